What follows belongs to an exercise in optimizing a design on an open flow for small area; a production flow would make more cautious choices.
At most, simulation tests tie the RTL to the original design; equivalence was not proved.
The runs stand in the order in which they began. Some may have run side by side, so a run need not build on the results above it, and the first need not be the original design.
The series may have gaps, and a smaller design here may also do less where the tests do not look.
The RTL of runs 2, 3, 5, 10 to 12, 19, 23 and 24 was laid out without a check of its function.
Power and IR drop assume default switching activity.

==> flow/design.v <==
 `timescale 1ns / 1ps
module calc_logic(
   input clk,
   input rst,
   input [4:0] keycode,
   input newkey,
   output [15:0] Xdisplay,
   output LED_NEG_digit,
   output LED_OVW
   );
   localparam[4:0] KEY_CE = 5'b01100,
                   KEY_CA = 5'b00100,
                   KEY_MULTI = 5'b01001,
                   KEY_SUB = 5'b01010,
                   KEY_ADD = 5'b01011,
                   KEY_SQR = 5'b00001,
                   KEY_CH_SIGN = 5'b00010,
                   KEY_EQUALS = 5'b00011;
   reg signed [17:0] X, nextX, Y, nextY, ANS;
   reg [1:0] OP, nextOP;
   wire ADD = (OP == KEY_ADD [1:0]);
   wire SUB = (OP == KEY_SUB [1:0]);
   wire MULTI = (OP == KEY_MULTI [1:0]);        
   wire OP_T2 = (newkey && (keycode[4:2] == 3'b010) );
   wire CA = (newkey && (keycode == KEY_CA) );             
   wire CE = (newkey && (keycode == KEY_CE) );
   wire digit = (newkey && (keycode[4] == 1'b1) );
   wire EQUALS = (newkey && (keycode == KEY_EQUALS) );
   wire SQR = (newkey && (keycode == KEY_SQR) );
   wire CH_SIGN = (newkey && (keycode == KEY_CH_SIGN) );
   wire [6:0] CONTROL = {CE, CA, OP_T2, digit, EQUALS, SQR, CH_SIGN};  
   wire signed [17:0] ANS_ADD, ANS_MULTI, ANS_SUB, ANS_SQR, ANS_CH_SIGN;
   assign ANS_ADD = X+Y;
   assign ANS_SUB = Y-X;
   assign ANS_MULTI = X*Y;
   assign ANS_SQR = X*X;
   assign ANS_CH_SIGN = X*-1;  
   assign LED_OVW = X[16]; 
   assign Xdisplay = X[15:0];
   assign LED_NEG_digit = X[17];  
   always @ (ADD, MULTI, SUB, ANS_ADD, ANS_MULTI, ANS_SUB, X)
       case({ADD, SUB, MULTI})
           3'b100: ANS = ANS_ADD;
           3'b010: ANS = ANS_SUB;
           3'b001: ANS = ANS_MULTI;
           default: ANS = X;
       endcase   
   always @ (CONTROL, X, keycode, ANS, ANS_SQR, ANS_CH_SIGN)
       casez(CONTROL)
           7'b1000000: nextX = 18'b0;
           7'b?1?????: nextX = 18'b0;
           7'b0010000: nextX = 18'b0;
           7'b0001000: nextX = {X[12:0], keycode[3:0]};  
           7'b0000100: nextX = ANS;
           7'b0000010: nextX = ANS_SQR;
           7'b0000001: nextX = ANS_CH_SIGN;
           default: nextX = X;
       endcase
   always @ (posedge clk or posedge rst)
   begin
       if(rst) X <= 18'b0;
       else X <= nextX;
   end
   always @ (OP_T2, CA, Y, X)
       case({OP_T2, CA})
           2'b00: nextY = Y;
           2'b10: nextY = X;
           default: nextY = 18'b0;
       endcase
   always @ (posedge clk or posedge rst)
     begin
         if(rst) Y <= 18'b0;
         else Y <= nextY;
     end
   always @ (OP_T2, CA, keycode, OP)
       case({OP_T2, CA})
           2'b00: nextOP = OP;
           2'b10: nextOP = keycode[1:0];
           default: nextOP = 2'b0;
       endcase
   always @ (posedge clk or posedge rst)
     begin
         if(rst) OP <= 2'b0;
         else OP <= nextOP;
     end
   endmodule
==> flow/run.sh <==
#!/bin/bash
# synth_recipe.tcl (not shown) runs the flow's synth.tcl, then flattens the netlist and writes it again
# the make line also repeats each setting of config.mk as NAME=value (left out here)
make -C /OpenROAD-flow-scripts/flow DESIGN_CONFIG=/design/flow/config.mk WORK_HOME=/design/flow/orfs CLKGATE_MAP_FILE= SYNTH_SCRIPT=/design/flow/synth_recipe.tcl finish
==> flow/config.mk <==
export PLATFORM = sky130hd
export DESIGN_NAME = calc_logic
export DESIGN_NICKNAME = calc_logic
export VERILOG_FILES = /design/flow/design.v
export SDC_FILE = /design/flow/constraint.sdc
export NUM_CORES = 4
export LEC_CHECK = 0
export CAP_MARGIN = 20
export CORE_MARGIN = 2
export CORE_UTILIZATION = 40
export SLEW_MARGIN = 20
==> flow/constraint.sdc <==
create_clock -name core_clock -period 8.0 [get_ports {clk}]
set_input_delay 1.6000 -clock core_clock [delete_from_list [all_inputs] [get_ports {clk}]]
set_output_delay 1.6000 -clock core_clock [all_outputs]
set_load 0.01 [all_outputs]
==> flow_metrics.env, run 1 <==
export IMPL_timing_final_setup_violations=0
export IMPL_synthToLayoutAreaGrowth_pct=6.63
export IMPL_worst_slack_ps=1490
export IMPL_first_global_vias=10600
export IMPL_grt_max_degree=39
export IMPL_wl_per_cell_um=18.8
export IMPL_vias_per_cell=5.28
export IMPL_cts_resized=0
export IMPL_crit_path_start_kind="flop"
export IMPL_worstRegToRegCells=20
export IMPL_setup_worst_path_end="X[17]"
export IMPL_postRouteAntennaNets=0
export IMPL_numClockSinks=38
export IMPL_via_count=9777
export IMPL_routed_wirelength_um=34800
export IMPL_design_portCount=26
export IMPL_seq_area_frac_synth_pct=7.47
export IMPL_syn_area_per_cell_um2=8.68
export IMPL_detailedRoute_firstPassIterationCount=5
export IMPL_number_of_non_filler_instances_in_the_completed_layout=1852
export IMPL_synth_warning_count=1
export IMPL_maxSlewViolCount=0
export IMPL_die_x_um=182
export IMPL_total_power_mw=1.28
export IMPL_finClkSkew_ps=9.29
export IMPL_max_freq_mhz=154
export IMPL_die_height_um=182
export IMPL_routed_wl_met3_um=1990
export IMPL_placed_cells=1844
export IMPL_min_period_over_period_pct=81.3
export IMPL_cts_hold_buffers_added=0
export IMPL_final_min_period_ps=6510
export IMPL_highest_signal_layer="met4"
export IMPL_whs_ps=588
export IMPL_max_vdd_ir_drop_v=0.0000821
export IMPL_root_buffer="sky130_fd_sc_hd__clkbuf_16"
export IMPL_critical_path_most_common_cell="sky130_fd_sc_hd__fa_1"
export IMPL_worstReg2RegEnd="X[17]"
export IMPL_post_route_setup_tns_ps=0
export IMPL_placementRows=65
export IMPL_wire_length_of_the_first_global_routing_pass_um=58000
export IMPL_h_tree_depth=2
export IMPL_clkLatencyLatePin_ps=300
export IMPL_critical_path_required_ps=8180
export IMPL_timing_critical_path_depth=20
export IMPL_count_of_nets_after_finishing=1815
export IMPL_worstMarginPinSlew_ps=1060
export IMPL_setup_repair_after_global_routing_missed_its_margin="no"
export IMPL_buffer_ports_inserted=25
export IMPL_postSynthRegisterBits=38
export IMPL_clock_tree_buffer_depth=2
export IMPL_postCtsSetupRepairBufs=0
export IMPL_post_dp_hpwl_um=26500
export IMPL_cts_tree="built"
export IMPL_critPathBufInv=4
export IMPL_drt_initial_drc_count=744
export IMPL_slowest_stage_delay_on_critical_path_ps=1040
export IMPL_clkTransAtPathRegs_ps=70
export IMPL_synth_area_um2=12700
export IMPL_die_area_um2=33300
export IMPL_drc=0
export IMPL_async_reset_ff_share_pct=100
export IMPL_worst_endpoint_arrival_ps=6690
export IMPL_global_route_usage_total_pct=22.3
export IMPL_dpl_worst_slack_ps=1560
export IMPL_status="no timing/DRC/antenna violations"
export IMPL_timing_critical_path_to_type="flop"
export IMPL_floorplan_initialDensity_pct=40.4
export IMPL_critical_path_reg2reg_startpoint="X[9]"
export IMPL_total_length_of_routed_met2_wires_um=16900
export IMPL_max_slew_margin_rel_pct=29.6
export IMPL_timing_critical_path_max_delay_family="adder cells"
export IMPL_syn_inst=1466
export IMPL_num_antenna_cells=0
export IMPL_synth_lib_cells_used_distinct=63
export IMPL_max_cap_violations=0
export IMPL_slowest_stage_cell_crit_path="sky130_fd_sc_hd__dfrtp_1"
export IMPL_cellLeakagePower_nw=7.18
export IMPL_cts_bufs_inserted=5
export IMPL_detail_route_wirelength_met1_um=14900
export IMPL_gr_total_overflow=0
export IMPL_post_synth_edffs=0
export IMPL_ws_path_type="reg -> reg"
export IMPL_r2r_slack_ps=1490
export IMPL_power_density_nw_per_um2=93.9
export IMPL_drive_gt1_share_pct=3.03
export IMPL_min_delay_path_class="reg -> reg"
export IMPL_antenna_found_initial=0
export IMPL_timing_critical_path_fanout_max=25
export IMPL_startpoint="X[9]"
export IMPL_gpl_final_weighted_congestion=0.896
export IMPL_core_area_um2=31500
export IMPL_synth_ff_type="sky130_fd_sc_hd__dfrtp_1"
export IMPL_crit_chain="and2_1 -> fa_1 -> fa_1 -> ha_1 -> inv_1 -> fa_1 -> inv_1 -> fa_1 -> inv_1 -> fa_1 -> inv_1 -> ha_1 -> or3_1 -> o21bai_1 -> a311o_1 -> a21o_1 -> a21oi_1 -> xnor2_1 -> o22ai_1 -> a221o_1"
export IMPL_final_hold_viol_count=0
## area by class of cell
class,instances,area [um2]
Fill cell,3094,17900
Inverter,294,1100
Clock buffer,5,125
Timing Repair Buffer,48,423
Tap cell,402,503
Sequential cell,38,951
Clock inverter,3,68.8
Multi-Input combinational cell,1062,10400
## power by group
| group | total, mW | internal [mW] | leakage (nW) | switching (mW) |
|---|---|---|---|---|
| clock | 0.273 | 0.180 | 0.0940 | 0.0938 |
| sequential | 0.283 | 0.209 | 0.519 | 0.0743 |
| combinational | 0.719 | 0.299 | 6.56 | 0.420 |
## cells in the mapped netlist (9+ instances only)
library cell,count,area [um2]
sky130_fd_sc_hd__o21a_1,15,113
sky130_fd_sc_hd__ha_1,158,1980
sky130_fd_sc_hd__and2_1,142,888
sky130_fd_sc_hd__inv_1,294,1100
sky130_fd_sc_hd__a21oi_1,31,155
sky130_fd_sc_hd__nor2_1,62,233
sky130_fd_sc_hd__fa_1,200,4000
sky130_fd_sc_hd__nor2b_1,9,56.3
sky130_fd_sc_hd__clkbuf_1,64,240
sky130_fd_sc_hd__nand2_1,130,488
sky130_fd_sc_hd__xor2_1,26,228
sky130_fd_sc_hd__a211oi_1,13,97.6
sky130_fd_sc_hd__nor3_1,20,100
sky130_fd_sc_hd__a22o_1,25,219
sky130_fd_sc_hd__o21ai_0,31,155
sky130_fd_sc_hd__a21o_1,11,82.6
sky130_fd_sc_hd__dfrtp_1,38,951
sky130_fd_sc_hd__xnor2_1,79,692
## how the worst min path moves through the flow
stage                from    end  slack (ps)  cells after the start
CTS                 Y[17]  Y[17]         590                      1
global placement    Y[17]  Y[17]         570                      1
global route        Y[16]  Y[16]         610                      1
detailed placement  Y[17]  Y[17]         570                      1
floorplan           Y[16]  Y[16]         510                      1
finish              Y[17]  Y[17]         590                      1
## per-stage QoR
step	area, um2	util, %
final	13600	43.1
after CTS	13600	43.1
after global placement	13400	42.5
after global routing	13600	43.1
after detailed placement	13400	42.5
after floorplan	12700	-
## layer usage
layer / global-route usage (%) / vias to the layer above
met2: 38.5 / 327
met1: 29.6 / 4836
met4: 6.48 / 0
met3: 2.16 / 62
met5: 0 / -
li1: - / 4552
## placed cells by master (no fill, tap or decap), types with 5 or more instances in the layout
master / count
sky130_fd_sc_hd__inv_1: 294
sky130_fd_sc_hd__fa_1: 200
sky130_fd_sc_hd__ha_1: 158
sky130_fd_sc_hd__and2_1: 142
sky130_fd_sc_hd__nand2_1: 130
sky130_fd_sc_hd__xnor2_1: 79
sky130_fd_sc_hd__nor2_1: 62
sky130_fd_sc_hd__dfrtp_1: 38
sky130_fd_sc_hd__a21oi_1: 31
sky130_fd_sc_hd__o21ai_0: 30
sky130_fd_sc_hd__xor2_1: 26
sky130_fd_sc_hd__a22o_1: 25
sky130_fd_sc_hd__clkdlybuf4s50_1: 25
sky130_fd_sc_hd__buf_4: 23
sky130_fd_sc_hd__nor3_1: 20
sky130_fd_sc_hd__o21a_1: 15
sky130_fd_sc_hd__a211oi_1: 13
sky130_fd_sc_hd__a21o_1: 11
sky130_fd_sc_hd__nor2b_1: 9
sky130_fd_sc_hd__or3_1: 8
sky130_fd_sc_hd__a222oi_1: 8
sky130_fd_sc_hd__nand3_1: 7
sky130_fd_sc_hd__mux2i_1: 6
sky130_fd_sc_hd__nand2b_1: 5
sky130_fd_sc_hd__o21bai_1: 5
sky130_fd_sc_hd__o22ai_1: 5
sky130_fd_sc_hd__clkbuf_16: 5
## flip-flops by register name, summed over array words and instances (netlist names)
name and cells:
Y 18, X 18, OP 2
## kinds of logic (layout without fill, tap and decap cells)
| logic type | Yosys count | after routing | synth area share [%] |
|---|---|---|---|
| simple gates | 407 | 407 | 16.4 |
| mux | 6 | 6 | 0.472 |
| fa+ha+maj | 358 | 358 | 47.0 |
| compound gates | 184 | 184 | 10.2 |
| xor+xnor | 107 | 107 | 7.58 |
| flops | 38 | 38 | 7.47 |
| buf+inv | 366 | 350 | 10.9 |
==> run 2, diff against run 1 <==
==> flow/design.v (replaced) <==
module calc_logic(
   input clk,
   input rst,
   input [4:0] keycode,
   input newkey,
   output [15:0] Xdisplay,
   output LED_NEG_digit,
   output LED_OVW
   );
   reg [17:0] X, Y;
   reg [1:0] OP;
   assign Xdisplay = X[15:0];
   assign LED_OVW = X[16];
   assign LED_NEG_digit = X[17];
   wire digit  = newkey & keycode[4];
   wire optr   = newkey & (keycode[4:2] == 3'b010);
   wire clra   = newkey & (keycode == 5'b00100);
   wire clre   = newkey & (keycode == 5'b01100);
   wire equals = newkey & (keycode == 5'b00011);
   wire sqr    = newkey & (keycode == 5'b00001);
   wire chs    = newkey & (keycode == 5'b00010);
   wire eq_add = equals & (OP == 2'b11);
   wire eq_sub = equals & (OP == 2'b10);
   wire eq_mul = equals & (OP == 2'b01);
   wire zero   = optr | clra | clre;
   wire b_all  = eq_sub | chs;
   wire b_one  = ~(zero | digit | sqr | eq_mul);
   wire c_y    = eq_add | eq_sub;
   wire [17:0] B, C;
   genvar gi;
   generate for (gi = 0; gi < 18; gi = gi + 1) begin : g_bc
      if (gi == 0)
         assign B[gi] = b_one | (sqr & X[gi]) | (eq_mul & Y[gi]);
      else if (gi == 4)
         assign B[gi] = b_all | digit | (sqr & X[gi]) | (eq_mul & Y[gi]);
      else
         assign B[gi] = b_all | (sqr & X[gi]) | (eq_mul & Y[gi]);
      if (gi < 4)
         assign C[gi] = (c_y & Y[gi]) | (digit & keycode[gi]);
      else
         assign C[gi] = c_y & Y[gi];
   end endgenerate
   wire p1, p2, p3, p4, p5, p6, p7, p8, p9, p10, p11, p12, p13, p14, p15, p16, p17, p18, p19, p20, p21, p22, p23, p24, p25, p26, p27, p28, p29, p30, p31, p32, p33, p34, p35, p36, p37, p38, p39, p40, p41, p42, p43, p44, p45, p46, p47, p48, p49, p50, p51, p52, p53, p54, p55, p56, p57, p58, p59, p60, p61, p62, p63, p64, p65, p66, p67, p68, p69, p70, p71, p72, p73, p74, p75, p76, p77, p78, p79, p80, p81, p82, p83, p84, p85, p86, p87, p88, p89, p90, s91, c92, s93, c94, s95, c96, s97, c98, s99, s100, s101, c102, s103, c104, s105, c106, s107, c108, s109, c110, s111, c112, s113, c114, s115, c116, s117, c118, s119, c120, s121, c122, s123, c124, s125, c126, s127, c128, s129, c130, s131, c132, s133, c134, s135, c136, s137, c138, s139, c140, s141, c142, s143, s144, s145, s146, c147, s148, c149, s150, c151, s152, c153, s154, c155, s156, c157, s158, c159, s160, c161, s162, c163, s164, c165, s166, c167, s168, c169, s170, c171, s172, c173, s174, c175, s176, c177, s178, c179, s180, c181, s182, c183, s184, c185, s186, c187, s188, c189, s190, c191, s192, c193, s194, s195, s196, c197, s198, c199, s200, c201, s202, c203, s204, c205, s206, c207, s208, c209, s210, c211, s212, c213, s214, c215, s216, c217, s218, c219, s220, c221, s222, c223, s224, c225, s226, s227, c228, s229, c230, s231, c232, s233, c234, s235, c236, s237, c238, s239, c240, s241, c242, s243, c244, s245, c246, s247, c248, s249, c250, s251, c252, s253, c254, s255, c256, s257, c258, s259, c260, s261, s262, c263, s264, c265, s266, c267, s268, c269, s270, c271, s272, c273, s274, c275, s276, c277, s278, c279, s280, c281, s282, c283, s284, c285, s286, c287, s288, c289, s290, c291, s292, c293, s294, c295, s296;
   wire one0 = B[0] ^ 1'b0;
   wire two0 = (B[1] & ~B[0] & ~1'b0) | (~B[1] & B[0] & 1'b0);
   wire neg0 = B[1];
   assign p1 = ((one0 & X[0]) | (two0 & 1'b0)) ^ neg0;
   assign p2 = ((one0 & X[1]) | (two0 & X[0])) ^ neg0;
   assign p3 = ((one0 & X[2]) | (two0 & X[1])) ^ neg0;
   assign p4 = ((one0 & X[3]) | (two0 & X[2])) ^ neg0;
   assign p5 = ((one0 & X[4]) | (two0 & X[3])) ^ neg0;
   assign p6 = ((one0 & X[5]) | (two0 & X[4])) ^ neg0;
   assign p7 = ((one0 & X[6]) | (two0 & X[5])) ^ neg0;
   assign p8 = ((one0 & X[7]) | (two0 & X[6])) ^ neg0;
   assign p9 = ((one0 & X[8]) | (two0 & X[7])) ^ neg0;
   assign p10 = ((one0 & X[9]) | (two0 & X[8])) ^ neg0;
   assign p11 = ((one0 & X[10]) | (two0 & X[9])) ^ neg0;
   assign p12 = ((one0 & X[11]) | (two0 & X[10])) ^ neg0;
   assign p13 = ((one0 & X[12]) | (two0 & X[11])) ^ neg0;
   assign p14 = ((one0 & X[13]) | (two0 & X[12])) ^ neg0;
   assign p15 = ((one0 & X[14]) | (two0 & X[13])) ^ neg0;
   assign p16 = ((one0 & X[15]) | (two0 & X[14])) ^ neg0;
   assign p17 = ((one0 & X[16]) | (two0 & X[15])) ^ neg0;
   assign p18 = ((one0 & X[17]) | (two0 & X[16])) ^ neg0;
   wire one1 = B[2] ^ B[1];
   wire two1 = (B[3] & ~B[2] & ~B[1]) | (~B[3] & B[2] & B[1]);
   wire neg1 = B[3];
   assign p19 = ((one1 & X[0]) | (two1 & 1'b0)) ^ neg1;
   assign p20 = ((one1 & X[1]) | (two1 & X[0])) ^ neg1;
   assign p21 = ((one1 & X[2]) | (two1 & X[1])) ^ neg1;
   assign p22 = ((one1 & X[3]) | (two1 & X[2])) ^ neg1;
   assign p23 = ((one1 & X[4]) | (two1 & X[3])) ^ neg1;
   assign p24 = ((one1 & X[5]) | (two1 & X[4])) ^ neg1;
   assign p25 = ((one1 & X[6]) | (two1 & X[5])) ^ neg1;
   assign p26 = ((one1 & X[7]) | (two1 & X[6])) ^ neg1;
   assign p27 = ((one1 & X[8]) | (two1 & X[7])) ^ neg1;
   assign p28 = ((one1 & X[9]) | (two1 & X[8])) ^ neg1;
   assign p29 = ((one1 & X[10]) | (two1 & X[9])) ^ neg1;
   assign p30 = ((one1 & X[11]) | (two1 & X[10])) ^ neg1;
   assign p31 = ((one1 & X[12]) | (two1 & X[11])) ^ neg1;
   assign p32 = ((one1 & X[13]) | (two1 & X[12])) ^ neg1;
   assign p33 = ((one1 & X[14]) | (two1 & X[13])) ^ neg1;
   assign p34 = ((one1 & X[15]) | (two1 & X[14])) ^ neg1;
   wire one2 = B[4] ^ B[3];
   wire two2 = (B[5] & ~B[4] & ~B[3]) | (~B[5] & B[4] & B[3]);
   wire neg2 = B[5];
   assign p35 = ((one2 & X[0]) | (two2 & 1'b0)) ^ neg2;
   assign p36 = ((one2 & X[1]) | (two2 & X[0])) ^ neg2;
   assign p37 = ((one2 & X[2]) | (two2 & X[1])) ^ neg2;
   assign p38 = ((one2 & X[3]) | (two2 & X[2])) ^ neg2;
   assign p39 = ((one2 & X[4]) | (two2 & X[3])) ^ neg2;
   assign p40 = ((one2 & X[5]) | (two2 & X[4])) ^ neg2;
   assign p41 = ((one2 & X[6]) | (two2 & X[5])) ^ neg2;
   assign p42 = ((one2 & X[7]) | (two2 & X[6])) ^ neg2;
   assign p43 = ((one2 & X[8]) | (two2 & X[7])) ^ neg2;
   assign p44 = ((one2 & X[9]) | (two2 & X[8])) ^ neg2;
   assign p45 = ((one2 & X[10]) | (two2 & X[9])) ^ neg2;
   assign p46 = ((one2 & X[11]) | (two2 & X[10])) ^ neg2;
   assign p47 = ((one2 & X[12]) | (two2 & X[11])) ^ neg2;
   assign p48 = ((one2 & X[13]) | (two2 & X[12])) ^ neg2;
   wire one3 = B[6] ^ B[5];
   wire two3 = (B[7] & ~B[6] & ~B[5]) | (~B[7] & B[6] & B[5]);
   wire neg3 = B[7];
   assign p49 = ((one3 & X[0]) | (two3 & 1'b0)) ^ neg3;
   assign p50 = ((one3 & X[1]) | (two3 & X[0])) ^ neg3;
   assign p51 = ((one3 & X[2]) | (two3 & X[1])) ^ neg3;
   assign p52 = ((one3 & X[3]) | (two3 & X[2])) ^ neg3;
   assign p53 = ((one3 & X[4]) | (two3 & X[3])) ^ neg3;
   assign p54 = ((one3 & X[5]) | (two3 & X[4])) ^ neg3;
   assign p55 = ((one3 & X[6]) | (two3 & X[5])) ^ neg3;
   assign p56 = ((one3 & X[7]) | (two3 & X[6])) ^ neg3;
   assign p57 = ((one3 & X[8]) | (two3 & X[7])) ^ neg3;
   assign p58 = ((one3 & X[9]) | (two3 & X[8])) ^ neg3;
   assign p59 = ((one3 & X[10]) | (two3 & X[9])) ^ neg3;
   assign p60 = ((one3 & X[11]) | (two3 & X[10])) ^ neg3;
   wire one4 = B[8] ^ B[7];
   wire two4 = (B[9] & ~B[8] & ~B[7]) | (~B[9] & B[8] & B[7]);
   wire neg4 = B[9];
   assign p61 = ((one4 & X[0]) | (two4 & 1'b0)) ^ neg4;
   assign p62 = ((one4 & X[1]) | (two4 & X[0])) ^ neg4;
   assign p63 = ((one4 & X[2]) | (two4 & X[1])) ^ neg4;
   assign p64 = ((one4 & X[3]) | (two4 & X[2])) ^ neg4;
   assign p65 = ((one4 & X[4]) | (two4 & X[3])) ^ neg4;
   assign p66 = ((one4 & X[5]) | (two4 & X[4])) ^ neg4;
   assign p67 = ((one4 & X[6]) | (two4 & X[5])) ^ neg4;
   assign p68 = ((one4 & X[7]) | (two4 & X[6])) ^ neg4;
   assign p69 = ((one4 & X[8]) | (two4 & X[7])) ^ neg4;
   assign p70 = ((one4 & X[9]) | (two4 & X[8])) ^ neg4;
   wire one5 = B[10] ^ B[9];
   wire two5 = (B[11] & ~B[10] & ~B[9]) | (~B[11] & B[10] & B[9]);
   wire neg5 = B[11];
   assign p71 = ((one5 & X[0]) | (two5 & 1'b0)) ^ neg5;
   assign p72 = ((one5 & X[1]) | (two5 & X[0])) ^ neg5;
   assign p73 = ((one5 & X[2]) | (two5 & X[1])) ^ neg5;
   assign p74 = ((one5 & X[3]) | (two5 & X[2])) ^ neg5;
   assign p75 = ((one5 & X[4]) | (two5 & X[3])) ^ neg5;
   assign p76 = ((one5 & X[5]) | (two5 & X[4])) ^ neg5;
   assign p77 = ((one5 & X[6]) | (two5 & X[5])) ^ neg5;
   assign p78 = ((one5 & X[7]) | (two5 & X[6])) ^ neg5;
   wire one6 = B[12] ^ B[11];
   wire two6 = (B[13] & ~B[12] & ~B[11]) | (~B[13] & B[12] & B[11]);
   wire neg6 = B[13];
   assign p79 = ((one6 & X[0]) | (two6 & 1'b0)) ^ neg6;
   assign p80 = ((one6 & X[1]) | (two6 & X[0])) ^ neg6;
   assign p81 = ((one6 & X[2]) | (two6 & X[1])) ^ neg6;
   assign p82 = ((one6 & X[3]) | (two6 & X[2])) ^ neg6;
   assign p83 = ((one6 & X[4]) | (two6 & X[3])) ^ neg6;
   assign p84 = ((one6 & X[5]) | (two6 & X[4])) ^ neg6;
   wire one7 = B[14] ^ B[13];
   wire two7 = (B[15] & ~B[14] & ~B[13]) | (~B[15] & B[14] & B[13]);
   wire neg7 = B[15];
   assign p85 = ((one7 & X[0]) | (two7 & 1'b0)) ^ neg7;
   assign p86 = ((one7 & X[1]) | (two7 & X[0])) ^ neg7;
   assign p87 = ((one7 & X[2]) | (two7 & X[1])) ^ neg7;
   assign p88 = ((one7 & X[3]) | (two7 & X[2])) ^ neg7;
   wire one8 = B[16] ^ B[15];
   wire two8 = (B[17] & ~B[16] & ~B[15]) | (~B[17] & B[16] & B[15]);
   wire neg8 = B[17];
   assign p89 = ((one8 & X[0]) | (two8 & 1'b0)) ^ neg8;
   assign p90 = ((one8 & X[1]) | (two8 & X[0])) ^ neg8;
   assign s91 = p15 ^ p31;
   assign c92 = p15 & p31;
   assign s93 = p16 ^ p32;
   assign c94 = p16 & p32;
   assign s95 = p17 ^ p33 ^ p47;
   assign c96 = (p17 & p33) | (p17 & p47) | (p33 & p47);
   assign s97 = p59 ^ p69;
   assign c98 = p59 & p69;
   assign s99 = p18 ^ p34 ^ p48;
   assign s100 = p60 ^ p70;
   assign s101 = p9 ^ p25;
   assign c102 = p9 & p25;
   assign s103 = p10 ^ p26;
   assign c104 = p10 & p26;
   assign s105 = p11 ^ p27 ^ p41;
   assign c106 = (p11 & p27) | (p11 & p41) | (p27 & p41);
   assign s107 = p53 ^ p63;
   assign c108 = p53 & p63;
   assign s109 = p12 ^ p28 ^ p42;
   assign c110 = (p12 & p28) | (p12 & p42) | (p28 & p42);
   assign s111 = p54 ^ p64;
   assign c112 = p54 & p64;
   assign s113 = p13 ^ p29 ^ p43;
   assign c114 = (p13 & p29) | (p13 & p43) | (p29 & p43);
   assign s115 = p55 ^ p65 ^ p73;
   assign c116 = (p55 & p65) | (p55 & p73) | (p65 & p73);
   assign s117 = p79 ^ neg6;
   assign c118 = p79 & neg6;
   assign s119 = p14 ^ p30 ^ p44;
   assign c120 = (p14 & p30) | (p14 & p44) | (p30 & p44);
   assign s121 = p56 ^ p66 ^ p74;
   assign c122 = (p56 & p66) | (p56 & p74) | (p66 & p74);
   assign s123 = p80 ^ C[13];
   assign c124 = p80 & C[13];
   assign s125 = p45 ^ p57 ^ p67;
   assign c126 = (p45 & p57) | (p45 & p67) | (p57 & p67);
   assign s127 = p75 ^ p81 ^ p85;
   assign c128 = (p75 & p81) | (p75 & p85) | (p81 & p85);
   assign s129 = neg7 ^ C[14] ^ s91;
   assign c130 = (neg7 & C[14]) | (neg7 & s91) | (C[14] & s91);
   assign s131 = p46 ^ p58 ^ p68;
   assign c132 = (p46 & p58) | (p46 & p68) | (p58 & p68);
   assign s133 = p76 ^ p82 ^ p86;
   assign c134 = (p76 & p82) | (p76 & p86) | (p82 & p86);
   assign s135 = C[15] ^ s93 ^ c92;
   assign c136 = (C[15] & s93) | (C[15] & c92) | (s93 & c92);
   assign s137 = p77 ^ p83 ^ p87;
   assign c138 = (p77 & p83) | (p77 & p87) | (p83 & p87);
   assign s139 = p89 ^ neg8 ^ C[16];
   assign c140 = (p89 & neg8) | (p89 & C[16]) | (neg8 & C[16]);
   assign s141 = s95 ^ s97 ^ c94;
   assign c142 = (s95 & s97) | (s95 & c94) | (s97 & c94);
   assign s143 = p78 ^ p84 ^ p88;
   assign s144 = p90 ^ C[17] ^ s99;
   assign s145 = s100 ^ c96 ^ c98;
   assign s146 = p5 ^ p21;
   assign c147 = p5 & p21;
   assign s148 = p6 ^ p22;
   assign c149 = p6 & p22;
   assign s150 = p7 ^ p23 ^ p37;
   assign c151 = (p7 & p23) | (p7 & p37) | (p23 & p37);
   assign s152 = p49 ^ neg3;
   assign c153 = p49 & neg3;
   assign s154 = p8 ^ p24 ^ p38;
   assign c155 = (p8 & p24) | (p8 & p38) | (p24 & p38);
   assign s156 = p50 ^ C[7];
   assign c157 = p50 & C[7];
   assign s158 = p39 ^ p51 ^ p61;
   assign c159 = (p39 & p51) | (p39 & p61) | (p51 & p61);
   assign s160 = neg4 ^ C[8] ^ s101;
   assign c161 = (neg4 & C[8]) | (neg4 & s101) | (C[8] & s101);
   assign s162 = p40 ^ p52 ^ p62;
   assign c163 = (p40 & p52) | (p40 & p62) | (p52 & p62);
   assign s164 = C[9] ^ s103 ^ c102;
   assign c165 = (C[9] & s103) | (C[9] & c102) | (s103 & c102);
   assign s166 = p71 ^ neg5 ^ C[10];
   assign c167 = (p71 & neg5) | (p71 & C[10]) | (neg5 & C[10]);
   assign s168 = s105 ^ s107 ^ c104;
   assign c169 = (s105 & s107) | (s105 & c104) | (s107 & c104);
   assign s170 = p72 ^ C[11] ^ s109;
   assign c171 = (p72 & C[11]) | (p72 & s109) | (C[11] & s109);
   assign s172 = s111 ^ c106 ^ c108;
   assign c173 = (s111 & c106) | (s111 & c108) | (c106 & c108);
   assign s174 = C[12] ^ s113 ^ s115;
   assign c175 = (C[12] & s113) | (C[12] & s115) | (s113 & s115);
   assign s176 = s117 ^ c110 ^ c112;
   assign c177 = (s117 & c110) | (s117 & c112) | (c110 & c112);
   assign s178 = s119 ^ s121 ^ s123;
   assign c179 = (s119 & s121) | (s119 & s123) | (s121 & s123);
   assign s180 = c114 ^ c116 ^ c118;
   assign c181 = (c114 & c116) | (c114 & c118) | (c116 & c118);
   assign s182 = s125 ^ s127 ^ s129;
   assign c183 = (s125 & s127) | (s125 & s129) | (s127 & s129);
   assign s184 = c120 ^ c122 ^ c124;
   assign c185 = (c120 & c122) | (c120 & c124) | (c122 & c124);
   assign s186 = s131 ^ s133 ^ s135;
   assign c187 = (s131 & s133) | (s131 & s135) | (s133 & s135);
   assign s188 = c126 ^ c128 ^ c130;
   assign c189 = (c126 & c128) | (c126 & c130) | (c128 & c130);
   assign s190 = s137 ^ s139 ^ s141;
   assign c191 = (s137 & s139) | (s137 & s141) | (s139 & s141);
   assign s192 = c132 ^ c134 ^ c136;
   assign c193 = (c132 & c134) | (c132 & c136) | (c134 & c136);
   assign s194 = s143 ^ s144 ^ s145;
   assign s195 = c138 ^ c140 ^ c142;
   assign s196 = p3 ^ p19;
   assign c197 = p3 & p19;
   assign s198 = p4 ^ p20;
   assign c199 = p4 & p20;
   assign s200 = p35 ^ neg2 ^ C[4];
   assign c201 = (p35 & neg2) | (p35 & C[4]) | (neg2 & C[4]);
   assign s202 = p36 ^ C[5] ^ s148;
   assign c203 = (p36 & C[5]) | (p36 & s148) | (C[5] & s148);
   assign s204 = C[6] ^ s150 ^ s152;
   assign c205 = (C[6] & s150) | (C[6] & s152) | (s150 & s152);
   assign s206 = s154 ^ s156 ^ c151;
   assign c207 = (s154 & s156) | (s154 & c151) | (s156 & c151);
   assign s208 = s158 ^ s160 ^ c155;
   assign c209 = (s158 & s160) | (s158 & c155) | (s160 & c155);
   assign s210 = s162 ^ s164 ^ c159;
   assign c211 = (s162 & s164) | (s162 & c159) | (s164 & c159);
   assign s212 = s166 ^ s168 ^ c163;
   assign c213 = (s166 & s168) | (s166 & c163) | (s168 & c163);
   assign s214 = s170 ^ s172 ^ c167;
   assign c215 = (s170 & s172) | (s170 & c167) | (s172 & c167);
   assign s216 = s174 ^ s176 ^ c171;
   assign c217 = (s174 & s176) | (s174 & c171) | (s176 & c171);
   assign s218 = s178 ^ s180 ^ c175;
   assign c219 = (s178 & s180) | (s178 & c175) | (s180 & c175);
   assign s220 = s182 ^ s184 ^ c179;
   assign c221 = (s182 & s184) | (s182 & c179) | (s184 & c179);
   assign s222 = s186 ^ s188 ^ c183;
   assign c223 = (s186 & s188) | (s186 & c183) | (s188 & c183);
   assign s224 = s190 ^ s192 ^ c187;
   assign c225 = (s190 & s192) | (s190 & c187) | (s192 & c187);
   assign s226 = s194 ^ s195 ^ c191;
   assign s227 = p1 ^ neg0;
   assign c228 = p1 & neg0;
   assign s229 = p2 ^ C[1];
   assign c230 = p2 & C[1];
   assign s231 = neg1 ^ C[2] ^ s196;
   assign c232 = (neg1 & C[2]) | (neg1 & s196) | (C[2] & s196);
   assign s233 = C[3] ^ s198 ^ c197;
   assign c234 = (C[3] & s198) | (C[3] & c197) | (s198 & c197);
   assign s235 = s146 ^ s200 ^ c199;
   assign c236 = (s146 & s200) | (s146 & c199) | (s200 & c199);
   assign s237 = c147 ^ s202 ^ c201;
   assign c238 = (c147 & s202) | (c147 & c201) | (s202 & c201);
   assign s239 = c149 ^ s204 ^ c203;
   assign c240 = (c149 & s204) | (c149 & c203) | (s204 & c203);
   assign s241 = c153 ^ s206 ^ c205;
   assign c242 = (c153 & s206) | (c153 & c205) | (s206 & c205);
   assign s243 = c157 ^ s208 ^ c207;
   assign c244 = (c157 & s208) | (c157 & c207) | (s208 & c207);
   assign s245 = c161 ^ s210 ^ c209;
   assign c246 = (c161 & s210) | (c161 & c209) | (s210 & c209);
   assign s247 = c165 ^ s212 ^ c211;
   assign c248 = (c165 & s212) | (c165 & c211) | (s212 & c211);
   assign s249 = c169 ^ s214 ^ c213;
   assign c250 = (c169 & s214) | (c169 & c213) | (s214 & c213);
   assign s251 = c173 ^ s216 ^ c215;
   assign c252 = (c173 & s216) | (c173 & c215) | (s216 & c215);
   assign s253 = c177 ^ s218 ^ c217;
   assign c254 = (c177 & s218) | (c177 & c217) | (s218 & c217);
   assign s255 = c181 ^ s220 ^ c219;
   assign c256 = (c181 & s220) | (c181 & c219) | (s220 & c219);
   assign s257 = c185 ^ s222 ^ c221;
   assign c258 = (c185 & s222) | (c185 & c221) | (s222 & c221);
   assign s259 = c189 ^ s224 ^ c223;
   assign c260 = (c189 & s224) | (c189 & c223) | (s224 & c223);
   assign s261 = c193 ^ s226 ^ c225;
   assign s262 = C[0] ^ s227;
   assign c263 = C[0] & s227;
   assign s264 = s229 ^ c228 ^ c263;
   assign c265 = (s229 & c228) | (s229 & c263) | (c228 & c263);
   assign s266 = s231 ^ c230 ^ c265;
   assign c267 = (s231 & c230) | (s231 & c265) | (c230 & c265);
   assign s268 = s233 ^ c232 ^ c267;
   assign c269 = (s233 & c232) | (s233 & c267) | (c232 & c267);
   assign s270 = s235 ^ c234 ^ c269;
   assign c271 = (s235 & c234) | (s235 & c269) | (c234 & c269);
   assign s272 = s237 ^ c236 ^ c271;
   assign c273 = (s237 & c236) | (s237 & c271) | (c236 & c271);
   assign s274 = s239 ^ c238 ^ c273;
   assign c275 = (s239 & c238) | (s239 & c273) | (c238 & c273);
   assign s276 = s241 ^ c240 ^ c275;
   assign c277 = (s241 & c240) | (s241 & c275) | (c240 & c275);
   assign s278 = s243 ^ c242 ^ c277;
   assign c279 = (s243 & c242) | (s243 & c277) | (c242 & c277);
   assign s280 = s245 ^ c244 ^ c279;
   assign c281 = (s245 & c244) | (s245 & c279) | (c244 & c279);
   assign s282 = s247 ^ c246 ^ c281;
   assign c283 = (s247 & c246) | (s247 & c281) | (c246 & c281);
   assign s284 = s249 ^ c248 ^ c283;
   assign c285 = (s249 & c248) | (s249 & c283) | (c248 & c283);
   assign s286 = s251 ^ c250 ^ c285;
   assign c287 = (s251 & c250) | (s251 & c285) | (c250 & c285);
   assign s288 = s253 ^ c252 ^ c287;
   assign c289 = (s253 & c252) | (s253 & c287) | (c252 & c287);
   assign s290 = s255 ^ c254 ^ c289;
   assign c291 = (s255 & c254) | (s255 & c289) | (c254 & c289);
   assign s292 = s257 ^ c256 ^ c291;
   assign c293 = (s257 & c256) | (s257 & c291) | (c256 & c291);
   assign s294 = s259 ^ c258 ^ c293;
   assign c295 = (s259 & c258) | (s259 & c293) | (c258 & c293);
   assign s296 = s261 ^ c260 ^ c295;
   wire [17:0] R = {s296, s294, s292, s290, s288, s286, s284, s282, s280, s278, s276, s274, s272, s270, s268, s266, s264, s262};
   wire [17:0] nextX = {R[17] & ~digit, R[16:0]};
   always @(posedge clk or posedge rst)
      if (rst) begin
         X <= 18'b0;
         OP <= 2'b0;
      end else begin
         X <= nextX;
         if (optr | clra) OP <= clra ? 2'b00 : keycode[1:0];
      end
   always @(posedge clk)
      if (optr) Y <= X;
endmodule
==> run 2 against run 1 <==
Now fails the layout checks on setup timing. Clock power down 21%. Synthesized cell count down 55%. Register-to-register slack worse by 2500 ps. Sequential power up 22%. Critical path depth up 17. Worst hold slack better by 33 ps. Worst setup slack worse by 3600 ps.
==> flow_metrics.env, run 2 <==
export IMPL_synthTopCellsByCount="sky130_fd_sc_hd__fa_1 (77), sky130_fd_sc_hd__inv_1 (72), sky130_fd_sc_hd__a22oi_1 (52), sky130_fd_sc_hd__nand2_1 (49), sky130_fd_sc_hd__a21oi_1 (45)"
export IMPL_synth_warning_count=1
export IMPL_netSwitchingFraction_pct=47.9
export IMPL_numClockSinks=38
export IMPL_r2r_slack_ps=-1050
export IMPL_critical_path_most_common_cell="sky130_fd_sc_hd__fa_2"
export IMPL_slowest_stage_cell_crit_path="sky130_fd_sc_hd__or4b_4"
export IMPL_wl_per_cell_um=21.1
export IMPL_min_period_over_period_pct=126
export IMPL_final_fill_count=1416
export IMPL_design_portCount=26
export IMPL_finClkSkew_ps=6.97
export IMPL_seq_area_frac_synth_pct=16.7
export IMPL_floorplan_initialDensity_pct=41.0
export IMPL_count_of_nets_after_finishing=856
export IMPL_pwr_share_seq_pct=19.9
export IMPL_postRouteAntennaNets=0
export IMPL_critical_path_required_ps=8230
export IMPL_final_hold_viol_count=0
export IMPL_share_clk_of_total_power_pct=12.6
export IMPL_placementRows=45
export IMPL_routed_wirelength_um=19800
export IMPL_worst_slack_ps=-2120
export IMPL_min_delay_path_class="reg -> reg"
export IMPL_synth_lib_cells_used_distinct=61
export IMPL_die_height_um=129
export IMPL_gpl_final_weighted_congestion=0.890
export IMPL_power_density_nw_per_um2=225
export IMPL_antenna_found_initial=0
export IMPL_max_cap_violations=0
export IMPL_net_switching_power_uw=826
export IMPL_grt_max_degree=25
export IMPL_synth_ff_type="sky130_fd_sc_hd__dfrtp_1"
export IMPL_post_synth_edffs=18
export IMPL_timing_critical_path_fanout_max=15
export IMPL_final_min_period_ps=10120
export IMPL_layout_top_registers="X x18, Y x18, OP x2"
export IMPL_max_slew_margin_rel_pct=65.9
export IMPL_h_tree_depth=2
export IMPL_max_freq_mhz=98.8
export IMPL_syn_area_per_cell_um2=9.40
export IMPL_layout_cells_most_common="sky130_fd_sc_hd__buf_4"
export IMPL_mostFrequentLayoutCells="sky130_fd_sc_hd__buf_4 (109), sky130_fd_sc_hd__inv_1 (66), sky130_fd_sc_hd__fa_1 (63)"
export IMPL_critPathBufInv=7
export IMPL_ys_top_cells_by_area="sky130_fd_sc_hd__fa_1 (25%), sky130_fd_sc_hd__edfxtp_1 (8.7%), sky130_fd_sc_hd__dfrtp_1 (8.0%)"
export IMPL_synth_area_um2=6240
export IMPL_clkTransAtPathRegs_ps=60
export IMPL_area_of_the_multi_input_gates_um2=4820
export IMPL_whs_ps=622
export IMPL_cellInternalPower_uw=899
export IMPL_crit_path_start_kind="input pin"
export IMPL_register_area_um2=1040
export IMPL_first_global_vias=5766
export IMPL_worst_endpoint_arrival_ps=10340
export IMPL_total_power_mw=1.73
export IMPL_post_dp_hpwl_um=15100
export IMPL_detailedRoute_firstPassIterationCount=6
export IMPL_die_area_um2=16600
export IMPL_core_area_um2=15200
export IMPL_post_route_setup_tns_ps=-3770
export IMPL_root_buffer="sky130_fd_sc_hd__clkbuf_16"
export IMPL_clkLatencyLatePin_ps=300
export IMPL_wire_length_of_the_first_global_routing_pass_um=31700
export IMPL_maxSlewViolCount=0
export IMPL_async_reset_ff_share_pct=52.6
export IMPL_cts_tree="built"
export IMPL_max_vdd_ir_drop_v=0.0000977
export IMPL_slowest_stage_delay_on_critical_path_ps=560
export IMPL_drt_initial_drc_count=537
export IMPL_ws_path_type="in -> reg"
export IMPL_comb_power_share_pct=67.4
export IMPL_die_x_um=129
export IMPL_synthDominantAreaCellType="sky130_fd_sc_hd__fa_1"
export IMPL_timing_critical_path_to_type="flop"
export IMPL_synthToLayoutAreaGrowth_pct=22.7
export IMPL_status="finished with violations"
export IMPL_cts_bufs_inserted=5
export IMPL_drive_gt1_share_pct=23.6
export IMPL_postSynthRegisterBits=38
export IMPL_via_count=5469
export IMPL_worstMarginPinSlew_ps=498
export IMPL_so_faults="setup timing"
export IMPL_cellLeakagePower_nw=3.18
export IMPL_num_antenna_cells=0
export IMPL_buffer_ports_inserted=25
export IMPL_gr_total_overflow=0
export IMPL_global_route_usage_total_pct=25.1
export IMPL_timing_critical_path_max_delay_family="adder cells"
export IMPL_setup_repair_after_global_routing_missed_its_margin="yes"
export IMPL_timing_final_setup_violations=4
export IMPL_drc=0
export IMPL_vias_per_cell=5.81
export IMPL_post_synth_top_count_cell="sky130_fd_sc_hd__fa_1"
export IMPL_syn_inst=664
export IMPL_netlist_area_leader_share_pct=24.7
export IMPL_clock_tree_buffer_depth=2
[run 2: worst paths after layout]
path	from	cells after the start	endpoint
max in group asynchronous	rst	3	X[17]
worst min-delay path	X[17]	0	Y[17]
worst max register to register	OP[1]	38	X[17]
worst max-delay path	keycode[3]	37	X[17]
min in group asynchronous	rst	2	X[8]
worst min register to register	X[17]	0	Y[17]
[run 2: repair_timing]
action	4_1_cts	5_1_grt
buffers inserted	9	0
pin swaps	34	0
gates resized for setup	37	2
hold buffers	0	0
endpoints found under the setup margin	6	5
[run 2: stage by stage]
step / setup slack (ps) / utilization, % / cells / instance area [um2]
3_3_place_gp: -2850 / 48.6 / 925 / 7390
2_1_floorplan: -2350 / - / 664 / 6370
4_1_cts: -2170 / 50.3 / 941 / 7640
6_report: -2120 / 50.4 / 942 / 7650
3_5_place_dp: -2950 / 48.6 / 925 / 7390
5_1_grt: -2460 / 50.4 / 942 / 7650
[run 2: power by group through the flow]
stage	registers, mW	logic, mW	clock network (mW)
after global routing	0.351	1.29	0.229
after detailed placement	0.347	1.15	0
final	0.344	1.16	0.217
after floorplan	0.344	0.725	0
after CTS	0.343	1.16	0.222
after global placement	0.345	1.13	0
[run 2: cell type report]
cell class | instances | share of cell area (%)
clock buffers | 6 | 1.81
clock inverters | 2 | 0.163
inverters | 72 | 3.53
multi-input cells | 495 | 62.9
flip-flops and latches | 38 | 13.6
well taps | 188 | 3.07
repair buffers | 141 | 14.9
[run 2: logic make-up (layout without fill, tap and decap cells)]
family	count (synthesis)	count (layout)	synth area share, %
AO/OA/AOI/OAI	170	170	20.5
AND/OR/NAND/NOR	132	132	11.1
buffers and inverters	131	221	8.20
adder cells (fa/ha/maj)	95	95	28.3
XOR/XNOR	69	69	10.4
flip-flops	38	38	16.7
multiplexers	29	29	4.85
[run 2: worst register-to-register path: cells and delay by family, from the launching register on]
kind                       cells  cell delay [ps]
and+or+nand+nor                4              600
muxes                          1              130
AOI/OAI and AO/OA              2              470
adders and majority gates     16             5220
DFF                            1              440
buffers and inverters          7              630
xor gates and xnor gates       8             1460
[run 2: per-layer routing]
layer	up-vias	wire length [um]	global-route usage, %
met3	42	1370	4.37
met4	0	619	9.59
met5	-	0	0
li1	2483	-	-
met2	218	9560	41.3
met1	2726	8290	33.3
==> run 3, diff against run 2 <==
==> flow/design.v (replaced) <==
module calc_logic(
   input clk,
   input rst,
   input [4:0] keycode,
   input newkey,
   output [15:0] Xdisplay,
   output LED_NEG_digit,
   output LED_OVW
   );
   reg [17:0] X, Y;
   reg [1:0] OP;
   assign Xdisplay = X[15:0];
   assign LED_OVW = X[16];
   assign LED_NEG_digit = X[17];
   wire digit  = newkey & keycode[4];
   wire optr   = newkey & (keycode[4:2] == 3'b010);
   wire clra   = newkey & (keycode == 5'b00100);
   wire equals = newkey & (keycode == 5'b00011);
   wire sqr    = newkey & (keycode == 5'b00001);
   wire chs    = newkey & (keycode == 5'b00010);
   wire eq_add = equals & (OP == 2'b11);
   wire eq_sub = equals & (OP == 2'b10);
   wire eq_mul = equals & (OP == 2'b01);
   wire hold   = ~newkey | (keycode == 5'b00000) | (keycode == 5'b00101) |
                 (keycode == 5'b00110) | (keycode == 5'b00111) |
                 (keycode == 5'b01101) | (keycode == 5'b01110) |
                 (keycode == 5'b01111) | (equals & (OP == 2'b00));
   wire ysel   = eq_add | eq_sub;
   wire c_one  = hold | eq_add | eq_sub | chs;    
   wire c_neg  = eq_sub | chs;                    
   wire [8:0] one, two, neg;
   wire one2_top;
   wire [3:0] C = ({4{ysel}} & Y[3:0]) | ({4{digit}} & keycode[3:0]);
   wire [17:0] B = ({18{sqr}} & X) | ({18{eq_mul}} & Y);
   wire [8:0] e_one, e_two, e_neg;
   calc_benc u_enc (.b(B), .one(e_one), .two(e_two), .neg(e_neg));
   assign one = e_one | {6'b0, digit, 1'b0, c_one};
   assign two = e_two;
   assign neg = e_neg | {8'b0, c_neg};
   assign one2_top = e_one[2];
   wire p1, pn2, p3, pn4, p5, pn6, p7, pn8, p9, pn10, p11, pn12, p13, pn14, p15, pn16, p17, pn18, p19, pn20, p21, pn22, p23, pn24, p25, pn26, p27, pn28, p29, pn30, p31, pn32, p33, pn34, p35, pn36, p37, pn38, p39, pn40, p41, p42, p43, p44, p45, p46, p47, p48, p49, p50, p51, p52, p53, p54, p55, pn56, p57, pn58, p59, pn60, p61, pn62, p63, pn64, p65, pn66, p67, pn68, p69, pn70, p71, pn72, p73, pn74, p75, pn76, p77, pn78, p79, pn80, p81, pn82, p83, pn84, p85, pn86, p87, pn88, p89, pn90, p91, pn92, p93, pn94, p95, pn96, p97, pn98, p99, pn100, p101, pn102, p103, pn104, p105, pn106, p107, pn108, p109, pn110, p111, pn112, p113, pn114, p115, pn116, p117, pn118, p119, pn120, p121, pn122, p123, pn124, p125, pn126, p127, pn128, p129, pn130, p131, pn132, p133, pn134, p135, pn136, p137, pn138, p139, pn140, p141, pn142, p143, pn144, p145, pn146, p147, pn148, p149, pn150, p151, pn152, p153, pn154, p155, pn156, p157, pn158, p159, pn160, p161, pn162, p163, pn164, p165, pn166, s167, c168, x169, s170, c171, s172, c173, s174, c175, s176, c177, s178, c179, s180, c181, s182, c183, s184, c185, s186, c187, s188, c189, s190, c191, s192, c193, s194, c195, s196, c197, s198, c199, x200, x201, x202, s203, c204, s205, c206, s207, c208, s209, c210, s211, c212, s213, c214, s215, c216, s217, c218, s219, c220, s221, c222, s223, c224, s225, c226, s227, c228, s229, c230, s231, c232, s233, c234, s235, c236, s237, c238, s239, c240, s241, c242, x243, x244, s245, c246, s247, c248, s249, c250, s251, c252, s253, c254, s255, c256, s257, c258, s259, c260, s261, c262, s263, c264, s265, c266, s267, c268, s269, c270, s271, c272, s273, c274, x275, s276, c277, s278, c279, s280, c281, s282, c283, s284, c285, s286, c287, s288, c289, s290, c291, s292, c293, s294, c295, s296, c297, s298, c299, s300, c301, s302, c303, s304, c305, s306, c307, s308, c309, x310, s311, c312, s313, c314, s315, c316, s317, c318, s319, c320, s321, c322, s323, c324, s325, c326, s327, c328, s329, c330, s331, c332, s333, c334, s335, c336, s337, c338, s339, c340, s341, c342, s343, c344, x345, g346, g347, q348, g349, q350, g351, q352, g353, q354, g355, q356, g357, q358, g359, q360, g361, q362, g363, g364, g365, q366, g367, q368, g369, q370, g371, q372, g373, q374, g375, q376, g377, g378, g379, g380, g381, q382, g383, q384, g385, q386, g387, q388, g389, g390, g391, g392, g393, g394, g395, g396, g397, g398, x399, x400, x401, x402, x403, x404, x405, x406, x407, x408, x409, x410, x411, x412, x413, x414, x415;
   calc_ao22n u_bs0_0 (.a1(one[0]), .b1(X[0]), .a2(two[0]), .b2(1'b0), .y(pn2));
   assign p1 = ~(pn2 ^ neg[0]);
   calc_ao22n u_bs1_0 (.a1(one[0]), .b1(X[1]), .a2(two[0]), .b2(X[0]), .y(pn4));
   assign p3 = ~(pn4 ^ neg[0]);
   calc_ao22n u_bs2_0 (.a1(one[0]), .b1(X[2]), .a2(two[0]), .b2(X[1]), .y(pn6));
   assign p5 = ~(pn6 ^ neg[0]);
   calc_ao22n u_bs3_0 (.a1(one[0]), .b1(X[3]), .a2(two[0]), .b2(X[2]), .y(pn8));
   assign p7 = ~(pn8 ^ neg[0]);
   calc_ao22n u_bs4_0 (.a1(one[0]), .b1(X[4]), .a2(two[0]), .b2(X[3]), .y(pn10));
   assign p9 = ~(pn10 ^ neg[0]);
   calc_ao22n u_bs5_0 (.a1(one[0]), .b1(X[5]), .a2(two[0]), .b2(X[4]), .y(pn12));
   assign p11 = ~(pn12 ^ neg[0]);
   calc_ao22n u_bs6_0 (.a1(one[0]), .b1(X[6]), .a2(two[0]), .b2(X[5]), .y(pn14));
   assign p13 = ~(pn14 ^ neg[0]);
   calc_ao22n u_bs7_0 (.a1(one[0]), .b1(X[7]), .a2(two[0]), .b2(X[6]), .y(pn16));
   assign p15 = ~(pn16 ^ neg[0]);
   calc_ao22n u_bs8_0 (.a1(one[0]), .b1(X[8]), .a2(two[0]), .b2(X[7]), .y(pn18));
   assign p17 = ~(pn18 ^ neg[0]);
   calc_ao22n u_bs9_0 (.a1(one[0]), .b1(X[9]), .a2(two[0]), .b2(X[8]), .y(pn20));
   assign p19 = ~(pn20 ^ neg[0]);
   calc_ao22n u_bs10_0 (.a1(one[0]), .b1(X[10]), .a2(two[0]), .b2(X[9]), .y(pn22));
   assign p21 = ~(pn22 ^ neg[0]);
   calc_ao22n u_bs11_0 (.a1(one[0]), .b1(X[11]), .a2(two[0]), .b2(X[10]), .y(pn24));
   assign p23 = ~(pn24 ^ neg[0]);
   calc_ao22n u_bs12_0 (.a1(one[0]), .b1(X[12]), .a2(two[0]), .b2(X[11]), .y(pn26));
   assign p25 = ~(pn26 ^ neg[0]);
   calc_ao22n u_bs13_0 (.a1(one[0]), .b1(X[13]), .a2(two[0]), .b2(X[12]), .y(pn28));
   assign p27 = ~(pn28 ^ neg[0]);
   calc_ao22n u_bs14_0 (.a1(one[0]), .b1(X[14]), .a2(two[0]), .b2(X[13]), .y(pn30));
   assign p29 = ~(pn30 ^ neg[0]);
   calc_ao22n u_bs15_0 (.a1(one[0]), .b1(X[15]), .a2(two[0]), .b2(X[14]), .y(pn32));
   assign p31 = ~(pn32 ^ neg[0]);
   calc_ao22n u_bs16_0 (.a1(one[0]), .b1(X[16]), .a2(two[0]), .b2(X[15]), .y(pn34));
   assign p33 = ~(pn34 ^ neg[0]);
   calc_ao22n u_bs17_0 (.a1(one[0]), .b1(X[17]), .a2(two[0]), .b2(X[16]), .y(pn36));
   assign p35 = ~(pn36 ^ neg[0]);
   calc_ao22n u_bs2_1 (.a1(one[1]), .b1(X[0]), .a2(two[1]), .b2(1'b0), .y(pn38));
   assign p37 = ~(pn38 ^ neg[1]);
   calc_ao22n u_bs3_1 (.a1(one[1]), .b1(X[1]), .a2(two[1]), .b2(X[0]), .y(pn40));
   assign p39 = ~(pn40 ^ neg[1]);
   calc_bsel3 u_bs4_1 (.one(one[1]), .two(two[1]), .neg(neg[1]), .ys(ysel), .x1(X[2]), .x2(X[1]), .y(Y[4]), .p(p41));
   calc_bsel3 u_bs5_1 (.one(one[1]), .two(two[1]), .neg(neg[1]), .ys(ysel), .x1(X[3]), .x2(X[2]), .y(Y[5]), .p(p42));
   calc_bsel3 u_bs6_1 (.one(one[1]), .two(two[1]), .neg(neg[1]), .ys(ysel), .x1(X[4]), .x2(X[3]), .y(Y[6]), .p(p43));
   calc_bsel3 u_bs7_1 (.one(one[1]), .two(two[1]), .neg(neg[1]), .ys(ysel), .x1(X[5]), .x2(X[4]), .y(Y[7]), .p(p44));
   calc_bsel3 u_bs8_1 (.one(one[1]), .two(two[1]), .neg(neg[1]), .ys(ysel), .x1(X[6]), .x2(X[5]), .y(Y[8]), .p(p45));
   calc_bsel3 u_bs9_1 (.one(one[1]), .two(two[1]), .neg(neg[1]), .ys(ysel), .x1(X[7]), .x2(X[6]), .y(Y[9]), .p(p46));
   calc_bsel3 u_bs10_1 (.one(one[1]), .two(two[1]), .neg(neg[1]), .ys(ysel), .x1(X[8]), .x2(X[7]), .y(Y[10]), .p(p47));
   calc_bsel3 u_bs11_1 (.one(one[1]), .two(two[1]), .neg(neg[1]), .ys(ysel), .x1(X[9]), .x2(X[8]), .y(Y[11]), .p(p48));
   calc_bsel3 u_bs12_1 (.one(one[1]), .two(two[1]), .neg(neg[1]), .ys(ysel), .x1(X[10]), .x2(X[9]), .y(Y[12]), .p(p49));
   calc_bsel3 u_bs13_1 (.one(one[1]), .two(two[1]), .neg(neg[1]), .ys(ysel), .x1(X[11]), .x2(X[10]), .y(Y[13]), .p(p50));
   calc_bsel3 u_bs14_1 (.one(one[1]), .two(two[1]), .neg(neg[1]), .ys(ysel), .x1(X[12]), .x2(X[11]), .y(Y[14]), .p(p51));
   calc_bsel3 u_bs15_1 (.one(one[1]), .two(two[1]), .neg(neg[1]), .ys(ysel), .x1(X[13]), .x2(X[12]), .y(Y[15]), .p(p52));
   calc_bsel3 u_bs16_1 (.one(one[1]), .two(two[1]), .neg(neg[1]), .ys(ysel), .x1(X[14]), .x2(X[13]), .y(Y[16]), .p(p53));
   calc_bsel3 u_bs17_1 (.one(one[1]), .two(two[1]), .neg(neg[1]), .ys(ysel), .x1(X[15]), .x2(X[14]), .y(Y[17]), .p(p54));
   calc_ao22n u_bs4_2 (.a1(one[2]), .b1(X[0]), .a2(two[2]), .b2(1'b0), .y(pn56));
   assign p55 = ~(pn56 ^ neg[2]);
   calc_ao22n u_bs5_2 (.a1(one[2]), .b1(X[1]), .a2(two[2]), .b2(X[0]), .y(pn58));
   assign p57 = ~(pn58 ^ neg[2]);
   calc_ao22n u_bs6_2 (.a1(one[2]), .b1(X[2]), .a2(two[2]), .b2(X[1]), .y(pn60));
   assign p59 = ~(pn60 ^ neg[2]);
   calc_ao22n u_bs7_2 (.a1(one[2]), .b1(X[3]), .a2(two[2]), .b2(X[2]), .y(pn62));
   assign p61 = ~(pn62 ^ neg[2]);
   calc_ao22n u_bs8_2 (.a1(one[2]), .b1(X[4]), .a2(two[2]), .b2(X[3]), .y(pn64));
   assign p63 = ~(pn64 ^ neg[2]);
   calc_ao22n u_bs9_2 (.a1(one[2]), .b1(X[5]), .a2(two[2]), .b2(X[4]), .y(pn66));
   assign p65 = ~(pn66 ^ neg[2]);
   calc_ao22n u_bs10_2 (.a1(one[2]), .b1(X[6]), .a2(two[2]), .b2(X[5]), .y(pn68));
   assign p67 = ~(pn68 ^ neg[2]);
   calc_ao22n u_bs11_2 (.a1(one[2]), .b1(X[7]), .a2(two[2]), .b2(X[6]), .y(pn70));
   assign p69 = ~(pn70 ^ neg[2]);
   calc_ao22n u_bs12_2 (.a1(one[2]), .b1(X[8]), .a2(two[2]), .b2(X[7]), .y(pn72));
   assign p71 = ~(pn72 ^ neg[2]);
   calc_ao22n u_bs13_2 (.a1(one[2]), .b1(X[9]), .a2(two[2]), .b2(X[8]), .y(pn74));
   assign p73 = ~(pn74 ^ neg[2]);
   calc_ao22n u_bs14_2 (.a1(one[2]), .b1(X[10]), .a2(two[2]), .b2(X[9]), .y(pn76));
   assign p75 = ~(pn76 ^ neg[2]);
   calc_ao22n u_bs15_2 (.a1(one[2]), .b1(X[11]), .a2(two[2]), .b2(X[10]), .y(pn78));
   assign p77 = ~(pn78 ^ neg[2]);
   calc_ao22n u_bs16_2 (.a1(one[2]), .b1(X[12]), .a2(two[2]), .b2(X[11]), .y(pn80));
   assign p79 = ~(pn80 ^ neg[2]);
   calc_ao22n u_bs17_2 (.a1(one2_top), .b1(X[13]), .a2(two[2]), .b2(X[12]), .y(pn82));
   assign p81 = ~(pn82 ^ neg[2]);
   calc_ao22n u_bs6_3 (.a1(one[3]), .b1(X[0]), .a2(two[3]), .b2(1'b0), .y(pn84));
   assign p83 = ~(pn84 ^ neg[3]);
   calc_ao22n u_bs7_3 (.a1(one[3]), .b1(X[1]), .a2(two[3]), .b2(X[0]), .y(pn86));
   assign p85 = ~(pn86 ^ neg[3]);
   calc_ao22n u_bs8_3 (.a1(one[3]), .b1(X[2]), .a2(two[3]), .b2(X[1]), .y(pn88));
   assign p87 = ~(pn88 ^ neg[3]);
   calc_ao22n u_bs9_3 (.a1(one[3]), .b1(X[3]), .a2(two[3]), .b2(X[2]), .y(pn90));
   assign p89 = ~(pn90 ^ neg[3]);
   calc_ao22n u_bs10_3 (.a1(one[3]), .b1(X[4]), .a2(two[3]), .b2(X[3]), .y(pn92));
   assign p91 = ~(pn92 ^ neg[3]);
   calc_ao22n u_bs11_3 (.a1(one[3]), .b1(X[5]), .a2(two[3]), .b2(X[4]), .y(pn94));
   assign p93 = ~(pn94 ^ neg[3]);
   calc_ao22n u_bs12_3 (.a1(one[3]), .b1(X[6]), .a2(two[3]), .b2(X[5]), .y(pn96));
   assign p95 = ~(pn96 ^ neg[3]);
   calc_ao22n u_bs13_3 (.a1(one[3]), .b1(X[7]), .a2(two[3]), .b2(X[6]), .y(pn98));
   assign p97 = ~(pn98 ^ neg[3]);
   calc_ao22n u_bs14_3 (.a1(one[3]), .b1(X[8]), .a2(two[3]), .b2(X[7]), .y(pn100));
   assign p99 = ~(pn100 ^ neg[3]);
   calc_ao22n u_bs15_3 (.a1(one[3]), .b1(X[9]), .a2(two[3]), .b2(X[8]), .y(pn102));
   assign p101 = ~(pn102 ^ neg[3]);
   calc_ao22n u_bs16_3 (.a1(one[3]), .b1(X[10]), .a2(two[3]), .b2(X[9]), .y(pn104));
   assign p103 = ~(pn104 ^ neg[3]);
   calc_ao22n u_bs17_3 (.a1(one[3]), .b1(X[11]), .a2(two[3]), .b2(X[10]), .y(pn106));
   assign p105 = ~(pn106 ^ neg[3]);
   calc_ao22n u_bs8_4 (.a1(one[4]), .b1(X[0]), .a2(two[4]), .b2(1'b0), .y(pn108));
   assign p107 = ~(pn108 ^ neg[4]);
   calc_ao22n u_bs9_4 (.a1(one[4]), .b1(X[1]), .a2(two[4]), .b2(X[0]), .y(pn110));
   assign p109 = ~(pn110 ^ neg[4]);
   calc_ao22n u_bs10_4 (.a1(one[4]), .b1(X[2]), .a2(two[4]), .b2(X[1]), .y(pn112));
   assign p111 = ~(pn112 ^ neg[4]);
   calc_ao22n u_bs11_4 (.a1(one[4]), .b1(X[3]), .a2(two[4]), .b2(X[2]), .y(pn114));
   assign p113 = ~(pn114 ^ neg[4]);
   calc_ao22n u_bs12_4 (.a1(one[4]), .b1(X[4]), .a2(two[4]), .b2(X[3]), .y(pn116));
   assign p115 = ~(pn116 ^ neg[4]);
   calc_ao22n u_bs13_4 (.a1(one[4]), .b1(X[5]), .a2(two[4]), .b2(X[4]), .y(pn118));
   assign p117 = ~(pn118 ^ neg[4]);
   calc_ao22n u_bs14_4 (.a1(one[4]), .b1(X[6]), .a2(two[4]), .b2(X[5]), .y(pn120));
   assign p119 = ~(pn120 ^ neg[4]);
   calc_ao22n u_bs15_4 (.a1(one[4]), .b1(X[7]), .a2(two[4]), .b2(X[6]), .y(pn122));
   assign p121 = ~(pn122 ^ neg[4]);
   calc_ao22n u_bs16_4 (.a1(one[4]), .b1(X[8]), .a2(two[4]), .b2(X[7]), .y(pn124));
   assign p123 = ~(pn124 ^ neg[4]);
   calc_ao22n u_bs17_4 (.a1(one[4]), .b1(X[9]), .a2(two[4]), .b2(X[8]), .y(pn126));
   assign p125 = ~(pn126 ^ neg[4]);
   calc_ao22n u_bs10_5 (.a1(one[5]), .b1(X[0]), .a2(two[5]), .b2(1'b0), .y(pn128));
   assign p127 = ~(pn128 ^ neg[5]);
   calc_ao22n u_bs11_5 (.a1(one[5]), .b1(X[1]), .a2(two[5]), .b2(X[0]), .y(pn130));
   assign p129 = ~(pn130 ^ neg[5]);
   calc_ao22n u_bs12_5 (.a1(one[5]), .b1(X[2]), .a2(two[5]), .b2(X[1]), .y(pn132));
   assign p131 = ~(pn132 ^ neg[5]);
   calc_ao22n u_bs13_5 (.a1(one[5]), .b1(X[3]), .a2(two[5]), .b2(X[2]), .y(pn134));
   assign p133 = ~(pn134 ^ neg[5]);
   calc_ao22n u_bs14_5 (.a1(one[5]), .b1(X[4]), .a2(two[5]), .b2(X[3]), .y(pn136));
   assign p135 = ~(pn136 ^ neg[5]);
   calc_ao22n u_bs15_5 (.a1(one[5]), .b1(X[5]), .a2(two[5]), .b2(X[4]), .y(pn138));
   assign p137 = ~(pn138 ^ neg[5]);
   calc_ao22n u_bs16_5 (.a1(one[5]), .b1(X[6]), .a2(two[5]), .b2(X[5]), .y(pn140));
   assign p139 = ~(pn140 ^ neg[5]);
   calc_ao22n u_bs17_5 (.a1(one[5]), .b1(X[7]), .a2(two[5]), .b2(X[6]), .y(pn142));
   assign p141 = ~(pn142 ^ neg[5]);
   calc_ao22n u_bs12_6 (.a1(one[6]), .b1(X[0]), .a2(two[6]), .b2(1'b0), .y(pn144));
   assign p143 = ~(pn144 ^ neg[6]);
   calc_ao22n u_bs13_6 (.a1(one[6]), .b1(X[1]), .a2(two[6]), .b2(X[0]), .y(pn146));
   assign p145 = ~(pn146 ^ neg[6]);
   calc_ao22n u_bs14_6 (.a1(one[6]), .b1(X[2]), .a2(two[6]), .b2(X[1]), .y(pn148));
   assign p147 = ~(pn148 ^ neg[6]);
   calc_ao22n u_bs15_6 (.a1(one[6]), .b1(X[3]), .a2(two[6]), .b2(X[2]), .y(pn150));
   assign p149 = ~(pn150 ^ neg[6]);
   calc_ao22n u_bs16_6 (.a1(one[6]), .b1(X[4]), .a2(two[6]), .b2(X[3]), .y(pn152));
   assign p151 = ~(pn152 ^ neg[6]);
   calc_ao22n u_bs17_6 (.a1(one[6]), .b1(X[5]), .a2(two[6]), .b2(X[4]), .y(pn154));
   assign p153 = ~(pn154 ^ neg[6]);
   calc_ao22n u_bs14_7 (.a1(one[7]), .b1(X[0]), .a2(two[7]), .b2(1'b0), .y(pn156));
   assign p155 = ~(pn156 ^ neg[7]);
   calc_ao22n u_bs15_7 (.a1(one[7]), .b1(X[1]), .a2(two[7]), .b2(X[0]), .y(pn158));
   assign p157 = ~(pn158 ^ neg[7]);
   calc_ao22n u_bs16_7 (.a1(one[7]), .b1(X[2]), .a2(two[7]), .b2(X[1]), .y(pn160));
   assign p159 = ~(pn160 ^ neg[7]);
   calc_ao22n u_bs17_7 (.a1(one[7]), .b1(X[3]), .a2(two[7]), .b2(X[2]), .y(pn162));
   assign p161 = ~(pn162 ^ neg[7]);
   calc_ao22n u_bs16_8 (.a1(one[8]), .b1(X[0]), .a2(two[8]), .b2(1'b0), .y(pn164));
   assign p163 = ~(pn164 ^ neg[8]);
   calc_ao22n u_bs17_8 (.a1(one[8]), .b1(X[1]), .a2(two[8]), .b2(X[0]), .y(pn166));
   assign p165 = ~(pn166 ^ neg[8]);
   calc_ha u_ha1 (.a(neg[8]), .b(p33), .s(s167), .co(c168));
   assign x169 = p35 ^ p54;
   calc_ha u_ha2 (.a(neg[5]), .b(p21), .s(s170), .co(c171));
   calc_ha u_ha3 (.a(p23), .b(p48), .s(s172), .co(c173));
   calc_fa u_fa4 (.a(neg[6]), .b(p25), .c(p49), .s(s174), .co(c175));
   calc_ha u_ha5 (.a(p71), .b(p95), .s(s176), .co(c177));
   calc_fa u_fa6 (.a(p27), .b(p50), .c(p73), .s(s178), .co(c179));
   calc_ha u_ha7 (.a(p97), .b(p117), .s(s180), .co(c181));
   calc_fa u_fa8 (.a(neg[7]), .b(p29), .c(p51), .s(s182), .co(c183));
   calc_fa u_fa9 (.a(p75), .b(p99), .c(p119), .s(s184), .co(c185));
   calc_ha u_ha10 (.a(p135), .b(p147), .s(s186), .co(c187));
   calc_fa u_fa11 (.a(p31), .b(p52), .c(p77), .s(s188), .co(c189));
   calc_fa u_fa12 (.a(p101), .b(p121), .c(p137), .s(s190), .co(c191));
   calc_ha u_ha13 (.a(p149), .b(p157), .s(s192), .co(c193));
   calc_fa u_fa14 (.a(p53), .b(p79), .c(p103), .s(s194), .co(c195));
   calc_fa u_fa15 (.a(p123), .b(p139), .c(p151), .s(s196), .co(c197));
   calc_fa u_fa16 (.a(p159), .b(p163), .c(s167), .s(s198), .co(c199));
   assign x200 = p81 ^ p105 ^ p125;
   assign x201 = p141 ^ p153 ^ p161;
   assign x202 = p165 ^ c168 ^ x169;
   calc_ha u_ha17 (.a(neg[3]), .b(p13), .s(s203), .co(c204));
   calc_ha u_ha18 (.a(p15), .b(p44), .s(s205), .co(c206));
   calc_fa u_fa19 (.a(neg[4]), .b(p17), .c(p45), .s(s207), .co(c208));
   calc_ha u_ha20 (.a(p63), .b(p87), .s(s209), .co(c210));
   calc_fa u_fa21 (.a(p19), .b(p46), .c(p65), .s(s211), .co(c212));
   calc_ha u_ha22 (.a(p89), .b(p109), .s(s213), .co(c214));
   calc_fa u_fa23 (.a(p47), .b(p67), .c(p91), .s(s215), .co(c216));
   calc_fa u_fa24 (.a(p111), .b(p127), .c(s170), .s(s217), .co(c218));
   calc_fa u_fa25 (.a(p69), .b(p93), .c(p113), .s(s219), .co(c220));
   calc_fa u_fa26 (.a(p129), .b(c171), .c(s172), .s(s221), .co(c222));
   calc_fa u_fa27 (.a(p115), .b(p131), .c(p143), .s(s223), .co(c224));
   calc_fa u_fa28 (.a(c173), .b(s176), .c(s174), .s(s225), .co(c226));
   calc_fa u_fa29 (.a(p133), .b(p145), .c(c177), .s(s227), .co(c228));
   calc_fa u_fa30 (.a(s180), .b(c175), .c(s178), .s(s229), .co(c230));
   calc_fa u_fa31 (.a(p155), .b(c181), .c(s186), .s(s231), .co(c232));
   calc_fa u_fa32 (.a(c179), .b(s182), .c(s184), .s(s233), .co(c234));
   calc_fa u_fa33 (.a(c187), .b(s192), .c(c183), .s(s235), .co(c236));
   calc_fa u_fa34 (.a(c185), .b(s188), .c(s190), .s(s237), .co(c238));
   calc_fa u_fa35 (.a(c193), .b(c189), .c(c191), .s(s239), .co(c240));
   calc_fa u_fa36 (.a(s194), .b(s196), .c(s198), .s(s241), .co(c242));
   assign x243 = c195 ^ c197 ^ x200;
   assign x244 = x201 ^ c199 ^ x202;
   calc_ha u_ha37 (.a(C[2]), .b(neg[1]), .s(s245), .co(c246));
   calc_ha u_ha38 (.a(C[3]), .b(p7), .s(s247), .co(c248));
   calc_fa u_fa39 (.a(neg[2]), .b(p9), .c(p41), .s(s249), .co(c250));
   calc_ha u_ha40 (.a(p11), .b(p42), .s(s251), .co(c252));
   calc_fa u_fa41 (.a(p43), .b(p59), .c(p83), .s(s253), .co(c254));
   calc_fa u_fa42 (.a(p61), .b(p85), .c(c204), .s(s255), .co(c256));
   calc_fa u_fa43 (.a(p107), .b(c206), .c(s209), .s(s257), .co(c258));
   calc_fa u_fa44 (.a(c210), .b(s213), .c(c208), .s(s259), .co(c260));
   calc_fa u_fa45 (.a(c214), .b(c212), .c(s215), .s(s261), .co(c262));
   calc_fa u_fa46 (.a(c216), .b(s219), .c(c218), .s(s263), .co(c264));
   calc_fa u_fa47 (.a(c220), .b(s223), .c(c222), .s(s265), .co(c266));
   calc_fa u_fa48 (.a(c224), .b(s227), .c(c226), .s(s267), .co(c268));
   calc_fa u_fa49 (.a(c228), .b(s231), .c(c230), .s(s269), .co(c270));
   calc_fa u_fa50 (.a(c232), .b(s235), .c(c234), .s(s271), .co(c272));
   calc_fa u_fa51 (.a(c236), .b(s239), .c(c238), .s(s273), .co(c274));
   assign x275 = c240 ^ x243 ^ c242;
   calc_ha u_ha52 (.a(C[0]), .b(neg[0]), .s(s276), .co(c277));
   calc_ha u_ha53 (.a(C[1]), .b(p3), .s(s278), .co(c279));
   calc_fa u_fa54 (.a(p5), .b(p37), .c(s245), .s(s280), .co(c281));
   calc_fa u_fa55 (.a(c246), .b(p39), .c(s247), .s(s282), .co(c283));
   calc_fa u_fa56 (.a(p55), .b(c248), .c(s249), .s(s284), .co(c285));
   calc_fa u_fa57 (.a(p57), .b(s251), .c(c250), .s(s286), .co(c287));
   calc_fa u_fa58 (.a(c252), .b(s203), .c(s253), .s(s288), .co(c289));
   calc_fa u_fa59 (.a(s205), .b(c254), .c(s255), .s(s290), .co(c291));
   calc_fa u_fa60 (.a(s207), .b(c256), .c(s257), .s(s292), .co(c293));
   calc_fa u_fa61 (.a(s211), .b(c258), .c(s259), .s(s294), .co(c295));
   calc_fa u_fa62 (.a(s217), .b(c260), .c(s261), .s(s296), .co(c297));
   calc_fa u_fa63 (.a(s221), .b(c262), .c(s263), .s(s298), .co(c299));
   calc_fa u_fa64 (.a(s225), .b(c264), .c(s265), .s(s300), .co(c301));
   calc_fa u_fa65 (.a(s229), .b(c266), .c(s267), .s(s302), .co(c303));
   calc_fa u_fa66 (.a(s233), .b(c268), .c(s269), .s(s304), .co(c305));
   calc_fa u_fa67 (.a(s237), .b(c270), .c(s271), .s(s306), .co(c307));
   calc_fa u_fa68 (.a(s241), .b(c272), .c(s273), .s(s308), .co(c309));
   assign x310 = x244 ^ c274 ^ x275;
   calc_ha u_ha69 (.a(p1), .b(s276), .s(s311), .co(c312));
   calc_ha u_ha70 (.a(c277), .b(s278), .s(s313), .co(c314));
   calc_ha u_ha71 (.a(c279), .b(s280), .s(s315), .co(c316));
   calc_ha u_ha72 (.a(c281), .b(s282), .s(s317), .co(c318));
   calc_ha u_ha73 (.a(c283), .b(s284), .s(s319), .co(c320));
   calc_ha u_ha74 (.a(s286), .b(c285), .s(s321), .co(c322));
   calc_ha u_ha75 (.a(c287), .b(s288), .s(s323), .co(c324));
   calc_ha u_ha76 (.a(c289), .b(s290), .s(s325), .co(c326));
   calc_ha u_ha77 (.a(c291), .b(s292), .s(s327), .co(c328));
   calc_ha u_ha78 (.a(c293), .b(s294), .s(s329), .co(c330));
   calc_ha u_ha79 (.a(c295), .b(s296), .s(s331), .co(c332));
   calc_ha u_ha80 (.a(c297), .b(s298), .s(s333), .co(c334));
   calc_ha u_ha81 (.a(c299), .b(s300), .s(s335), .co(c336));
   calc_ha u_ha82 (.a(c301), .b(s302), .s(s337), .co(c338));
   calc_ha u_ha83 (.a(c303), .b(s304), .s(s339), .co(c340));
   calc_ha u_ha84 (.a(c305), .b(s306), .s(s341), .co(c342));
   calc_ha u_ha85 (.a(c307), .b(s308), .s(s343), .co(c344));
   assign x345 = c309 ^ x310;
   assign g346 = c312 | (s311 & 1'b0);
   assign g347 = c316 | (s315 & c314);
   assign q348 = s315 & s313;
   assign g349 = c320 | (s319 & c318);
   assign q350 = s319 & s317;
   assign g351 = c324 | (s323 & c322);
   assign q352 = s323 & s321;
   assign g353 = c328 | (s327 & c326);
   assign q354 = s327 & s325;
   assign g355 = c332 | (s331 & c330);
   assign q356 = s331 & s329;
   assign g357 = c336 | (s335 & c334);
   assign q358 = s335 & s333;
   assign g359 = c340 | (s339 & c338);
   assign q360 = s339 & s337;
   assign g361 = c344 | (s343 & c342);
   assign q362 = s343 & s341;
   assign g363 = c314 | (s313 & g346);
   assign g364 = g347 | (q348 & g346);
   assign g365 = c322 | (s321 & g349);
   assign q366 = s321 & q350;
   assign g367 = g351 | (q352 & g349);
   assign q368 = q352 & q350;
   assign g369 = c330 | (s329 & g353);
   assign q370 = s329 & q354;
   assign g371 = g355 | (q356 & g353);
   assign q372 = q356 & q354;
   assign g373 = c338 | (s337 & g357);
   assign q374 = s337 & q358;
   assign g375 = g359 | (q360 & g357);
   assign q376 = q360 & q358;
   assign g377 = c318 | (s317 & g364);
   assign g378 = g349 | (q350 & g364);
   assign g379 = g365 | (q366 & g364);
   assign g380 = g367 | (q368 & g364);
   assign g381 = c334 | (s333 & g371);
   assign q382 = s333 & q372;
   assign g383 = g357 | (q358 & g371);
   assign q384 = q358 & q372;
   assign g385 = g373 | (q374 & g371);
   assign q386 = q374 & q372;
   assign g387 = g375 | (q376 & g371);
   assign q388 = q376 & q372;
   assign g389 = c326 | (s325 & g380);
   assign g390 = g353 | (q354 & g380);
   assign g391 = g369 | (q370 & g380);
   assign g392 = g371 | (q372 & g380);
   assign g393 = g381 | (q382 & g380);
   assign g394 = g383 | (q384 & g380);
   assign g395 = g385 | (q386 & g380);
   assign g396 = g387 | (q388 & g380);
   assign g397 = c342 | (s341 & g396);
   assign g398 = g361 | (q362 & g396);
   assign x399 = s313 ^ g346;
   assign x400 = s315 ^ g363;
   assign x401 = s317 ^ g364;
   assign x402 = s319 ^ g377;
   assign x403 = s321 ^ g378;
   assign x404 = s323 ^ g379;
   assign x405 = s325 ^ g380;
   assign x406 = s327 ^ g389;
   assign x407 = s329 ^ g390;
   assign x408 = s331 ^ g391;
   assign x409 = s333 ^ g392;
   assign x410 = s335 ^ g393;
   assign x411 = s337 ^ g394;
   assign x412 = s339 ^ g395;
   assign x413 = s341 ^ g396;
   assign x414 = s343 ^ g397;
   assign x415 = x345 ^ g398;
   wire [17:0] nextX = {x415, x414, x413, x412, x411, x410, x409, x408, x407, x406, x405, x404, x403, x402, x401, x400, x399, s311};
   always @(posedge clk or posedge rst)
      if (rst) begin
         X <= 18'b0;
         OP <= 2'b0;
      end else begin
         X <= nextX;
         if (optr | clra) OP <= clra ? 2'b00 : keycode[1:0];
      end
   always @(posedge clk)
      if (optr) Y <= X;
endmodule
module calc_benc(input [17:0] b, output [8:0] one, output [8:0] two, output [8:0] neg);
   wire [18:0] bb = {b, 1'b0};
   genvar j;
   generate for (j = 0; j < 9; j = j + 1) begin : g_enc
      assign one[j] = bb[2*j+1] ^ bb[2*j];
      assign two[j] = (bb[2*j+2] & ~bb[2*j+1] & ~bb[2*j]) | (~bb[2*j+2] & bb[2*j+1] & bb[2*j]);
      assign neg[j] = bb[2*j+2];
   end endgenerate
endmodule
module calc_fa(input a, input b, input c, output s, output co);
   assign s = a ^ b ^ c;
   assign co = (a & b) | (a & c) | (b & c);
endmodule
module calc_ha(input a, input b, output s, output co);
   assign s = a ^ b;
   assign co = a & b;
endmodule
module calc_bsel(input one, input two, input neg, input x1, input x2, output p);
   assign p = ((one & x1) | (two & x2)) ^ neg;
endmodule
module calc_ao22n(input a1, input b1, input a2, input b2, output y);
   assign y = ~((a1 & b1) | (a2 & b2));
endmodule
module calc_bsel3(input one, input two, input neg, input ys, input x1, input x2, input y, output p);
   assign p = ((one & x1) | (two & x2) | (ys & y)) ^ neg;
endmodule
--- a/flow/config.mk
+++ b/flow/config.mk
@@ -10,2 +10,4 @@
 export CORE_UTILIZATION = 40
 export SLEW_MARGIN = 20
+export SYNTH_HIERARCHICAL = 1
+export SYNTH_MINIMUM_KEEP_SIZE = 0
==> run 3 against run 2 <==
Wire length decreased by 22%. Largest cell class unchanged. Non-clock buffer count is 61 lower. Now clean on timing, DRC and antenna. Fmax increased by 36%. Count of clock-buffer cells in the layout is 1 lower.
==> flow_metrics.env, run 3 <==
export IMPL_routed_wirelength_um=15500
export IMPL_synth_warning_count=7
export IMPL_via_count=4294
export IMPL_seq_area_frac_synth_pct=18.4
export IMPL_worst_slack_ps=548
export IMPL_worstMarginPinSlew_ps=885
export IMPL_status="no timing/DRC/antenna violations"
export IMPL_syn_area_per_cell_um2=11.6
export IMPL_timing_critical_path_to_type="flop"
export IMPL_final_min_period_ps=7450
export IMPL_drt_initial_drc_count=277
export IMPL_die_x_um=123
export IMPL_postCtsSetupRepairBufs=0
export IMPL_numClockSinks=38
export IMPL_vias_per_cell=5.79
export IMPL_timing_critical_path_fanout_max=11
export IMPL_setup_repair_after_global_routing_missed_its_margin="no"
export IMPL_critical_path_required_ps=8210
export IMPL_clkTransAtPathRegs_ps=60
export IMPL_synth_ff_type="sky130_fd_sc_hd__dfrtp_1"
export IMPL_clkLatencyLatePin_ps=290
export IMPL_placed_cells=733
export IMPL_cts_tree="built"
export IMPL_postSynthRegisterBits=38
export IMPL_drc=0
export IMPL_wl_per_cell_um=20.9
export IMPL_r2r_slack_ps=2430
export IMPL_detailedRoute_firstPassIterationCount=5
export IMPL_synthTopCellsByCount="sky130_fd_sc_hd__xnor2_1 (95), sky130_fd_sc_hd__a22oi_2 (76), sky130_fd_sc_hd__fa_1 (52), sky130_fd_sc_hd__ha_1 (37), sky130_fd_sc_hd__xor2_1 (29)"
export IMPL_count_of_nets_after_finishing=657
export IMPL_cts_bufs_inserted=5
export IMPL_max_freq_mhz=134
export IMPL_cellLeakagePower_nw=2.65
export IMPL_max_cap_violations=0
export IMPL_post_dp_hpwl_um=11900
export IMPL_net_switching_power_uw=592
export IMPL_first_global_vias=4621
export IMPL_number_of_non_filler_instances_in_the_completed_layout=741
export IMPL_min_period_over_period_pct=93.1
export IMPL_finClkSkew_ps=4.37
export IMPL_max_vdd_ir_drop_v=0.000151
export IMPL_root_buffer="sky130_fd_sc_hd__clkbuf_16"
export IMPL_critical_path_reg2reg_startpoint="OP[1]"
export IMPL_floorplan_initialDensity_pct=40.8
export IMPL_dpl_worst_slack_ps=337
export IMPL_share_clk_of_total_power_pct=18.0
export IMPL_netlist_area_leader_share_pct=18.4
export IMPL_post_synth_edffs=18
export IMPL_wire_length_of_the_first_global_routing_pass_um=25600
export IMPL_power_density_nw_per_um2=196
export IMPL_synthDominantAreaCellType="sky130_fd_sc_hd__fa_1"
export IMPL_clock_tree_buffer_depth=2
export IMPL_synth_lib_cells_used_distinct=50
export IMPL_postRouteAntennaNets=0
export IMPL_final_core_utilization_pct=47.9
export IMPL_max_slew_margin_rel_pct=41.0
export IMPL_async_reset_ff_share_pct=52.6
export IMPL_startpoint="keycode[4]"
export IMPL_global_route_usage_total_pct=22.3
export IMPL_gpl_final_weighted_congestion=0.911
export IMPL_gr_total_overflow=0
export IMPL_hold_path_startpoint="OP[1]"
export IMPL_comb_power_share_pct=52.9
export IMPL_crit_path_start_kind="input pin"
export IMPL_ws_path_type="in -> reg"
export IMPL_ys_top_cells_by_area="sky130_fd_sc_hd__fa_1 (18%), sky130_fd_sc_hd__a22oi_2 (17%), sky130_fd_sc_hd__xnor2_1 (15%)"
export IMPL_final_fill_count=1264
export IMPL_num_antenna_cells=0
export IMPL_netSwitchingFraction_pct=45.3
export IMPL_design_portCount=26
export IMPL_die_area_um2=15100
export IMPL_maxSlewViolCount=0
export IMPL_core_area_um2=13900
export IMPL_synth_area_um2=5670
export IMPL_mostFrequentLayoutCells="sky130_fd_sc_hd__xnor2_1 (95), sky130_fd_sc_hd__a22oi_2 (76), sky130_fd_sc_hd__buf_4 (55)"
export IMPL_pwr_share_seq_pct=29.1
export IMPL_buffer_ports_inserted=25
export IMPL_final_hold_viol_count=0
export IMPL_post_synth_top_count_cell="sky130_fd_sc_hd__xnor2_1"
export IMPL_cellInternalPower_uw=713
export IMPL_placementRows=43
export IMPL_cts_hold_buffers_added=0
export IMPL_min_delay_path_class="reg -> reg"
export IMPL_post_route_setup_tns_ps=0
export IMPL_cts_resized=0
export IMPL_worst_endpoint_arrival_ps=7660
export IMPL_layout_top_registers="X x18, Y x18, OP x2"
export IMPL_layout_cells_most_common="sky130_fd_sc_hd__xnor2_1"
export IMPL_die_height_um=123
export IMPL_drive_gt1_share_pct=26.6
export IMPL_grt_max_degree=22
export IMPL_antenna_found_initial=0
export IMPL_syn_inst=488
export IMPL_timing_final_setup_violations=0
export IMPL_total_power_mw=1.30
export IMPL_synthToLayoutAreaGrowth_pct=17.4
export IMPL_h_tree_depth=2
-- run 3: cell count changes after synthesis, sizes merged, moves of 10 or more --
cell,delta
clkbuf,-38
nand4b,-10
a221oi,-11
ha,+19
a21oi,-39
inv,-66
mux2i,-21
a22oi,+24
a222oi,+14
fa,-25
xnor2,+56
and2,-14
nand2,-42
-- run 3: area by class of cell --
cell class	instances	area [um2]	area share [%]
multi-input cells	429	4530	68.2
flip-flops and latches	38	1040	15.7
repair buffers	80	663	9.97
well taps	180	225	3.39
clock buffers	5	125	1.88
clock inverters	3	40.0	0.602
inverters	6	22.5	0.339
-- run 3: power by group through the flow --
stage	clock (mW)	combinational, mW	sequential (mW)
final	0.235	0.690	0.379
after global routing	0.248	0.747	0.388
after floorplan	0	0.357	0.416
after global placement	0	0.670	0.380
after CTS	0.241	0.688	0.376
after detailed placement	0	0.678	0.380
-- run 3: cell families after synthesis --
kind of cell               share of synthesized area (%)
AOI/OAI and AO/OA                                   27.8
xor gates and xnor gates                            19.2
adders and majority gates                           26.5
and+or+nand+nor                                     5.15
DFF                                                 18.4
buffers and inverters                               2.69
other                                             0.0662
muxes                                              0.177
-- run 3: through the flow --
stage / hold slack, ps / cell area, um2
floorplan: 466 / 5700
CTS: 535 / 6650
global route: 548 / 6650
finish: 527 / 6650
global placement: 494 / 6480
detailed placement: 517 / 6480
-- run 3: per-module statistics from Yosys (local to each module, per instance) --
module	cells	cell area, um2
calc_fa	1	20.0
calc_ha	1	12.5
calc_benc	43	299
calc_logic	256	2700
calc_ao22n	1	12.5
calc_bsel3	2	18.8
-- run 3: final timing paths --
path / cells after the start / end
max: 22 / X[16]
min: 1 / OP[1]
max reg2reg: 21 / X[16]
min reg2reg: 1 / OP[1]
max in group asynchronous: 2 / OP[1]
min in group asynchronous: 2 / X[8]
-- run 3: critical path, cell delays in order --
cell	delay, ps
sky130_fd_sc_hd__clkdlybuf4s50_1	420
sky130_fd_sc_hd__nand2b_1	200
sky130_fd_sc_hd__nor4b_1	370
sky130_fd_sc_hd__nand2_1	150
sky130_fd_sc_hd__nor2_2	210
sky130_fd_sc_hd__buf_4	210
sky130_fd_sc_hd__a22o_1	210
sky130_fd_sc_hd__xor2_1	340
sky130_fd_sc_hd__a222oi_1	190
sky130_fd_sc_hd__xnor2_1	250
sky130_fd_sc_hd__fa_1	490
sky130_fd_sc_hd__fa_1	400
sky130_fd_sc_hd__fa_1	510
sky130_fd_sc_hd__fa_1	430
sky130_fd_sc_hd__ha_1	340
sky130_fd_sc_hd__a21oi_1	140
sky130_fd_sc_hd__o21ai_0	110
sky130_fd_sc_hd__or4_1	420
sky130_fd_sc_hd__o22a_2	230
sky130_fd_sc_hd__ha_1	170
sky130_fd_sc_hd__nor2_1	130
sky130_fd_sc_hd__xnor2_1	140
-- run 3: routing by layer --
| metal | GRT usage [%] | routed length [um] | vias up |
|---|---|---|---|
| met4 | 3.98 | 140 | 0 |
| met5 | 0 | 0 | - |
| li1 | - | - | 1973 |
| met1 | 32.2 | 7410 | 2200 |
| met3 | 3.14 | 807 | 12 |
| met2 | 36.0 | 7120 | 109 |
==> run 4, diff against run 3 <==
==> flow/design.v (replaced) <==
module calc_logic(
   input clk,
   input rst,
   input [4:0] keycode,
   input newkey,
   output [15:0] Xdisplay,
   output LED_NEG_digit,
   output LED_OVW
   );
   reg [17:0] X, Y;
   reg [1:0] OP;
   assign Xdisplay = X[15:0];
   assign LED_OVW = X[16];
   assign LED_NEG_digit = X[17];
   wire digit  = newkey & keycode[4];
   wire optr   = newkey & (keycode[4:2] == 3'b010);
   wire clra   = newkey & (keycode == 5'b00100);
   wire equals = newkey & (keycode == 5'b00011);
   wire sqr    = newkey & (keycode == 5'b00001);
   wire chs    = newkey & (keycode == 5'b00010);
   wire eq_add = equals & (OP == 2'b11);
   wire eq_sub = equals & (OP == 2'b10);
   wire eq_mul = equals & (OP == 2'b01);
   wire hold   = ~newkey | (keycode == 5'b00000) | (keycode == 5'b00101) |
                 (keycode == 5'b00110) | (keycode == 5'b00111) |
                 (keycode == 5'b01101) | (keycode == 5'b01110) |
                 (keycode == 5'b01111) | (equals & (OP == 2'b00));
   wire ysel   = eq_add | eq_sub;
   wire c_one  = hold | eq_add | eq_sub | chs;    
   wire c_neg  = eq_sub | chs;                    
   wire [8:0] one, two, neg;
   wire one2_top;
   wire [3:0] C = ({4{ysel}} & Y[3:0]) | ({4{digit}} & keycode[3:0]);
   wire [17:0] B = ({18{sqr}} & X) | ({18{eq_mul}} & Y);
   wire [8:0] e_one, e_two, e_neg;
   calc_benc u_enc (.b(B), .one(e_one), .two(e_two), .neg(e_neg));
   assign one = e_one | {6'b0, digit, 1'b0, c_one};
   assign two = e_two;
   assign neg = e_neg | {8'b0, c_neg};
   assign one2_top = e_one[2];
   wire p1, p2, p3, p4, p5, p6, p7, p8, p9, p10, p11, p12, p13, p14, p15, p16, p17, p18, p19, p20, p21, p22, p23, p24, p25, p26, p27, p28, p29, p30, p31, p32, p33, p34, p35, p36, p37, p38, p39, p40, p41, p42, p43, p44, p45, p46, p47, p48, p49, p50, p51, p52, p53, p54, p55, p56, p57, p58, p59, p60, p61, p62, p63, p64, p65, p66, p67, p68, p69, p70, p71, p72, p73, p74, p75, p76, p77, p78, p79, p80, p81, p82, p83, p84, p85, p86, p87, p88, p89, p90, s91, c92, x93, s94, c95, s96, c97, s98, c99, s100, c101, s102, c103, s104, c105, s106, c107, s108, c109, s110, c111, s112, c113, s114, c115, s116, c117, s118, c119, s120, c121, s122, c123, x124, x125, x126, s127, c128, s129, c130, s131, c132, s133, c134, s135, c136, s137, c138, s139, c140, s141, c142, s143, c144, s145, c146, s147, c148, s149, c150, s151, c152, s153, c154, s155, c156, s157, c158, s159, c160, s161, c162, s163, c164, s165, c166, x167, x168, s169, c170, s171, c172, s173, c174, s175, c176, s177, c178, s179, c180, s181, c182, s183, c184, s185, c186, s187, c188, s189, c190, s191, c192, s193, c194, s195, c196, s197, c198, x199, s200, c201, s202, c203, s204, c205, s206, c207, s208, c209, s210, c211, s212, c213, s214, c215, s216, c217, s218, c219, s220, c221, s222, c223, s224, c225, s226, c227, s228, c229, s230, c231, s232, c233, x234, s235, c236, s237, c238, s239, c240, s241, c242, s243, c244, s245, c246, s247, c248, s249, c250, s251, c252, s253, c254, s255, c256, s257, c258, s259, c260, s261, c262, s263, c264, s265, c266, s267, c268, x269, g270, g271, q272, g273, q274, g275, q276, g277, q278, g279, q280, g281, q282, g283, q284, g285, q286, g287, g288, q289, g290, q291, g292, q293, g294, g295, q296, g297, g298, g299, g300, g301, g302, g303, g304, g305, g306, g307, g308, g309, g310, x311, x312, x313, x314, x315, x316, x317, x318, x319, x320, x321, x322, x323, x324, x325, x326, x327;
   calc_bsel u_bs0_0 (.one(one[0]), .two(two[0]), .neg(neg[0]), .x1(X[0]), .x2(1'b0), .p(p1));
   calc_bsel u_bs1_0 (.one(one[0]), .two(two[0]), .neg(neg[0]), .x1(X[1]), .x2(X[0]), .p(p2));
   calc_bsel u_bs2_0 (.one(one[0]), .two(two[0]), .neg(neg[0]), .x1(X[2]), .x2(X[1]), .p(p3));
   calc_bsel u_bs3_0 (.one(one[0]), .two(two[0]), .neg(neg[0]), .x1(X[3]), .x2(X[2]), .p(p4));
   calc_bsel u_bs4_0 (.one(one[0]), .two(two[0]), .neg(neg[0]), .x1(X[4]), .x2(X[3]), .p(p5));
   calc_bsel u_bs5_0 (.one(one[0]), .two(two[0]), .neg(neg[0]), .x1(X[5]), .x2(X[4]), .p(p6));
   calc_bsel u_bs6_0 (.one(one[0]), .two(two[0]), .neg(neg[0]), .x1(X[6]), .x2(X[5]), .p(p7));
   calc_bsel u_bs7_0 (.one(one[0]), .two(two[0]), .neg(neg[0]), .x1(X[7]), .x2(X[6]), .p(p8));
   calc_bsel u_bs8_0 (.one(one[0]), .two(two[0]), .neg(neg[0]), .x1(X[8]), .x2(X[7]), .p(p9));
   calc_bsel u_bs9_0 (.one(one[0]), .two(two[0]), .neg(neg[0]), .x1(X[9]), .x2(X[8]), .p(p10));
   calc_bsel u_bs10_0 (.one(one[0]), .two(two[0]), .neg(neg[0]), .x1(X[10]), .x2(X[9]), .p(p11));
   calc_bsel u_bs11_0 (.one(one[0]), .two(two[0]), .neg(neg[0]), .x1(X[11]), .x2(X[10]), .p(p12));
   calc_bsel u_bs12_0 (.one(one[0]), .two(two[0]), .neg(neg[0]), .x1(X[12]), .x2(X[11]), .p(p13));
   calc_bsel u_bs13_0 (.one(one[0]), .two(two[0]), .neg(neg[0]), .x1(X[13]), .x2(X[12]), .p(p14));
   calc_bsel u_bs14_0 (.one(one[0]), .two(two[0]), .neg(neg[0]), .x1(X[14]), .x2(X[13]), .p(p15));
   calc_bsel u_bs15_0 (.one(one[0]), .two(two[0]), .neg(neg[0]), .x1(X[15]), .x2(X[14]), .p(p16));
   calc_bsel u_bs16_0 (.one(one[0]), .two(two[0]), .neg(neg[0]), .x1(X[16]), .x2(X[15]), .p(p17));
   calc_bsel u_bs17_0 (.one(one[0]), .two(two[0]), .neg(neg[0]), .x1(X[17]), .x2(X[16]), .p(p18));
   calc_bsel u_bs2_1 (.one(one[1]), .two(two[1]), .neg(neg[1]), .x1(X[0]), .x2(1'b0), .p(p19));
   calc_bsel u_bs3_1 (.one(one[1]), .two(two[1]), .neg(neg[1]), .x1(X[1]), .x2(X[0]), .p(p20));
   calc_bsel3 u_bs4_1 (.one(one[1]), .two(two[1]), .neg(neg[1]), .ys(ysel), .x1(X[2]), .x2(X[1]), .y(Y[4]), .p(p21));
   calc_bsel3 u_bs5_1 (.one(one[1]), .two(two[1]), .neg(neg[1]), .ys(ysel), .x1(X[3]), .x2(X[2]), .y(Y[5]), .p(p22));
   calc_bsel3 u_bs6_1 (.one(one[1]), .two(two[1]), .neg(neg[1]), .ys(ysel), .x1(X[4]), .x2(X[3]), .y(Y[6]), .p(p23));
   calc_bsel3 u_bs7_1 (.one(one[1]), .two(two[1]), .neg(neg[1]), .ys(ysel), .x1(X[5]), .x2(X[4]), .y(Y[7]), .p(p24));
   calc_bsel3 u_bs8_1 (.one(one[1]), .two(two[1]), .neg(neg[1]), .ys(ysel), .x1(X[6]), .x2(X[5]), .y(Y[8]), .p(p25));
   calc_bsel3 u_bs9_1 (.one(one[1]), .two(two[1]), .neg(neg[1]), .ys(ysel), .x1(X[7]), .x2(X[6]), .y(Y[9]), .p(p26));
   calc_bsel3 u_bs10_1 (.one(one[1]), .two(two[1]), .neg(neg[1]), .ys(ysel), .x1(X[8]), .x2(X[7]), .y(Y[10]), .p(p27));
   calc_bsel3 u_bs11_1 (.one(one[1]), .two(two[1]), .neg(neg[1]), .ys(ysel), .x1(X[9]), .x2(X[8]), .y(Y[11]), .p(p28));
   calc_bsel3 u_bs12_1 (.one(one[1]), .two(two[1]), .neg(neg[1]), .ys(ysel), .x1(X[10]), .x2(X[9]), .y(Y[12]), .p(p29));
   calc_bsel3 u_bs13_1 (.one(one[1]), .two(two[1]), .neg(neg[1]), .ys(ysel), .x1(X[11]), .x2(X[10]), .y(Y[13]), .p(p30));
   calc_bsel3 u_bs14_1 (.one(one[1]), .two(two[1]), .neg(neg[1]), .ys(ysel), .x1(X[12]), .x2(X[11]), .y(Y[14]), .p(p31));
   calc_bsel3 u_bs15_1 (.one(one[1]), .two(two[1]), .neg(neg[1]), .ys(ysel), .x1(X[13]), .x2(X[12]), .y(Y[15]), .p(p32));
   calc_bsel3 u_bs16_1 (.one(one[1]), .two(two[1]), .neg(neg[1]), .ys(ysel), .x1(X[14]), .x2(X[13]), .y(Y[16]), .p(p33));
   calc_bsel3 u_bs17_1 (.one(one[1]), .two(two[1]), .neg(neg[1]), .ys(ysel), .x1(X[15]), .x2(X[14]), .y(Y[17]), .p(p34));
   calc_bsel u_bs4_2 (.one(one[2]), .two(two[2]), .neg(neg[2]), .x1(X[0]), .x2(1'b0), .p(p35));
   calc_bsel u_bs5_2 (.one(one[2]), .two(two[2]), .neg(neg[2]), .x1(X[1]), .x2(X[0]), .p(p36));
   calc_bsel u_bs6_2 (.one(one[2]), .two(two[2]), .neg(neg[2]), .x1(X[2]), .x2(X[1]), .p(p37));
   calc_bsel u_bs7_2 (.one(one[2]), .two(two[2]), .neg(neg[2]), .x1(X[3]), .x2(X[2]), .p(p38));
   calc_bsel u_bs8_2 (.one(one[2]), .two(two[2]), .neg(neg[2]), .x1(X[4]), .x2(X[3]), .p(p39));
   calc_bsel u_bs9_2 (.one(one[2]), .two(two[2]), .neg(neg[2]), .x1(X[5]), .x2(X[4]), .p(p40));
   calc_bsel u_bs10_2 (.one(one[2]), .two(two[2]), .neg(neg[2]), .x1(X[6]), .x2(X[5]), .p(p41));
   calc_bsel u_bs11_2 (.one(one[2]), .two(two[2]), .neg(neg[2]), .x1(X[7]), .x2(X[6]), .p(p42));
   calc_bsel u_bs12_2 (.one(one[2]), .two(two[2]), .neg(neg[2]), .x1(X[8]), .x2(X[7]), .p(p43));
   calc_bsel u_bs13_2 (.one(one[2]), .two(two[2]), .neg(neg[2]), .x1(X[9]), .x2(X[8]), .p(p44));
   calc_bsel u_bs14_2 (.one(one[2]), .two(two[2]), .neg(neg[2]), .x1(X[10]), .x2(X[9]), .p(p45));
   calc_bsel u_bs15_2 (.one(one[2]), .two(two[2]), .neg(neg[2]), .x1(X[11]), .x2(X[10]), .p(p46));
   calc_bsel u_bs16_2 (.one(one[2]), .two(two[2]), .neg(neg[2]), .x1(X[12]), .x2(X[11]), .p(p47));
   calc_bsel u_bs17_2 (.one(one2_top), .two(two[2]), .neg(neg[2]), .x1(X[13]), .x2(X[12]), .p(p48));
   calc_bsel u_bs6_3 (.one(one[3]), .two(two[3]), .neg(neg[3]), .x1(X[0]), .x2(1'b0), .p(p49));
   calc_bsel u_bs7_3 (.one(one[3]), .two(two[3]), .neg(neg[3]), .x1(X[1]), .x2(X[0]), .p(p50));
   calc_bsel u_bs8_3 (.one(one[3]), .two(two[3]), .neg(neg[3]), .x1(X[2]), .x2(X[1]), .p(p51));
   calc_bsel u_bs9_3 (.one(one[3]), .two(two[3]), .neg(neg[3]), .x1(X[3]), .x2(X[2]), .p(p52));
   calc_bsel u_bs10_3 (.one(one[3]), .two(two[3]), .neg(neg[3]), .x1(X[4]), .x2(X[3]), .p(p53));
   calc_bsel u_bs11_3 (.one(one[3]), .two(two[3]), .neg(neg[3]), .x1(X[5]), .x2(X[4]), .p(p54));
   calc_bsel u_bs12_3 (.one(one[3]), .two(two[3]), .neg(neg[3]), .x1(X[6]), .x2(X[5]), .p(p55));
   calc_bsel u_bs13_3 (.one(one[3]), .two(two[3]), .neg(neg[3]), .x1(X[7]), .x2(X[6]), .p(p56));
   calc_bsel u_bs14_3 (.one(one[3]), .two(two[3]), .neg(neg[3]), .x1(X[8]), .x2(X[7]), .p(p57));
   calc_bsel u_bs15_3 (.one(one[3]), .two(two[3]), .neg(neg[3]), .x1(X[9]), .x2(X[8]), .p(p58));
   calc_bsel u_bs16_3 (.one(one[3]), .two(two[3]), .neg(neg[3]), .x1(X[10]), .x2(X[9]), .p(p59));
   calc_bsel u_bs17_3 (.one(one[3]), .two(two[3]), .neg(neg[3]), .x1(X[11]), .x2(X[10]), .p(p60));
   calc_bsel u_bs8_4 (.one(one[4]), .two(two[4]), .neg(neg[4]), .x1(X[0]), .x2(1'b0), .p(p61));
   calc_bsel u_bs9_4 (.one(one[4]), .two(two[4]), .neg(neg[4]), .x1(X[1]), .x2(X[0]), .p(p62));
   calc_bsel u_bs10_4 (.one(one[4]), .two(two[4]), .neg(neg[4]), .x1(X[2]), .x2(X[1]), .p(p63));
   calc_bsel u_bs11_4 (.one(one[4]), .two(two[4]), .neg(neg[4]), .x1(X[3]), .x2(X[2]), .p(p64));
   calc_bsel u_bs12_4 (.one(one[4]), .two(two[4]), .neg(neg[4]), .x1(X[4]), .x2(X[3]), .p(p65));
   calc_bsel u_bs13_4 (.one(one[4]), .two(two[4]), .neg(neg[4]), .x1(X[5]), .x2(X[4]), .p(p66));
   calc_bsel u_bs14_4 (.one(one[4]), .two(two[4]), .neg(neg[4]), .x1(X[6]), .x2(X[5]), .p(p67));
   calc_bsel u_bs15_4 (.one(one[4]), .two(two[4]), .neg(neg[4]), .x1(X[7]), .x2(X[6]), .p(p68));
   calc_bsel u_bs16_4 (.one(one[4]), .two(two[4]), .neg(neg[4]), .x1(X[8]), .x2(X[7]), .p(p69));
   calc_bsel u_bs17_4 (.one(one[4]), .two(two[4]), .neg(neg[4]), .x1(X[9]), .x2(X[8]), .p(p70));
   calc_bsel u_bs10_5 (.one(one[5]), .two(two[5]), .neg(neg[5]), .x1(X[0]), .x2(1'b0), .p(p71));
   calc_bsel u_bs11_5 (.one(one[5]), .two(two[5]), .neg(neg[5]), .x1(X[1]), .x2(X[0]), .p(p72));
   calc_bsel u_bs12_5 (.one(one[5]), .two(two[5]), .neg(neg[5]), .x1(X[2]), .x2(X[1]), .p(p73));
   calc_bsel u_bs13_5 (.one(one[5]), .two(two[5]), .neg(neg[5]), .x1(X[3]), .x2(X[2]), .p(p74));
   calc_bsel u_bs14_5 (.one(one[5]), .two(two[5]), .neg(neg[5]), .x1(X[4]), .x2(X[3]), .p(p75));
   calc_bsel u_bs15_5 (.one(one[5]), .two(two[5]), .neg(neg[5]), .x1(X[5]), .x2(X[4]), .p(p76));
   calc_bsel u_bs16_5 (.one(one[5]), .two(two[5]), .neg(neg[5]), .x1(X[6]), .x2(X[5]), .p(p77));
   calc_bsel u_bs17_5 (.one(one[5]), .two(two[5]), .neg(neg[5]), .x1(X[7]), .x2(X[6]), .p(p78));
   calc_bsel u_bs12_6 (.one(one[6]), .two(two[6]), .neg(neg[6]), .x1(X[0]), .x2(1'b0), .p(p79));
   calc_bsel u_bs13_6 (.one(one[6]), .two(two[6]), .neg(neg[6]), .x1(X[1]), .x2(X[0]), .p(p80));
   calc_bsel u_bs14_6 (.one(one[6]), .two(two[6]), .neg(neg[6]), .x1(X[2]), .x2(X[1]), .p(p81));
   calc_bsel u_bs15_6 (.one(one[6]), .two(two[6]), .neg(neg[6]), .x1(X[3]), .x2(X[2]), .p(p82));
   calc_bsel u_bs16_6 (.one(one[6]), .two(two[6]), .neg(neg[6]), .x1(X[4]), .x2(X[3]), .p(p83));
   calc_bsel u_bs17_6 (.one(one[6]), .two(two[6]), .neg(neg[6]), .x1(X[5]), .x2(X[4]), .p(p84));
   calc_bsel u_bs14_7 (.one(one[7]), .two(two[7]), .neg(neg[7]), .x1(X[0]), .x2(1'b0), .p(p85));
   calc_bsel u_bs15_7 (.one(one[7]), .two(two[7]), .neg(neg[7]), .x1(X[1]), .x2(X[0]), .p(p86));
   calc_bsel u_bs16_7 (.one(one[7]), .two(two[7]), .neg(neg[7]), .x1(X[2]), .x2(X[1]), .p(p87));
   calc_bsel u_bs17_7 (.one(one[7]), .two(two[7]), .neg(neg[7]), .x1(X[3]), .x2(X[2]), .p(p88));
   calc_bsel u_bs16_8 (.one(one[8]), .two(two[8]), .neg(neg[8]), .x1(X[0]), .x2(1'b0), .p(p89));
   calc_bsel u_bs17_8 (.one(one[8]), .two(two[8]), .neg(neg[8]), .x1(X[1]), .x2(X[0]), .p(p90));
   calc_ha u_ha1 (.a(neg[8]), .b(p17), .s(s91), .co(c92));
   assign x93 = p18 ^ p34;
   calc_ha u_ha2 (.a(neg[5]), .b(p11), .s(s94), .co(c95));
   calc_ha u_ha3 (.a(p12), .b(p28), .s(s96), .co(c97));
   calc_fa u_fa4 (.a(neg[6]), .b(p13), .c(p29), .s(s98), .co(c99));
   calc_ha u_ha5 (.a(p43), .b(p55), .s(s100), .co(c101));
   calc_fa u_fa6 (.a(p14), .b(p30), .c(p44), .s(s102), .co(c103));
   calc_ha u_ha7 (.a(p56), .b(p66), .s(s104), .co(c105));
   calc_fa u_fa8 (.a(neg[7]), .b(p15), .c(p31), .s(s106), .co(c107));
   calc_fa u_fa9 (.a(p45), .b(p57), .c(p67), .s(s108), .co(c109));
   calc_ha u_ha10 (.a(p75), .b(p81), .s(s110), .co(c111));
   calc_fa u_fa11 (.a(p16), .b(p32), .c(p46), .s(s112), .co(c113));
   calc_fa u_fa12 (.a(p58), .b(p68), .c(p76), .s(s114), .co(c115));
   calc_ha u_ha13 (.a(p82), .b(p86), .s(s116), .co(c117));
   calc_fa u_fa14 (.a(p33), .b(p47), .c(p59), .s(s118), .co(c119));
   calc_fa u_fa15 (.a(p69), .b(p77), .c(p83), .s(s120), .co(c121));
   calc_fa u_fa16 (.a(p87), .b(p89), .c(s91), .s(s122), .co(c123));
   assign x124 = p48 ^ p60 ^ p70;
   assign x125 = p78 ^ p84 ^ p88;
   assign x126 = p90 ^ c92 ^ x93;
   calc_ha u_ha17 (.a(neg[3]), .b(p7), .s(s127), .co(c128));
   calc_ha u_ha18 (.a(p8), .b(p24), .s(s129), .co(c130));
   calc_fa u_fa19 (.a(neg[4]), .b(p9), .c(p25), .s(s131), .co(c132));
   calc_ha u_ha20 (.a(p39), .b(p51), .s(s133), .co(c134));
   calc_fa u_fa21 (.a(p10), .b(p26), .c(p40), .s(s135), .co(c136));
   calc_ha u_ha22 (.a(p52), .b(p62), .s(s137), .co(c138));
   calc_fa u_fa23 (.a(p27), .b(p41), .c(p53), .s(s139), .co(c140));
   calc_fa u_fa24 (.a(p63), .b(p71), .c(s94), .s(s141), .co(c142));
   calc_fa u_fa25 (.a(p42), .b(p54), .c(p64), .s(s143), .co(c144));
   calc_fa u_fa26 (.a(p72), .b(c95), .c(s96), .s(s145), .co(c146));
   calc_fa u_fa27 (.a(p65), .b(p73), .c(p79), .s(s147), .co(c148));
   calc_fa u_fa28 (.a(c97), .b(s100), .c(s98), .s(s149), .co(c150));
   calc_fa u_fa29 (.a(p74), .b(p80), .c(c101), .s(s151), .co(c152));
   calc_fa u_fa30 (.a(s104), .b(c99), .c(s102), .s(s153), .co(c154));
   calc_fa u_fa31 (.a(p85), .b(c105), .c(s110), .s(s155), .co(c156));
   calc_fa u_fa32 (.a(c103), .b(s106), .c(s108), .s(s157), .co(c158));
   calc_fa u_fa33 (.a(c111), .b(s116), .c(c107), .s(s159), .co(c160));
   calc_fa u_fa34 (.a(c109), .b(s112), .c(s114), .s(s161), .co(c162));
   calc_fa u_fa35 (.a(c117), .b(c113), .c(c115), .s(s163), .co(c164));
   calc_fa u_fa36 (.a(s118), .b(s120), .c(s122), .s(s165), .co(c166));
   assign x167 = c119 ^ c121 ^ x124;
   assign x168 = x125 ^ c123 ^ x126;
   calc_ha u_ha37 (.a(C[2]), .b(neg[1]), .s(s169), .co(c170));
   calc_ha u_ha38 (.a(C[3]), .b(p4), .s(s171), .co(c172));
   calc_fa u_fa39 (.a(neg[2]), .b(p5), .c(p21), .s(s173), .co(c174));
   calc_ha u_ha40 (.a(p6), .b(p22), .s(s175), .co(c176));
   calc_fa u_fa41 (.a(p23), .b(p37), .c(p49), .s(s177), .co(c178));
   calc_fa u_fa42 (.a(p38), .b(p50), .c(c128), .s(s179), .co(c180));
   calc_fa u_fa43 (.a(p61), .b(c130), .c(s133), .s(s181), .co(c182));
   calc_fa u_fa44 (.a(c134), .b(s137), .c(c132), .s(s183), .co(c184));
   calc_fa u_fa45 (.a(c138), .b(c136), .c(s139), .s(s185), .co(c186));
   calc_fa u_fa46 (.a(c140), .b(s143), .c(c142), .s(s187), .co(c188));
   calc_fa u_fa47 (.a(c144), .b(s147), .c(c146), .s(s189), .co(c190));
   calc_fa u_fa48 (.a(c148), .b(s151), .c(c150), .s(s191), .co(c192));
   calc_fa u_fa49 (.a(c152), .b(s155), .c(c154), .s(s193), .co(c194));
   calc_fa u_fa50 (.a(c156), .b(s159), .c(c158), .s(s195), .co(c196));
   calc_fa u_fa51 (.a(c160), .b(s163), .c(c162), .s(s197), .co(c198));
   assign x199 = c164 ^ x167 ^ c166;
   calc_ha u_ha52 (.a(C[0]), .b(neg[0]), .s(s200), .co(c201));
   calc_ha u_ha53 (.a(C[1]), .b(p2), .s(s202), .co(c203));
   calc_fa u_fa54 (.a(p3), .b(p19), .c(s169), .s(s204), .co(c205));
   calc_fa u_fa55 (.a(c170), .b(p20), .c(s171), .s(s206), .co(c207));
   calc_fa u_fa56 (.a(p35), .b(c172), .c(s173), .s(s208), .co(c209));
   calc_fa u_fa57 (.a(p36), .b(s175), .c(c174), .s(s210), .co(c211));
   calc_fa u_fa58 (.a(c176), .b(s127), .c(s177), .s(s212), .co(c213));
   calc_fa u_fa59 (.a(s129), .b(c178), .c(s179), .s(s214), .co(c215));
   calc_fa u_fa60 (.a(s131), .b(c180), .c(s181), .s(s216), .co(c217));
   calc_fa u_fa61 (.a(s135), .b(c182), .c(s183), .s(s218), .co(c219));
   calc_fa u_fa62 (.a(s141), .b(c184), .c(s185), .s(s220), .co(c221));
   calc_fa u_fa63 (.a(s145), .b(c186), .c(s187), .s(s222), .co(c223));
   calc_fa u_fa64 (.a(s149), .b(c188), .c(s189), .s(s224), .co(c225));
   calc_fa u_fa65 (.a(s153), .b(c190), .c(s191), .s(s226), .co(c227));
   calc_fa u_fa66 (.a(s157), .b(c192), .c(s193), .s(s228), .co(c229));
   calc_fa u_fa67 (.a(s161), .b(c194), .c(s195), .s(s230), .co(c231));
   calc_fa u_fa68 (.a(s165), .b(c196), .c(s197), .s(s232), .co(c233));
   assign x234 = x168 ^ c198 ^ x199;
   calc_ha u_ha69 (.a(p1), .b(s200), .s(s235), .co(c236));
   calc_ha u_ha70 (.a(c201), .b(s202), .s(s237), .co(c238));
   calc_ha u_ha71 (.a(c203), .b(s204), .s(s239), .co(c240));
   calc_ha u_ha72 (.a(c205), .b(s206), .s(s241), .co(c242));
   calc_ha u_ha73 (.a(c207), .b(s208), .s(s243), .co(c244));
   calc_ha u_ha74 (.a(s210), .b(c209), .s(s245), .co(c246));
   calc_ha u_ha75 (.a(c211), .b(s212), .s(s247), .co(c248));
   calc_ha u_ha76 (.a(c213), .b(s214), .s(s249), .co(c250));
   calc_ha u_ha77 (.a(c215), .b(s216), .s(s251), .co(c252));
   calc_ha u_ha78 (.a(c217), .b(s218), .s(s253), .co(c254));
   calc_ha u_ha79 (.a(c219), .b(s220), .s(s255), .co(c256));
   calc_ha u_ha80 (.a(c221), .b(s222), .s(s257), .co(c258));
   calc_ha u_ha81 (.a(c223), .b(s224), .s(s259), .co(c260));
   calc_ha u_ha82 (.a(c225), .b(s226), .s(s261), .co(c262));
   calc_ha u_ha83 (.a(c227), .b(s228), .s(s263), .co(c264));
   calc_ha u_ha84 (.a(c229), .b(s230), .s(s265), .co(c266));
   calc_ha u_ha85 (.a(c231), .b(s232), .s(s267), .co(c268));
   assign x269 = c233 ^ x234;
   assign g270 = c236 | (s235 & 1'b0);
   assign g271 = c240 | (s239 & c238);
   assign q272 = s239 & s237;
   assign g273 = c244 | (s243 & c242);
   assign q274 = s243 & s241;
   assign g275 = c248 | (s247 & c246);
   assign q276 = s247 & s245;
   assign g277 = c252 | (s251 & c250);
   assign q278 = s251 & s249;
   assign g279 = c256 | (s255 & c254);
   assign q280 = s255 & s253;
   assign g281 = c260 | (s259 & c258);
   assign q282 = s259 & s257;
   assign g283 = c264 | (s263 & c262);
   assign q284 = s263 & s261;
   assign g285 = c268 | (s267 & c266);
   assign q286 = s267 & s265;
   assign g287 = g271 | (q272 & g270);
   assign g288 = g275 | (q276 & g273);
   assign q289 = q276 & q274;
   assign g290 = g279 | (q280 & g277);
   assign q291 = q280 & q278;
   assign g292 = g283 | (q284 & g281);
   assign q293 = q284 & q282;
   assign g294 = g288 | (q289 & g287);
   assign g295 = g292 | (q293 & g290);
   assign q296 = q293 & q291;
   assign g297 = g295 | (q296 & g294);
   assign g298 = g290 | (q291 & g294);
   assign g299 = g273 | (q274 & g287);
   assign g300 = g277 | (q278 & g294);
   assign g301 = g281 | (q282 & g298);
   assign g302 = g285 | (q286 & g297);
   assign g303 = c238 | (s237 & g270);
   assign g304 = c242 | (s241 & g287);
   assign g305 = c246 | (s245 & g299);
   assign g306 = c250 | (s249 & g294);
   assign g307 = c254 | (s253 & g300);
   assign g308 = c258 | (s257 & g298);
   assign g309 = c262 | (s261 & g301);
   assign g310 = c266 | (s265 & g297);
   assign x311 = s237 ^ g270;
   assign x312 = s239 ^ g303;
   assign x313 = s241 ^ g287;
   assign x314 = s243 ^ g304;
   assign x315 = s245 ^ g299;
   assign x316 = s247 ^ g305;
   assign x317 = s249 ^ g294;
   assign x318 = s251 ^ g306;
   assign x319 = s253 ^ g300;
   assign x320 = s255 ^ g307;
   assign x321 = s257 ^ g298;
   assign x322 = s259 ^ g308;
   assign x323 = s261 ^ g301;
   assign x324 = s263 ^ g309;
   assign x325 = s265 ^ g297;
   assign x326 = s267 ^ g310;
   assign x327 = x269 ^ g302;
   wire [17:0] nextX = {x327, x326, x325, x324, x323, x322, x321, x320, x319, x318, x317, x316, x315, x314, x313, x312, x311, s235};
   always @(posedge clk or posedge rst)
      if (rst) begin
         X <= 18'b0;
         OP <= 2'b0;
      end else begin
         X <= nextX;
         if (optr | clra) OP <= clra ? 2'b00 : keycode[1:0];
      end
   always @(posedge clk)
      if (optr) Y <= X;
endmodule
module calc_benc(input [17:0] b, output [8:0] one, output [8:0] two, output [8:0] neg);
   wire [18:0] bb = {b, 1'b0};
   genvar j;
   generate for (j = 0; j < 9; j = j + 1) begin : g_enc
      assign one[j] = bb[2*j+1] ^ bb[2*j];
      assign two[j] = (bb[2*j+2] & ~bb[2*j+1] & ~bb[2*j]) | (~bb[2*j+2] & bb[2*j+1] & bb[2*j]);
      assign neg[j] = bb[2*j+2];
   end endgenerate
endmodule
module calc_fa(input a, input b, input c, output s, output co);
   assign s = a ^ b ^ c;
   assign co = (a & b) | (a & c) | (b & c);
endmodule
module calc_ha(input a, input b, output s, output co);
   assign s = a ^ b;
   assign co = a & b;
endmodule
module calc_bsel(input one, input two, input neg, input x1, input x2, output p);
   assign p = ((one & x1) | (two & x2)) ^ neg;
endmodule
module calc_bsel3(input one, input two, input neg, input ys, input x1, input x2, input y, output p);
   assign p = ((one & x1) | (two & x2) | (ys & y)) ^ neg;
endmodule
==> run 4 against run 3 <==
Wire length shrank 0.72%. Count of clock-buffer cells in the layout grew 1. First-iteration DRC count grew 38%. Highest routed layer unchanged. Still clean. Fmax shrank 0.57%. Worst setup slack lost 43 ps. Critical path depth grew 2. Via count shrank 1.4%.
==> flow_metrics.env, run 4 <==
export IMPL_status="no timing/DRC/antenna violations"
export IMPL_drive_gt1_share_pct=23.6
export IMPL_synth_lib_cells_used_distinct=42
export IMPL_max_vdd_ir_drop_v=0.000137
export IMPL_min_period_over_period_pct=93.7
export IMPL_postSynthRegisterBits=38
export IMPL_comb_power_share_pct=49.6
export IMPL_critical_path_required_ps=8210
export IMPL_post_route_setup_tns_ps=0
export IMPL_worst_endpoint_arrival_ps=7710
export IMPL_postCtsSetupRepairBufs=0
export IMPL_setup_repair_after_global_routing_missed_its_margin="no"
export IMPL_mostFrequentLayoutCells="sky130_fd_sc_hd__xnor2_1 (113), sky130_fd_sc_hd__a22oi_2 (76), sky130_fd_sc_hd__fa_1 (52)"
export IMPL_syn_inst=481
export IMPL_post_dp_hpwl_um=11500
export IMPL_detailedRoute_firstPassIterationCount=6
export IMPL_clock_tree_buffer_depth=2
export IMPL_final_min_period_ps=7490
export IMPL_cellLeakagePower_nw=2.61
export IMPL_postRouteAntennaNets=0
export IMPL_cts_resized=0
export IMPL_async_reset_ff_share_pct=52.6
export IMPL_h_tree_depth=2
export IMPL_global_route_usage_met2_pct=35.5
export IMPL_grt_busiest_layer="met2"
export IMPL_wire_length_of_the_first_global_routing_pass_um=25500
export IMPL_max_freq_mhz=133
export IMPL_root_buffer="sky130_fd_sc_hd__clkbuf_16"
export IMPL_core_area_um2=13900
export IMPL_die_x_um=123
export IMPL_synthToLayoutAreaGrowth_pct=14.8
export IMPL_design_portCount=26
export IMPL_timing_final_setup_violations=0
export IMPL_synth_area_um2=5670
export IMPL_global_route_usage_total_pct=22.0
export IMPL_worstMarginPinSlew_ps=965
export IMPL_placementRows=43
export IMPL_clkTransAtPathRegs_ps=60
export IMPL_synthDominantAreaCellType="sky130_fd_sc_hd__fa_1"
export IMPL_cellInternalPower_uw=645
export IMPL_pwr_share_seq_pct=33.4
export IMPL_vias_per_cell=5.83
export IMPL_first_global_vias=4601
export IMPL_min_delay_path_class="reg -> reg"
export IMPL_grt_met3_usage_pct=3.51
export IMPL_floorplan_initialDensity_pct=40.9
export IMPL_die_area_um2=15100
export IMPL_finClkSkew_ps=3.12
export IMPL_drt_initial_drc_count=382
export IMPL_clkLatencyLatePin_ps=290
export IMPL_gpl_final_weighted_congestion=0.866
export IMPL_routed_wirelength_um=15400
export IMPL_netlist_area_leader_share_pct=18.4
export IMPL_final_hold_viol_count=0
export IMPL_cts_tree="built"
export IMPL_final_fill_count=1302
export IMPL_numClockSinks=38
export IMPL_antenna_found_initial=0
export IMPL_count_of_nets_after_finishing=647
export IMPL_crit_path_start_kind="input pin"
export IMPL_buffer_ports_inserted=25
export IMPL_maxSlewViolCount=0
export IMPL_cts_bufs_inserted=5
export IMPL_cts_hold_buffers_added=0
export IMPL_seq_area_frac_synth_pct=18.4
export IMPL_net_switching_power_uw=543
export IMPL_ys_top_cells_by_area="sky130_fd_sc_hd__fa_1 (18%), sky130_fd_sc_hd__xnor2_1 (17%), sky130_fd_sc_hd__a22oi_2 (17%)"
export IMPL_power_density_nw_per_um2=182
export IMPL_timing_critical_path_fanout_max=21
export IMPL_synth_ff_type="sky130_fd_sc_hd__dfrtp_1"
export IMPL_max_cap_violations=0
export IMPL_share_clk_of_total_power_pct=16.9
export IMPL_gr_total_overflow=0
export IMPL_num_antenna_cells=0
export IMPL_layout_top_registers="X x18, Y x18, OP x2"
export IMPL_wl_per_cell_um=21.1
export IMPL_synth_warning_count=7
export IMPL_timing_critical_path_to_type="flop"
export IMPL_netSwitchingFraction_pct=45.7
export IMPL_drc=0
export IMPL_number_of_non_filler_instances_in_the_completed_layout=727
export IMPL_placed_cells=719
export IMPL_max_slew_margin_rel_pct=35.7
export IMPL_globalRouteMet1Util_pct=31.9
export IMPL_die_height_um=123
export IMPL_post_synth_edffs=18
export IMPL_syn_area_per_cell_um2=11.8
export IMPL_via_count=4235
export IMPL_ws_path_type="in -> reg"
export IMPL_layout_cells_most_common="sky130_fd_sc_hd__xnor2_1"
export IMPL_post_synth_top_count_cell="sky130_fd_sc_hd__xnor2_1"
export IMPL_grt_max_degree=22
export IMPL_synthTopCellsByCount="sky130_fd_sc_hd__xnor2_1 (113), sky130_fd_sc_hd__a22oi_2 (76), sky130_fd_sc_hd__fa_1 (52), sky130_fd_sc_hd__ha_1 (41), sky130_fd_sc_hd__dfrtp_1 (20)"
## run 4: cell types whose count changed in the layout (fill, tap and decap cells not counted), sizes merged, moves of 4 or more
cell	before	now
xor2	29	10
xnor2	95	113
buf	55	39
nand2	7	12
ha	37	41
## run 4: path summary, 6_finish.rpt
check	from	end	slack [ps]	depth (start not counted)
worst max-delay path	keycode[4]	X[16]	510	24
worst min-delay path	OP[1]	OP[1]	540	2
worst max register to register	OP[1]	X[16]	2430	22
worst min register to register	OP[1]	OP[1]	540	2
max in group asynchronous	rst	X[17]	5610	2
min in group asynchronous	rst	X[5]	1820	2
## run 4: power groups by stage
stage               Combinational, mW  Clock [mW]  Sequential (mW)
finish                          0.590       0.201            0.397
global route                    0.652       0.212            0.404
CTS                             0.597       0.205            0.394
detailed placement              0.588           0            0.398
global placement                0.580           0            0.398
floorplan                       0.316           0            0.409
## run 4: per-module statistics from Yosys (local to each module, per instance)
module      cells inside  times used
calc_benc             43           1
calc_bsel              2          76
calc_bsel3             2          14
calc_ha                1          33
calc_logic           173           1
calc_fa                1          52
## run 4: routing by layer
layer,up-vias,share of wire (%)
met2,132,46
met5,-,0
met4,0,1.2
li1,1936,-
met1,2147,47
met3,20,6.2
## run 4: logic make-up (layout without fill, tap and decap cells)
group | count (synthesis) | in the layout | share of synthesized area, %
AO/OA/AOI/OAI | 149 | 149 | 26.7
XOR/XNOR | 123 | 123 | 19.0
adder cells (fa/ha/maj) | 93 | 93 | 27.4
buffers and inverters | 20 | 78 | 2.18
flip-flops | 38 | 38 | 18.4
other | 1 | 9 | 0.0661
AND/OR/NAND/NOR | 57 | 57 | 6.27
## run 4: per-stage QoR
step	power [mW]	area, um2	setup slack (ps)	utilization (%)	hold WS, ps
global route	1.27	6510	148	46.9	572
CTS	1.20	6510	581	46.9	545
detailed placement	0.986	6370	309	45.9	538
finish	1.19	6510	506	46.9	540
global placement	0.978	6370	468	45.9	522
floorplan	0.725	5700	686	-	514
## run 4: critical path, stage by stage
cell and delay (ps):
sky130_fd_sc_hd__clkdlybuf4s50_1 570, sky130_fd_sc_hd__nand2b_4 250, sky130_fd_sc_hd__nor4b_4 280, sky130_fd_sc_hd__nand2_2 150
sky130_fd_sc_hd__nor2_8 300, sky130_fd_sc_hd__a22o_1 240, sky130_fd_sc_hd__buf_4 320, sky130_fd_sc_hd__nand2b_1 90
sky130_fd_sc_hd__o22ai_1 130, sky130_fd_sc_hd__buf_4 240, sky130_fd_sc_hd__a222oi_1 110, sky130_fd_sc_hd__xnor2_1 330
sky130_fd_sc_hd__fa_1 480, sky130_fd_sc_hd__fa_1 540, sky130_fd_sc_hd__fa_1 430, sky130_fd_sc_hd__ha_1 340
sky130_fd_sc_hd__nand4_1 130, sky130_fd_sc_hd__nor2_1 60, sky130_fd_sc_hd__a211o_1 280, sky130_fd_sc_hd__o21ai_0 290
sky130_fd_sc_hd__nand2_1 110, sky130_fd_sc_hd__ha_1 190, sky130_fd_sc_hd__nor2_1 130, sky130_fd_sc_hd__xnor2_1 130
## run 4: final cells by class
type                            count  area (um2)  share of cell area [%]
Clock inverter                      2        8.76                   0.135
Multi-Input combinational cell    431        4540                    69.8
Sequential cell                    38        1040                    16.0
Tap cell                          180         225                    3.46
Timing Repair Buffer               64         543                    8.34
Clock buffer                        6         129                    1.98
Inverter                            6        22.5                   0.346
==> run 5, diff against run 4 <==
==> flow/design.v (replaced) <==
module calc_logic(
   input clk,
   input rst,
   input [4:0] keycode,
   input newkey,
   output [15:0] Xdisplay,
   output LED_NEG_digit,
   output LED_OVW
   );
   reg [17:0] X, Y;
   reg [1:0] OP;
   assign Xdisplay = X[15:0];
   assign LED_OVW = X[16];
   assign LED_NEG_digit = X[17];
   wire digit  = newkey & keycode[4];
   wire optr   = newkey & (keycode[4:2] == 3'b010);
   wire clra   = newkey & (keycode == 5'b00100);
   wire equals = newkey & (keycode == 5'b00011);
   wire sqr    = newkey & (keycode == 5'b00001);
   wire chs    = newkey & (keycode == 5'b00010);
   wire eq_add = equals & (OP == 2'b11);
   wire eq_sub = equals & (OP == 2'b10);
   wire eq_mul = equals & (OP == 2'b01);
   wire hold   = ~newkey | (keycode == 5'b00000) | (keycode == 5'b00101) |
                 (keycode == 5'b00110) | (keycode == 5'b00111) |
                 (keycode == 5'b01101) | (keycode == 5'b01110) |
                 (keycode == 5'b01111) | (equals & (OP == 2'b00));
   wire ysel   = eq_add | eq_sub;
   wire c_one  = hold | eq_add | eq_sub | chs;    
   wire c_neg  = eq_sub | chs;                    
   wire [8:0] one, two, neg;
   wire one2_top;
   wire [3:0] C = ({4{ysel}} & Y[3:0]) | ({4{digit}} & keycode[3:0]);
   wire [17:0] B = ({18{sqr}} & X) | ({18{eq_mul}} & Y);
   wire [8:0] e_one, e_two, e_neg;
   calc_benc u_enc (.b(B), .one(e_one), .two(e_two), .neg(e_neg));
   assign one = e_one | {6'b0, digit, 1'b0, c_one};
   assign two = e_two;
   assign neg = e_neg | {8'b0, c_neg};
   assign one2_top = e_one[2];
   wire [17:0] nX = ~X;
   wire [8:0] onen = ~one, twon = ~two;
   wire one2_topn = ~one2_top;
   wire p1, sl2, p3, sl4, p5, sl6, p7, sl8, p9, sl10, p11, sl12, p13, sl14, p15, sl16, p17, sl18, p19, sl20, p21, sl22, p23, sl24, p25, sl26, p27, sl28, p29, sl30, p31, sl32, p33, sl34, p35, sl36, p37, sl38, p39, sl40, p41, p42, p43, p44, p45, p46, p47, p48, p49, p50, p51, p52, p53, p54, p55, sl56, p57, sl58, p59, sl60, p61, sl62, p63, sl64, p65, sl66, p67, sl68, p69, sl70, p71, sl72, p73, sl74, p75, sl76, p77, sl78, p79, sl80, p81, sl82, p83, sl84, p85, sl86, p87, sl88, p89, sl90, p91, sl92, p93, sl94, p95, sl96, p97, sl98, p99, sl100, p101, sl102, p103, sl104, p105, sl106, p107, sl108, p109, sl110, p111, sl112, p113, sl114, p115, sl116, p117, sl118, p119, sl120, p121, sl122, p123, sl124, p125, sl126, p127, sl128, p129, sl130, p131, sl132, p133, sl134, p135, sl136, p137, sl138, p139, sl140, p141, sl142, p143, sl144, p145, sl146, p147, sl148, p149, sl150, p151, sl152, p153, sl154, p155, sl156, p157, sl158, p159, sl160, p161, sl162, p163, sl164, p165, sl166, s167, c168, x169, s170, c171, s172, c173, s174, c175, s176, c177, s178, c179, s180, c181, s182, c183, s184, c185, s186, c187, s188, c189, s190, c191, s192, c193, s194, c195, s196, c197, s198, c199, x200, x201, x202, s203, c204, s205, c206, s207, c208, s209, c210, s211, c212, s213, c214, s215, c216, s217, c218, s219, c220, s221, c222, s223, c224, s225, c226, s227, c228, s229, c230, s231, c232, s233, c234, s235, c236, s237, c238, s239, c240, s241, c242, x243, x244, s245, c246, s247, c248, s249, c250, s251, c252, s253, c254, s255, c256, s257, c258, s259, c260, s261, c262, s263, c264, s265, c266, s267, c268, s269, c270, s271, c272, s273, c274, x275, s276, c277, s278, c279, s280, c281, s282, c283, s284, c285, s286, c287, s288, c289, s290, c291, s292, c293, s294, c295, s296, c297, s298, c299, s300, c301, s302, c303, s304, c305, s306, c307, s308, c309, x310, s311, c312, s313, c314, s315, c316, s317, c318, s319, c320, s321, c322, s323, c324, s325, c326, s327, c328, s329, c330, s331, c332, s333, c334, s335, c336, s337, c338, s339, c340, s341, c342, s343, c344, x345, g346, g347, q348, g349, q350, g351, q352, g353, q354, g355, q356, g357, q358, g359, q360, g361, q362, g363, g364, q365, g366, q367, g368, q369, g370, g371, q372, g373, g374, g375, g376, g377, g378, g379, g380, g381, g382, g383, g384, g385, g386, x387, x388, x389, x390, x391, x392, x393, x394, x395, x396, x397, x398, x399, x400, x401, x402, x403;
   calc_o22ai u_bs0_0 (.a1(onen[0]), .a2(nX[0]), .b1(twon[0]), .b2(1'b1), .y(sl2));
   assign p1 = sl2 ^ neg[0];
   calc_o22ai u_bs1_0 (.a1(onen[0]), .a2(nX[1]), .b1(twon[0]), .b2(nX[0]), .y(sl4));
   assign p3 = sl4 ^ neg[0];
   calc_o22ai u_bs2_0 (.a1(onen[0]), .a2(nX[2]), .b1(twon[0]), .b2(nX[1]), .y(sl6));
   assign p5 = sl6 ^ neg[0];
   calc_o22ai u_bs3_0 (.a1(onen[0]), .a2(nX[3]), .b1(twon[0]), .b2(nX[2]), .y(sl8));
   assign p7 = sl8 ^ neg[0];
   calc_o22ai u_bs4_0 (.a1(onen[0]), .a2(nX[4]), .b1(twon[0]), .b2(nX[3]), .y(sl10));
   assign p9 = sl10 ^ neg[0];
   calc_o22ai u_bs5_0 (.a1(onen[0]), .a2(nX[5]), .b1(twon[0]), .b2(nX[4]), .y(sl12));
   assign p11 = sl12 ^ neg[0];
   calc_o22ai u_bs6_0 (.a1(onen[0]), .a2(nX[6]), .b1(twon[0]), .b2(nX[5]), .y(sl14));
   assign p13 = sl14 ^ neg[0];
   calc_o22ai u_bs7_0 (.a1(onen[0]), .a2(nX[7]), .b1(twon[0]), .b2(nX[6]), .y(sl16));
   assign p15 = sl16 ^ neg[0];
   calc_o22ai u_bs8_0 (.a1(onen[0]), .a2(nX[8]), .b1(twon[0]), .b2(nX[7]), .y(sl18));
   assign p17 = sl18 ^ neg[0];
   calc_o22ai u_bs9_0 (.a1(onen[0]), .a2(nX[9]), .b1(twon[0]), .b2(nX[8]), .y(sl20));
   assign p19 = sl20 ^ neg[0];
   calc_o22ai u_bs10_0 (.a1(onen[0]), .a2(nX[10]), .b1(twon[0]), .b2(nX[9]), .y(sl22));
   assign p21 = sl22 ^ neg[0];
   calc_o22ai u_bs11_0 (.a1(onen[0]), .a2(nX[11]), .b1(twon[0]), .b2(nX[10]), .y(sl24));
   assign p23 = sl24 ^ neg[0];
   calc_o22ai u_bs12_0 (.a1(onen[0]), .a2(nX[12]), .b1(twon[0]), .b2(nX[11]), .y(sl26));
   assign p25 = sl26 ^ neg[0];
   calc_o22ai u_bs13_0 (.a1(onen[0]), .a2(nX[13]), .b1(twon[0]), .b2(nX[12]), .y(sl28));
   assign p27 = sl28 ^ neg[0];
   calc_o22ai u_bs14_0 (.a1(onen[0]), .a2(nX[14]), .b1(twon[0]), .b2(nX[13]), .y(sl30));
   assign p29 = sl30 ^ neg[0];
   calc_o22ai u_bs15_0 (.a1(onen[0]), .a2(nX[15]), .b1(twon[0]), .b2(nX[14]), .y(sl32));
   assign p31 = sl32 ^ neg[0];
   calc_o22ai u_bs16_0 (.a1(onen[0]), .a2(nX[16]), .b1(twon[0]), .b2(nX[15]), .y(sl34));
   assign p33 = sl34 ^ neg[0];
   calc_o22ai u_bs17_0 (.a1(onen[0]), .a2(nX[17]), .b1(twon[0]), .b2(nX[16]), .y(sl36));
   assign p35 = sl36 ^ neg[0];
   calc_o22ai u_bs2_1 (.a1(onen[1]), .a2(nX[0]), .b1(twon[1]), .b2(1'b1), .y(sl38));
   assign p37 = sl38 ^ neg[1];
   calc_o22ai u_bs3_1 (.a1(onen[1]), .a2(nX[1]), .b1(twon[1]), .b2(nX[0]), .y(sl40));
   assign p39 = sl40 ^ neg[1];
   calc_bsel3 u_bs4_1 (.one(one[1]), .two(two[1]), .neg(neg[1]), .ys(ysel), .x1(X[2]), .x2(X[1]), .y(Y[4]), .p(p41));
   calc_bsel3 u_bs5_1 (.one(one[1]), .two(two[1]), .neg(neg[1]), .ys(ysel), .x1(X[3]), .x2(X[2]), .y(Y[5]), .p(p42));
   calc_bsel3 u_bs6_1 (.one(one[1]), .two(two[1]), .neg(neg[1]), .ys(ysel), .x1(X[4]), .x2(X[3]), .y(Y[6]), .p(p43));
   calc_bsel3 u_bs7_1 (.one(one[1]), .two(two[1]), .neg(neg[1]), .ys(ysel), .x1(X[5]), .x2(X[4]), .y(Y[7]), .p(p44));
   calc_bsel3 u_bs8_1 (.one(one[1]), .two(two[1]), .neg(neg[1]), .ys(ysel), .x1(X[6]), .x2(X[5]), .y(Y[8]), .p(p45));
   calc_bsel3 u_bs9_1 (.one(one[1]), .two(two[1]), .neg(neg[1]), .ys(ysel), .x1(X[7]), .x2(X[6]), .y(Y[9]), .p(p46));
   calc_bsel3 u_bs10_1 (.one(one[1]), .two(two[1]), .neg(neg[1]), .ys(ysel), .x1(X[8]), .x2(X[7]), .y(Y[10]), .p(p47));
   calc_bsel3 u_bs11_1 (.one(one[1]), .two(two[1]), .neg(neg[1]), .ys(ysel), .x1(X[9]), .x2(X[8]), .y(Y[11]), .p(p48));
   calc_bsel3 u_bs12_1 (.one(one[1]), .two(two[1]), .neg(neg[1]), .ys(ysel), .x1(X[10]), .x2(X[9]), .y(Y[12]), .p(p49));
   calc_bsel3 u_bs13_1 (.one(one[1]), .two(two[1]), .neg(neg[1]), .ys(ysel), .x1(X[11]), .x2(X[10]), .y(Y[13]), .p(p50));
   calc_bsel3 u_bs14_1 (.one(one[1]), .two(two[1]), .neg(neg[1]), .ys(ysel), .x1(X[12]), .x2(X[11]), .y(Y[14]), .p(p51));
   calc_bsel3 u_bs15_1 (.one(one[1]), .two(two[1]), .neg(neg[1]), .ys(ysel), .x1(X[13]), .x2(X[12]), .y(Y[15]), .p(p52));
   calc_bsel3 u_bs16_1 (.one(one[1]), .two(two[1]), .neg(neg[1]), .ys(ysel), .x1(X[14]), .x2(X[13]), .y(Y[16]), .p(p53));
   calc_bsel3 u_bs17_1 (.one(one[1]), .two(two[1]), .neg(neg[1]), .ys(ysel), .x1(X[15]), .x2(X[14]), .y(Y[17]), .p(p54));
   calc_o22ai u_bs4_2 (.a1(onen[2]), .a2(nX[0]), .b1(twon[2]), .b2(1'b1), .y(sl56));
   assign p55 = sl56 ^ neg[2];
   calc_o22ai u_bs5_2 (.a1(onen[2]), .a2(nX[1]), .b1(twon[2]), .b2(nX[0]), .y(sl58));
   assign p57 = sl58 ^ neg[2];
   calc_o22ai u_bs6_2 (.a1(onen[2]), .a2(nX[2]), .b1(twon[2]), .b2(nX[1]), .y(sl60));
   assign p59 = sl60 ^ neg[2];
   calc_o22ai u_bs7_2 (.a1(onen[2]), .a2(nX[3]), .b1(twon[2]), .b2(nX[2]), .y(sl62));
   assign p61 = sl62 ^ neg[2];
   calc_o22ai u_bs8_2 (.a1(onen[2]), .a2(nX[4]), .b1(twon[2]), .b2(nX[3]), .y(sl64));
   assign p63 = sl64 ^ neg[2];
   calc_o22ai u_bs9_2 (.a1(onen[2]), .a2(nX[5]), .b1(twon[2]), .b2(nX[4]), .y(sl66));
   assign p65 = sl66 ^ neg[2];
   calc_o22ai u_bs10_2 (.a1(onen[2]), .a2(nX[6]), .b1(twon[2]), .b2(nX[5]), .y(sl68));
   assign p67 = sl68 ^ neg[2];
   calc_o22ai u_bs11_2 (.a1(onen[2]), .a2(nX[7]), .b1(twon[2]), .b2(nX[6]), .y(sl70));
   assign p69 = sl70 ^ neg[2];
   calc_o22ai u_bs12_2 (.a1(onen[2]), .a2(nX[8]), .b1(twon[2]), .b2(nX[7]), .y(sl72));
   assign p71 = sl72 ^ neg[2];
   calc_o22ai u_bs13_2 (.a1(onen[2]), .a2(nX[9]), .b1(twon[2]), .b2(nX[8]), .y(sl74));
   assign p73 = sl74 ^ neg[2];
   calc_o22ai u_bs14_2 (.a1(onen[2]), .a2(nX[10]), .b1(twon[2]), .b2(nX[9]), .y(sl76));
   assign p75 = sl76 ^ neg[2];
   calc_o22ai u_bs15_2 (.a1(onen[2]), .a2(nX[11]), .b1(twon[2]), .b2(nX[10]), .y(sl78));
   assign p77 = sl78 ^ neg[2];
   calc_o22ai u_bs16_2 (.a1(onen[2]), .a2(nX[12]), .b1(twon[2]), .b2(nX[11]), .y(sl80));
   assign p79 = sl80 ^ neg[2];
   calc_o22ai u_bs17_2 (.a1(one2_topn), .a2(nX[13]), .b1(twon[2]), .b2(nX[12]), .y(sl82));
   assign p81 = sl82 ^ neg[2];
   calc_o22ai u_bs6_3 (.a1(onen[3]), .a2(nX[0]), .b1(twon[3]), .b2(1'b1), .y(sl84));
   assign p83 = sl84 ^ neg[3];
   calc_o22ai u_bs7_3 (.a1(onen[3]), .a2(nX[1]), .b1(twon[3]), .b2(nX[0]), .y(sl86));
   assign p85 = sl86 ^ neg[3];
   calc_o22ai u_bs8_3 (.a1(onen[3]), .a2(nX[2]), .b1(twon[3]), .b2(nX[1]), .y(sl88));
   assign p87 = sl88 ^ neg[3];
   calc_o22ai u_bs9_3 (.a1(onen[3]), .a2(nX[3]), .b1(twon[3]), .b2(nX[2]), .y(sl90));
   assign p89 = sl90 ^ neg[3];
   calc_o22ai u_bs10_3 (.a1(onen[3]), .a2(nX[4]), .b1(twon[3]), .b2(nX[3]), .y(sl92));
   assign p91 = sl92 ^ neg[3];
   calc_o22ai u_bs11_3 (.a1(onen[3]), .a2(nX[5]), .b1(twon[3]), .b2(nX[4]), .y(sl94));
   assign p93 = sl94 ^ neg[3];
   calc_o22ai u_bs12_3 (.a1(onen[3]), .a2(nX[6]), .b1(twon[3]), .b2(nX[5]), .y(sl96));
   assign p95 = sl96 ^ neg[3];
   calc_o22ai u_bs13_3 (.a1(onen[3]), .a2(nX[7]), .b1(twon[3]), .b2(nX[6]), .y(sl98));
   assign p97 = sl98 ^ neg[3];
   calc_o22ai u_bs14_3 (.a1(onen[3]), .a2(nX[8]), .b1(twon[3]), .b2(nX[7]), .y(sl100));
   assign p99 = sl100 ^ neg[3];
   calc_o22ai u_bs15_3 (.a1(onen[3]), .a2(nX[9]), .b1(twon[3]), .b2(nX[8]), .y(sl102));
   assign p101 = sl102 ^ neg[3];
   calc_o22ai u_bs16_3 (.a1(onen[3]), .a2(nX[10]), .b1(twon[3]), .b2(nX[9]), .y(sl104));
   assign p103 = sl104 ^ neg[3];
   calc_o22ai u_bs17_3 (.a1(onen[3]), .a2(nX[11]), .b1(twon[3]), .b2(nX[10]), .y(sl106));
   assign p105 = sl106 ^ neg[3];
   calc_o22ai u_bs8_4 (.a1(onen[4]), .a2(nX[0]), .b1(twon[4]), .b2(1'b1), .y(sl108));
   assign p107 = sl108 ^ neg[4];
   calc_o22ai u_bs9_4 (.a1(onen[4]), .a2(nX[1]), .b1(twon[4]), .b2(nX[0]), .y(sl110));
   assign p109 = sl110 ^ neg[4];
   calc_o22ai u_bs10_4 (.a1(onen[4]), .a2(nX[2]), .b1(twon[4]), .b2(nX[1]), .y(sl112));
   assign p111 = sl112 ^ neg[4];
   calc_o22ai u_bs11_4 (.a1(onen[4]), .a2(nX[3]), .b1(twon[4]), .b2(nX[2]), .y(sl114));
   assign p113 = sl114 ^ neg[4];
   calc_o22ai u_bs12_4 (.a1(onen[4]), .a2(nX[4]), .b1(twon[4]), .b2(nX[3]), .y(sl116));
   assign p115 = sl116 ^ neg[4];
   calc_o22ai u_bs13_4 (.a1(onen[4]), .a2(nX[5]), .b1(twon[4]), .b2(nX[4]), .y(sl118));
   assign p117 = sl118 ^ neg[4];
   calc_o22ai u_bs14_4 (.a1(onen[4]), .a2(nX[6]), .b1(twon[4]), .b2(nX[5]), .y(sl120));
   assign p119 = sl120 ^ neg[4];
   calc_o22ai u_bs15_4 (.a1(onen[4]), .a2(nX[7]), .b1(twon[4]), .b2(nX[6]), .y(sl122));
   assign p121 = sl122 ^ neg[4];
   calc_o22ai u_bs16_4 (.a1(onen[4]), .a2(nX[8]), .b1(twon[4]), .b2(nX[7]), .y(sl124));
   assign p123 = sl124 ^ neg[4];
   calc_o22ai u_bs17_4 (.a1(onen[4]), .a2(nX[9]), .b1(twon[4]), .b2(nX[8]), .y(sl126));
   assign p125 = sl126 ^ neg[4];
   calc_o22ai u_bs10_5 (.a1(onen[5]), .a2(nX[0]), .b1(twon[5]), .b2(1'b1), .y(sl128));
   assign p127 = sl128 ^ neg[5];
   calc_o22ai u_bs11_5 (.a1(onen[5]), .a2(nX[1]), .b1(twon[5]), .b2(nX[0]), .y(sl130));
   assign p129 = sl130 ^ neg[5];
   calc_o22ai u_bs12_5 (.a1(onen[5]), .a2(nX[2]), .b1(twon[5]), .b2(nX[1]), .y(sl132));
   assign p131 = sl132 ^ neg[5];
   calc_o22ai u_bs13_5 (.a1(onen[5]), .a2(nX[3]), .b1(twon[5]), .b2(nX[2]), .y(sl134));
   assign p133 = sl134 ^ neg[5];
   calc_o22ai u_bs14_5 (.a1(onen[5]), .a2(nX[4]), .b1(twon[5]), .b2(nX[3]), .y(sl136));
   assign p135 = sl136 ^ neg[5];
   calc_o22ai u_bs15_5 (.a1(onen[5]), .a2(nX[5]), .b1(twon[5]), .b2(nX[4]), .y(sl138));
   assign p137 = sl138 ^ neg[5];
   calc_o22ai u_bs16_5 (.a1(onen[5]), .a2(nX[6]), .b1(twon[5]), .b2(nX[5]), .y(sl140));
   assign p139 = sl140 ^ neg[5];
   calc_o22ai u_bs17_5 (.a1(onen[5]), .a2(nX[7]), .b1(twon[5]), .b2(nX[6]), .y(sl142));
   assign p141 = sl142 ^ neg[5];
   calc_o22ai u_bs12_6 (.a1(onen[6]), .a2(nX[0]), .b1(twon[6]), .b2(1'b1), .y(sl144));
   assign p143 = sl144 ^ neg[6];
   calc_o22ai u_bs13_6 (.a1(onen[6]), .a2(nX[1]), .b1(twon[6]), .b2(nX[0]), .y(sl146));
   assign p145 = sl146 ^ neg[6];
   calc_o22ai u_bs14_6 (.a1(onen[6]), .a2(nX[2]), .b1(twon[6]), .b2(nX[1]), .y(sl148));
   assign p147 = sl148 ^ neg[6];
   calc_o22ai u_bs15_6 (.a1(onen[6]), .a2(nX[3]), .b1(twon[6]), .b2(nX[2]), .y(sl150));
   assign p149 = sl150 ^ neg[6];
   calc_o22ai u_bs16_6 (.a1(onen[6]), .a2(nX[4]), .b1(twon[6]), .b2(nX[3]), .y(sl152));
   assign p151 = sl152 ^ neg[6];
   calc_o22ai u_bs17_6 (.a1(onen[6]), .a2(nX[5]), .b1(twon[6]), .b2(nX[4]), .y(sl154));
   assign p153 = sl154 ^ neg[6];
   calc_o22ai u_bs14_7 (.a1(onen[7]), .a2(nX[0]), .b1(twon[7]), .b2(1'b1), .y(sl156));
   assign p155 = sl156 ^ neg[7];
   calc_o22ai u_bs15_7 (.a1(onen[7]), .a2(nX[1]), .b1(twon[7]), .b2(nX[0]), .y(sl158));
   assign p157 = sl158 ^ neg[7];
   calc_o22ai u_bs16_7 (.a1(onen[7]), .a2(nX[2]), .b1(twon[7]), .b2(nX[1]), .y(sl160));
   assign p159 = sl160 ^ neg[7];
   calc_o22ai u_bs17_7 (.a1(onen[7]), .a2(nX[3]), .b1(twon[7]), .b2(nX[2]), .y(sl162));
   assign p161 = sl162 ^ neg[7];
   calc_o22ai u_bs16_8 (.a1(onen[8]), .a2(nX[0]), .b1(twon[8]), .b2(1'b1), .y(sl164));
   assign p163 = sl164 ^ neg[8];
   calc_o22ai u_bs17_8 (.a1(onen[8]), .a2(nX[1]), .b1(twon[8]), .b2(nX[0]), .y(sl166));
   assign p165 = sl166 ^ neg[8];
   calc_ha u_ha1 (.a(neg[8]), .b(p33), .s(s167), .co(c168));
   assign x169 = p35 ^ p54;
   calc_ha u_ha2 (.a(neg[5]), .b(p21), .s(s170), .co(c171));
   calc_ha u_ha3 (.a(p23), .b(p48), .s(s172), .co(c173));
   calc_fa u_fa4 (.a(neg[6]), .b(p25), .c(p49), .s(s174), .co(c175));
   calc_ha u_ha5 (.a(p71), .b(p95), .s(s176), .co(c177));
   calc_fa u_fa6 (.a(p27), .b(p50), .c(p73), .s(s178), .co(c179));
   calc_ha u_ha7 (.a(p97), .b(p117), .s(s180), .co(c181));
   calc_fa u_fa8 (.a(neg[7]), .b(p29), .c(p51), .s(s182), .co(c183));
   calc_fa u_fa9 (.a(p75), .b(p99), .c(p119), .s(s184), .co(c185));
   calc_ha u_ha10 (.a(p135), .b(p147), .s(s186), .co(c187));
   calc_fa u_fa11 (.a(p31), .b(p52), .c(p77), .s(s188), .co(c189));
   calc_fa u_fa12 (.a(p101), .b(p121), .c(p137), .s(s190), .co(c191));
   calc_ha u_ha13 (.a(p149), .b(p157), .s(s192), .co(c193));
   calc_fa u_fa14 (.a(p53), .b(p79), .c(p103), .s(s194), .co(c195));
   calc_fa u_fa15 (.a(p123), .b(p139), .c(p151), .s(s196), .co(c197));
   calc_fa u_fa16 (.a(p159), .b(p163), .c(s167), .s(s198), .co(c199));
   assign x200 = p81 ^ p105 ^ p125;
   assign x201 = p141 ^ p153 ^ p161;
   assign x202 = p165 ^ c168 ^ x169;
   calc_ha u_ha17 (.a(neg[3]), .b(p13), .s(s203), .co(c204));
   calc_ha u_ha18 (.a(p15), .b(p44), .s(s205), .co(c206));
   calc_fa u_fa19 (.a(neg[4]), .b(p17), .c(p45), .s(s207), .co(c208));
   calc_ha u_ha20 (.a(p63), .b(p87), .s(s209), .co(c210));
   calc_fa u_fa21 (.a(p19), .b(p46), .c(p65), .s(s211), .co(c212));
   calc_ha u_ha22 (.a(p89), .b(p109), .s(s213), .co(c214));
   calc_fa u_fa23 (.a(p47), .b(p67), .c(p91), .s(s215), .co(c216));
   calc_fa u_fa24 (.a(p111), .b(p127), .c(s170), .s(s217), .co(c218));
   calc_fa u_fa25 (.a(p69), .b(p93), .c(p113), .s(s219), .co(c220));
   calc_fa u_fa26 (.a(p129), .b(c171), .c(s172), .s(s221), .co(c222));
   calc_fa u_fa27 (.a(p115), .b(p131), .c(p143), .s(s223), .co(c224));
   calc_fa u_fa28 (.a(c173), .b(s176), .c(s174), .s(s225), .co(c226));
   calc_fa u_fa29 (.a(p133), .b(p145), .c(c177), .s(s227), .co(c228));
   calc_fa u_fa30 (.a(s180), .b(c175), .c(s178), .s(s229), .co(c230));
   calc_fa u_fa31 (.a(p155), .b(c181), .c(s186), .s(s231), .co(c232));
   calc_fa u_fa32 (.a(c179), .b(s182), .c(s184), .s(s233), .co(c234));
   calc_fa u_fa33 (.a(c187), .b(s192), .c(c183), .s(s235), .co(c236));
   calc_fa u_fa34 (.a(c185), .b(s188), .c(s190), .s(s237), .co(c238));
   calc_fa u_fa35 (.a(c193), .b(c189), .c(c191), .s(s239), .co(c240));
   calc_fa u_fa36 (.a(s194), .b(s196), .c(s198), .s(s241), .co(c242));
   assign x243 = c195 ^ c197 ^ x200;
   assign x244 = x201 ^ c199 ^ x202;
   calc_ha u_ha37 (.a(C[2]), .b(neg[1]), .s(s245), .co(c246));
   calc_ha u_ha38 (.a(C[3]), .b(p7), .s(s247), .co(c248));
   calc_fa u_fa39 (.a(neg[2]), .b(p9), .c(p41), .s(s249), .co(c250));
   calc_ha u_ha40 (.a(p11), .b(p42), .s(s251), .co(c252));
   calc_fa u_fa41 (.a(p43), .b(p59), .c(p83), .s(s253), .co(c254));
   calc_fa u_fa42 (.a(p61), .b(p85), .c(c204), .s(s255), .co(c256));
   calc_fa u_fa43 (.a(p107), .b(c206), .c(s209), .s(s257), .co(c258));
   calc_fa u_fa44 (.a(c210), .b(s213), .c(c208), .s(s259), .co(c260));
   calc_fa u_fa45 (.a(c214), .b(c212), .c(s215), .s(s261), .co(c262));
   calc_fa u_fa46 (.a(c216), .b(s219), .c(c218), .s(s263), .co(c264));
   calc_fa u_fa47 (.a(c220), .b(s223), .c(c222), .s(s265), .co(c266));
   calc_fa u_fa48 (.a(c224), .b(s227), .c(c226), .s(s267), .co(c268));
   calc_fa u_fa49 (.a(c228), .b(s231), .c(c230), .s(s269), .co(c270));
   calc_fa u_fa50 (.a(c232), .b(s235), .c(c234), .s(s271), .co(c272));
   calc_fa u_fa51 (.a(c236), .b(s239), .c(c238), .s(s273), .co(c274));
   assign x275 = c240 ^ x243 ^ c242;
   calc_ha u_ha52 (.a(C[0]), .b(neg[0]), .s(s276), .co(c277));
   calc_ha u_ha53 (.a(C[1]), .b(p3), .s(s278), .co(c279));
   calc_fa u_fa54 (.a(p5), .b(p37), .c(s245), .s(s280), .co(c281));
   calc_fa u_fa55 (.a(c246), .b(p39), .c(s247), .s(s282), .co(c283));
   calc_fa u_fa56 (.a(p55), .b(c248), .c(s249), .s(s284), .co(c285));
   calc_fa u_fa57 (.a(p57), .b(s251), .c(c250), .s(s286), .co(c287));
   calc_fa u_fa58 (.a(c252), .b(s203), .c(s253), .s(s288), .co(c289));
   calc_fa u_fa59 (.a(s205), .b(c254), .c(s255), .s(s290), .co(c291));
   calc_fa u_fa60 (.a(s207), .b(c256), .c(s257), .s(s292), .co(c293));
   calc_fa u_fa61 (.a(s211), .b(c258), .c(s259), .s(s294), .co(c295));
   calc_fa u_fa62 (.a(s217), .b(c260), .c(s261), .s(s296), .co(c297));
   calc_fa u_fa63 (.a(s221), .b(c262), .c(s263), .s(s298), .co(c299));
   calc_fa u_fa64 (.a(s225), .b(c264), .c(s265), .s(s300), .co(c301));
   calc_fa u_fa65 (.a(s229), .b(c266), .c(s267), .s(s302), .co(c303));
   calc_fa u_fa66 (.a(s233), .b(c268), .c(s269), .s(s304), .co(c305));
   calc_fa u_fa67 (.a(s237), .b(c270), .c(s271), .s(s306), .co(c307));
   calc_fa u_fa68 (.a(s241), .b(c272), .c(s273), .s(s308), .co(c309));
   assign x310 = x244 ^ c274 ^ x275;
   calc_ha u_ha69 (.a(p1), .b(s276), .s(s311), .co(c312));
   calc_ha u_ha70 (.a(c277), .b(s278), .s(s313), .co(c314));
   calc_ha u_ha71 (.a(c279), .b(s280), .s(s315), .co(c316));
   calc_ha u_ha72 (.a(c281), .b(s282), .s(s317), .co(c318));
   calc_ha u_ha73 (.a(c283), .b(s284), .s(s319), .co(c320));
   calc_ha u_ha74 (.a(s286), .b(c285), .s(s321), .co(c322));
   calc_ha u_ha75 (.a(c287), .b(s288), .s(s323), .co(c324));
   calc_ha u_ha76 (.a(c289), .b(s290), .s(s325), .co(c326));
   calc_ha u_ha77 (.a(c291), .b(s292), .s(s327), .co(c328));
   calc_ha u_ha78 (.a(c293), .b(s294), .s(s329), .co(c330));
   calc_ha u_ha79 (.a(c295), .b(s296), .s(s331), .co(c332));
   calc_ha u_ha80 (.a(c297), .b(s298), .s(s333), .co(c334));
   calc_ha u_ha81 (.a(c299), .b(s300), .s(s335), .co(c336));
   calc_ha u_ha82 (.a(c301), .b(s302), .s(s337), .co(c338));
   calc_ha u_ha83 (.a(c303), .b(s304), .s(s339), .co(c340));
   calc_ha u_ha84 (.a(c305), .b(s306), .s(s341), .co(c342));
   calc_ha u_ha85 (.a(c307), .b(s308), .s(s343), .co(c344));
   assign x345 = c309 ^ x310;
   assign g346 = c312 | (s311 & 1'b0);
   assign g347 = c316 | (s315 & c314);
   assign q348 = s315 & s313;
   assign g349 = c320 | (s319 & c318);
   assign q350 = s319 & s317;
   assign g351 = c324 | (s323 & c322);
   assign q352 = s323 & s321;
   assign g353 = c328 | (s327 & c326);
   assign q354 = s327 & s325;
   assign g355 = c332 | (s331 & c330);
   assign q356 = s331 & s329;
   assign g357 = c336 | (s335 & c334);
   assign q358 = s335 & s333;
   assign g359 = c340 | (s339 & c338);
   assign q360 = s339 & s337;
   assign g361 = c344 | (s343 & c342);
   assign q362 = s343 & s341;
   assign g363 = g347 | (q348 & g346);
   assign g364 = g351 | (q352 & g349);
   assign q365 = q352 & q350;
   assign g366 = g355 | (q356 & g353);
   assign q367 = q356 & q354;
   assign g368 = g359 | (q360 & g357);
   assign q369 = q360 & q358;
   assign g370 = g364 | (q365 & g363);
   assign g371 = g368 | (q369 & g366);
   assign q372 = q369 & q367;
   assign g373 = g371 | (q372 & g370);
   assign g374 = g366 | (q367 & g370);
   assign g375 = g349 | (q350 & g363);
   assign g376 = g353 | (q354 & g370);
   assign g377 = g357 | (q358 & g374);
   assign g378 = g361 | (q362 & g373);
   assign g379 = c314 | (s313 & g346);
   assign g380 = c318 | (s317 & g363);
   assign g381 = c322 | (s321 & g375);
   assign g382 = c326 | (s325 & g370);
   assign g383 = c330 | (s329 & g376);
   assign g384 = c334 | (s333 & g374);
   assign g385 = c338 | (s337 & g377);
   assign g386 = c342 | (s341 & g373);
   assign x387 = s313 ^ g346;
   assign x388 = s315 ^ g379;
   assign x389 = s317 ^ g363;
   assign x390 = s319 ^ g380;
   assign x391 = s321 ^ g375;
   assign x392 = s323 ^ g381;
   assign x393 = s325 ^ g370;
   assign x394 = s327 ^ g382;
   assign x395 = s329 ^ g376;
   assign x396 = s331 ^ g383;
   assign x397 = s333 ^ g374;
   assign x398 = s335 ^ g384;
   assign x399 = s337 ^ g377;
   assign x400 = s339 ^ g385;
   assign x401 = s341 ^ g373;
   assign x402 = s343 ^ g386;
   assign x403 = x345 ^ g378;
   wire [17:0] nextX = {x403, x402, x401, x400, x399, x398, x397, x396, x395, x394, x393, x392, x391, x390, x389, x388, x387, s311};
   always @(posedge clk or posedge rst)
      if (rst) begin
         X <= 18'b0;
         OP <= 2'b0;
      end else begin
         X <= nextX;
         if (optr | clra) OP <= clra ? 2'b00 : keycode[1:0];
      end
   always @(posedge clk)
      if (optr) Y <= X;
endmodule
module calc_benc(input [17:0] b, output [8:0] one, output [8:0] two, output [8:0] neg);
   wire [18:0] bb = {b, 1'b0};
   genvar j;
   generate for (j = 0; j < 9; j = j + 1) begin : g_enc
      assign one[j] = bb[2*j+1] ^ bb[2*j];
      assign two[j] = (bb[2*j+2] & ~bb[2*j+1] & ~bb[2*j]) | (~bb[2*j+2] & bb[2*j+1] & bb[2*j]);
      assign neg[j] = bb[2*j+2];
   end endgenerate
endmodule
module calc_fa(input a, input b, input c, output s, output co);
   assign s = a ^ b ^ c;
   assign co = (a & b) | (a & c) | (b & c);
endmodule
module calc_ha(input a, input b, output s, output co);
   assign s = a ^ b;
   assign co = a & b;
endmodule
module calc_bsel(input one, input two, input neg, input x1, input x2, output p);
   assign p = ((one & x1) | (two & x2)) ^ neg;
endmodule
module calc_o22ai(input a1, input a2, input b1, input b2, output y);
   assign y = ~((a1 | a2) & (b1 | b2));
endmodule
module calc_ao22n(input a1, input b1, input a2, input b2, output y);
   assign y = ~((a1 & b1) | (a2 & b2));
endmodule
module calc_bsel3(input one, input two, input neg, input ys, input x1, input x2, input y, output p);
   assign p = ((one & x1) | (two & x2) | (ys & y)) ^ neg;
endmodule
==> run 5 against run 4 <==
Wire length decreased by 2.6%. Clock power is 15% higher. Via count grew 2.7%. Die area is 4.9% lower. Non-clock buffer count shrank 12. Count of clock-buffer cells in the layout is 1 lower. Worst setup slack got worse by 76 ps. First-iteration DRC count is 19% higher. Power down 2.3%. Fmax shrank 1.0%. Critical path depth down 2. Core utilization decreased by 0.48 points. Critical endpoint is now X[14]. Largest cell class unchanged. Highest routed layer unchanged.
==> flow_metrics.env, run 5 <==
export IMPL_status="no timing/DRC/antenna violations"
export IMPL_detailedRoute_firstPassIterationCount=5
export IMPL_r2r_slack_ps=2290
export IMPL_netSwitchingFraction_pct=42.9
export IMPL_root_buffer="sky130_fd_sc_hd__clkbuf_16"
export IMPL_wl_per_cell_um=20.1
export IMPL_drive_gt1_share_pct=7.94
export IMPL_slowest_stage_cell_crit_path="sky130_fd_sc_hd__clkdlybuf4s50_1"
export IMPL_dpl_worst_slack_ps=273
export IMPL_antenna_found_initial=0
export IMPL_postCtsSetupRepairBufs=0
export IMPL_layout_cells_most_common="sky130_fd_sc_hd__o22ai_1"
export IMPL_min_delay_path_class="reg -> reg"
export IMPL_critical_path_most_common_cell="sky130_fd_sc_hd__fa_1"
export IMPL_post_synth_edffs=18
export IMPL_floorplan_initialDensity_pct=40.8
export IMPL_via_count=4350
export IMPL_max_freq_mhz=132
export IMPL_final_min_period_ps=7570
export IMPL_crit_chain="clkdlybuf4s50_1 -> nor4b_4 -> nand2_1 -> nor2_2 -> a22o_1 -> buf_4 -> o22ai_1 -> buf_4 -> a222oi_1 -> xnor2_1 -> fa_1 -> fa_1 -> fa_1 -> ha_1 -> and4_1 -> a221o_1 -> or2_1 -> a21o_1 -> a21o_1 -> ha_1 -> nor2_1 -> xnor2_1"
export IMPL_register_area_um2=1040
export IMPL_max_cap_violations=0
export IMPL_design_area_um2=6120
export IMPL_clock_tree_buffer_depth=2
export IMPL_setup_repair_after_global_routing_missed_its_margin="no"
export IMPL_vias_per_cell=5.85
export IMPL_die_x_um=120
export IMPL_synthTopCellsByCount="sky130_fd_sc_hd__o22ai_1 (77), sky130_fd_sc_hd__xnor2_1 (61), sky130_fd_sc_hd__xor2_1 (61), sky130_fd_sc_hd__fa_1 (52), sky130_fd_sc_hd__ha_1 (41)"
export IMPL_finClkSkew_ps=6.05
export IMPL_seq_area_frac_synth_pct=19.3
export IMPL_grt_max_degree=22
export IMPL_synthDominantAreaCellType="sky130_fd_sc_hd__fa_1"
export IMPL_worstMarginPinSlew_ps=861
export IMPL_worst_endpoint_arrival_ps=7760
export IMPL_critical_path_required_ps=8190
export IMPL_design_portCount=26
export IMPL_timing_critical_path_fanout_max=21
export IMPL_post_synth_top_count_cell="sky130_fd_sc_hd__o22ai_1"
export IMPL_whs_ps=518
export IMPL_post_route_setup_tns_ps=0
export IMPL_h_tree_depth=2
export IMPL_die_area_um2=14400
export IMPL_numClockSinks=38
export IMPL_cts_hold_buffers_added=0
export IMPL_synth_lib_cells_used_distinct=48
export IMPL_final_core_utilization_pct=46.4
export IMPL_global_route_usage_total_pct=21.8
export IMPL_syn_area_per_cell_um2=10.3
export IMPL_wire_length_of_the_first_global_routing_pass_um=24300
export IMPL_net_switching_power_uw=498
export IMPL_crit_path_start_kind="input pin"
export IMPL_final_hold_viol_count=0
export IMPL_post_dp_hpwl_um=11300
export IMPL_drc=0
export IMPL_cts_resized=0
export IMPL_timing_final_setup_violations=0
export IMPL_ys_top_cells_by_area="sky130_fd_sc_hd__fa_1 (19%), sky130_fd_sc_hd__edfxtp_1 (10%), sky130_fd_sc_hd__xnor2_1 (9.9%)"
export IMPL_postSynthRegisterBits=38
export IMPL_ws_path_type="in -> reg"
export IMPL_drt_initial_drc_count=454
export IMPL_layout_top_registers="X x18, Y x18, OP x2"
export IMPL_timing_critical_path_max_delay_family="adder cells"
export IMPL_share_clk_of_total_power_pct=20.0
export IMPL_area_of_the_multi_input_gates_um2=4090
export IMPL_netlist_area_leader_share_pct=19.3
export IMPL_mostFrequentLayoutCells="sky130_fd_sc_hd__o22ai_1 (77), sky130_fd_sc_hd__xor2_1 (61), sky130_fd_sc_hd__xnor2_1 (61)"
export IMPL_maxSlewViolCount=0
export IMPL_postRouteAntennaNets=0
export IMPL_syn_inst=522
export IMPL_cts_tree="built"
export IMPL_gpl_final_weighted_congestion=0.899
export IMPL_core_area_um2=13200
export IMPL_clkLatencyLatePin_ps=290
export IMPL_slowest_stage_delay_on_critical_path_ps=610
export IMPL_final_fill_count=1241
export IMPL_critPathBufInv=3
export IMPL_count_of_nets_after_finishing=667
export IMPL_min_period_over_period_pct=94.6
export IMPL_buffer_ports_inserted=25
export IMPL_synth_warning_count=7
export IMPL_die_height_um=120
export IMPL_gr_total_overflow=0
export IMPL_clkTransAtPathRegs_ps=60
export IMPL_comb_power_share_pct=50.7
export IMPL_cellLeakagePower_nw=2.98
export IMPL_cellInternalPower_uw=663
export IMPL_worst_slack_ps=429
export IMPL_cts_bufs_inserted=5
export IMPL_routed_wirelength_um=15000
export IMPL_first_global_vias=4396
export IMPL_max_vdd_ir_drop_v=0.000144
export IMPL_placementRows=42
export IMPL_synth_area_um2=5380
export IMPL_num_antenna_cells=0
export IMPL_max_slew_margin_rel_pct=42.5
export IMPL_postPlaceCellArea_um2=5950
export IMPL_synth_ff_type="sky130_fd_sc_hd__dfrtp_1"
export IMPL_power_density_nw_per_um2=190
export IMPL_async_reset_ff_share_pct=52.6
export IMPL_pwr_share_seq_pct=29.3
export IMPL_timing_critical_path_to_type="flop"
export IMPL_synthToLayoutAreaGrowth_pct=13.8
==> run 5: through the flow <==
step / cells / power [mW]
floorplan: 530 / 0.686
global placement: 735 / 0.919
detailed placement: 735 / 0.923
CTS: 743 / 1.16
global route: 743 / 1.24
finish: 743 / 1.16
==> run 5: kinds of logic after synthesis <==
group | share of synthesized area, %
compound gates | 19.9
xor+xnor | 20.2
fa+ha+maj | 28.9
buf+inv | 5.46
flops | 19.3
other cells | 0.0697
simple gates | 6.25
==> run 5: layout make-up <==
class                   count  share of cell area [%]
inverters                  39                    2.39
flip-flops and latches     38                    17.0
clock inverters             3                   0.736
clock buffers               5                    2.04
repair buffers             52                    7.40
well taps                 176                    3.60
multi-input cells         430                    66.8
==> run 5: power groups by stage <==
| stage | sequential, mW | combinational, mW | clock [mW] |
|---|---|---|---|
| 6_report | 0.340 | 0.589 | 0.232 |
| 5_1_grt | 0.347 | 0.648 | 0.244 |
| 4_1_cts | 0.338 | 0.589 | 0.236 |
| 3_5_place_dp | 0.342 | 0.581 | 0 |
| 3_3_place_gp | 0.341 | 0.577 | 0 |
| 2_1_floorplan | 0.324 | 0.363 | 0 |
==> run 5: Yosys stat by module (local to each module, per instance) <==
| module | area [um2] | flops+latches |
|---|---|---|
| calc_benc | 299 | 0 |
| calc_ha | 12.5 | 0 |
| calc_o22ai | 6.26 | 0 |
| calc_fa | 20.0 | 0 |
| calc_bsel3 | 18.8 | 0 |
| calc_logic | 2890 | 38 |
==> run 5: worst paths after layout <==
kind | startpoint | cells past startpoint | to
max in group asynchronous | rst | 2 | X[15]
max | keycode[1] | 22 | X[14]
min | X[16] | 0 | Y[16]
min in group asynchronous | rst | 2 | X[6]
min reg2reg | X[16] | 0 | Y[16]
max reg2reg | OP[1] | 21 | X[14]
==> run 5: per-layer routing <==
layer,routed length (um),vias up,share of wire (%),track usage (%)
li1,-,1986,-,-
met1,7010,2186,47,31.7
met2,6810,160,46,33.9
met3,979,18,6.5,4.13
met4,153,0,1.0,4.19
met5,0,-,0,0
==> run 6, diff against run 5 <==
--- a/flow/design.v
+++ b/flow/design.v
@@ -42,6 +42,6 @@
    wire [8:0] onen = ~one, twon = ~two;
    wire one2_topn = ~one2_top;
-   wire p1, sl2, p3, sl4, p5, sl6, p7, sl8, p9, sl10, p11, sl12, p13, sl14, p15, sl16, p17, sl18, p19, sl20, p21, sl22, p23, sl24, p25, sl26, p27, sl28, p29, sl30, p31, sl32, p33, sl34, p35, sl36, p37, sl38, p39, sl40, p41, p42, p43, p44, p45, p46, p47, p48, p49, p50, p51, p52, p53, p54, p55, sl56, p57, sl58, p59, sl60, p61, sl62, p63, sl64, p65, sl66, p67, sl68, p69, sl70, p71, sl72, p73, sl74, p75, sl76, p77, sl78, p79, sl80, p81, sl82, p83, sl84, p85, sl86, p87, sl88, p89, sl90, p91, sl92, p93, sl94, p95, sl96, p97, sl98, p99, sl100, p101, sl102, p103, sl104, p105, sl106, p107, sl108, p109, sl110, p111, sl112, p113, sl114, p115, sl116, p117, sl118, p119, sl120, p121, sl122, p123, sl124, p125, sl126, p127, sl128, p129, sl130, p131, sl132, p133, sl134, p135, sl136, p137, sl138, p139, sl140, p141, sl142, p143, sl144, p145, sl146, p147, sl148, p149, sl150, p151, sl152, p153, sl154, p155, sl156, p157, sl158, p159, sl160, p161, sl162, p163, sl164, p165, sl166, s167, c168, x169, s170, c171, s172, c173, s174, c175, s176, c177, s178, c179, s180, c181, s182, c183, s184, c185, s186, c187, s188, c189, s190, c191, s192, c193, s194, c195, s196, c197, s198, c199, x200, x201, x202, s203, c204, s205, c206, s207, c208, s209, c210, s211, c212, s213, c214, s215, c216, s217, c218, s219, c220, s221, c222, s223, c224, s225, c226, s227, c228, s229, c230, s231, c232, s233, c234, s235, c236, s237, c238, s239, c240, s241, c242, x243, x244, s245, c246, s247, c248, s249, c250, s251, c252, s253, c254, s255, c256, s257, c258, s259, c260, s261, c262, s263, c264, s265, c266, s267, c268, s269, c270, s271, c272, s273, c274, x275, s276, c277, s278, c279, s280, c281, s282, c283, s284, c285, s286, c287, s288, c289, s290, c291, s292, c293, s294, c295, s296, c297, s298, c299, s300, c301, s302, c303, s304, c305, s306, c307, s308, c309, x310, s311, c312, s313, c314, s315, c316, s317, c318, s319, c320, s321, c322, s323, c324, s325, c326, s327, c328, s329, c330, s331, c332, s333, c334, s335, c336, s337, c338, s339, c340, s341, c342, s343, c344, x345, g346, g347, q348, g349, q350, g351, q352, g353, q354, g355, q356, g357, q358, g359, q360, g361, q362, g363, g364, q365, g366, q367, g368, q369, g370, g371, q372, g373, g374, g375, g376, g377, g378, g379, g380, g381, g382, g383, g384, g385, g386, x387, x388, x389, x390, x391, x392, x393, x394, x395, x396, x397, x398, x399, x400, x401, x402, x403;
-   calc_o22ai u_bs0_0 (.a1(onen[0]), .a2(nX[0]), .b1(twon[0]), .b2(1'b1), .y(sl2));
+   wire p1, sl2, p3, sl4, p5, sl6, p7, sl8, p9, sl10, p11, sl12, p13, sl14, p15, sl16, p17, sl18, p19, sl20, p21, sl22, p23, sl24, p25, sl26, p27, sl28, p29, sl30, p31, sl32, p33, sl34, p35, sl36, p37, sl38, p39, sl40, p41, p42, p43, p44, p45, p46, p47, p48, p49, p50, p51, p52, p53, p54, p55, sl56, p57, sl58, p59, sl60, p61, sl62, p63, sl64, p65, sl66, p67, sl68, p69, sl70, p71, sl72, p73, sl74, p75, sl76, p77, sl78, p79, sl80, p81, sl82, p83, sl84, p85, sl86, p87, sl88, p89, sl90, p91, sl92, p93, sl94, p95, sl96, p97, sl98, p99, sl100, p101, sl102, p103, sl104, p105, sl106, p107, sl108, p109, sl110, p111, sl112, p113, sl114, p115, sl116, p117, sl118, p119, sl120, p121, sl122, p123, sl124, p125, sl126, p127, sl128, p129, sl130, p131, sl132, p133, sl134, p135, sl136, p137, sl138, p139, sl140, p141, sl142, p143, sl144, p145, sl146, p147, sl148, p149, sl150, p151, sl152, p153, sl154, p155, sl156, p157, sl158, p159, sl160, p161, sl162, p163, sl164, p165, sl166, s167, c168, x169, s170, c171, s172, c173, s174, c175, s176, c177, s178, c179, s180, c181, s182, c183, s184, c185, s186, c187, s188, c189, s190, c191, s192, c193, s194, c195, s196, c197, s198, c199, x200, x201, x202, s203, c204, s205, c206, s207, c208, s209, c210, s211, c212, s213, c214, s215, c216, s217, c218, s219, c220, s221, c222, s223, c224, s225, c226, s227, c228, s229, c230, s231, c232, s233, c234, s235, c236, s237, c238, s239, c240, s241, c242, x243, x244, s245, c246, s247, c248, s249, c250, s251, c252, s253, c254, s255, c256, s257, c258, s259, c260, s261, c262, s263, c264, s265, c266, s267, c268, s269, c270, s271, c272, s273, c274, x275, s276, c277, s278, c279, s280, c281, s282, c283, s284, c285, s286, c287, s288, c289, s290, c291, s292, c293, s294, c295, s296, c297, s298, c299, s300, c301, s302, c303, s304, c305, s306, c307, s308, c309, x310, s311, c312, s313, c314, s315, c316, s317, c318, s319, c320, s321, c322, s323, c324, s325, c326, s327, c328, s329, c330, s331, c332, s333, c334, s335, c336, s337, c338, s339, c340, s341, c342, s343, c344, x345, g346, g347, q348, g349, q350, g351, q352, g353, q354, g355, q356, g357, g358, q359, g360, q361, g362, g363, g364, g365, g366, g367, g368, g369, g370, x371, x372, x373, x374, x375, x376, x377, x378, x379, x380, x381, x382;
+   calc_nor2 u_bs0_0 (.a(onen[0]), .b(nX[0]), .y(sl2));
    assign p1 = sl2 ^ neg[0];
    calc_o22ai u_bs1_0 (.a1(onen[0]), .a2(nX[1]), .b1(twon[0]), .b2(nX[0]), .y(sl4));
@@ -79,5 +79,5 @@
    calc_o22ai u_bs17_0 (.a1(onen[0]), .a2(nX[17]), .b1(twon[0]), .b2(nX[16]), .y(sl36));
    assign p35 = sl36 ^ neg[0];
-   calc_o22ai u_bs2_1 (.a1(onen[1]), .a2(nX[0]), .b1(twon[1]), .b2(1'b1), .y(sl38));
+   calc_nor2 u_bs2_1 (.a(onen[1]), .b(nX[0]), .y(sl38));
    assign p37 = sl38 ^ neg[1];
    calc_o22ai u_bs3_1 (.a1(onen[1]), .a2(nX[1]), .b1(twon[1]), .b2(nX[0]), .y(sl40));
@@ -97,5 +97,5 @@
    calc_bsel3 u_bs16_1 (.one(one[1]), .two(two[1]), .neg(neg[1]), .ys(ysel), .x1(X[14]), .x2(X[13]), .y(Y[16]), .p(p53));
    calc_bsel3 u_bs17_1 (.one(one[1]), .two(two[1]), .neg(neg[1]), .ys(ysel), .x1(X[15]), .x2(X[14]), .y(Y[17]), .p(p54));
-   calc_o22ai u_bs4_2 (.a1(onen[2]), .a2(nX[0]), .b1(twon[2]), .b2(1'b1), .y(sl56));
+   calc_nor2 u_bs4_2 (.a(onen[2]), .b(nX[0]), .y(sl56));
    assign p55 = sl56 ^ neg[2];
    calc_o22ai u_bs5_2 (.a1(onen[2]), .a2(nX[1]), .b1(twon[2]), .b2(nX[0]), .y(sl58));
@@ -125,5 +125,5 @@
    calc_o22ai u_bs17_2 (.a1(one2_topn), .a2(nX[13]), .b1(twon[2]), .b2(nX[12]), .y(sl82));
    assign p81 = sl82 ^ neg[2];
-   calc_o22ai u_bs6_3 (.a1(onen[3]), .a2(nX[0]), .b1(twon[3]), .b2(1'b1), .y(sl84));
+   calc_nor2 u_bs6_3 (.a(onen[3]), .b(nX[0]), .y(sl84));
    assign p83 = sl84 ^ neg[3];
    calc_o22ai u_bs7_3 (.a1(onen[3]), .a2(nX[1]), .b1(twon[3]), .b2(nX[0]), .y(sl86));
@@ -149,5 +149,5 @@
    calc_o22ai u_bs17_3 (.a1(onen[3]), .a2(nX[11]), .b1(twon[3]), .b2(nX[10]), .y(sl106));
    assign p105 = sl106 ^ neg[3];
-   calc_o22ai u_bs8_4 (.a1(onen[4]), .a2(nX[0]), .b1(twon[4]), .b2(1'b1), .y(sl108));
+   calc_nor2 u_bs8_4 (.a(onen[4]), .b(nX[0]), .y(sl108));
    assign p107 = sl108 ^ neg[4];
    calc_o22ai u_bs9_4 (.a1(onen[4]), .a2(nX[1]), .b1(twon[4]), .b2(nX[0]), .y(sl110));
@@ -169,5 +169,5 @@
    calc_o22ai u_bs17_4 (.a1(onen[4]), .a2(nX[9]), .b1(twon[4]), .b2(nX[8]), .y(sl126));
    assign p125 = sl126 ^ neg[4];
-   calc_o22ai u_bs10_5 (.a1(onen[5]), .a2(nX[0]), .b1(twon[5]), .b2(1'b1), .y(sl128));
+   calc_nor2 u_bs10_5 (.a(onen[5]), .b(nX[0]), .y(sl128));
    assign p127 = sl128 ^ neg[5];
    calc_o22ai u_bs11_5 (.a1(onen[5]), .a2(nX[1]), .b1(twon[5]), .b2(nX[0]), .y(sl130));
@@ -185,5 +185,5 @@
    calc_o22ai u_bs17_5 (.a1(onen[5]), .a2(nX[7]), .b1(twon[5]), .b2(nX[6]), .y(sl142));
    assign p141 = sl142 ^ neg[5];
-   calc_o22ai u_bs12_6 (.a1(onen[6]), .a2(nX[0]), .b1(twon[6]), .b2(1'b1), .y(sl144));
+   calc_nor2 u_bs12_6 (.a(onen[6]), .b(nX[0]), .y(sl144));
    assign p143 = sl144 ^ neg[6];
    calc_o22ai u_bs13_6 (.a1(onen[6]), .a2(nX[1]), .b1(twon[6]), .b2(nX[0]), .y(sl146));
@@ -197,5 +197,5 @@
    calc_o22ai u_bs17_6 (.a1(onen[6]), .a2(nX[5]), .b1(twon[6]), .b2(nX[4]), .y(sl154));
    assign p153 = sl154 ^ neg[6];
-   calc_o22ai u_bs14_7 (.a1(onen[7]), .a2(nX[0]), .b1(twon[7]), .b2(1'b1), .y(sl156));
+   calc_nor2 u_bs14_7 (.a(onen[7]), .b(nX[0]), .y(sl156));
    assign p155 = sl156 ^ neg[7];
    calc_o22ai u_bs15_7 (.a1(onen[7]), .a2(nX[1]), .b1(twon[7]), .b2(nX[0]), .y(sl158));
@@ -205,5 +205,5 @@
    calc_o22ai u_bs17_7 (.a1(onen[7]), .a2(nX[3]), .b1(twon[7]), .b2(nX[2]), .y(sl162));
    assign p161 = sl162 ^ neg[7];
-   calc_o22ai u_bs16_8 (.a1(onen[8]), .a2(nX[0]), .b1(twon[8]), .b2(1'b1), .y(sl164));
+   calc_nor2 u_bs16_8 (.a(onen[8]), .b(nX[0]), .y(sl164));
    assign p163 = sl164 ^ neg[8];
    calc_o22ai u_bs17_8 (.a1(onen[8]), .a2(nX[1]), .b1(twon[8]), .b2(nX[0]), .y(sl166));
@@ -286,9 +286,9 @@
    assign x310 = x244 ^ c274 ^ x275;
    calc_ha u_ha69 (.a(p1), .b(s276), .s(s311), .co(c312));
-   calc_ha u_ha70 (.a(c277), .b(s278), .s(s313), .co(c314));
-   calc_ha u_ha71 (.a(c279), .b(s280), .s(s315), .co(c316));
-   calc_ha u_ha72 (.a(c281), .b(s282), .s(s317), .co(c318));
-   calc_ha u_ha73 (.a(c283), .b(s284), .s(s319), .co(c320));
-   calc_ha u_ha74 (.a(s286), .b(c285), .s(s321), .co(c322));
+   calc_fa u_fa70 (.a(c277), .b(s278), .c(c312), .s(s313), .co(c314));
+   calc_fa u_fa71 (.a(c279), .b(s280), .c(c314), .s(s315), .co(c316));
+   calc_fa u_fa72 (.a(c281), .b(s282), .c(c316), .s(s317), .co(c318));
+   calc_fa u_fa73 (.a(c283), .b(s284), .c(c318), .s(s319), .co(c320));
+   calc_fa u_fa74 (.a(s286), .b(c285), .c(c320), .s(s321), .co(c322));
    calc_ha u_ha75 (.a(c287), .b(s288), .s(s323), .co(c324));
    calc_ha u_ha76 (.a(c289), .b(s290), .s(s325), .co(c326));
@@ -303,63 +303,42 @@
    calc_ha u_ha85 (.a(c307), .b(s308), .s(s343), .co(c344));
    assign x345 = c309 ^ x310;
-   assign g346 = c312 | (s311 & 1'b0);
-   assign g347 = c316 | (s315 & c314);
-   assign q348 = s315 & s313;
-   assign g349 = c320 | (s319 & c318);
-   assign q350 = s319 & s317;
-   assign g351 = c324 | (s323 & c322);
-   assign q352 = s323 & s321;
-   assign g353 = c328 | (s327 & c326);
-   assign q354 = s327 & s325;
-   assign g355 = c332 | (s331 & c330);
-   assign q356 = s331 & s329;
-   assign g357 = c336 | (s335 & c334);
-   assign q358 = s335 & s333;
-   assign g359 = c340 | (s339 & c338);
-   assign q360 = s339 & s337;
-   assign g361 = c344 | (s343 & c342);
-   assign q362 = s343 & s341;
-   assign g363 = g347 | (q348 & g346);
-   assign g364 = g351 | (q352 & g349);
-   assign q365 = q352 & q350;
-   assign g366 = g355 | (q356 & g353);
-   assign q367 = q356 & q354;
-   assign g368 = g359 | (q360 & g357);
-   assign q369 = q360 & q358;
-   assign g370 = g364 | (q365 & g363);
-   assign g371 = g368 | (q369 & g366);
-   assign q372 = q369 & q367;
-   assign g373 = g371 | (q372 & g370);
-   assign g374 = g366 | (q367 & g370);
-   assign g375 = g349 | (q350 & g363);
-   assign g376 = g353 | (q354 & g370);
-   assign g377 = g357 | (q358 & g374);
-   assign g378 = g361 | (q362 & g373);
-   assign g379 = c314 | (s313 & g346);
-   assign g380 = c318 | (s317 & g363);
-   assign g381 = c322 | (s321 & g375);
-   assign g382 = c326 | (s325 & g370);
-   assign g383 = c330 | (s329 & g376);
-   assign g384 = c334 | (s333 & g374);
-   assign g385 = c338 | (s337 & g377);
-   assign g386 = c342 | (s341 & g373);
-   assign x387 = s313 ^ g346;
-   assign x388 = s315 ^ g379;
-   assign x389 = s317 ^ g363;
-   assign x390 = s319 ^ g380;
-   assign x391 = s321 ^ g375;
-   assign x392 = s323 ^ g381;
-   assign x393 = s325 ^ g370;
-   assign x394 = s327 ^ g382;
-   assign x395 = s329 ^ g376;
-   assign x396 = s331 ^ g383;
-   assign x397 = s333 ^ g374;
-   assign x398 = s335 ^ g384;
-   assign x399 = s337 ^ g377;
-   assign x400 = s339 ^ g385;
-   assign x401 = s341 ^ g373;
-   assign x402 = s343 ^ g386;
-   assign x403 = x345 ^ g378;
-   wire [17:0] nextX = {x403, x402, x401, x400, x399, x398, x397, x396, x395, x394, x393, x392, x391, x390, x389, x388, x387, s311};
+   assign g346 = c324 | (s323 & c322);
+   assign g347 = c328 | (s327 & c326);
+   assign q348 = s327 & s325;
+   assign g349 = c332 | (s331 & c330);
+   assign q350 = s331 & s329;
+   assign g351 = c336 | (s335 & c334);
+   assign q352 = s335 & s333;
+   assign g353 = c340 | (s339 & c338);
+   assign q354 = s339 & s337;
+   assign g355 = c344 | (s343 & c342);
+   assign q356 = s343 & s341;
+   assign g357 = g347 | (q348 & g346);
+   assign g358 = g351 | (q352 & g349);
+   assign q359 = q352 & q350;
+   assign g360 = g355 | (q356 & g353);
+   assign q361 = q356 & q354;
+   assign g362 = g358 | (q359 & g357);
+   assign g363 = g360 | (q361 & g362);
+   assign g364 = g349 | (q350 & g357);
+   assign g365 = g353 | (q354 & g362);
+   assign g366 = c326 | (s325 & g346);
+   assign g367 = c330 | (s329 & g357);
+   assign g368 = c334 | (s333 & g364);
+   assign g369 = c338 | (s337 & g362);
+   assign g370 = c342 | (s341 & g365);
+   assign x371 = s323 ^ c322;
+   assign x372 = s325 ^ g346;
+   assign x373 = s327 ^ g366;
+   assign x374 = s329 ^ g357;
+   assign x375 = s331 ^ g367;
+   assign x376 = s333 ^ g364;
+   assign x377 = s335 ^ g368;
+   assign x378 = s337 ^ g362;
+   assign x379 = s339 ^ g369;
+   assign x380 = s341 ^ g365;
+   assign x381 = s343 ^ g370;
+   assign x382 = x345 ^ g363;
+   wire [17:0] nextX = {x382, x381, x380, x379, x378, x377, x376, x375, x374, x373, x372, x371, s321, s319, s317, s315, s313, s311};
    always @(posedge clk or posedge rst)
       if (rst) begin
@@ -393,4 +372,7 @@
    assign p = ((one & x1) | (two & x2)) ^ neg;
 endmodule
+module calc_nor2(input a, input b, output y);
+   assign y = ~(a | b);
+endmodule
 module calc_o22ai(input a1, input a2, input b1, input b2, output y);
    assign y = ~((a1 | a2) & (b1 | b2));
--- a/flow/config.mk
+++ b/flow/config.mk
@@ -9,4 +9,5 @@
 export CORE_MARGIN = 2
 export CORE_UTILIZATION = 40
+export CTS_BUF_LIST = sky130_fd_sc_hd__clkbuf_4
 export SLEW_MARGIN = 20
 export SYNTH_HIERARCHICAL = 1
==> run 6 against run 5 <==
Count of clock-buffer cells in the layout is 2 higher. Power is 7.8% lower. Combinational power is 0.7% lower. Worst setup slack better by 180 ps. First-iteration DRC count is 2.4% lower. Critical endpoint is now X[16]. Non-clock buffer count is 2 lower. Via count is 7.0% lower.
==> flow_metrics.env, run 6 <==
export IMPL_syn_inst=496
export IMPL_synth_area_um2=5240
export IMPL_drive_gt1_share_pct=8.29
export IMPL_synthToLayoutAreaGrowth_pct=11.4
export IMPL_layout_cells_most_common="sky130_fd_sc_hd__o22ai_1"
export IMPL_max_vdd_ir_drop_v=0.000108
export IMPL_final_min_period_ps=7400
export IMPL_slowest_stage_cell_crit_path="sky130_fd_sc_hd__clkdlybuf4s50_1"
export IMPL_critical_path_required_ps=8290
export IMPL_mostFrequentLayoutCells="sky130_fd_sc_hd__o22ai_1 (68), sky130_fd_sc_hd__xor2_1 (60), sky130_fd_sc_hd__xnor2_1 (59)"
export IMPL_drt_initial_drc_count=443
export IMPL_gr_total_overflow=0
export IMPL_clkLatencyLatePin_ps=370
export IMPL_netlist_area_leader_share_pct=21.8
export IMPL_ys_top_cells_by_area="sky130_fd_sc_hd__fa_1 (22%), sky130_fd_sc_hd__edfxtp_1 (10%), sky130_fd_sc_hd__xor2_1 (10%)"
export IMPL_worst_slack_ps=605
export IMPL_min_period_over_period_pct=92.4
export IMPL_cts_bufs_inserted=5
export IMPL_vias_per_cell=5.71
export IMPL_antenna_found_initial=1
export IMPL_die_area_um2=14000
export IMPL_placementRows=41
export IMPL_synth_warning_count=7
export IMPL_maxSlewViolCount=0
export IMPL_slowest_stage_delay_on_critical_path_ps=540
export IMPL_max_cap_violations=0
export IMPL_min_delay_path_class="reg -> reg"
export IMPL_post_route_setup_tns_ps=0
export IMPL_design_portCount=26
export IMPL_max_slew_margin_rel_pct=33.8
export IMPL_synth_lib_cells_used_distinct=43
export IMPL_post_synth_edffs=18
export IMPL_synthTopCellsByCount="sky130_fd_sc_hd__o22ai_1 (68), sky130_fd_sc_hd__xor2_1 (60), sky130_fd_sc_hd__xnor2_1 (59), sky130_fd_sc_hd__fa_1 (57), sky130_fd_sc_hd__inv_1 (40)"
export IMPL_ws_path_type="in -> reg"
export IMPL_clock_tree_buffer_depth=2
export IMPL_finClkSkew_ps=8.97
export IMPL_setup_repair_after_global_routing_missed_its_margin="no"
export IMPL_critical_path_most_common_cell="sky130_fd_sc_hd__fa_1"
export IMPL_floorplan_initialDensity_pct=41.2
export IMPL_final_core_utilization_pct=45.9
export IMPL_timing_critical_path_fanout_max=8
export IMPL_wl_per_cell_um=19.5
export IMPL_core_area_um2=12700
export IMPL_critPathBufInv=3
export IMPL_seq_area_frac_synth_pct=19.9
export IMPL_die_height_um=118
export IMPL_async_reset_ff_share_pct=52.6
export IMPL_synth_ff_type="sky130_fd_sc_hd__dfrtp_1"
export IMPL_global_route_usage_total_pct=20.4
export IMPL_syn_area_per_cell_um2=10.6
export IMPL_drc=0
export IMPL_count_of_nets_after_finishing=629
export IMPL_routed_wirelength_um=13800
export IMPL_postRouteAntennaNets=0
export IMPL_root_buffer="sky130_fd_sc_hd__clkbuf_4"
export IMPL_cts_resized=0
export IMPL_crit_path_start_kind="input pin"
export IMPL_h_tree_depth=2
export IMPL_gpl_final_weighted_congestion=0.911
export IMPL_area_of_the_multi_input_gates_um2=3900
export IMPL_cellLeakagePower_nw=2.80
export IMPL_timing_final_setup_violations=0
export IMPL_die_x_um=118
export IMPL_post_synth_top_count_cell="sky130_fd_sc_hd__o22ai_1"
export IMPL_final_fill_count=1275
export IMPL_final_hold_viol_count=0
export IMPL_timing_critical_path_max_delay_family="adder cells"
export IMPL_postSynthRegisterBits=38
export IMPL_power_density_nw_per_um2=183
export IMPL_cts_hold_buffers_added=0
export IMPL_placed_cells=695
export IMPL_status="no timing/DRC/antenna violations"
export IMPL_register_area_um2=1040
export IMPL_synthDominantAreaCellType="sky130_fd_sc_hd__fa_1"
export IMPL_layout_top_registers="X x18, Y x18, OP x2"
export IMPL_timing_critical_path_to_type="flop"
export IMPL_dpl_worst_slack_ps=82.7
export IMPL_grt_max_degree=21
export IMPL_numClockSinks=38
export IMPL_first_global_vias=4206
export IMPL_worstMarginPinSlew_ps=993
export IMPL_postCtsSetupRepairBufs=0
export IMPL_number_of_non_filler_instances_in_the_completed_layout=708
export IMPL_clkTransAtPathRegs_ps=130
export IMPL_buffer_ports_inserted=25
export IMPL_cts_tree="built"
export IMPL_via_count=4046
export IMPL_max_freq_mhz=135
export IMPL_post_dp_hpwl_um=10700
export IMPL_wire_length_of_the_first_global_routing_pass_um=22700
export IMPL_worst_endpoint_arrival_ps=7690
export IMPL_detailedRoute_firstPassIterationCount=5
[run 6: final timing paths]
path,from,to,slack [ps],depth (start not counted)
worst min-delay path,OP[1],OP[1],540,1
worst max-delay path,keycode[3],X[16],600,26
min in group asynchronous,rst,OP[1],1720,2
worst max register to register,OP[1],X[16],2270,24
worst min register to register,OP[1],OP[1],540,1
max in group asynchronous,rst,X[7],5720,2
[run 6: cell type report]
type	instances	share of cell area, %
multi-input combinational	395	66.8
sequential	38	17.8
timing repair buffer	50	7.50
tap	172	3.69
inverter	40	2.57
clock buffer	7	0.900
clock inverter	1	0.514
antenna	5	0.214
[run 6: worst register-to-register path: cells and delay by family (launching register included)]
kind / cells / cell delay [ps]
adders and majority gates: 7 / 2410
and+or+nand+nor: 6 / 1030
buffers and inverters: 2 / 320
DFF: 1 / 400
xor gates and xnor gates: 2 / 430
AOI/OAI and AO/OA: 7 / 1060
[run 6: per-module statistics from Yosys (local to each module, per instance)]
module      cell area [um2]  flops+latches  cells  copies in the design
calc_logic             2730             38    264                     1
calc_benc               299              0     43                     1
calc_fa                20.0              0      1                    57
calc_bsel3             18.8              0      2                    14
calc_ha                12.5              0      1                    28
calc_o22ai             6.26              0      1                    67
calc_nor2              3.75              0      1                     9
[run 6: cells by family after synthesis]
| family | Yosys count | synth area share, % |
|---|---|---|
| AO/OA/AOI/OAI | 130 | 17.8 |
| XOR/XNOR | 120 | 20.2 |
| adder cells (fa/ha/maj) | 91 | 29.9 |
| buffers and inverters | 63 | 5.92 |
| AND/OR/NAND/NOR | 52 | 5.90 |
| flip-flops | 38 | 19.9 |
| multiplexers | 2 | 0.430 |
[run 6: power breakdown]
part | internal, mW | switching (mW)
Combinational | 0.255 | 0.330
Sequential | 0.261 | 0.0809
Clock | 0.0731 | 0.0699
[run 6: layer usage]
| layer | GRT usage, % | routed length, um | up-vias |
|---|---|---|---|
| li1 | - | - | 1857 |
| met4 | 5.13 | 273 | 0 |
| met5 | 0 | 0 | - |
| met2 | 31.6 | 6170 | 151 |
| met3 | 2.75 | 831 | 20 |
| met1 | 30.2 | 6560 | 2018 |
[run 6: metrics by stage]
| stage | total power [mW] | cell area, um2 | hold slack [ps] |
|---|---|---|---|
| after floorplan | 0.687 | 5250 | 479 |
| after global placement | 0.921 | 5740 | 497 |
| after detailed placement | 0.922 | 5740 | 502 |
| after CTS | 1.07 | 5820 | 542 |
| after global routing | 1.15 | 5840 | 559 |
| final | 1.07 | 5840 | 539 |
==> run 7, diff against run 6 <==
--- a/flow/config.mk
+++ b/flow/config.mk
@@ -10,4 +10,5 @@
 export CORE_UTILIZATION = 40
 export CTS_BUF_LIST = sky130_fd_sc_hd__clkbuf_4
+export CTS_CLUSTER_SIZE = 8
 export SLEW_MARGIN = 20
 export SYNTH_HIERARCHICAL = 1
==> run 7 against run 6 <==
Via count unchanged. Sequential power about the same. Die area unchanged. Synthesized area unchanged. Sequential share of layout area unchanged. First-iteration DRC count unchanged. Clock power about the same. Critical path type unchanged. Largest cell class unchanged.
==> flow_metrics.env, run 7 <==
export IMPL_cts_tree="built"
export IMPL_mostFrequentLayoutCells="sky130_fd_sc_hd__o22ai_1 (68), sky130_fd_sc_hd__xor2_1 (60), sky130_fd_sc_hd__xnor2_1 (59)"
export IMPL_gr_total_overflow=0
export IMPL_netlist_area_leader_share_pct=21.8
export IMPL_worstMarginPinSlew_ps=993
export IMPL_synth_area_um2=5240
export IMPL_max_slew_margin_rel_pct=33.8
export IMPL_floorplan_initialDensity_pct=41.2
export IMPL_detailedRoute_firstPassIterationCount=5
export IMPL_final_core_utilization_pct=45.9
export IMPL_timing_critical_path_max_delay_family="adder cells"
export IMPL_post_dp_hpwl_um=10700
export IMPL_cts_hold_buffers_added=0
export IMPL_comb_power_share_pct=54.7
export IMPL_critPathBufInv=3
export IMPL_first_global_vias=4206
export IMPL_buffer_ports_inserted=25
export IMPL_drc=0
export IMPL_slowest_stage_delay_on_critical_path_ps=540
export IMPL_min_period_over_period_pct=92.4
export IMPL_ys_top_cells_by_area="sky130_fd_sc_hd__fa_1 (22%), sky130_fd_sc_hd__edfxtp_1 (10%), sky130_fd_sc_hd__xor2_1 (10%)"
export IMPL_numClockSinks=38
export IMPL_netSwitchingFraction_pct=44.9
export IMPL_synth_ff_type="sky130_fd_sc_hd__dfrtp_1"
export IMPL_critical_path_most_common_cell="sky130_fd_sc_hd__fa_1"
export IMPL_post_route_setup_tns_ps=0
export IMPL_final_min_period_ps=7400
export IMPL_die_height_um=118
export IMPL_die_area_um2=14000
export IMPL_global_route_usage_total_pct=20.4
export IMPL_finClkSkew_ps=8.97
export IMPL_count_of_nets_after_finishing=629
export IMPL_final_hold_viol_count=0
export IMPL_clock_tree_buffer_depth=2
export IMPL_gpl_final_weighted_congestion=0.911
export IMPL_ws_path_type="in -> reg"
export IMPL_cts_bufs_inserted=5
export IMPL_timing_critical_path_to_type="flop"
export IMPL_async_reset_ff_share_pct=52.6
export IMPL_total_power_mw=1.07
export IMPL_via_count=4046
export IMPL_slowest_stage_cell_crit_path="sky130_fd_sc_hd__clkdlybuf4s50_1"
export IMPL_postCtsSetupRepairBufs=0
export IMPL_r2r_slack_ps=2270
export IMPL_cts_resized=0
export IMPL_routed_wirelength_um=13800
export IMPL_layout_top_registers="X x18, Y x18, OP x2"
export IMPL_layout_cells_most_common="sky130_fd_sc_hd__o22ai_1"
export IMPL_min_delay_path_class="reg -> reg"
export IMPL_antenna_found_initial=1
export IMPL_synth_warning_count=7
export IMPL_final_fill_count=1275
export IMPL_vias_per_cell=5.71
export IMPL_syn_area_per_cell_um2=10.6
export IMPL_die_x_um=118
export IMPL_timing_final_setup_violations=0
export IMPL_status="no timing/DRC/antenna violations"
export IMPL_synthTopCellsByCount="sky130_fd_sc_hd__o22ai_1 (68), sky130_fd_sc_hd__xor2_1 (60), sky130_fd_sc_hd__xnor2_1 (59), sky130_fd_sc_hd__fa_1 (57), sky130_fd_sc_hd__inv_1 (40)"
export IMPL_maxSlewViolCount=0
export IMPL_clkTransAtPathRegs_ps=130
export IMPL_seq_area_frac_synth_pct=19.9
export IMPL_max_freq_mhz=135
export IMPL_root_buffer="sky130_fd_sc_hd__clkbuf_4"
export IMPL_crit_path_start_kind="input pin"
export IMPL_h_tree_depth=2
export IMPL_placementRows=41
export IMPL_synth_lib_cells_used_distinct=43
export IMPL_postRouteAntennaNets=0
export IMPL_post_synth_top_count_cell="sky130_fd_sc_hd__o22ai_1"
export IMPL_postSynthRegisterBits=38
export IMPL_synthDominantAreaCellType="sky130_fd_sc_hd__fa_1"
export IMPL_design_portCount=26
export IMPL_share_clk_of_total_power_pct=13.4
export IMPL_grt_max_degree=21
export IMPL_max_cap_violations=0
export IMPL_critical_path_required_ps=8290
export IMPL_pwr_share_seq_pct=32.0
export IMPL_drt_initial_drc_count=443
export IMPL_power_density_nw_per_um2=183
export IMPL_core_area_um2=12700
export IMPL_drive_gt1_share_pct=8.29
export IMPL_clkLatencyLatePin_ps=370
export IMPL_post_synth_edffs=18
export IMPL_timing_critical_path_fanout_max=8
export IMPL_worst_endpoint_arrival_ps=7690
export IMPL_wire_length_of_the_first_global_routing_pass_um=22700
export IMPL_net_switching_power_uw=481
export IMPL_syn_inst=496
export IMPL_cellInternalPower_uw=590
export IMPL_max_vdd_ir_drop_v=0.000108
export IMPL_wl_per_cell_um=19.5
export IMPL_cellLeakagePower_nw=2.80
export IMPL_synthToLayoutAreaGrowth_pct=11.4
export IMPL_setup_repair_after_global_routing_missed_its_margin="no"
## run 7: worst paths after layout
path / start / end / cells after the start
setup / recovery: keycode[3] / X[16] / 26
hold / removal: OP[1] / OP[1] / 1
setup reg to reg: OP[1] / X[16] / 24
hold reg to reg: OP[1] / OP[1] / 1
max in group asynchronous: rst / X[7] / 2
min in group asynchronous: rst / OP[1] / 2
## run 7: area by class of cell
type / instances / area [um2] / share of cell area, %
multi-input combinational: 395 / 3900 / 66.8
sequential: 38 / 1040 / 17.8
timing repair buffer: 50 / 438 / 7.50
tap: 172 / 215 / 3.69
inverter: 40 / 150 / 2.57
clock buffer: 7 / 52.6 / 0.900
clock inverter: 1 / 30.0 / 0.514
antenna: 5 / 12.5 / 0.214
## run 7: Yosys stat by module (local to each module, per instance)
module      copies in the design  flops+latches  cells inside  cell area (um2)
calc_bsel3                    14              0             2             18.8
calc_nor2                      9              0             1             3.75
calc_o22ai                    67              0             1             6.26
calc_fa                       57              0             1             20.0
calc_logic                     1             38           264             2730
calc_ha                       28              0             1             12.5
calc_benc                      1              0            43              299
## run 7: per-stage QoR
stage | hold WS [ps] | instances | setup slack, ps | cell area, um2
after floorplan | 479 | 496 | 537 | 5250
after global placement | 497 | 695 | 227 | 5740
after detailed placement | 502 | 695 | 82.7 | 5740
after CTS | 542 | 703 | 466 | 5820
after global routing | 559 | 708 | 130 | 5840
final | 539 | 708 | 605 | 5840
## run 7: worst register-to-register path: cells and delay by family, from the launching register on
kind                       cells  cell delay [ps]
AOI/OAI and AO/OA              7             1060
xor gates and xnor gates       2              430
adders and majority gates      7             2410
buffers and inverters          2              320
DFF                            1              400
and+or+nand+nor                6             1030
## run 7: logic make-up (layout without fill, tap and decap cells)
family / Yosys count / count (layout) / synth area share [%]
AOI/OAI and AO/OA: 130 / 130 / 17.8
xor gates and xnor gates: 120 / 120 / 20.2
adders and majority gates: 91 / 91 / 29.9
buffers and inverters: 63 / 98 / 5.92
and+or+nand+nor: 52 / 52 / 5.90
DFF: 38 / 38 / 19.9
muxes: 2 / 2 / 0.430
other: 0 / 5 / 0
## run 7: layer usage
metal / routed length [um] / up-vias / GRT usage (%)
met2: 6170 / 151 / 31.6
met4: 273 / 0 / 5.13
met1: 6560 / 2018 / 30.2
met5: 0 / - / 0
li1: - / 1857 / -
met3: 831 / 20 / 2.75
## run 7: power groups by stage
| stage | clock [mW] | combinational (mW) | sequential (mW) |
|---|---|---|---|
| global route | 0.155 | 0.645 | 0.349 |
| CTS | 0.147 | 0.586 | 0.342 |
| floorplan | 0 | 0.359 | 0.328 |
| detailed placement | 0 | 0.577 | 0.345 |
| finish | 0.143 | 0.585 | 0.342 |
| global placement | 0 | 0.575 | 0.347 |
==> run 8, diff against run 7 <==
--- a/flow/config.mk
+++ b/flow/config.mk
@@ -9,6 +9,5 @@
 export CORE_MARGIN = 2
 export CORE_UTILIZATION = 40
-export CTS_BUF_LIST = sky130_fd_sc_hd__clkbuf_4
-export CTS_CLUSTER_SIZE = 8
+export CTS_BUF_LIST = sky130_fd_sc_hd__clkbuf_8
 export SLEW_MARGIN = 20
 export SYNTH_HIERARCHICAL = 1
==> run 8 against run 7 <==
Sequential power is essentially flat. Critical path type unchanged. Register-to-register slack hardly changed. Still clean on timing, DRC and antenna. Core utilization grew 0.089 points. Global-route usage grew 0.16 points. Largest cell class unchanged. Final area rose by 0.19%. Non-clock buffer count unchanged. Highest routed layer unchanged. Power rose by 2.2%. Clock skew decreased by 1.4 ps.
==> flow_metrics.env, run 8 <==
export IMPL_status="no timing/DRC/antenna violations"
export IMPL_slowest_stage_delay_on_critical_path_ps=540
export IMPL_timing_final_setup_violations=0
export IMPL_critical_path_required_ps=8230
export IMPL_seq_area_frac_synth_pct=19.9
export IMPL_syn_area_per_cell_um2=10.6
export IMPL_post_dp_hpwl_um=10700
export IMPL_worst_endpoint_arrival_ps=7690
export IMPL_comb_power_share_pct=53.6
export IMPL_max_vdd_ir_drop_v=0.000109
export IMPL_antenna_found_initial=0
export IMPL_synth_warning_count=7
export IMPL_first_global_vias=4198
export IMPL_startpoint="keycode[3]"
export IMPL_crit_path_start_kind="input pin"
export IMPL_max_cap_violations=0
export IMPL_post_synth_top_count_cell="sky130_fd_sc_hd__o22ai_1"
export IMPL_cts_hold_buffers_added=0
export IMPL_clkLatencyLatePin_ps=310
export IMPL_syn_inst=496
export IMPL_synth_area_um2=5240
export IMPL_cellInternalPower_uw=609
export IMPL_gr_total_overflow=0
export IMPL_synth_ff_type="sky130_fd_sc_hd__dfrtp_1"
export IMPL_post_synth_edffs=18
export IMPL_buffer_ports_inserted=25
export IMPL_cts_bufs_inserted=5
export IMPL_critical_path_reg2reg_startpoint="OP[1]"
export IMPL_numClockSinks=38
export IMPL_finClkSkew_ps=7.54
export IMPL_setup_worst_path_end="X[16]"
export IMPL_net_switching_power_uw=485
export IMPL_synthTopCellsByCount="sky130_fd_sc_hd__o22ai_1 (68), sky130_fd_sc_hd__xor2_1 (60), sky130_fd_sc_hd__xnor2_1 (59), sky130_fd_sc_hd__fa_1 (57), sky130_fd_sc_hd__inv_1 (40)"
export IMPL_postRouteAntennaNets=0
export IMPL_max_slew_margin_rel_pct=37.4
export IMPL_design_area_um2=5850
export IMPL_die_area_um2=14000
export IMPL_routed_wirelength_um=13800
export IMPL_ys_top_cells_by_area="sky130_fd_sc_hd__fa_1 (22%), sky130_fd_sc_hd__edfxtp_1 (10%), sky130_fd_sc_hd__xor2_1 (10%)"
export IMPL_drive_gt1_share_pct=7.91
export IMPL_root_buffer="sky130_fd_sc_hd__clkbuf_8"
export IMPL_core_area_um2=12700
export IMPL_h_tree_depth=2
export IMPL_drt_initial_drc_count=393
export IMPL_min_delay_path_class="reg -> reg"
export IMPL_worstMarginPinSlew_ps=940
export IMPL_die_height_um=118
export IMPL_layout_top_registers="X x18, Y x18, OP x2"
export IMPL_min_period_over_period_pct=93.2
export IMPL_ws_path_type="in -> reg"
export IMPL_netSwitchingFraction_pct=44.4
export IMPL_global_route_usage_total_pct=20.6
export IMPL_final_min_period_ps=7450
export IMPL_postCtsSetupRepairBufs=0
export IMPL_slowest_stage_cell_crit_path="sky130_fd_sc_hd__clkdlybuf4s50_1"
export IMPL_design_portCount=26
export IMPL_wire_length_of_the_first_global_routing_pass_um=22700
export IMPL_mostFrequentLayoutCells="sky130_fd_sc_hd__o22ai_1 (68), sky130_fd_sc_hd__xor2_1 (60), sky130_fd_sc_hd__xnor2_1 (59)"
export IMPL_detailedRoute_firstPassIterationCount=7
export IMPL_power_density_nw_per_um2=187
export IMPL_cts_resized=0
export IMPL_cellLeakagePower_nw=2.81
export IMPL_synth_lib_cells_used_distinct=43
export IMPL_post_route_setup_tns_ps=0
export IMPL_synthToLayoutAreaGrowth_pct=11.6
export IMPL_worstReg2RegEnd="X[16]"
export IMPL_worstRegToRegCells=24
export IMPL_postSynthRegisterBits=38
export IMPL_die_x_um=118
export IMPL_async_reset_ff_share_pct=52.6
export IMPL_final_hold_viol_count=0
export IMPL_postPlaceCellArea_um2=5740
export IMPL_maxSlewViolCount=0
export IMPL_whs_ps=528
export IMPL_floorplan_initialDensity_pct=41.2
export IMPL_cts_tree="built"
export IMPL_share_clk_of_total_power_pct=15.1
export IMPL_via_count=4031
export IMPL_timing_critical_path_fanout_max=8
export IMPL_timing_critical_path_to_type="flop"
export IMPL_layout_cells_most_common="sky130_fd_sc_hd__o22ai_1"
export IMPL_gpl_final_weighted_congestion=0.911
export IMPL_drc=0
export IMPL_setup_repair_after_global_routing_missed_its_margin="no"
export IMPL_netlist_area_leader_share_pct=21.8
export IMPL_critical_path_most_common_cell="sky130_fd_sc_hd__fa_1"
export IMPL_r2r_slack_ps=2270
export IMPL_synthDominantAreaCellType="sky130_fd_sc_hd__fa_1"
export IMPL_clock_tree_buffer_depth=2
export IMPL_grt_max_degree=21
export IMPL_vias_per_cell=5.73
export IMPL_pwr_share_seq_pct=31.4
export IMPL_max_freq_mhz=134
export IMPL_clkTransAtPathRegs_ps=80
export IMPL_wl_per_cell_um=19.7
export IMPL_count_of_nets_after_finishing=629
export IMPL_num_antenna_cells=0
export IMPL_placementRows=41
## run 8: worst min-delay path by stage
| stage | start | endpoint | slack, ps | cells after the start |
|---|---|---|---|---|
| 2_1_floorplan | OP[1] | OP[1] | 480 | 1 |
| 3_3_place_gp | OP[1] | OP[1] | 500 | 1 |
| 3_5_place_dp | OP[1] | OP[1] | 500 | 1 |
| 4_1_cts | OP[1] | OP[1] | 530 | 1 |
| 5_1_grt | OP[1] | OP[1] | 550 | 1 |
| 6_report | OP[1] | OP[1] | 530 | 1 |
## run 8: metal layers
layer	vias to the layer above	global-route usage [%]	routed length, um
li1	1849	-	-
met2	147	32.1	6230
met4	0	5.43	272
met3	21	2.99	842
met1	2014	30.0	6480
met5	-	0	0
## run 8: logic make-up (layout without fill, tap and decap cells)
group	count (synthesis)	count (layout)	synth area share (%)
XOR/XNOR	120	120	20.2
adder cells (fa/ha/maj)	91	91	29.9
buffers and inverters	63	98	5.92
AO/OA/AOI/OAI	130	130	17.8
multiplexers	2	2	0.430
flip-flops	38	38	19.9
AND/OR/NAND/NOR	52	52	5.90
## run 8: area by class of cell
cell class              instances  area (um2)
clock buffers                   5        68.8
fillers                      1272        6870
repair buffers                 50         438
flip-flops and latches         38        1040
clock inverters                 3        37.5
well taps                     172         215
inverters                      40         150
multi-input cells             395        3900
## run 8: through the flow
step | std cells | util (%) | power (mW) | setup slack [ps]
2_1_floorplan | 496 | - | 0.687 | 537
3_3_place_gp | 695 | 45.1 | 0.921 | 227
3_5_place_dp | 695 | 45.1 | 0.922 | 82.7
4_1_cts | 703 | 45.9 | 1.10 | 400
5_1_grt | 703 | 46.0 | 1.17 | 64.3
6_report | 703 | 46.0 | 1.09 | 545
## run 8: per-module statistics from Yosys, one instance, submodules excluded
module      times used  flops+latches  cells inside  cell area (um2)
calc_bsel3          14              0             2             18.8
calc_ha             28              0             1             12.5
calc_logic           1             38           264             2730
calc_nor2            9              0             1             3.75
calc_fa             57              0             1             20.0
calc_o22ai          67              0             1             6.26
calc_benc            1              0            43              299
## run 8: critical path, delay by kind of cell
kind,cells,cell delay (ps)
compound gates,5,850
simple gates,8,1340
xor+xnor,3,620
fa+ha+maj,7,2410
buf+inv,3,830
## run 8: power groups by stage
stage / logic (mW) / clock network (mW) / registers (mW)
floorplan: 0.359 / 0 / 0.328
global placement: 0.575 / 0 / 0.347
detailed placement: 0.577 / 0 / 0.345
CTS: 0.587 / 0.169 / 0.342
global route: 0.646 / 0.178 / 0.349
finish: 0.586 / 0.165 / 0.343
==> run 9, diff against run 8 <==
==> flow/flow/run.sh (new file) <==
#!/bin/bash
# Standard ORFS layout (standard.sh, standard synthesis unchanged) with three
# layout-only tweaks: plain buf_1 port buffers, no CTS dummy loads, and a power/area
# recovery pass (downsizing of gates off the critical path) after global routing.
set -euo pipefail
bash standard.sh \
  "BUFFER_PORTS_ARGS=-buffer_cell sky130_fd_sc_hd__buf_1" \
  "CTS_ARGS=-sink_clustering_enable -repair_clock_nets -buf_list sky130_fd_sc_hd__clkbuf_8 -dont_use_dummy_load" \
  "RECOVER_POWER=100" \
  finish > flow_make.log 2>&1
==> flow/standard.sh (new file) <==
#!/bin/bash
# synth_recipe.tcl (not shown) runs the flow's synth.tcl, then flattens the netlist and writes it again
# the make line also repeats each setting of config.mk as NAME=value (left out here)
make -C /OpenROAD-flow-scripts/flow DESIGN_CONFIG=/design/flow/config.mk WORK_HOME=/design/flow/orfs CLKGATE_MAP_FILE= SYNTH_SCRIPT=/design/flow/synth_recipe.tcl "${@:-finish}"
removed: flow/run.sh
==> run 9 against run 8 <==
Still clean. First-iteration DRC count is 2.8% higher. Sequential power is 2% higher. Critical path depth is 4 lower. Die area stayed put. Synthesized cell count stayed put. Count of clock-buffer cells in the layout stayed put. Register-to-register slack better by 20 ps. Non-clock buffer count is 9 lower. Core utilization is 2.2 points lower. Critical endpoint is now X[17]. Highest routed layer unchanged.
==> flow_metrics.env, run 9 <==
export IMPL_status="no timing/DRC/antenna violations"
export IMPL_power_density_nw_per_um2=181
export IMPL_clkTransAtPathRegs_ps=70
export IMPL_critPathBufInv=3
export IMPL_post_synth_edffs=18
export IMPL_via_count=3983
export IMPL_detail_route_wirelength_met1_um=6260
export IMPL_slowest_stage_delay_on_critical_path_ps=650
export IMPL_cts_tree="built"
export IMPL_worst_endpoint_arrival_ps=7540
export IMPL_gpl_final_weighted_congestion=0.864
export IMPL_min_delay_path_class="reg -> reg"
export IMPL_drive_gt1_share_pct=5.39
export IMPL_critical_path_reg2reg_startpoint="OP[1]"
export IMPL_synth_lib_cells_used_distinct=43
export IMPL_design_portCount=26
export IMPL_critical_path_most_common_cell="sky130_fd_sc_hd__fa_1"
export IMPL_synthToLayoutAreaGrowth_pct=6.38
export IMPL_max_freq_mhz=136
export IMPL_count_of_nets_after_finishing=620
export IMPL_clkLatencyLatePin_ps=300
export IMPL_timing_critical_path_max_delay_family="adder cells"
export IMPL_seq_area_frac_synth_pct=19.9
export IMPL_h_tree_depth=2
export IMPL_post_route_setup_tns_ps=0
export IMPL_timing_critical_path_to_type="flop"
export IMPL_startpoint="keycode[4]"
export IMPL_max_vdd_ir_drop_v=0.0000823
export IMPL_clock_tree_buffer_depth=2
export IMPL_drt_initial_drc_count=404
export IMPL_setup_repair_after_global_routing_missed_its_margin="no"
export IMPL_layout_top_registers="X x18, Y x18, OP x2"
export IMPL_postCtsSetupRepairBufs=0
export IMPL_synthDominantAreaCellType="sky130_fd_sc_hd__fa_1"
export IMPL_ys_top_cells_by_area="sky130_fd_sc_hd__fa_1 (22%), sky130_fd_sc_hd__edfxtp_1 (10%), sky130_fd_sc_hd__xor2_1 (10%)"
export IMPL_die_height_um=118
export IMPL_post_dp_hpwl_um=10600
export IMPL_highest_signal_layer="met4"
export IMPL_grt_max_degree=21
export IMPL_async_reset_ff_share_pct=52.6
export IMPL_num_antenna_cells=0
export IMPL_drc=0
export IMPL_max_slew_margin_rel_pct=38.2
export IMPL_final_hold_viol_count=0
export IMPL_ws_path_type="in -> reg"
export IMPL_wire_length_of_the_first_global_routing_pass_um=22400
export IMPL_cellLeakagePower_nw=2.67
export IMPL_post_synth_top_count_cell="sky130_fd_sc_hd__o22ai_1"
export IMPL_cts_resized=0
export IMPL_buffer_ports_inserted=25
export IMPL_min_period_over_period_pct=92.1
export IMPL_root_buffer="sky130_fd_sc_hd__clkbuf_8"
export IMPL_area_of_the_multi_input_gates_um2=3880
export IMPL_floorplan_initialDensity_pct=41.2
export IMPL_syn_area_per_cell_um2=10.6
export IMPL_synth_ff_type="sky130_fd_sc_hd__dfrtp_1"
export IMPL_global_route_usage_total_pct=20.4
export IMPL_crit_path_start_kind="input pin"
export IMPL_synth_warning_count=7
export IMPL_synthTopCellsByCount="sky130_fd_sc_hd__o22ai_1 (68), sky130_fd_sc_hd__xor2_1 (60), sky130_fd_sc_hd__xnor2_1 (59), sky130_fd_sc_hd__fa_1 (57), sky130_fd_sc_hd__inv_1 (40)"
export IMPL_cts_hold_buffers_added=0
export IMPL_timing_critical_path_fanout_max=10
export IMPL_crit_chain="clkbuf_1 -> nor4b_4 -> and2_0 -> nand2_1 -> nor2_4 -> buf_4 -> a22o_1 -> xor2_1 -> a21oi_1 -> buf_4 -> o22ai_1 -> xor2_1 -> ha_1 -> fa_1 -> fa_1 -> fa_1 -> ha_1 -> a21oi_1 -> a21boi_0 -> o21a_1 -> o32ai_1 -> xnor2_1"
export IMPL_finClkSkew_ps=12.7
export IMPL_wl_per_cell_um=20.1
export IMPL_die_x_um=118
export IMPL_worstMarginPinSlew_ps=926
export IMPL_register_area_um2=1040
export IMPL_final_fill_count=1268
export IMPL_timing_final_setup_violations=0
export IMPL_slowest_stage_cell_crit_path="sky130_fd_sc_hd__a21oi_1"
export IMPL_final_min_period_ps=7370
export IMPL_total_length_of_routed_met2_wires_um=6450
export IMPL_cts_bufs_inserted=5
export IMPL_first_global_vias=4043
export IMPL_detailedRoute_firstPassIterationCount=6
export IMPL_core_area_um2=12700
export IMPL_maxSlewViolCount=0
export IMPL_gr_total_overflow=0
export IMPL_placementRows=41
export IMPL_hold_path_startpoint="OP[1]"
export IMPL_numClockSinks=38
export IMPL_postSynthRegisterBits=38
export IMPL_antenna_found_initial=0
export IMPL_routed_wirelength_um=13900
export IMPL_total_power_mw=1.01
export IMPL_synth_area_um2=5240
export IMPL_critical_path_required_ps=8170
export IMPL_max_cap_violations=0
export IMPL_syn_inst=496
export IMPL_layout_cells_most_common="sky130_fd_sc_hd__o22ai_1"
export IMPL_die_area_um2=14000
export IMPL_routed_wl_met3_um=896
export IMPL_netlist_area_leader_share_pct=21.8
export IMPL_vias_per_cell=5.76
export IMPL_postRouteAntennaNets=0
export IMPL_mostFrequentLayoutCells="sky130_fd_sc_hd__o22ai_1 (68), sky130_fd_sc_hd__xor2_1 (60), sky130_fd_sc_hd__xnor2_1 (59)"
[run 9: through the flow]
| step | instance area [um2] | hold WS (ps) | setup WS (ps) | std cells | util (%) |
|---|---|---|---|---|---|
| finish | 5570 | 542 | 632 | 691 | 43.8 |
| global route | 5570 | 568 | 160 | 691 | 43.8 |
| CTS | 5580 | 538 | 756 | 691 | 43.9 |
| detailed placement | 5510 | 512 | 432 | 686 | 43.3 |
| global placement | 5510 | 500 | 583 | 686 | 43.3 |
| floorplan | 5250 | 479 | 537 | 496 | - |
[run 9: final timing paths]
kind                            endpoint  slack [ps]  cells past startpoint
min in group asynchronous           X[1]        1470                      2
worst max register to register     X[17]        2290                     20
max in group asynchronous          OP[1]        5960                      2
worst max-delay path               X[17]         630                     22
worst min register to register     OP[1]         540                      1
worst min-delay path               OP[1]         540                      1
[run 9: layout make-up]
class                           count  area share [%]
Sequential cell                    38            18.7
Timing Repair Buffer               41            3.84
Tap cell                          172            3.86
Clock buffer                        5            1.23
Inverter                           40            2.69
Multi-Input combinational cell    395            69.7
[run 9: worst reg2reg max path: cells and delay by family, from the launching register on]
kind                       cells  cell delay (ps)
and+or+nand+nor                2              320
adders and majority gates      5             2050
AOI/OAI and AO/OA              7             1790
xor gates and xnor gates       3              440
DFF                            1              390
buffers and inverters          3              600
[run 9: cell families after synthesis]
| logic type | count (synthesis) | share of synthesized area, % |
|---|---|---|
| xor gates and xnor gates | 120 | 20.2 |
| DFF | 38 | 19.9 |
| AOI/OAI and AO/OA | 130 | 17.8 |
| buffers and inverters | 63 | 5.92 |
| muxes | 2 | 0.430 |
| and+or+nand+nor | 52 | 5.90 |
| adders and majority gates | 91 | 29.9 |
[run 9: Yosys stat by module (local to each module, per instance)]
module	cell area (um2)	flops+latches	copies in the design
calc_benc	299	0	1
calc_fa	20.0	0	57
calc_bsel3	18.8	0	14
calc_logic	2730	38	1
calc_nor2	3.75	0	9
calc_o22ai	6.26	0	67
calc_ha	12.5	0	28
[run 9: power breakdown]
part	switching (mW)	internal, mW	total (mW)
Combinational	0.330	0.206	0.536
Sequential	0.0875	0.262	0.349
Clock	0.0681	0.0563	0.124
[run 9: routing by layer]
| metal | vias up | track usage, % |
|---|---|---|
| li1 | 1823 | - |
| met1 | 1977 | 29.9 |
| met2 | 161 | 31.4 |
| met3 | 22 | 3.33 |
| met4 | 0 | 4.91 |
| met5 | - | 0 |
==> run 10, diff against run 9 <==
--- a/flow/design.v
+++ b/flow/design.v
@@ -42,5 +42,5 @@
    wire [8:0] onen = ~one, twon = ~two;
    wire one2_topn = ~one2_top;
-   wire p1, sl2, p3, sl4, p5, sl6, p7, sl8, p9, sl10, p11, sl12, p13, sl14, p15, sl16, p17, sl18, p19, sl20, p21, sl22, p23, sl24, p25, sl26, p27, sl28, p29, sl30, p31, sl32, p33, sl34, p35, sl36, p37, sl38, p39, sl40, p41, p42, p43, p44, p45, p46, p47, p48, p49, p50, p51, p52, p53, p54, p55, sl56, p57, sl58, p59, sl60, p61, sl62, p63, sl64, p65, sl66, p67, sl68, p69, sl70, p71, sl72, p73, sl74, p75, sl76, p77, sl78, p79, sl80, p81, sl82, p83, sl84, p85, sl86, p87, sl88, p89, sl90, p91, sl92, p93, sl94, p95, sl96, p97, sl98, p99, sl100, p101, sl102, p103, sl104, p105, sl106, p107, sl108, p109, sl110, p111, sl112, p113, sl114, p115, sl116, p117, sl118, p119, sl120, p121, sl122, p123, sl124, p125, sl126, p127, sl128, p129, sl130, p131, sl132, p133, sl134, p135, sl136, p137, sl138, p139, sl140, p141, sl142, p143, sl144, p145, sl146, p147, sl148, p149, sl150, p151, sl152, p153, sl154, p155, sl156, p157, sl158, p159, sl160, p161, sl162, p163, sl164, p165, sl166, s167, c168, x169, s170, c171, s172, c173, s174, c175, s176, c177, s178, c179, s180, c181, s182, c183, s184, c185, s186, c187, s188, c189, s190, c191, s192, c193, s194, c195, s196, c197, s198, c199, x200, x201, x202, s203, c204, s205, c206, s207, c208, s209, c210, s211, c212, s213, c214, s215, c216, s217, c218, s219, c220, s221, c222, s223, c224, s225, c226, s227, c228, s229, c230, s231, c232, s233, c234, s235, c236, s237, c238, s239, c240, s241, c242, x243, x244, s245, c246, s247, c248, s249, c250, s251, c252, s253, c254, s255, c256, s257, c258, s259, c260, s261, c262, s263, c264, s265, c266, s267, c268, s269, c270, s271, c272, s273, c274, x275, s276, c277, s278, c279, s280, c281, s282, c283, s284, c285, s286, c287, s288, c289, s290, c291, s292, c293, s294, c295, s296, c297, s298, c299, s300, c301, s302, c303, s304, c305, s306, c307, s308, c309, x310, s311, c312, s313, c314, s315, c316, s317, c318, s319, c320, s321, c322, s323, c324, s325, c326, s327, c328, s329, c330, s331, c332, s333, c334, s335, c336, s337, c338, s339, c340, s341, c342, s343, c344, x345, g346, g347, q348, g349, q350, g351, q352, g353, q354, g355, q356, g357, g358, q359, g360, q361, g362, g363, g364, g365, g366, g367, g368, g369, g370, x371, x372, x373, x374, x375, x376, x377, x378, x379, x380, x381, x382;
+   wire p1, sl2, p3, sl4, p5, sl6, p7, sl8, p9, sl10, p11, sl12, p13, sl14, p15, sl16, p17, sl18, p19, sl20, p21, sl22, p23, sl24, p25, sl26, p27, sl28, p29, sl30, p31, sl32, p33, sl34, p35, sl36, p37, sl38, p39, sl40, p41, p42, p43, p44, p45, p46, p47, p48, p49, p50, p51, p52, p53, p54, p55, sl56, p57, sl58, p59, sl60, p61, sl62, p63, sl64, p65, sl66, p67, sl68, p69, sl70, p71, sl72, p73, sl74, p75, sl76, p77, sl78, p79, sl80, p81, sl82, p83, sl84, p85, sl86, p87, sl88, p89, sl90, p91, sl92, p93, sl94, p95, sl96, p97, sl98, p99, sl100, p101, sl102, p103, sl104, p105, sl106, p107, sl108, p109, sl110, p111, sl112, p113, sl114, p115, sl116, p117, sl118, p119, sl120, p121, sl122, p123, sl124, p125, sl126, p127, sl128, p129, sl130, p131, sl132, p133, sl134, p135, sl136, p137, sl138, p139, sl140, p141, sl142, p143, sl144, p145, sl146, p147, sl148, p149, sl150, p151, sl152, p153, sl154, p155, sl156, p157, sl158, p159, sl160, p161, sl162, p163, sl164, p165, sl166, s167, c168, x169, s170, c171, s172, c173, s174, c175, s176, c177, s178, c179, s180, c181, s182, c183, s184, c185, s186, c187, s188, c189, s190, c191, s192, c193, s194, c195, s196, c197, s198, c199, x200, x201, x202, s203, c204, s205, c206, s207, c208, s209, c210, s211, c212, s213, c214, s215, c216, s217, c218, s219, c220, s221, c222, s223, c224, s225, c226, s227, c228, s229, c230, s231, c232, s233, c234, s235, c236, s237, c238, s239, c240, s241, c242, x243, x244, s245, c246, s247, c248, s249, c250, s251, c252, s253, c254, s255, c256, s257, c258, s259, c260, s261, c262, s263, c264, s265, c266, s267, c268, s269, c270, s271, c272, s273, c274, x275, s276, c277, s278, c279, s280, c281, s282, c283, s284, c285, s286, c287, s288, c289, s290, c291, s292, c293, s294, c295, s296, c297, s298, c299, s300, c301, s302, c303, s304, c305, s306, c307, s308, c309, x310, s311, c312, s313, c314, s315, c316, s317, c318, s319, c320, s321, c322, s323, c324, s325, c326, s327, c328, s329, c330, s331, c332, s333, c334, s335, c336, s337, c338, s339, c340, s341, c342, s343, c344, x345, g346, g347, q348, g349, q350, g351, q352, g353, q354, g355, g356, q357, g358, g359, g360, g361, g362, g363, g364, x365, x366, x367, x368, x369, x370, x371, x372, x373, x374;
    calc_nor2 u_bs0_0 (.a(onen[0]), .b(nX[0]), .y(sl2));
    assign p1 = sl2 ^ neg[0];
@@ -291,6 +291,6 @@
    calc_fa u_fa73 (.a(c283), .b(s284), .c(c318), .s(s319), .co(c320));
    calc_fa u_fa74 (.a(s286), .b(c285), .c(c320), .s(s321), .co(c322));
-   calc_ha u_ha75 (.a(c287), .b(s288), .s(s323), .co(c324));
-   calc_ha u_ha76 (.a(c289), .b(s290), .s(s325), .co(c326));
+   calc_fa u_fa75 (.a(c287), .b(s288), .c(c322), .s(s323), .co(c324));
+   calc_fa u_fa76 (.a(c289), .b(s290), .c(c324), .s(s325), .co(c326));
    calc_ha u_ha77 (.a(c291), .b(s292), .s(s327), .co(c328));
    calc_ha u_ha78 (.a(c293), .b(s294), .s(s329), .co(c330));
@@ -303,42 +303,34 @@
    calc_ha u_ha85 (.a(c307), .b(s308), .s(s343), .co(c344));
    assign x345 = c309 ^ x310;
-   assign g346 = c324 | (s323 & c322);
-   assign g347 = c328 | (s327 & c326);
-   assign q348 = s327 & s325;
-   assign g349 = c332 | (s331 & c330);
-   assign q350 = s331 & s329;
-   assign g351 = c336 | (s335 & c334);
-   assign q352 = s335 & s333;
-   assign g353 = c340 | (s339 & c338);
-   assign q354 = s339 & s337;
-   assign g355 = c344 | (s343 & c342);
-   assign q356 = s343 & s341;
-   assign g357 = g347 | (q348 & g346);
-   assign g358 = g351 | (q352 & g349);
-   assign q359 = q352 & q350;
-   assign g360 = g355 | (q356 & g353);
-   assign q361 = q356 & q354;
-   assign g362 = g358 | (q359 & g357);
-   assign g363 = g360 | (q361 & g362);
-   assign g364 = g349 | (q350 & g357);
-   assign g365 = g353 | (q354 & g362);
-   assign g366 = c326 | (s325 & g346);
-   assign g367 = c330 | (s329 & g357);
-   assign g368 = c334 | (s333 & g364);
-   assign g369 = c338 | (s337 & g362);
-   assign g370 = c342 | (s341 & g365);
-   assign x371 = s323 ^ c322;
-   assign x372 = s325 ^ g346;
-   assign x373 = s327 ^ g366;
-   assign x374 = s329 ^ g357;
-   assign x375 = s331 ^ g367;
-   assign x376 = s333 ^ g364;
-   assign x377 = s335 ^ g368;
-   assign x378 = s337 ^ g362;
-   assign x379 = s339 ^ g369;
-   assign x380 = s341 ^ g365;
-   assign x381 = s343 ^ g370;
-   assign x382 = x345 ^ g363;
-   wire [17:0] nextX = {x382, x381, x380, x379, x378, x377, x376, x375, x374, x373, x372, x371, s321, s319, s317, s315, s313, s311};
+   assign g346 = c328 | (s327 & c326);
+   assign g347 = c332 | (s331 & c330);
+   assign q348 = s331 & s329;
+   assign g349 = c336 | (s335 & c334);
+   assign q350 = s335 & s333;
+   assign g351 = c340 | (s339 & c338);
+   assign q352 = s339 & s337;
+   assign g353 = c344 | (s343 & c342);
+   assign q354 = s343 & s341;
+   assign g355 = g347 | (q348 & g346);
+   assign g356 = g351 | (q352 & g349);
+   assign q357 = q352 & q350;
+   assign g358 = g356 | (q357 & g355);
+   assign g359 = g349 | (q350 & g355);
+   assign g360 = g353 | (q354 & g358);
+   assign g361 = c330 | (s329 & g346);
+   assign g362 = c334 | (s333 & g355);
+   assign g363 = c338 | (s337 & g359);
+   assign g364 = c342 | (s341 & g358);
+   assign x365 = s327 ^ c326;
+   assign x366 = s329 ^ g346;
+   assign x367 = s331 ^ g361;
+   assign x368 = s333 ^ g355;
+   assign x369 = s335 ^ g362;
+   assign x370 = s337 ^ g359;
+   assign x371 = s339 ^ g363;
+   assign x372 = s341 ^ g358;
+   assign x373 = s343 ^ g364;
+   assign x374 = x345 ^ g360;
+   wire [17:0] nextX = {x374, x373, x372, x371, x370, x369, x368, x367, x366, x365, s325, s323, s321, s319, s317, s315, s313, s311};
    always @(posedge clk or posedge rst)
       if (rst) begin
==> flow/run.sh (new file) <==
#!/bin/bash
# synth_recipe.tcl (not shown) runs the flow's synth.tcl, then flattens the netlist and writes it again
# the make line also repeats each setting of config.mk as NAME=value (left out here)
make -C /OpenROAD-flow-scripts/flow DESIGN_CONFIG=/design/flow/config.mk WORK_HOME=/design/flow/orfs CLKGATE_MAP_FILE= SYNTH_SCRIPT=/design/flow/synth_recipe.tcl finish
--- a/flow/config.mk
+++ b/flow/config.mk
@@ -8,5 +8,5 @@
 export CAP_MARGIN = 20
 export CORE_MARGIN = 2
-export CORE_UTILIZATION = 40
+export CORE_UTILIZATION = 65
 export CTS_BUF_LIST = sky130_fd_sc_hd__clkbuf_8
 export SLEW_MARGIN = 20
removed: flow/flow/run.sh
removed: flow/standard.sh
==> run 10 against run 9 <==
Die area fell by 38%. Sequential share of layout area fell by 1.2 points. Via count is 8.5% higher. Final area up 6.8%. Critical path depth up 5. Largest cell class unchanged.
==> flow_metrics.env, run 10 <==
export IMPL_status="no timing/DRC/antenna violations"
export IMPL_netlist_area_leader_share_pct=22.7
export IMPL_drt_initial_drc_count=530
export IMPL_core_area_um2=7730
export IMPL_whs_ps=561
export IMPL_maxSlewViolCount=0
export IMPL_wire_length_of_the_first_global_routing_pass_um=23800
export IMPL_drive_gt1_share_pct=13.0
export IMPL_synth_lib_cells_used_distinct=42
export IMPL_detailedRoute_firstPassIterationCount=8
export IMPL_async_reset_ff_share_pct=52.6
export IMPL_gpl_final_weighted_congestion=0.922
export IMPL_cellLeakagePower_nw=2.87
export IMPL_placementRows=32
export IMPL_timing_critical_path_to_type="flop"
export IMPL_numClockSinks=38
export IMPL_post_synth_top_count_cell="sky130_fd_sc_hd__o22ai_1"
export IMPL_grt_max_degree=21
export IMPL_timing_final_setup_violations=0
export IMPL_first_global_vias=4378
export IMPL_dpl_worst_slack_ps=-158
export IMPL_design_portCount=26
export IMPL_die_x_um=93.5
export IMPL_max_slew_margin_rel_pct=52.7
export IMPL_number_of_non_filler_instances_in_the_completed_layout=647
export IMPL_cts_bufs_inserted=5
export IMPL_worst_endpoint_arrival_ps=7820
export IMPL_ws_path_type="in -> reg"
export IMPL_mostFrequentLayoutCells="sky130_fd_sc_hd__o22ai_1 (66), sky130_fd_sc_hd__xor2_1 (59), sky130_fd_sc_hd__xnor2_1 (58)"
export IMPL_h_tree_depth=2
export IMPL_routed_wirelength_um=14400
export IMPL_min_period_over_period_pct=94.9
export IMPL_cts_tree="built"
export IMPL_die_height_um=93.5
export IMPL_min_delay_path_class="reg -> reg"
export IMPL_synth_area_um2=5200
export IMPL_synth_warning_count=7
export IMPL_synthToLayoutAreaGrowth_pct=14.4
export IMPL_postSynthRegisterBits=38
export IMPL_startpoint="keycode[4]"
export IMPL_final_hold_viol_count=0
export IMPL_slowest_stage_delay_on_critical_path_ps=510
export IMPL_postRouteAntennaNets=0
export IMPL_total_power_mw=1.08
export IMPL_crit_path_start_kind="input pin"
export IMPL_synth_ff_type="sky130_fd_sc_hd__dfrtp_1"
export IMPL_critical_path_most_common_cell="sky130_fd_sc_hd__fa_1"
export IMPL_finClkSkew_ps=10.9
export IMPL_gr_total_overflow=0
export IMPL_syn_inst=492
export IMPL_worst_slack_ps=404
export IMPL_max_vdd_ir_drop_v=0.000155
export IMPL_layout_cells_most_common="sky130_fd_sc_hd__o22ai_1"
export IMPL_ys_top_cells_by_area="sky130_fd_sc_hd__fa_1 (23%), sky130_fd_sc_hd__edfxtp_1 (10%), sky130_fd_sc_hd__xor2_1 (10%)"
export IMPL_global_route_usage_total_pct=35.7
export IMPL_num_antenna_cells=0
export IMPL_slowest_stage_cell_crit_path="sky130_fd_sc_hd__fa_1"
export IMPL_vias_per_cell=6.68
export IMPL_max_freq_mhz=132
export IMPL_clock_tree_buffer_depth=2
export IMPL_synthDominantAreaCellType="sky130_fd_sc_hd__fa_1"
export IMPL_final_min_period_ps=7600
export IMPL_critical_path_reg2reg_startpoint="OP[1]"
export IMPL_hold_path_startpoint="X[0]"
export IMPL_post_dp_hpwl_um=11000
export IMPL_via_count=4322
export IMPL_max_cap_violations=0
export IMPL_critical_path_required_ps=8230
export IMPL_placed_cells=637
export IMPL_count_of_nets_after_finishing=642
export IMPL_floorplan_initialDensity_pct=67.3
export IMPL_seq_area_frac_synth_pct=20.0
export IMPL_worstMarginPinSlew_ps=709
export IMPL_wl_per_cell_um=22.2
export IMPL_synthTopCellsByCount="sky130_fd_sc_hd__o22ai_1 (69), sky130_fd_sc_hd__xor2_1 (60), sky130_fd_sc_hd__fa_1 (59), sky130_fd_sc_hd__xnor2_1 (58), sky130_fd_sc_hd__inv_1 (39)"
export IMPL_drc=0
export IMPL_root_buffer="sky130_fd_sc_hd__clkbuf_8"
export IMPL_clkLatencyLatePin_ps=300
export IMPL_timing_critical_path_fanout_max=14
export IMPL_layout_top_registers="X x18, Y x18, OP x2"
export IMPL_buffer_ports_inserted=25
export IMPL_power_density_nw_per_um2=181
export IMPL_antenna_found_initial=0
export IMPL_die_area_um2=8730
export IMPL_syn_area_per_cell_um2=10.6
export IMPL_clkTransAtPathRegs_ps=90
export IMPL_post_synth_edffs=18
run 10: cell families after synthesis:
kind of cell	share of synthesized area, %
compound gates	17.6
fa+ha+maj	30.2
simple gates	6.25
buf+inv	5.75
flops	20.0
xor+xnor	20.2
run 10: per-module statistics from Yosys, one instance, submodules excluded:
| module | cells inside | flip-flops and latches | area [um2] | copies in the design |
|---|---|---|---|---|
| calc_o22ai | 1 | 0 | 6.26 | 67 |
| calc_logic | 260 | 38 | 2680 | 1 |
| calc_benc | 43 | 0 | 299 | 1 |
| calc_nor2 | 1 | 0 | 3.75 | 9 |
| calc_ha | 1 | 0 | 12.5 | 26 |
| calc_fa | 1 | 0 | 20.0 | 59 |
| calc_bsel3 | 2 | 0 | 18.8 | 14 |
run 10: cell type report:
cell class	instances	area [um2]
Multi-Input combinational cell	392	3930
Clock inverter	2	12.5
Timing Repair Buffer	68	612
Fill cell	558	1780
Clock buffer	6	82.6
Tap cell	102	128
Inverter	39	146
Sequential cell	38	1040
run 10: where the power goes:
group	switching [mW]	internal, mW	total (mW)
Clock	0.0793	0.0695	0.149
Combinational	0.331	0.254	0.584
Sequential	0.0865	0.259	0.345
Total	0.497	0.582	1.08
run 10: metal layers:
layer / part of all wire (%) / vias to the layer above / GRT usage (%) / routed length, um
met1: 41 / 2133 / 52.7 / 5890
met2: 47 / 277 / 57.0 / 6710
met5: 0 / - / 0 / 0
li1: - / 1868 / - / -
met4: 2.2 / 0 / 6.86 / 317
met3: 10 / 44 / 4.92 / 1480
run 10: worst max-delay path: cells and delay by family:
family | cells | cell delay (ps)
AO/OA/AOI/OAI | 6 | 1190
XOR/XNOR | 3 | 380
adder cells (fa/ha/maj) | 8 | 2890
buffers and inverters | 3 | 740
AND/OR/NAND/NOR | 7 | 1020
run 10: per-stage QoR:
step	instance area [um2]	utilization (%)	setup TNS [ps]
3_5_place_dp	5770	74.7	-479
3_3_place_gp	5770	74.7	-12.6
5_1_grt	5950	77.0	-8.27
2_1_floorplan	5220	-	0
4_1_cts	5870	76.0	0
6_report	5950	77.0	0
run 10: path summary, 6_finish.rpt:
check | slack (ps) | to | cells past startpoint
min | 560 | Y[0] | 0
max | 400 | X[16] | 27
min reg2reg | 560 | Y[0] | 0
max in group asynchronous | 5940 | X[8] | 3
max reg2reg | 1850 | X[16] | 27
min in group asynchronous | 1600 | X[13] | 2
run 10: timing repair:
item	CTS	global route
gates resized for setup	0	13
endpoints found under the setup margin	0	5
hold buffers	0	0
setup buffers	0	1
==> run 11, diff against run 10 <==
==> flow/design.v (replaced) <==
module calc_logic(
   input clk,
   input rst,
   input [4:0] keycode,
   input newkey,
   output [15:0] Xdisplay,
   output LED_NEG_digit,
   output LED_OVW
   );
   reg [17:0] X, Y;
   reg [1:0] OP;
   assign Xdisplay = X[15:0];
   assign LED_OVW = X[16];
   assign LED_NEG_digit = X[17];
   wire digit  = newkey & keycode[4];
   wire optr   = newkey & (keycode[4:2] == 3'b010);
   wire clra   = newkey & (keycode == 5'b00100);
   wire equals = newkey & (keycode == 5'b00011);
   wire sqr    = newkey & (keycode == 5'b00001);
   wire chs    = newkey & (keycode == 5'b00010);
   wire eq_add = equals & (OP == 2'b11);
   wire eq_sub = equals & (OP == 2'b10);
   wire eq_mul = equals & (OP == 2'b01);
   wire hold   = ~newkey | (keycode == 5'b00000) | (keycode == 5'b00101) |
                 (keycode == 5'b00110) | (keycode == 5'b00111) |
                 (keycode == 5'b01101) | (keycode == 5'b01110) |
                 (keycode == 5'b01111) | (equals & (OP == 2'b00));
   wire ysel   = eq_add | eq_sub;
   wire c_one  = hold | eq_add | eq_sub | chs;    
   wire c_neg  = eq_sub | chs;                    
   wire [8:0] neg, onen, twon, e_onen, e_twon;
   wire one2_topn;
   wire [3:0] C = ({4{ysel}} & Y[3:0]) | ({4{digit}} & keycode[3:0]);
   wire [17:0] B = ({18{sqr}} & X) | ({18{eq_mul}} & Y);
   wire [18:0] Bx = {B, 1'b0};
   genvar gj;
   generate for (gj = 0; gj < 9; gj = gj + 1) begin : g_enc
      wire d21;
      calc_xnor2 u_one (.a(Bx[2*gj+1]), .b(Bx[2*gj]), .y(e_onen[gj]));
      calc_xor2  u_d21 (.a(Bx[2*gj+2]), .b(Bx[2*gj+1]), .y(d21));
      calc_nand2 u_two (.a(e_onen[gj]), .b(d21), .y(e_twon[gj]));
   end endgenerate
   assign onen = e_onen & ~{6'b0, digit, 1'b0, c_one};
   assign twon = e_twon;
   assign neg = {B[17], B[15], B[13], B[11], B[9], B[7], B[5], B[3], B[1]} | {8'b0, c_neg};
   assign one2_topn = e_onen[2];
   wire [17:0] nX = ~X;
   wire [8:0] one = ~onen, two = ~twon;
   wire p1, sl2, cn3, p4, sl5, p6, sl7, p8, sl9, p10, sl11, p12, sl13, p14, sl15, p16, sl17, p18, sl19, p20, sl21, p22, sl23, p24, sl25, p26, sl27, p28, sl29, p30, sl31, p32, sl33, p34, sl35, p36, sl37, p38, sl39, cn40, m41, m42, p43, sl44, p45, p46, p47, p48, p49, p50, p51, p52, p53, p54, p55, p56, p57, p58, p59, sl60, cn61, p62, sl63, p64, sl65, p66, sl67, p68, sl69, p70, sl71, p72, sl73, p74, sl75, p76, sl77, p78, sl79, p80, sl81, p82, sl83, p84, sl85, p86, sl87, p88, sl89, cn90, p91, sl92, p93, sl94, p95, sl96, p97, sl98, p99, sl100, p101, sl102, p103, sl104, p105, sl106, p107, sl108, p109, sl110, p111, sl112, p113, sl114, cn115, p116, sl117, p118, sl119, p120, sl121, p122, sl123, p124, sl125, p126, sl127, p128, sl129, p130, sl131, p132, sl133, p134, sl135, cn136, p137, sl138, p139, sl140, p141, sl142, p143, sl144, p145, sl146, p147, sl148, p149, sl150, p151, sl152, cn153, p154, sl155, p156, sl157, p158, sl159, p160, sl161, p162, sl163, p164, sl165, cn166, p167, sl168, p169, sl170, p171, sl172, p173, sl174, cn175, p176, sl177, x178, s179, c180, s181, c182, s183, c184, s185, c186, s187, c188, s189, c190, s191, c192, s193, c194, s195, c196, s197, c198, s199, c200, s201, c202, x203, x204, x205, s206, c207, s208, c209, s210, c211, s212, c213, s214, c215, s216, c217, s218, c219, s220, c221, s222, c223, s224, c225, s226, c227, s228, c229, s230, c231, s232, c233, s234, c235, s236, c237, s238, c239, s240, c241, x242, x243, s244, c245, s246, c247, s248, c249, s250, c251, s252, c253, s254, c255, s256, c257, s258, c259, s260, c261, s262, c263, s264, c265, s266, c267, x268, s269, c270, s271, c272, s273, c274, s275, c276, s277, c278, s279, c280, s281, c282, s283, c284, s285, c286, s287, c288, s289, c290, s291, c292, s293, c294, s295, c296, s297, c298, s299, c300, x301, s302, c303, s304, c305, s306, c307, s308, c309, s310, c311, s312, c313, s314, c315, s316, c317, s318, c319, s320, c321, s322, c323, s324, c325, s326, c327, s328, c329, s330, c331, s332, c333, s334, c335, x336, g337, g338, q339, g340, q341, g342, q343, g344, q345, g346, g347, q348, g349, g350, g351, g352, g353, g354, g355, x356, x357, x358, x359, x360, x361, x362, x363, x364, x365;
   calc_nor2 u_bs0_0 (.a(onen[0]), .b(nX[0]), .y(sl2));
   assign cn3 = neg[0] & ~sl2;
   calc_o22ai u_bs1_0 (.a1(onen[0]), .a2(nX[1]), .b1(twon[0]), .b2(nX[0]), .y(sl5));
   assign p4 = sl5 ^ neg[0];
   calc_o22ai u_bs2_0 (.a1(onen[0]), .a2(nX[2]), .b1(twon[0]), .b2(nX[1]), .y(sl7));
   assign p6 = sl7 ^ neg[0];
   calc_o22ai u_bs3_0 (.a1(onen[0]), .a2(nX[3]), .b1(twon[0]), .b2(nX[2]), .y(sl9));
   assign p8 = sl9 ^ neg[0];
   calc_o22ai u_bs4_0 (.a1(onen[0]), .a2(nX[4]), .b1(twon[0]), .b2(nX[3]), .y(sl11));
   assign p10 = sl11 ^ neg[0];
   calc_o22ai u_bs5_0 (.a1(onen[0]), .a2(nX[5]), .b1(twon[0]), .b2(nX[4]), .y(sl13));
   assign p12 = sl13 ^ neg[0];
   calc_o22ai u_bs6_0 (.a1(onen[0]), .a2(nX[6]), .b1(twon[0]), .b2(nX[5]), .y(sl15));
   assign p14 = sl15 ^ neg[0];
   calc_o22ai u_bs7_0 (.a1(onen[0]), .a2(nX[7]), .b1(twon[0]), .b2(nX[6]), .y(sl17));
   assign p16 = sl17 ^ neg[0];
   calc_o22ai u_bs8_0 (.a1(onen[0]), .a2(nX[8]), .b1(twon[0]), .b2(nX[7]), .y(sl19));
   assign p18 = sl19 ^ neg[0];
   calc_o22ai u_bs9_0 (.a1(onen[0]), .a2(nX[9]), .b1(twon[0]), .b2(nX[8]), .y(sl21));
   assign p20 = sl21 ^ neg[0];
   calc_o22ai u_bs10_0 (.a1(onen[0]), .a2(nX[10]), .b1(twon[0]), .b2(nX[9]), .y(sl23));
   assign p22 = sl23 ^ neg[0];
   calc_o22ai u_bs11_0 (.a1(onen[0]), .a2(nX[11]), .b1(twon[0]), .b2(nX[10]), .y(sl25));
   assign p24 = sl25 ^ neg[0];
   calc_o22ai u_bs12_0 (.a1(onen[0]), .a2(nX[12]), .b1(twon[0]), .b2(nX[11]), .y(sl27));
   assign p26 = sl27 ^ neg[0];
   calc_o22ai u_bs13_0 (.a1(onen[0]), .a2(nX[13]), .b1(twon[0]), .b2(nX[12]), .y(sl29));
   assign p28 = sl29 ^ neg[0];
   calc_o22ai u_bs14_0 (.a1(onen[0]), .a2(nX[14]), .b1(twon[0]), .b2(nX[13]), .y(sl31));
   assign p30 = sl31 ^ neg[0];
   calc_o22ai u_bs15_0 (.a1(onen[0]), .a2(nX[15]), .b1(twon[0]), .b2(nX[14]), .y(sl33));
   assign p32 = sl33 ^ neg[0];
   calc_o22ai u_bs16_0 (.a1(onen[0]), .a2(nX[16]), .b1(twon[0]), .b2(nX[15]), .y(sl35));
   assign p34 = sl35 ^ neg[0];
   calc_o22ai u_bs17_0 (.a1(onen[0]), .a2(nX[17]), .b1(twon[0]), .b2(nX[16]), .y(sl37));
   assign p36 = sl37 ^ neg[0];
   calc_nor2 u_bs2_1 (.a(onen[1]), .b(nX[0]), .y(sl39));
   assign cn40 = neg[1] & ~sl39;
   assign m41 = sl39 | C[2];
   assign m42 = cn40 | C[3];
   calc_o22ai u_bs3_1 (.a1(onen[1]), .a2(nX[1]), .b1(twon[1]), .b2(nX[0]), .y(sl44));
   assign p43 = sl44 ^ neg[1];
   calc_bsel3 u_bs4_1 (.one(one[1]), .two(two[1]), .neg(neg[1]), .ys(ysel), .x1(X[2]), .x2(X[1]), .y(Y[4]), .p(p45));
   calc_bsel3 u_bs5_1 (.one(one[1]), .two(two[1]), .neg(neg[1]), .ys(ysel), .x1(X[3]), .x2(X[2]), .y(Y[5]), .p(p46));
   calc_bsel3 u_bs6_1 (.one(one[1]), .two(two[1]), .neg(neg[1]), .ys(ysel), .x1(X[4]), .x2(X[3]), .y(Y[6]), .p(p47));
   calc_bsel3 u_bs7_1 (.one(one[1]), .two(two[1]), .neg(neg[1]), .ys(ysel), .x1(X[5]), .x2(X[4]), .y(Y[7]), .p(p48));
   calc_bsel3 u_bs8_1 (.one(one[1]), .two(two[1]), .neg(neg[1]), .ys(ysel), .x1(X[6]), .x2(X[5]), .y(Y[8]), .p(p49));
   calc_bsel3 u_bs9_1 (.one(one[1]), .two(two[1]), .neg(neg[1]), .ys(ysel), .x1(X[7]), .x2(X[6]), .y(Y[9]), .p(p50));
   calc_bsel3 u_bs10_1 (.one(one[1]), .two(two[1]), .neg(neg[1]), .ys(ysel), .x1(X[8]), .x2(X[7]), .y(Y[10]), .p(p51));
   calc_bsel3 u_bs11_1 (.one(one[1]), .two(two[1]), .neg(neg[1]), .ys(ysel), .x1(X[9]), .x2(X[8]), .y(Y[11]), .p(p52));
   calc_bsel3 u_bs12_1 (.one(one[1]), .two(two[1]), .neg(neg[1]), .ys(ysel), .x1(X[10]), .x2(X[9]), .y(Y[12]), .p(p53));
   calc_bsel3 u_bs13_1 (.one(one[1]), .two(two[1]), .neg(neg[1]), .ys(ysel), .x1(X[11]), .x2(X[10]), .y(Y[13]), .p(p54));
   calc_bsel3 u_bs14_1 (.one(one[1]), .two(two[1]), .neg(neg[1]), .ys(ysel), .x1(X[12]), .x2(X[11]), .y(Y[14]), .p(p55));
   calc_bsel3 u_bs15_1 (.one(one[1]), .two(two[1]), .neg(neg[1]), .ys(ysel), .x1(X[13]), .x2(X[12]), .y(Y[15]), .p(p56));
   calc_bsel3 u_bs16_1 (.one(one[1]), .two(two[1]), .neg(neg[1]), .ys(ysel), .x1(X[14]), .x2(X[13]), .y(Y[16]), .p(p57));
   calc_bsel3 u_bs17_1 (.one(one[1]), .two(two[1]), .neg(neg[1]), .ys(ysel), .x1(X[15]), .x2(X[14]), .y(Y[17]), .p(p58));
   calc_nor2 u_bs4_2 (.a(onen[2]), .b(nX[0]), .y(sl60));
   assign cn61 = neg[2] & ~sl60;
   calc_o22ai u_bs5_2 (.a1(onen[2]), .a2(nX[1]), .b1(twon[2]), .b2(nX[0]), .y(sl63));
   assign p62 = sl63 ^ neg[2];
   calc_o22ai u_bs6_2 (.a1(onen[2]), .a2(nX[2]), .b1(twon[2]), .b2(nX[1]), .y(sl65));
   assign p64 = sl65 ^ neg[2];
   calc_o22ai u_bs7_2 (.a1(onen[2]), .a2(nX[3]), .b1(twon[2]), .b2(nX[2]), .y(sl67));
   assign p66 = sl67 ^ neg[2];
   calc_o22ai u_bs8_2 (.a1(onen[2]), .a2(nX[4]), .b1(twon[2]), .b2(nX[3]), .y(sl69));
   assign p68 = sl69 ^ neg[2];
   calc_o22ai u_bs9_2 (.a1(onen[2]), .a2(nX[5]), .b1(twon[2]), .b2(nX[4]), .y(sl71));
   assign p70 = sl71 ^ neg[2];
   calc_o22ai u_bs10_2 (.a1(onen[2]), .a2(nX[6]), .b1(twon[2]), .b2(nX[5]), .y(sl73));
   assign p72 = sl73 ^ neg[2];
   calc_o22ai u_bs11_2 (.a1(onen[2]), .a2(nX[7]), .b1(twon[2]), .b2(nX[6]), .y(sl75));
   assign p74 = sl75 ^ neg[2];
   calc_o22ai u_bs12_2 (.a1(onen[2]), .a2(nX[8]), .b1(twon[2]), .b2(nX[7]), .y(sl77));
   assign p76 = sl77 ^ neg[2];
   calc_o22ai u_bs13_2 (.a1(onen[2]), .a2(nX[9]), .b1(twon[2]), .b2(nX[8]), .y(sl79));
   assign p78 = sl79 ^ neg[2];
   calc_o22ai u_bs14_2 (.a1(onen[2]), .a2(nX[10]), .b1(twon[2]), .b2(nX[9]), .y(sl81));
   assign p80 = sl81 ^ neg[2];
   calc_o22ai u_bs15_2 (.a1(onen[2]), .a2(nX[11]), .b1(twon[2]), .b2(nX[10]), .y(sl83));
   assign p82 = sl83 ^ neg[2];
   calc_o22ai u_bs16_2 (.a1(onen[2]), .a2(nX[12]), .b1(twon[2]), .b2(nX[11]), .y(sl85));
   assign p84 = sl85 ^ neg[2];
   calc_o22ai u_bs17_2 (.a1(one2_topn), .a2(nX[13]), .b1(twon[2]), .b2(nX[12]), .y(sl87));
   assign p86 = sl87 ^ neg[2];
   calc_nor2 u_bs6_3 (.a(onen[3]), .b(nX[0]), .y(sl89));
   assign cn90 = neg[3] & ~sl89;
   calc_o22ai u_bs7_3 (.a1(onen[3]), .a2(nX[1]), .b1(twon[3]), .b2(nX[0]), .y(sl92));
   assign p91 = sl92 ^ neg[3];
   calc_o22ai u_bs8_3 (.a1(onen[3]), .a2(nX[2]), .b1(twon[3]), .b2(nX[1]), .y(sl94));
   assign p93 = sl94 ^ neg[3];
   calc_o22ai u_bs9_3 (.a1(onen[3]), .a2(nX[3]), .b1(twon[3]), .b2(nX[2]), .y(sl96));
   assign p95 = sl96 ^ neg[3];
   calc_o22ai u_bs10_3 (.a1(onen[3]), .a2(nX[4]), .b1(twon[3]), .b2(nX[3]), .y(sl98));
   assign p97 = sl98 ^ neg[3];
   calc_o22ai u_bs11_3 (.a1(onen[3]), .a2(nX[5]), .b1(twon[3]), .b2(nX[4]), .y(sl100));
   assign p99 = sl100 ^ neg[3];
   calc_o22ai u_bs12_3 (.a1(onen[3]), .a2(nX[6]), .b1(twon[3]), .b2(nX[5]), .y(sl102));
   assign p101 = sl102 ^ neg[3];
   calc_o22ai u_bs13_3 (.a1(onen[3]), .a2(nX[7]), .b1(twon[3]), .b2(nX[6]), .y(sl104));
   assign p103 = sl104 ^ neg[3];
   calc_o22ai u_bs14_3 (.a1(onen[3]), .a2(nX[8]), .b1(twon[3]), .b2(nX[7]), .y(sl106));
   assign p105 = sl106 ^ neg[3];
   calc_o22ai u_bs15_3 (.a1(onen[3]), .a2(nX[9]), .b1(twon[3]), .b2(nX[8]), .y(sl108));
   assign p107 = sl108 ^ neg[3];
   calc_o22ai u_bs16_3 (.a1(onen[3]), .a2(nX[10]), .b1(twon[3]), .b2(nX[9]), .y(sl110));
   assign p109 = sl110 ^ neg[3];
   calc_o22ai u_bs17_3 (.a1(onen[3]), .a2(nX[11]), .b1(twon[3]), .b2(nX[10]), .y(sl112));
   assign p111 = sl112 ^ neg[3];
   calc_nor2 u_bs8_4 (.a(onen[4]), .b(nX[0]), .y(sl114));
   assign cn115 = neg[4] & ~sl114;
   calc_o22ai u_bs9_4 (.a1(onen[4]), .a2(nX[1]), .b1(twon[4]), .b2(nX[0]), .y(sl117));
   assign p116 = sl117 ^ neg[4];
   calc_o22ai u_bs10_4 (.a1(onen[4]), .a2(nX[2]), .b1(twon[4]), .b2(nX[1]), .y(sl119));
   assign p118 = sl119 ^ neg[4];
   calc_o22ai u_bs11_4 (.a1(onen[4]), .a2(nX[3]), .b1(twon[4]), .b2(nX[2]), .y(sl121));
   assign p120 = sl121 ^ neg[4];
   calc_o22ai u_bs12_4 (.a1(onen[4]), .a2(nX[4]), .b1(twon[4]), .b2(nX[3]), .y(sl123));
   assign p122 = sl123 ^ neg[4];
   calc_o22ai u_bs13_4 (.a1(onen[4]), .a2(nX[5]), .b1(twon[4]), .b2(nX[4]), .y(sl125));
   assign p124 = sl125 ^ neg[4];
   calc_o22ai u_bs14_4 (.a1(onen[4]), .a2(nX[6]), .b1(twon[4]), .b2(nX[5]), .y(sl127));
   assign p126 = sl127 ^ neg[4];
   calc_o22ai u_bs15_4 (.a1(onen[4]), .a2(nX[7]), .b1(twon[4]), .b2(nX[6]), .y(sl129));
   assign p128 = sl129 ^ neg[4];
   calc_o22ai u_bs16_4 (.a1(onen[4]), .a2(nX[8]), .b1(twon[4]), .b2(nX[7]), .y(sl131));
   assign p130 = sl131 ^ neg[4];
   calc_o22ai u_bs17_4 (.a1(onen[4]), .a2(nX[9]), .b1(twon[4]), .b2(nX[8]), .y(sl133));
   assign p132 = sl133 ^ neg[4];
   calc_nor2 u_bs10_5 (.a(onen[5]), .b(nX[0]), .y(sl135));
   assign cn136 = neg[5] & ~sl135;
   calc_o22ai u_bs11_5 (.a1(onen[5]), .a2(nX[1]), .b1(twon[5]), .b2(nX[0]), .y(sl138));
   assign p137 = sl138 ^ neg[5];
   calc_o22ai u_bs12_5 (.a1(onen[5]), .a2(nX[2]), .b1(twon[5]), .b2(nX[1]), .y(sl140));
   assign p139 = sl140 ^ neg[5];
   calc_o22ai u_bs13_5 (.a1(onen[5]), .a2(nX[3]), .b1(twon[5]), .b2(nX[2]), .y(sl142));
   assign p141 = sl142 ^ neg[5];
   calc_o22ai u_bs14_5 (.a1(onen[5]), .a2(nX[4]), .b1(twon[5]), .b2(nX[3]), .y(sl144));
   assign p143 = sl144 ^ neg[5];
   calc_o22ai u_bs15_5 (.a1(onen[5]), .a2(nX[5]), .b1(twon[5]), .b2(nX[4]), .y(sl146));
   assign p145 = sl146 ^ neg[5];
   calc_o22ai u_bs16_5 (.a1(onen[5]), .a2(nX[6]), .b1(twon[5]), .b2(nX[5]), .y(sl148));
   assign p147 = sl148 ^ neg[5];
   calc_o22ai u_bs17_5 (.a1(onen[5]), .a2(nX[7]), .b1(twon[5]), .b2(nX[6]), .y(sl150));
   assign p149 = sl150 ^ neg[5];
   calc_nor2 u_bs12_6 (.a(onen[6]), .b(nX[0]), .y(sl152));
   assign cn153 = neg[6] & ~sl152;
   calc_o22ai u_bs13_6 (.a1(onen[6]), .a2(nX[1]), .b1(twon[6]), .b2(nX[0]), .y(sl155));
   assign p154 = sl155 ^ neg[6];
   calc_o22ai u_bs14_6 (.a1(onen[6]), .a2(nX[2]), .b1(twon[6]), .b2(nX[1]), .y(sl157));
   assign p156 = sl157 ^ neg[6];
   calc_o22ai u_bs15_6 (.a1(onen[6]), .a2(nX[3]), .b1(twon[6]), .b2(nX[2]), .y(sl159));
   assign p158 = sl159 ^ neg[6];
   calc_o22ai u_bs16_6 (.a1(onen[6]), .a2(nX[4]), .b1(twon[6]), .b2(nX[3]), .y(sl161));
   assign p160 = sl161 ^ neg[6];
   calc_o22ai u_bs17_6 (.a1(onen[6]), .a2(nX[5]), .b1(twon[6]), .b2(nX[4]), .y(sl163));
   assign p162 = sl163 ^ neg[6];
   calc_nor2 u_bs14_7 (.a(onen[7]), .b(nX[0]), .y(sl165));
   assign cn166 = neg[7] & ~sl165;
   calc_o22ai u_bs15_7 (.a1(onen[7]), .a2(nX[1]), .b1(twon[7]), .b2(nX[0]), .y(sl168));
   assign p167 = sl168 ^ neg[7];
   calc_o22ai u_bs16_7 (.a1(onen[7]), .a2(nX[2]), .b1(twon[7]), .b2(nX[1]), .y(sl170));
   assign p169 = sl170 ^ neg[7];
   calc_o22ai u_bs17_7 (.a1(onen[7]), .a2(nX[3]), .b1(twon[7]), .b2(nX[2]), .y(sl172));
   assign p171 = sl172 ^ neg[7];
   calc_nor2 u_bs16_8 (.a(onen[8]), .b(nX[0]), .y(sl174));
   assign cn175 = neg[8] & ~sl174;
   calc_o22ai u_bs17_8 (.a1(onen[8]), .a2(nX[1]), .b1(twon[8]), .b2(nX[0]), .y(sl177));
   assign p176 = sl177 ^ neg[8];
   assign x178 = p36 ^ p58;
   calc_ha u_ha1 (.a(p24), .b(p52), .s(s179), .co(c180));
   calc_fa u_fa2 (.a(p26), .b(p53), .c(p76), .s(s181), .co(c182));
   calc_fa u_fa3 (.a(p28), .b(p54), .c(p78), .s(s183), .co(c184));
   calc_ha u_ha4 (.a(p103), .b(p124), .s(s185), .co(c186));
   calc_fa u_fa5 (.a(p30), .b(p55), .c(p80), .s(s187), .co(c188));
   calc_fa u_fa6 (.a(p105), .b(p126), .c(p143), .s(s189), .co(c190));
   calc_fa u_fa7 (.a(p32), .b(p56), .c(p82), .s(s191), .co(c192));
   calc_fa u_fa8 (.a(p107), .b(p128), .c(p145), .s(s193), .co(c194));
   calc_ha u_ha9 (.a(p158), .b(cn166), .s(s195), .co(c196));
   calc_fa u_fa10 (.a(p34), .b(p57), .c(p84), .s(s197), .co(c198));
   calc_fa u_fa11 (.a(p109), .b(p130), .c(p147), .s(s199), .co(c200));
   calc_fa u_fa12 (.a(p160), .b(p169), .c(sl174), .s(s201), .co(c202));
   assign x203 = p86 ^ p111 ^ p132;
   assign x204 = p149 ^ p162 ^ p171;
   assign x205 = cn175 ^ p176 ^ x178;
   calc_ha u_ha13 (.a(p16), .b(p48), .s(s206), .co(c207));
   calc_fa u_fa14 (.a(p18), .b(p49), .c(p68), .s(s208), .co(c209));
   calc_fa u_fa15 (.a(p20), .b(p50), .c(p70), .s(s210), .co(c211));
   calc_ha u_ha16 (.a(p95), .b(cn115), .s(s212), .co(c213));
   calc_fa u_fa17 (.a(p22), .b(p51), .c(p72), .s(s214), .co(c215));
   calc_fa u_fa18 (.a(p97), .b(p118), .c(sl135), .s(s216), .co(c217));
   calc_fa u_fa19 (.a(p74), .b(p99), .c(p120), .s(s218), .co(c219));
   calc_fa u_fa20 (.a(cn136), .b(p137), .c(s179), .s(s220), .co(c221));
   calc_fa u_fa21 (.a(p101), .b(p122), .c(p139), .s(s222), .co(c223));
   calc_fa u_fa22 (.a(sl152), .b(c180), .c(s181), .s(s224), .co(c225));
   calc_fa u_fa23 (.a(p141), .b(cn153), .c(p154), .s(s226), .co(c227));
   calc_fa u_fa24 (.a(s185), .b(c182), .c(s183), .s(s228), .co(c229));
   calc_fa u_fa25 (.a(p156), .b(sl165), .c(c186), .s(s230), .co(c231));
   calc_fa u_fa26 (.a(c184), .b(s187), .c(s189), .s(s232), .co(c233));
   calc_fa u_fa27 (.a(p167), .b(s195), .c(c188), .s(s234), .co(c235));
   calc_fa u_fa28 (.a(c190), .b(s191), .c(s193), .s(s236), .co(c237));
   calc_fa u_fa29 (.a(c196), .b(c192), .c(c194), .s(s238), .co(c239));
   calc_fa u_fa30 (.a(s197), .b(s199), .c(s201), .s(s240), .co(c241));
   assign x242 = c198 ^ c200 ^ c202;
   assign x243 = x203 ^ x204 ^ x205;
   calc_ha u_ha31 (.a(p12), .b(p46), .s(s244), .co(c245));
   calc_fa u_fa32 (.a(p14), .b(p47), .c(p64), .s(s246), .co(c247));
   calc_fa u_fa33 (.a(p66), .b(cn90), .c(p91), .s(s248), .co(c249));
   calc_fa u_fa34 (.a(p93), .b(sl114), .c(c207), .s(s250), .co(c251));
   calc_fa u_fa35 (.a(p116), .b(s212), .c(c209), .s(s252), .co(c253));
   calc_fa u_fa36 (.a(c213), .b(c211), .c(s214), .s(s254), .co(c255));
   calc_fa u_fa37 (.a(c215), .b(c217), .c(s218), .s(s256), .co(c257));
   calc_fa u_fa38 (.a(c219), .b(s222), .c(c221), .s(s258), .co(c259));
   calc_fa u_fa39 (.a(c223), .b(s226), .c(c225), .s(s260), .co(c261));
   calc_fa u_fa40 (.a(c227), .b(s230), .c(c229), .s(s262), .co(c263));
   calc_fa u_fa41 (.a(c231), .b(s234), .c(c233), .s(s264), .co(c265));
   calc_fa u_fa42 (.a(c235), .b(s238), .c(c237), .s(s266), .co(c267));
   assign x268 = c239 ^ x242 ^ c241;
   calc_ha u_ha43 (.a(C[1]), .b(cn3), .s(s269), .co(c270));
   calc_ha u_ha44 (.a(p6), .b(m41), .s(s271), .co(c272));
   calc_fa u_fa45 (.a(p8), .b(m42), .c(p43), .s(s273), .co(c274));
   calc_fa u_fa46 (.a(p10), .b(p45), .c(sl60), .s(s275), .co(c276));
   calc_fa u_fa47 (.a(cn61), .b(p62), .c(s244), .s(s277), .co(c278));
   calc_fa u_fa48 (.a(sl89), .b(c245), .c(s246), .s(s279), .co(c280));
   calc_fa u_fa49 (.a(s206), .b(c247), .c(s248), .s(s281), .co(c282));
   calc_fa u_fa50 (.a(c249), .b(s208), .c(s250), .s(s283), .co(c284));
   calc_fa u_fa51 (.a(s210), .b(c251), .c(s252), .s(s285), .co(c286));
   calc_fa u_fa52 (.a(s216), .b(c253), .c(s254), .s(s287), .co(c288));
   calc_fa u_fa53 (.a(s220), .b(c255), .c(s256), .s(s289), .co(c290));
   calc_fa u_fa54 (.a(c257), .b(s224), .c(s258), .s(s291), .co(c292));
   calc_fa u_fa55 (.a(s228), .b(c259), .c(s260), .s(s293), .co(c294));
   calc_fa u_fa56 (.a(s232), .b(c261), .c(s262), .s(s295), .co(c296));
   calc_fa u_fa57 (.a(s236), .b(c263), .c(s264), .s(s297), .co(c298));
   calc_fa u_fa58 (.a(s240), .b(c265), .c(s266), .s(s299), .co(c300));
   assign x301 = x243 ^ c267 ^ x268;
   calc_ha u_ha59 (.a(C[0]), .b(sl2), .s(s302), .co(c303));
   calc_fa u_fa60 (.a(p4), .b(s269), .c(c303), .s(s304), .co(c305));
   calc_fa u_fa61 (.a(c270), .b(s271), .c(c305), .s(s306), .co(c307));
   calc_fa u_fa62 (.a(c272), .b(s273), .c(c307), .s(s308), .co(c309));
   calc_fa u_fa63 (.a(c274), .b(s275), .c(c309), .s(s310), .co(c311));
   calc_fa u_fa64 (.a(c276), .b(s277), .c(c311), .s(s312), .co(c313));
   calc_fa u_fa65 (.a(c278), .b(s279), .c(c313), .s(s314), .co(c315));
   calc_fa u_fa66 (.a(c280), .b(s281), .c(c315), .s(s316), .co(c317));
   calc_ha u_ha67 (.a(c282), .b(s283), .s(s318), .co(c319));
   calc_ha u_ha68 (.a(c284), .b(s285), .s(s320), .co(c321));
   calc_ha u_ha69 (.a(c286), .b(s287), .s(s322), .co(c323));
   calc_ha u_ha70 (.a(c288), .b(s289), .s(s324), .co(c325));
   calc_ha u_ha71 (.a(c290), .b(s291), .s(s326), .co(c327));
   calc_ha u_ha72 (.a(c292), .b(s293), .s(s328), .co(c329));
   calc_ha u_ha73 (.a(c294), .b(s295), .s(s330), .co(c331));
   calc_ha u_ha74 (.a(c296), .b(s297), .s(s332), .co(c333));
   calc_ha u_ha75 (.a(c298), .b(s299), .s(s334), .co(c335));
   assign x336 = c300 ^ x301;
   assign g337 = c319 | (s318 & c317);
   assign g338 = c323 | (s322 & c321);
   assign q339 = s322 & s320;
   assign g340 = c327 | (s326 & c325);
   assign q341 = s326 & s324;
   assign g342 = c331 | (s330 & c329);
   assign q343 = s330 & s328;
   assign g344 = c335 | (s334 & c333);
   assign q345 = s334 & s332;
   assign g346 = g338 | (q339 & g337);
   assign g347 = g342 | (q343 & g340);
   assign q348 = q343 & q341;
   assign g349 = g347 | (q348 & g346);
   assign g350 = g340 | (q341 & g346);
   assign g351 = g344 | (q345 & g349);
   assign g352 = c321 | (s320 & g337);
   assign g353 = c325 | (s324 & g346);
   assign g354 = c329 | (s328 & g350);
   assign g355 = c333 | (s332 & g349);
   assign x356 = s318 ^ c317;
   assign x357 = s320 ^ g337;
   assign x358 = s322 ^ g352;
   assign x359 = s324 ^ g346;
   assign x360 = s326 ^ g353;
   assign x361 = s328 ^ g350;
   assign x362 = s330 ^ g354;
   assign x363 = s332 ^ g349;
   assign x364 = s334 ^ g355;
   assign x365 = x336 ^ g351;
   wire [17:0] nextX = {x365, x364, x363, x362, x361, x360, x359, x358, x357, x356, s316, s314, s312, s310, s308, s306, s304, s302};
   always @(posedge clk or posedge rst)
      if (rst) begin
         X <= 18'b0;
         OP <= 2'b0;
      end else begin
         X <= nextX;
         if (optr | clra) OP <= clra ? 2'b00 : keycode[1:0];
      end
   always @(posedge clk)
      if (optr) Y <= X;
endmodule
module calc_benc(input [17:0] b, output [8:0] one, output [8:0] two, output [8:0] neg);
   wire [18:0] bb = {b, 1'b0};
   genvar j;
   generate for (j = 0; j < 9; j = j + 1) begin : g_enc
      assign one[j] = bb[2*j+1] ^ bb[2*j];
      assign two[j] = (bb[2*j+2] & ~bb[2*j+1] & ~bb[2*j]) | (~bb[2*j+2] & bb[2*j+1] & bb[2*j]);
      assign neg[j] = bb[2*j+2];
   end endgenerate
endmodule
module calc_fa(input a, input b, input c, output s, output co);
   assign s = a ^ b ^ c;
   assign co = (a & b) | (a & c) | (b & c);
endmodule
module calc_ha(input a, input b, output s, output co);
   assign s = a ^ b;
   assign co = a & b;
endmodule
module calc_bsel(input one, input two, input neg, input x1, input x2, output p);
   assign p = ((one & x1) | (two & x2)) ^ neg;
endmodule
module calc_xnor2(input a, input b, output y);
   assign y = ~(a ^ b);
endmodule
module calc_xor2(input a, input b, output y);
   assign y = a ^ b;
endmodule
module calc_nand2(input a, input b, output y);
   assign y = ~(a & b);
endmodule
module calc_nor2(input a, input b, output y);
   assign y = ~(a | b);
endmodule
module calc_o22ai(input a1, input a2, input b1, input b2, output y);
   assign y = ~((a1 | a2) & (b1 | b2));
endmodule
module calc_ao22n(input a1, input b1, input a2, input b2, output y);
   assign y = ~((a1 & b1) | (a2 & b2));
endmodule
module calc_bsel3(input one, input two, input neg, input ys, input x1, input x2, input y, output p);
   assign p = ((one & x1) | (two & x2) | (ys & y)) ^ neg;
endmodule
==> flow/flow/run.sh (new file) <==
#!/bin/bash
# Standard ORFS layout (standard.sh, standard synthesis unchanged) with three
# layout-only tweaks: plain buf_1 port buffers, no CTS dummy loads, and a power/area
# recovery pass (downsizing of gates off the critical path) after global routing.
set -euo pipefail
bash standard.sh \
  "BUFFER_PORTS_ARGS=-buffer_cell sky130_fd_sc_hd__buf_1" \
  "CTS_ARGS=-sink_clustering_enable -repair_clock_nets -buf_list sky130_fd_sc_hd__clkbuf_8 -dont_use_dummy_load" \
  "RECOVER_POWER=100" \
  finish > flow_make.log 2>&1
==> flow/standard.sh (new file) <==
#!/bin/bash
# synth_recipe.tcl (not shown) runs the flow's synth.tcl, then flattens the netlist and writes it again
# the make line also repeats each setting of config.mk as NAME=value (left out here)
make -C /OpenROAD-flow-scripts/flow DESIGN_CONFIG=/design/flow/config.mk WORK_HOME=/design/flow/orfs CLKGATE_MAP_FILE= SYNTH_SCRIPT=/design/flow/synth_recipe.tcl "${@:-finish}"
--- a/flow/config.mk
+++ b/flow/config.mk
@@ -8,6 +8,5 @@
 export CAP_MARGIN = 20
 export CORE_MARGIN = 2
-export CORE_UTILIZATION = 65
-export CTS_BUF_LIST = sky130_fd_sc_hd__clkbuf_8
+export CORE_UTILIZATION = 40
 export SLEW_MARGIN = 20
 export SYNTH_HIERARCHICAL = 1
removed: flow/run.sh
==> run 11 against run 10 <==
The layout now fails its checks (capacitance limit, slew limit). Count of clock-buffer cells in the layout fell by 1. Sequential share of layout area rose by 1.5 points. Synthesized cell count fell by 1.4%. Sequential power rose by 9.3%. Via count fell by 6.2%. Critical path type unchanged. Final area fell by 7.9%. Combinational power rose by 48%. Largest cell class unchanged. Worst setup slack got worse by 36 ps. Power rose by 27%. Critical path depth rose by 1. Critical endpoint unchanged.
==> flow_metrics.env, run 11 <==
export IMPL_synthDominantAreaCellType="sky130_fd_sc_hd__fa_1"
export IMPL_timing_critical_path_fanout_max=12
export IMPL_layout_top_registers="X x18, Y x18, OP x2"
export IMPL_crit_path_start_kind="input pin"
export IMPL_setup_repair_after_global_routing_missed_its_margin="no"
export IMPL_seq_area_frac_synth_pct=20.9
export IMPL_netSwitchingFraction_pct=49.1
export IMPL_num_antenna_cells=0
export IMPL_power_density_nw_per_um2=249
export IMPL_postCtsSetupRepairBufs=0
export IMPL_gr_total_overflow=0
export IMPL_status="finished with violations"
export IMPL_routed_wirelength_um=14200
export IMPL_syn_area_per_cell_um2=10.3
export IMPL_synthToLayoutAreaGrowth_pct=9.83
export IMPL_worst_slack_ps=368
export IMPL_cts_hold_buffers_added=0
export IMPL_buffer_ports_inserted=25
export IMPL_synth_lib_cells_used_distinct=47
export IMPL_timing_critical_path_max_delay_family="adder cells"
export IMPL_drt_initial_drc_count=437
export IMPL_async_reset_ff_share_pct=52.6
export IMPL_gpl_final_weighted_congestion=0.945
export IMPL_clock_tree_buffer_depth=2
export IMPL_first_global_vias=4285
export IMPL_synth_ff_type="sky130_fd_sc_hd__dfrtp_1"
export IMPL_critical_path_required_ps=8210
export IMPL_slowest_stage_delay_on_critical_path_ps=410
export IMPL_comb_power_share_pct=63.4
export IMPL_post_synth_edffs=18
export IMPL_critPathBufInv=2
export IMPL_placementRows=40
export IMPL_max_cap_violations=1
export IMPL_post_dp_hpwl_um=10700
export IMPL_antenna_found_initial=0
export IMPL_die_x_um=116
export IMPL_max_slew_margin_rel_pct=-21.6
export IMPL_core_area_um2=12100
export IMPL_design_portCount=26
export IMPL_dpl_worst_slack_ps=88.7
export IMPL_ws_path_type="in -> reg"
export IMPL_worstMarginPinSlew_ps=1820
export IMPL_min_delay_path_class="reg -> reg"
export IMPL_max_vdd_ir_drop_v=0.000189
export IMPL_netlist_area_leader_share_pct=22.9
export IMPL_via_count=4052
export IMPL_min_period_over_period_pct=95.4
export IMPL_floorplan_initialDensity_pct=41.2
export IMPL_die_height_um=116
export IMPL_max_freq_mhz=131
export IMPL_clkTransAtPathRegs_ps=70
export IMPL_mostFrequentLayoutCells="sky130_fd_sc_hd__xnor2_1 (87), sky130_fd_sc_hd__o22ai_1 (68), sky130_fd_sc_hd__fa_1 (57)"
export IMPL_net_switching_power_uw=671
export IMPL_share_clk_of_total_power_pct=9.0
export IMPL_h_tree_depth=2
export IMPL_wl_per_cell_um=20.5
export IMPL_finClkSkew_ps=12.5
export IMPL_ys_top_cells_by_area="sky130_fd_sc_hd__fa_1 (23%), sky130_fd_sc_hd__xnor2_1 (15%), sky130_fd_sc_hd__edfxtp_1 (11%)"
export IMPL_slowest_stage_cell_crit_path="sky130_fd_sc_hd__fa_1"
export IMPL_cellLeakagePower_nw=2.43
export IMPL_cts_tree="built"
export IMPL_synthTopCellsByCount="sky130_fd_sc_hd__xnor2_1 (87), sky130_fd_sc_hd__o22ai_1 (68), sky130_fd_sc_hd__fa_1 (57), sky130_fd_sc_hd__nor2_1 (32), sky130_fd_sc_hd__inv_1 (30)"
export IMPL_post_route_setup_tns_ps=0
export IMPL_final_hold_viol_count=0
export IMPL_post_synth_top_count_cell="sky130_fd_sc_hd__xnor2_1"
export IMPL_cellInternalPower_uw=695
export IMPL_count_of_nets_after_finishing=615
export IMPL_vias_per_cell=5.85
export IMPL_die_area_um2=13400
export IMPL_root_buffer="sky130_fd_sc_hd__clkbuf_8"
export IMPL_final_min_period_ps=7630
export IMPL_critical_path_most_common_cell="sky130_fd_sc_hd__fa_1"
export IMPL_pwr_share_seq_pct=27.6
export IMPL_synth_area_um2=4990
export IMPL_postRouteAntennaNets=0
export IMPL_cts_bufs_inserted=5
export IMPL_synth_warning_count=7
export IMPL_postSynthRegisterBits=38
export IMPL_detailedRoute_firstPassIterationCount=8
export IMPL_layout_cells_most_common="sky130_fd_sc_hd__xnor2_1"
export IMPL_syn_inst=485
export IMPL_drive_gt1_share_pct=6.29
export IMPL_grt_max_degree=26
export IMPL_so_faults="capacitance limit, slew limit"
export IMPL_numClockSinks=38
export IMPL_maxSlewViolCount=21
export IMPL_worst_endpoint_arrival_ps=7840
export IMPL_drc=0
export IMPL_wire_length_of_the_first_global_routing_pass_um=23300
export IMPL_total_power_mw=1.37
export IMPL_global_route_usage_total_pct=22.8
export IMPL_timing_final_setup_violations=0
export IMPL_clkLatencyLatePin_ps=300
export IMPL_timing_critical_path_to_type="flop"
export IMPL_cts_resized=0
-- run 11: per-module statistics from Yosys (local to each module, per instance) --
module / copies in the design / flops+latches / cells inside / cell area [um2]
calc_xor2: 9 / 0 / 1 / 8.76
calc_o22ai: 67 / 0 / 1 / 6.26
calc_nand2: 9 / 0 / 1 / 3.75
calc_bsel3: 14 / 0 / 2 / 18.8
calc_nor2: 9 / 0 / 1 / 3.75
calc_xnor2: 9 / 0 / 1 / 8.76
calc_logic: 1 / 38 / 279 / 2710
calc_fa: 57 / 0 / 1 / 20.0
calc_ha: 18 / 0 / 1 / 12.5
-- run 11: path summary, 6_finish.rpt --
kind	endpoint	slack [ps]	from	depth (start not counted)
setup / recovery	X[16]	370	keycode[2]	28
hold / removal	Y[17]	520	X[17]	0
setup reg to reg	X[16]	1520	OP[0]	25
hold reg to reg	Y[17]	520	X[17]	0
max in group asynchronous	X[9]	6000	rst	2
min in group asynchronous	X[1]	1440	rst	2
-- run 11: routing by layer --
layer | part of all wire, % | GRT usage (%) | routed length, um | vias up
met5 | 0 | 0 | 0 | -
met2 | 47 | 37.2 | 6740 | 178
met4 | 1.1 | 4.76 | 157 | 0
met3 | 8.6 | 5.44 | 1220 | 16
li1 | - | - | - | 1825
met1 | 43 | 31.3 | 6090 | 2033
-- run 11: cell families after synthesis --
logic type | synth area share, %
xor+xnor | 21.1
buf+inv | 3.49
fa+ha+maj | 28.7
other cells | 0.0752
flops | 20.9
simple gates | 8.35
compound gates | 17.5
-- run 11: per-stage QoR --
step | area [um2] | hold WS (ps) | std cells | utilization [%]
2_1_floorplan | 5000 | 525 | 485 | -
3_3_place_gp | 5420 | 494 | 688 | 44.7
3_5_place_dp | 5420 | 506 | 688 | 44.7
4_1_cts | 5480 | 522 | 693 | 45.3
5_1_grt | 5480 | 536 | 693 | 45.2
6_report | 5480 | 523 | 693 | 45.2
-- run 11: power groups by stage --
stage	logic, mW	clock network (mW)	registers (mW)
after floorplan	0.607	0	0.355
after global placement	0.857	0	0.379
after detailed placement	0.856	0	0.378
after CTS	0.873	0.128	0.375
after global routing	0.971	0.134	0.386
final	0.865	0.123	0.377
-- run 11: final cells by class --
cell class	count	area, um2
Sequential cell	38	1040
Tap cell	168	210
Fill cell	1212	6630
Multi-Input combinational cell	405	3790
Timing Repair Buffer	47	255
Clock buffer	5	68.8
Inverter	30	113
==> run 12, diff against run 11 <==
==> flow/flow/run.sh (replaced) <==
#!/bin/bash
# Standard ORFS layout (standard.sh, standard synthesis unchanged) with two
# layout-only tweaks: plain buf_1 port buffers and no CTS dummy loads.
set -euo pipefail
bash standard.sh \
  "BUFFER_PORTS_ARGS=-buffer_cell sky130_fd_sc_hd__buf_1" \
  "CTS_ARGS=-sink_clustering_enable -repair_clock_nets -buf_list sky130_fd_sc_hd__clkbuf_8 -dont_use_dummy_load" \
  finish > flow_make.log 2>&1
==> run 12 against run 11 <==
Now clean on timing, DRC and antenna. Power about the same. First-iteration DRC count unchanged. Largest power group unchanged. Register-to-register slack better by 20 ps.
==> flow_metrics.env, run 12 <==
export IMPL_wl_per_cell_um=20.5
export IMPL_post_route_setup_tns_ps=0
export IMPL_async_reset_ff_share_pct=52.6
export IMPL_cts_bufs_inserted=5
export IMPL_cellInternalPower_uw=695
export IMPL_min_delay_path_depth=0
export IMPL_num_antenna_cells=0
export IMPL_synth_area_um2=4990
export IMPL_postSynthRegisterBits=38
export IMPL_die_height_um=116
export IMPL_max_slew_margin_rel_pct=42.0
export IMPL_post_synth_edffs=18
export IMPL_final_hold_viol_count=0
export IMPL_gr_total_overflow=0
export IMPL_setup_repair_after_global_routing_missed_its_margin="no"
export IMPL_first_global_vias=4285
export IMPL_max_cap_violations=0
export IMPL_r2r_slack_ps=1540
export IMPL_layout_cells_most_common="sky130_fd_sc_hd__xnor2_1"
export IMPL_status="no timing/DRC/antenna violations"
export IMPL_ws_path_type="in -> reg"
export IMPL_drc=0
export IMPL_design_portCount=26
export IMPL_cts_hold_buffers_added=0
export IMPL_floorplan_initialDensity_pct=41.2
export IMPL_cts_resized=0
export IMPL_layout_top_registers="X x18, Y x18, OP x2"
export IMPL_timing_critical_path_fanout_max=12
export IMPL_gpl_final_weighted_congestion=0.945
export IMPL_drt_initial_drc_count=437
export IMPL_ys_top_cells_by_area="sky130_fd_sc_hd__fa_1 (23%), sky130_fd_sc_hd__xnor2_1 (15%), sky130_fd_sc_hd__edfxtp_1 (11%)"
export IMPL_synthTopCellsByCount="sky130_fd_sc_hd__xnor2_1 (87), sky130_fd_sc_hd__o22ai_1 (68), sky130_fd_sc_hd__fa_1 (57), sky130_fd_sc_hd__nor2_1 (32), sky130_fd_sc_hd__inv_1 (30)"
export IMPL_timing_final_setup_violations=0
export IMPL_syn_area_per_cell_um2=10.3
export IMPL_worst_slack_ps=367
export IMPL_min_delay_path_class="reg -> reg"
export IMPL_syn_inst=485
export IMPL_dpl_worst_slack_ps=88.7
export IMPL_global_route_usage_total_pct=22.8
export IMPL_core_area_um2=12100
export IMPL_synth_warning_count=7
export IMPL_postCtsSetupRepairBufs=0
export IMPL_worstRegToRegCells=25
export IMPL_critical_path_reg2reg_startpoint="OP[0]"
export IMPL_post_dp_hpwl_um=10700
export IMPL_synth_ff_type="sky130_fd_sc_hd__dfrtp_1"
export IMPL_die_x_um=116
export IMPL_die_area_um2=13400
export IMPL_root_buffer="sky130_fd_sc_hd__clkbuf_8"
export IMPL_drive_gt1_share_pct=6.67
export IMPL_wire_length_of_the_first_global_routing_pass_um=23300
export IMPL_max_freq_mhz=131
export IMPL_post_synth_top_count_cell="sky130_fd_sc_hd__xnor2_1"
export IMPL_finClkSkew_ps=11.7
export IMPL_power_density_nw_per_um2=249
export IMPL_synth_lib_cells_used_distinct=47
export IMPL_synthDominantAreaCellType="sky130_fd_sc_hd__fa_1"
export IMPL_numClockSinks=38
export IMPL_share_clk_of_total_power_pct=9.0
export IMPL_mostFrequentLayoutCells="sky130_fd_sc_hd__xnor2_1 (87), sky130_fd_sc_hd__o22ai_1 (68), sky130_fd_sc_hd__fa_1 (57)"
export IMPL_detailedRoute_firstPassIterationCount=7
export IMPL_net_switching_power_uw=671
export IMPL_routed_wirelength_um=14200
export IMPL_clock_tree_buffer_depth=2
export IMPL_netSwitchingFraction_pct=49.1
export IMPL_cellLeakagePower_nw=2.43
export IMPL_clkLatencyLatePin_ps=300
export IMPL_comb_power_share_pct=63.3
export IMPL_hold_path_end="Y[17]"
export IMPL_worstMarginPinSlew_ps=869
export IMPL_timing_critical_path_to_type="flop"
export IMPL_postRouteAntennaNets=0
export IMPL_cts_tree="built"
export IMPL_h_tree_depth=2
export IMPL_max_vdd_ir_drop_v=0.000191
export IMPL_vias_per_cell=5.87
export IMPL_crit_path_start_kind="input pin"
export IMPL_count_of_nets_after_finishing=615
export IMPL_clkTransAtPathRegs_ps=70
export IMPL_hold_path_startpoint="X[17]"
export IMPL_synthToLayoutAreaGrowth_pct=10.1
export IMPL_grt_max_degree=26
export IMPL_seq_area_frac_synth_pct=20.9
export IMPL_critical_path_required_ps=8210
export IMPL_pwr_share_seq_pct=27.7
export IMPL_final_min_period_ps=7630
export IMPL_placementRows=40
export IMPL_worstReg2RegEnd="X[16]"
export IMPL_buffer_ports_inserted=25
export IMPL_worst_endpoint_arrival_ps=7840
export IMPL_maxSlewViolCount=0
export IMPL_min_period_over_period_pct=95.4
export IMPL_antenna_found_initial=0
export IMPL_via_count=4069
export IMPL_netlist_area_leader_share_pct=22.9
-- run 12: cell counts after synthesis --
No cell type changed its count.
-- run 12: worst max path at each step --
stage	start	cells past startpoint	endpoint
after floorplan	keycode[1]	27	X[14]
after global placement	keycode[2]	28	X[16]
after detailed placement	keycode[2]	28	X[16]
after CTS	keycode[2]	28	X[16]
after global routing	keycode[2]	28	X[16]
final	keycode[2]	28	X[16]
-- run 12: modules after synthesis (local to each module, per instance) --
module      cells  times used
calc_logic    279           1
calc_xnor2      1           9
calc_fa         1          57
calc_o22ai      1          67
calc_nand2      1           9
calc_ha         1          18
calc_xor2       1           9
calc_bsel3      2          14
calc_nor2       1           9
-- run 12: logic make-up (layout without fill, tap and decap cells) --
group | after synthesis | after routing | share of synthesized area (%)
buffers and inverters | 42 | 82 | 3.49
flip-flops | 38 | 38 | 20.9
AO/OA/AOI/OAI | 125 | 125 | 17.5
adder cells (fa/ha/maj) | 80 | 80 | 28.7
other | 1 | 1 | 0.0752
AND/OR/NAND/NOR | 82 | 82 | 8.35
XOR/XNOR | 117 | 117 | 21.1
-- run 12: cell type report --
| cell class | count | area (um2) |
|---|---|---|
| Timing Repair Buffer | 47 | 259 |
| Clock buffer | 5 | 68.8 |
| Fill cell | 1212 | 6620 |
| Inverter | 30 | 113 |
| Tap cell | 168 | 210 |
| Multi-Input combinational cell | 405 | 3800 |
| Sequential cell | 38 | 1040 |
-- run 12: through the flow --
step	power [mW]	utilization [%]	instances	hold slack (ps)	cell area [um2]
after floorplan	0.963	-	485	525	5000
after global placement	1.24	44.7	688	494	5420
after detailed placement	1.23	44.7	688	506	5420
after CTS	1.38	45.3	693	522	5480
after global routing	1.49	45.3	693	536	5490
final	1.37	45.3	693	521	5490
-- run 12: worst max-delay path, stage by stage --
cell and delay (ps):
sky130_fd_sc_hd__buf_1 280, sky130_fd_sc_hd__nor4b_4 100, sky130_fd_sc_hd__nand2_2 170, sky130_fd_sc_hd__nor2_1 90, sky130_fd_sc_hd__a22o_1 270, sky130_fd_sc_hd__xnor2_1 190
sky130_fd_sc_hd__nand2_1 110, sky130_fd_sc_hd__a221oi_4 260, sky130_fd_sc_hd__buf_4 260, sky130_fd_sc_hd__o22ai_1 130, sky130_fd_sc_hd__xor2_1 230, sky130_fd_sc_hd__ha_1 330
sky130_fd_sc_hd__fa_1 410, sky130_fd_sc_hd__fa_1 380, sky130_fd_sc_hd__fa_1 390, sky130_fd_sc_hd__fa_1 400, sky130_fd_sc_hd__fa_1 390, sky130_fd_sc_hd__fa_1 380
sky130_fd_sc_hd__ha_1 200, sky130_fd_sc_hd__or2_2 300, sky130_fd_sc_hd__nand3_1 80, sky130_fd_sc_hd__nand2_1 90, sky130_fd_sc_hd__nand4_1 130, sky130_fd_sc_hd__nand2_1 60
sky130_fd_sc_hd__a21o_1 180, sky130_fd_sc_hd__ha_1 170, sky130_fd_sc_hd__nor2_1 120, sky130_fd_sc_hd__xnor2_1 140
-- run 12: per-layer routing --
layer / share of wire [%] / wire length [um] / vias up / GRT usage, %
li1: - / - / 1823 / -
met1: 43 / 6090 / 2049 / 31.3
met2: 48 / 6770 / 182 / 37.2
met3: 8.4 / 1200 / 15 / 5.44
met4: 1.1 / 156 / 0 / 4.76
met5: 0 / 0 / - / 0
-- run 12: power groups by stage --
| stage | Clock [mW] | Sequential (mW) | Combinational, mW |
|---|---|---|---|
| after global routing | 0.134 | 0.386 | 0.971 |
| after global placement | 0 | 0.379 | 0.857 |
| after detailed placement | 0 | 0.378 | 0.856 |
| after CTS | 0.128 | 0.375 | 0.873 |
| after floorplan | 0 | 0.355 | 0.607 |
| final | 0.123 | 0.378 | 0.865 |
==> run 13, diff against run 12 <==
--- a/flow/design.v
+++ b/flow/design.v
@@ -29,22 +29,17 @@
    wire c_one  = hold | eq_add | eq_sub | chs;    
    wire c_neg  = eq_sub | chs;                    
-   wire [8:0] neg, onen, twon, e_onen, e_twon;
-   wire one2_topn;
+   wire [8:0] one, two, neg;
+   wire one2_top;
    wire [3:0] C = ({4{ysel}} & Y[3:0]) | ({4{digit}} & keycode[3:0]);
    wire [17:0] B = ({18{sqr}} & X) | ({18{eq_mul}} & Y);
-   wire [18:0] Bx = {B, 1'b0};
-   genvar gj;
-   generate for (gj = 0; gj < 9; gj = gj + 1) begin : g_enc
-      wire d21;
-      calc_xnor2 u_one (.a(Bx[2*gj+1]), .b(Bx[2*gj]), .y(e_onen[gj]));
-      calc_xor2  u_d21 (.a(Bx[2*gj+2]), .b(Bx[2*gj+1]), .y(d21));
-      calc_nand2 u_two (.a(e_onen[gj]), .b(d21), .y(e_twon[gj]));
-   end endgenerate
-   assign onen = e_onen & ~{6'b0, digit, 1'b0, c_one};
-   assign twon = e_twon;
-   assign neg = {B[17], B[15], B[13], B[11], B[9], B[7], B[5], B[3], B[1]} | {8'b0, c_neg};
-   assign one2_topn = e_onen[2];
+   wire [8:0] e_one, e_two, e_neg;
+   calc_benc u_enc (.b(B), .one(e_one), .two(e_two), .neg(e_neg));
+   assign one = e_one | {6'b0, digit, 1'b0, c_one};
+   assign two = e_two;
+   assign neg = e_neg | {8'b0, c_neg};
+   assign one2_top = e_one[2];
    wire [17:0] nX = ~X;
-   wire [8:0] one = ~onen, two = ~twon;
+   wire [8:0] onen = ~one, twon = ~two;
+   wire one2_topn = ~one2_top;
    wire p1, sl2, cn3, p4, sl5, p6, sl7, p8, sl9, p10, sl11, p12, sl13, p14, sl15, p16, sl17, p18, sl19, p20, sl21, p22, sl23, p24, sl25, p26, sl27, p28, sl29, p30, sl31, p32, sl33, p34, sl35, p36, sl37, p38, sl39, cn40, m41, m42, p43, sl44, p45, p46, p47, p48, p49, p50, p51, p52, p53, p54, p55, p56, p57, p58, p59, sl60, cn61, p62, sl63, p64, sl65, p66, sl67, p68, sl69, p70, sl71, p72, sl73, p74, sl75, p76, sl77, p78, sl79, p80, sl81, p82, sl83, p84, sl85, p86, sl87, p88, sl89, cn90, p91, sl92, p93, sl94, p95, sl96, p97, sl98, p99, sl100, p101, sl102, p103, sl104, p105, sl106, p107, sl108, p109, sl110, p111, sl112, p113, sl114, cn115, p116, sl117, p118, sl119, p120, sl121, p122, sl123, p124, sl125, p126, sl127, p128, sl129, p130, sl131, p132, sl133, p134, sl135, cn136, p137, sl138, p139, sl140, p141, sl142, p143, sl144, p145, sl146, p147, sl148, p149, sl150, p151, sl152, cn153, p154, sl155, p156, sl157, p158, sl159, p160, sl161, p162, sl163, p164, sl165, cn166, p167, sl168, p169, sl170, p171, sl172, p173, sl174, cn175, p176, sl177, x178, s179, c180, s181, c182, s183, c184, s185, c186, s187, c188, s189, c190, s191, c192, s193, c194, s195, c196, s197, c198, s199, c200, s201, c202, x203, x204, x205, s206, c207, s208, c209, s210, c211, s212, c213, s214, c215, s216, c217, s218, c219, s220, c221, s222, c223, s224, c225, s226, c227, s228, c229, s230, c231, s232, c233, s234, c235, s236, c237, s238, c239, s240, c241, x242, x243, s244, c245, s246, c247, s248, c249, s250, c251, s252, c253, s254, c255, s256, c257, s258, c259, s260, c261, s262, c263, s264, c265, s266, c267, x268, s269, c270, s271, c272, s273, c274, s275, c276, s277, c278, s279, c280, s281, c282, s283, c284, s285, c286, s287, c288, s289, c290, s291, c292, s293, c294, s295, c296, s297, c298, s299, c300, x301, s302, c303, s304, c305, s306, c307, s308, c309, s310, c311, s312, c313, s314, c315, s316, c317, s318, c319, s320, c321, s322, c323, s324, c325, s326, c327, s328, c329, s330, c331, s332, c333, s334, c335, x336, g337, g338, q339, g340, q341, g342, q343, g344, q345, g346, g347, q348, g349, g350, g351, g352, g353, g354, g355, x356, x357, x358, x359, x360, x361, x362, x363, x364, x365;
    calc_nor2 u_bs0_0 (.a(onen[0]), .b(nX[0]), .y(sl2));
@@ -361,13 +356,4 @@
    assign p = ((one & x1) | (two & x2)) ^ neg;
 endmodule
-module calc_xnor2(input a, input b, output y);
-   assign y = ~(a ^ b);
-endmodule
-module calc_xor2(input a, input b, output y);
-   assign y = a ^ b;
-endmodule
-module calc_nand2(input a, input b, output y);
-   assign y = ~(a & b);
-endmodule
 module calc_nor2(input a, input b, output y);
    assign y = ~(a | b);
==> flow/flow/run.sh (replaced) <==
#!/bin/bash
# Standard ORFS layout (standard.sh, standard synthesis unchanged) with two
# layout-only tweaks: plain buf_1 port buffers and no CTS dummy loads.
set -euo pipefail
bash standard.sh \
  "BUFFER_PORTS_ARGS=-buffer_cell sky130_fd_sc_hd__buf_1" \
  "CTS_ARGS=-sink_clustering_enable -repair_clock_nets -buf_list sky130_fd_sc_hd__clkbuf_8 -dont_use_dummy_load -sink_clustering_size 20 -sink_clustering_max_diameter 300" \
  finish > flow_make.log 2>&1
==> run 13 against run 12 <==
Final cell count decreased by 2.9%. Largest power group unchanged. Still clean on timing, DRC and antenna. Combinational power is 39% lower. Sequential power decreased by 6.9%.
==> flow_metrics.env, run 13 <==
export IMPL_async_reset_ff_share_pct=52.6
export IMPL_buffer_ports_inserted=25
export IMPL_root_buffer="sky130_fd_sc_hd__clkbuf_8"
export IMPL_crit_path_start_kind="input pin"
export IMPL_h_tree_depth=2
export IMPL_timing_final_setup_violations=0
export IMPL_final_core_utilization_pct=44.5
export IMPL_ys_top_cells_by_area="sky130_fd_sc_hd__fa_1 (23%), sky130_fd_sc_hd__edfxtp_1 (11%), sky130_fd_sc_hd__dfrtp_1 (10%)"
export IMPL_syn_inst=480
export IMPL_count_of_nets_after_finishing=595
export IMPL_critical_path_required_ps=8210
export IMPL_final_hold_viol_count=0
export IMPL_postRouteAntennaNets=0
export IMPL_die_area_um2=13400
export IMPL_max_slew_margin_rel_pct=38.5
export IMPL_max_cap_violations=0
export IMPL_floorplan_initialDensity_pct=41.3
export IMPL_grt_busiest_layer="met2"
export IMPL_design_portCount=26
export IMPL_synthTopCellsByCount="sky130_fd_sc_hd__o22ai_1 (69), sky130_fd_sc_hd__fa_1 (57), sky130_fd_sc_hd__xnor2_1 (54), sky130_fd_sc_hd__xor2_1 (53), sky130_fd_sc_hd__inv_1 (38)"
export IMPL_gr_total_overflow=0
export IMPL_max_freq_mhz=132
export IMPL_grt_max_degree=21
export IMPL_antenna_found_initial=0
export IMPL_dpl_worst_slack_ps=103
export IMPL_post_route_setup_tns_ps=0
export IMPL_timing_critical_path_fanout_max=10
export IMPL_placementRows=40
export IMPL_worstMarginPinSlew_ps=920
export IMPL_synth_lib_cells_used_distinct=40
export IMPL_cellLeakagePower_nw=2.51
export IMPL_cts_hold_buffers_added=0
export IMPL_first_global_vias=4034
export IMPL_total_power_mw=1.00
export IMPL_ws_path_type="in -> reg"
export IMPL_routed_wirelength_um=14000
export IMPL_global_route_usage_met2_pct=34.6
export IMPL_final_fill_count=1181
export IMPL_seq_area_frac_synth_pct=20.8
export IMPL_worst_slack_ps=407
export IMPL_die_x_um=116
export IMPL_timing_critical_path_to_type="flop"
export IMPL_synthDominantAreaCellType="sky130_fd_sc_hd__fa_1"
export IMPL_synthToLayoutAreaGrowth_pct=7.52
export IMPL_max_vdd_ir_drop_v=0.000101
export IMPL_postSynthRegisterBits=38
export IMPL_min_period_over_period_pct=94.9
export IMPL_mostFrequentLayoutCells="sky130_fd_sc_hd__o22ai_1 (69), sky130_fd_sc_hd__fa_1 (57), sky130_fd_sc_hd__xnor2_1 (54)"
export IMPL_finClkSkew_ps=9.60
export IMPL_detailedRoute_firstPassIterationCount=6
export IMPL_synth_warning_count=7
export IMPL_final_min_period_ps=7590
export IMPL_layout_top_registers="X x18, Y x18, OP x2"
export IMPL_clkTransAtPathRegs_ps=80
export IMPL_num_antenna_cells=0
export IMPL_gpl_final_weighted_congestion=0.877
export IMPL_clkLatencyLatePin_ps=290
export IMPL_drive_gt1_share_pct=6.14
export IMPL_min_delay_path_class="reg -> reg"
export IMPL_post_synth_edffs=18
export IMPL_synth_ff_type="sky130_fd_sc_hd__dfrtp_1"
export IMPL_syn_area_per_cell_um2=10.4
export IMPL_worst_endpoint_arrival_ps=7800
export IMPL_globalRouteMet1Util_pct=31.4
export IMPL_post_synth_top_count_cell="sky130_fd_sc_hd__o22ai_1"
export IMPL_netlist_area_leader_share_pct=22.8
export IMPL_global_route_usage_total_pct=22.2
export IMPL_drt_initial_drc_count=415
export IMPL_status="no timing/DRC/antenna violations"
export IMPL_clock_tree_buffer_depth=2
export IMPL_cts_bufs_inserted=5
export IMPL_power_density_nw_per_um2=186
export IMPL_synth_area_um2=5010
export IMPL_core_area_um2=12100
export IMPL_cts_resized=0
export IMPL_die_height_um=116
export IMPL_numClockSinks=38
export IMPL_wire_length_of_the_first_global_routing_pass_um=22600
export IMPL_via_count=3954
export IMPL_vias_per_cell=5.88
export IMPL_grt_met3_usage_pct=5.13
export IMPL_cts_tree="built"
export IMPL_post_dp_hpwl_um=10400
export IMPL_wl_per_cell_um=20.8
export IMPL_layout_cells_most_common="sky130_fd_sc_hd__o22ai_1"
export IMPL_drc=0
export IMPL_maxSlewViolCount=0
export IMPL_postCtsSetupRepairBufs=0
-- run 13: cell count changes in the layout (fill, tap and decap cells not counted), moves of 7 or more --
| cell | previous run | this run |
|---|---|---|
| sky130_fd_sc_hd__xnor2_1 | 87 | 54 |
| sky130_fd_sc_hd__xor2_1 | 28 | 53 |
| sky130_fd_sc_hd__nand2_1 | 21 | 4 |
| sky130_fd_sc_hd__a22o_1 | 9 | 20 |
| sky130_fd_sc_hd__inv_1 | 30 | 38 |
| sky130_fd_sc_hd__nor2_1 | 31 | 24 |
-- run 13: per-module statistics from Yosys, one instance, submodules excluded --
| module | copies in the design | area (um2) |
|---|---|---|
| calc_benc | 1 | 299 |
| calc_bsel3 | 14 | 18.8 |
| calc_fa | 57 | 20.0 |
| calc_ha | 18 | 12.5 |
| calc_logic | 1 | 2630 |
| calc_nor2 | 9 | 3.75 |
| calc_o22ai | 67 | 6.26 |
-- run 13: layout make-up --
cell class / count / area, um2 / share of cell area [%]
inverter: 38 / 143 / 2.65
multi-input combinational: 382 / 3680 / 68.3
sequential: 38 / 1040 / 19.3
clock buffer: 5 / 68.8 / 1.28
tap: 168 / 210 / 3.90
timing repair buffer: 42 / 241 / 4.49
-- run 13: worst paths after layout --
path                            depth (start not counted)  slack (ps)  endpoint        from
worst min register to register                          0         520      Y[0]        X[0]
worst max register to register                         26        1700     X[16]       OP[1]
max in group asynchronous                               3        6300      X[5]         rst
worst max-delay path                                   26         410     X[16]  keycode[1]
min in group asynchronous                               2        1280     X[13]         rst
worst min-delay path                                    0         520      Y[0]        X[0]
-- run 13: stage by stage --
step	area (um2)	hold WS [ps]	cells
after detailed placement	5280	511	666
after global placement	5280	517	666
after CTS	5350	533	671
final	5380	525	673
after floorplan	5010	495	480
after global routing	5380	538	673
-- run 13: power breakdown --
group / switching, mW / leakage [nW] / internal, mW / total (mW)
logic: 0.319 / 2.06 / 0.205 / 0.524
registers: 0.0918 / 0.418 / 0.261 / 0.352
clock network: 0.0705 / 0.0359 / 0.0564 / 0.127
-- run 13: per-layer routing --
metal  vias to the layer above  part of all wire (%)  wire length, um
li1                       1767                     -                -
met2                       193                    46             6420
met1                      1968                    43             6020
met3                        26                   9.0             1260
met4                         0                   2.1              293
met5                         -                     0                0
-- run 13: worst max-delay path: stages --
cell                       delay, ps
sky130_fd_sc_hd__buf_1           240
sky130_fd_sc_hd__nor4b_4         290
sky130_fd_sc_hd__nand2_1         120
sky130_fd_sc_hd__nor2_2          210
sky130_fd_sc_hd__a22o_1          300
sky130_fd_sc_hd__nor2b_1         160
sky130_fd_sc_hd__inv_1           160
sky130_fd_sc_hd__o22ai_1         180
sky130_fd_sc_hd__xnor2_1         140
sky130_fd_sc_hd__fa_1            450
sky130_fd_sc_hd__fa_1            390
sky130_fd_sc_hd__fa_1            380
sky130_fd_sc_hd__fa_1            400
sky130_fd_sc_hd__fa_1            400
sky130_fd_sc_hd__fa_1            390
sky130_fd_sc_hd__fa_1            390
sky130_fd_sc_hd__ha_1            220
sky130_fd_sc_hd__o21a_1          180
sky130_fd_sc_hd__o21ai_0         130
sky130_fd_sc_hd__nand2b_1        120
sky130_fd_sc_hd__a31o_2          290
sky130_fd_sc_hd__nor2_1           80
sky130_fd_sc_hd__o21ai_0          90
sky130_fd_sc_hd__ha_1            200
sky130_fd_sc_hd__nor2_1          140
sky130_fd_sc_hd__xnor2_1         130
-- run 13: cell families (layout without fill, tap and decap cells) --
| group | Yosys count | after routing | share of synthesized area (%) |
|---|---|---|---|
| fa+ha+maj | 80 | 80 | 28.5 |
| buf+inv | 60 | 85 | 5.92 |
| simple gates | 64 | 64 | 7.32 |
| flops | 38 | 38 | 20.8 |
| xor+xnor | 109 | 109 | 19.4 |
| compound gates | 129 | 129 | 18.1 |
==> run 14, diff against run 13 <==
==> flow/flow/run.sh (replaced) <==
#!/bin/bash
# Standard ORFS layout (standard.sh, standard synthesis unchanged) with three
# layout-only tweaks: plain buf_1 port buffers, no CTS dummy loads, and a power/area
# recovery pass (downsizing of gates off the critical path) after global routing.
set -euo pipefail
bash standard.sh \
  "BUFFER_PORTS_ARGS=-buffer_cell sky130_fd_sc_hd__buf_1" \
  "CTS_ARGS=-sink_clustering_enable -repair_clock_nets -buf_list sky130_fd_sc_hd__clkbuf_8 -dont_use_dummy_load" \
  "RECOVER_POWER=100" \
  finish > flow_make.log 2>&1
==> run 14 against run 13 <==
Still clean on timing, DRC and antenna. Core utilization down 0.23 points. Final cell count unchanged. Global-route usage unchanged. Sequential power about the same. Wire length up 0.12%. Sequential share of layout area up 0.099 points. Synthesized area unchanged. Clock power about the same. Non-clock buffer count unchanged. Flip-flop and latch count unchanged. First-iteration DRC count up 6.7%.
==> flow_metrics.env, run 14 <==
export IMPL_cts_resized=0
export IMPL_drive_gt1_share_pct=5.74
export IMPL_via_count=3943
export IMPL_gpl_final_weighted_congestion=0.877
export IMPL_synthToLayoutAreaGrowth_pct=6.97
export IMPL_design_portCount=26
export IMPL_total_power_mw=1.00
export IMPL_worst_endpoint_arrival_ps=7780
export IMPL_drt_initial_drc_count=443
export IMPL_netlist_area_leader_share_pct=22.8
export IMPL_power_density_nw_per_um2=188
export IMPL_mostFrequentLayoutCells="sky130_fd_sc_hd__o22ai_1 (69), sky130_fd_sc_hd__fa_1 (57), sky130_fd_sc_hd__xnor2_1 (54)"
export IMPL_buffer_ports_inserted=25
export IMPL_clock_tree_buffer_depth=2
export IMPL_max_cap_violations=0
export IMPL_synthTopCellsByCount="sky130_fd_sc_hd__o22ai_1 (69), sky130_fd_sc_hd__fa_1 (57), sky130_fd_sc_hd__xnor2_1 (54), sky130_fd_sc_hd__xor2_1 (53), sky130_fd_sc_hd__inv_1 (38)"
export IMPL_max_vdd_ir_drop_v=0.000103
export IMPL_cts_bufs_inserted=5
export IMPL_clkLatencyLatePin_ps=290
export IMPL_grt_max_degree=21
export IMPL_antenna_found_initial=0
export IMPL_syn_area_per_cell_um2=10.4
export IMPL_clkTransAtPathRegs_ps=80
export IMPL_layout_top_registers="X x18, Y x18, OP x2"
export IMPL_postPlaceCellArea_um2=5280
export IMPL_wl_per_cell_um=20.8
export IMPL_post_route_setup_tns_ps=0
export IMPL_gr_total_overflow=0
export IMPL_layout_cells_most_common="sky130_fd_sc_hd__o22ai_1"
export IMPL_num_antenna_cells=0
export IMPL_numClockSinks=38
export IMPL_finClkSkew_ps=7.62
export IMPL_ws_path_type="in -> reg"
export IMPL_critical_path_required_ps=8210
export IMPL_synth_lib_cells_used_distinct=40
export IMPL_drc=0
export IMPL_synth_ff_type="sky130_fd_sc_hd__dfrtp_1"
export IMPL_slowest_stage_delay_on_critical_path_ps=450
export IMPL_synth_warning_count=7
export IMPL_wire_length_of_the_first_global_routing_pass_um=22600
export IMPL_synthDominantAreaCellType="sky130_fd_sc_hd__fa_1"
export IMPL_postRouteAntennaNets=0
export IMPL_min_delay_path_class="reg -> reg"
export IMPL_cellLeakagePower_nw=2.50
export IMPL_status="no timing/DRC/antenna violations"
export IMPL_min_period_over_period_pct=94.5
export IMPL_post_dp_hpwl_um=10400
export IMPL_timing_critical_path_to_type="flop"
export IMPL_worstMarginPinSlew_ps=940
export IMPL_detailedRoute_firstPassIterationCount=5
export IMPL_seq_area_frac_synth_pct=20.8
export IMPL_async_reset_ff_share_pct=52.6
export IMPL_cts_tree="built"
export IMPL_worst_slack_ps=436
export IMPL_floorplan_initialDensity_pct=41.3
export IMPL_vias_per_cell=5.86
export IMPL_count_of_nets_after_finishing=595
export IMPL_h_tree_depth=2
export IMPL_dpl_worst_slack_ps=103
export IMPL_final_min_period_ps=7560
export IMPL_slowest_stage_cell_crit_path="sky130_fd_sc_hd__fa_1"
export IMPL_placementRows=40
export IMPL_maxSlewViolCount=0
export IMPL_timing_final_setup_violations=0
export IMPL_die_area_um2=13400
export IMPL_post_synth_edffs=18
export IMPL_max_slew_margin_rel_pct=37.3
export IMPL_timing_critical_path_fanout_max=10
export IMPL_core_area_um2=12100
export IMPL_die_height_um=116
export IMPL_design_area_um2=5360
export IMPL_first_global_vias=4034
export IMPL_final_hold_viol_count=0
export IMPL_max_freq_mhz=132
export IMPL_routed_wirelength_um=14000
export IMPL_post_synth_top_count_cell="sky130_fd_sc_hd__o22ai_1"
export IMPL_ys_top_cells_by_area="sky130_fd_sc_hd__fa_1 (23%), sky130_fd_sc_hd__edfxtp_1 (11%), sky130_fd_sc_hd__dfrtp_1 (10%)"
export IMPL_crit_path_start_kind="input pin"
export IMPL_synth_area_um2=5010
export IMPL_whs_ps=524
export IMPL_postSynthRegisterBits=38
export IMPL_syn_inst=480
export IMPL_critical_path_most_common_cell="sky130_fd_sc_hd__fa_1"
export IMPL_root_buffer="sky130_fd_sc_hd__clkbuf_8"
export IMPL_global_route_usage_total_pct=22.2
export IMPL_die_x_um=116
export IMPL_cts_hold_buffers_added=0
-- run 14: changes by cell type in the layout (fill, tap and decap cells not counted), sizes merged --
cell,change
buf,-5
clkbuf,+5
-- run 14: path summary, 6_finish.rpt --
| check | startpoint | to | slack, ps | depth (start not counted) |
|---|---|---|---|---|
| setup / recovery | keycode[1] | X[16] | 440 | 26 |
| hold / removal | X[0] | Y[0] | 520 | 0 |
| setup reg to reg | OP[1] | X[16] | 1720 | 26 |
| hold reg to reg | X[0] | Y[0] | 520 | 0 |
| max in group asynchronous | rst | X[5] | 5610 | 3 |
| min in group asynchronous | rst | X[13] | 1240 | 2 |
-- run 14: power breakdown --
part	total, mW	internal [mW]	switching (mW)
sequential	0.353	0.261	0.0919
clock	0.129	0.0565	0.0721
combinational	0.523	0.204	0.319
-- run 14: per-stage QoR --
stage	utilization [%]	cells
after CTS	44.2	671
after floorplan	-	480
after global placement	43.6	666
final	44.2	673
after global routing	44.2	673
after detailed placement	43.6	666
-- run 14: what timing repair did --
action                     4_1_cts  5_1_grt
buffers inserted                 0        1
setup endpoints to repair        0        1
hold endpoints to repair         0        0
-- run 14: worst max-delay path, delay by kind of cell --
kind / cells / cell delay [ps]
AOI/OAI and AO/OA: 6 / 1180
xor gates and xnor gates: 2 / 270
buffers and inverters: 2 / 390
adders and majority gates: 9 / 3210
and+or+nand+nor: 7 / 1120
-- run 14: cell families (layout without fill, tap and decap cells) --
group,count (synthesis),count (layout),synth area share (%)
DFF,38,38,20.8
AOI/OAI and AO/OA,129,129,18.1
xor gates and xnor gates,109,109,19.4
adders and majority gates,80,80,28.5
buffers and inverters,60,85,5.92
and+or+nand+nor,64,64,7.32
-- run 14: area by class of cell --
| class | instances | area [um2] |
|---|---|---|
| inverter | 38 | 143 |
| clock buffer | 5 | 68.8 |
| timing repair buffer | 42 | 214 |
| sequential | 38 | 1040 |
| fill | 1184 | 6760 |
| tap | 168 | 210 |
| multi-input combinational | 382 | 3680 |
-- run 14: metal layers --
| metal | global-route usage [%] | up-vias | share of wire, % |
|---|---|---|---|
| met2 | 34.6 | 192 | 46 |
| met4 | 5.48 | 0 | 2.0 |
| met3 | 5.13 | 20 | 9.1 |
| met1 | 31.4 | 1963 | 43 |
| li1 | - | 1768 | - |
| met5 | 0 | - | 0 |
-- run 14: per-module statistics from Yosys (local to each module, per instance) --
module	cell area, um2	copies in the design	cells inside
calc_fa	20.0	57	1
calc_nor2	3.75	9	1
calc_bsel3	18.8	14	2
calc_benc	299	1	43
calc_o22ai	6.26	67	1
calc_logic	2630	1	258
calc_ha	12.5	18	1
==> run 15, diff against run 14 <==
==> flow/flow/run.sh (replaced) <==
#!/bin/bash
# Standard ORFS layout (standard.sh, standard synthesis unchanged) with two
# layout-only tweaks: plain buf_1 port buffers and no CTS dummy loads.
set -euo pipefail
bash standard.sh \
  "BUFFER_PORTS_ARGS=-buffer_cell sky130_fd_sc_hd__buf_1" \
  "CTS_ARGS=-sink_clustering_enable -repair_clock_nets -buf_list sky130_fd_sc_hd__clkbuf_8 -dont_use_dummy_load" \
  finish > flow_make.log 2>&1
--- a/flow/config.mk
+++ b/flow/config.mk
@@ -8,5 +8,5 @@
 export CAP_MARGIN = 20
 export CORE_MARGIN = 2
-export CORE_UTILIZATION = 40
+export CORE_UTILIZATION = 30
 export SLEW_MARGIN = 20
 export SYNTH_HIERARCHICAL = 1
==> run 15 against run 14 <==
Die area grew 32%. Final cell count rose by 7.6%. Via count shrank 0.61%. Register-to-register slack got worse by 30 ps. Combinational power fell by 3%. Clock skew up 13 ps. Final area increased by 1.4%.
==> flow_metrics.env, run 15 <==
export IMPL_status="no timing/DRC/antenna violations"
export IMPL_synth_lib_cells_used_distinct=40
export IMPL_hold_path_end="Y[0]"
export IMPL_postPlaceCellArea_um2=5350
export IMPL_post_synth_edffs=18
export IMPL_timing_critical_path_fanout_max=17
export IMPL_seq_area_frac_synth_pct=20.8
export IMPL_max_cap_violations=0
export IMPL_clock_tree_buffer_depth=2
export IMPL_crit_path_start_kind="input pin"
export IMPL_gpl_final_weighted_congestion=0.851
export IMPL_finClkSkew_ps=21.0
export IMPL_wire_length_of_the_first_global_routing_pass_um=22200
export IMPL_core_area_um2=16500
export IMPL_mostFrequentLayoutCells="sky130_fd_sc_hd__o22ai_1 (69), sky130_fd_sc_hd__fa_1 (57), sky130_fd_sc_hd__xnor2_1 (54)"
export IMPL_async_reset_ff_share_pct=52.6
export IMPL_h_tree_depth=2
export IMPL_cellLeakagePower_nw=2.51
export IMPL_hold_path_startpoint="X[0]"
export IMPL_die_area_um2=17700
export IMPL_routed_wirelength_um=13500
export IMPL_max_slew_margin_rel_pct=30.9
export IMPL_synth_ff_type="sky130_fd_sc_hd__dfrtp_1"
export IMPL_drt_initial_drc_count=510
export IMPL_synthToLayoutAreaGrowth_pct=8.45
export IMPL_worst_endpoint_arrival_ps=7820
export IMPL_first_global_vias=4062
export IMPL_worstReg2RegEnd="X[16]"
export IMPL_ws_path_type="in -> reg"
export IMPL_final_hold_viol_count=0
export IMPL_critical_path_reg2reg_startpoint="OP[1]"
export IMPL_detailedRoute_firstPassIterationCount=5
export IMPL_drive_gt1_share_pct=6.15
export IMPL_postRouteAntennaNets=0
export IMPL_critical_path_required_ps=8240
export IMPL_r2r_slack_ps=1690
export IMPL_cts_tree="built"
export IMPL_max_freq_mhz=132
export IMPL_buffer_ports_inserted=25
export IMPL_die_height_um=133
export IMPL_root_buffer="sky130_fd_sc_hd__clkbuf_8"
export IMPL_synthTopCellsByCount="sky130_fd_sc_hd__o22ai_1 (69), sky130_fd_sc_hd__fa_1 (57), sky130_fd_sc_hd__xnor2_1 (54), sky130_fd_sc_hd__xor2_1 (53), sky130_fd_sc_hd__inv_1 (38)"
export IMPL_min_delay_path_depth=0
export IMPL_cts_resized=0
export IMPL_maxSlewViolCount=0
export IMPL_num_antenna_cells=0
export IMPL_grt_max_degree=21
export IMPL_die_x_um=133
export IMPL_placementRows=47
export IMPL_final_min_period_ps=7580
export IMPL_drc=0
export IMPL_post_dp_hpwl_um=10100
export IMPL_min_delay_path_class="reg -> reg"
export IMPL_clkLatencyLatePin_ps=310
export IMPL_synthDominantAreaCellType="sky130_fd_sc_hd__fa_1"
export IMPL_count_of_nets_after_finishing=594
export IMPL_syn_area_per_cell_um2=10.4
export IMPL_design_area_um2=5430
export IMPL_min_period_over_period_pct=94.8
export IMPL_setup_repair_after_global_routing_missed_its_margin="no"
export IMPL_postCtsSetupRepairBufs=0
export IMPL_syn_inst=480
export IMPL_antenna_found_initial=0
export IMPL_ys_top_cells_by_area="sky130_fd_sc_hd__fa_1 (23%), sky130_fd_sc_hd__edfxtp_1 (11%), sky130_fd_sc_hd__dfrtp_1 (10%)"
export IMPL_cts_hold_buffers_added=0
export IMPL_vias_per_cell=5.41
export IMPL_layout_top_registers="X x18, Y x18, OP x2"
export IMPL_final_fill_count=1687
export IMPL_worstRegToRegCells=26
export IMPL_design_portCount=26
export IMPL_gr_total_overflow=0
export IMPL_numClockSinks=38
export IMPL_power_density_nw_per_um2=178
export IMPL_timing_critical_path_to_type="flop"
export IMPL_max_vdd_ir_drop_v=0.0000999
export IMPL_post_synth_top_count_cell="sky130_fd_sc_hd__o22ai_1"
export IMPL_synth_area_um2=5010
export IMPL_layout_cells_most_common="sky130_fd_sc_hd__o22ai_1"
export IMPL_clkTransAtPathRegs_ps=70
export IMPL_wl_per_cell_um=18.6
export IMPL_total_power_uw=969
export IMPL_global_route_usage_total_pct=15.9
export IMPL_via_count=3919
export IMPL_netlist_area_leader_share_pct=22.8
export IMPL_worstMarginPinSlew_ps=1030
export IMPL_floorplan_initialDensity_pct=30.4
export IMPL_cts_bufs_inserted=5
export IMPL_postSynthRegisterBits=38
export IMPL_post_route_setup_tns_ps=0
export IMPL_timing_final_setup_violations=0
export IMPL_synth_warning_count=7
run 15: layout make-up:
| cell class | count | area, um2 | area share [%] |
|---|---|---|---|
| inverters | 38 | 143 | 2.63 |
| clock buffers | 5 | 68.8 | 1.27 |
| flip-flops and latches | 38 | 1040 | 19.2 |
| multi-input cells | 382 | 3690 | 67.9 |
| repair buffers | 41 | 214 | 3.94 |
| well taps | 220 | 275 | 5.07 |
run 15: metrics by stage:
stage / util, % / cells / setup slack (ps) / hold WS [ps]
floorplan: - / 480 / 55.6 / 495
global placement: 32.5 / 719 / 200 / 528
detailed placement: 32.5 / 719 / 111 / 515
CTS: 32.9 / 724 / 405 / 534
global route: 33.0 / 724 / 19.9 / 539
finish: 33.0 / 724 / 418 / 517
run 15: cell families after synthesis:
kind of cell	count (synthesis)	share of synthesized area [%]
DFF	38	20.8
adders and majority gates	80	28.5
and+or+nand+nor	64	7.32
buffers and inverters	60	5.92
xor gates and xnor gates	109	19.4
AOI/OAI and AO/OA	129	18.1
run 15: worst max path at each step:
| stage | startpoint | endpoint | slack (ps) | cells past startpoint |
|---|---|---|---|---|
| after detailed placement | newkey | X[16] | 110 | 27 |
| after CTS | keycode[3] | X[16] | 400 | 26 |
| after global placement | keycode[2] | X[16] | 200 | 26 |
| after floorplan | keycode[4] | X[16] | 60 | 27 |
| after global routing | newkey | X[16] | 20 | 25 |
| final | keycode[3] | X[16] | 420 | 26 |
run 15: worst max-delay path, cell delays in order:
cell and delay [ps]:
sky130_fd_sc_hd__buf_1 310, sky130_fd_sc_hd__nor4b_4 110, sky130_fd_sc_hd__nand2_1 120, sky130_fd_sc_hd__nor2_2 80, sky130_fd_sc_hd__a22o_1 260, sky130_fd_sc_hd__nor4b_2 320
sky130_fd_sc_hd__buf_4 270, sky130_fd_sc_hd__o22ai_1 120, sky130_fd_sc_hd__xnor2_1 200, sky130_fd_sc_hd__fa_1 470, sky130_fd_sc_hd__fa_1 400, sky130_fd_sc_hd__fa_1 400
sky130_fd_sc_hd__fa_1 390, sky130_fd_sc_hd__fa_1 400, sky130_fd_sc_hd__fa_1 410, sky130_fd_sc_hd__fa_1 380, sky130_fd_sc_hd__ha_1 210, sky130_fd_sc_hd__o21a_1 180
sky130_fd_sc_hd__o21ai_0 140, sky130_fd_sc_hd__nand2b_1 130, sky130_fd_sc_hd__a31o_2 300, sky130_fd_sc_hd__nor2_1 90, sky130_fd_sc_hd__o21ai_0 80, sky130_fd_sc_hd__ha_1 190
sky130_fd_sc_hd__nor2_1 130, sky130_fd_sc_hd__xnor2_1 120
run 15: power breakdown:
group          total, mW  switching [mW]  internal, mW
logic              0.507           0.313         0.195
registers          0.343          0.0815         0.261
clock network      0.119          0.0633        0.0560
run 15: routing by layer:
metal  vias up  wire length [um]  global-route usage (%)
li1       1759                 -                       -
met1      1982              5900                    22.3
met2       156              6360                    24.7
met3        22               895                    2.51
met4         0               327                    5.97
met5         -                 0                       0
run 15: modules after synthesis (local to each module, per instance):
module,times used,flip-flops and latches,cells inside
calc_logic,1,38,258
calc_benc,1,0,43
calc_bsel3,14,0,2
calc_fa,57,0,1
calc_nor2,9,0,1
calc_o22ai,67,0,1
calc_ha,18,0,1
==> run 16, diff against run 15 <==
--- a/flow/config.mk
+++ b/flow/config.mk
@@ -6,8 +6,8 @@
 export NUM_CORES = 4
 export LEC_CHECK = 0
-export CAP_MARGIN = 20
+export CAP_MARGIN = 0
 export CORE_MARGIN = 2
-export CORE_UTILIZATION = 30
-export SLEW_MARGIN = 20
+export CORE_UTILIZATION = 40
+export SLEW_MARGIN = 0
 export SYNTH_HIERARCHICAL = 1
 export SYNTH_MINIMUM_KEEP_SIZE = 0
==> run 16 against run 15 <==
Via count is 0.66% higher. Worst hold slack better by 8.1 ps. Worst setup slack improved by 12 ps. Still clean on timing, DRC and antenna. First-iteration DRC count down 20%. Largest power group unchanged. Critical path type unchanged. Die area is 24% lower. Power rose by 3.7%.
==> flow_metrics.env, run 16 <==
export IMPL_status="no timing/DRC/antenna violations"
export IMPL_core_area_um2=12100
export IMPL_die_height_um=116
export IMPL_clkTransAtPathRegs_ps=80
export IMPL_grt_max_degree=21
export IMPL_num_antenna_cells=0
export IMPL_postSynthRegisterBits=38
export IMPL_postPlaceCellArea_um2=5280
export IMPL_die_area_um2=13400
export IMPL_total_power_mw=1.01
export IMPL_synthesized_area_fraction_occupied_by_xor_and_xnor_cells_pct=19.4
export IMPL_synthToLayoutAreaGrowth_pct=6.97
export IMPL_critical_path_required_ps=8210
export IMPL_whs_ps=525
export IMPL_cts_bufs_inserted=5
export IMPL_synthDominantAreaCellType="sky130_fd_sc_hd__fa_1"
export IMPL_seq_area_frac_synth_pct=20.8
export IMPL_synth_compound_gate_area_share_pct=18.1
export IMPL_hold_path_startpoint="X[0]"
export IMPL_placementRows=40
export IMPL_detailedRoute_firstPassIterationCount=8
export IMPL_design_portCount=26
export IMPL_design_area_um2=5360
export IMPL_final_hold_viol_count=0
export IMPL_post_synth_mux_area_share_pct=0
export IMPL_clock_tree_buffer_depth=2
export IMPL_yosys_area_share_adder_pct=28.5
export IMPL_syn_inst=480
export IMPL_drc=0
export IMPL_hold_path_end="Y[0]"
export IMPL_worst_slack_ps=430
export IMPL_post_dp_hpwl_um=10400
export IMPL_vias_per_cell=5.87
export IMPL_post_synth_edffs=18
export IMPL_die_x_um=116
export IMPL_layout_cells_most_common="sky130_fd_sc_hd__o22ai_1"
export IMPL_numClockSinks=38
export IMPL_slowest_stage_delay_on_critical_path_ps=450
export IMPL_root_buffer="sky130_fd_sc_hd__clkbuf_8"
export IMPL_min_delay_path_depth=0
export IMPL_r2r_slack_ps=1720
export IMPL_timing_critical_path_fanout_max=10
export IMPL_async_reset_ff_share_pct=52.6
export IMPL_cellLeakagePower_nw=2.50
export IMPL_timing_critical_path_to_type="flop"
export IMPL_worstReg2RegEnd="X[16]"
export IMPL_worstMarginPinSlew_ps=962
export IMPL_mostFrequentLayoutCells="sky130_fd_sc_hd__o22ai_1 (69), sky130_fd_sc_hd__fa_1 (57), sky130_fd_sc_hd__xnor2_1 (54)"
export IMPL_synth_simple_area_share_pct=7.32
export IMPL_max_slew_margin_rel_pct=35.8
export IMPL_synth_area_um2=5010
export IMPL_wl_per_cell_um=20.8
export IMPL_post_route_setup_tns_ps=0
export IMPL_postRouteAntennaNets=0
export IMPL_max_freq_mhz=132
export IMPL_timing_final_setup_violations=0
export IMPL_layout_top_registers="X x18, Y x18, OP x2"
export IMPL_first_global_vias=4034
export IMPL_post_synth_top_count_cell="sky130_fd_sc_hd__o22ai_1"
export IMPL_final_core_utilization_pct=44.2
export IMPL_global_route_usage_total_pct=22.2
export IMPL_clkLatencyLatePin_ps=290
export IMPL_slowest_stage_cell_crit_path="sky130_fd_sc_hd__fa_1"
export IMPL_count_of_nets_after_finishing=594
export IMPL_critical_path_reg2reg_startpoint="OP[1]"
export IMPL_netlist_area_leader_share_pct=22.8
export IMPL_synth_warning_count=7
export IMPL_max_cap_violations=0
export IMPL_gr_total_overflow=0
export IMPL_synth_ff_type="sky130_fd_sc_hd__dfrtp_1"
export IMPL_floorplan_initialDensity_pct=41.3
export IMPL_final_min_period_ps=7570
export IMPL_min_period_over_period_pct=94.6
export IMPL_drt_initial_drc_count=407
export IMPL_crit_path_start_kind="input pin"
export IMPL_h_tree_depth=2
export IMPL_max_vdd_ir_drop_v=0.000102
export IMPL_placed_cells=666
export IMPL_ws_path_type="in -> reg"
export IMPL_ys_top_cells_by_area="sky130_fd_sc_hd__fa_1 (23%), sky130_fd_sc_hd__edfxtp_1 (11%), sky130_fd_sc_hd__dfrtp_1 (10%)"
export IMPL_cts_tree="built"
export IMPL_synthTopCellsByCount="sky130_fd_sc_hd__o22ai_1 (69), sky130_fd_sc_hd__fa_1 (57), sky130_fd_sc_hd__xnor2_1 (54), sky130_fd_sc_hd__xor2_1 (53), sky130_fd_sc_hd__inv_1 (38)"
export IMPL_worst_endpoint_arrival_ps=7780
export IMPL_routed_wirelength_um=14000
export IMPL_min_delay_path_class="reg -> reg"
export IMPL_cts_hold_buffers_added=0
export IMPL_critical_path_most_common_cell="sky130_fd_sc_hd__fa_1"
export IMPL_buffer_ports_inserted=25
export IMPL_drive_gt1_share_pct=5.95
export IMPL_finClkSkew_ps=5.83
export IMPL_synth_top_family_by_area="adder cells"
export IMPL_synth_lib_cells_used_distinct=40
export IMPL_timing_critical_path_max_delay_family="adder cells"
export IMPL_syn_area_per_cell_um2=10.4
export IMPL_dpl_worst_slack_ps=103
export IMPL_wire_length_of_the_first_global_routing_pass_um=22600
export IMPL_via_count=3945
export IMPL_critPathBufInv=2
export IMPL_antenna_found_initial=0
export IMPL_power_density_nw_per_um2=188
export IMPL_maxSlewViolCount=0
export IMPL_gpl_final_weighted_congestion=0.877
export IMPL_number_of_non_filler_instances_in_the_completed_layout=672
export IMPL_worstRegToRegCells=26
## run 16: cell counts after synthesis
Identical to the previous run, type by type.
## run 16: how the worst max path moves through the flow
stage | startpoint | end | slack [ps] | cells after the start
after floorplan | keycode[4] | X[16] | 60 | 27
after global placement | keycode[4] | X[16] | 270 | 27
after detailed placement | keycode[1] | X[16] | 100 | 26
after CTS | keycode[3] | X[16] | 390 | 26
after global routing | keycode[1] | X[16] | -10 | 26
final | keycode[1] | X[16] | 430 | 26
## run 16: what timing repair did
action / CTS / global route
buffers inserted: 0 / 1
setup endpoints to repair: 0 / 1
gates resized for setup: 0 / 0
endpoints found under the hold margin: 0 / 0
## run 16: cell families after synthesis
family / after synthesis
AOI/OAI and AO/OA: 129
xor gates and xnor gates: 109
adders and majority gates: 80
buffers and inverters: 60
DFF: 38
and+or+nand+nor: 64
## run 16: layout make-up
| type | instances | area, um2 |
|---|---|---|
| inverters | 38 | 143 |
| multi-input cells | 382 | 3680 |
| well taps | 168 | 210 |
| flip-flops and latches | 38 | 1040 |
| clock buffers | 5 | 68.8 |
| repair buffers | 41 | 214 |
| fillers | 1187 | 6760 |
## run 16: power breakdown
group          internal (mW)  switching (mW)  total (mW)
clock network         0.0565          0.0718       0.128
registers              0.261          0.0920       0.353
logic                  0.204           0.320       0.524
total                  0.521           0.484        1.01
## run 16: per-layer routing
metal	global-route usage, %	vias to the layer above	wire [um]
met4	5.48	0	259
met2	34.6	205	6410
met1	31.4	1949	5990
li1	-	1772	-
met3	5.13	19	1290
met5	0	-	0
## run 16: modules after synthesis (local to each module, per instance)
| module | cell area (um2) | copies in the design | cells inside |
|---|---|---|---|
| calc_bsel3 | 18.8 | 14 | 2 |
| calc_nor2 | 3.75 | 9 | 1 |
| calc_o22ai | 6.26 | 67 | 1 |
| calc_ha | 12.5 | 18 | 1 |
| calc_fa | 20.0 | 57 | 1 |
| calc_benc | 299 | 1 | 43 |
| calc_logic | 2630 | 1 | 258 |
==> run 17, diff against run 16 <==
==> flow/flow/run.sh (replaced) <==
#!/bin/bash
# Standard ORFS layout (standard.sh, standard synthesis unchanged) with two
# layout-only tweaks: plain buf_1 port buffers and no CTS dummy loads.
set -euo pipefail
bash standard.sh \
  "BUFFER_PORTS_ARGS=-buffer_cell sky130_fd_sc_hd__buf_1" \
  "CTS_ARGS=-sink_clustering_enable -repair_clock_nets -buf_list sky130_fd_sc_hd__clkbuf_16 -dont_use_dummy_load -sink_clustering_size 40 -sink_clustering_max_diameter 500" \
  finish > flow_make.log 2>&1
--- a/flow/config.mk
+++ b/flow/config.mk
@@ -6,8 +6,8 @@
 export NUM_CORES = 4
 export LEC_CHECK = 0
-export CAP_MARGIN = 0
+export CAP_MARGIN = 20
 export CORE_MARGIN = 2
 export CORE_UTILIZATION = 40
-export SLEW_MARGIN = 0
+export SLEW_MARGIN = 20
 export SYNTH_HIERARCHICAL = 1
 export SYNTH_MINIMUM_KEEP_SIZE = 0
==> run 17 against run 16 <==
Count of clock-buffer cells in the layout unchanged. Flip-flop and latch count unchanged. Largest power group unchanged. Worst setup slack got worse by 7.9 ps. First-iteration DRC count increased by 4.9%. Clock skew decreased by 1.1 ps. Critical endpoint unchanged.
==> flow_metrics.env, run 17 <==
export IMPL_synth_area_um2=5010
export IMPL_global_route_usage_total_pct=22.2
export IMPL_grt_busiest_layer="met2"
export IMPL_drt_initial_drc_count=427
export IMPL_max_vdd_ir_drop_v=0.000102
export IMPL_cellLeakagePower_nw=2.54
export IMPL_synthTopCellsByCount="sky130_fd_sc_hd__o22ai_1 (69), sky130_fd_sc_hd__fa_1 (57), sky130_fd_sc_hd__xnor2_1 (54), sky130_fd_sc_hd__xor2_1 (53), sky130_fd_sc_hd__inv_1 (38)"
export IMPL_wire_length_of_the_first_global_routing_pass_um=22600
export IMPL_buffer_ports_inserted=25
export IMPL_slowest_stage_delay_on_critical_path_ps=450
export IMPL_root_buffer="sky130_fd_sc_hd__clkbuf_16"
export IMPL_min_period_over_period_pct=94.7
export IMPL_num_antenna_cells=0
export IMPL_cts_bufs_inserted=5
export IMPL_clkTransAtPathRegs_ps=60
export IMPL_vias_per_cell=5.85
export IMPL_final_core_utilization_pct=44.9
export IMPL_netlist_area_leader_share_pct=22.8
export IMPL_maxSlewViolCount=0
export IMPL_seq_area_frac_synth_pct=20.8
export IMPL_globalRouteMet1Util_pct=31.5
export IMPL_synth_warning_count=7
export IMPL_number_of_non_filler_instances_in_the_completed_layout=673
export IMPL_first_global_vias=4025
export IMPL_grt_max_degree=21
export IMPL_whs_ps=523
export IMPL_total_power_mw=1.06
export IMPL_mostFrequentLayoutCells="sky130_fd_sc_hd__o22ai_1 (69), sky130_fd_sc_hd__fa_1 (57), sky130_fd_sc_hd__xnor2_1 (54)"
export IMPL_max_freq_mhz=132
export IMPL_cts_hold_buffers_added=0
export IMPL_gpl_final_weighted_congestion=0.877
export IMPL_slowest_stage_cell_crit_path="sky130_fd_sc_hd__fa_1"
export IMPL_setup_worst_path_end="X[16]"
export IMPL_worstMarginPinSlew_ps=942
export IMPL_final_hold_viol_count=0
export IMPL_drive_gt1_share_pct=6.14
export IMPL_clock_tree_buffer_depth=2
export IMPL_syn_area_per_cell_um2=10.4
export IMPL_h_tree_depth=2
export IMPL_core_area_um2=12100
export IMPL_placed_cells=666
export IMPL_routed_wirelength_um=13900
export IMPL_post_synth_top_count_cell="sky130_fd_sc_hd__o22ai_1"
export IMPL_layout_cells_most_common="sky130_fd_sc_hd__o22ai_1"
export IMPL_global_route_usage_met2_pct=34.8
export IMPL_timing_critical_path_to_type="flop"
export IMPL_final_min_period_ps=7580
export IMPL_synth_lib_cells_used_distinct=40
export IMPL_die_height_um=116
export IMPL_status="no timing/DRC/antenna violations"
export IMPL_clkLatencyLatePin_ps=280
export IMPL_post_synth_edffs=18
export IMPL_worst_endpoint_arrival_ps=7780
export IMPL_syn_inst=480
export IMPL_cts_tree="built"
export IMPL_critical_path_most_common_cell="sky130_fd_sc_hd__fa_1"
export IMPL_die_area_um2=13400
export IMPL_startpoint="keycode[1]"
export IMPL_gr_total_overflow=0
export IMPL_grt_met3_usage_pct=5.28
export IMPL_async_reset_ff_share_pct=52.6
export IMPL_count_of_nets_after_finishing=595
export IMPL_final_fill_count=1173
export IMPL_r2r_slack_ps=1730
export IMPL_design_portCount=26
export IMPL_finClkSkew_ps=4.68
export IMPL_timing_final_setup_violations=0
export IMPL_layout_top_registers="X x18, Y x18, OP x2"
export IMPL_ws_path_type="in -> reg"
export IMPL_synthDominantAreaCellType="sky130_fd_sc_hd__fa_1"
export IMPL_wl_per_cell_um=20.6
export IMPL_critical_path_reg2reg_startpoint="OP[1]"
export IMPL_antenna_found_initial=0
export IMPL_floorplan_initialDensity_pct=41.3
export IMPL_detailedRoute_firstPassIterationCount=6
export IMPL_ys_top_cells_by_area="sky130_fd_sc_hd__fa_1 (23%), sky130_fd_sc_hd__edfxtp_1 (11%), sky130_fd_sc_hd__dfrtp_1 (10%)"
export IMPL_max_slew_margin_rel_pct=37.0
export IMPL_postRouteAntennaNets=0
export IMPL_synth_ff_type="sky130_fd_sc_hd__dfrtp_1"
export IMPL_drc=0
export IMPL_worstReg2RegEnd="X[16]"
export IMPL_postSynthRegisterBits=38
export IMPL_worstRegToRegCells=26
export IMPL_min_delay_path_class="reg -> reg"
export IMPL_critical_path_required_ps=8200
export IMPL_power_density_nw_per_um2=196
export IMPL_numClockSinks=38
export IMPL_crit_path_start_kind="input pin"
export IMPL_post_dp_hpwl_um=10400
export IMPL_die_x_um=116
export IMPL_max_cap_violations=0
export IMPL_placementRows=40
export IMPL_timing_critical_path_fanout_max=10
export IMPL_synthToLayoutAreaGrowth_pct=8.65
export IMPL_via_count=3936
[run 17: cell types whose count changed in the layout (fill, tap and decap cells not counted), sizes merged]
cell  previous run  this run
buf             41        42
[run 17: cells by family after synthesis]
logic type / Yosys count / synth area share, %
fa+ha+maj: 80 / 28.5
compound gates: 129 / 18.1
flops: 38 / 20.8
buf+inv: 60 / 5.92
xor+xnor: 109 / 19.4
simple gates: 64 / 7.32
[run 17: layout make-up]
class	instances	area, um2	share of cell area (%)
repair buffers	42	241	4.44
multi-input cells	382	3680	67.6
well taps	168	210	3.86
clock buffers	5	125	2.30
flip-flops and latches	38	1040	19.1
inverters	38	143	2.62
[run 17: power breakdown]
part	total (mW)	switching (mW)	internal, mW
clock	0.189	0.0789	0.110
combinational	0.524	0.319	0.205
sequential	0.352	0.0905	0.261
[run 17: worst min-delay path by stage]
| stage | from | to | slack (ps) | cells after the start |
|---|---|---|---|---|
| after global routing | X[0] | Y[0] | 530 | 0 |
| after detailed placement | X[0] | Y[0] | 510 | 0 |
| after global placement | X[0] | Y[0] | 520 | 0 |
| after CTS | X[0] | Y[0] | 530 | 0 |
| final | X[0] | Y[0] | 520 | 0 |
| after floorplan | OP[1] | OP[1] | 490 | 2 |
[run 17: stage by stage]
stage | worst slack [ps] | TNS [ps] | area, um2
final | 422 | 0 | 5440
after global routing | -28.7 | -28.7 | 5440
after CTS | 378 | 0 | 5410
after detailed placement | 103 | 0 | 5280
after global placement | 273 | 0 | 5280
after floorplan | 55.6 | 0 | 5010
[run 17: per-layer routing]
| metal | up-vias | share of wire, % |
|---|---|---|
| li1 | 1771 | - |
| met1 | 1942 | 42 |
| met2 | 204 | 46 |
| met3 | 19 | 10 |
| met4 | 0 | 1.7 |
| met5 | - | 0 |
[run 17: per-module statistics from Yosys (local to each module, per instance), excerpt]
module / cells inside / copies in the design
calc_o22ai: 1 / 67
calc_nor2: 1 / 9
calc_bsel3: 2 / 14
calc_fa: 1 / 57
calc_logic: 258 / 1
calc_ha: 1 / 18
[run 17: worst max-delay path: cells and delay by family]
kind                     cells  cell delay, ps
buffers and inverters        2             400
XOR/XNOR                     2             270
AND/OR/NAND/NOR              7            1140
adder cells (fa/ha/maj)      9            3220
AO/OA/AOI/OAI                6            1170
[run 17: timing repair]
item / in CTS / in global routing
endpoints found under the setup margin: 0 / 1
resized for setup: 0 / 0
setup buffers: 0 / 1
==> run 18, diff against run 17 <==
==> flow/flow/run.sh (replaced) <==
#!/bin/bash
# Standard ORFS layout (standard.sh, standard synthesis unchanged) with two
# layout-only tweaks: plain buf_1 port buffers and no CTS dummy loads.
set -euo pipefail
bash standard.sh \
  "BUFFER_PORTS_ARGS=-buffer_cell sky130_fd_sc_hd__buf_1" \
  "CTS_ARGS=-sink_clustering_enable -repair_clock_nets -buf_list sky130_fd_sc_hd__clkbuf_8 -dont_use_dummy_load" \
  finish > flow_make.log 2>&1
--- a/flow/config.mk
+++ b/flow/config.mk
@@ -9,4 +9,5 @@
 export CORE_MARGIN = 2
 export CORE_UTILIZATION = 40
+export GPL_TIMING_DRIVEN = 0
 export SLEW_MARGIN = 20
 export SYNTH_HIERARCHICAL = 1
==> run 18 against run 17 <==
Sequential share of layout area is 0.44 points lower. Critical path depth is 2 higher. Die area stayed put. Clock skew up 15 ps. Via count up 1.6%. Worst setup slack lost 69 ps. Worst hold slack got worse by 4.6 ps. Core utilization increased by 1.1 points. Clock power shrank 34%. Register-to-register slack worse by 140 ps. Critical endpoint unchanged.
==> flow_metrics.env, run 18 <==
export IMPL_timing_critical_path_fanout_max=18
export IMPL_cts_bufs_inserted=5
export IMPL_synth_ff_type="sky130_fd_sc_hd__dfrtp_1"
export IMPL_core_area_um2=12100
export IMPL_ws_path_type="in -> reg"
export IMPL_min_delay_path_class="reg -> reg"
export IMPL_via_count=4000
export IMPL_worstRegToRegCells=28
export IMPL_maxSlewViolCount=0
export IMPL_routed_wirelength_um=13500
export IMPL_post_synth_top_count_cell="sky130_fd_sc_hd__o22ai_1"
export IMPL_status="no timing/DRC/antenna violations"
export IMPL_number_of_non_filler_instances_in_the_completed_layout=688
export IMPL_hold_path_end="Y[0]"
export IMPL_postRouteAntennaNets=0
export IMPL_layout_cells_most_common="sky130_fd_sc_hd__o22ai_1"
export IMPL_syn_area_per_cell_um2=10.4
export IMPL_clock_tree_buffer_depth=2
export IMPL_critical_path_required_ps=8220
export IMPL_setup_repair_after_global_routing_missed_its_margin="no"
export IMPL_global_route_usage_total_pct=21.8
export IMPL_final_hold_viol_count=0
export IMPL_worstReg2RegEnd="X[16]"
export IMPL_timing_critical_path_max_delay_family="adder cells"
export IMPL_ys_top_cells_by_area="sky130_fd_sc_hd__fa_1 (23%), sky130_fd_sc_hd__edfxtp_1 (11%), sky130_fd_sc_hd__dfrtp_1 (10%)"
export IMPL_netlist_area_leader_share_pct=22.8
export IMPL_post_synth_edffs=18
export IMPL_antenna_found_initial=0
export IMPL_synthToLayoutAreaGrowth_pct=11.2
export IMPL_postSynthRegisterBits=38
export IMPL_buffer_ports_inserted=24
export IMPL_critical_path_reg2reg_startpoint="OP[1]"
export IMPL_vias_per_cell=5.81
export IMPL_placed_cells=675
export IMPL_numClockSinks=38
export IMPL_power_density_nw_per_um2=175
export IMPL_synth_warning_count=7
export IMPL_cts_hold_buffers_added=0
export IMPL_min_delay_path_depth=0
export IMPL_total_power_uw=976
export IMPL_placementRows=40
export IMPL_final_min_period_ps=7650
export IMPL_postPlaceCellArea_um2=5360
export IMPL_drc=0
export IMPL_critical_path_most_common_cell="sky130_fd_sc_hd__fa_1"
export IMPL_timing_critical_path_to_type="flop"
export IMPL_synth_area_um2=5010
export IMPL_worst_endpoint_arrival_ps=7860
export IMPL_async_reset_ff_share_pct=52.6
export IMPL_detailedRoute_firstPassIterationCount=5
export IMPL_floorplan_initialDensity_pct=41.3
export IMPL_max_freq_mhz=131
export IMPL_max_slew_margin_rel_pct=33.5
export IMPL_timing_final_setup_violations=0
export IMPL_crit_path_start_kind="input pin"
export IMPL_syn_inst=480
export IMPL_worstMarginPinSlew_ps=994
export IMPL_drive_gt1_share_pct=10.4
export IMPL_cts_tree="built"
export IMPL_dpl_worst_slack_ps=-964
export IMPL_seq_area_frac_synth_pct=20.8
export IMPL_wl_per_cell_um=19.7
export IMPL_h_tree_depth=2
export IMPL_final_core_utilization_pct=46.0
export IMPL_first_global_vias=4072
export IMPL_mostFrequentLayoutCells="sky130_fd_sc_hd__o22ai_1 (68), sky130_fd_sc_hd__fa_1 (57), sky130_fd_sc_hd__xnor2_1 (54)"
export IMPL_cellLeakagePower_nw=2.61
export IMPL_slowest_stage_cell_crit_path="sky130_fd_sc_hd__fa_1"
export IMPL_drt_initial_drc_count=439
export IMPL_max_cap_violations=0
export IMPL_gr_total_overflow=0
export IMPL_root_buffer="sky130_fd_sc_hd__clkbuf_8"
export IMPL_critPathBufInv=4
export IMPL_synthTopCellsByCount="sky130_fd_sc_hd__o22ai_1 (69), sky130_fd_sc_hd__fa_1 (57), sky130_fd_sc_hd__xnor2_1 (54), sky130_fd_sc_hd__xor2_1 (53), sky130_fd_sc_hd__inv_1 (38)"
export IMPL_post_dp_hpwl_um=10200
export IMPL_grt_max_degree=21
export IMPL_layout_top_registers="X x18, Y x18, OP x2"
export IMPL_slowest_stage_delay_on_critical_path_ps=410
export IMPL_die_height_um=116
export IMPL_synth_lib_cells_used_distinct=40
export IMPL_design_portCount=26
export IMPL_min_period_over_period_pct=95.6
export IMPL_num_antenna_cells=0
export IMPL_count_of_nets_after_finishing=610
export IMPL_clkTransAtPathRegs_ps=80
export IMPL_hold_path_startpoint="X[0]"
export IMPL_wire_length_of_the_first_global_routing_pass_um=22200
export IMPL_synthDominantAreaCellType="sky130_fd_sc_hd__fa_1"
export IMPL_finClkSkew_ps=19.9
export IMPL_die_area_um2=13400
export IMPL_design_area_um2=5570
export IMPL_worst_slack_ps=353
export IMPL_clkLatencyLatePin_ps=310
export IMPL_gpl_final_weighted_congestion=0.910
export IMPL_r2r_slack_ps=1590
export IMPL_max_vdd_ir_drop_v=0.000117
export IMPL_die_x_um=116
run 18: changes by cell type in the layout (fill, tap and decap cells not counted), moves of 3 or more:
cell                        delta
sky130_fd_sc_hd__buf_6         +4
sky130_fd_sc_hd__clkbuf_8      +5
sky130_fd_sc_hd__a22o_1        -3
sky130_fd_sc_hd__clkbuf_16     -5
sky130_fd_sc_hd__buf_4         +6
run 18: final cells by class:
| type | instances | area (um2) |
|---|---|---|
| timing repair buffer | 36 | 206 |
| tap | 168 | 210 |
| multi-input combinational | 382 | 3740 |
| fill | 1200 | 6540 |
| buffer | 21 | 156 |
| inverter | 38 | 146 |
| sequential | 38 | 1040 |
| clock buffer | 5 | 68.8 |
run 18: per-stage QoR:
| stage | hold slack, ps | TNS (ps) |
|---|---|---|
| floorplan | 495 | 0 |
| global placement | 491 | -5920 |
| detailed placement | 504 | -5160 |
| CTS | 525 | 0 |
| global route | 556 | 0 |
| finish | 518 | 0 |
run 18: worst reg2reg max path, delay by kind of cell (launching register included):
kind                     cells  cell delay, ps
buffers and inverters        4             490
AND/OR/NAND/NOR              8             960
adder cells (fa/ha/maj)     10            3390
AO/OA/AOI/OAI                5             950
flip-flops                   1             360
XOR/XNOR                     1             140
run 18: cell families (layout without fill, tap and decap cells):
group	after synthesis	after routing	share of synthesized area [%]
buf+inv	60	100	5.92
flops	38	38	20.8
fa+ha+maj	80	80	28.5
compound gates	129	129	18.1
xor+xnor	109	109	19.4
simple gates	64	64	7.32
run 18: Yosys stat by module (local to each module, per instance):
module      cells  area (um2)  flops+latches
calc_benc      43         299              0
calc_bsel3      2        18.8              0
calc_fa         1        20.0              0
calc_ha         1        12.5              0
calc_logic    258        2630             38
calc_nor2       1        3.75              0
calc_o22ai      1        6.26              0
run 18: worst max-delay path by stage:
stage               startpoint  endpoint  slack [ps]  cells after the start
finish              keycode[4]     X[16]         350                     28
global route        keycode[4]     X[16]           8                     28
CTS                 keycode[2]     X[16]          60                     29
detailed placement  keycode[3]     X[16]        -960                     27
global placement    keycode[3]     X[16]       -1020                     27
floorplan           keycode[4]     X[16]          60                     27
run 18: report_power, final:
group / internal (mW) / total, mW / leakage (nW) / switching (mW)
Combinational: 0.199 / 0.507 / 2.16 / 0.309
Clock: 0.0563 / 0.125 / 0.0359 / 0.0685
Sequential: 0.261 / 0.344 / 0.418 / 0.0827
Total: 0.516 / 0.976 / 2.61 / 0.460
run 18: timing repair:
item                                    4_1_cts  5_1_grt
endpoints found under the setup margin        7        3
resized for setup                             9        8
endpoints found under the hold margin         0        0
pin swaps                                     3        2
buffers inserted                              5        4
run 18: metal layers:
| layer | part of all wire [%] | track usage, % |
|---|---|---|
| met5 | 0 | 0 |
| met3 | 6.7 | 3.03 |
| met2 | 46 | 34.3 |
| met4 | 1.5 | 5.00 |
| met1 | 46 | 32.0 |
==> run 19, diff against run 18 <==
==> flow/design.v: back to that of run 11 <==
==> run 19 against run 18 <==
Fmax decreased by 1.2%. Final cell count is 0.15% higher. Global-route usage rose by 0.93 points. Largest cell class unchanged. Highest routed layer unchanged.
==> flow_metrics.env, run 19 <==
export IMPL_clock_tree_buffer_depth=2
export IMPL_placementRows=40
export IMPL_synthToLayoutAreaGrowth_pct=10.5
export IMPL_dpl_worst_slack_ps=-1090
export IMPL_finClkSkew_ps=10.3
export IMPL_layout_cells_most_common="sky130_fd_sc_hd__xnor2_1"
export IMPL_die_height_um=116
export IMPL_min_delay_path_class="reg -> reg"
export IMPL_critical_path_required_ps=8170
export IMPL_synth_lib_cells_used_distinct=47
export IMPL_syn_inst=485
export IMPL_power_density_nw_per_um2=252
export IMPL_max_freq_mhz=129
export IMPL_max_slew_margin_rel_pct=32.9
export IMPL_async_reset_ff_share_pct=52.6
export IMPL_die_area_um2=13400
export IMPL_final_fill_count=1172
export IMPL_vias_per_cell=6.02
export IMPL_share_clk_of_total_power_pct=9.2
export IMPL_max_cap_violations=0
export IMPL_postPlaceCellArea_um2=5330
export IMPL_global_route_usage_total_pct=22.7
export IMPL_worstRegToRegCells=26
export IMPL_antenna_found_initial=0
export IMPL_placed_cells=678
export IMPL_critical_path_most_common_cell="sky130_fd_sc_hd__fa_1"
export IMPL_worst_endpoint_arrival_ps=7910
export IMPL_crit_path_start_kind="input pin"
export IMPL_worst_slack_ps=261
export IMPL_cts_tree="built"
export IMPL_netlist_area_leader_share_pct=22.9
export IMPL_drt_initial_drc_count=467
export IMPL_gpl_final_weighted_congestion=0.906
export IMPL_pwr_share_seq_pct=27.0
export IMPL_max_vdd_ir_drop_v=0.000184
export IMPL_whs_ps=513
export IMPL_netSwitchingFraction_pct=49.7
export IMPL_seq_area_frac_synth_pct=20.9
export IMPL_wire_length_of_the_first_global_routing_pass_um=23200
export IMPL_wl_per_cell_um=20.7
export IMPL_drc=0
export IMPL_postSynthRegisterBits=38
export IMPL_h_tree_depth=2
export IMPL_design_portCount=26
export IMPL_die_x_um=116
export IMPL_detailedRoute_firstPassIterationCount=8
export IMPL_timing_final_setup_violations=0
export IMPL_drive_gt1_share_pct=8.25
export IMPL_synth_ff_type="sky130_fd_sc_hd__dfrtp_1"
export IMPL_maxSlewViolCount=0
export IMPL_synth_warning_count=7
export IMPL_slowest_stage_delay_on_critical_path_ps=410
export IMPL_count_of_nets_after_finishing=611
export IMPL_syn_area_per_cell_um2=10.3
export IMPL_layout_top_registers="X x18, Y x18, OP x2"
export IMPL_numClockSinks=38
export IMPL_ws_path_type="in -> reg"
export IMPL_final_min_period_ps=7740
export IMPL_gr_total_overflow=0
export IMPL_worstMarginPinSlew_ps=999
export IMPL_first_global_vias=4198
export IMPL_num_antenna_cells=0
export IMPL_min_delay_path_depth=0
export IMPL_post_synth_edffs=18
export IMPL_post_dp_hpwl_um=10400
export IMPL_routed_wirelength_um=14300
export IMPL_cts_hold_buffers_added=0
export IMPL_r2r_slack_ps=1400
export IMPL_floorplan_initialDensity_pct=41.2
export IMPL_critical_path_reg2reg_startpoint="OP[1]"
export IMPL_root_buffer="sky130_fd_sc_hd__clkbuf_8"
export IMPL_final_hold_viol_count=0
export IMPL_mostFrequentLayoutCells="sky130_fd_sc_hd__xnor2_1 (85), sky130_fd_sc_hd__o22ai_1 (68), sky130_fd_sc_hd__fa_1 (57)"
export IMPL_synth_area_um2=4990
export IMPL_post_synth_top_count_cell="sky130_fd_sc_hd__xnor2_1"
export IMPL_setup_worst_path_end="X[16]"
export IMPL_min_period_over_period_pct=96.7
export IMPL_total_power_mw=1.39
export IMPL_cts_bufs_inserted=5
export IMPL_worstReg2RegEnd="X[16]"
export IMPL_timing_critical_path_fanout_max=10
export IMPL_synthTopCellsByCount="sky130_fd_sc_hd__xnor2_1 (87), sky130_fd_sc_hd__o22ai_1 (68), sky130_fd_sc_hd__fa_1 (57), sky130_fd_sc_hd__nor2_1 (32), sky130_fd_sc_hd__inv_1 (30)"
export IMPL_grt_max_degree=21
export IMPL_clkLatencyLatePin_ps=300
export IMPL_core_area_um2=12100
export IMPL_buffer_ports_inserted=23
export IMPL_number_of_non_filler_instances_in_the_completed_layout=689
export IMPL_slowest_stage_cell_crit_path="sky130_fd_sc_hd__fa_1"
export IMPL_ys_top_cells_by_area="sky130_fd_sc_hd__fa_1 (23%), sky130_fd_sc_hd__xnor2_1 (15%), sky130_fd_sc_hd__edfxtp_1 (11%)"
export IMPL_via_count=4146
export IMPL_cellInternalPower_uw=698
export IMPL_comb_power_share_pct=63.8
export IMPL_design_area_um2=5510
export IMPL_cellLeakagePower_nw=2.42
export IMPL_net_switching_power_uw=690
export IMPL_synthDominantAreaCellType="sky130_fd_sc_hd__fa_1"
export IMPL_clkTransAtPathRegs_ps=80
export IMPL_postRouteAntennaNets=0
export IMPL_status="no timing/DRC/antenna violations"
export IMPL_timing_critical_path_to_type="flop"
export IMPL_startpoint="keycode[1]"
[run 19: changes by cell type after synthesis, sizes merged, moves of 6 or more]
cell / change
nor2: +7
a22o: -11
xnor2: +32
nand3b: -6
xor2: -26
inv: -8
buf: -10
nand2: +18
[run 19: power by group through the flow]
stage	logic (mW)	clock network [mW]	registers [mW]
2_1_floorplan	0.607	0	0.355
3_3_place_gp	0.854	0	0.371
3_5_place_dp	0.863	0	0.374
4_1_cts	0.881	0.131	0.370
5_1_grt	0.989	0.137	0.381
6_report	0.886	0.128	0.374
[run 19: repair_timing]
item | CTS | global route
pin swaps | 1 | 2
buffers inserted | 3 | 4
endpoints found under the hold margin | 0 | 0
resized for setup | 8 | 12
endpoints found under the setup margin | 8 | 5
[run 19: metrics by stage]
step | TNS [ps] | util (%)
floorplan | 0 | -
global placement | -6310 | 43.8
detailed placement | -6390 | 44.0
CTS | 0 | 44.9
global route | -34.9 | 45.5
finish | 0 | 45.5
[run 19: kinds of logic (layout without fill, tap and decap cells)]
| group | Yosys count | count (layout) | synth area share [%] |
|---|---|---|---|
| compound gates | 125 | 125 | 17.5 |
| xor+xnor | 117 | 117 | 21.1 |
| simple gates | 82 | 82 | 8.35 |
| fa+ha+maj | 80 | 80 | 28.7 |
| buf+inv | 42 | 78 | 3.49 |
| flops | 38 | 38 | 20.9 |
| other cells | 1 | 1 | 0.0752 |
[run 19: how the worst min path moves through the flow]
stage / from / end / slack (ps)
detailed placement: X[16] / Y[16] / 500
global route: X[16] / Y[16] / 530
global placement: X[17] / Y[17] / 490
CTS: X[16] / Y[16] / 520
floorplan: X[17] / Y[17] / 530
finish: X[0] / Y[0] / 510
[run 19: routing by layer]
metal / global-route usage [%] / share of wire, %
met1: 33.3 / 45
met2: 35.6 / 46
met3: 3.77 / 8.1
met4: 5.00 / 1.2
met5: 0 / 0
[run 19: final cells by class]
cell class	instances	area (um2)	area share [%]
sequential	38	1040	18.9
timing repair buffer	32	165	3.00
buffer	11	67.6	1.23
multi-input combinational	405	3840	69.6
tap	168	210	3.81
inverter	30	120	2.18
clock buffer	5	68.8	1.25
[run 19: per-module statistics from Yosys, one instance, submodules excluded]
module | times used | cells inside
calc_logic | 1 | 279
calc_fa | 57 | 1
calc_bsel3 | 14 | 2
calc_ha | 18 | 1
calc_xnor2 | 9 | 1
calc_xor2 | 9 | 1
calc_o22ai | 67 | 1
calc_nand2 | 9 | 1
calc_nor2 | 9 | 1
[run 19: worst max-delay path: cells and delay by family]
kind            cells  cell delay [ps]
xor+xnor            2              410
fa+ha+maj          10             3360
buf+inv             3              560
compound gates      3              700
simple gates       10             1250
==> run 20, diff against run 19 <==
--- a/flow/design.v
+++ b/flow/design.v
@@ -29,22 +29,17 @@
    wire c_one  = hold | eq_add | eq_sub | chs;    
    wire c_neg  = eq_sub | chs;                    
-   wire [8:0] neg, onen, twon, e_onen, e_twon;
-   wire one2_topn;
+   wire [8:0] one, two, neg;
+   wire one2_top;
    wire [3:0] C = ({4{ysel}} & Y[3:0]) | ({4{digit}} & keycode[3:0]);
    wire [17:0] B = ({18{sqr}} & X) | ({18{eq_mul}} & Y);
-   wire [18:0] Bx = {B, 1'b0};
-   genvar gj;
-   generate for (gj = 0; gj < 9; gj = gj + 1) begin : g_enc
-      wire d21;
-      calc_xnor2 u_one (.a(Bx[2*gj+1]), .b(Bx[2*gj]), .y(e_onen[gj]));
-      calc_xor2  u_d21 (.a(Bx[2*gj+2]), .b(Bx[2*gj+1]), .y(d21));
-      calc_nand2 u_two (.a(e_onen[gj]), .b(d21), .y(e_twon[gj]));
-   end endgenerate
-   assign onen = e_onen & ~{6'b0, digit, 1'b0, c_one};
-   assign twon = e_twon;
-   assign neg = {B[17], B[15], B[13], B[11], B[9], B[7], B[5], B[3], B[1]} | {8'b0, c_neg};
-   assign one2_topn = e_onen[2];
+   wire [8:0] e_onen, e_twon, e_neg;
+   calc_benc u_enc (.b(B), .onen(e_onen), .twon(e_twon), .neg(e_neg));
+   wire [8:0] onen = e_onen & ~{6'b0, digit, 1'b0, c_one};
+   wire [8:0] twon = e_twon;
+   assign one = ~onen;
+   assign two = ~twon;
+   assign neg = e_neg | {8'b0, c_neg};
+   wire one2_topn = e_onen[2];
    wire [17:0] nX = ~X;
-   wire [8:0] one = ~onen, two = ~twon;
    wire p1, sl2, cn3, p4, sl5, p6, sl7, p8, sl9, p10, sl11, p12, sl13, p14, sl15, p16, sl17, p18, sl19, p20, sl21, p22, sl23, p24, sl25, p26, sl27, p28, sl29, p30, sl31, p32, sl33, p34, sl35, p36, sl37, p38, sl39, cn40, m41, m42, p43, sl44, p45, p46, p47, p48, p49, p50, p51, p52, p53, p54, p55, p56, p57, p58, p59, sl60, cn61, p62, sl63, p64, sl65, p66, sl67, p68, sl69, p70, sl71, p72, sl73, p74, sl75, p76, sl77, p78, sl79, p80, sl81, p82, sl83, p84, sl85, p86, sl87, p88, sl89, cn90, p91, sl92, p93, sl94, p95, sl96, p97, sl98, p99, sl100, p101, sl102, p103, sl104, p105, sl106, p107, sl108, p109, sl110, p111, sl112, p113, sl114, cn115, p116, sl117, p118, sl119, p120, sl121, p122, sl123, p124, sl125, p126, sl127, p128, sl129, p130, sl131, p132, sl133, p134, sl135, cn136, p137, sl138, p139, sl140, p141, sl142, p143, sl144, p145, sl146, p147, sl148, p149, sl150, p151, sl152, cn153, p154, sl155, p156, sl157, p158, sl159, p160, sl161, p162, sl163, p164, sl165, cn166, p167, sl168, p169, sl170, p171, sl172, p173, sl174, cn175, p176, sl177, x178, s179, c180, s181, c182, s183, c184, s185, c186, s187, c188, s189, c190, s191, c192, s193, c194, s195, c196, s197, c198, s199, c200, s201, c202, x203, x204, x205, s206, c207, s208, c209, s210, c211, s212, c213, s214, c215, s216, c217, s218, c219, s220, c221, s222, c223, s224, c225, s226, c227, s228, c229, s230, c231, s232, c233, s234, c235, s236, c237, s238, c239, s240, c241, x242, x243, s244, c245, s246, c247, s248, c249, s250, c251, s252, c253, s254, c255, s256, c257, s258, c259, s260, c261, s262, c263, s264, c265, s266, c267, x268, s269, c270, s271, c272, s273, c274, s275, c276, s277, c278, s279, c280, s281, c282, s283, c284, s285, c286, s287, c288, s289, c290, s291, c292, s293, c294, s295, c296, s297, c298, s299, c300, x301, s302, c303, s304, c305, s306, c307, s308, c309, s310, c311, s312, c313, s314, c315, s316, c317, s318, c319, s320, c321, s322, c323, s324, c325, s326, c327, s328, c329, s330, c331, s332, c333, s334, c335, x336, g337, g338, q339, g340, q341, g342, q343, g344, q345, g346, g347, q348, g349, g350, g351, g352, g353, g354, g355, x356, x357, x358, x359, x360, x361, x362, x363, x364, x365;
    calc_nor2 u_bs0_0 (.a(onen[0]), .b(nX[0]), .y(sl2));
@@ -341,10 +336,10 @@
       if (optr) Y <= X;
 endmodule
-module calc_benc(input [17:0] b, output [8:0] one, output [8:0] two, output [8:0] neg);
+module calc_benc(input [17:0] b, output [8:0] onen, output [8:0] twon, output [8:0] neg);
    wire [18:0] bb = {b, 1'b0};
    genvar j;
    generate for (j = 0; j < 9; j = j + 1) begin : g_enc
-      assign one[j] = bb[2*j+1] ^ bb[2*j];
-      assign two[j] = (bb[2*j+2] & ~bb[2*j+1] & ~bb[2*j]) | (~bb[2*j+2] & bb[2*j+1] & bb[2*j]);
+      assign onen[j] = ~(bb[2*j+1] ^ bb[2*j]);
+      assign twon[j] = ~((bb[2*j+2] & ~bb[2*j+1] & ~bb[2*j]) | (~bb[2*j+2] & bb[2*j+1] & bb[2*j]));
       assign neg[j] = bb[2*j+2];
    end endgenerate
@@ -361,13 +356,4 @@
    assign p = ((one & x1) | (two & x2)) ^ neg;
 endmodule
-module calc_xnor2(input a, input b, output y);
-   assign y = ~(a ^ b);
-endmodule
-module calc_xor2(input a, input b, output y);
-   assign y = a ^ b;
-endmodule
-module calc_nand2(input a, input b, output y);
-   assign y = ~(a & b);
-endmodule
 module calc_nor2(input a, input b, output y);
    assign y = ~(a | b);
--- a/flow/config.mk
+++ b/flow/config.mk
@@ -9,5 +9,4 @@
 export CORE_MARGIN = 2
 export CORE_UTILIZATION = 40
-export GPL_TIMING_DRIVEN = 0
 export SLEW_MARGIN = 20
 export SYNTH_HIERARCHICAL = 1
==> run 20 against run 19 <==
Worst hold slack improved by 7.8 ps. Clock power decreased by 8%. Worst setup slack improved by 190 ps. Final area shrank 3.0%. Count of clock-buffer cells in the layout is the same. Register-to-register slack improved by 330 ps. Synthesized cell count decreased by 4.7%. Clock skew increased by 5.6 ps.
==> flow_metrics.env, run 20 <==
export IMPL_status="no timing/DRC/antenna violations"
export IMPL_mostFrequentLayoutCells="sky130_fd_sc_hd__o22ai_1 (67), sky130_fd_sc_hd__xnor2_1 (62), sky130_fd_sc_hd__fa_1 (57)"
export IMPL_timing_critical_path_to_type="flop"
export IMPL_cts_resized=0
export IMPL_critical_path_required_ps=8220
export IMPL_syn_area_per_cell_um2=10.7
export IMPL_postCtsSetupRepairBufs=0
export IMPL_postRouteAntennaNets=0
export IMPL_grt_max_degree=21
export IMPL_die_x_um=115
export IMPL_design_area_um2=5350
export IMPL_buffer_ports_inserted=25
export IMPL_root_buffer="sky130_fd_sc_hd__clkbuf_8"
export IMPL_drive_gt1_share_pct=8.25
export IMPL_setup_repair_after_global_routing_missed_its_margin="no"
export IMPL_syn_inst=462
export IMPL_via_count=3808
export IMPL_finClkSkew_ps=15.9
export IMPL_post_synth_edffs=18
export IMPL_timing_critical_path_fanout_max=11
export IMPL_numClockSinks=38
export IMPL_clkTransAtPathRegs_ps=70
export IMPL_power_density_nw_per_um2=182
export IMPL_synthesized_area_fraction_occupied_by_xor_and_xnor_cells_pct=19.5
export IMPL_clkLatencyLatePin_ps=300
export IMPL_post_route_setup_tns_ps=0
export IMPL_drc=0
export IMPL_antenna_found_initial=0
export IMPL_gr_total_overflow=0
export IMPL_async_reset_ff_share_pct=52.6
export IMPL_max_vdd_ir_drop_v=0.0000584
export IMPL_design_portCount=26
export IMPL_synthDominantAreaCellType="sky130_fd_sc_hd__fa_1"
export IMPL_layout_cells_most_common="sky130_fd_sc_hd__o22ai_1"
export IMPL_cellLeakagePower_nw=2.54
export IMPL_synthTopCellsByCount="sky130_fd_sc_hd__o22ai_1 (67), sky130_fd_sc_hd__xnor2_1 (62), sky130_fd_sc_hd__fa_1 (57), sky130_fd_sc_hd__xor2_1 (46), sky130_fd_sc_hd__nor2_1 (28)"
export IMPL_gpl_final_weighted_congestion=0.851
export IMPL_first_global_vias=3970
export IMPL_wire_length_of_the_first_global_routing_pass_um=21300
export IMPL_detailedRoute_firstPassIterationCount=5
export IMPL_cts_hold_buffers_added=0
export IMPL_routed_wirelength_um=13100
export IMPL_max_freq_mhz=133
export IMPL_slowest_stage_cell_crit_path="sky130_fd_sc_hd__fa_1"
export IMPL_synth_area_um2=4920
export IMPL_synth_top_family_by_area="adder cells"
export IMPL_vias_per_cell=5.91
export IMPL_cts_bufs_inserted=5
export IMPL_total_power_uw=973
export IMPL_max_slew_margin_rel_pct=30.9
export IMPL_placed_cells=639
export IMPL_critPathBufInv=2
export IMPL_die_area_um2=13200
export IMPL_seq_area_frac_synth_pct=21.1
export IMPL_postSynthRegisterBits=38
export IMPL_clock_tree_buffer_depth=2
export IMPL_drt_initial_drc_count=344
export IMPL_max_cap_violations=0
export IMPL_count_of_nets_after_finishing=587
export IMPL_num_antenna_cells=0
export IMPL_die_height_um=115
export IMPL_worstMarginPinSlew_ps=1030
export IMPL_wl_per_cell_um=20.3
export IMPL_post_dp_hpwl_um=10100
export IMPL_netlist_area_leader_share_pct=23.2
export IMPL_synth_ff_type="sky130_fd_sc_hd__dfrtp_1"
export IMPL_critical_path_most_common_cell="sky130_fd_sc_hd__fa_1"
export IMPL_synth_compound_gate_area_share_pct=18.6
export IMPL_final_core_utilization_pct=44.5
export IMPL_yosys_area_share_adder_pct=29.0
export IMPL_layout_top_registers="X x18, Y x18, OP x2"
export IMPL_crit_path_start_kind="input pin"
export IMPL_synth_lib_cells_used_distinct=40
export IMPL_cts_tree="built"
export IMPL_worst_endpoint_arrival_ps=7770
export IMPL_slowest_stage_delay_on_critical_path_ps=420
export IMPL_timing_critical_path_max_delay_family="adder cells"
export IMPL_placementRows=40
export IMPL_post_synth_top_count_cell="sky130_fd_sc_hd__o22ai_1"
export IMPL_timing_final_setup_violations=0
export IMPL_post_synth_mux_area_share_pct=0
export IMPL_floorplan_initialDensity_pct=41.0
export IMPL_ys_top_cells_by_area="sky130_fd_sc_hd__fa_1 (23%), sky130_fd_sc_hd__xnor2_1 (11%), sky130_fd_sc_hd__edfxtp_1 (11%)"
export IMPL_number_of_non_filler_instances_in_the_completed_layout=644
export IMPL_final_min_period_ps=7550
export IMPL_synthToLayoutAreaGrowth_pct=8.54
export IMPL_maxSlewViolCount=0
export IMPL_min_delay_path_class="reg -> reg"
export IMPL_final_hold_viol_count=0
export IMPL_core_area_um2=12000
export IMPL_ws_path_type="in -> reg"
export IMPL_h_tree_depth=2
export IMPL_global_route_usage_total_pct=20.9
export IMPL_synth_simple_area_share_pct=7.19
export IMPL_synth_warning_count=7
export IMPL_min_period_over_period_pct=94.3
export IMPL_postPlaceCellArea_um2=5280
## run 20: cell count changes in the layout (fill, tap and decap cells not counted), sizes merged, moves of 3 or more
cell,delta
a21oi,+7
nor2,-3
xor2,+18
o21ai,-5
xnor2,-24
clkbuf,-4
nand2,-16
nand2b,-4
buf,+11
and3b,+8
a22o,+11
a31oi,-5
## run 20: cell families (layout without fill, tap and decap cells)
group / after synthesis / count (layout)
AO/OA/AOI/OAI: 128 / 128
AND/OR/NAND/NOR: 61 / 61
buffers and inverters: 46 / 81
adder cells (fa/ha/maj): 80 / 80
XOR/XNOR: 109 / 109
flip-flops: 38 / 38
## run 20: stage by stage
step,setup slack [ps],hold slack [ps]
2_1_floorplan,78.3,495
3_3_place_gp,220,501
3_5_place_dp,99.4,517
4_1_cts,395,532
5_1_grt,97.9,555
6_report,455,520
## run 20: modules after synthesis, one instance, submodules excluded
module | flip-flops and latches | times used | cell area, um2
calc_logic | 38 | 1 | 2560
calc_benc | 0 | 1 | 287
calc_fa | 0 | 57 | 20.0
calc_bsel3 | 0 | 14 | 18.8
calc_ha | 0 | 18 | 12.5
calc_o22ai | 0 | 67 | 6.26
calc_nor2 | 0 | 9 | 3.75
## run 20: worst paths after layout
| kind | cells past startpoint | from | endpoint | slack (ps) |
|---|---|---|---|---|
| setup / recovery | 27 | newkey | X[16] | 450 |
| hold / removal | 0 | X[16] | Y[16] | 520 |
| setup reg to reg | 27 | OP[1] | X[16] | 1730 |
| max in group asynchronous | 2 | rst | X[10] | 6020 |
| hold reg to reg | 0 | X[16] | Y[16] | 520 |
| min in group asynchronous | 2 | rst | X[0] | 1430 |
## run 20: layer usage
layer	global-route usage (%)	vias to the layer above	part of all wire [%]
met5	0	-	0
met4	8.03	0	2.8
met3	2.58	20	4.9
met2	34.5	124	49
met1	28.1	1913	44
li1	-	1751	-
## run 20: final cells by class
type | instances | area [um2]
clock buffers | 5 | 68.8
fillers | 1152 | 6670
inverters | 26 | 97.6
multi-input cells | 378 | 3670
flip-flops and latches | 38 | 1040
well taps | 147 | 184
repair buffers | 50 | 282
## run 20: power by group
part / leakage (nW) / switching (mW) / internal, mW / total [mW]
Clock: 0.0359 / 0.0620 / 0.0561 / 0.118
Sequential: 0.418 / 0.0746 / 0.261 / 0.336
Combinational: 2.09 / 0.319 / 0.199 / 0.519
==> run 21, diff against run 20 <==
==> flow/flow/run.sh (replaced) <==
#!/bin/bash
# Standard ORFS layout (standard.sh, standard synthesis unchanged) with three
# layout-only tweaks: plain buf_1 port buffers, no CTS dummy loads, and a power/area
# recovery pass (downsizing of gates off the critical path) after global routing.
set -euo pipefail
bash standard.sh \
  "BUFFER_PORTS_ARGS=-buffer_cell sky130_fd_sc_hd__buf_1" \
  "CTS_ARGS=-sink_clustering_enable -repair_clock_nets -buf_list sky130_fd_sc_hd__clkbuf_8 -dont_use_dummy_load" \
  "RECOVER_POWER=100" \
  finish > flow_make.log 2>&1
==> run 21 against run 20 <==
Global-route usage is the same. Register-to-register slack barely moved. Sequential share of layout area up 0.069 points. Worst hold slack is essentially flat. Synthesized cell count unchanged. Wire length decreased by 0.18%. Fmax shrank 0.51%. Die area unchanged. Synthesized area did not move. Largest cell class unchanged. Critical path type unchanged. Power down 0.43%. Still clean on timing, DRC and antenna. Worst setup slack lost 39 ps.
==> flow_metrics.env, run 21 <==
export IMPL_timing_final_setup_violations=0
export IMPL_final_core_utilization_pct=44.3
export IMPL_num_antenna_cells=0
export IMPL_cts_hold_buffers_added=0
export IMPL_root_buffer="sky130_fd_sc_hd__clkbuf_8"
export IMPL_post_dp_hpwl_um=10100
export IMPL_floorplan_initialDensity_pct=41.0
export IMPL_ys_top_cells_by_area="sky130_fd_sc_hd__fa_1 (23%), sky130_fd_sc_hd__xnor2_1 (11%), sky130_fd_sc_hd__edfxtp_1 (11%)"
export IMPL_final_min_period_ps=7580
export IMPL_core_area_um2=12000
export IMPL_drive_gt1_share_pct=7.65
export IMPL_routed_wirelength_um=13000
export IMPL_netlist_area_leader_share_pct=23.2
export IMPL_numClockSinks=38
export IMPL_postRouteAntennaNets=0
export IMPL_drt_initial_drc_count=329
export IMPL_seq_area_frac_synth_pct=21.1
export IMPL_worstRegToRegCells=26
export IMPL_mostFrequentLayoutCells="sky130_fd_sc_hd__o22ai_1 (67), sky130_fd_sc_hd__xnor2_1 (62), sky130_fd_sc_hd__fa_1 (57)"
export IMPL_antenna_found_initial=0
export IMPL_postCtsSetupRepairBufs=0
export IMPL_vias_per_cell=5.92
export IMPL_async_reset_ff_share_pct=52.6
export IMPL_power_density_nw_per_um2=182
export IMPL_post_route_setup_tns_ps=0
export IMPL_post_synth_top_count_cell="sky130_fd_sc_hd__o22ai_1"
export IMPL_wl_per_cell_um=20.2
export IMPL_setup_repair_after_global_routing_missed_its_margin="no"
export IMPL_gpl_final_weighted_congestion=0.851
export IMPL_final_fill_count=1159
export IMPL_syn_inst=462
export IMPL_ws_path_type="in -> reg"
export IMPL_die_height_um=115
export IMPL_design_area_um2=5330
export IMPL_startpoint="keycode[4]"
export IMPL_h_tree_depth=2
export IMPL_timing_critical_path_max_delay_family="adder cells"
export IMPL_clkLatencyLatePin_ps=300
export IMPL_worst_endpoint_arrival_ps=7810
export IMPL_global_route_usage_total_pct=20.9
export IMPL_synthDominantAreaCellType="sky130_fd_sc_hd__fa_1"
export IMPL_hold_path_startpoint="X[16]"
export IMPL_synth_ff_type="sky130_fd_sc_hd__dfrtp_1"
export IMPL_critPathBufInv=2
export IMPL_drc=0
export IMPL_slowest_stage_delay_on_critical_path_ps=430
export IMPL_cellLeakagePower_nw=2.52
export IMPL_wire_length_of_the_first_global_routing_pass_um=21300
export IMPL_design_portCount=26
export IMPL_buffer_ports_inserted=25
export IMPL_max_vdd_ir_drop_v=0.0000588
export IMPL_layout_top_registers="X x18, Y x18, OP x2"
export IMPL_critical_path_most_common_cell="sky130_fd_sc_hd__fa_1"
export IMPL_postSynthRegisterBits=38
export IMPL_finClkSkew_ps=15.5
export IMPL_placementRows=40
export IMPL_min_delay_path_class="reg -> reg"
export IMPL_timing_critical_path_fanout_max=4
export IMPL_via_count=3812
export IMPL_critical_path_reg2reg_startpoint="OP[0]"
export IMPL_number_of_non_filler_instances_in_the_completed_layout=644
export IMPL_count_of_nets_after_finishing=587
export IMPL_cts_resized=0
export IMPL_min_delay_path_depth=0
export IMPL_status="no timing/DRC/antenna violations"
export IMPL_post_synth_edffs=18
export IMPL_total_power_uw=969
export IMPL_cts_tree="built"
export IMPL_die_area_um2=13200
export IMPL_min_period_over_period_pct=94.8
export IMPL_die_x_um=115
export IMPL_detailedRoute_firstPassIterationCount=6
export IMPL_timing_critical_path_to_type="flop"
export IMPL_synthTopCellsByCount="sky130_fd_sc_hd__o22ai_1 (67), sky130_fd_sc_hd__xnor2_1 (62), sky130_fd_sc_hd__fa_1 (57), sky130_fd_sc_hd__xor2_1 (46), sky130_fd_sc_hd__nor2_1 (28)"
export IMPL_dpl_worst_slack_ps=99.4
export IMPL_timing_critical_path_depth=29
export IMPL_cts_bufs_inserted=5
export IMPL_clkTransAtPathRegs_ps=70
export IMPL_postPlaceCellArea_um2=5280
export IMPL_grt_max_degree=21
export IMPL_syn_area_per_cell_um2=10.7
export IMPL_synth_lib_cells_used_distinct=40
export IMPL_slowest_stage_cell_crit_path="sky130_fd_sc_hd__fa_1"
export IMPL_synthToLayoutAreaGrowth_pct=8.16
export IMPL_placed_cells=639
export IMPL_final_hold_viol_count=0
export IMPL_worst_slack_ps=416
export IMPL_layout_cells_most_common="sky130_fd_sc_hd__o22ai_1"
export IMPL_max_cap_violations=0
export IMPL_first_global_vias=3970
export IMPL_synth_area_um2=4920
export IMPL_max_freq_mhz=132
export IMPL_synth_warning_count=7
export IMPL_critical_path_required_ps=8220
export IMPL_maxSlewViolCount=0
export IMPL_max_slew_margin_rel_pct=31.0
export IMPL_whs_ps=521
export IMPL_worstMarginPinSlew_ps=1030
export IMPL_gr_total_overflow=0
export IMPL_clock_tree_buffer_depth=2
export IMPL_crit_path_start_kind="input pin"
-- run 21: kinds of logic after synthesis --
kind of cell	share of synthesized area, %
AOI/OAI and AO/OA	18.6
xor gates and xnor gates	19.5
adders and majority gates	29.0
and+or+nand+nor	7.19
buffers and inverters	4.50
DFF	21.1
-- run 21: final cells by class --
class / instances / area [um2] / area share [%]
Clock buffer: 5 / 68.8 / 1.29
Inverter: 26 / 97.6 / 1.83
Multi-Input combinational cell: 378 / 3660 / 68.7
Sequential cell: 38 / 1040 / 19.5
Tap cell: 147 / 184 / 3.45
Timing Repair Buffer: 50 / 274 / 5.14
-- run 21: per-module statistics from Yosys, one instance, submodules excluded --
module | cells inside | area (um2)
calc_logic | 240 | 2560
calc_nor2 | 1 | 3.75
calc_benc | 43 | 287
calc_o22ai | 1 | 6.26
calc_fa | 1 | 20.0
calc_bsel3 | 2 | 18.8
calc_ha | 1 | 12.5
-- run 21: layer usage --
layer  vias up  routed length [um]  GRT usage, %
met5         -                   0             0
met4         0                 389          8.03
met3        27                 712          2.58
met2       131                6300          34.5
met1      1901                5640          28.1
li1       1753                   -             -
-- run 21: worst paths after layout --
| path | end | slack, ps |
|---|---|---|
| worst min register to register | Y[16] | 520 |
| min in group asynchronous | X[0] | 1430 |
| worst max-delay path | X[16] | 420 |
| worst min-delay path | Y[16] | 520 |
| max in group asynchronous | X[10] | 6020 |
| worst max register to register | X[16] | 1740 |
-- run 21: power by group --
part	total (mW)	switching, mW	internal [mW]
combinational	0.515	0.317	0.198
sequential	0.335	0.0741	0.261
clock	0.118	0.0621	0.0561
total	0.969	0.453	0.516
==> run 22, diff against run 21 <==
==> flow/flow/run.sh (replaced) <==
#!/bin/bash
# Standard ORFS layout (standard.sh, standard synthesis unchanged) with two
# layout-only tweaks: plain buf_1 port buffers and no CTS dummy loads.
set -euo pipefail
bash standard.sh \
  "BUFFER_PORTS_ARGS=-buffer_cell sky130_fd_sc_hd__buf_1" \
  "CTS_ARGS=-sink_clustering_enable -repair_clock_nets -buf_list sky130_fd_sc_hd__clkbuf_8 -dont_use_dummy_load" \
  "GPL_KEEP_OVERFLOW=0" \
  finish > flow_make.log 2>&1
==> run 22 against run 21 <==
Highest routed layer unchanged. Largest cell class unchanged. Final area up 0.82%. Clock power up 5%. Count of clock-buffer cells in the layout unchanged. Critical endpoint unchanged. Global-route usage about the same. Combinational power up 0.8%. Synthesized area unchanged. Final cell count down 1.4%.
==> flow_metrics.env, run 22 <==
export IMPL_worst_slack_ps=265
export IMPL_net_switching_power_uw=462
export IMPL_post_synth_edffs=18
export IMPL_gpl_final_weighted_congestion=0.884
export IMPL_die_area_um2=13200
export IMPL_netlist_area_leader_share_pct=23.2
export IMPL_maxSlewViolCount=0
export IMPL_synth_area_um2=4920
export IMPL_finClkSkew_ps=24.3
export IMPL_die_height_um=115
export IMPL_crit_path_start_kind="input pin"
export IMPL_critical_path_required_ps=8230
export IMPL_first_global_vias=3937
export IMPL_drc=0
export IMPL_max_slew_margin_rel_pct=40.0
export IMPL_power_density_nw_per_um2=182
export IMPL_worstMarginPinSlew_ps=900
export IMPL_cellLeakagePower_nw=2.53
export IMPL_timing_critical_path_to_type="flop"
export IMPL_synthToLayoutAreaGrowth_pct=9.04
export IMPL_timing_critical_path_fanout_max=4
export IMPL_core_area_um2=12000
export IMPL_final_hold_viol_count=0
export IMPL_pwr_share_seq_pct=34.3
export IMPL_comb_power_share_pct=53.1
export IMPL_antenna_found_initial=0
export IMPL_max_freq_mhz=129
export IMPL_layout_cells_most_common="sky130_fd_sc_hd__o22ai_1"
export IMPL_placementRows=40
export IMPL_synthDominantAreaCellType="sky130_fd_sc_hd__fa_1"
export IMPL_slowest_stage_cell_crit_path="sky130_fd_sc_hd__fa_1"
export IMPL_routed_wirelength_um=13200
export IMPL_placed_cells=615
export IMPL_drt_initial_drc_count=413
export IMPL_mostFrequentLayoutCells="sky130_fd_sc_hd__o22ai_1 (67), sky130_fd_sc_hd__xnor2_1 (61), sky130_fd_sc_hd__fa_1 (57)"
export IMPL_synth_warning_count=7
export IMPL_ws_path_type="in -> reg"
export IMPL_wl_per_cell_um=20.8
export IMPL_drive_gt1_share_pct=10.0
export IMPL_via_count=3814
export IMPL_grt_max_degree=22
export IMPL_clock_tree_buffer_depth=2
export IMPL_count_of_nets_after_finishing=578
export IMPL_cts_hold_buffers_added=0
export IMPL_min_period_over_period_pct=96.7
export IMPL_cts_bufs_inserted=5
export IMPL_clkLatencyLatePin_ps=310
export IMPL_design_portCount=26
export IMPL_vias_per_cell=6.01
export IMPL_postSynthRegisterBits=38
export IMPL_numClockSinks=38
export IMPL_detailedRoute_firstPassIterationCount=6
export IMPL_share_clk_of_total_power_pct=12.6
export IMPL_floorplan_initialDensity_pct=41.0
export IMPL_postRouteAntennaNets=0
export IMPL_post_dp_hpwl_um=9580
export IMPL_max_cap_violations=0
export IMPL_slowest_stage_delay_on_critical_path_ps=430
export IMPL_wire_length_of_the_first_global_routing_pass_um=21200
export IMPL_critical_path_most_common_cell="sky130_fd_sc_hd__fa_1"
export IMPL_ys_top_cells_by_area="sky130_fd_sc_hd__fa_1 (23%), sky130_fd_sc_hd__xnor2_1 (11%), sky130_fd_sc_hd__edfxtp_1 (11%)"
export IMPL_seq_area_frac_synth_pct=21.1
export IMPL_status="no timing/DRC/antenna violations"
export IMPL_number_of_non_filler_instances_in_the_completed_layout=635
export IMPL_cellInternalPower_uw=516
export IMPL_final_core_utilization_pct=44.7
export IMPL_synth_ff_type="sky130_fd_sc_hd__dfrtp_1"
export IMPL_post_synth_top_count_cell="sky130_fd_sc_hd__o22ai_1"
export IMPL_r2r_slack_ps=1570
export IMPL_syn_area_per_cell_um2=10.7
export IMPL_netSwitchingFraction_pct=47.2
export IMPL_global_route_usage_total_pct=20.9
export IMPL_cts_tree="built"
export IMPL_async_reset_ff_share_pct=52.6
export IMPL_die_x_um=115
export IMPL_root_buffer="sky130_fd_sc_hd__clkbuf_8"
export IMPL_layout_top_registers="X x18, Y x18, OP x2"
export IMPL_synth_lib_cells_used_distinct=40
export IMPL_worst_endpoint_arrival_ps=7960
export IMPL_synthTopCellsByCount="sky130_fd_sc_hd__o22ai_1 (67), sky130_fd_sc_hd__xnor2_1 (62), sky130_fd_sc_hd__fa_1 (57), sky130_fd_sc_hd__xor2_1 (46), sky130_fd_sc_hd__nor2_1 (28)"
export IMPL_syn_inst=462
export IMPL_max_vdd_ir_drop_v=0.0000599
export IMPL_h_tree_depth=2
export IMPL_timing_final_setup_violations=0
export IMPL_num_antenna_cells=0
export IMPL_min_delay_path_class="reg -> reg"
export IMPL_gr_total_overflow=0
export IMPL_dpl_worst_slack_ps=-1310
export IMPL_final_min_period_ps=7730
export IMPL_clkTransAtPathRegs_ps=70
export IMPL_buffer_ports_inserted=25
==> run 22: what timing repair did <==
item | 4_1_cts | 5_1_grt
pin swaps | 2 | 2
cloned | 0 | 0
resized for setup | 8 | 11
setup buffers | 9 | 6
endpoints found under the setup margin | 9 | 5
==> run 22: path summary, 6_finish.rpt <==
| path | endpoint | startpoint | depth (start not counted) |
|---|---|---|---|
| hold reg to reg | Y[16] | X[16] | 0 |
| setup reg to reg | X[16] | OP[1] | 27 |
| setup / recovery | X[16] | newkey | 29 |
| min in group asynchronous | X[0] | rst | 2 |
| hold / removal | Y[16] | X[16] | 0 |
| max in group asynchronous | X[8] | rst | 2 |
==> run 22: worst max-delay path, delay by kind of cell <==
family,cells,cell delay [ps]
buf+inv,3,430
xor+xnor,1,130
compound gates,5,820
simple gates,10,1460
fa+ha+maj,10,3510
==> run 22: area by class of cell <==
cell class	count	area (um2)
repair buffers	41	225
multi-input cells	378	3750
flip-flops and latches	38	1040
fillers	1125	6640
clock buffers	5	68.8
inverters	26	97.6
well taps	147	184
==> run 22: per-module statistics from Yosys, one instance, submodules excluded <==
| module | cell area [um2] | copies in the design |
|---|---|---|
| calc_logic | 2560 | 1 |
| calc_benc | 287 | 1 |
| calc_fa | 20.0 | 57 |
| calc_bsel3 | 18.8 | 14 |
| calc_ha | 12.5 | 18 |
| calc_o22ai | 6.26 | 67 |
| calc_nor2 | 3.75 | 9 |
==> run 22: logic make-up after synthesis <==
group                    count (synthesis)  synth area share [%]
buffers and inverters                   46                  4.50
AO/OA/AOI/OAI                          128                  18.6
XOR/XNOR                               109                  19.5
AND/OR/NAND/NOR                         61                  7.19
adder cells (fa/ha/maj)                 80                  29.0
flip-flops                              38                  21.1
==> run 22: per-stage QoR <==
step           TNS (ps)  cell area, um2  power, mW  hold WS [ps]
2_1_floorplan         0            4930      0.677           495
3_3_place_gp      -8310            5080      0.838           513
3_5_place_dp      -8230            5120      0.844           509
4_1_cts               0            5290      0.977           522
5_1_grt           -24.4            5370       1.05           548
6_report              0            5370      0.978           518
==> run 22: power groups by stage <==
stage	Clock, mW	Combinational [mW]	Sequential, mW
finish	0.124	0.519	0.335
global route	0.133	0.581	0.341
CTS	0.127	0.517	0.334
detailed placement	0	0.507	0.337
global placement	0	0.500	0.338
floorplan	0	0.350	0.327
==> run 22: metal layers <==
layer	vias to the layer above	wire [um]	track usage, %
li1	1730	-	-
met3	26	662	2.53
met1	1926	5720	28.9
met5	-	0	0
met2	132	6390	33.3
met4	0	430	8.76
==> run 23, diff against run 22 <==
--- a/flow/design.v
+++ b/flow/design.v
@@ -42,5 +42,5 @@
    wire one2_topn = e_onen[2];
    wire [17:0] nX = ~X;
-   wire p1, sl2, cn3, p4, sl5, p6, sl7, p8, sl9, p10, sl11, p12, sl13, p14, sl15, p16, sl17, p18, sl19, p20, sl21, p22, sl23, p24, sl25, p26, sl27, p28, sl29, p30, sl31, p32, sl33, p34, sl35, p36, sl37, p38, sl39, cn40, m41, m42, p43, sl44, p45, p46, p47, p48, p49, p50, p51, p52, p53, p54, p55, p56, p57, p58, p59, sl60, cn61, p62, sl63, p64, sl65, p66, sl67, p68, sl69, p70, sl71, p72, sl73, p74, sl75, p76, sl77, p78, sl79, p80, sl81, p82, sl83, p84, sl85, p86, sl87, p88, sl89, cn90, p91, sl92, p93, sl94, p95, sl96, p97, sl98, p99, sl100, p101, sl102, p103, sl104, p105, sl106, p107, sl108, p109, sl110, p111, sl112, p113, sl114, cn115, p116, sl117, p118, sl119, p120, sl121, p122, sl123, p124, sl125, p126, sl127, p128, sl129, p130, sl131, p132, sl133, p134, sl135, cn136, p137, sl138, p139, sl140, p141, sl142, p143, sl144, p145, sl146, p147, sl148, p149, sl150, p151, sl152, cn153, p154, sl155, p156, sl157, p158, sl159, p160, sl161, p162, sl163, p164, sl165, cn166, p167, sl168, p169, sl170, p171, sl172, p173, sl174, cn175, p176, sl177, x178, s179, c180, s181, c182, s183, c184, s185, c186, s187, c188, s189, c190, s191, c192, s193, c194, s195, c196, s197, c198, s199, c200, s201, c202, x203, x204, x205, s206, c207, s208, c209, s210, c211, s212, c213, s214, c215, s216, c217, s218, c219, s220, c221, s222, c223, s224, c225, s226, c227, s228, c229, s230, c231, s232, c233, s234, c235, s236, c237, s238, c239, s240, c241, x242, x243, s244, c245, s246, c247, s248, c249, s250, c251, s252, c253, s254, c255, s256, c257, s258, c259, s260, c261, s262, c263, s264, c265, s266, c267, x268, s269, c270, s271, c272, s273, c274, s275, c276, s277, c278, s279, c280, s281, c282, s283, c284, s285, c286, s287, c288, s289, c290, s291, c292, s293, c294, s295, c296, s297, c298, s299, c300, x301, s302, c303, s304, c305, s306, c307, s308, c309, s310, c311, s312, c313, s314, c315, s316, c317, s318, c319, s320, c321, s322, c323, s324, c325, s326, c327, s328, c329, s330, c331, s332, c333, s334, c335, x336, g337, g338, q339, g340, q341, g342, q343, g344, q345, g346, g347, q348, g349, g350, g351, g352, g353, g354, g355, x356, x357, x358, x359, x360, x361, x362, x363, x364, x365;
+   wire p1, sl2, cn3, p4, sl5, p6, sl7, p8, sl9, p10, sl11, p12, sl13, p14, sl15, p16, sl17, p18, sl19, p20, sl21, p22, sl23, p24, sl25, p26, sl27, p28, sl29, p30, sl31, p32, sl33, p34, sl35, p36, sl37, p38, sl39, cn40, m41, m42, p43, sl44, p45, p46, p47, p48, p49, p50, p51, p52, p53, p54, p55, p56, p57, p58, p59, sl60, cn61, p62, sl63, p64, sl65, p66, sl67, p68, sl69, p70, sl71, p72, sl73, p74, sl75, p76, sl77, p78, sl79, p80, sl81, p82, sl83, p84, sl85, p86, sl87, p88, sl89, cn90, p91, sl92, p93, sl94, p95, sl96, p97, sl98, p99, sl100, p101, sl102, p103, sl104, p105, sl106, p107, sl108, p109, sl110, p111, sl112, p113, sl114, cn115, p116, sl117, p118, sl119, p120, sl121, p122, sl123, p124, sl125, p126, sl127, p128, sl129, p130, sl131, p132, sl133, p134, sl135, cn136, p137, sl138, p139, sl140, p141, sl142, p143, sl144, p145, sl146, p147, sl148, p149, sl150, p151, sl152, cn153, p154, sl155, p156, sl157, p158, sl159, p160, sl161, p162, sl163, p164, sl165, cn166, p167, sl168, p169, sl170, p171, sl172, p173, sl174, cn175, p176, sl177, x178, s179, c180, s181, c182, s183, c184, s185, c186, s187, c188, s189, c190, s191, c192, s193, c194, s195, c196, s197, c198, s199, c200, s201, c202, x203, x204, x205, s206, c207, s208, c209, s210, c211, s212, c213, s214, c215, s216, c217, s218, c219, s220, c221, s222, c223, s224, c225, s226, c227, s228, c229, s230, c231, s232, c233, s234, c235, s236, c237, s238, c239, s240, c241, x242, x243, s244, c245, s246, c247, s248, c249, s250, c251, s252, c253, s254, c255, s256, c257, s258, c259, s260, c261, s262, c263, s264, c265, s266, c267, x268, s269, c270, s271, c272, s273, c274, s275, c276, s277, c278, s279, c280, s281, c282, s283, c284, s285, c286, s287, c288, s289, c290, s291, c292, s293, c294, s295, c296, s297, c298, s299, c300, x301, s302, c303, s304, c305, s306, c307, s308, c309, s310, c311, s312, c313, s314, c315, s316, c317, s318, c319, s320, c321, s322, c323, s324, c325, s326, c327, s328, c329, s330, c331, s332, c333, s334, c335, x336, g337, g338, q339, g340, q341, g342, q343, g344, g345, q346, g347, g348, g349, g350, g351, g352, x353, x354, x355, x356, x357, x358, x359, x360, x361;
    calc_nor2 u_bs0_0 (.a(onen[0]), .b(nX[0]), .y(sl2));
    assign cn3 = neg[0] & ~sl2;
@@ -285,5 +285,5 @@
    calc_fa u_fa65 (.a(c278), .b(s279), .c(c313), .s(s314), .co(c315));
    calc_fa u_fa66 (.a(c280), .b(s281), .c(c315), .s(s316), .co(c317));
-   calc_ha u_ha67 (.a(c282), .b(s283), .s(s318), .co(c319));
+   calc_fa u_fa67 (.a(c282), .b(s283), .c(c317), .s(s318), .co(c319));
    calc_ha u_ha68 (.a(c284), .b(s285), .s(s320), .co(c321));
    calc_ha u_ha69 (.a(c286), .b(s287), .s(s322), .co(c323));
@@ -295,34 +295,30 @@
    calc_ha u_ha75 (.a(c298), .b(s299), .s(s334), .co(c335));
    assign x336 = c300 ^ x301;
-   assign g337 = c319 | (s318 & c317);
-   assign g338 = c323 | (s322 & c321);
-   assign q339 = s322 & s320;
-   assign g340 = c327 | (s326 & c325);
-   assign q341 = s326 & s324;
-   assign g342 = c331 | (s330 & c329);
-   assign q343 = s330 & s328;
-   assign g344 = c335 | (s334 & c333);
-   assign q345 = s334 & s332;
-   assign g346 = g338 | (q339 & g337);
-   assign g347 = g342 | (q343 & g340);
-   assign q348 = q343 & q341;
-   assign g349 = g347 | (q348 & g346);
-   assign g350 = g340 | (q341 & g346);
-   assign g351 = g344 | (q345 & g349);
-   assign g352 = c321 | (s320 & g337);
-   assign g353 = c325 | (s324 & g346);
-   assign g354 = c329 | (s328 & g350);
-   assign g355 = c333 | (s332 & g349);
-   assign x356 = s318 ^ c317;
-   assign x357 = s320 ^ g337;
-   assign x358 = s322 ^ g352;
-   assign x359 = s324 ^ g346;
-   assign x360 = s326 ^ g353;
-   assign x361 = s328 ^ g350;
-   assign x362 = s330 ^ g354;
-   assign x363 = s332 ^ g349;
-   assign x364 = s334 ^ g355;
-   assign x365 = x336 ^ g351;
-   wire [17:0] nextX = {x365, x364, x363, x362, x361, x360, x359, x358, x357, x356, s316, s314, s312, s310, s308, s306, s304, s302};
+   assign g337 = c321 | (s320 & c319);
+   assign g338 = c325 | (s324 & c323);
+   assign q339 = s324 & s322;
+   assign g340 = c329 | (s328 & c327);
+   assign q341 = s328 & s326;
+   assign g342 = c333 | (s332 & c331);
+   assign q343 = s332 & s330;
+   assign g344 = g338 | (q339 & g337);
+   assign g345 = g342 | (q343 & g340);
+   assign q346 = q343 & q341;
+   assign g347 = g345 | (q346 & g344);
+   assign g348 = g340 | (q341 & g344);
+   assign g349 = c323 | (s322 & g337);
+   assign g350 = c327 | (s326 & g344);
+   assign g351 = c331 | (s330 & g348);
+   assign g352 = c335 | (s334 & g347);
+   assign x353 = s320 ^ c319;
+   assign x354 = s322 ^ g337;
+   assign x355 = s324 ^ g349;
+   assign x356 = s326 ^ g344;
+   assign x357 = s328 ^ g350;
+   assign x358 = s330 ^ g348;
+   assign x359 = s332 ^ g351;
+   assign x360 = s334 ^ g347;
+   assign x361 = x336 ^ g352;
+   wire [17:0] nextX = {x361, x360, x359, x358, x357, x356, x355, x354, x353, s318, s316, s314, s312, s310, s308, s306, s304, s302};
    always @(posedge clk or posedge rst)
       if (rst) begin
==> flow/flow/run.sh (replaced) <==
#!/bin/bash
# Standard ORFS layout (standard.sh, standard synthesis unchanged) with three
# layout-only tweaks: plain buf_1 port buffers, no CTS dummy loads, and a power/area
# recovery pass (downsizing of gates off the critical path) after global routing.
set -euo pipefail
bash standard.sh \
  "BUFFER_PORTS_ARGS=-buffer_cell sky130_fd_sc_hd__buf_1" \
  "CTS_ARGS=-sink_clustering_enable -repair_clock_nets -buf_list sky130_fd_sc_hd__clkbuf_8 -dont_use_dummy_load" \
  "RECOVER_POWER=100" \
  finish > flow_make.log 2>&1
==> run 23 against run 22 <==
Still clean on timing, DRC and antenna. Global-route usage increased by 0.15 points. Sequential power about the same. Final cell count is 9.3% higher. Count of clock-buffer cells in the layout unchanged. Worst hold slack improved by 11 ps. Register-to-register slack got worse by 140 ps. Die area up 2.0%. Power up 5.0%. First-iteration DRC count is 18% lower. Core utilization grew 3.9 points. Fmax fell by 0.66%. Critical endpoint is now X[17].
==> flow_metrics.env, run 23 <==
export IMPL_wire_length_of_the_first_global_routing_pass_um=21600
export IMPL_synth_lib_cells_used_distinct=40
export IMPL_mostFrequentLayoutCells="sky130_fd_sc_hd__o22ai_1 (64), sky130_fd_sc_hd__buf_4 (61), sky130_fd_sc_hd__fa_1 (50)"
export IMPL_worstRegToRegCells=29
export IMPL_hold_path_startpoint="X[0]"
export IMPL_synthDominantAreaCellType="sky130_fd_sc_hd__fa_1"
export IMPL_cts_hold_buffers_added=0
export IMPL_post_dp_hpwl_um=10400
export IMPL_drt_initial_drc_count=337
export IMPL_post_synth_top_count_cell="sky130_fd_sc_hd__o22ai_1"
export IMPL_num_antenna_cells=0
export IMPL_h_tree_depth=2
export IMPL_root_buffer="sky130_fd_sc_hd__clkbuf_8"
export IMPL_worst_endpoint_arrival_ps=8000
export IMPL_finClkSkew_ps=16.4
export IMPL_vias_per_cell=5.70
export IMPL_synth_top_family_by_area="adder cells"
export IMPL_layout_cells_most_common="sky130_fd_sc_hd__o22ai_1"
export IMPL_critical_path_most_common_cell="sky130_fd_sc_hd__fa_2"
export IMPL_critical_path_reg2reg_startpoint="OP[0]"
export IMPL_grt_met3_usage_pct=2.39
export IMPL_synth_area_um2=5030
export IMPL_timing_critical_path_fanout_max=3
export IMPL_final_min_period_ps=7790
export IMPL_max_cap_violations=0
export IMPL_max_slew_margin_rel_pct=40.5
export IMPL_cellLeakagePower_nw=2.82
export IMPL_crit_path_start_kind="input pin"
export IMPL_global_route_usage_met2_pct=35.7
export IMPL_ws_path_type="in -> reg"
export IMPL_die_area_um2=13500
export IMPL_via_count=3953
export IMPL_synthesized_area_fraction_occupied_by_xor_and_xnor_cells_pct=21.0
export IMPL_timing_critical_path_to_type="flop"
export IMPL_die_height_um=116
export IMPL_dpl_worst_slack_ps=-281
export IMPL_netlist_area_leader_share_pct=23.1
export IMPL_floorplan_initialDensity_pct=41.3
export IMPL_maxSlewViolCount=0
export IMPL_cts_bufs_inserted=5
export IMPL_antenna_found_initial=0
export IMPL_async_reset_ff_share_pct=52.6
export IMPL_max_freq_mhz=128
export IMPL_synth_simple_area_share_pct=6.59
export IMPL_core_area_um2=12200
export IMPL_synth_ff_type="sky130_fd_sc_hd__dfrtp_1"
export IMPL_synth_compound_gate_area_share_pct=17.9
export IMPL_clkTransAtPathRegs_ps=70
export IMPL_gr_total_overflow=0
export IMPL_drc=0
export IMPL_synthTopCellsByCount="sky130_fd_sc_hd__o22ai_1 (67), sky130_fd_sc_hd__fa_1 (58), sky130_fd_sc_hd__xnor2_1 (51), sky130_fd_sc_hd__xor2_1 (44)"
export IMPL_syn_area_per_cell_um2=11.0
export IMPL_detailedRoute_firstPassIterationCount=5
export IMPL_globalRouteMet1Util_pct=28.8
export IMPL_min_delay_path_depth=0
export IMPL_wl_per_cell_um=19.6
export IMPL_clock_tree_buffer_depth=2
export IMPL_grt_busiest_layer="met2"
export IMPL_total_power_mw=1.03
export IMPL_grt_max_degree=21
export IMPL_seq_area_frac_synth_pct=20.7
export IMPL_synthToLayoutAreaGrowth_pct=17.5
export IMPL_final_hold_viol_count=0
export IMPL_whs_ps=529
export IMPL_gpl_final_weighted_congestion=0.931
export IMPL_routed_wirelength_um=13600
export IMPL_postRouteAntennaNets=0
export IMPL_slowest_stage_cell_crit_path="sky130_fd_sc_hd__fa_2"
export IMPL_worstMarginPinSlew_ps=891
export IMPL_postSynthRegisterBits=38
export IMPL_post_synth_mux_area_share_pct=0
export IMPL_numClockSinks=38
export IMPL_global_route_usage_total_pct=21.0
export IMPL_min_delay_path_class="reg -> reg"
export IMPL_timing_final_setup_violations=0
export IMPL_count_of_nets_after_finishing=616
export IMPL_first_global_vias=4001
export IMPL_max_vdd_ir_drop_v=0.0000820
export IMPL_post_synth_edffs=18
export IMPL_synth_warning_count=7
export IMPL_yosys_area_share_adder_pct=28.6
export IMPL_drive_gt1_share_pct=23.2
export IMPL_syn_inst=457
export IMPL_startpoint="keycode[4]"
export IMPL_critical_path_required_ps=8220
export IMPL_clkLatencyLatePin_ps=290
export IMPL_placementRows=40
export IMPL_final_fill_count=1120
export IMPL_design_portCount=26
export IMPL_ys_top_cells_by_area="sky130_fd_sc_hd__fa_1 (23%), sky130_fd_sc_hd__edfxtp_1 (11%), sky130_fd_sc_hd__dfrtp_1 (10%)"
export IMPL_cts_tree="built"
export IMPL_worst_slack_ps=214
export IMPL_layout_top_registers="X x18, Y x18, OP x2"
export IMPL_status="no timing/DRC/antenna violations"
export IMPL_power_density_nw_per_um2=174
export IMPL_buffer_ports_inserted=25
export IMPL_die_x_um=116
export IMPL_min_period_over_period_pct=97.3
export IMPL_slowest_stage_delay_on_critical_path_ps=420
[run 23: cell count changes in the layout (fill, tap and decap cells not counted), sizes merged, moves of 2 or more]
cell,previous run,this run
buf,38,84
inv,26,24
nor4b,2,0
nor2b,8,10
a21oi,12,15
nand2,6,2
nor2,29,25
a221oi,2,0
o21ai,5,2
o32a,0,2
xor2,46,44
[run 23: Yosys stat by module (local to each module, per instance)]
module	cell area (um2)	cells	flops+latches	times used
calc_bsel3	18.8	2	0	14
calc_fa	20.0	1	0	58
calc_ha	12.5	1	0	17
calc_nor2	3.75	1	0	9
calc_logic	2650	235	38	1
calc_o22ai	6.26	1	0	67
calc_benc	287	43	0	1
[run 23: metrics by stage]
stage	std cells	util, %	TNS, ps	instance area, um2
floorplan	457	-	-54.4	5160
global placement	683	47.0	-165	5720
detailed placement	683	47.0	-281	5720
CTS	688	47.6	0	5790
global route	694	48.6	-13.1	5910
finish	694	48.6	0	5910
[run 23: path summary, 6_finish.rpt]
check	endpoint	slack (ps)
worst max-delay path	X[17]	210
worst min-delay path	Y[0]	530
worst max register to register	X[17]	1430
worst min register to register	Y[0]	530
max in group asynchronous	X[1]	5980
min in group asynchronous	X[2]	1460
[run 23: repair_timing]
action | CTS | global route
setup buffers | 0 | 6
gates resized for setup | 0 | 18
endpoints found under the setup margin | 0 | 1
[run 23: critical path: cells and delay by family]
kind            cells  cell delay [ps]
buf+inv             2              160
simple gates        9             1170
xor+xnor            4              540
compound gates      6             1110
fa+ha+maj          11             3410
[run 23: layout make-up]
type,instances,area (um2),share of cell area [%]
multi-input combinational,371,3920,66.3
inverter,24,90.1,1.52
timing repair buffer,88,579,9.81
tap,168,210,3.56
clock buffer,5,68.8,1.16
sequential,38,1040,17.6
[run 23: metal layers]
layer  wire length, um  up-vias
met1              6000     1992
met3               667       19
met5                 0        -
met2              6720      139
met4               231        0
li1                  -     1803
[run 23: logic make-up (layout without fill, tap and decap cells)]
| kind of cell | after synthesis | after routing |
|---|---|---|
| AO/OA/AOI/OAI | 127 | 127 |
| XOR/XNOR | 108 | 108 |
| adder cells (fa/ha/maj) | 80 | 80 |
| buffers and inverters | 48 | 117 |
| flip-flops | 38 | 38 |
| AND/OR/NAND/NOR | 56 | 56 |
[run 23: power by group]
group          total [mW]  switching (mW)  leakage [nW]  internal [mW]
logic               0.567           0.340          2.36          0.227
registers           0.338          0.0750         0.418          0.263
clock network       0.123          0.0663        0.0359         0.0563
==> run 24, diff against run 23 <==
--- a/flow/design.v
+++ b/flow/design.v
@@ -42,5 +42,5 @@
    wire one2_topn = e_onen[2];
    wire [17:0] nX = ~X;
-   wire p1, sl2, cn3, p4, sl5, p6, sl7, p8, sl9, p10, sl11, p12, sl13, p14, sl15, p16, sl17, p18, sl19, p20, sl21, p22, sl23, p24, sl25, p26, sl27, p28, sl29, p30, sl31, p32, sl33, p34, sl35, p36, sl37, p38, sl39, cn40, m41, m42, p43, sl44, p45, p46, p47, p48, p49, p50, p51, p52, p53, p54, p55, p56, p57, p58, p59, sl60, cn61, p62, sl63, p64, sl65, p66, sl67, p68, sl69, p70, sl71, p72, sl73, p74, sl75, p76, sl77, p78, sl79, p80, sl81, p82, sl83, p84, sl85, p86, sl87, p88, sl89, cn90, p91, sl92, p93, sl94, p95, sl96, p97, sl98, p99, sl100, p101, sl102, p103, sl104, p105, sl106, p107, sl108, p109, sl110, p111, sl112, p113, sl114, cn115, p116, sl117, p118, sl119, p120, sl121, p122, sl123, p124, sl125, p126, sl127, p128, sl129, p130, sl131, p132, sl133, p134, sl135, cn136, p137, sl138, p139, sl140, p141, sl142, p143, sl144, p145, sl146, p147, sl148, p149, sl150, p151, sl152, cn153, p154, sl155, p156, sl157, p158, sl159, p160, sl161, p162, sl163, p164, sl165, cn166, p167, sl168, p169, sl170, p171, sl172, p173, sl174, cn175, p176, sl177, x178, s179, c180, s181, c182, s183, c184, s185, c186, s187, c188, s189, c190, s191, c192, s193, c194, s195, c196, s197, c198, s199, c200, s201, c202, x203, x204, x205, s206, c207, s208, c209, s210, c211, s212, c213, s214, c215, s216, c217, s218, c219, s220, c221, s222, c223, s224, c225, s226, c227, s228, c229, s230, c231, s232, c233, s234, c235, s236, c237, s238, c239, s240, c241, x242, x243, s244, c245, s246, c247, s248, c249, s250, c251, s252, c253, s254, c255, s256, c257, s258, c259, s260, c261, s262, c263, s264, c265, s266, c267, x268, s269, c270, s271, c272, s273, c274, s275, c276, s277, c278, s279, c280, s281, c282, s283, c284, s285, c286, s287, c288, s289, c290, s291, c292, s293, c294, s295, c296, s297, c298, s299, c300, x301, s302, c303, s304, c305, s306, c307, s308, c309, s310, c311, s312, c313, s314, c315, s316, c317, s318, c319, s320, c321, s322, c323, s324, c325, s326, c327, s328, c329, s330, c331, s332, c333, s334, c335, x336, g337, g338, q339, g340, q341, g342, q343, g344, g345, q346, g347, g348, g349, g350, g351, g352, x353, x354, x355, x356, x357, x358, x359, x360, x361;
+   wire p1, sl2, cn3, p4, sl5, p6, sl7, p8, sl9, p10, sl11, p12, sl13, p14, sl15, p16, sl17, p18, sl19, p20, sl21, p22, sl23, p24, sl25, p26, sl27, p28, sl29, p30, sl31, p32, sl33, p34, sl35, p36, sl37, p38, sl39, cn40, m41, m42, p43, sl44, p45, p46, p47, p48, p49, p50, p51, p52, p53, p54, p55, p56, p57, p58, p59, sl60, cn61, p62, sl63, p64, sl65, p66, sl67, p68, sl69, p70, sl71, p72, sl73, p74, sl75, p76, sl77, p78, sl79, p80, sl81, p82, sl83, p84, sl85, p86, sl87, p88, sl89, cn90, p91, sl92, p93, sl94, p95, sl96, p97, sl98, p99, sl100, p101, sl102, p103, sl104, p105, sl106, p107, sl108, p109, sl110, p111, sl112, p113, sl114, cn115, p116, sl117, p118, sl119, p120, sl121, p122, sl123, p124, sl125, p126, sl127, p128, sl129, p130, sl131, p132, sl133, p134, sl135, cn136, p137, sl138, p139, sl140, p141, sl142, p143, sl144, p145, sl146, p147, sl148, p149, sl150, p151, sl152, cn153, p154, sl155, p156, sl157, p158, sl159, p160, sl161, p162, sl163, p164, sl165, cn166, p167, sl168, p169, sl170, p171, sl172, p173, sl174, cn175, p176, sl177, x178, s179, c180, s181, c182, s183, c184, s185, c186, s187, c188, s189, c190, s191, c192, s193, c194, s195, c196, s197, c198, s199, c200, s201, c202, x203, x204, x205, s206, c207, s208, c209, s210, c211, s212, c213, s214, c215, s216, c217, s218, c219, s220, c221, s222, c223, s224, c225, s226, c227, s228, c229, s230, c231, s232, c233, s234, c235, s236, c237, s238, c239, s240, c241, x242, x243, s244, c245, s246, c247, s248, c249, s250, c251, s252, c253, s254, c255, s256, c257, s258, c259, s260, c261, s262, c263, s264, c265, s266, c267, x268, s269, c270, s271, c272, s273, c274, s275, c276, s277, c278, s279, c280, s281, c282, s283, c284, s285, c286, s287, c288, s289, c290, s291, c292, s293, c294, s295, c296, s297, c298, s299, c300, x301, s302, c303, s304, c305, s306, c307, s308, c309, s310, c311, s312, c313, s314, c315, s316, c317, s318, c319, s320, c321, s322, c323, s324, c325, s326, c327, s328, c329, s330, c331, s332, c333, s334, c335, x336, g337, g338, q339, g340, q341, g342, q343, g344, q345, g346, g347, q348, g349, g350, g351, g352, g353, g354, g355, g356, x357, x358, x359, x360, x361, x362, x363, x364, x365, x366, x367;
    calc_nor2 u_bs0_0 (.a(onen[0]), .b(nX[0]), .y(sl2));
    assign cn3 = neg[0] & ~sl2;
@@ -284,6 +284,6 @@
    calc_fa u_fa64 (.a(c276), .b(s277), .c(c311), .s(s312), .co(c313));
    calc_fa u_fa65 (.a(c278), .b(s279), .c(c313), .s(s314), .co(c315));
-   calc_fa u_fa66 (.a(c280), .b(s281), .c(c315), .s(s316), .co(c317));
-   calc_fa u_fa67 (.a(c282), .b(s283), .c(c317), .s(s318), .co(c319));
+   calc_ha u_ha66 (.a(c280), .b(s281), .s(s316), .co(c317));
+   calc_ha u_ha67 (.a(c282), .b(s283), .s(s318), .co(c319));
    calc_ha u_ha68 (.a(c284), .b(s285), .s(s320), .co(c321));
    calc_ha u_ha69 (.a(c286), .b(s287), .s(s322), .co(c323));
@@ -295,30 +295,36 @@
    calc_ha u_ha75 (.a(c298), .b(s299), .s(s334), .co(c335));
    assign x336 = c300 ^ x301;
-   assign g337 = c321 | (s320 & c319);
-   assign g338 = c325 | (s324 & c323);
-   assign q339 = s324 & s322;
-   assign g340 = c329 | (s328 & c327);
-   assign q341 = s328 & s326;
-   assign g342 = c333 | (s332 & c331);
-   assign q343 = s332 & s330;
-   assign g344 = g338 | (q339 & g337);
-   assign g345 = g342 | (q343 & g340);
-   assign q346 = q343 & q341;
-   assign g347 = g345 | (q346 & g344);
-   assign g348 = g340 | (q341 & g344);
-   assign g349 = c323 | (s322 & g337);
-   assign g350 = c327 | (s326 & g344);
-   assign g351 = c331 | (s330 & g348);
-   assign g352 = c335 | (s334 & g347);
-   assign x353 = s320 ^ c319;
-   assign x354 = s322 ^ g337;
-   assign x355 = s324 ^ g349;
-   assign x356 = s326 ^ g344;
-   assign x357 = s328 ^ g350;
-   assign x358 = s330 ^ g348;
-   assign x359 = s332 ^ g351;
-   assign x360 = s334 ^ g347;
-   assign x361 = x336 ^ g352;
-   wire [17:0] nextX = {x361, x360, x359, x358, x357, x356, x355, x354, x353, s318, s316, s314, s312, s310, s308, s306, s304, s302};
+   assign g337 = c317 | (s316 & c315);
+   assign g338 = c321 | (s320 & c319);
+   assign q339 = s320 & s318;
+   assign g340 = c325 | (s324 & c323);
+   assign q341 = s324 & s322;
+   assign g342 = c329 | (s328 & c327);
+   assign q343 = s328 & s326;
+   assign g344 = c333 | (s332 & c331);
+   assign q345 = s332 & s330;
+   assign g346 = g338 | (q339 & g337);
+   assign g347 = g342 | (q343 & g340);
+   assign q348 = q343 & q341;
+   assign g349 = g347 | (q348 & g346);
+   assign g350 = g340 | (q341 & g346);
+   assign g351 = g344 | (q345 & g349);
+   assign g352 = c319 | (s318 & g337);
+   assign g353 = c323 | (s322 & g346);
+   assign g354 = c327 | (s326 & g350);
+   assign g355 = c331 | (s330 & g349);
+   assign g356 = c335 | (s334 & g351);
+   assign x357 = s316 ^ c315;
+   assign x358 = s318 ^ g337;
+   assign x359 = s320 ^ g352;
+   assign x360 = s322 ^ g346;
+   assign x361 = s324 ^ g353;
+   assign x362 = s326 ^ g350;
+   assign x363 = s328 ^ g354;
+   assign x364 = s330 ^ g349;
+   assign x365 = s332 ^ g355;
+   assign x366 = s334 ^ g351;
+   assign x367 = x336 ^ g356;
+   wire [17:0] nextX = {x367, x366, x365, x364, x363, x362, x361, x360, x359, x358, x357, s314, s312, s310, s308, s306, s304, s302};
    always @(posedge clk or posedge rst)
       if (rst) begin
==> run 24 against run 23 <==
Now fails the layout checks on capacitance limit, slew limit. Final area is 9.6% lower. Sequential share of layout area is 1.9 points higher. Combinational power is about 10% lower. Final cell count is 6.3% lower. Register-to-register slack better by 100 ps. Worst setup slack better by 18 ps. Core utilization is 3.9 points lower. Count of clock-buffer cells in the layout stayed put. Worst hold slack worse by 14 ps. Fmax is 0.23% higher. Critical path type unchanged. Largest power group unchanged. Highest routed layer unchanged.
==> flow_metrics.env, run 24 <==
export IMPL_die_height_um=115
export IMPL_postSynthRegisterBits=38
export IMPL_postRouteAntennaNets=0
export IMPL_power_density_nw_per_um2=184
export IMPL_seq_area_frac_synth_pct=21.3
export IMPL_area_of_the_multi_input_gates_um2=3650
export IMPL_synthTopCellsByCount="sky130_fd_sc_hd__o22ai_1 (67), sky130_fd_sc_hd__xnor2_1 (65), sky130_fd_sc_hd__fa_1 (56), sky130_fd_sc_hd__xor2_1 (44), sky130_fd_sc_hd__nor2_1 (31)"
export IMPL_finClkSkew_ps=11.1
export IMPL_timing_critical_path_max_delay_family="adder cells"
export IMPL_timing_critical_path_fanout_max=3
export IMPL_synth_ff_type="sky130_fd_sc_hd__dfrtp_1"
export IMPL_min_delay_path_class="reg -> reg"
export IMPL_clkTransAtPathRegs_ps=90
export IMPL_antenna_found_initial=0
export IMPL_placementRows=40
export IMPL_wl_per_cell_um=20.2
export IMPL_max_cap_violations=1
export IMPL_num_antenna_cells=0
export IMPL_critical_path_required_ps=8220
export IMPL_gr_total_overflow=0
export IMPL_synthesized_area_fraction_occupied_by_xor_and_xnor_cells_pct=19.5
export IMPL_clock_tree_buffer_depth=2
export IMPL_post_synth_edffs=18
export IMPL_mostFrequentLayoutCells="sky130_fd_sc_hd__o22ai_1 (67), sky130_fd_sc_hd__xnor2_1 (65), sky130_fd_sc_hd__fa_1 (56)"
export IMPL_timing_critical_path_to_type="flop"
export IMPL_netlist_area_leader_share_pct=23.0
export IMPL_pwr_share_seq_pct=34.8
export IMPL_post_synth_top_count_cell="sky130_fd_sc_hd__o22ai_1"
export IMPL_syn_area_per_cell_um2=10.5
export IMPL_syn_inst=467
export IMPL_net_switching_power_uw=466
export IMPL_worstRegToRegCells=29
export IMPL_die_area_um2=13100
export IMPL_drc=0
export IMPL_hold_path_startpoint="X[0]"
export IMPL_core_area_um2=12000
export IMPL_whs_ps=516
export IMPL_buffer_ports_inserted=25
export IMPL_final_fill_count=1152
export IMPL_postCtsSetupRepairBufs=0
export IMPL_critical_path_reg2reg_startpoint="OP[1]"
export IMPL_root_buffer="sky130_fd_sc_hd__clkbuf_8"
export IMPL_layout_top_registers="X x18, Y x18, OP x2"
export IMPL_share_clk_of_total_power_pct=13.1
export IMPL_min_period_over_period_pct=97.1
export IMPL_via_count=3907
export IMPL_ys_top_cells_by_area="sky130_fd_sc_hd__fa_1 (23%), sky130_fd_sc_hd__xnor2_1 (12%), sky130_fd_sc_hd__edfxtp_1 (11%)"
export IMPL_design_portCount=26
export IMPL_maxSlewViolCount=21
export IMPL_gpl_final_weighted_congestion=0.885
export IMPL_first_global_vias=3983
export IMPL_synth_area_um2=4880
export IMPL_die_x_um=115
export IMPL_post_synth_mux_area_share_pct=0
export IMPL_final_core_utilization_pct=44.6
export IMPL_cellInternalPower_uw=514
export IMPL_status="finished with violations"
export IMPL_clkLatencyLatePin_ps=300
export IMPL_detailedRoute_firstPassIterationCount=7
export IMPL_grt_max_degree=21
export IMPL_ws_path_type="in -> reg"
export IMPL_worstMarginPinSlew_ps=1760
export IMPL_cts_bufs_inserted=5
export IMPL_dpl_worst_slack_ps=-78.8
export IMPL_timing_final_setup_violations=0
export IMPL_cts_tree="built"
export IMPL_global_route_usage_total_pct=21.3
export IMPL_max_vdd_ir_drop_v=0.000118
export IMPL_register_area_um2=1040
export IMPL_synth_compound_gate_area_share_pct=19.0
export IMPL_r2r_slack_ps=1530
export IMPL_placed_cells=645
export IMPL_synth_top_family_by_area="adder cells"
export IMPL_final_min_period_ps=7770
export IMPL_total_power_uw=981
export IMPL_worst_slack_ps=232
export IMPL_slowest_stage_delay_on_critical_path_ps=420
export IMPL_count_of_nets_after_finishing=594
export IMPL_comb_power_share_pct=52.0
export IMPL_numClockSinks=38
export IMPL_critPathBufInv=2
export IMPL_synth_simple_area_share_pct=6.43
export IMPL_drt_initial_drc_count=521
export IMPL_floorplan_initialDensity_pct=40.8
export IMPL_synthToLayoutAreaGrowth_pct=9.32
export IMPL_vias_per_cell=6.01
export IMPL_cellLeakagePower_nw=2.54
export IMPL_async_reset_ff_share_pct=52.6
export IMPL_number_of_non_filler_instances_in_the_completed_layout=650
export IMPL_slowest_stage_cell_crit_path="sky130_fd_sc_hd__fa_1"
export IMPL_final_hold_viol_count=0
export IMPL_h_tree_depth=2
export IMPL_synth_lib_cells_used_distinct=35
export IMPL_post_route_setup_tns_ps=0
export IMPL_synthDominantAreaCellType="sky130_fd_sc_hd__fa_1"
export IMPL_worst_endpoint_arrival_ps=7990
export IMPL_drive_gt1_share_pct=8.35
export IMPL_max_slew_margin_rel_pct=-18.0
export IMPL_crit_path_start_kind="input pin"
export IMPL_layout_cells_most_common="sky130_fd_sc_hd__o22ai_1"
export IMPL_post_dp_hpwl_um=9930
export IMPL_wire_length_of_the_first_global_routing_pass_um=21500
export IMPL_design_area_um2=5340
export IMPL_netSwitchingFraction_pct=47.5
export IMPL_postPlaceCellArea_um2=5260
export IMPL_routed_wirelength_um=13100
export IMPL_worstReg2RegEnd="X[17]"
export IMPL_so_faults="capacitance limit, slew limit"
export IMPL_yosys_area_share_adder_pct=29.4
export IMPL_synth_warning_count=7
export IMPL_min_delay_path_depth=0
export IMPL_max_freq_mhz=129
export IMPL_hold_path_end="Y[0]"
export IMPL_critical_path_most_common_cell="sky130_fd_sc_hd__fa_1"
run 24: cell count changes after synthesis, moves of 3 or more:
cell / before / now
sky130_fd_sc_hd__xnor2_1: 51 / 65
sky130_fd_sc_hd__xnor2_2: 12 / 0
sky130_fd_sc_hd__ha_1: 22 / 25
sky130_fd_sc_hd__nand2_1: 2 / 7
sky130_fd_sc_hd__a21o_1: 3 / 7
sky130_fd_sc_hd__nor2_1: 24 / 31
sky130_fd_sc_hd__buf_6: 4 / 0
run 24: how the worst max path moves through the flow:
stage | start | to | slack [ps] | depth (start not counted)
after floorplan | keycode[4] | X[17] | 250 | 31
after CTS | keycode[3] | X[17] | 220 | 30
after detailed placement | keycode[3] | X[17] | -80 | 30
final | keycode[3] | X[17] | 230 | 32
after global routing | keycode[3] | X[17] | -80 | 32
after global placement | keycode[3] | X[17] | 90 | 30
run 24: routing by layer:
layer	up-vias	share of wire [%]	GRT usage (%)
met2	161	48	33.6
met5	-	0	0
met3	18	6.9	3.71
met1	1965	44	30.3
li1	1763	-	-
met4	0	1.2	5.20
run 24: what timing repair did:
| item | in CTS | in global routing |
|---|---|---|
| hold endpoints to repair | 0 | 0 |
| setup endpoints to repair | 0 | 1 |
| hold buffers | 0 | 0 |
| resized for setup | 0 | 5 |
run 24: cells by family (layout without fill, tap and decap cells):
family	count (synthesis)	after routing
compound gates	132	132
xor+xnor	109	109
fa+ha+maj	81	81
simple gates	62	62
buf+inv	45	81
flops	38	38
run 24: power groups by stage:
stage,Sequential (mW),Combinational [mW],Clock [mW]
CTS,0.340,0.514,0.135
floorplan,0.327,0.344,0
global placement,0.344,0.498,0
detailed placement,0.344,0.507,0
global route,0.348,0.573,0.140
finish,0.342,0.510,0.129
run 24: cell type report:
type	count	area share, %
multi-input combinational	384	68.4
inverter	24	1.69
tap	147	3.44
clock buffer	5	1.29
timing repair buffer	52	5.72
sequential	38	19.5
run 24: Yosys stat by module (local to each module, per instance), a selection:
module,times used,area [um2],cells,flops+latches
calc_benc,1,287,43,0
calc_fa,56,20.0,1,0
calc_ha,19,12.5,1,0
calc_logic,1,2520,245,38
calc_nor2,9,3.75,1,0
calc_o22ai,67,6.26,1,0

## port drivers added, routing unchanged
Ports are ideal in the flow. The routed layouts listed here were re-timed in OpenROAD.
Step 1 (the two cells are an assumption about what drives the block):
set clk [get_ports {clk}]
set_driving_cell -lib_cell sky130_fd_sc_hd__clkbuf_16 $clk
set_driving_cell -lib_cell sky130_fd_sc_hd__buf_2 [delete_from_list [all_inputs] $clk]
Step 2 moves the port delays by t, midway between the first and last clock arrival at a register: inputs arrive t later, outputs are due t later. That takes back most of the time a late clock gives input paths.
Three values: ideal ports, drivers, drivers and shift; two values: the first two.
| run | t, ns | setup WS [ns] | worst hold slack (ns) |
|---|---|---|---|
| run 1 | 0.334 | 1.494 / 1.494 / 1.494 | 0.588 / 0.588 / 0.588 |
| run 2 | 0.340 | -2.119 / -2.104 / -2.443 | 0.622 / 0.622 / 0.622 |
| run 3 | 0.329 | 0.548 / 0.561 / 0.232 | 0.527 / 0.527 / 0.527 |
| run 4 | 0.322 | 0.506 / 0.512 / 0.190 | 0.540 / 0.540 / 0.540 |
| run 5 | 0.319 | 0.429 / 0.440 / 0.122 | 0.518 / 0.518 / 0.518 |
| run 6 | 0.395 | 0.605 / 0.617 / 0.222 | 0.539 / 0.539 / 0.539 |
| run 7 | 0.395 | 0.605 / 0.617 / 0.222 | 0.539 / 0.539 / 0.539 |
| run 8 | 0.336 | 0.545 / 0.553 / 0.218 | 0.528 / 0.528 / 0.528 |
| run 9 | 0.325 | 0.632 / 0.639 / 0.315 | 0.542 / 0.542 / 0.542 |
| run 10 | 0.324 | 0.404 / 0.407 / 0.084 | 0.561 / 0.561 / 0.561 |
| run 11 | 0.331 | 0.368 / 0.376 / 0.046 | 0.523 / 0.523 / 0.523 |
| run 12 | 0.331 | 0.367 / 0.374 / 0.043 | 0.521 / 0.521 / 0.521 |
| run 13 | 0.318 | 0.407 / 0.414 / 0.096 | 0.525 / 0.525 / 0.525 |
| run 14 | 0.320 | 0.436 / 0.443 / 0.123 | 0.524 / 0.524 / 0.524 |
| run 15 | 0.336 | 0.418 / 0.430 / 0.094 | 0.517 / 0.517 / 0.517 |
| run 16 | 0.319 | 0.430 / 0.437 / 0.118 | 0.525 / 0.525 / 0.525 |
| run 17 | 0.312 | 0.422 / 0.432 / 0.120 | 0.523 / 0.523 / 0.523 |
| run 18 | 0.330 | 0.353 / 0.364 / 0.034 | 0.518 / 0.518 / 0.518 |
| run 19 | 0.331 | 0.261 / 0.270 / -0.061 | 0.513 / 0.513 / 0.513 |
| run 20 | 0.322 | 0.455 / 0.465 / 0.143 | 0.520 / 0.520 / 0.520 |
| run 21 | 0.322 | 0.416 / 0.428 / 0.106 | 0.521 / 0.521 / 0.521 |
| run 22 | 0.330 | 0.265 / 0.278 / -0.052 | 0.518 / 0.518 / 0.518 |
| run 23 | 0.317 | 0.214 / 0.217 / -0.100 | 0.529 / 0.529 / 0.529 |
| run 24 | 0.331 | 0.232 / 0.241 / -0.090 | 0.516 / 0.516 / 0.516 |
